This is an optimization exercise on Yosys and OpenROAD, whose aim is small area and a short achievable clock period, not a production implementation. At most, simulation tests tie the RTL to the original design; equivalence was not proved. Order is by start time. A run may have started before the one above it ended, and the first run may already hold edits. Not every run is shown, and edits may drop behaviour that the tests do not exercise. The RTL of runs 6 to 13, 19 to 21 and 26 was laid out without a check of its function.

### config.mk
export PLATFORM = sky130hd
export DESIGN_NAME = CONV
export DESIGN_NICKNAME = CONV
export VERILOG_FILES = /design/flow/design.v
export SDC_FILE = /design/flow/constraint.sdc
export NUM_CORES = 4
export LEC_CHECK = 0
export CAP_MARGIN = 20
export CORE_MARGIN = 2
export CORE_UTILIZATION = 40
export SLEW_MARGIN = 20
### constraint.sdc
create_clock -name core_clock -period 10.0 [get_ports {clk}]
set_input_delay 2.0000 -clock core_clock [delete_from_list [all_inputs] [get_ports {clk}]]
set_output_delay 2.0000 -clock core_clock [all_outputs]
set_load 0.01 [all_outputs]
### design.v
module CONV(
 input wire reset,  
 input wire clk,  
 input wire signed [7: 0] CONV_iData0,  
 input wire signed [7: 0] CONV_iData1,  
 output reg signed [15: 0] CONV_oData  
);
parameter LengthOfConv = 8;  
parameter InState = 4'b0001,ConvState = 4'b0010,OutState = 4'b0100,ClrState = 4'b1000;
reg signed [7:0] CONV_iData0reg[LengthOfConv - 1:0];
reg signed [7:0] CONV_iData1reg[LengthOfConv - 1:0];
reg [15:0] CONV_oDatareg[2*LengthOfConv - 2:0];
reg [7: 0] index_input;  
reg [7: 0] index_conv;
reg [7: 0] index_conv2;  
reg [7: 0] index_output;  
reg [7: 0] index_clr;  
reg [3:0] state,nextstate;
wire signed [7:0] conv_a = CONV_iData0reg[index_conv2[2:0]];
wire signed [7:0] conv_b = CONV_iData1reg[index_conv[2:0]];
wire signed [15:0] conv_prod = conv_a * conv_b;
wire conv_valid = (index_conv2 < LengthOfConv) && (index_conv < LengthOfConv);
wire [7:0] conv_idx = index_conv2 + index_conv;
integer i;
always @ (posedge clk)
begin
	if(reset == 0)
	begin
		for (i = 0; i < 2*LengthOfConv - 1; i = i + 1)
			CONV_oDatareg[i] <= 16'b0;
		index_input <= 8'b0;
		index_conv	<= 8'b0;
		index_conv2 <= 8'b0;
		index_output<= 8'b0;
		index_clr <= 8'b0;
		state <= InState;
		nextstate <= ConvState;
		CONV_oData <= 0;
	end
	else
	begin
		 if (state == InState)  
		begin
			begin
				CONV_iData0reg[index_input[2:0]] <= CONV_iData0;
				CONV_iData1reg[index_input[2:0]] <= CONV_iData1;
				index_input <= index_input + 8'b1;
				 CONV_oData <= 0;  
			end
			if(index_input >= LengthOfConv - 1)
			begin
				index_input <= 8'b0;
				state <= nextstate;
				nextstate  <= OutState;
			end
		end
		 if (state == ConvState)  
		begin
			  CONV_oData <= 0;  
			 if (conv_valid)
				CONV_oDatareg[conv_idx] <= CONV_oDatareg[conv_idx] + conv_prod;
			 if (index_conv2 == LengthOfConv)  
			begin
				index_conv2 <= 8'b0;
				index_conv <= index_conv + 8'b1;
			end
			else
				index_conv2 <= index_conv2 + 8'b1;
			if(index_conv  == LengthOfConv )
			begin
				index_conv <= 8'b0;
				index_conv2 <= 8'b0;
				state <= nextstate;
				nextstate  <= ClrState;
			end
		end
		 if (state == OutState)  
		begin
			CONV_oData <= CONV_oDatareg[index_output];
			index_output <= index_output + 8'b1;
			 if (index_output == LengthOfConv * 2-2)
			begin
				 index_output <= 8'b0;
				state <= nextstate;
				nextstate  <= InState;
			end
		end
		 if (state == ClrState)  
		begin
			 CONV_oData <= 0;  
			if (index_clr < LengthOfConv * 2 - 1)
				CONV_oDatareg[index_clr] <= 0;
			index_clr<= index_clr + 8'b1;
			if(index_clr  == LengthOfConv * 2 - 1 )
			begin
				index_clr <= 8'b0;
				state <= nextstate;
				nextstate  <= ConvState;
			end
		end
	end
end
endmodule
### run.sh
#!/bin/bash
# synth_recipe.tcl (not shown) runs the flow's synth.tcl, then flattens the netlist and writes it again
# the make line also repeats each setting of config.mk as NAME=value (left out here)
make -C /OpenROAD-flow-scripts/flow DESIGN_CONFIG=/design/flow/config.mk WORK_HOME=/design/flow/orfs CLKGATE_MAP_FILE= SYNTH_SCRIPT=/design/flow/synth_recipe.tcl finish
==> summary.txt, run 1 <==
GPL Wtd Cong - 0.796
data required time of the worst path - 10.31 ns
Mapped Cells - 1,754
Yosys Warn Count - 1
Starting Density - 40.6%
XOR/XNOR Fraction of Synth Area - 1.93%
adder and majority gate portion of the synthesized area - 8.51%
Yosys top cell area share - 48.0%
DIE WIDTH - 249 µm
vias in the first global route - 15.2k
Post-Syn Area - 24,000 µm²
largest net degree at the start of global routing - 65
maximum clock rate - 124 MHz
Remaining DRCs - 0
post-DP HPWL - 40,800 µm
synthesis-stage register bit count - 458
Max Transition Viols Final - 0
crit path from - index_conv2[0]$_SDFFE_PN0N_
first-pass GRT wire length - 94,700 µm
total iterations of the first detailed-routing run - 7
endpoint class of the critical path - flip-flop
RSZ-0062 raised after global routing - no
leading area contributor after synthesis - edfxtp_1
reg2reg end - CONV_oDatareg[3][15]$_SDFFCE_PN0P_
CTS Buf Count - 48
final hold vios - 0
share of cells above drive strength 1 - 18.8%
cts hold-fix bufs - 0
Synth Area in Simple Gates - 11.6%
Antenna diodes - 0
Area growth syn-to-layout - 11.9%
largest family of logic cells by synthesized area - multiplexers
Reg-to-Reg Start - index_conv2[0]$_SDFFE_PN0N_
Final Cell Area - 26,900 µm²
critical path data arrival time - 8.35 ns
antenna violations before repair - 0
Clock Tree Root - clkbuf_16
final setup vio count - 0
Overflow after GRT - 0
H-tree level count - 2
CTS Sinks - 458
clk buf depth - 3
CTS tree - done
Max Cap Violations - 0
top area cells in the synthesized netlist - edfxtp_1 (48%), mux4_2 (17%), dfxtp_1 (6.2%)
Syn Nets - 1,892
post-synthesis mux area share - 17.5%
WL/cell - 24.1 µm
total number of vias - 14.8k
GRT Resource Usage Total - 20.3%
drt via density - 5.69
async set-reset flop share out of synthesis - 0%
Reg clk slew, reported paths - 0.06 ns
Final #Nets - 1,922
post-cts sizing count - 0
Clock Skew - 0.0377 ns
Die Area - 62,000 µm²
Skew-Pair Late Insertion Delay - 0.61 ns
Compound-Gate Fraction of Synth Area - 3.10%
row cnt - 89
Seq/Total Area, Yosys - 54.2%
commonest non-fill, non-tap cell in the layout - edfxtp_1
average size of a mapped cell - 13.7 µm²
io pins - 34
Post-Place Cell Area - 25,300 µm²
setup TNS - 0 ns
Initial DRC Count - 1,470
final WL - 62,600 µm
Most used DFF post-synth - edfxtp_1
Final Critical Period - 8.04 ns
Hold Path Class - flip-flop to flip-flop
Post-Place Setup Slack - 2.02 ns
crit share post-route - 80.4%
final setup margin - 1.96 ns
# port buffers - 33
worst reg2reg setup slack - 1.96 ns
Post-synth EDFFs - 384
total setup buffers inserted after CTS - 0
CP endpoint - CONV_oDatareg[3][15]$_SDFFCE_PN0P_
Worst-Margin Slew - 1.11 ns
Critical Setup Path Class - flip-flop to flip-flop
Unique masters post-synth - 66
worst-path maximum fanout - 43
headroom to the max-slew limit - 25.7%
run status - timing/DRC/antenna clean
CP Launch Type - flip-flop
Die Ht - 249 µm
commonest cells after routing, fill and taps aside - edfxtp_1 (384), nor2_1 (316), mux4_2 (176), nand2_1 (173), inv_1 (89)
total core area - 59,100 µm²
ANT nets after route - 0
Reg2Reg Depth - 23
kinds of logic (layout without fill, tap and decap cells):
| group | Yosys count | count (layout) |
|---|---|---|
| buffers and inverters | 184 | 253 |
| AOI/OAI and AO/OA | 109 | 109 |
| adders and majority gates | 120 | 120 |
| xor gates and xnor gates | 49 | 49 |
| and+or+nand+nor | 636 | 636 |
| DFF | 458 | 458 |
| muxes | 198 | 198 |
worst min path at each step:
| stage | depth (start not counted) | to | start |
|---|---|---|---|
| floorplan | 1 | nextstate[1]$_SDFF_PN1_ | nextstate[1]$_SDFF_PN1_ |
| global placement | 1 | nextstate[1]$_SDFF_PN1_ | nextstate[1]$_SDFF_PN1_ |
| detailed placement | 2 | nextstate[3]$_SDFF_PN0_ | nextstate[3]$_SDFF_PN0_ |
| CTS | 2 | nextstate[3]$_SDFF_PN0_ | nextstate[3]$_SDFF_PN0_ |
| global route | 2 | nextstate[0]$_SDFF_PN0_ | nextstate[0]$_SDFF_PN0_ |
| finish | 2 | nextstate[0]$_SDFF_PN0_ | nextstate[0]$_SDFF_PN0_ |
metrics by stage:
step / hold WS, ns / instances / utilization [%]
2_1_floorplan: 0.427 / 1754 / -
3_3_place_gp: 0.440 / 2506 / 42.8
3_5_place_dp: 0.462 / 2507 / 42.8
4_1_cts: 0.472 / 2596 / 45.4
5_1_grt: 0.485 / 2596 / 45.4
6_report: 0.469 / 2596 / 45.4
critical path, cell delays in order, from the launching register on:
cell       delay, ns
dfxtp_1         0.40
ha_4            0.21
fa_4            1.24
buf_4           0.50
mux4_2          0.27
nand2_1         0.07
nand2_1         0.09
a21oi_1         0.12
fa_1            0.58
inv_1           0.05
fa_1            0.50
inv_1           0.06
fa_1            0.54
inv_1           0.06
fa_1            0.38
fa_1            0.46
ha_1            0.36
o21a_1          0.20
a2111oi_2       0.09
o31ai_1         0.35
a21o_1          0.19
a21oi_2         0.08
xnor2_2         0.80
nor3_1          0.10
cell usage after synthesis, types with 3 or more instances:
| master | count |
|---|---|
| edfxtp_1 | 384 |
| nor2_1 | 316 |
| mux4_2 | 176 |
| nand2_1 | 175 |
| inv_1 | 89 |
| dfxtp_1 | 74 |
| fa_1 | 72 |
| clkbuf_1 | 53 |
| ha_1 | 48 |
| a21oi_1 | 36 |
| buf_2 | 35 |
| nor3_1 | 32 |
| xor2_1 | 25 |
| xnor2_1 | 21 |
| a22oi_1 | 20 |
| mux2i_1 | 19 |
| nand3_1 | 19 |
| nand2b_1 | 14 |
| and2_1 | 12 |
| nand4_1 | 11 |
| nor2b_1 | 11 |
| nor3_2 | 11 |
| or2_2 | 10 |
| a21o_1 | 7 |
| o21ai_0 | 7 |
| and3_1 | 6 |
| a211oi_1 | 5 |
| a31oi_1 | 5 |
| buf_1 | 4 |
| o21a_1 | 4 |
| a21boi_0 | 3 |
| a21oi_2 | 3 |
| nor4_1 | 3 |
| o31ai_1 | 3 |
| or3_1 | 3 |
cell type report:
cell class | instances | area (µm²)
fillers | 5195 | 32300
multi-input cells | 1112 | 10400
flip-flops and latches | 458 | 13000
inverters | 90 | 338
clock inverters | 23 | 209
clock buffers | 66 | 1310
repair buffers | 74 | 658
well taps | 773 | 967
metal layers:
layer,track usage [%],part of all wire [%],up-vias
li1,-,-,6485
met1,27.3,42,7643
met2,33.8,49,517
met3,2.87,6.1,117
met4,7.36,3.2,0
met5,0,0,-
flip-flops by register name, summed over array words and instances, names as in the netlist, 8 cells and up, named ones only:
register,cells
CONV_iData0reg,64
CONV_iData1reg,64
CONV_oData,16
CONV_oDatareg,256
index_clr,8
index_conv,8
index_conv2,8
index_input,8
index_output,8
Power of run 1 is not shown: the default activity estimate is doubtful for this run.
==> inputs of run 2 (changes only) <==
==> design.v (replaced) <==
module CONV(
 input wire reset,  
 input wire clk,  
 input wire signed [7: 0] CONV_iData0,  
 input wire signed [7: 0] CONV_iData1,  
 output reg signed [15: 0] CONV_oData  
);
reg [6:0] cnt;           
reg [3:0] ii;            
reg [2:0] jj;            
reg signed [7:0] ra [0:8];   
reg [15:0] rl [0:7];     
reg [15:0] ru [0:7];     
reg signed [7:0] bj;     
reg [15:0] prod;         
wire signed [7:0] a_tap = ra[6];
wire signed [15:0] mul = a_tap * bj;
reg v_d, up_d, clr_d;    
wire load = (cnt < 7'd8);
wire in_block = (cnt >= 7'd7) && (cnt <= 7'd77);
wire valid = in_block && (ii != 4'd8);
wire upper = ({1'b0, ii} + {2'b0, jj}) >= 5'd8;
wire clear = (jj == 3'd0) || (ii == 4'd7);
wire [15:0] sel = up_d ? ru[7] : rl[7];
wire [15:0] sum = (clr_d ? 16'd0 : sel) + prod;
integer s;
always @(posedge clk) begin
	if (reset == 0) begin
		cnt <= 7'd0;
		v_d <= 1'b0;
		CONV_oData <= 16'd0;
	end else begin
		cnt <= (cnt == 7'd111) ? 7'd0 : cnt + 7'd1;
		v_d <= valid;
		if (cnt >= 7'd81 && cnt <= 7'd88)
			CONV_oData <= rl[0];
		else if (cnt >= 7'd89 && cnt <= 7'd95)
			CONV_oData <= ru[0];
		else
			CONV_oData <= 16'd0;
	end
	if (cnt == 7'd6) begin
		ii <= 4'd0;
		jj <= 3'd0;
	end else if (ii == 4'd8) begin
		ii <= 4'd0;
		jj <= jj + 3'd1;
	end else
		ii <= ii + 4'd1;
	up_d <= upper;
	clr_d <= clear;
	if (cnt == 7'd6 || ii == 4'd8)
		bj <= ru[5][7:0];
	prod <= mul;
	ra[0] <= load ? CONV_iData0 : ra[8];
	for (s = 1; s < 9; s = s + 1)
		ra[s] <= ra[s-1];
	for (s = 1; s < 8; s = s + 1) begin
		rl[s] <= rl[s-1];
		ru[s] <= ru[s-1];
	end
	rl[0] <= (v_d && !up_d) ? sum : rl[7];
	ru[0] <= load ? {ru[7][15:8], CONV_iData1} : (v_d && up_d) ? sum : ru[7];
end
endmodule
==> run 2 against run 1 <==
Compared with the run above:
- largest cell class unchanged
- final area fell by 45%
- critical path type unchanged
- still clean on timing, DRC and antenna
- worst setup slack improved by 3.4 ns
- highest routed layer unchanged
- die area fell by 47%
==> summary.txt, run 2 <==
Max Transition Viols Final - 0
drt via density - 4.42
CP Launch Type - flip-flop
Unique masters post-synth - 52
setup TNS - 0 ns
Reg clk slew, reported paths - 0.07 ns
endpoint class of the critical path - flip-flop
first-pass GRT wire length - 34,300 µm
critical path data arrival time - 5.12 ns
row cnt - 64
Die Area - 32,800 µm²
Clock Tree Root - clkbuf_16
total number of vias - 6,597
total core area - 30,700 µm²
Mapped Cells - 1,010
Final Critical Period - 4.67 ns
Final #Nets - 1,197
share of cells above drive strength 1 - 8.47%
leading area contributor after synthesis - dfxtp_1
largest net degree at the start of global routing - 29
io pins - 34
CTS Buf Count - 39
fillers - 2,795
Seq/Total Area, Yosys - 62.1%
Yosys Warn Count - 4
Skew-Pair Late Insertion Delay - 0.53 ns
Worst-Margin Slew - 1.00 ns
GRT Resource Usage Total - 13.1%
CTS tree - done
# port buffers - 33
maximum clock rate - 214 MHz
final hold vios - 0
Area growth syn-to-layout - 17.1%
Syn Nets - 1,140
antenna violations before repair - 0
Clock Skew - 0.0181 ns
Post-Syn Area - 12,500 µm²
ANT nets after route - 0
CTS Sinks - 385
Most used DFF post-synth - dfxtp_1
top area cells in the synthesized netlist - dfxtp_1 (60%), fa_1 (9.1%), ha_1 (5.5%)
Overflow after GRT - 0
RSZ-0062 raised after global routing - no
top post-synthesis cells by count - dfxtp_1 (377), inv_1 (97), fa_1 (57), ha_1 (55), nand2_1 (55)
Critical Setup Path Class - flip-flop to flip-flop
cell with the most instances after synthesis - dfxtp_1
Antenna diodes - 0
final WL - 20,400 µm
post-cts sizing count - 0
commonest cells after routing, fill and taps aside - dfxtp_1 (377), inv_1 (97), fa_1 (57), nand2_1 (55), ha_1 (55)
hold_ws - 0.314 ns
WL/cell - 13.7 µm
headroom to the max-slew limit - 32.9%
run status - timing/DRC/antenna clean
synthesis-stage register bit count - 385
Max Cap Violations - 0
final setup vio count - 0
Remaining DRCs - 0
H-tree level count - 2
Die Ht - 181 µm
average size of a mapped cell - 12.4 µm²
clk buf depth - 3
Post-synth EDFFs - 8
crit share post-route - 46.7%
vias in the first global route - 6,807
post-DP HPWL - 14,200 µm
Yosys top cell area share - 60.1%
cts hold-fix bufs - 0
GPL Wtd Cong - 0.789
total iterations of the first detailed-routing run - 4
total setup buffers inserted after CTS - 0
data required time of the worst path - 10.44 ns
worst-path maximum fanout - 8
Hold Path Class - flip-flop to flip-flop
async set-reset flop share out of synthesis - 0%
commonest non-fill, non-tap cell in the layout - dfxtp_1
DIE WIDTH - 181 µm
Starting Density - 40.8%
Initial DRC Count - 246
run 2: cell types whose count changed after synthesis, moves of 27 or more:
cell | previous run | this run
clkbuf_1 | 53 | 11
and2_1 | 12 | 41
dfxtp_1 | 74 | 377
o21ai_0 | 7 | 37
buf_2 | 35 | 8
edfxtp_1 | 384 | 8
mux4_2 | 176 | 0
nand2_1 | 175 | 55
nor2_1 | 316 | 43
run 2: stage by stage:
stage,utilization [%],cells,instance area (µm²),setup WS [ns]
finish,47.8,1494,14700,5.33
global placement,43.3,1422,13300,5.39
detailed placement,43.3,1422,13300,5.32
global route,47.8,1494,14700,5.00
floorplan,-,1010,12500,5.61
CTS,47.8,1494,14700,5.29
run 2: layer usage:
metal / track usage [%] / routed length (µm) / up-vias
met5: 0 / 0 / -
li1: - / - / 3375
met4: 5.53 / 762 / 0
met2: 20.6 / 8820 / 80
met1: 17.6 / 10200 / 3094
met3: 2.62 / 617 / 48
run 2: worst paths after layout:
| path | end | cells after the start | from | slack, ns |
|---|---|---|---|---|
| setup / recovery | prod[14]$_DFF_P_ | 16 | bj[2]$_DFFE_PP_ | 5.33 |
| hold / removal | ra[6][1]$_DFF_P_ | 0 | ra[5][1]$_DFF_P_ | 0.31 |
| setup reg to reg | prod[14]$_DFF_P_ | 16 | bj[2]$_DFFE_PP_ | 5.33 |
| hold reg to reg | ra[6][1]$_DFF_P_ | 0 | ra[5][1]$_DFF_P_ | 0.31 |
run 2: final cells by class:
cell class	instances	area (µm²)	share of cell area (%)
Clock buffer	50	1120	7.62
Clock inverter	22	260	1.77
Inverter	97	364	2.48
Multi-Input combinational cell	508	4320	29.4
Sequential cell	385	7790	53.0
Tap cell	396	495	3.37
Timing Repair Buffer	36	353	2.40
run 2: cell families after synthesis:
group / Yosys count / synth area share, %
flops: 385 / 62.1
simple gates: 223 / 9.32
buf+inv: 117 / 3.58
fa+ha+maj: 112 / 14.6
compound gates: 103 / 5.16
xor+xnor: 39 / 2.72
mux: 31 / 2.58
run 2: worst max-delay path, stage by stage (launching register included):
cell,delay (ns)
edfxtp_1,0.48
nand2_1,0.20
inv_1,0.08
fa_1,0.60
inv_1,0.15
fa_1,0.56
inv_1,0.06
fa_1,0.53
inv_1,0.05
fa_1,0.52
inv_1,0.04
ha_1,0.22
or3_1,0.37
a311oi_1,0.29
o41ai_1,0.13
a21oi_1,0.18
xnor2_1,0.12
Power of run 2 is not shown: the default activity estimate is doubtful for this run.
==> inputs of run 3 (changes only) <==
--- a/design.v
+++ b/design.v
@@ -9,11 +9,35 @@
 reg [3:0] ii;            
 reg [2:0] jj;            
-reg signed [7:0] ra [0:8];   
+reg [7:0] ra [0:8];      
 reg [15:0] rl [0:7];     
 reg [15:0] ru [0:7];     
-reg signed [7:0] bj;     
-reg [15:0] prod;         
-wire signed [7:0] a_tap = ra[6];
-wire signed [15:0] mul = a_tap * bj;
+reg [7:0] bj;            
+reg [8:0] nb;            
+reg [15:0] ps, pc;       
+function [9:0] bpp;
+	input [2:0] x;
+	input [7:0] b;
+	input [8:0] n;
+	case (x)
+		3'b001, 3'b010: bpp = {{2{b[7]}}, b};
+		3'b011:         bpp = {b[7], b, 1'b0};
+		3'b100:         bpp = {n, 1'b0};
+		3'b101, 3'b110: bpp = {n[8], n};
+		default:        bpp = 10'd0;
+	endcase
+endfunction
+wire [7:0] a_tap = ra[6];
+wire [9:0] pp0 = bpp({a_tap[1:0], 1'b0}, bj, nb);
+wire [9:0] pp1 = bpp(a_tap[3:1], bj, nb);
+wire [9:0] pp2 = bpp(a_tap[5:3], bj, nb);
+wire [9:0] pp3 = bpp(a_tap[7:5], bj, nb);
+wire [15:0] r0 = {{6{pp0[9]}}, pp0};
+wire [15:0] r1 = {{4{pp1[9]}}, pp1, 2'b0};
+wire [15:0] r2 = {{2{pp2[9]}}, pp2, 4'b0};
+wire [15:0] r3 = {pp3, 6'b0};
+wire [15:0] s1 = r0 ^ r1 ^ r2;
+wire [15:0] c1 = {(r0[14:0] & r1[14:0]) | (r0[14:0] & r2[14:0]) | (r1[14:0] & r2[14:0]), 1'b0};
+wire [15:0] s2 = s1 ^ c1 ^ r3;
+wire [15:0] c2 = {(s1[14:0] & c1[14:0]) | (s1[14:0] & r3[14:0]) | (c1[14:0] & r3[14:0]), 1'b0};
 reg v_d, up_d, clr_d;    
 wire load = (cnt < 7'd8);
@@ -23,5 +47,8 @@
 wire clear = (jj == 3'd0) || (ii == 4'd7);
 wire [15:0] sel = up_d ? ru[7] : rl[7];
-wire [15:0] sum = (clr_d ? 16'd0 : sel) + prod;
+wire [15:0] base = clr_d ? 16'd0 : sel;
+wire [15:0] s3 = base ^ ps ^ pc;
+wire [15:0] c3 = {(base[14:0] & ps[14:0]) | (base[14:0] & pc[14:0]) | (ps[14:0] & pc[14:0]), 1'b0};
+wire [15:0] sum = s3 + c3;
 integer s;
 always @(posedge clk) begin
@@ -50,7 +77,10 @@
 	up_d <= upper;
 	clr_d <= clear;
-	if (cnt == 7'd6 || ii == 4'd8)
+	if (cnt == 7'd6 || ii == 4'd8) begin
 		bj <= ru[5][7:0];
-	prod <= mul;
+		nb <= 9'd0 - {ru[5][7], ru[5][7:0]};
+	end
+	ps <= s2;
+	pc <= c2;
 	ra[0] <= load ? CONV_iData0 : ra[8];
 	for (s = 1; s < 9; s = s + 1)
==> run 3 against run 2 <==
Compared with the run above:
- still clean
- wire length rose by 9.4%
- critical path depth shrank 15
- final cell count up 8.4%
- first-iteration DRC count is 70% higher
- clock skew grew 0.020 ns
==> summary.txt, run 3 <==
Yosys Warn Count - 4
vias in the first global route - 7,083
DIE WIDTH - 185 µm
cts hold-fix bufs - 0
CP Launch Type - flip-flop
total number of vias - 7,358
Final #Nets - 1,237
GPL Wtd Cong - 0.832
commonest non-fill, non-tap cell in the layout - dfxtp_1
Critical Setup Path Class - flip-flop to primary output
total setup buffers inserted after CTS - 0
Unique masters post-synth - 60
total core area - 32,300 µm²
Max Transition Viols Final - 0
post-cts sizing count - 0
WP buf/inv - 1
setup TNS - 0 ns
async set-reset flop share out of synthesis - 0%
CTS tree - done
Hold Path Class - flip-flop to flip-flop
cell with the most instances after synthesis - dfxtp_1
CTS Sinks - 405
Die Ht - 185 µm
Seq/Total Area, Yosys - 63.4%
Skew-Pair Late Insertion Delay - 0.54 ns
Clock Skew - 0.0379 ns
Final Critical Period - 3.42 ns
cell chain of the critical path - clkdlybuf4s50_1
maximum clock rate - 293 MHz
run status - timing/DRC/antenna clean
H-tree level count - 2
critical path data arrival time - 1.42 ns
RSZ-0062 raised after global routing - no
row cnt - 66
Post-synth EDFFs - 16
Post-Syn Area - 13,000 µm²
Most used DFF post-synth - dfxtp_1
Remaining DRCs - 0
synthesis-stage register bit count - 405
antenna violations before repair - 0
first-pass GRT wire length - 36,400 µm
Antenna diodes - 0
slowest stage delay, CP - 0.55 ns
Reg clk slew, reported paths - 0.07 ns
commonest cells after routing, fill and taps aside - dfxtp_1 (388), inv_1 (110), nand2_1 (77), a21oi_1 (58), nor2_1 (47)
CTS Buf Count - 41
top post-synthesis cells by count - dfxtp_1 (389), inv_1 (110), nand2_1 (77), a21oi_1 (58), nor2_1 (47)
final hold vios - 0
io pins - 34
area of the multi-input gates - 4160 µm²
final setup margin - 6.58 ns
Max Cap Violations - 0
Post-Place Setup Slack - 6.57 ns
Initial DRC Count - 418
largest net degree at the start of global routing - 40
Clock Tree Root - clkbuf_16
headroom to the max-slew limit - 38.0%
GRT Resource Usage Total - 13.7%
ANT nets after route - 0
Mapped Cells - 1,113
CP max stage cell - clkdlybuf4s50_1
Overflow after GRT - 0
Die Area - 34,100 µm²
FF/Latch Area - 8270 µm²
endpoint class of the critical path - primary output
drt via density - 4.54
Yosys top cell area share - 59.7%
fillers - 2,933
leading area contributor after synthesis - dfxtp_1
final setup vio count - 0
Area growth syn-to-layout - 16.0%
worst-path maximum fanout - 1
total iterations of the first detailed-routing run - 4
final WL - 22,400 µm
top area cells in the synthesized netlist - dfxtp_1 (60%), fa_1 (4.9%), edfxtp_1 (3.7%)
WL/cell - 13.8 µm
share of cells above drive strength 1 - 9.42%
data required time of the worst path - 8.00 ns
Starting Density - 40.4%
# port buffers - 33
post-DP HPWL - 15,100 µm
Syn Nets - 1,199
crit share post-route - 34.2%
Worst-Margin Slew - 0.929 ns
Top delay family on crit path - buffers and inverters
clk buf depth - 3
average size of a mapped cell - 11.7 µm²
-- run 3: logic make-up after synthesis --
group                    count (synthesis)  share of synthesized area, %
flip-flops                             405                          63.4
AND/OR/NAND/NOR                        204                          7.36
AO/OA/AOI/OAI                          185                          8.87
buffers and inverters                  157                          4.80
adder cells (fa/ha/maj)                 68                          8.36
multiplexers                            61                          5.02
XOR/XNOR                                33                          2.22
-- run 3: path summary, 6_finish.rpt --
check	startpoint	endpoint	slack, ns	cells past startpoint
setup / recovery	CONV_oData[15]$_SDFF_PN0_	CONV_oData[15]	6.58	1
hold / removal	ru[6][11]$_DFF_P_	ru[7][11]$_DFF_P_	0.30	0
setup reg to reg	up_d$_DFF_P_	rl[0][14]$_DFF_P_	6.82	12
hold reg to reg	ru[6][11]$_DFF_P_	ru[7][11]$_DFF_P_	0.30	0
-- run 3: area by class of cell --
cell class | instances | share of cell area (%)
clock buffers | 52 | 7.60
clock inverters | 18 | 1.25
inverters | 110 | 2.73
multi-input cells | 551 | 27.5
flip-flops and latches | 405 | 54.7
well taps | 442 | 3.65
repair buffers | 42 | 2.63
-- run 3: metal layers --
layer / vias up / wire (µm) / track usage [%]
li1: 3728 / - / -
met1: 3422 / 10600 / 18.1
met2: 141 / 9990 / 21.5
met3: 67 / 993 / 2.98
met4: 0 / 834 / 6.05
met5: - / 0 / 0
-- run 3: stage by stage --
step | utilization [%] | area [µm²] | instances | hold WS (ns)
2_1_floorplan | - | 13000 | 1113 | 0.310
3_5_place_dp | 42.7 | 13800 | 1550 | 0.312
4_1_cts | 46.9 | 15100 | 1620 | 0.305
3_3_place_gp | 42.7 | 13800 | 1550 | 0.310
5_1_grt | 46.9 | 15100 | 1620 | 0.308
6_report | 46.9 | 15100 | 1620 | 0.301
Power of run 3 is not shown: the default activity estimate is doubtful for this run.
==> inputs of run 4 (changes only) <==
--- a/config.mk
+++ b/config.mk
@@ -8,4 +8,4 @@
 export CAP_MARGIN = 20
 export CORE_MARGIN = 2
-export CORE_UTILIZATION = 40
+export CORE_UTILIZATION = 70
 export SLEW_MARGIN = 20
==> run 4 against run 3 <==
Compared with the run above:
- utilization grew 34 points
- worst setup slack lost 0.0030 ns
- critical path depth unchanged
- register-to-register slack worse by 0.17 ns
- synthesized cell count unchanged
- global-route usage rose by 13 points
- non-clock buffer count shrank 2
- sequential share of layout area grew 1.4 points
- maximum frequency is essentially flat
- worst hold slack better by 0.020 ns
==> summary.txt, run 4 <==
worst-path maximum fanout - 1
slowest stage delay, CP - 0.57 ns
commonest cells after routing, fill and taps aside - dfxtp_1 (388), inv_1 (110), nand2_1 (77), a21oi_1 (58), nor2_1 (47)
WL/cell - 18.1 µm
Reg clk slew, reported paths - 0.06 ns
Critical Setup Path Class - flip-flop to primary output
vias in the first global route - 7,840
antenna violations before repair - 0
RSZ-0062 raised after global routing - no
WP buf/inv - 1
endpoint class of the critical path - primary output
total setup buffers inserted after CTS - 0
final setup vio count - 0
Area growth syn-to-layout - 13.0%
GRT Resource Usage Total - 26.7%
Starting Density - 71.9%
met1 wire length - 11,000 µm
drt via density - 5.46
Clock Tree Root - clkbuf_16
top sig layer - met4
Final #Nets - 1,231
critical path data arrival time - 1.42 ns
total number of vias - 7,650
cell with the most instances after synthesis - dfxtp_1
top post-synthesis cells by count - dfxtp_1 (389), inv_1 (110), nand2_1 (77), a21oi_1 (58), nor2_1 (47)
Most used DFF post-synth - dfxtp_1
setup TNS - 0 ns
DIE WIDTH - 141 µm
Seq/Total Area, Yosys - 63.4%
Max Cap Violations - 0
CTS tree - done
total iterations of the first detailed-routing run - 6
final WL - 25,300 µm
crit share post-route - 34.2%
top area cells in the synthesized netlist - dfxtp_1 (60%), fa_1 (4.9%), edfxtp_1 (3.7%)
leading area contributor after synthesis - dfxtp_1
Clock Skew - 0.0154 ns
Final Critical Period - 3.42 ns
clk buf depth - 3
total core area - 18,100 µm²
maximum clock rate - 292 MHz
Post-Syn Area - 13,000 µm²
data required time of the worst path - 8.00 ns
Top delay family on crit path - buffers and inverters
GPL Wtd Cong - 0.874
row cnt - 49
Max Transition Viols Final - 0
commonest non-fill, non-tap cell in the layout - dfxtp_1
run status - timing/DRC/antenna clean
Die Ht - 141 µm
cts hold-fix bufs - 0
synthesis-stage register bit count - 405
post-cts sizing count - 0
Yosys Warn Count - 4
H-tree level count - 2
fillers - 1,034
CP max stage cell - clkdlybuf4s50_1
CP Launch Type - flip-flop
final hold vios - 0
Syn Nets - 1,199
io pins - 34
Worst-Margin Slew - 0.964 ns
Hold Path Class - flip-flop to flip-flop
Overflow after GRT - 0
Unique masters post-synth - 60
headroom to the max-slew limit - 35.6%
post-DP HPWL - 15,200 µm
first-pass GRT wire length - 41,000 µm
cell chain of the critical path - clkdlybuf4s50_1
Die Area - 19,700 µm²
Remaining DRCs - 0
CTS Sinks - 405
met3 routed WL - 1300 µm
Post-synth EDFFs - 16
Antenna diodes - 0
ANT nets after route - 0
Mapped Cells - 1,113
async set-reset flop share out of synthesis - 0%
Skew-Pair Late Insertion Delay - 0.53 ns
met2 WL - 12,300 µm
Yosys top cell area share - 59.7%
Initial DRC Count - 444
CTS Buf Count - 37
largest net degree at the start of global routing - 40
share of cells above drive strength 1 - 8.62%
average size of a mapped cell - 11.7 µm²
# port buffers - 33
[run 4: path summary, 6_finish.rpt]
path                            end  depth (start not counted)                startpoint  slack, ns
hold / removal     ru[2][9]$_DFF_P_                          0          ru[1][9]$_DFF_P_       0.32
setup / recovery      CONV_oData[6]                          1  CONV_oData[6]$_SDFF_PN0_       6.58
hold reg to reg    ru[2][9]$_DFF_P_                          0          ru[1][9]$_DFF_P_       0.32
setup reg to reg  rl[0][14]$_DFF_P_                         12              up_d$_DFF_P_       6.65
[run 4: metal layers]
metal | GRT usage (%) | up-vias
li1 | - | 3728
met1 | 34.8 | 3644
met2 | 45.5 | 219
met3 | 4.51 | 59
met4 | 9.05 | 0
met5 | 0 | -
[run 4: area by class of cell]
cell class,instances,area (µm²),share of cell area (%)
clock buffer,49,1020,6.92
clock inverter,17,214,1.45
inverter,110,413,2.80
multi-input combinational,551,4160,28.2
sequential,405,8270,56.1
tap,229,287,1.94
timing repair buffer,40,383,2.60
[run 4: logic make-up (layout without fill, tap and decap cells)]
group,after synthesis,in the layout,synth area share (%)
muxes,61,61,5.02
xor gates and xnor gates,33,33,2.22
AOI/OAI and AO/OA,185,185,8.87
adders and majority gates,68,68,8.36
and+or+nand+nor,204,204,7.36
buffers and inverters,157,216,4.80
DFF,405,405,63.4
[run 4: per-stage QoR]
step | util [%] | setup slack [ns] | instances | area [µm²] | hold slack [ns]
2_1_floorplan | - | 6.84 | 1113 | 13000 | 0.310
5_1_grt | 81.3 | 6.53 | 1401 | 14700 | 0.325
6_report | 81.3 | 6.58 | 1401 | 14700 | 0.321
3_5_place_dp | 74.4 | 6.54 | 1335 | 13500 | 0.312
4_1_cts | 81.2 | 6.56 | 1401 | 14700 | 0.316
3_3_place_gp | 74.4 | 6.61 | 1335 | 13500 | 0.310
Power of run 4 is not shown: the default activity estimate is doubtful for this run.
==> inputs of run 5 (changes only) <==
--- a/config.mk
+++ b/config.mk
@@ -9,3 +9,4 @@
 export CORE_MARGIN = 2
 export CORE_UTILIZATION = 70
+export CTS_BUF_LIST = sky130_fd_sc_hd__clkbuf_4
 export SLEW_MARGIN = 20
==> run 5 against run 4 <==
Compared with the run above:
- first-iteration DRC count rose by 26%
- flip-flop and latch count did not move
- worst hold slack got worse by 0.027 ns
- final area fell by 0.25%
- count of clock-buffer cells in the layout rose by 86
- wire length fell by 0.67%
- sequential share of layout area rose by 0.14 points
- critical path depth did not move
- die area did not move
- worst setup slack got worse by 0.21 ns
- final cell count rose by 7.2%
==> summary.txt, run 5 <==
Post-synth EDFFs - 16
CTS Sinks - 405
Top delay family on crit path - buffers and inverters
total iterations of the first detailed-routing run - 6
commonest cells after routing, fill and taps aside - dfxtp_1 (388), clkbuf_4 (135), inv_1 (110), nand2_1 (77), a21oi_1 (58)
average size of a mapped cell - 11.7 µm²
clk buf depth - 3
Hold Path Class - flip-flop to flip-flop
final WL - 25,100 µm
io pins - 34
Most used DFF post-synth - dfxtp_1
WL/cell - 16.7 µm
Post-Syn Area - 13,000 µm²
total setup buffers inserted after CTS - 0
leading area contributor after synthesis - dfxtp_1
Seq/Total Area, Yosys - 63.4%
Mapped Cells - 1,113
CP max stage cell - clkdlybuf4s50_1
CP Launch Type - flip-flop
WP buf/inv - 1
final core utilization - 81.0%
ANT nets after route - 0
H-tree level count - 3
Reg2Reg Depth - 12
vias in the first global route - 8,107
Overflow after GRT - 0
depth of the worst hold-timing path - 0
Final Critical Period - 3.63 ns
largest net degree at the start of global routing - 40
top post-synthesis cells by count - dfxtp_1 (389), inv_1 (110), nand2_1 (77), a21oi_1 (58), nor2_1 (47)
CTS Buf Count - 91
Stages on worst setup path - 1
endpoint class of the critical path - primary output
run status - timing/DRC/antenna clean
Clock Skew - 0.0537 ns
# port buffers - 33
async set-reset flop share out of synthesis - 0%
row cnt - 49
total core area - 18,100 µm²
Die Area - 19,700 µm²
fillers - 1,084
crit share post-route - 36.3%
Initial DRC Count - 558
GPL Wtd Cong - 0.874
Syn Nets - 1,199
cts hold-fix bufs - 0
cell chain of the critical path - clkdlybuf4s50_1
antenna violations before repair - 1
Max Cap Violations - 0
data required time of the worst path - 8.00 ns
GRT Resource Usage Total - 26.7%
post-cts sizing count - 0
critical path data arrival time - 1.63 ns
slowest stage delay, CP - 0.55 ns
maximum clock rate - 275 MHz
final setup vio count - 0
Starting Density - 71.9%
Max Transition Viols Final - 0
Area growth syn-to-layout - 12.7%
Skew-Pair Late Insertion Delay - 0.72 ns
Remaining DRCs - 0
top area cells in the synthesized netlist - dfxtp_1 (60%), fa_1 (4.9%), edfxtp_1 (3.7%)
Yosys Warn Count - 4
headroom to the max-slew limit - 37.7%
Unique masters post-synth - 60
post-DP HPWL - 15,200 µm
Reg clk slew, reported paths - 0.08 ns
Clock Tree Root - clkbuf_4
Die Ht - 141 µm
synthesis-stage register bit count - 405
cell with the most instances after synthesis - dfxtp_1
Worst-Margin Slew - 0.933 ns
total number of vias - 7,958
Final #Nets - 1,285
share of cells above drive strength 1 - 15.1%
first-pass GRT wire length - 40,900 µm
drt via density - 5.30
setup TNS - 0 ns
CTS tree - done
RSZ-0062 raised after global routing - no
Critical Setup Path Class - flip-flop to primary output
Yosys top cell area share - 59.7%
commonest non-fill, non-tap cell in the layout - dfxtp_1
worst-path maximum fanout - 1
DIE WIDTH - 141 µm
final hold vios - 0
==> run 5: cell counts after synthesis <==
No cell type changed its count.
==> run 5: final timing paths <==
kind	startpoint	endpoint	slack [ns]
worst max-delay path	CONV_oData[11]$_SDFF_PN0_	CONV_oData[11]	6.37
worst min-delay path	rl[1][7]$_DFF_P_	rl[2][7]$_DFF_P_	0.29
worst max register to register	up_d$_DFF_P_	rl[0][15]$_DFF_P_	6.75
worst min register to register	rl[1][7]$_DFF_P_	rl[2][7]$_DFF_P_	0.29
==> run 5: final cells by class <==
type	count	area (µm²)	share of cell area, %
clock inverter	31	181	1.23
multi-input combinational	551	4160	28.3
timing repair buffer	40	383	2.60
sequential	405	8270	56.2
clock buffer	135	1010	6.89
tap	229	287	1.95
inverter	110	413	2.81
antenna	1	2.50	0.0170
==> run 5: cells by family after synthesis <==
kind of cell | count (synthesis) | synth area share, %
adders and majority gates | 68 | 8.36
DFF | 405 | 63.4
and+or+nand+nor | 204 | 7.36
xor gates and xnor gates | 33 | 2.22
AOI/OAI and AO/OA | 185 | 8.87
muxes | 61 | 5.02
buffers and inverters | 157 | 4.80
==> run 5: metrics by stage <==
step | hold slack [ns] | cell area [µm²] | setup slack (ns) | cells
after detailed placement | 0.312 | 13500 | 6.54 | 1335
after CTS | 0.286 | 14700 | 6.30 | 1501
after global placement | 0.310 | 13500 | 6.61 | 1335
after floorplan | 0.310 | 13000 | 6.84 | 1113
final | 0.294 | 14700 | 6.37 | 1502
after global routing | 0.291 | 14700 | 6.29 | 1502
==> run 5: per-layer routing <==
| layer | share of wire (%) | vias to the layer above | GRT usage, % | wire length, µm |
|---|---|---|---|---|
| met5 | 0 | - | 0 | 0 |
| met2 | 48 | 259 | 44.7 | 12100 |
| met3 | 5.2 | 67 | 5.74 | 1310 |
| met1 | 43 | 3732 | 33.8 | 10900 |
| li1 | - | 3900 | - | - |
| met4 | 3.4 | 0 | 11.8 | 845 |
Power of run 5 is not shown: the default activity estimate is doubtful for this run.
==> inputs of run 6 (changes only) <==
--- a/design.v
+++ b/design.v
@@ -40,12 +40,12 @@
 wire [15:0] s2 = s1 ^ c1 ^ r3;
 wire [15:0] c2 = {(s1[14:0] & c1[14:0]) | (s1[14:0] & r3[14:0]) | (c1[14:0] & r3[14:0]), 1'b0};
-reg v_d, up_d, clr_d;    
+reg v_d, up_d, zu_d;     
 wire load = (cnt < 7'd8);
 wire in_block = (cnt >= 7'd7) && (cnt <= 7'd77);
 wire valid = in_block && (ii != 4'd8);
 wire upper = ({1'b0, ii} + {2'b0, jj}) >= 5'd8;
-wire clear = (jj == 3'd0) || (ii == 4'd7);
+wire zero_u = (ii == 4'd0);     
 wire [15:0] sel = up_d ? ru[7] : rl[7];
-wire [15:0] base = clr_d ? 16'd0 : sel;
+wire [15:0] base = sel;
 wire [15:0] s3 = base ^ ps ^ pc;
 wire [15:0] c3 = {(base[14:0] & ps[14:0]) | (base[14:0] & pc[14:0]) | (ps[14:0] & pc[14:0]), 1'b0};
@@ -76,5 +76,5 @@
 		ii <= ii + 4'd1;
 	up_d <= upper;
-	clr_d <= clear;
+	zu_d <= zero_u;
 	if (cnt == 7'd6 || ii == 4'd8) begin
 		bj <= ru[5][7:0];
@@ -90,6 +90,6 @@
 		ru[s] <= ru[s-1];
 	end
-	rl[0] <= (v_d && !up_d) ? sum : rl[7];
-	ru[0] <= load ? {ru[7][15:8], CONV_iData1} : (v_d && up_d) ? sum : ru[7];
+	rl[0] <= load ? 16'd0 : (v_d && !up_d) ? sum : rl[7];
+	ru[0] <= load ? {ru[7][15:8], CONV_iData1} : (v_d && up_d) ? sum : (v_d && zu_d) ? 16'd0 : ru[7];
 end
 endmodule
--- a/config.mk
+++ b/config.mk
@@ -9,4 +9,6 @@
 export CORE_MARGIN = 2
 export CORE_UTILIZATION = 70
-export CTS_BUF_LIST = sky130_fd_sc_hd__clkbuf_4
+export CTS_BUF_LIST = sky130_fd_sc_hd__clkbuf_16
+export CTS_CLUSTER_DIAMETER = 50
+export CTS_CLUSTER_SIZE = 20
 export SLEW_MARGIN = 20
==> run 6 against run 5 <==
Compared with the run above:
- critical path depth rose by 10
- clock skew fell by 0.039 ns
- maximum frequency fell by 3.7%
- count of clock-buffer cells in the layout fell by 105
- critical path type is now flip-flop to flip-flop
- via count fell by 4.6%
- final cell count fell by 9.5%
- wire length fell by 2.7%
- global-route usage fell by 1.2 points
- sequential share of layout area rose by 1.1 points
==> summary.txt, run 6 <==
Reg clk slew, reported paths - 0.08 ns
Hold Path Class - flip-flop to flip-flop
vias in the first global route - 7,556
Die Area - 19,600 µm²
Post-Syn Area - 13,000 µm²
setup TNS - 0 ns
Antenna diodes - 0
Post-synth EDFFs - 16
Critical Setup Path Class - flip-flop to flip-flop
hold_ws - 0.323 ns
slowest stage delay, CP - 1.00 ns
# port buffers - 33
cell with the most instances after synthesis - dfxtp_1
final hold vios - 0
RSZ-0062 raised after global routing - no
io pins - 34
H-tree level count - 1
Starting Density - 71.8%
total core area - 18,100 µm²
final WL - 24,500 µm
headroom to the max-slew limit - 31.5%
total setup buffers inserted after CTS - 0
total number of vias - 7,591
CTS tree - done
Clock Tree Root - clkbuf_16
Seq/Total Area, Yosys - 63.7%
async set-reset flop share out of synthesis - 0%
endpoint class of the critical path - flip-flop
Most used DFF post-synth - dfxtp_1
share of cells above drive strength 1 - 7.17%
maximum clock rate - 265 MHz
cts hold-fix bufs - 0
drt via density - 5.59
clk buf depth - 3
Final #Nets - 1,198
Overflow after GRT - 0
commonest cells after routing, fill and taps aside - dfxtp_1 (389), nand2_1 (106), inv_1 (60), a21oi_1 (56), nor2_1 (49)
Yosys top cell area share - 60.0%
post-DP HPWL - 15,700 µm
Mapped Cells - 1,091
Max Transition Viols Final - 0
row cnt - 49
Initial DRC Count - 500
Area growth syn-to-layout - 11.2%
Die Ht - 140 µm
leading area contributor after synthesis - dfxtp_1
Remaining DRCs - 0
post-cts sizing count - 0
Syn Nets - 1,176
antenna violations before repair - 0
crit share post-route - 37.7%
Post-Place Setup Slack - 6.35 ns
critical path data arrival time - 4.28 ns
largest net degree at the start of global routing - 43
GRT Resource Usage Total - 25.5%
Max Cap Violations - 0
final setup margin - 6.23 ns
final setup vio count - 0
cell chain of the critical path - mux2_2, ha_1, ha_1, inv_1, fa_1, nor2b_1, o2111ai_1, a21oi_1, o21bai_1, or4_1, nand3_1
worst-path maximum fanout - 21
DIE WIDTH - 140 µm
WP buf/inv - 1
top post-synthesis cells by count - dfxtp_1 (389), nand2_1 (106), inv_1 (57), a21oi_1 (56), nor2_1 (49)
Unique masters post-synth - 59
Worst-Margin Slew - 1.03 ns
Yosys Warn Count - 4
run status - timing/DRC/antenna clean
commonest non-fill, non-tap cell in the layout - dfxtp_1
synthesis-stage register bit count - 405
WL/cell - 18.0 µm
total iterations of the first detailed-routing run - 5
Clock Skew - 0.0146 ns
CP max stage cell - dfxtp_1
CTS Buf Count - 30
CP Launch Type - flip-flop
top area cells in the synthesized netlist - dfxtp_1 (60%), fa_1 (4.9%), edfxtp_1 (3.7%)
CTS Sinks - 405
GPL Wtd Cong - 0.867
Top delay family on crit path - flip-flops
Final Critical Period - 3.77 ns
fillers - 1,076
crit-path most repeated cell - ha_1
data required time of the worst path - 10.51 ns
first-pass GRT wire length - 39,400 µm
Skew-Pair Late Insertion Delay - 0.57 ns
average size of a mapped cell - 11.9 µm²
ANT nets after route - 0
==> run 6: changes by cell type in the layout (fill, tap and decap cells not counted), sizes merged, moves of 6 or more <==
cell / previous run / this run
inv: 114 / 69
nor2b: 11 / 28
clkinv: 25 / 6
mux2i: 44 / 17
nand2: 77 / 106
o21ai: 53 / 32
a22oi: 1 / 21
clkbuf: 135 / 30
a22o: 18 / 4
or2: 13 / 1
mux4: 2 / 8
==> run 6: stage by stage <==
step / instance area, µm² / util, % / cells
after floorplan: 13000 / - / 1091
after global placement: 13400 / 74.3 / 1310
after detailed placement: 13400 / 74.3 / 1310
after CTS: 14400 / 79.8 / 1359
after global routing: 14400 / 79.8 / 1359
final: 14400 / 79.8 / 1359
==> run 6: final cells by class <==
type,instances,area [µm²],share of cell area [%]
tap,229,287,1.99
timing repair buffer,39,375,2.60
clock buffer,30,751,5.20
clock inverter,19,231,1.60
inverter,57,214,1.48
sequential,405,8270,57.3
multi-input combinational,580,4300,29.8
==> run 6: per-layer routing <==
layer | routed length (µm) | vias up | track usage, %
li1 | - | 3699 | -
met1 | 10900 | 3622 | 35.2
met2 | 11300 | 206 | 40.8
met3 | 1360 | 64 | 4.68
met4 | 855 | 0 | 9.57
met5 | 0 | - | 0
==> run 6: kinds of logic after synthesis <==
logic type	count (synthesis)	synth area share, %
flops	405	63.7
simple gates	259	9.53
compound gates	180	8.91
buf+inv	106	3.18
fa+ha+maj	67	8.31
mux	42	4.20
xor+xnor	32	2.16
==> run 6: worst paths after layout <==
check                         from              endpoint  slack, ns  depth (start not counted)
setup / recovery      up_d$_DFF_P_  rl[0][13]$_SDFF_PP0_       6.23                         11
hold / removal    rl[4][5]$_DFF_P_      rl[5][5]$_DFF_P_       0.32                          0
setup reg to reg      up_d$_DFF_P_  rl[0][13]$_SDFF_PP0_       6.23                         11
hold reg to reg   rl[4][5]$_DFF_P_      rl[5][5]$_DFF_P_       0.32                          0
Power of run 6 is not shown: the default activity estimate is doubtful for this run.
==> inputs of run 7 (changes only) <==
--- a/config.mk
+++ b/config.mk
@@ -9,6 +9,6 @@
 export CORE_MARGIN = 2
 export CORE_UTILIZATION = 70
-export CTS_BUF_LIST = sky130_fd_sc_hd__clkbuf_16
-export CTS_CLUSTER_DIAMETER = 50
-export CTS_CLUSTER_SIZE = 20
+export CTS_BUF_LIST = sky130_fd_sc_hd__clkbuf_8
+export CTS_CLUSTER_DIAMETER = 40
+export CTS_CLUSTER_SIZE = 16
 export SLEW_MARGIN = 20
==> run 7 against run 6 <==
Compared with the run above:
- critical path depth stayed put
- utilization is 1.2 points lower
- synthesized cell count stayed put
- count of clock-buffer cells in the layout is 12 higher
- register-to-register slack hardly changed
- global-route usage is 0.84 points lower
- wire length is 3.8% lower
- flip-flop and latch count stayed put
- via count is 0.25% lower
- maximum frequency hardly changed
- final cell count is 1.0% higher
- first-iteration DRC count is 17% higher
==> summary.txt, run 7 <==
maximum clock rate - 265 MHz
endpoint class of the critical path - flip-flop
Most used DFF post-synth - dfxtp_1
Area growth syn-to-layout - 9.44%
vias in the first global route - 7,340
CTS tree - done
setup TNS - 0 ns
post-cts sizing count - 0
CTS Buf Count - 37
Max Cap Violations - 0
commonest non-fill, non-tap cell in the layout - dfxtp_1
worst reg2reg setup slack - 6.23 ns
Initial DRC Count - 587
io pins - 34
H-tree level count - 2
share of cells above drive strength 1 - 8.22%
Die Ht - 140 µm
run status - timing/DRC/antenna clean
GPL Wtd Cong - 0.867
DIE WIDTH - 140 µm
Clock Tree Root - clkbuf_8
Yosys top cell area share - 60.0%
cell chain of the critical path - mux2_2, ha_1, ha_1, inv_1, fa_1, nor2b_1, o2111ai_1, a21oi_1, o21bai_1, or4_1, nand3_1
total number of vias - 7,572
Seq/Total Area, Yosys - 63.7%
WL/cell - 17.1 µm
Yosys Warn Count - 4
critical path data arrival time - 4.25 ns
slowest stage delay, CP - 0.99 ns
CP max stage cell - dfxtp_1
Reg-to-Reg Start - up_d$_DFF_P_
Starting Density - 71.8%
Final Critical Period - 3.77 ns
cell with the most instances after synthesis - dfxtp_1
headroom to the max-slew limit - 33.3%
final setup vio count - 0
top post-synthesis cells by count - dfxtp_1 (389), nand2_1 (106), inv_1 (57), a21oi_1 (56), nor2_1 (49)
synthesis-stage register bit count - 405
GRT Resource Usage Total - 24.7%
Clock Skew - 0.0176 ns
fillers - 1,120
largest net degree at the start of global routing - 43
total iterations of the first detailed-routing run - 6
Skew-Pair Late Insertion Delay - 0.54 ns
Post-synth EDFFs - 16
commonest cells after routing, fill and taps aside - dfxtp_1 (389), nand2_1 (106), inv_1 (62), a21oi_1 (56), nor2_1 (49)
cts hold-fix bufs - 0
Hold Path Class - flip-flop to flip-flop
Overflow after GRT - 0
final WL - 23,500 µm
Top delay family on crit path - flip-flops
Max Transition Viols Final - 0
crit path from - up_d$_DFF_P_
antenna violations before repair - 0
first-pass GRT wire length - 38,000 µm
final hold vios - 0
average size of a mapped cell - 11.9 µm²
Antenna diodes - 0
async set-reset flop share out of synthesis - 0%
row cnt - 49
Unique masters post-synth - 59
CP Launch Type - flip-flop
Final #Nets - 1,205
leading area contributor after synthesis - dfxtp_1
Hold Crit Start - ra[4][1]$_DFF_P_
# port buffers - 33
clk buf depth - 3
Reg clk slew, reported paths - 0.10 ns
Worst-Margin Slew - 0.999 ns
total core area - 18,100 µm²
WP buf/inv - 1
Remaining DRCs - 0
post-DP HPWL - 15,700 µm
top area cells in the synthesized netlist - dfxtp_1 (60%), fa_1 (4.9%), edfxtp_1 (3.7%)
Critical Setup Path Class - flip-flop to flip-flop
drt via density - 5.51
ANT nets after route - 0
Post-Syn Area - 13,000 µm²
crit-path most repeated cell - ha_1
crit share post-route - 37.7%
data required time of the worst path - 10.48 ns
CTS Sinks - 405
RSZ-0062 raised after global routing - no
Syn Nets - 1,176
total setup buffers inserted after CTS - 0
Die Area - 19,600 µm²
Mapped Cells - 1,091
worst-path maximum fanout - 21
[run 7: cell counts after synthesis]
No cell type changed its count.
[run 7: worst paths after layout]
path                               end  cells after the start
setup reg to reg  rl[0][13]$_SDFF_PP0_                     11
hold / removal        ra[5][1]$_DFF_P_                      0
hold reg to reg       ra[5][1]$_DFF_P_                      0
setup / recovery  rl[0][13]$_SDFF_PP0_                     11
[run 7: layout make-up]
| cell class | count | area [µm²] | share of cell area [%] |
|---|---|---|---|
| clock buffer | 42 | 578 | 4.07 |
| clock inverter | 21 | 181 | 1.28 |
| inverter | 57 | 214 | 1.51 |
| multi-input combinational | 580 | 4300 | 30.3 |
| sequential | 405 | 8270 | 58.2 |
| tap | 229 | 287 | 2.02 |
| timing repair buffer | 39 | 375 | 2.64 |
[run 7: cell families after synthesis]
kind of cell	synth area share, %
xor+xnor	2.16
simple gates	9.53
mux	4.20
compound gates	8.91
fa+ha+maj	8.31
buf+inv	3.18
flops	63.7
[run 7: through the flow]
| stage | std cells | utilization [%] | hold WS (ns) | worst slack [ns] | area [µm²] |
|---|---|---|---|---|---|
| 3_3_place_gp | 1310 | 74.3 | 0.310 | 6.38 | 13400 |
| 4_1_cts | 1373 | 78.5 | 0.323 | 6.28 | 14200 |
| 3_5_place_dp | 1310 | 74.3 | 0.312 | 6.35 | 13400 |
| 6_report | 1373 | 78.5 | 0.323 | 6.23 | 14200 |
| 5_1_grt | 1373 | 78.5 | 0.321 | 6.01 | 14200 |
| 2_1_floorplan | 1091 | - | 0.310 | 6.61 | 13000 |
[run 7: routing by layer]
layer	global-route usage (%)	part of all wire, %
met1	34.6	46
met2	38.6	45
met4	8.98	3.1
met5	0	0
met3	4.85	5.8
Power of run 7 is not shown: the default activity estimate is doubtful for this run.
==> inputs of run 8 (changes only) <==
--- a/config.mk
+++ b/config.mk
@@ -6,4 +6,5 @@
 export NUM_CORES = 4
 export LEC_CHECK = 0
+export ABC_CLOCK_PERIOD_IN_PS = 2500
 export CAP_MARGIN = 20
 export CORE_MARGIN = 2
==> run 8 against run 7 <==
Compared with the run above:
- final area unchanged
- synthesized cell count unchanged
- worst hold slack stayed put
- die area did not move
- worst setup slack stayed put
- final cell count stayed put
- synthesized area stayed put
- first-iteration DRC count did not move
- flip-flop and latch count is the same
- wire length is the same
- sequential share of layout area is the same
- register-to-register slack about the same
- still clean on timing, DRC and antenna
==> summary.txt, run 8 <==
drt via density - 5.51
final WL - 23,500 µm
average size of a mapped cell - 11.9 µm²
Seq/Total Area, Yosys - 63.7%
async set-reset flop share out of synthesis - 0%
CTS Sinks - 405
post-cts sizing count - 0
leading area contributor after synthesis - dfxtp_1
Worst-Margin Slew - 0.999 ns
final hold vios - 0
Max Transition Viols Final - 0
Final Cell Area - 14,200 µm²
CTS tree - done
top area cells in the synthesized netlist - dfxtp_1 (60%), fa_1 (4.9%), edfxtp_1 (3.7%)
WL/cell - 17.1 µm
post-synthesis mux area share - 4.20%
run status - timing/DRC/antenna clean
cts hold-fix bufs - 0
Overflow after GRT - 0
Post-synth EDFFs - 16
Final Critical Period - 3.77 ns
Yosys Warn Count - 4
clk buf depth - 3
Remaining DRCs - 0
commonest cells after routing, fill and taps aside - dfxtp_1 (389), nand2_1 (106), inv_1 (62), a21oi_1 (56), nor2_1 (49)
row cnt - 49
maximum clock rate - 265 MHz
Post-Syn Area - 13,000 µm²
Post-Place Cell Area - 13,400 µm²
Critical Setup Path Class - flip-flop to flip-flop
Yosys top cell area share - 60.0%
Clock Tree Root - clkbuf_8
final setup vio count - 0
crit-path most repeated cell - ha_1
GRT Resource Usage Total - 24.7%
largest net degree at the start of global routing - 43
cell with the most instances after synthesis - dfxtp_1
crit share post-route - 37.7%
top post-synthesis cells by count - dfxtp_1 (389), nand2_1 (106), inv_1 (57), a21oi_1 (56), nor2_1 (49)
Starting Density - 71.8%
total iterations of the first detailed-routing run - 6
adder and majority gate portion of the synthesized area - 8.31%
Die Ht - 140 µm
critical path data arrival time - 4.25 ns
Most used DFF post-synth - dfxtp_1
Unique masters post-synth - 59
DIE WIDTH - 140 µm
vias in the first global route - 7,340
setup TNS - 0 ns
H-tree level count - 2
GPL Wtd Cong - 0.867
Clock Skew - 0.0176 ns
Die Area - 19,600 µm²
Reg clk slew, reported paths - 0.10 ns
Initial DRC Count - 587
synthesis-stage register bit count - 405
CP Launch Type - flip-flop
endpoint class of the critical path - flip-flop
total setup buffers inserted after CTS - 0
antenna violations before repair - 0
Syn Nets - 1,176
CTS Buf Count - 37
Compound-Gate Fraction of Synth Area - 8.91%
# port buffers - 33
worst-path maximum fanout - 21
hold_ws - 0.323 ns
total core area - 18,100 µm²
ANT nets after route - 0
Antenna diodes - 0
headroom to the max-slew limit - 33.3%
total number of vias - 7,572
largest family of logic cells by synthesized area - simple AND/OR/NAND/NOR gates
share of cells above drive strength 1 - 8.22%
cell chain of the critical path - mux2_2, ha_1, ha_1, inv_1, fa_1, nor2b_1, o2111ai_1, a21oi_1, o21bai_1, or4_1, nand3_1
slowest stage delay, CP - 0.99 ns
CP max stage cell - dfxtp_1
fillers - 1,120
RSZ-0062 raised after global routing - no
first-pass GRT wire length - 38,000 µm
Hold Path Class - flip-flop to flip-flop
Max Cap Violations - 0
Synth Area in Simple Gates - 9.53%
Mapped Cells - 1,091
commonest non-fill, non-tap cell in the layout - dfxtp_1
WP buf/inv - 1
Top delay family on crit path - flip-flops
io pins - 34
data required time of the worst path - 10.48 ns
Final #Nets - 1,205
post-DP HPWL - 15,700 µm
XOR/XNOR Fraction of Synth Area - 2.16%
Area growth syn-to-layout - 9.44%
Skew-Pair Late Insertion Delay - 0.54 ns
[run 8: final cells by class]
class                      count  area (µm²)  share of cell area (%)
sequential                   405        8270                    58.2
multi-input combinational    580        4300                    30.3
clock buffer                  42         578                    4.07
timing repair buffer          39         375                    2.64
tap                          229         287                    2.02
inverter                      57         214                    1.51
clock inverter                21         181                    1.28
[run 8: layer usage]
layer  track usage (%)  vias up  part of all wire (%)
met2              38.6      225                    45
met5                 0        -                     0
met3              4.85       59                   5.8
met1              34.6     3566                    46
li1                  -     3722                     -
met4              8.98        0                   3.1
[run 8: stage by stage]
| step | worst slack, ns | utilization (%) | cells |
|---|---|---|---|
| CTS | 6.28 | 78.5 | 1373 |
| finish | 6.23 | 78.5 | 1373 |
| global placement | 6.38 | 74.3 | 1310 |
| global route | 6.01 | 78.5 | 1373 |
| detailed placement | 6.35 | 74.3 | 1310 |
| floorplan | 6.61 | - | 1091 |
[run 8: kinds of logic after synthesis]
| family | Yosys count |
|---|---|
| flip-flops | 405 |
| AND/OR/NAND/NOR | 259 |
| AO/OA/AOI/OAI | 180 |
| buffers and inverters | 106 |
| adder cells (fa/ha/maj) | 67 |
| multiplexers | 42 |
| XOR/XNOR | 32 |
[run 8: path summary, 6_finish.rpt]
kind                                       start                   end  slack, ns  cells after the start
worst max-delay path                up_d$_DFF_P_  rl[0][13]$_SDFF_PP0_       6.23                     11
worst min-delay path            ra[4][1]$_DFF_P_      ra[5][1]$_DFF_P_       0.32                      0
worst max register to register      up_d$_DFF_P_  rl[0][13]$_SDFF_PP0_       6.23                     11
worst min register to register  ra[4][1]$_DFF_P_      ra[5][1]$_DFF_P_       0.32                      0
Power of run 8 is not shown: the default activity estimate is doubtful for this run.
==> inputs of run 9 (changes only) <==
==> flow/run.sh (new file) <==
#!/bin/bash
# Standard layout, with stronger port buffers and timing repair aimed at a
# shorter period than the constraint (the constraint itself is unchanged).
set -uo pipefail
export BUFFER_PORTS_ARGS="-buffer_cell sky130_fd_sc_hd__buf_2"
export SETUP_SLACK_MARGIN=7.0
bash standard.sh > standard_flow.log 2>&1
==> standard.sh (new file) <==
#!/bin/bash
# synth_recipe.tcl (not shown) runs the flow's synth.tcl, then flattens the netlist and writes it again
# the make line also repeats each setting of config.mk as NAME=value (left out here)
make -C /OpenROAD-flow-scripts/flow DESIGN_CONFIG=/design/flow/config.mk WORK_HOME=/design/flow/orfs CLKGATE_MAP_FILE= SYNTH_SCRIPT=/design/flow/synth_recipe.tcl "${@:-finish}"
--- a/config.mk
+++ b/config.mk
@@ -6,5 +6,4 @@
 export NUM_CORES = 4
 export LEC_CHECK = 0
-export ABC_CLOCK_PERIOD_IN_PS = 2500
 export CAP_MARGIN = 20
 export CORE_MARGIN = 2
removed: run.sh
==> run 9 against run 8 <==
Compared with the run above:
- utilization rose by 1.3 points
- final area increased by 1.7%
- worst hold slack lost 0.0071 ns
- still clean
- sequential share of layout area decreased by 0.83 points
- critical path depth decreased by 10
- clock skew is 0.0040 ns higher
- worst setup slack improved by 0.77 ns
==> summary.txt, run 9 <==
commonest cells after routing, fill and taps aside - dfxtp_1 (376), nand2_1 (105), inv_1 (60), a21oi_1 (52), nor2_1 (48)
setup TNS - 0 ns
CP max stage cell - dfxtp_2
fillers - 1,052
Critical Setup Path Class - flip-flop to primary output
Antenna diodes - 0
Unique masters post-synth - 59
Hold Path Class - flip-flop to flip-flop
GPL Wtd Cong - 0.869
io pins - 34
leading area contributor after synthesis - dfxtp_1
CTS Sinks - 405
CTS tree - done
critical path data arrival time - 1.00 ns
total core area - 18,100 µm²
crit share post-route - 30.0%
Starting Density - 71.8%
Die Area - 19,600 µm²
commonest non-fill, non-tap cell in the layout - dfxtp_1
Area growth syn-to-layout - 11.3%
synthesis-stage register bit count - 405
H-tree level count - 2
total number of vias - 7,721
cell chain of the critical path - buf_6
Worst-Margin Slew - 0.878 ns
Post-Syn Area - 13,000 µm²
first-pass GRT wire length - 38,900 µm
ANT nets after route - 0
CTS Buf Count - 39
Syn Nets - 1,176
cts hold-fix bufs - 0
WP buf/inv - 1
row cnt - 49
Skew-Pair Late Insertion Delay - 0.54 ns
# port buffers - 33
Clock Tree Root - clkbuf_8
Overflow after GRT - 0
share of cells above drive strength 1 - 15.7%
CP Launch Type - flip-flop
Yosys Warn Count - 4
Yosys top cell area share - 60.0%
post-DP HPWL - 15,900 µm
cell with the most instances after synthesis - dfxtp_1
largest net degree at the start of global routing - 43
async set-reset flop share out of synthesis - 0%
headroom to the max-slew limit - 41.4%
RSZ-0062 raised after global routing - yes
Final Critical Period - 3.00 ns
run status - timing/DRC/antenna clean
DIE WIDTH - 140 µm
Initial DRC Count - 512
Clock Skew - 0.0216 ns
Most used DFF post-synth - dfxtp_1
Top delay family on crit path - flip-flops
Die Ht - 140 µm
clk buf depth - 3
total iterations of the first detailed-routing run - 7
worst-path maximum fanout - 1
antenna violations before repair - 0
final hold vios - 0
maximum clock rate - 333 MHz
GRT Resource Usage Total - 25.2%
average size of a mapped cell - 11.9 µm²
Max Cap Violations - 0
Seq/Total Area, Yosys - 63.7%
Final #Nets - 1,220
Remaining DRCs - 0
final setup vio count - 0
drt via density - 5.57
Post-synth EDFFs - 16
final WL - 24,600 µm
slowest stage delay, CP - 0.36 ns
FF/Latch Area - 8290 µm²
top post-synthesis cells by count - dfxtp_1 (389), nand2_1 (106), inv_1 (57), a21oi_1 (56), nor2_1 (49)
endpoint class of the critical path - primary output
Max Transition Viols Final - 0
Mapped Cells - 1,091
data required time of the worst path - 8.00 ns
top area cells in the synthesized netlist - dfxtp_1 (60%), fa_1 (4.9%), edfxtp_1 (3.7%)
area of the multi-input gates - 4490 µm²
Reg clk slew, reported paths - 0.10 ns
vias in the first global route - 7,666
WL/cell - 17.8 µm
-- run 9: cell counts after synthesis --
No cell type changed its count.
-- run 9: cell families after synthesis --
logic type               share of synthesized area, %
AND/OR/NAND/NOR                                  9.53
buffers and inverters                            3.18
adder cells (fa/ha/maj)                          8.31
multiplexers                                     4.20
AO/OA/AOI/OAI                                    8.91
XOR/XNOR                                         2.16
flip-flops                                       63.7
-- run 9: per-layer routing --
metal	vias to the layer above	track usage [%]	routed length, µm
met4	0	8.72	648
met3	51	4.51	1430
met2	222	41.4	11600
met5	-	0	0
met1	3699	34.1	11000
li1	3749	-	-
-- run 9: stage by stage --
stage | area, µm² | setup slack [ns] | instances | util (%) | hold slack [ns]
4_1_cts | 14200 | 6.95 | 1382 | 78.5 | 0.320
2_1_floorplan | 13000 | 7.00 | 1091 | - | 0.310
3_5_place_dp | 13300 | 6.26 | 1310 | 73.4 | 0.312
3_3_place_gp | 13300 | 6.37 | 1310 | 73.4 | 0.310
5_1_grt | 14400 | 6.94 | 1387 | 79.8 | 0.320
6_report | 14400 | 7.00 | 1387 | 79.8 | 0.315
-- run 9: repair_timing --
action / CTS / global route
pin swaps: 1 / 6
gates resized for setup: 20 / 46
endpoints found under the setup margin: 33 / 43
setup buffers: 8 / 5
-- run 9: layout make-up --
| type | instances | share of cell area [%] |
|---|---|---|
| inverter | 57 | 1.48 |
| clock inverter | 23 | 1.52 |
| timing repair buffer | 52 | 2.61 |
| multi-input combinational | 580 | 31.1 |
| tap | 229 | 1.98 |
| sequential | 405 | 57.4 |
| clock buffer | 41 | 3.91 |
-- run 9: path summary, 6_finish.rpt --
check | from | to | slack, ns | cells past startpoint
worst max register to register | up_d$_DFF_P_ | rl[0][13]$_SDFF_PP0_ | 7.03 | 10
worst max-delay path | CONV_oData[9]$_SDFF_PN0_ | CONV_oData[9] | 7.00 | 1
worst min register to register | rl[1][6]$_DFF_P_ | rl[2][6]$_DFF_P_ | 0.32 | 0
worst min-delay path | rl[1][6]$_DFF_P_ | rl[2][6]$_DFF_P_ | 0.32 | 0
Power of run 9 is not shown: the default activity estimate is doubtful for this run.
==> inputs of run 10 (changes only) <==
--- a/design.v
+++ b/design.v
@@ -10,9 +10,10 @@
 reg [2:0] jj;            
 reg [7:0] ra [0:8];      
-reg [15:0] rl [0:7];     
-reg [15:0] ru [0:7];     
+reg [15:0] rf [0:7];     
+reg [15:0] rs [0:7];     
 reg [7:0] bj;            
 reg [8:0] nb;            
 reg [15:0] ps, pc;       
+reg clr_d, sw_d;         
 function [9:0] bpp;
 	input [2:0] x;
@@ -27,4 +28,9 @@
 	endcase
 endfunction
+wire load = (cnt < 7'd8);
+wire in_block = (cnt >= 7'd7) && (cnt <= 7'd77);
+wire valid = in_block && (ii != 4'd8);
+wire clear = (jj == 3'd0) || (ii == 4'd7);
+wire swap = (jj != 3'd0) && (ii == 4'd7);
 wire [7:0] a_tap = ra[6];
 wire [9:0] pp0 = bpp({a_tap[1:0], 1'b0}, bj, nb);
@@ -40,12 +46,6 @@
 wire [15:0] s2 = s1 ^ c1 ^ r3;
 wire [15:0] c2 = {(s1[14:0] & c1[14:0]) | (s1[14:0] & r3[14:0]) | (c1[14:0] & r3[14:0]), 1'b0};
-reg v_d, up_d, zu_d;     
-wire load = (cnt < 7'd8);
-wire in_block = (cnt >= 7'd7) && (cnt <= 7'd77);
-wire valid = in_block && (ii != 4'd8);
-wire upper = ({1'b0, ii} + {2'b0, jj}) >= 5'd8;
-wire zero_u = (ii == 4'd0);     
-wire [15:0] sel = up_d ? ru[7] : rl[7];
-wire [15:0] base = sel;
+wire [15:0] f_in = rf[7];
+wire [15:0] base = clr_d ? 16'd0 : f_in;
 wire [15:0] s3 = base ^ ps ^ pc;
 wire [15:0] c3 = {(base[14:0] & ps[14:0]) | (base[14:0] & pc[14:0]) | (ps[14:0] & pc[14:0]), 1'b0};
@@ -55,13 +55,11 @@
 	if (reset == 0) begin
 		cnt <= 7'd0;
-		v_d <= 1'b0;
 		CONV_oData <= 16'd0;
 	end else begin
 		cnt <= (cnt == 7'd111) ? 7'd0 : cnt + 7'd1;
-		v_d <= valid;
-		if (cnt >= 7'd81 && cnt <= 7'd88)
-			CONV_oData <= rl[0];
-		else if (cnt >= 7'd89 && cnt <= 7'd95)
-			CONV_oData <= ru[0];
+		if (cnt >= 7'd81 && cnt <= 7'd87)
+			CONV_oData <= rs[0];
+		else if (cnt >= 7'd88 && cnt <= 7'd95)
+			CONV_oData <= rf[0];
 		else
 			CONV_oData <= 16'd0;
@@ -75,21 +73,26 @@
 	end else
 		ii <= ii + 4'd1;
-	up_d <= upper;
-	zu_d <= zero_u;
+	clr_d <= clear && valid && reset;
+	sw_d <= swap && valid && reset;
 	if (cnt == 7'd6 || ii == 4'd8) begin
-		bj <= ru[5][7:0];
-		nb <= 9'd0 - {ru[5][7], ru[5][7:0]};
+		bj <= rs[5][7:0];
+		nb <= 9'd0 - {rs[5][7], rs[5][7:0]};
 	end
-	ps <= s2;
-	pc <= c2;
+	if (valid && reset) begin
+		ps <= s2;
+		pc <= c2;
+	end else begin
+		ps <= 16'd0;
+		pc <= 16'd0;
+	end
 	ra[0] <= load ? CONV_iData0 : ra[8];
 	for (s = 1; s < 9; s = s + 1)
 		ra[s] <= ra[s-1];
 	for (s = 1; s < 8; s = s + 1) begin
-		rl[s] <= rl[s-1];
-		ru[s] <= ru[s-1];
+		rf[s] <= rf[s-1];
+		rs[s] <= rs[s-1];
 	end
-	rl[0] <= load ? 16'd0 : (v_d && !up_d) ? sum : rl[7];
-	ru[0] <= load ? {ru[7][15:8], CONV_iData1} : (v_d && up_d) ? sum : (v_d && zu_d) ? 16'd0 : ru[7];
+	rf[0] <= sum;
+	rs[0] <= load ? {rs[7][15:8], CONV_iData1} : sw_d ? f_in : rs[7];
 end
 endmodule
==> run 10 against run 9 <==
Compared with the run above:
- sequential share of layout area up 1.9 points
- final area down 3.4%
- register-to-register slack better by 0.23 ns
- worst hold slack improved by 0.012 ns
- clock skew shrank 0.0075 ns
- final cell count is 2.5% lower
- utilization down 2.2 points
- count of clock-buffer cells in the layout increased by 2
- critical path depth unchanged
- critical endpoint is now CONV_oData[2]
- largest cell class unchanged
==> summary.txt, run 10 <==
synthesis-stage register bit count - 404
Die Ht - 139 µm
GRT Resource Usage Total - 22.9%
GPL Wtd Cong - 0.863
commonest non-fill, non-tap cell in the layout - dfxtp_1
antenna violations before repair - 0
Stages on worst setup path - 1
async set-reset flop share out of synthesis - 0%
run status - timing/DRC/antenna clean
adder and majority gate portion of the synthesized area - 8.07%
DIE WIDTH - 139 µm
Remaining DRCs - 0
Reg clk slew, reported paths - 0.09 ns
Yosys top cell area share - 60.6%
Mapped Cells - 1,065
# port buffers - 33
fillers - 1,147
cell chain of the critical path - buf_2
cts hold-fix bufs - 0
post-synthesis mux area share - 4.15%
Final Critical Period - 2.99 ns
leading area contributor after synthesis - dfxtp_1
met2 WL - 10,400 µm
first-pass GRT wire length - 35,100 µm
Seq/Total Area, Yosys - 64.4%
Most used DFF post-synth - dfxtp_1
Overflow after GRT - 0
ANT nets after route - 0
crit share post-route - 29.9%
setup TNS - 0 ns
critical path data arrival time - 0.99 ns
CTS Buf Count - 37
Critical Setup Path Class - flip-flop to primary output
Clock Tree Root - clkbuf_8
Hold Path Class - flip-flop to flip-flop
largest family of logic cells by synthesized area - simple AND/OR/NAND/NOR gates
total setup buffers inserted after CTS - 0
average size of a mapped cell - 12.0 µm²
WL/cell - 15.9 µm
top post-synthesis cells by count - dfxtp_1 (388), inv_1 (75), nand2_1 (64), a21oi_1 (51), o21ai_0 (46)
top sig layer - met4
Yosys Warn Count - 4
final hold vios - 0
worst-path maximum fanout - 1
row cnt - 49
Initial DRC Count - 433
RSZ-0062 raised after global routing - yes
commonest cells after routing, fill and taps aside - dfxtp_1 (379), inv_1 (81), nand2_1 (64), a21oi_1 (51), o21ai_0 (45)
WP buf/inv - 1
crit path from - CONV_oData[2]$_SDFF_PN0_
total number of vias - 7,128
worst reg2reg setup slack - 7.26 ns
Post-Syn Area - 12,800 µm²
Skew-Pair Late Insertion Delay - 0.55 ns
Antenna diodes - 0
CTS tree - done
total core area - 18,000 µm²
H-tree level count - 2
CP Launch Type - flip-flop
Post-synth EDFFs - 16
Compound-Gate Fraction of Synth Area - 8.16%
met3 routed WL - 1010 µm
clk buf depth - 3
Syn Nets - 1,147
Max Transition Viols Final - 0
Area growth syn-to-layout - 8.84%
slowest stage delay, CP - 0.32 ns
CTS Sinks - 404
Reg2Reg Depth - 9
total iterations of the first detailed-routing run - 5
largest net degree at the start of global routing - 41
final WL - 21,500 µm
post-DP HPWL - 15,000 µm
final setup vio count - 0
maximum clock rate - 334 MHz
share of cells above drive strength 1 - 11.3%
CP endpoint - CONV_oData[2]
Reg-to-Reg Start - clr_d$_DFF_P_
top area cells in the synthesized netlist - dfxtp_1 (61%), fa_1 (4.8%), edfxtp_1 (3.8%)
data required time of the worst path - 8.00 ns
headroom to the max-slew limit - 27.6%
Unique masters post-synth - 56
reg2reg end - rf[0][12]$_DFF_P_
io pins - 34
CP max stage cell - dfxtp_1
endpoint class of the critical path - primary output
Worst-Margin Slew - 1.08 ns
vias in the first global route - 6,992
met1 wire length - 9590 µm
cell with the most instances after synthesis - dfxtp_1
area of the multi-input gates - 4080 µm²
Clock Skew - 0.0141 ns
Top delay family on crit path - flip-flops
Starting Density - 71.3%
Synth Area in Simple Gates - 9.38%
Final #Nets - 1,181
Die Area - 19,400 µm²
XOR/XNOR Fraction of Synth Area - 2.09%
drt via density - 5.27
FF/Latch Area - 8260 µm²
Max Cap Violations - 0
## run 10: worst min path at each step
stage | to | cells past startpoint | startpoint | slack [ns]
5_1_grt | ra[6][4]$_DFF_P_ | 0 | ra[5][4]$_DFF_P_ | 0.33
6_report | rs[6][14]$_DFF_P_ | 0 | rs[5][14]$_DFF_P_ | 0.33
3_5_place_dp | ra[6][7]$_DFF_P_ | 0 | ra[5][7]$_DFF_P_ | 0.31
4_1_cts | rf[2][8]$_DFF_P_ | 0 | rf[1][8]$_DFF_P_ | 0.33
2_1_floorplan | ra[1][0]$_DFF_P_ | 0 | ra[0][0]$_DFF_P_ | 0.31
3_3_place_gp | ra[5][5]$_DFF_P_ | 0 | ra[4][5]$_DFF_P_ | 0.31
## run 10: repair_timing
item	CTS	global route
resized for setup	2	14
setup endpoints to repair	27	34
pin swaps	0	0
## run 10: cell type report
cell class	instances	share of cell area (%)
clock buffer	43	4.24
clock inverter	21	1.33
inverter	76	2.05
multi-input combinational	540	29.3
sequential	404	59.2
tap	229	2.05
timing repair buffer	40	1.83
## run 10: metal layers
layer	global-route usage (%)	vias to the layer above
met5	0	-
met4	8.61	0
met3	3.89	44
met2	38.0	150
met1	30.6	3352
li1	-	3582
## run 10: stage by stage
stage | setup slack [ns] | util, % | cell area, µm² | hold slack, ns | instances
6_report | 7.01 | 77.6 | 13900 | 0.327 | 1353
5_1_grt | 6.97 | 77.6 | 13900 | 0.330 | 1353
4_1_cts | 6.97 | 77.4 | 13900 | 0.328 | 1353
3_5_place_dp | 6.85 | 73.0 | 13100 | 0.312 | 1289
3_3_place_gp | 6.87 | 73.0 | 13100 | 0.310 | 1289
2_1_floorplan | 7.07 | - | 12800 | 0.310 | 1065
## run 10: cells by family (layout without fill, tap and decap cells)
family	Yosys count	count (layout)
flops	404	404
simple gates	230	230
compound gates	170	170
buf+inv	121	180
fa+ha+maj	64	64
mux	47	47
xor+xnor	29	29
Power of run 10 is not shown: the default activity estimate is doubtful for this run.
==> inputs of run 11 (changes only) <==
--- a/flow/run.sh
+++ b/flow/run.sh
@@ -4,4 +4,4 @@
 set -uo pipefail
 export BUFFER_PORTS_ARGS="-buffer_cell sky130_fd_sc_hd__buf_2"
-export SETUP_SLACK_MARGIN=7.0
+export SETUP_SLACK_MARGIN=7.3
 bash standard.sh > standard_flow.log 2>&1
==> run 11 against run 10 <==
Compared with the run above:
- non-clock buffer count is the same
- count of clock-buffer cells in the layout shrank 2
- final area is 0.75% higher
- wire length up 1.7%
- synthesized cell count is the same
- clock skew up 0.023 ns
- via count grew 1.2%
==> summary.txt, run 11 <==
CTS Buf Count - 39
row cnt - 49
GPL Wtd Cong - 0.865
Reg clk slew, reported paths - 0.09 ns
depth of the worst hold-timing path - 0
total core area - 18,000 µm²
data required time of the worst path - 8.00 ns
Syn Nets - 1,147
Worst-Margin Slew - 1.01 ns
CTS Sinks - 404
clk buf depth - 3
commonest non-fill, non-tap cell in the layout - dfxtp_1
Mapped Cells - 1,065
final WL - 21,900 µm
CP Launch Type - flip-flop
Overflow after GRT - 0
Most used DFF post-synth - dfxtp_1
Stages on worst setup path - 1
run status - timing/DRC/antenna clean
drt via density - 5.32
crit share post-route - 30.0%
total number of vias - 7,210
Clock Tree Root - clkbuf_8
RSZ-0062 raised after global routing - yes
vias in the first global route - 7,315
CP max stage cell - dfxtp_1
Remaining DRCs - 0
io pins - 34
critical path data arrival time - 1.00 ns
WL/cell - 16.2 µm
final setup vio count - 0
Final Critical Period - 3.00 ns
Reg2Reg Depth - 6
Initial DRC Count - 440
Hold Path Class - flip-flop to flip-flop
top area cells in the synthesized netlist - dfxtp_1 (61%), fa_1 (4.8%), edfxtp_1 (3.8%)
cts hold-fix bufs - 0
Clock Skew - 0.0369 ns
share of cells above drive strength 1 - 12.5%
Starting Density - 71.3%
Antenna diodes - 0
CTS tree - done
Critical Setup Path Class - flip-flop to primary output
# port buffers - 33
ANT nets after route - 0
average size of a mapped cell - 12.0 µm²
setup TNS - 0 ns
Die Ht - 139 µm
Post-Syn Area - 12,800 µm²
Post-synth EDFFs - 16
Post-Place Setup Slack - 6.79 ns
WP buf/inv - 1
final hold vios - 0
maximum clock rate - 334 MHz
H-tree level count - 2
Max Cap Violations - 0
Final Cell Area - 14,000 µm²
post-DP HPWL - 14,700 µm
Yosys top cell area share - 60.6%
headroom to the max-slew limit - 32.6%
final setup margin - 7.00 ns
antenna violations before repair - 0
Skew-Pair Late Insertion Delay - 0.55 ns
synthesis-stage register bit count - 404
DIE WIDTH - 139 µm
total iterations of the first detailed-routing run - 5
leading area contributor after synthesis - dfxtp_1
Yosys Warn Count - 4
top post-synthesis cells by count - dfxtp_1 (388), inv_1 (75), nand2_1 (64), a21oi_1 (51), o21ai_0 (46)
largest net degree at the start of global routing - 41
worst-path maximum fanout - 1
Post-Place Cell Area - 13,100 µm²
Unique masters post-synth - 56
GRT Resource Usage Total - 23.5%
slowest stage delay, CP - 0.32 ns
Max Transition Viols Final - 0
endpoint class of the critical path - primary output
commonest cells after routing, fill and taps aside - dfxtp_1 (377), inv_1 (79), nand2_1 (63), a21oi_1 (50), o21ai_0 (43)
Final #Nets - 1,183
cell chain of the critical path - buf_2
Die Area - 19,400 µm²
Area growth syn-to-layout - 9.66%
cell with the most instances after synthesis - dfxtp_1
Seq/Total Area, Yosys - 64.4%
first-pass GRT wire length - 36,200 µm
Top delay family on crit path - flip-flops
final core utilization - 78.2%
async set-reset flop share out of synthesis - 0%
-- run 11: cell counts after synthesis --
Identical to the previous run, type by type.
-- run 11: area by class of cell --
type	instances	area [µm²]
repair buffers	40	275
clock buffers	41	564
flip-flops and latches	404	8270
clock inverters	24	253
inverters	76	290
multi-input cells	540	4110
fillers	1168	3920
well taps	229	287
-- run 11: repair_timing --
item,CTS,global route
setup buffers,0,0
gates resized for setup,13,25
pin swaps,0,1
setup endpoints to repair,46,68
-- run 11: cell families (layout without fill, tap and decap cells) --
family                   after synthesis  after routing  synth area share [%]
AO/OA/AOI/OAI                        170            170                  8.16
XOR/XNOR                              29             29                  2.09
adder cells (fa/ha/maj)               64             64                  8.07
buffers and inverters                121            181                  3.77
flip-flops                           404            404                  64.4
multiplexers                          47             47                  4.15
AND/OR/NAND/NOR                      230            230                  9.38
-- run 11: per-stage QoR --
stage	instances	hold WS (ns)
after global placement	1288	0.310
after detailed placement	1288	0.312
final	1354	0.309
after CTS	1353	0.315
after global routing	1354	0.326
after floorplan	1065	0.310
-- run 11: per-layer routing --
layer / track usage (%) / part of all wire, % / up-vias
met2: 39.1 / 48 / 170
met3: 3.89 / 4.7 / 39
met5: 0 / 0 / -
met4: 8.24 / 2.8 / 0
met1: 31.5 / 45 / 3413
li1: - / - / 3588
-- run 11: worst paths after layout --
check                            from  slack, ns               end
max          CONV_oData[3]$_SDFF_PN0_       7.00     CONV_oData[3]
min reg2reg          ra[5][4]$_DFF_P_       0.31  ra[6][4]$_DFF_P_
max reg2reg           nb[5]$_DFFE_PP_       7.44  ps[7]$_SDFF_PN0_
min                  ra[5][4]$_DFF_P_       0.31  ra[6][4]$_DFF_P_
Power of run 11 is not shown: the default activity estimate is doubtful for this run.
==> inputs of run 12 (changes only) <==
--- a/design.v
+++ b/design.v
@@ -13,19 +13,6 @@
 reg [15:0] rs [0:7];     
 reg [7:0] bj;            
-reg [8:0] nb;            
 reg [15:0] ps, pc;       
 reg clr_d, sw_d;         
-function [9:0] bpp;
-	input [2:0] x;
-	input [7:0] b;
-	input [8:0] n;
-	case (x)
-		3'b001, 3'b010: bpp = {{2{b[7]}}, b};
-		3'b011:         bpp = {b[7], b, 1'b0};
-		3'b100:         bpp = {n, 1'b0};
-		3'b101, 3'b110: bpp = {n[8], n};
-		default:        bpp = 10'd0;
-	endcase
-endfunction
 wire load = (cnt < 7'd8);
 wire in_block = (cnt >= 7'd7) && (cnt <= 7'd77);
@@ -33,17 +20,92 @@
 wire clear = (jj == 3'd0) || (ii == 4'd7);
 wire swap = (jj != 3'd0) && (ii == 4'd7);
-wire [7:0] a_tap = ra[6];
-wire [9:0] pp0 = bpp({a_tap[1:0], 1'b0}, bj, nb);
-wire [9:0] pp1 = bpp(a_tap[3:1], bj, nb);
-wire [9:0] pp2 = bpp(a_tap[5:3], bj, nb);
-wire [9:0] pp3 = bpp(a_tap[7:5], bj, nb);
-wire [15:0] r0 = {{6{pp0[9]}}, pp0};
-wire [15:0] r1 = {{4{pp1[9]}}, pp1, 2'b0};
-wire [15:0] r2 = {{2{pp2[9]}}, pp2, 4'b0};
-wire [15:0] r3 = {pp3, 6'b0};
-wire [15:0] s1 = r0 ^ r1 ^ r2;
-wire [15:0] c1 = {(r0[14:0] & r1[14:0]) | (r0[14:0] & r2[14:0]) | (r1[14:0] & r2[14:0]), 1'b0};
-wire [15:0] s2 = s1 ^ c1 ^ r3;
-wire [15:0] c2 = {(s1[14:0] & c1[14:0]) | (s1[14:0] & r3[14:0]) | (c1[14:0] & r3[14:0]), 1'b0};
+wire [7:0] ma = ra[6];
+wire [7:0] mb = bj;
+wire t1 = (ma[0] & mb[6]) ^ (ma[1] & mb[5]);
+wire t2 = (ma[0] & mb[6]) & (ma[1] & mb[5]);
+wire t3 = ~(ma[0] & mb[7]) ^ (ma[1] & mb[6]) ^ (ma[2] & mb[5]);
+wire t4 = (~(ma[0] & mb[7]) & (ma[1] & mb[6])) | (~(ma[0] & mb[7]) & (ma[2] & mb[5])) | ((ma[1] & mb[6]) & (ma[2] & mb[5]));
+wire t5 = (ma[3] & mb[4]) ^ (ma[4] & mb[3]);
+wire t6 = (ma[3] & mb[4]) & (ma[4] & mb[3]);
+wire t7 = ~(ma[1] & mb[7]) ^ (ma[2] & mb[6]) ^ (ma[3] & mb[5]);
+wire t8 = (~(ma[1] & mb[7]) & (ma[2] & mb[6])) | (~(ma[1] & mb[7]) & (ma[3] & mb[5])) | ((ma[2] & mb[6]) & (ma[3] & mb[5]));
+wire t9 = (ma[4] & mb[4]) ^ (ma[5] & mb[3]) ^ (ma[6] & mb[2]);
+wire t10 = ((ma[4] & mb[4]) & (ma[5] & mb[3])) | ((ma[4] & mb[4]) & (ma[6] & mb[2])) | ((ma[5] & mb[3]) & (ma[6] & mb[2]));
+wire t11 = ~(ma[2] & mb[7]) ^ (ma[3] & mb[6]) ^ (ma[4] & mb[5]);
+wire t12 = (~(ma[2] & mb[7]) & (ma[3] & mb[6])) | (~(ma[2] & mb[7]) & (ma[4] & mb[5])) | ((ma[3] & mb[6]) & (ma[4] & mb[5]));
+wire t13 = (ma[0] & mb[4]) ^ (ma[1] & mb[3]);
+wire t14 = (ma[0] & mb[4]) & (ma[1] & mb[3]);
+wire t15 = (ma[0] & mb[5]) ^ (ma[1] & mb[4]) ^ (ma[2] & mb[3]);
+wire t16 = ((ma[0] & mb[5]) & (ma[1] & mb[4])) | ((ma[0] & mb[5]) & (ma[2] & mb[3])) | ((ma[1] & mb[4]) & (ma[2] & mb[3]));
+wire t17 = (ma[3] & mb[2]) ^ (ma[4] & mb[1]);
+wire t18 = (ma[3] & mb[2]) & (ma[4] & mb[1]);
+wire t19 = t1 ^ (ma[2] & mb[4]) ^ (ma[3] & mb[3]);
+wire t20 = (t1 & (ma[2] & mb[4])) | (t1 & (ma[3] & mb[3])) | ((ma[2] & mb[4]) & (ma[3] & mb[3]));
+wire t21 = (ma[4] & mb[2]) ^ (ma[5] & mb[1]) ^ (ma[6] & mb[0]);
+wire t22 = ((ma[4] & mb[2]) & (ma[5] & mb[1])) | ((ma[4] & mb[2]) & (ma[6] & mb[0])) | ((ma[5] & mb[1]) & (ma[6] & mb[0]));
+wire t23 = t2 ^ t3 ^ t5;
+wire t24 = (t2 & t3) | (t2 & t5) | (t3 & t5);
+wire t25 = (ma[5] & mb[2]) ^ (ma[6] & mb[1]) ^ ~(ma[7] & mb[0]);
+wire t26 = ((ma[5] & mb[2]) & (ma[6] & mb[1])) | ((ma[5] & mb[2]) & ~(ma[7] & mb[0])) | ((ma[6] & mb[1]) & ~(ma[7] & mb[0]));
+wire t27 = t4 ^ t6 ^ t7;
+wire t28 = (t4 & t6) | (t4 & t7) | (t6 & t7);
+wire t29 = t9 ^ ~(ma[7] & mb[1]) ^ 1'b1;
+wire t30 = (t9 & ~(ma[7] & mb[1])) | (t9 & 1'b1) | (~(ma[7] & mb[1]) & 1'b1);
+wire t31 = t8 ^ t10 ^ t11;
+wire t32 = (t8 & t10) | (t8 & t11) | (t10 & t11);
+wire t33 = (ma[5] & mb[4]) ^ (ma[6] & mb[3]) ^ ~(ma[7] & mb[2]);
+wire t34 = ((ma[5] & mb[4]) & (ma[6] & mb[3])) | ((ma[5] & mb[4]) & ~(ma[7] & mb[2])) | ((ma[6] & mb[3]) & ~(ma[7] & mb[2]));
+wire t35 = t12 ^ ~(ma[3] & mb[7]) ^ (ma[4] & mb[6]);
+wire t36 = (t12 & ~(ma[3] & mb[7])) | (t12 & (ma[4] & mb[6])) | (~(ma[3] & mb[7]) & (ma[4] & mb[6]));
+wire t37 = (ma[5] & mb[5]) ^ (ma[6] & mb[4]) ^ ~(ma[7] & mb[3]);
+wire t38 = ((ma[5] & mb[5]) & (ma[6] & mb[4])) | ((ma[5] & mb[5]) & ~(ma[7] & mb[3])) | ((ma[6] & mb[4]) & ~(ma[7] & mb[3]));
+wire t39 = ~(ma[4] & mb[7]) ^ (ma[5] & mb[6]) ^ (ma[6] & mb[5]);
+wire t40 = (~(ma[4] & mb[7]) & (ma[5] & mb[6])) | (~(ma[4] & mb[7]) & (ma[6] & mb[5])) | ((ma[5] & mb[6]) & (ma[6] & mb[5]));
+wire t41 = (ma[0] & mb[3]) ^ (ma[1] & mb[2]);
+wire t42 = (ma[0] & mb[3]) & (ma[1] & mb[2]);
+wire t43 = t13 ^ (ma[2] & mb[2]) ^ (ma[3] & mb[1]);
+wire t44 = (t13 & (ma[2] & mb[2])) | (t13 & (ma[3] & mb[1])) | ((ma[2] & mb[2]) & (ma[3] & mb[1]));
+wire t45 = t14 ^ t15 ^ t17;
+wire t46 = (t14 & t15) | (t14 & t17) | (t15 & t17);
+wire t47 = t16 ^ t18 ^ t19;
+wire t48 = (t16 & t18) | (t16 & t19) | (t18 & t19);
+wire t49 = t20 ^ t22 ^ t23;
+wire t50 = (t20 & t22) | (t20 & t23) | (t22 & t23);
+wire t51 = t24 ^ t26 ^ t27;
+wire t52 = (t24 & t26) | (t24 & t27) | (t26 & t27);
+wire t53 = t28 ^ t30 ^ t31;
+wire t54 = (t28 & t30) | (t28 & t31) | (t30 & t31);
+wire t55 = t32 ^ t34 ^ t35;
+wire t56 = (t32 & t34) | (t32 & t35) | (t34 & t35);
+wire t57 = t36 ^ t38 ^ t39;
+wire t58 = (t36 & t38) | (t36 & t39) | (t38 & t39);
+wire t59 = t40 ^ ~(ma[5] & mb[7]) ^ (ma[6] & mb[6]);
+wire t60 = (t40 & ~(ma[5] & mb[7])) | (t40 & (ma[6] & mb[6])) | (~(ma[5] & mb[7]) & (ma[6] & mb[6]));
+wire t61 = (ma[0] & mb[2]) ^ (ma[1] & mb[1]);
+wire t62 = (ma[0] & mb[2]) & (ma[1] & mb[1]);
+wire t63 = t41 ^ (ma[2] & mb[1]) ^ (ma[3] & mb[0]);
+wire t64 = (t41 & (ma[2] & mb[1])) | (t41 & (ma[3] & mb[0])) | ((ma[2] & mb[1]) & (ma[3] & mb[0]));
+wire t65 = t42 ^ t43 ^ (ma[4] & mb[0]);
+wire t66 = (t42 & t43) | (t42 & (ma[4] & mb[0])) | (t43 & (ma[4] & mb[0]));
+wire t67 = t44 ^ t45 ^ (ma[5] & mb[0]);
+wire t68 = (t44 & t45) | (t44 & (ma[5] & mb[0])) | (t45 & (ma[5] & mb[0]));
+wire t69 = t46 ^ t47 ^ t21;
+wire t70 = (t46 & t47) | (t46 & t21) | (t47 & t21);
+wire t71 = t48 ^ t49 ^ t25;
+wire t72 = (t48 & t49) | (t48 & t25) | (t49 & t25);
+wire t73 = t50 ^ t51 ^ t29;
+wire t74 = (t50 & t51) | (t50 & t29) | (t51 & t29);
+wire t75 = t52 ^ t53 ^ t33;
+wire t76 = (t52 & t53) | (t52 & t33) | (t53 & t33);
+wire t77 = t54 ^ t55 ^ t37;
+wire t78 = (t54 & t55) | (t54 & t37) | (t55 & t37);
+wire t79 = t56 ^ t57 ^ ~(ma[7] & mb[4]);
+wire t80 = (t56 & t57) | (t56 & ~(ma[7] & mb[4])) | (t57 & ~(ma[7] & mb[4]));
+wire t81 = t58 ^ t59 ^ ~(ma[7] & mb[5]);
+wire t82 = (t58 & t59) | (t58 & ~(ma[7] & mb[5])) | (t59 & ~(ma[7] & mb[5]));
+wire t83 = t60 ^ ~(ma[6] & mb[7]) ^ ~(ma[7] & mb[6]);
+wire t84 = (t60 & ~(ma[6] & mb[7])) | (t60 & ~(ma[7] & mb[6])) | (~(ma[6] & mb[7]) & ~(ma[7] & mb[6]));
+wire [15:0] m_s = {1'b1, t84, t82, t80, t78, t76, t74, t72, t70, t68, t66, t64, t62, t61, (ma[0] & mb[1]), (ma[0] & mb[0])};
+wire [15:0] m_c = {1'b0, (ma[7] & mb[7]), t83, t81, t79, t77, t75, t73, t71, t69, t67, t65, t63, (ma[2] & mb[0]), (ma[1] & mb[0]), 1'b0};
 wire [15:0] f_in = rf[7];
 wire [15:0] base = clr_d ? 16'd0 : f_in;
@@ -75,11 +137,9 @@
 	clr_d <= clear && valid && reset;
 	sw_d <= swap && valid && reset;
-	if (cnt == 7'd6 || ii == 4'd8) begin
+	if (cnt == 7'd6 || ii == 4'd8)
 		bj <= rs[5][7:0];
-		nb <= 9'd0 - {rs[5][7], rs[5][7:0]};
-	end
 	if (valid && reset) begin
-		ps <= s2;
-		pc <= c2;
+		ps <= m_s;
+		pc <= m_c;
 	end else begin
 		ps <= 16'd0;
--- a/flow/run.sh
+++ b/flow/run.sh
@@ -4,4 +4,4 @@
 set -uo pipefail
 export BUFFER_PORTS_ARGS="-buffer_cell sky130_fd_sc_hd__buf_2"
-export SETUP_SLACK_MARGIN=7.3
+export SETUP_SLACK_MARGIN=7.0
 bash standard.sh > standard_flow.log 2>&1
--- a/config.mk
+++ b/config.mk
@@ -9,6 +9,6 @@
 export CORE_MARGIN = 2
 export CORE_UTILIZATION = 70
-export CTS_BUF_LIST = sky130_fd_sc_hd__clkbuf_8
-export CTS_CLUSTER_DIAMETER = 40
-export CTS_CLUSTER_SIZE = 16
+export CTS_BUF_LIST = sky130_fd_sc_hd__clkbuf_16
+export CTS_CLUSTER_DIAMETER = 50
+export CTS_CLUSTER_SIZE = 20
 export SLEW_MARGIN = 20
==> run 12 against run 11 <==
Compared with the run above:
- global-route usage increased by 0.11 points
- synthesized cell count shrank 14%
- via count is 14% lower
- count of clock-buffer cells in the layout shrank 10
- synthesized area shrank 6.1%
- clock skew decreased by 0.021 ns
- wire length shrank 7.0%
- register-to-register slack got worse by 0.34 ns
- worst setup slack worse by 0.023 ns
- first-iteration DRC count shrank 36%
- maximum frequency down 0.75%
- critical path depth is the same
==> summary.txt, run 12 <==
run status - timing/DRC/antenna clean
leading area contributor after synthesis - dfxtp_1
drt via density - 5.13
Remaining DRCs - 0
commonest non-fill, non-tap cell in the layout - dfxtp_1
setup TNS - 0 ns
FF/Latch Area - 8070 µm²
Die Ht - 135 µm
Antenna diodes - 0
area of the multi-input gates - 3510 µm²
reg2reg end - pc[7]$_SDFF_PN0_
average size of a mapped cell - 13.1 µm²
share of cells above drive strength 1 - 13.3%
first-pass GRT wire length - 33,600 µm
total iterations of the first detailed-routing run - 4
worst-path maximum fanout - 1
crit path from - CONV_oData[1]$_SDFF_PN0_
# port buffers - 33
async set-reset flop share out of synthesis - 0%
slowest stage delay, CP - 0.33 ns
ANT nets after route - 0
WP buf/inv - 1
H-tree level count - 1
final WL - 20,400 µm
Most used DFF post-synth - dfxtp_1
commonest cells after routing, fill and taps aside - dfxtp_1 (376), inv_1 (102), and2_1 (59), fa_1 (50), nand2_1 (42)
hold_ws - 0.322 ns
cell with the most instances after synthesis - dfxtp_1
maximum clock rate - 331 MHz
Skew-Pair Late Insertion Delay - 0.55 ns
row cnt - 47
Die Area - 18,300 µm²
Reg clk slew, reported paths - 0.08 ns
Final Critical Period - 3.02 ns
CP max stage cell - dfxtp_1
GRT Resource Usage Total - 23.6%
post-DP HPWL - 13,200 µm
Syn Nets - 1,018
Unique masters post-synth - 52
Hold Path Class - flip-flop to flip-flop
Yosys Warn Count - 4
GR met1 Demand/Resource - 29.7%
worst reg2reg setup slack - 7.10 ns
Yosys top cell area share - 64.9%
largest net degree at the start of global routing - 33
crit share post-route - 30.2%
Clock Tree Root - clkbuf_16
Worst-Margin Slew - 0.741 ns
CP Launch Type - flip-flop
total core area - 16,700 µm²
Max Cap Violations - 0
io pins - 34
met2 Use GR - 42.3%
synthesis-stage register bit count - 398
antenna violations before repair - 0
Clock Skew - 0.0163 ns
top area cells in the synthesized netlist - dfxtp_1 (65%), fa_1 (8.3%), and2_1 (3.3%)
vias in the first global route - 6,605
total number of vias - 6,210
Stages on worst setup path - 1
Reg-to-Reg Start - bj[7]$_DFFE_PP_
final hold vios - 0
Final #Nets - 1,070
critical path data arrival time - 1.02 ns
GPL Wtd Cong - 0.829
Reg2Reg Depth - 9
DIE WIDTH - 135 µm
busiest grt layer - met2
Area growth syn-to-layout - 12.9%
Post-synth EDFFs - 8
Max Transition Viols Final - 0
Starting Density - 72.0%
fillers - 904
Post-Syn Area - 12,000 µm²
CP endpoint - CONV_oData[1]
WL/cell - 16.8 µm
Top delay family on crit path - flip-flops
data required time of the worst path - 8.00 ns
CTS tree - done
Initial DRC Count - 281
clk buf depth - 3
Seq/Total Area, Yosys - 66.9%
GR Util met3 - 4.02%
CTS Sinks - 398
Mapped Cells - 920
final setup vio count - 0
dpl cells - 1,155
Overflow after GRT - 0
cell chain of the critical path - buf_2
headroom to the max-slew limit - 50.5%
top post-synthesis cells by count - dfxtp_1 (390), inv_1 (101), and2_1 (63), fa_1 (50), nand2_1 (42)
CTS Buf Count - 30
Critical Setup Path Class - flip-flop to primary output
final non-filler cell total - 1,210
RSZ-0062 raised after global routing - yes
endpoint class of the critical path - primary output
## run 12: repair_timing
item / in CTS / in global routing
hold buffers: 0 / 0
setup endpoints to repair: 11 / 28
buffers inserted: 1 / 4
gates resized for setup: 10 / 17
pin swaps: 0 / 2
## run 12: per-layer routing
metal,up-vias,share of wire (%)
met5,-,0
met4,0,2.0
met3,40,3.9
met2,123,51
met1,3045,43
li1,3002,-
## run 12: worst reg2reg max path, stage by stage (launching register included)
cell and delay [ns]:
edfxtp_1 0.39, and2_4 0.18, fa_1 0.52, inv_1 0.05, fa_1 0.50, inv_1 0.06
fa_1 0.47, inv_1 0.06, fa_1 0.44, and2_1 0.14
## run 12: through the flow
step	instance area, µm²	worst slack (ns)	util [%]
after CTS	13500	6.98	80.9
final	13600	6.98	81.4
after detailed placement	12400	6.77	74.2
after global placement	12400	6.88	74.2
after floorplan	12000	7.07	-
after global routing	13600	6.95	81.4
## run 12: final cells by class
class	count	share of cell area, %
inverter	101	2.79
tap	220	2.03
sequential	398	59.3
clock buffer	31	5.71
multi-input combinational	399	25.8
clock inverter	19	2.17
timing repair buffer	42	2.13
## run 12: cell families after synthesis
family                     after synthesis  synth area share [%]
and+or+nand+nor                        197                  9.16
xor gates and xnor gates                19                  1.38
buffers and inverters                  123                  4.09
AOI/OAI and AO/OA                       77                  4.71
DFF                                    398                  66.9
adders and majority gates               80                  11.4
muxes                                   26                  2.33
## run 12: how the worst min path moves through the flow
stage	startpoint	to	cells after the start
floorplan	ra[0][0]$_DFF_P_	ra[1][0]$_DFF_P_	0
global placement	rs[4][0]$_DFF_P_	rs[5][0]$_DFF_P_	0
detailed placement	rf[1][0]$_DFF_P_	rf[2][0]$_DFF_P_	0
CTS	rs[4][0]$_DFF_P_	rs[5][0]$_DFF_P_	0
global route	rf[2][2]$_DFF_P_	rf[3][2]$_DFF_P_	0
finish	rf[5][2]$_DFF_P_	rf[6][2]$_DFF_P_	0
Power of run 12 is not shown: the default activity estimate is doubtful for this run.
==> inputs of run 13 (changes only) <==
--- a/config.mk
+++ b/config.mk
@@ -9,6 +9,6 @@
 export CORE_MARGIN = 2
 export CORE_UTILIZATION = 70
-export CTS_BUF_LIST = sky130_fd_sc_hd__clkbuf_16
-export CTS_CLUSTER_DIAMETER = 50
-export CTS_CLUSTER_SIZE = 20
+export CTS_BUF_LIST = sky130_fd_sc_hd__clkbuf_8
+export CTS_CLUSTER_DIAMETER = 40
+export CTS_CLUSTER_SIZE = 16
 export SLEW_MARGIN = 20
==> run 13 against run 12 <==
Compared with the run above:
- synthesized cell count is the same
- worst hold slack lost 0.0028 ns
- synthesized area is the same
- critical path depth is the same
- non-clock buffer count shrank 1
==> summary.txt, run 13 <==
Antenna diodes - 0
top area cells in the synthesized netlist - dfxtp_1 (65%), fa_1 (8.3%), and2_1 (3.3%)
run status - timing/DRC/antenna clean
Final Critical Period - 2.98 ns
row cnt - 47
commonest cells after routing, fill and taps aside - dfxtp_1 (378), inv_1 (107), and2_1 (61), fa_1 (50)
total number of vias - 6,097
Yosys top cell area share - 64.9%
Post-Place Setup Slack - 6.77 ns
endpoint class of the critical path - primary output
Remaining DRCs - 0
top post-synthesis cells by count - dfxtp_1 (390), inv_1 (101), and2_1 (63), fa_1 (50), nand2_1 (42)
CP Launch Type - flip-flop
met2 WL - 9840 µm
GPL Wtd Cong - 0.829
Area growth syn-to-layout - 10.6%
Mapped Cells - 920
slowest stage delay, CP - 0.32 ns
io pins - 34
vias in the first global route - 6,501
Reg-to-Reg Start - bj[6]$_DFFE_PP_
Die Area - 18,300 µm²
setup TNS - 0 ns
CTS Sinks - 398
DIE WIDTH - 135 µm
critical path data arrival time - 0.98 ns
Hold Path Class - flip-flop to flip-flop
Initial DRC Count - 235
Overflow after GRT - 0
top sig layer - met4
CP max stage cell - dfxtp_1
Max Cap Violations - 0
Final Cell Area - 13,300 µm²
met3 routed WL - 774 µm
first-pass GRT wire length - 32,100 µm
total iterations of the first detailed-routing run - 4
Starting Density - 72.0%
WP buf/inv - 1
Final #Nets - 1,076
worst-path maximum fanout - 1
cell with the most instances after synthesis - dfxtp_1
Unique masters post-synth - 52
ANT nets after route - 0
Clock Skew - 0.0275 ns
data required time of the worst path - 8.00 ns
Syn Nets - 1,018
CTS tree - done
Critical Setup Path Class - flip-flop to primary output
headroom to the max-slew limit - 52.8%
dpl cells - 1,155
share of cells above drive strength 1 - 13.7%
leading area contributor after synthesis - dfxtp_1
final setup margin - 7.02 ns
total core area - 16,700 µm²
crit share post-route - 29.8%
H-tree level count - 2
# port buffers - 33
Yosys Warn Count - 4
WL/cell - 16.0 µm
clk buf depth - 3
commonest non-fill, non-tap cell in the layout - dfxtp_1
final non-filler cell total - 1,223
async set-reset flop share out of synthesis - 0%
Clock Tree Root - clkbuf_8
cell chain of the critical path - buf_2
antenna violations before repair - 0
Hold Crit Start - rs[3][1]$_DFF_P_
synthesis-stage register bit count - 398
maximum clock rate - 335 MHz
Worst-Margin Slew - 0.707 ns
largest net degree at the start of global routing - 33
final WL - 19,600 µm
Skew-Pair Late Insertion Delay - 0.54 ns
fillers - 981
crit path from - CONV_oData[15]$_SDFF_PN0_
cts hold-fix bufs - 0
GRT Resource Usage Total - 22.7%
Post-Syn Area - 12,000 µm²
final setup vio count - 0
Die Ht - 135 µm
Most used DFF post-synth - dfxtp_1
average size of a mapped cell - 13.1 µm²
Post-synth EDFFs - 8
Post-Place Cell Area - 12,400 µm²
final hold vios - 0
met1 wire length - 8540 µm
Top delay family on crit path - flip-flops
drt via density - 4.99
Reg clk slew, reported paths - 0.10 ns
Seq/Total Area, Yosys - 66.9%
Max Transition Viols Final - 0
CTS Buf Count - 37
RSZ-0062 raised after global routing - yes
post-DP HPWL - 13,200 µm
==> run 13: cell counts after synthesis <==
Identical to the previous run, type by type.
==> run 13: routing by layer <==
| metal | vias up | GRT usage [%] |
|---|---|---|
| li1 | 3022 | - |
| met1 | 2938 | 28.1 |
| met2 | 105 | 39.9 |
| met3 | 32 | 4.58 |
| met4 | 0 | 7.52 |
| met5 | - | 0 |
==> run 13: through the flow <==
| stage | hold slack, ns | util [%] |
|---|---|---|
| after floorplan | 0.310 | - |
| after global placement | 0.310 | 74.2 |
| after detailed placement | 0.312 | 74.2 |
| after CTS | 0.321 | 79.3 |
| after global routing | 0.328 | 79.7 |
| final | 0.320 | 79.7 |
==> run 13: repair_timing <==
| item | 4_1_cts | 5_1_grt |
|---|---|---|
| setup buffers | 1 | 3 |
| resized for setup | 7 | 15 |
| setup endpoints to repair | 14 | 26 |
==> run 13: final cells by class <==
type,instances,area (µm²),share of cell area (%)
Inverter,101,379,2.85
Clock inverter,22,240,1.80
Multi-Input combinational cell,399,3510,26.4
Clock buffer,42,578,4.34
Timing Repair Buffer,41,269,2.02
Tap cell,220,275,2.07
Sequential cell,398,8060,60.6
==> run 13: logic make-up (layout without fill, tap and decap cells) <==
| kind of cell | after synthesis | count (layout) | share of synthesized area [%] |
|---|---|---|---|
| buf+inv | 123 | 206 | 4.09 |
| mux | 26 | 26 | 2.33 |
| flops | 398 | 398 | 66.9 |
| fa+ha+maj | 80 | 80 | 11.4 |
| compound gates | 77 | 77 | 4.71 |
| simple gates | 197 | 197 | 9.16 |
| xor+xnor | 19 | 19 | 1.38 |
==> run 13: path summary, 6_finish.rpt <==
path	endpoint	slack (ns)	cells past startpoint
worst max-delay path	CONV_oData[15]	7.02	1
worst min-delay path	rs[4][1]$_DFF_P_	0.32	0
worst max register to register	pc[9]$_SDFF_PN0_	7.07	8
worst min register to register	rs[4][1]$_DFF_P_	0.32	0
Power of run 13 is not shown: the default activity estimate is doubtful for this run.
==> inputs of run 14 (changes only) <==
--- a/design.v
+++ b/design.v
@@ -110,7 +110,5 @@
 wire [15:0] f_in = rf[7];
 wire [15:0] base = clr_d ? 16'd0 : f_in;
-wire [15:0] s3 = base ^ ps ^ pc;
-wire [15:0] c3 = {(base[14:0] & ps[14:0]) | (base[14:0] & pc[14:0]) | (ps[14:0] & pc[14:0]), 1'b0};
-wire [15:0] sum = s3 + c3;
+wire [15:0] sum = base + ps + pc;
 integer s;
 always @(posedge clk) begin
@@ -138,15 +136,11 @@
 	sw_d <= swap && valid && reset;
 	if (cnt == 7'd6 || ii == 4'd8)
-		bj <= rs[5][7:0];
-	if (valid && reset) begin
-		ps <= m_s;
-		pc <= m_c;
-	end else begin
-		ps <= 16'd0;
-		pc <= 16'd0;
-	end
+		bj <= (cnt <= 7'd69) ? rs[5][7:0] : 8'd0;
+	ps <= m_s;
+	pc <= m_c;
 	ra[0] <= load ? CONV_iData0 : ra[8];
-	for (s = 1; s < 9; s = s + 1)
+	for (s = 1; s < 8; s = s + 1)
 		ra[s] <= ra[s-1];
+	ra[8] <= (cnt == 7'd7) ? 8'd0 : ra[7];
 	for (s = 1; s < 8; s = s + 1) begin
 		rf[s] <= rf[s-1];
==> run 14 against run 13 <==
Compared with the run above:
- final area down 3.3%
- flip-flop and latch count down 1
- first-iteration DRC count down 1.3%
- critical path depth unchanged
- sequential share of layout area up 1.9 points
- maximum frequency down 0.23%
- non-clock buffer count down 4
- clock skew down 0.0043 ns
- synthesized area down 3.7%
- worst hold slack worse by 0.0038 ns
- count of clock-buffer cells in the layout down 1
- final cell count down 6.5%
==> summary.txt, run 14 <==
Skew-Pair Late Insertion Delay - 0.54 ns
slowest stage delay, CP - 0.34 ns
total core area - 16,400 µm²
headroom to the max-slew limit - 31.0%
Most used DFF post-synth - dfxtp_1
maximum clock rate - 334 MHz
Remaining DRCs - 0
Starting Density - 70.6%
H-tree level count - 2
CP Launch Type - flip-flop
final setup margin - 7.01 ns
Overflow after GRT - 0
data required time of the worst path - 8.00 ns
commonest cells after routing, fill and taps aside - dfxtp_1 (380), inv_1 (56), and2_1 (51), fa_1 (50), clkbuf_8 (41)
final hold vios - 0
antenna violations before repair - 1
Syn Nets - 936
leading area contributor after synthesis - dfxtp_1
Final #Nets - 998
synthesis-stage register bit count - 397
drt via density - 4.99
Die Ht - 133 µm
run status - timing/DRC/antenna clean
CTS Buf Count - 38
adder and majority gate portion of the synthesized area - 11.9%
commonest non-fill, non-tap cell in the layout - dfxtp_1
Worst-Margin Slew - 1.03 ns
Clock Tree Root - clkbuf_8
Mapped Cells - 838
average size of a mapped cell - 13.8 µm²
Yosys top cell area share - 67.2%
Reg-to-Reg Start - clr_d$_DFF_P_
Final Cell Area - 12,900 µm²
async set-reset flop share out of synthesis - 0%
Hold Crit Start - rs[2][0]$_DFF_P_
fillers - 960
Final Critical Period - 2.99 ns
Hold Path Class - flip-flop to flip-flop
CP max stage cell - dfxtp_2
io pins - 34
RSZ-0062 raised after global routing - yes
DIE WIDTH - 133 µm
GRT Resource Usage Total - 22.0%
row cnt - 47
endpoint class of the critical path - primary output
post-synthesis mux area share - 2.42%
total number of vias - 5,702
Area growth syn-to-layout - 11.1%
Top delay family on crit path - flip-flops
Seq/Total Area, Yosys - 69.3%
dpl cells - 1,078
largest family of logic cells by synthesized area - adder cells
vias in the first global route - 6,128
Unique masters post-synth - 46
crit share post-route - 29.9%
CTS Sinks - 397
total iterations of the first detailed-routing run - 4
GPL Wtd Cong - 0.901
post-DP HPWL - 12,400 µm
final setup vio count - 0
Post-Place Cell Area - 12,000 µm²
Antenna diodes - 0
# port buffers - 33
Post-synth EDFFs - 8
Max Cap Violations - 0
Die Area - 17,600 µm²
share of cells above drive strength 1 - 14.2%
critical path data arrival time - 0.99 ns
worst-path maximum fanout - 1
Max Transition Viols Final - 0
cts hold-fix bufs - 0
WL/cell - 16.2 µm
Yosys Warn Count - 4
cell chain of the critical path - buf_6
Post-Place Setup Slack - 6.72 ns
final WL - 18,500 µm
cell with the most instances after synthesis - dfxtp_1
worst reg2reg setup slack - 7.06 ns
setup TNS - 0 ns
Synth Area in Simple Gates - 8.70%
XOR/XNOR Fraction of Synth Area - 1.51%
WP buf/inv - 1
crit path from - CONV_oData[12]$_SDFF_PN0_
CTS tree - done
Clock Skew - 0.0232 ns
Reg clk slew, reported paths - 0.09 ns
Compound-Gate Fraction of Synth Area - 3.90%
largest net degree at the start of global routing - 21
top area cells in the synthesized netlist - dfxtp_1 (67%), fa_1 (8.6%), ha_1 (3.2%)
Post-Syn Area - 11,600 µm²
clk buf depth - 3
first-pass GRT wire length - 30,400 µm
ANT nets after route - 0
Critical Setup Path Class - flip-flop to primary output
top post-synthesis cells by count - dfxtp_1 (389), inv_1 (53), and2_1 (51), fa_1 (50), nor2b_1 (40)
final non-filler cell total - 1,143
Initial DRC Count - 232
==> run 14: kinds of logic after synthesis <==
logic type	after synthesis
AO/OA/AOI/OAI	67
XOR/XNOR	20
adder cells (fa/ha/maj)	80
buffers and inverters	68
flip-flops	397
multiplexers	26
AND/OR/NAND/NOR	180
==> run 14: per-stage QoR <==
stage / hold slack [ns] / utilization, %
global route: 0.328 / 78.4
CTS: 0.320 / 78.1
finish: 0.316 / 78.4
floorplan: 0.310 / -
detailed placement: 0.312 / 73.1
global placement: 0.310 / 73.1
==> run 14: cell type report <==
type	count	area (µm²)	area share [%]
timing repair buffer	37	245	1.91
sequential	397	8040	62.5
inverter	53	199	1.55
clock inverter	22	218	1.69
multi-input combinational	373	3330	25.9
clock buffer	41	564	4.38
tap	220	275	2.14
==> run 14: metal layers <==
metal | routed length, µm | track usage (%) | up-vias
met2 | 8980 | 36.2 | 113
li1 | - | - | 2796
met5 | 0 | 0 | -
met4 | 384 | 7.23 | 0
met1 | 8270 | 29.3 | 2763
met3 | 892 | 4.94 | 30
==> run 14: worst paths after layout <==
check,to,cells after the start
max,CONV_oData[12],1
min reg2reg,rs[3][0]$_DFF_P_,0
max reg2reg,rf[0][15]$_DFF_P_,9
min,rs[3][0]$_DFF_P_,0
==> run 14: what timing repair did <==
item | 4_1_cts | 5_1_grt
gates resized for setup | 9 | 11
setup endpoints to repair | 15 | 19
pin swaps | 0 | 1
setup buffers | 0 | 2
Power of run 14 is not shown: the default activity estimate is doubtful for this run.
==> inputs of run 15 (changes only) <==
--- a/config.mk
+++ b/config.mk
@@ -8,5 +8,5 @@
 export CAP_MARGIN = 20
 export CORE_MARGIN = 2
-export CORE_UTILIZATION = 70
+export CORE_UTILIZATION = 85
 export CTS_BUF_LIST = sky130_fd_sc_hd__clkbuf_8
 export CTS_CLUSTER_DIAMETER = 40
==> run 15 against run 14 <==
Compared with the run above:
- synthesized area is the same
- synthesized cell count is the same
- the run now fails in global routing
==> summary.txt, run 15 <==
run status - aborted with a tool error
top post-synthesis cells by count - dfxtp_1 (389), inv_1 (53), and2_1 (51), fa_1 (50), nor2b_1 (40)
H-tree level count - 2
Most used DFF post-synth - dfxtp_1
Stopped at - global routing
largest net degree at the start of global routing - 30
io pins - 34
Clock Tree Root - clkbuf_8
post-DP HPWL - 16,100 µm
Worst EP Category - sequential cell input
Post-Syn Area - 11,600 µm²
Die Ht - 121 µm
DIE WIDTH - 121 µm
cell with the most instances after synthesis - dfxtp_1
top area cells in the synthesized netlist - dfxtp_1 (67%), fa_1 (8.6%), ha_1 (3.2%)
cts hold-fix bufs - 0
Unique masters post-synth - 46
GRT Resource Usage Total - 91.4%
dpl cells - 1,034
# port buffers - 33
synthesis-stage register bit count - 397
Worst Endpoint after GRT Repair - rf[0][15]$_DFF_P_/D
Yosys Warn Count - 4
async set-reset flop share out of synthesis - 0%
Post-synth EDFFs - 8
Seq/Total Area, Yosys - 69.3%
Overflow after GRT - 732
row cnt - 42
clk buf depth - 3
Mapped Cells - 838
GPL Wtd Cong - 0.891
Syn Nets - 936
CTS Sinks - 397
Yosys top cell area share - 67.2%
CTS Buf Count - 35
Run Error - [ERROR GRT-0232] Routing congestion too high. Check the congestion heatmap in the GUI.
Starting Density - 87.2%
leading area contributor after synthesis - dfxtp_1
average size of a mapped cell - 13.8 µm²
==> run 15: cell counts after synthesis <==
Identical to the previous run, type by type.
==> run 15: logic make-up after synthesis <==
family,after synthesis,share of synthesized area (%)
muxes,26,2.42
AOI/OAI and AO/OA,67,3.90
xor gates and xnor gates,20,1.51
adders and majority gates,80,11.9
and+or+nand+nor,180,8.70
buffers and inverters,68,2.31
DFF,397,69.3
==> run 15: worst min-delay path by stage <==
stage / startpoint / endpoint
CTS: rf[3][11]$_DFF_P_ / rf[4][11]$_DFF_P_
detailed placement: rf[4][14]$_DFF_P_ / rf[5][14]$_DFF_P_
global placement: rf[4][4]$_DFF_P_ / rf[5][4]$_DFF_P_
floorplan: ra[0][0]$_DFF_P_ / ra[1][0]$_DFF_P_
==> run 15: what timing repair did <==
action / CTS
endpoints found under the setup margin: 29
hold endpoints to repair: 0
setup buffers: 10
pin swaps: 2
gates resized for setup: 36
==> run 15: metal layers <==
| layer | track usage, % | GRT overflow |
|---|---|---|
| met1 | 85.8 | 3 |
| met4 | 105 | 250 |
| met3 | 71.9 | 6 |
| met5 | 34.2 | 2 |
| met2 | 111 | 471 |
==> run 15: per-stage QoR <==
step                      utilization, %  hold slack [ns]  worst slack (ns)  cell area (µm²)
after global placement              89.7            0.310              6.84            11900
after detailed placement            89.7            0.312              6.43            11900
after CTS                           96.5            0.327              6.96            12800
after floorplan                        -            0.310              7.19            11600
==> inputs of run 16 (changes only) <==
--- a/config.mk
+++ b/config.mk
@@ -8,7 +8,7 @@
 export CAP_MARGIN = 20
 export CORE_MARGIN = 2
-export CORE_UTILIZATION = 85
-export CTS_BUF_LIST = sky130_fd_sc_hd__clkbuf_8
-export CTS_CLUSTER_DIAMETER = 40
-export CTS_CLUSTER_SIZE = 16
+export CORE_UTILIZATION = 70
+export CTS_BUF_LIST = sky130_fd_sc_hd__clkbuf_16
+export CTS_CLUSTER_DIAMETER = 45
+export CTS_CLUSTER_SIZE = 30
 export SLEW_MARGIN = 20
==> run 16 against run 15 <==
Compared with the run above:
- the run now finishes clean
- synthesized area is the same
- synthesized cell count is the same
==> summary.txt, run 16 <==
CTS tree - done
Starting Density - 70.6%
Hold Path Class - flip-flop to flip-flop
largest net degree at the start of global routing - 29
H-tree level count - 2
top post-synthesis cells by count - dfxtp_1 (389), inv_1 (53), and2_1 (51), fa_1 (50), nor2b_1 (40)
endpoint class of the critical path - primary output
final non-filler cell total - 1,142
Area growth syn-to-layout - 14.9%
Most used DFF post-synth - dfxtp_1
setup TNS - 0 ns
Unique masters post-synth - 46
final hold vios - 0
Clock Tree Root - clkbuf_16
Compound-Gate Fraction of Synth Area - 3.90%
Final Critical Period - 2.99 ns
Post-Syn Area - 11,600 µm²
Clock Skew - 0.0298 ns
total iterations of the first detailed-routing run - 4
ANT nets after route - 0
Syn Nets - 936
Overflow after GRT - 0
worst reg2reg setup slack - 7.05 ns
CP Launch Type - flip-flop
data required time of the worst path - 8.00 ns
Max Transition Viols Final - 0
FF/Latch Area - 8030 µm²
CTS Sinks - 397
share of cells above drive strength 1 - 13.4%
crit share post-route - 29.9%
Remaining DRCs - 0
vias in the first global route - 6,303
WL/cell - 17.4 µm
Post-synth EDFFs - 8
Die Area - 17,600 µm²
post-synthesis mux area share - 2.42%
hold endpoint - rs[5][6]$_DFF_P_
Top delay family on crit path - flip-flops
final WL - 19,900 µm
RSZ-0062 raised after global routing - yes
row cnt - 47
top area cells in the synthesized netlist - dfxtp_1 (67%), fa_1 (8.6%), ha_1 (3.2%)
critical path data arrival time - 0.99 ns
Critical Setup Path Class - flip-flop to primary output
GRT Resource Usage Total - 23.2%
final setup vio count - 0
area of the multi-input gates - 3330 µm²
Synth Area in Simple Gates - 8.70%
leading area contributor after synthesis - dfxtp_1
headroom to the max-slew limit - 28.1%
Yosys Warn Count - 4
depth of the worst hold-timing path - 0
clk buf depth - 3
cell chain of the critical path - buf_2
cell with the most instances after synthesis - dfxtp_1
DIE WIDTH - 133 µm
Final #Nets - 995
CTS Buf Count - 34
Skew-Pair Late Insertion Delay - 0.52 ns
CP max stage cell - dfxtp_1
worst-path maximum fanout - 1
largest family of logic cells by synthesized area - adder cells
Max Cap Violations - 0
drt via density - 5.09
adder and majority gate portion of the synthesized area - 11.9%
first-pass GRT wire length - 32,000 µm
commonest non-fill, non-tap cell in the layout - dfxtp_1
slowest stage delay, CP - 0.33 ns
WP buf/inv - 1
reg2reg end - rf[0][15]$_DFF_P_
total number of vias - 5,817
Reg-to-Reg Start - clr_d$_DFF_P_
dpl cells - 1,078
Seq/Total Area, Yosys - 69.3%
fillers - 890
maximum clock rate - 334 MHz
synthesis-stage register bit count - 397
run status - timing/DRC/antenna clean
# port buffers - 33
Yosys top cell area share - 67.2%
XOR/XNOR Fraction of Synth Area - 1.51%
commonest cells after routing, fill and taps aside - dfxtp_1 (386), inv_1 (53), and2_1 (51), fa_1 (50)
total core area - 16,400 µm²
post-DP HPWL - 12,400 µm
Worst-Margin Slew - 1.08 ns
Reg2Reg Depth - 9
antenna violations before repair - 2
GPL Wtd Cong - 0.901
average size of a mapped cell - 13.8 µm²
Die Ht - 133 µm
Initial DRC Count - 289
io pins - 34
Hold Crit Start - rs[4][6]$_DFF_P_
Reg clk slew, reported paths - 0.10 ns
Antenna diodes - 0
async set-reset flop share out of synthesis - 0%
Mapped Cells - 838
[run 16: cell type report]
class / count / area share [%]
flip-flops and latches: 397 / 60.4
multi-input cells: 373 / 25.0
clock buffers: 35 / 6.58
clock inverters: 26 / 2.89
well taps: 220 / 2.07
repair buffers: 38 / 1.62
inverters: 53 / 1.49
[run 16: worst max-delay path by stage]
stage,slack (ns),from,to,depth (start not counted)
6_report,7.01,CONV_oData[6]$_SDFF_PN0_,CONV_oData[6],1
5_1_grt,6.94,clr_d$_DFF_P_,rf[0][15]$_DFF_P_,9
4_1_cts,7.00,CONV_oData[15]$_SDFF_PN0_,CONV_oData[15],1
3_5_place_dp,6.72,clr_d$_DFF_P_,rf[0][15]$_DFF_P_,9
3_3_place_gp,6.82,clr_d$_DFF_P_,rf[0][15]$_DFF_P_,9
2_1_floorplan,7.19,clr_d$_DFF_P_,rf[0][15]$_DFF_P_,9
[run 16: through the flow]
step                setup slack (ns)  hold slack, ns  utilization [%]  cell area, µm²
finish                          7.01           0.322             81.1           13300
floorplan                       7.19           0.310                -           11600
CTS                             7.00           0.322             80.9           13300
global route                    6.94           0.323             81.1           13300
detailed placement              6.72           0.312             73.1           12000
global placement                6.82           0.310             73.1           12000
[run 16: cells by family (layout without fill, tap and decap cells)]
kind of cell | count (synthesis) | count (layout)
buffers and inverters | 68 | 152
AOI/OAI and AO/OA | 67 | 67
muxes | 26 | 26
xor gates and xnor gates | 20 | 20
adders and majority gates | 80 | 80
and+or+nand+nor | 180 | 180
DFF | 397 | 397
[run 16: metal layers]
metal	vias up	routed length, µm	track usage, %
met5	-	0	0
met4	0	429	6.75
met3	39	821	4.79
met2	108	9930	39.9
met1	2870	8680	29.9
li1	2800	-	-
[run 16: timing repair]
action	4_1_cts	5_1_grt
setup endpoints to repair	7	5
buffers inserted	0	3
hold buffers	0	0
gates resized for setup	4	5
pin swaps	0	1
hold endpoints to repair	0	0
Power of run 16 is not shown: the default activity estimate is doubtful for this run.
==> inputs of run 17 (changes only) <==
==> flow/run.sh (replaced) <==
#!/bin/bash
# Standard layout, with stronger port buffers, a stronger clock root buffer and
# timing repair aimed at a shorter period than the constraint (the constraint
# itself is unchanged).
set -uo pipefail
export BUFFER_PORTS_ARGS="-buffer_cell sky130_fd_sc_hd__buf_2"
export SETUP_SLACK_MARGIN=7.0
export CTS_ARGS="-sink_clustering_enable -repair_clock_nets -sink_clustering_size 16 -sink_clustering_max_diameter 40 -buf_list sky130_fd_sc_hd__clkbuf_8 -root_buf sky130_fd_sc_hd__clkbuf_16 -sink_clustering_levels 1"
bash standard.sh > standard_flow.log 2>&1
--- a/config.mk
+++ b/config.mk
@@ -9,6 +9,6 @@
 export CORE_MARGIN = 2
 export CORE_UTILIZATION = 70
-export CTS_BUF_LIST = sky130_fd_sc_hd__clkbuf_16
-export CTS_CLUSTER_DIAMETER = 45
-export CTS_CLUSTER_SIZE = 30
+export CTS_BUF_LIST = sky130_fd_sc_hd__clkbuf_8
+export CTS_CLUSTER_DIAMETER = 40
+export CTS_CLUSTER_SIZE = 16
 export SLEW_MARGIN = 20
==> run 17 against run 16 <==
Compared with the run above:
- worst setup slack better by 0.039 ns
- final area is 3.3% lower
- synthesized area stayed put
- first-iteration DRC count is 2.8% lower
- critical endpoint is now rf[0][15]$_DFF_P_
- clock skew is 0.0076 ns lower
- maximum frequency is 1.3% higher
- non-clock buffer count is 1 lower
- flip-flop and latch count stayed put
==> summary.txt, run 17 <==
commonest non-fill, non-tap cell in the layout - dfxtp_1
top sig layer - met4
Remaining DRCs - 0
share of cells above drive strength 1 - 13.3%
clk buf depth - 3
Seq/Total Area, Yosys - 69.3%
Final #Nets - 998
Max Transition Viols Final - 0
Most used DFF post-synth - dfxtp_1
Post-synth EDFFs - 8
Reg-to-Reg Start - clr_d$_DFF_P_
GRT Resource Usage Total - 21.8%
setup TNS - 0 ns
critical path data arrival time - 3.31 ns
cts hold-fix bufs - 0
DIE WIDTH - 133 µm
row cnt - 47
Reg clk slew, reported paths - 0.09 ns
reg2reg end - rf[0][15]$_DFF_P_
Clock Tree Root - clkbuf_16
Hold Crit Start - rs[2][0]$_DFF_P_
first-pass GRT wire length - 30,200 µm
Final Critical Period - 2.95 ns
final WL - 18,300 µm
endpoint class of the critical path - flip-flop
Unique masters post-synth - 46
RSZ-0062 raised after global routing - yes
io pins - 34
Max Cap Violations - 0
CTS Sinks - 397
worst-path maximum fanout - 16
Antenna diodes - 0
Worst-Margin Slew - 0.988 ns
# port buffers - 33
met1 wire length - 8200 µm
total core area - 16,400 µm²
leading area contributor after synthesis - dfxtp_1
Overflow after GRT - 0
Initial DRC Count - 281
Die Ht - 133 µm
top post-synthesis cells by count - dfxtp_1 (389), inv_1 (53), and2_1 (51), fa_1 (50), nor2b_1 (40)
data required time of the worst path - 10.36 ns
met3 routed WL - 978 µm
Skew-Pair Late Insertion Delay - 0.50 ns
Post-Syn Area - 11,600 µm²
Die Area - 17,600 µm²
depth of the worst hold-timing path - 0
WL/cell - 16.0 µm
Syn Nets - 936
headroom to the max-slew limit - 34.1%
CP Launch Type - flip-flop
Hold Path Class - flip-flop to flip-flop
drt via density - 4.99
Critical Setup Path Class - flip-flop to flip-flop
average size of a mapped cell - 13.8 µm²
vias in the first global route - 6,112
largest net degree at the start of global routing - 21
run status - timing/DRC/antenna clean
worst reg2reg setup slack - 7.05 ns
final hold vios - 0
CTS Buf Count - 38
fillers - 962
GPL Wtd Cong - 0.901
Yosys Warn Count - 4
Clock Skew - 0.0222 ns
post-DP HPWL - 12,400 µm
maximum clock rate - 339 MHz
H-tree level count - 2
Area growth syn-to-layout - 11.0%
total iterations of the first detailed-routing run - 5
commonest cells after routing, fill and taps aside - dfxtp_1 (388), inv_1 (56), and2_1 (51), fa_1 (50)
top area cells in the synthesized netlist - dfxtp_1 (67%), fa_1 (8.6%), ha_1 (3.2%)
Mapped Cells - 838
total number of vias - 5,698
synthesis-stage register bit count - 397
final core utilization - 78.4%
ANT nets after route - 0
cell with the most instances after synthesis - dfxtp_1
crit share post-route - 29.5%
hold endpoint - rs[3][0]$_DFF_P_
final setup vio count - 0
Yosys top cell area share - 67.2%
async set-reset flop share out of synthesis - 0%
met2 WL - 8730 µm
CTS tree - done
Starting Density - 70.6%
antenna violations before repair - 1
Reg2Reg Depth - 9
## run 17: cell count changes in the layout (fill, tap and decap cells not counted), moves of 3 or more
cell        change
clkbuf_8       +36
clkbuf_16      -30
clkinv_16       -4
clkinv_1        -3
clkinv_8        -3
clkinvlp_4      +3
inv_1           +3
inv_16          -3
inv_8           +3
## run 17: per-stage QoR
step,area [µm²],worst slack (ns),hold slack [ns],std cells
2_1_floorplan,11600,7.19,0.310,838
3_3_place_gp,12000,6.82,0.310,1078
3_5_place_dp,12000,6.72,0.312,1078
4_1_cts,12800,7.02,0.320,1141
5_1_grt,12900,6.93,0.328,1143
6_report,12900,7.05,0.316,1143
## run 17: worst max path at each step
stage                              from  depth (start not counted)  slack (ns)           endpoint
after floorplan           clr_d$_DFF_P_                          9        7.19  rf[0][15]$_DFF_P_
after global placement    clr_d$_DFF_P_                          9        6.82  rf[0][15]$_DFF_P_
after detailed placement  clr_d$_DFF_P_                          9        6.72  rf[0][15]$_DFF_P_
after CTS                 clr_d$_DFF_P_                          9        7.02  rf[0][15]$_DFF_P_
after global routing      clr_d$_DFF_P_                          9        6.93  rf[0][15]$_DFF_P_
final                     clr_d$_DFF_P_                          9        7.05  rf[0][15]$_DFF_P_
## run 17: cells by family after synthesis
| group | share of synthesized area, % |
|---|---|
| AND/OR/NAND/NOR | 8.70 |
| buffers and inverters | 2.31 |
| multiplexers | 2.42 |
| AO/OA/AOI/OAI | 3.90 |
| XOR/XNOR | 1.51 |
| flip-flops | 69.3 |
| adder cells (fa/ha/maj) | 11.9 |
## run 17: cell type report
cell class | instances | area (µm²) | area share, %
Sequential cell | 397 | 8030 | 62.4
Multi-Input combinational cell | 373 | 3330 | 25.9
Clock buffer | 41 | 621 | 4.82
Tap cell | 220 | 275 | 2.14
Clock inverter | 22 | 218 | 1.69
Inverter | 53 | 199 | 1.55
Timing Repair Buffer | 37 | 195 | 1.52
## run 17: repair_timing
action                     4_1_cts  5_1_grt
pin swaps                        0        1
hold endpoints to repair         0        0
setup endpoints to repair        4        3
buffers inserted                 0        2
gates resized for setup          3        1
## run 17: layer usage
layer	track usage [%]	vias to the layer above
met3	4.98	34
li1	-	2801
met1	29.1	2752
met2	35.8	111
met5	0	-
met4	7.29	0
## run 17: worst max-delay path: stages (launching register included)
cell,delay [ns]
dfxtp_4,0.41
nor2b_2,0.15
fa_1,0.42
ha_1,0.24
fa_1,0.42
a21o_1,0.25
a221oi_4,0.32
nor3_1,0.10
mux2i_1,0.13
a2111o_1,0.39
Power of run 17 is not shown: the default activity estimate is doubtful for this run.
==> inputs of run 18 (changes only) <==
==> flow/run.sh (replaced) <==
#!/bin/bash
# Standard layout, with stronger port buffers, a stronger clock root buffer and
# timing repair aimed at a shorter period than the constraint (the constraint
# itself is unchanged).
set -uo pipefail
export BUFFER_PORTS_ARGS="-buffer_cell sky130_fd_sc_hd__buf_2"
export SETUP_SLACK_MARGIN=7.0
export CTS_ARGS="-sink_clustering_enable -repair_clock_nets -sink_clustering_size 16 -sink_clustering_max_diameter 40 -buf_list sky130_fd_sc_hd__clkbuf_8 -root_buf sky130_fd_sc_hd__clkbuf_16"
bash standard.sh > standard_flow.log 2>&1
==> run 18 against run 17 <==
Compared with the run above:
- still clean
- via count is the same
- final cell count unchanged
- die area unchanged
- utilization did not move
- flip-flop and latch count stayed put
- first-iteration DRC count is the same
- worst setup slack did not move
- synthesized area did not move
- maximum frequency is the same
- wire length did not move
- non-clock buffer count did not move
- largest cell class unchanged
==> summary.txt, run 18 <==
run status - timing/DRC/antenna clean
first-pass GRT wire length - 30,200 µm
DIE WIDTH - 133 µm
GRT Resource Usage Total - 21.8%
top area cells in the synthesized netlist - dfxtp_1 (67%), fa_1 (8.6%), ha_1 (3.2%)
maximum clock rate - 339 MHz
met1 wire length - 8200 µm
headroom to the max-slew limit - 34.1%
Hold Crit Start - rs[2][0]$_DFF_P_
RSZ-0062 raised after global routing - yes
Clock Tree Root - clkbuf_16
commonest non-fill, non-tap cell in the layout - dfxtp_1
total core area - 16,400 µm²
final setup vio count - 0
Antenna diodes - 0
Worst-Margin Slew - 0.988 ns
CTS Buf Count - 38
Yosys top cell area share - 67.2%
Max Transition Viols Final - 0
WL/cell - 16.0 µm
largest net degree at the start of global routing - 21
met3 routed WL - 978 µm
endpoint class of the critical path - flip-flop
Syn Nets - 936
commonest cells after routing, fill and taps aside - dfxtp_1 (388), inv_1 (56), and2_1 (51), fa_1 (50)
share of cells above drive strength 1 - 13.3%
Mapped Cells - 838
H-tree level count - 2
setup TNS - 0 ns
vias in the first global route - 6,112
Seq/Total Area, Yosys - 69.3%
Post-Syn Area - 11,600 µm²
GPL Wtd Cong - 0.901
Reg clk slew, reported paths - 0.09 ns
Max Cap Violations - 0
final WL - 18,300 µm
leading area contributor after synthesis - dfxtp_1
met2 WL - 8730 µm
Starting Density - 70.6%
async set-reset flop share out of synthesis - 0%
antenna violations before repair - 1
Initial DRC Count - 281
Final Critical Period - 2.95 ns
Skew-Pair Late Insertion Delay - 0.50 ns
total iterations of the first detailed-routing run - 5
Reg-to-Reg Start - clr_d$_DFF_P_
crit share post-route - 29.5%
# port buffers - 33
synthesis-stage register bit count - 397
clk buf depth - 3
drt via density - 4.99
Remaining DRCs - 0
Unique masters post-synth - 46
worst-path maximum fanout - 16
final hold vios - 0
io pins - 34
Clock Skew - 0.0222 ns
row cnt - 47
Final #Nets - 998
Most used DFF post-synth - dfxtp_1
Die Ht - 133 µm
cell with the most instances after synthesis - dfxtp_1
Yosys Warn Count - 4
critical path data arrival time - 3.31 ns
total number of vias - 5,698
CP Launch Type - flip-flop
post-DP HPWL - 12,400 µm
average size of a mapped cell - 13.8 µm²
Critical Setup Path Class - flip-flop to flip-flop
top post-synthesis cells by count - dfxtp_1 (389), inv_1 (53), and2_1 (51), fa_1 (50), nor2b_1 (40)
CTS Sinks - 397
ANT nets after route - 0
CTS tree - done
crit path from - clr_d$_DFF_P_
data required time of the worst path - 10.36 ns
Area growth syn-to-layout - 11.0%
top sig layer - met4
Overflow after GRT - 0
Die Area - 17,600 µm²
Hold Path Class - flip-flop to flip-flop
Post-synth EDFFs - 8
[run 18: cell counts after synthesis]
Identical to the previous run, type by type.
[run 18: worst paths after layout]
check                                          to  depth (start not counted)  slack, ns
worst min register to register   rs[3][0]$_DFF_P_                          0       0.32
worst min-delay path             rs[3][0]$_DFF_P_                          0       0.32
worst max register to register  rf[0][15]$_DFF_P_                          9       7.05
worst max-delay path            rf[0][15]$_DFF_P_                          9       7.05
[run 18: kinds of logic (layout without fill, tap and decap cells)]
group                    count (synthesis)  in the layout  share of synthesized area [%]
AO/OA/AOI/OAI                           67             67                           3.90
AND/OR/NAND/NOR                        180            180                           8.70
multiplexers                            26             26                           2.42
buffers and inverters                   68            153                           2.31
flip-flops                             397            397                           69.3
XOR/XNOR                                20             20                           1.51
adder cells (fa/ha/maj)                 80             80                           11.9
[run 18: through the flow]
step | hold slack [ns] | area [µm²] | util, % | setup slack (ns) | cells
5_1_grt | 0.328 | 12900 | 78.4 | 6.93 | 1143
6_report | 0.316 | 12900 | 78.4 | 7.05 | 1143
4_1_cts | 0.320 | 12800 | 78.3 | 7.02 | 1141
2_1_floorplan | 0.310 | 11600 | - | 7.19 | 838
3_5_place_dp | 0.312 | 12000 | 73.1 | 6.72 | 1078
3_3_place_gp | 0.310 | 12000 | 73.1 | 6.82 | 1078
[run 18: critical path: stages (launching register included)]
cell and delay (ns):
dfxtp_4 0.41, nor2b_2 0.15, fa_1 0.42, ha_1 0.24, fa_1 0.42, a21o_1 0.25, a221oi_4 0.32, nor3_1 0.10
mux2i_1 0.13, a2111o_1 0.39
[run 18: per-layer routing]
metal	track usage, %	vias to the layer above
met5	0	-
met4	7.29	0
met3	4.98	34
met2	35.8	111
met1	29.1	2752
li1	-	2801
[run 18: final cells by class]
type	count	area [µm²]
Sequential cell	397	8030
Fill cell	962	3540
Multi-Input combinational cell	373	3330
Clock buffer	41	621
Tap cell	220	275
Clock inverter	22	218
Inverter	53	199
Timing Repair Buffer	37	195
[run 18: timing repair]
action,CTS,global route
endpoints found under the hold margin,0,0
setup buffers,0,2
hold buffers,0,0
endpoints found under the setup margin,4,3
pin swaps,0,1
gates resized for setup,3,1
Power of run 18 is not shown: the default activity estimate is doubtful for this run.
==> inputs of run 19 (changes only) <==
--- a/design.v
+++ b/design.v
@@ -118,8 +118,6 @@
 	end else begin
 		cnt <= (cnt == 7'd111) ? 7'd0 : cnt + 7'd1;
-		if (cnt >= 7'd81 && cnt <= 7'd87)
+		if (cnt >= 7'd81 && cnt <= 7'd95)
 			CONV_oData <= rs[0];
-		else if (cnt >= 7'd88 && cnt <= 7'd95)
-			CONV_oData <= rf[0];
 		else
 			CONV_oData <= 16'd0;
@@ -134,5 +132,5 @@
 		ii <= ii + 4'd1;
 	clr_d <= clear && valid && reset;
-	sw_d <= swap && valid && reset;
+	sw_d <= ((swap && valid) || (cnt >= 7'd86 && cnt <= 7'd93)) && reset;
 	if (cnt == 7'd6 || ii == 4'd8)
 		bj <= (cnt <= 7'd69) ? rs[5][7:0] : 8'd0;
==> flow/run.sh (replaced) <==
#!/bin/bash
# Standard layout, with stronger port buffers and timing repair aimed at a
# shorter period than the constraint (the constraint itself is unchanged).
set -uo pipefail
export BUFFER_PORTS_ARGS="-buffer_cell sky130_fd_sc_hd__buf_2"
export SETUP_SLACK_MARGIN=7.0
bash standard.sh > standard_flow.log 2>&1
==> run 19 against run 18 <==
Compared with the run above:
- count of clock-buffer cells in the layout decreased by 4
- flip-flop and latch count unchanged
- via count decreased by 2.4%
- worst hold slack improved by 0.0056 ns
- final area decreased by 2.0%
- first-iteration DRC count decreased by 20%
- sequential share of layout area increased by 1.3 points
- utilization increased by 0.70 points
- global-route usage decreased by 0.53 points
- synthesized cell count decreased by 2.5%
- critical path type is now flip-flop to primary output
- critical endpoint is now CONV_oData[9]
==> summary.txt, run 19 <==
Compound-Gate Fraction of Synth Area - 3.02%
RSZ-0062 raised after global routing - yes
first-pass GRT wire length - 29,100 µm
Die Ht - 132 µm
DIE WIDTH - 132 µm
antenna violations before repair - 0
# port buffers - 33
ANT nets after route - 0
Antenna diodes - 0
Area growth syn-to-layout - 10.4%
run status - timing/DRC/antenna clean
Clock Skew - 0.0380 ns
synthesis-stage register bit count - 397
adder and majority gate portion of the synthesized area - 11.9%
post-DP HPWL - 12,000 µm
row cnt - 46
Seq/Total Area, Yosys - 70.3%
largest net degree at the start of global routing - 30
Top delay family on crit path - flip-flops
crit share post-route - 29.9%
Max Cap Violations - 0
Most used DFF post-synth - dfxtp_1
share of cells above drive strength 1 - 13.6%
final setup vio count - 0
WP buf/inv - 1
slowest stage delay, CP - 0.32 ns
Reg clk slew, reported paths - 0.10 ns
Syn Nets - 914
Hold Path Class - flip-flop to flip-flop
Overflow after GRT - 0
cell with the most instances after synthesis - dfxtp_1
post-synthesis mux area share - 2.37%
io pins - 34
top post-synthesis cells by count - dfxtp_1 (389), and2_1 (70), fa_1 (50), inv_1 (50), nand2_1 (39)
leading area contributor after synthesis - dfxtp_1
Worst-Margin Slew - 0.714 ns
Critical Setup Path Class - flip-flop to primary output
Max Transition Viols Final - 0
Skew-Pair Late Insertion Delay - 0.55 ns
critical path data arrival time - 0.99 ns
largest family of logic cells by synthesized area - adder cells
async set-reset flop share out of synthesis - 0%
Remaining DRCs - 0
XOR/XNOR Fraction of Synth Area - 1.46%
drt via density - 4.98
H-tree level count - 2
CTS Sinks - 397
Post-synth EDFFs - 8
CTS Buf Count - 36
Mapped Cells - 817
average size of a mapped cell - 14.0 µm²
Clock Tree Root - clkbuf_8
Unique masters post-synth - 47
final WL - 17,500 µm
CP Launch Type - flip-flop
Initial DRC Count - 225
setup TNS - 0 ns
clk buf depth - 3
WL/cell - 15.6 µm
Die Area - 17,400 µm²
total core area - 15,900 µm²
fillers - 918
total iterations of the first detailed-routing run - 4
CTS tree - done
Starting Density - 71.6%
data required time of the worst path - 8.00 ns
Synth Area in Simple Gates - 8.88%
worst-path maximum fanout - 1
GRT Resource Usage Total - 21.3%
endpoint class of the critical path - primary output
commonest non-fill, non-tap cell in the layout - dfxtp_1
Post-Syn Area - 11,400 µm²
headroom to the max-slew limit - 51.9%
vias in the first global route - 6,078
total number of vias - 5,563
commonest cells after routing, fill and taps aside - dfxtp_1 (383), and2_1 (70), inv_1 (51), fa_1 (49), nand2_1 (39)
Yosys top cell area share - 68.2%
maximum clock rate - 335 MHz
Yosys Warn Count - 4
Final Critical Period - 2.99 ns
GPL Wtd Cong - 0.842
final hold vios - 0
CP max stage cell - dfxtp_1
Final #Nets - 981
top area cells in the synthesized netlist - dfxtp_1 (68%), fa_1 (8.8%), and2_1 (3.8%)
cell chain of the critical path - buf_2
run 19: cell families after synthesis:
| logic type | count (synthesis) |
|---|---|
| flops | 397 |
| simple gates | 187 |
| fa+ha+maj | 79 |
| buf+inv | 61 |
| compound gates | 49 |
| mux | 25 |
| xor+xnor | 19 |
run 19: worst paths after layout:
check / startpoint / end / slack (ns) / cells past startpoint
worst min register to register: rs[3][9]$_DFF_P_ / rs[4][9]$_DFF_P_ / 0.32 / 0
worst max register to register: rf[7][1]$_DFF_P_ / rf[0][15]$_DFF_P_ / 7.15 / 9
worst max-delay path: CONV_oData[9]$_SDFF_PN0_ / CONV_oData[9] / 7.01 / 1
worst min-delay path: rs[3][9]$_DFF_P_ / rs[4][9]$_DFF_P_ / 0.32 / 0
run 19: area by class of cell:
class                           count  area, µm²  area share, %
Sequential cell                   397       8040           63.7
Multi-Input combinational cell    359       3180           25.2
Clock buffer                       37        509           4.04
Tap cell                          216        270           2.14
Timing Repair Buffer               40        249           1.97
Inverter                           50        188           1.49
Clock inverter                     17        175           1.39
run 19: through the flow:
step | setup slack [ns] | std cells | cell area (µm²) | utilization [%] | hold slack, ns
after detailed placement | 6.72 | 1057 | 11800 | 74.3 | 0.312
after global placement | 6.80 | 1057 | 11800 | 74.3 | 0.310
after global routing | 6.97 | 1116 | 12600 | 79.1 | 0.321
after floorplan | 7.10 | 817 | 11400 | - | 0.310
final | 7.01 | 1116 | 12600 | 79.1 | 0.322
after CTS | 6.98 | 1112 | 12500 | 78.7 | 0.324
run 19: metal layers:
layer  vias up  track usage (%)  part of all wire [%]  routed length (µm)
met3        47             4.11                   3.4                 594
met4         0             9.00                   2.7                 475
li1       2723                -                     -                   -
met1      2693             27.0                    45                7780
met2       100             36.2                    49                8610
met5         -                0                     0                   0
run 19: what timing repair did:
| action | in CTS | in global routing |
|---|---|---|
| hold buffers | 0 | 0 |
| buffers inserted | 1 | 4 |
| pin swaps | 1 | 2 |
| endpoints found under the setup margin | 8 | 17 |
| gates resized for setup | 4 | 10 |
Power of run 19 is not shown: the default activity estimate is doubtful for this run.
==> inputs of run 20 (changes only) <==
==> flow/run.sh (replaced) <==
#!/bin/bash
# Standard layout, with stronger port buffers, a stronger clock root buffer and
# timing repair aimed at a shorter period than the constraint (the constraint
# itself is unchanged).
set -uo pipefail
export BUFFER_PORTS_ARGS="-buffer_cell sky130_fd_sc_hd__buf_2"
export SETUP_SLACK_MARGIN=7.0
export CTS_ARGS="-sink_clustering_enable -repair_clock_nets -sink_clustering_size 16 -sink_clustering_max_diameter 40 -buf_list sky130_fd_sc_hd__clkbuf_8 -dont_use_dummy_load"
bash standard.sh > standard_flow.log 2>&1
==> run 20 against run 19 <==
Compared with the run above:
- still clean on timing, DRC and antenna
- maximum frequency rose by 0.64%
- synthesized area did not move
- wire length fell by 1.5%
- final area fell by 1.8%
- final cell count fell by 1.8%
- worst hold slack got worse by 0.041 ns
- critical path depth did not move
- global-route usage fell by 0.10 points
- via count fell by 1.6%
- highest routed layer unchanged
==> summary.txt, run 20 <==
run status - timing/DRC/antenna clean
top sig layer - met4
io pins - 34
data required time of the worst path - 8.00 ns
hold endpoint - rf[4][9]$_DFF_P_
Clock Skew - 0.0543 ns
Critical Setup Path Class - flip-flop to primary output
Reg2Reg Depth - 9
Unique masters post-synth - 47
CP Launch Type - flip-flop
Hold Path Class - flip-flop to flip-flop
setup TNS - 0 ns
Top delay family on crit path - flip-flops
Mapped Cells - 817
WP buf/inv - 1
final WL - 17,200 µm
Yosys top cell area share - 68.2%
Clock Tree Root - clkbuf_8
Post-Syn Area - 11,400 µm²
total core area - 15,900 µm²
# port buffers - 33
critical path data arrival time - 0.97 ns
Overflow after GRT - 0
top post-synthesis cells by count - dfxtp_1 (389), and2_1 (70), fa_1 (50), inv_1 (50), nand2_1 (39)
Max Cap Violations - 0
CP max stage cell - dfxtp_1
final setup vio count - 0
maximum clock rate - 337 MHz
Antenna diodes - 0
Syn Nets - 914
Die Area - 17,400 µm²
Most used DFF post-synth - dfxtp_1
Yosys Warn Count - 4
Max Transition Viols Final - 0
async set-reset flop share out of synthesis - 0%
leading area contributor after synthesis - dfxtp_1
post-DP HPWL - 12,000 µm
Seq/Total Area, Yosys - 70.3%
CTS Sinks - 397
CTS tree - done
clk buf depth - 3
final non-filler cell total - 1,096
top area cells in the synthesized netlist - dfxtp_1 (68%), fa_1 (8.8%), and2_1 (3.8%)
largest net degree at the start of global routing - 30
depth of the worst hold-timing path - 0
Area growth syn-to-layout - 8.42%
headroom to the max-slew limit - 53.2%
reg2reg end - rf[0][15]$_DFF_P_
met1 wire length - 7640 µm
Remaining DRCs - 0
share of cells above drive strength 1 - 11.7%
Hold Crit Start - rf[3][9]$_DFF_P_
Reg-to-Reg Start - rf[7][1]$_DFF_P_
GPL Wtd Cong - 0.842
hold_ws - 0.281 ns
Initial DRC Count - 190
Die Ht - 132 µm
dpl cells - 1,057
Reg clk slew, reported paths - 0.09 ns
commonest non-fill, non-tap cell in the layout - dfxtp_1
average size of a mapped cell - 14.0 µm²
vias in the first global route - 6,045
cell with the most instances after synthesis - dfxtp_1
Final #Nets - 979
WL/cell - 15.7 µm
total iterations of the first detailed-routing run - 4
Skew-Pair Late Insertion Delay - 0.53 ns
drt via density - 4.99
Final Critical Period - 2.97 ns
GRT Resource Usage Total - 21.2%
total number of vias - 5,474
DIE WIDTH - 132 µm
endpoint class of the critical path - primary output
final hold vios - 0
synthesis-stage register bit count - 397
cts hold-fix bufs - 0
final setup margin - 7.03 ns
H-tree level count - 2
Post-Place Setup Slack - 6.72 ns
cell chain of the critical path - buf_2
slowest stage delay, CP - 0.32 ns
worst-path maximum fanout - 1
CTS Buf Count - 36
Post-synth EDFFs - 8
Worst-Margin Slew - 0.694 ns
antenna violations before repair - 0
worst reg2reg setup slack - 7.14 ns
ANT nets after route - 0
RSZ-0062 raised after global routing - yes
crit share post-route - 29.7%
commonest cells after routing, fill and taps aside - dfxtp_1 (383), and2_1 (70), inv_1 (50), fa_1 (49), nand2_1 (39)
Starting Density - 71.6%
met3 routed WL - 596 µm
first-pass GRT wire length - 28,900 µm
row cnt - 46
met2 WL - 8500 µm
[run 20: logic make-up (layout without fill, tap and decap cells)]
kind of cell	after synthesis	after routing	synth area share [%]
fa+ha+maj	79	79	11.9
compound gates	49	49	3.02
simple gates	187	187	8.88
buf+inv	61	124	2.05
xor+xnor	19	19	1.46
mux	25	25	2.37
flops	397	397	70.3
[run 20: layout make-up]
cell class	instances	area [µm²]
multi-input cells	359	3180
clock buffers	36	495
fillers	947	3560
repair buffers	38	209
flip-flops and latches	397	8040
inverters	50	188
well taps	216	270
[run 20: how the worst max path moves through the flow]
| stage | startpoint | to | slack, ns | cells past startpoint |
|---|---|---|---|---|
| 4_1_cts | CONV_oData[8]$_SDFF_PN0_ | CONV_oData[8] | 6.99 | 1 |
| 2_1_floorplan | reset | CONV_oData[10]$_SDFF_PN0_ | 7.10 | 4 |
| 3_5_place_dp | clr_d$_DFF_P_ | rf[0][15]$_DFF_P_ | 6.72 | 9 |
| 6_report | CONV_oData[13]$_SDFF_PN0_ | CONV_oData[13] | 7.03 | 1 |
| 5_1_grt | CONV_oData[10]$_SDFF_PN0_ | CONV_oData[10] | 6.98 | 1 |
| 3_3_place_gp | clr_d$_DFF_P_ | rf[0][15]$_DFF_P_ | 6.80 | 9 |
[run 20: worst register-to-register path: cells and delay by family (launching register included)]
| family | cells | cell delay [ns] |
|---|---|---|
| adders and majority gates | 3 | 1.02 |
| and+or+nand+nor | 3 | 0.75 |
| AOI/OAI and AO/OA | 3 | 0.68 |
| DFF | 1 | 0.35 |
[run 20: routing by layer]
layer / up-vias / GRT usage [%]
met2: 100 / 36.1
met4: 0 / 9.36
met5: - / 0
li1: 2697 / -
met1: 2634 / 26.8
met3: 43 / 3.88
[run 20: repair_timing]
| action | in CTS | in global routing |
|---|---|---|
| pin swaps | 1 | 2 |
| endpoints found under the setup margin | 5 | 14 |
| resized for setup | 2 | 8 |
| buffers inserted | 1 | 2 |
[run 20: stage by stage]
step,util (%),instance area [µm²]
final,77.7,12400
after global placement,74.3,11800
after floorplan,-,11400
after global routing,77.7,12400
after detailed placement,74.3,11800
after CTS,77.4,12300
Power of run 20 is not shown: the default activity estimate is doubtful for this run.
==> inputs of run 21 (changes only) <==
==> design.v (replaced) <==
module CONV(
 input wire reset,  
 input wire clk,  
 input wire signed [7: 0] CONV_iData0,  
 input wire signed [7: 0] CONV_iData1,  
 output reg signed [15: 0] CONV_oData  
);
reg [6:0] cnt;           
reg [3:0] ii;            
reg [2:0] jj;            
reg [7:0] ra [0:8];      
reg [15:0] rf [0:6];     
reg [15:0] rs [0:7];     
reg [7:0] bj;            
reg [15:0] f7s, f7c;     
reg clr_e, sw_e;         
wire load = (cnt < 7'd8);
wire [6:0] cnt_n = (reset == 0 || cnt == 7'd111) ? 7'd0 : cnt + 7'd1;
wire [3:0] ii_n = (cnt == 7'd6 || ii == 4'd8) ? 4'd0 : ii + 4'd1;
wire [2:0] jj_n = (cnt == 7'd6) ? 3'd0 : (ii == 4'd8) ? jj + 3'd1 : jj;
wire valid_n = (cnt_n >= 7'd7) && (cnt_n <= 7'd77) && (ii_n != 4'd8);
wire clear_n = valid_n && ((jj_n == 3'd0) || (ii_n == 4'd7));
wire swap_n = (valid_n && (jj_n != 3'd0) && (ii_n == 4'd7)) ||
              (cnt_n >= 7'd86 && cnt_n <= 7'd93);
wire [7:0] ma = ra[6];
wire [7:0] mb = bj;
wire [15:0] fb = clr_e ? 16'd0 : rf[6];
wire t1 = (ma[0] & mb[5]) ^ (ma[1] & mb[4]);
wire t2 = (ma[0] & mb[5]) & (ma[1] & mb[4]);
wire t3 = (ma[0] & mb[6]) ^ (ma[1] & mb[5]) ^ (ma[2] & mb[4]);
wire t4 = ((ma[0] & mb[6]) & (ma[1] & mb[5])) | ((ma[0] & mb[6]) & (ma[2] & mb[4])) | ((ma[1] & mb[5]) & (ma[2] & mb[4]));
wire t5 = (ma[3] & mb[3]) ^ (ma[4] & mb[2]);
wire t6 = (ma[3] & mb[3]) & (ma[4] & mb[2]);
wire t7 = ~(ma[0] & mb[7]) ^ (ma[1] & mb[6]) ^ (ma[2] & mb[5]);
wire t8 = (~(ma[0] & mb[7]) & (ma[1] & mb[6])) | (~(ma[0] & mb[7]) & (ma[2] & mb[5])) | ((ma[1] & mb[6]) & (ma[2] & mb[5]));
wire t9 = (ma[3] & mb[4]) ^ (ma[4] & mb[3]) ^ (ma[5] & mb[2]);
wire t10 = ((ma[3] & mb[4]) & (ma[4] & mb[3])) | ((ma[3] & mb[4]) & (ma[5] & mb[2])) | ((ma[4] & mb[3]) & (ma[5] & mb[2]));
wire t11 = (ma[6] & mb[1]) ^ ~(ma[7] & mb[0]);
wire t12 = (ma[6] & mb[1]) & ~(ma[7] & mb[0]);
wire t13 = ~(ma[1] & mb[7]) ^ (ma[2] & mb[6]) ^ (ma[3] & mb[5]);
wire t14 = (~(ma[1] & mb[7]) & (ma[2] & mb[6])) | (~(ma[1] & mb[7]) & (ma[3] & mb[5])) | ((ma[2] & mb[6]) & (ma[3] & mb[5]));
wire t15 = (ma[4] & mb[4]) ^ (ma[5] & mb[3]) ^ (ma[6] & mb[2]);
wire t16 = ((ma[4] & mb[4]) & (ma[5] & mb[3])) | ((ma[4] & mb[4]) & (ma[6] & mb[2])) | ((ma[5] & mb[3]) & (ma[6] & mb[2]));
wire t17 = ~(ma[7] & mb[1]) ^ 1'b1 ^ fb[8];
wire t18 = (~(ma[7] & mb[1]) & 1'b1) | (~(ma[7] & mb[1]) & fb[8]) | (1'b1 & fb[8]);
wire t19 = ~(ma[2] & mb[7]) ^ (ma[3] & mb[6]) ^ (ma[4] & mb[5]);
wire t20 = (~(ma[2] & mb[7]) & (ma[3] & mb[6])) | (~(ma[2] & mb[7]) & (ma[4] & mb[5])) | ((ma[3] & mb[6]) & (ma[4] & mb[5]));
wire t21 = (ma[5] & mb[4]) ^ (ma[6] & mb[3]) ^ ~(ma[7] & mb[2]);
wire t22 = ((ma[5] & mb[4]) & (ma[6] & mb[3])) | ((ma[5] & mb[4]) & ~(ma[7] & mb[2])) | ((ma[6] & mb[3]) & ~(ma[7] & mb[2]));
wire t23 = ~(ma[3] & mb[7]) ^ (ma[4] & mb[6]) ^ (ma[5] & mb[5]);
wire t24 = (~(ma[3] & mb[7]) & (ma[4] & mb[6])) | (~(ma[3] & mb[7]) & (ma[5] & mb[5])) | ((ma[4] & mb[6]) & (ma[5] & mb[5]));
wire t25 = (ma[0] & mb[3]) ^ (ma[1] & mb[2]);
wire t26 = (ma[0] & mb[3]) & (ma[1] & mb[2]);
wire t27 = (ma[0] & mb[4]) ^ (ma[1] & mb[3]) ^ (ma[2] & mb[2]);
wire t28 = ((ma[0] & mb[4]) & (ma[1] & mb[3])) | ((ma[0] & mb[4]) & (ma[2] & mb[2])) | ((ma[1] & mb[3]) & (ma[2] & mb[2]));
wire t29 = (ma[3] & mb[1]) ^ (ma[4] & mb[0]);
wire t30 = (ma[3] & mb[1]) & (ma[4] & mb[0]);
wire t31 = t1 ^ (ma[2] & mb[3]) ^ (ma[3] & mb[2]);
wire t32 = (t1 & (ma[2] & mb[3])) | (t1 & (ma[3] & mb[2])) | ((ma[2] & mb[3]) & (ma[3] & mb[2]));
wire t33 = (ma[4] & mb[1]) ^ (ma[5] & mb[0]) ^ fb[5];
wire t34 = ((ma[4] & mb[1]) & (ma[5] & mb[0])) | ((ma[4] & mb[1]) & fb[5]) | ((ma[5] & mb[0]) & fb[5]);
wire t35 = t2 ^ t3 ^ t5;
wire t36 = (t2 & t3) | (t2 & t5) | (t3 & t5);
wire t37 = (ma[5] & mb[1]) ^ (ma[6] & mb[0]) ^ fb[6];
wire t38 = ((ma[5] & mb[1]) & (ma[6] & mb[0])) | ((ma[5] & mb[1]) & fb[6]) | ((ma[6] & mb[0]) & fb[6]);
wire t39 = t4 ^ t6 ^ t7;
wire t40 = (t4 & t6) | (t4 & t7) | (t6 & t7);
wire t41 = t9 ^ t11 ^ fb[7];
wire t42 = (t9 & t11) | (t9 & fb[7]) | (t11 & fb[7]);
wire t43 = t8 ^ t10 ^ t12;
wire t44 = (t8 & t10) | (t8 & t12) | (t10 & t12);
wire t45 = t13 ^ t15 ^ t17;
wire t46 = (t13 & t15) | (t13 & t17) | (t15 & t17);
wire t47 = t14 ^ t16 ^ t18;
wire t48 = (t14 & t16) | (t14 & t18) | (t16 & t18);
wire t49 = t19 ^ t21 ^ fb[9];
wire t50 = (t19 & t21) | (t19 & fb[9]) | (t21 & fb[9]);
wire t51 = t20 ^ t22 ^ t23;
wire t52 = (t20 & t22) | (t20 & t23) | (t22 & t23);
wire t53 = (ma[6] & mb[4]) ^ ~(ma[7] & mb[3]) ^ fb[10];
wire t54 = ((ma[6] & mb[4]) & ~(ma[7] & mb[3])) | ((ma[6] & mb[4]) & fb[10]) | (~(ma[7] & mb[3]) & fb[10]);
wire t55 = t24 ^ ~(ma[4] & mb[7]) ^ (ma[5] & mb[6]);
wire t56 = (t24 & ~(ma[4] & mb[7])) | (t24 & (ma[5] & mb[6])) | (~(ma[4] & mb[7]) & (ma[5] & mb[6]));
wire t57 = (ma[6] & mb[5]) ^ ~(ma[7] & mb[4]) ^ fb[11];
wire t58 = ((ma[6] & mb[5]) & ~(ma[7] & mb[4])) | ((ma[6] & mb[5]) & fb[11]) | (~(ma[7] & mb[4]) & fb[11]);
wire t59 = ~(ma[5] & mb[7]) ^ (ma[6] & mb[6]) ^ ~(ma[7] & mb[5]);
wire t60 = (~(ma[5] & mb[7]) & (ma[6] & mb[6])) | (~(ma[5] & mb[7]) & ~(ma[7] & mb[5])) | ((ma[6] & mb[6]) & ~(ma[7] & mb[5]));
wire t61 = (ma[0] & mb[2]) ^ (ma[1] & mb[1]);
wire t62 = (ma[0] & mb[2]) & (ma[1] & mb[1]);
wire t63 = t25 ^ (ma[2] & mb[1]) ^ (ma[3] & mb[0]);
wire t64 = (t25 & (ma[2] & mb[1])) | (t25 & (ma[3] & mb[0])) | ((ma[2] & mb[1]) & (ma[3] & mb[0]));
wire t65 = t26 ^ t27 ^ t29;
wire t66 = (t26 & t27) | (t26 & t29) | (t27 & t29);
wire t67 = t28 ^ t30 ^ t31;
wire t68 = (t28 & t30) | (t28 & t31) | (t30 & t31);
wire t69 = t32 ^ t34 ^ t35;
wire t70 = (t32 & t34) | (t32 & t35) | (t34 & t35);
wire t71 = t36 ^ t38 ^ t39;
wire t72 = (t36 & t38) | (t36 & t39) | (t38 & t39);
wire t73 = t40 ^ t42 ^ t43;
wire t74 = (t40 & t42) | (t40 & t43) | (t42 & t43);
wire t75 = t44 ^ t46 ^ t47;
wire t76 = (t44 & t46) | (t44 & t47) | (t46 & t47);
wire t77 = t48 ^ t50 ^ t51;
wire t78 = (t48 & t50) | (t48 & t51) | (t50 & t51);
wire t79 = t52 ^ t54 ^ t55;
wire t80 = (t52 & t54) | (t52 & t55) | (t54 & t55);
wire t81 = t56 ^ t58 ^ t59;
wire t82 = (t56 & t58) | (t56 & t59) | (t58 & t59);
wire t83 = t60 ^ ~(ma[6] & mb[7]) ^ ~(ma[7] & mb[6]);
wire t84 = (t60 & ~(ma[6] & mb[7])) | (t60 & ~(ma[7] & mb[6])) | (~(ma[6] & mb[7]) & ~(ma[7] & mb[6]));
wire t85 = (ma[0] & mb[1]) ^ (ma[1] & mb[0]);
wire t86 = (ma[0] & mb[1]) & (ma[1] & mb[0]);
wire t87 = t61 ^ (ma[2] & mb[0]) ^ fb[2];
wire t88 = (t61 & (ma[2] & mb[0])) | (t61 & fb[2]) | ((ma[2] & mb[0]) & fb[2]);
wire t89 = t62 ^ t63 ^ fb[3];
wire t90 = (t62 & t63) | (t62 & fb[3]) | (t63 & fb[3]);
wire t91 = t64 ^ t65 ^ fb[4];
wire t92 = (t64 & t65) | (t64 & fb[4]) | (t65 & fb[4]);
wire t93 = t66 ^ t67 ^ t33;
wire t94 = (t66 & t67) | (t66 & t33) | (t67 & t33);
wire t95 = t68 ^ t69 ^ t37;
wire t96 = (t68 & t69) | (t68 & t37) | (t69 & t37);
wire t97 = t70 ^ t71 ^ t41;
wire t98 = (t70 & t71) | (t70 & t41) | (t71 & t41);
wire t99 = t72 ^ t73 ^ t45;
wire t100 = (t72 & t73) | (t72 & t45) | (t73 & t45);
wire t101 = t74 ^ t75 ^ t49;
wire t102 = (t74 & t75) | (t74 & t49) | (t75 & t49);
wire t103 = t76 ^ t77 ^ t53;
wire t104 = (t76 & t77) | (t76 & t53) | (t77 & t53);
wire t105 = t78 ^ t79 ^ t57;
wire t106 = (t78 & t79) | (t78 & t57) | (t79 & t57);
wire t107 = t80 ^ t81 ^ fb[12];
wire t108 = (t80 & t81) | (t80 & fb[12]) | (t81 & fb[12]);
wire t109 = t82 ^ t83 ^ fb[13];
wire t110 = (t82 & t83) | (t82 & fb[13]) | (t83 & fb[13]);
wire t111 = t84 ^ (ma[7] & mb[7]) ^ fb[14];
wire t112 = (t84 & (ma[7] & mb[7])) | (t84 & fb[14]) | ((ma[7] & mb[7]) & fb[14]);
wire t113 = fb[15] ^ 1'b1;
wire [15:0] m_s = {t112, t110, t108, t106, t104, t102, t100, t98, t96, t94, t92, t90, t88, t86, t85, (ma[0] & mb[0])};
wire [15:0] m_c = {t113, t111, t109, t107, t105, t103, t101, t99, t97, t95, t93, t91, t89, t87, fb[1], fb[0]};
integer s;
always @(posedge clk) begin
	if (reset == 0) begin
		cnt <= 7'd0;
		CONV_oData <= 16'd0;
	end else begin
		cnt <= (cnt == 7'd111) ? 7'd0 : cnt + 7'd1;
		if (cnt >= 7'd81 && cnt <= 7'd95)
			CONV_oData <= rs[0];
		else
			CONV_oData <= 16'd0;
	end
	ii <= ii_n;
	jj <= jj_n;
	clr_e <= clear_n;
	sw_e <= swap_n;
	if (cnt == 7'd6 || ii == 4'd8)
		bj <= (cnt <= 7'd69) ? rs[5][7:0] : 8'd0;
	f7s <= m_s;
	f7c <= m_c;
	ra[0] <= load ? CONV_iData0 : ra[8];
	for (s = 1; s < 8; s = s + 1)
		ra[s] <= ra[s-1];
	ra[8] <= (cnt == 7'd7) ? 8'd0 : ra[7];
	for (s = 1; s < 7; s = s + 1)
		rf[s] <= rf[s-1];
	rf[0] <= f7s + f7c;
	for (s = 1; s < 7; s = s + 1)
		rs[s] <= rs[s-1];
	rs[7] <= sw_e ? rf[6] : rs[6];
	rs[0] <= load ? {rs[7][15:8], CONV_iData1} : rs[7];
end
endmodule
==> run 21 against run 20 <==
Compared with the run above:
- still clean on timing, DRC and antenna
- global-route usage grew 0.25 points
- register-to-register slack got worse by 0.05 ns
- critical path depth did not move
- non-clock buffer count shrank 4
- utilization barely moved
- first-iteration DRC count rose by 3.7%
- count of clock-buffer cells in the layout down 1
- synthesized cell count up 3.7%
- die area is 0.51% higher
- flip-flop and latch count decreased by 13
- final cell count rose by 1.8%
- synthesized area grew 0.53%
- critical path type unchanged
==> summary.txt, run 21 <==
run status - timing/DRC/antenna clean
commonest non-fill, non-tap cell in the layout - dfxtp_1
Starting Density - 72.0%
Area growth syn-to-layout - 7.90%
reg2reg end - f7c[8]$_DFF_P_
CP max stage cell - dfxtp_2
hold endpoint - ra[5][1]$_DFF_P_
Largest Register - rs
io pins - 34
average size of a mapped cell - 13.6 µm²
Remaining DRCs - 0
antenna violations before repair - 1
critical path data arrival time - 0.97 ns
endpoint class of the critical path - primary output
data required time of the worst path - 8.00 ns
crit share post-route - 29.7%
CP Launch Type - flip-flop
final setup margin - 7.03 ns
Skew-Pair Late Insertion Delay - 0.52 ns
worst reg2reg setup slack - 7.09 ns
first-pass GRT wire length - 29,600 µm
CTS Sinks - 384
Hold Crit Start - ra[4][1]$_DFF_P_
commonest cells after routing, fill and taps aside - dfxtp_1 (365), and2_1 (69), inv_1 (60), fa_1 (49), nand2_1 (39)
Syn Nets - 943
final non-filler cell total - 1,116
Initial DRC Count - 197
total iterations of the first detailed-routing run - 4
Critical Setup Path Class - flip-flop to primary output
CTS tree - done
setup TNS - 0 ns
GPL Wtd Cong - 0.904
vias in the first global route - 6,113
RSZ-0062 raised after global routing - yes
synthesis-stage register bit count - 384
depth of the worst hold-timing path - 0
Yosys top cell area share - 65.6%
Reg2Reg Depth - 7
total setup buffers inserted after CTS - 0
DIE WIDTH - 132 µm
dpl cells - 1,081
Final Cell Area - 12,400 µm²
clk buf depth - 3
Mapped Cells - 847
Die Area - 17,400 µm²
largest net degree at the start of global routing - 18
max reg flops - 128
fillers - 1,002
Post-Place Cell Area - 11,800 µm²
Seq/Total Area, Yosys - 67.6%
WL/cell - 16.0 µm
Max Transition Viols Final - 0
Worst-Margin Slew - 0.969 ns
Top delay family on crit path - flip-flops
Die Ht - 132 µm
Most used DFF post-synth - dfxtp_1
cell with the most instances after synthesis - dfxtp_1
Yosys Warn Count - 4
top area cells in the synthesized netlist - dfxtp_1 (66%), fa_1 (8.5%), and2_1 (3.8%)
total number of vias - 5,687
Final #Nets - 998
Post-Place Setup Slack - 7.02 ns
Clock Tree Root - clkbuf_8
total core area - 15,900 µm²
# port buffers - 33
top post-synthesis cells by count - dfxtp_1 (376), and2_1 (69), inv_1 (60), fa_1 (49), nand2_1 (39)
Max Cap Violations - 0
final WL - 17,900 µm
drt via density - 5.10
Overflow after GRT - 0
row cnt - 46
slowest stage delay, CP - 0.33 ns
headroom to the max-slew limit - 34.7%
final setup vio count - 0
ANT nets after route - 0
H-tree level count - 2
leading area contributor after synthesis - dfxtp_1
WP buf/inv - 1
GRT Resource Usage Total - 21.5%
Reg-to-Reg Start - bj[4]$_SDFFCE_PN0P_
share of cells above drive strength 1 - 13.4%
Hold Path Class - flip-flop to flip-flop
Unique masters post-synth - 57
CTS Buf Count - 35
final hold vios - 0
Clock Skew - 0.0571 ns
async set-reset flop share out of synthesis - 0%
cts hold-fix bufs - 0
Reg clk slew, reported paths - 0.09 ns
Post-synth EDFFs - 8
Antenna diodes - 0
worst-path maximum fanout - 1
post-DP HPWL - 12,300 µm
post-cts sizing count - 11
maximum clock rate - 336 MHz
cell chain of the critical path - buf_6
Final Critical Period - 2.97 ns
Post-Syn Area - 11,500 µm²
[run 21: changes by cell type in the layout (fill, tap and decap cells not counted), sizes merged, moves of 4 or more]
| cell | delta |
|---|---|
| a21o | -4 |
| buf | -4 |
| dfxtp | -13 |
| inv | +10 |
| mux2 | +17 |
| mux2i | -8 |
| nand2b | +5 |
| nor2 | +6 |
[run 21: cell families (layout without fill, tap and decap cells)]
kind of cell / count (synthesis) / after routing / synth area share [%]
DFF: 384 / 384 / 67.6
and+or+nand+nor: 196 / 196 / 9.40
adders and majority gates: 78 / 78 / 11.7
buffers and inverters: 76 / 129 / 2.72
AOI/OAI and AO/OA: 57 / 57 / 3.52
muxes: 34 / 34 / 3.32
xor gates and xnor gates: 22 / 22 / 1.68
[run 21: worst reg2reg max path, cell delays in order (launching register included)]
cell and delay, ns:
edfxtp_1 0.52, and2_1 0.23, fa_1 0.54, inv_1 0.06, fa_1 0.44, fa_1 0.52
inv_1 0.05, fa_1 0.43
[run 21: worst max-delay path by stage]
stage / from / to / slack, ns / cells after the start
floorplan: reset / CONV_oData[10]$_SDFF_PN0_ / 7.12 / 5
global placement: reset / CONV_oData[10]$_SDFF_PN0_ / 7.08 / 6
detailed placement: reset / CONV_oData[4]$_SDFF_PN0_ / 7.02 / 6
CTS: CONV_oData[15]$_SDFF_PN0_ / CONV_oData[15] / 6.99 / 1
global route: CONV_oData[15]$_SDFF_PN0_ / CONV_oData[15] / 6.97 / 1
finish: CONV_oData[15]$_SDFF_PN0_ / CONV_oData[15] / 7.03 / 1
[run 21: stage by stage]
| stage | util [%] | hold slack [ns] |
|---|---|---|
| after floorplan | - | 0.310 |
| after global placement | 74.3 | 0.310 |
| after detailed placement | 74.3 | 0.312 |
| after CTS | 77.5 | 0.303 |
| after global routing | 77.7 | 0.306 |
| final | 77.7 | 0.298 |
[run 21: routing by layer]
layer / routed length [µm] / GRT usage, % / part of all wire, % / vias up
li1: - / - / - / 2784
met1: 7870 / 27.4 / 44 / 2752
met2: 8910 / 37.0 / 50 / 123
met3: 674 / 4.23 / 3.8 / 28
met4: 403 / 7.07 / 2.3 / 0
met5: 0 / 0 / 0 / -
[run 21: final cells by class]
cell class / instances / area (µm²) / share of cell area (%)
Clock buffer: 35 / 482 / 3.89
Inverter: 60 / 225 / 1.82
Multi-Input combinational cell: 387 / 3400 / 27.5
Sequential cell: 384 / 7780 / 62.8
Tap cell: 216 / 270 / 2.18
Timing Repair Buffer: 34 / 229 / 1.85
Power of run 21 is not shown: the default activity estimate is doubtful for this run.
==> inputs of run 22 (changes only) <==
--- a/design.v
+++ b/design.v
@@ -14,16 +14,10 @@
 reg [7:0] bj;            
 reg [15:0] f7s, f7c;     
-reg clr_e, sw_e;         
+reg sw_d;                
 wire load = (cnt < 7'd8);
-wire [6:0] cnt_n = (reset == 0 || cnt == 7'd111) ? 7'd0 : cnt + 7'd1;
-wire [3:0] ii_n = (cnt == 7'd6 || ii == 4'd8) ? 4'd0 : ii + 4'd1;
-wire [2:0] jj_n = (cnt == 7'd6) ? 3'd0 : (ii == 4'd8) ? jj + 3'd1 : jj;
-wire valid_n = (cnt_n >= 7'd7) && (cnt_n <= 7'd77) && (ii_n != 4'd8);
-wire clear_n = valid_n && ((jj_n == 3'd0) || (ii_n == 4'd7));
-wire swap_n = (valid_n && (jj_n != 3'd0) && (ii_n == 4'd7)) ||
-              (cnt_n >= 7'd86 && cnt_n <= 7'd93);
+wire in_block = (cnt >= 7'd7) && (cnt <= 7'd77);
 wire [7:0] ma = ra[6];
 wire [7:0] mb = bj;
-wire [15:0] fb = clr_e ? 16'd0 : rf[6];
+wire [15:0] fb = rf[6];
 wire t1 = (ma[0] & mb[5]) ^ (ma[1] & mb[4]);
 wire t2 = (ma[0] & mb[5]) & (ma[1] & mb[4]);
@@ -141,4 +135,5 @@
 wire [15:0] m_s = {t112, t110, t108, t106, t104, t102, t100, t98, t96, t94, t92, t90, t88, t86, t85, (ma[0] & mb[0])};
 wire [15:0] m_c = {t113, t111, t109, t107, t105, t103, t101, t99, t97, t95, t93, t91, t89, t87, fb[1], fb[0]};
+wire [15:0] f_sum = f7s + f7c;
 integer s;
 always @(posedge clk) begin
@@ -153,8 +148,13 @@
 			CONV_oData <= 16'd0;
 	end
-	ii <= ii_n;
-	jj <= jj_n;
-	clr_e <= clear_n;
-	sw_e <= swap_n;
+	if (cnt == 7'd6) begin
+		ii <= 4'd0;
+		jj <= 3'd0;
+	end else if (ii == 4'd8) begin
+		ii <= 4'd0;
+		jj <= jj + 3'd1;
+	end else
+		ii <= ii + 4'd1;
+	sw_d <= (in_block && ii == 4'd8 && jj != 3'd7) || (cnt >= 7'd86 && cnt <= 7'd93);
 	if (cnt == 7'd6 || ii == 4'd8)
 		bj <= (cnt <= 7'd69) ? rs[5][7:0] : 8'd0;
@@ -167,9 +167,8 @@
 	for (s = 1; s < 7; s = s + 1)
 		rf[s] <= rf[s-1];
-	rf[0] <= f7s + f7c;
-	for (s = 1; s < 7; s = s + 1)
+	rf[0] <= (load || (sw_d && cnt <= 7'd77)) ? 16'd0 : f_sum;
+	for (s = 1; s < 8; s = s + 1)
 		rs[s] <= rs[s-1];
-	rs[7] <= sw_e ? rf[6] : rs[6];
-	rs[0] <= load ? {rs[7][15:8], CONV_iData1} : rs[7];
+	rs[0] <= load ? {rs[7][15:8], CONV_iData1} : sw_d ? f_sum : rs[7];
 end
 endmodule
==> run 22 against run 21 <==
Compared with the run above:
- still clean
- wire length is 4.0% higher
- utilization hardly changed
- maximum frequency is 0.77% lower
- worst hold slack worse by 0.035 ns
- non-clock buffer count is 5 higher
- worst setup slack worse by 0.023 ns
- count of clock-buffer cells in the layout is 1 higher
- flip-flop and latch count is 1 lower
- die area is 1.3% lower
- register-to-register slack hardly changed
- critical path depth stayed put
==> summary.txt, run 22 <==
CP Launch Type - flip-flop
synthesis-stage register bit count - 383
Top delay family on crit path - flip-flops
critical path data arrival time - 1.00 ns
GPL Wtd Cong - 0.871
Final #Nets - 1,005
maximum clock rate - 334 MHz
commonest cells after routing, fill and taps aside - dfxtp_1 (362), and2_1 (83), inv_1 (71), fa_1 (49), nand2_1 (47)
final hold vios - 0
run status - timing/DRC/antenna clean
Hold Crit Start - rf[5][7]$_DFF_P_
final core utilization - 77.7%
hold endpoint - rf[6][7]$_DFF_P_
largest net degree at the start of global routing - 18
vias in the first global route - 6,120
Reg2Reg Depth - 7
row cnt - 46
cell with the most instances after synthesis - dfxtp_1
Remaining DRCs - 0
ANT nets after route - 0
WL/cell - 16.5 µm
Overflow after GRT - 0
final WL - 18,600 µm
Yosys Warn Count - 4
worst-path maximum fanout - 1
first-pass GRT wire length - 30,900 µm
Post-Place Setup Slack - 6.82 ns
Largest Register - rs
cell chain of the critical path - buf_6
H-tree level count - 2
worst reg2reg setup slack - 7.08 ns
# port buffers - 33
Reg clk slew, reported paths - 0.09 ns
top post-synthesis cells by count - dfxtp_1 (375), and2_1 (83), inv_1 (71), fa_1 (49), nand2_1 (47)
GRT Resource Usage Total - 22.6%
Skew-Pair Late Insertion Delay - 0.54 ns
io pins - 34
commonest non-fill, non-tap cell in the layout - dfxtp_1
hold_ws - 0.264 ns
Unique masters post-synth - 55
Worst-Margin Slew - 0.665 ns
RSZ-0062 raised after global routing - yes
top area cells in the synthesized netlist - dfxtp_1 (66%), fa_1 (8.7%), and2_1 (4.6%)
Starting Density - 71.6%
data required time of the worst path - 8.00 ns
crit share post-route - 30.0%
Syn Nets - 944
max reg flops - 128
slowest stage delay, CP - 0.34 ns
Die Area - 17,200 µm²
Most used DFF post-synth - dfxtp_1
DIE WIDTH - 131 µm
Clock Skew - 0.0840 ns
reg2reg end - f7c[9]$_DFF_P_
async set-reset flop share out of synthesis - 0%
CTS Buf Count - 36
Mapped Cells - 847
Post-synth EDFFs - 8
setup TNS - 0 ns
total core area - 15,800 µm²
Final Critical Period - 3.00 ns
total iterations of the first detailed-routing run - 4
CTS tree - done
Initial DRC Count - 245
antenna violations before repair - 0
post-DP HPWL - 12,500 µm
WP buf/inv - 1
Clock Tree Root - clkbuf_8
Antenna diodes - 0
Hold Path Class - flip-flop to flip-flop
Reg-to-Reg Start - bj[4]$_SDFFCE_PN0P_
final setup vio count - 0
Max Transition Viols Final - 0
average size of a mapped cell - 13.4 µm²
clk buf depth - 3
Max Cap Violations - 0
CTS Sinks - 383
Post-Syn Area - 11,300 µm²
endpoint class of the critical path - primary output
depth of the worst hold-timing path - 0
leading area contributor after synthesis - dfxtp_1
share of cells above drive strength 1 - 12.5%
CP max stage cell - dfxtp_2
total number of vias - 5,690
drt via density - 5.07
headroom to the max-slew limit - 55.2%
Area growth syn-to-layout - 8.53%
Critical Setup Path Class - flip-flop to primary output
final setup margin - 7.00 ns
Seq/Total Area, Yosys - 68.4%
Yosys top cell area share - 66.3%
Die Ht - 131 µm
==> run 22: cells by family (layout without fill, tap and decap cells) <==
logic type	Yosys count	in the layout	share of synthesized area [%]
and+or+nand+nor	189	189	8.76
DFF	383	383	68.4
muxes	16	16	1.50
xor gates and xnor gates	21	21	1.69
AOI/OAI and AO/OA	72	72	4.62
adders and majority gates	79	79	12.0
buffers and inverters	87	146	3.08
==> run 22: per-stage QoR <==
step,instance area [µm²],std cells
2_1_floorplan,11300,847
3_3_place_gp,11700,1081
3_5_place_dp,11700,1081
4_1_cts,12200,1117
5_1_grt,12300,1122
6_report,12300,1122
==> run 22: timing repair <==
| item | 4_1_cts | 5_1_grt |
|---|---|---|
| buffers inserted | 0 | 4 |
| hold buffers | 0 | 0 |
| gates resized for setup | 11 | 9 |
| setup endpoints to repair | 10 | 18 |
==> run 22: worst max-delay path by stage <==
| stage | startpoint | endpoint | slack (ns) | depth (start not counted) |
|---|---|---|---|---|
| CTS | CONV_oData[11]$_SDFF_PN0_ | CONV_oData[11] | 6.97 | 1 |
| finish | CONV_oData[11]$_SDFF_PN0_ | CONV_oData[11] | 7.00 | 1 |
| global placement | reset | CONV_oData[8]$_SDFF_PN0_ | 6.97 | 5 |
| detailed placement | reset | CONV_oData[1]$_SDFF_PN0_ | 6.82 | 5 |
| global route | CONV_oData[11]$_SDFF_PN0_ | CONV_oData[11] | 6.96 | 1 |
| floorplan | reset | CONV_oData[10]$_SDFF_PN0_ | 7.23 | 5 |
==> run 22: per-layer routing <==
| metal | vias up | wire [µm] | global-route usage, % |
|---|---|---|---|
| li1 | 2771 | - | - |
| met1 | 2791 | 8580 | 30.6 |
| met2 | 97 | 8990 | 37.4 |
| met3 | 31 | 637 | 4.01 |
| met4 | 0 | 350 | 7.37 |
| met5 | - | 0 | 0 |
==> run 22: final cells by class <==
cell class                      count  area [µm²]
Sequential cell                   383        7760
Clock buffer                       36         495
Timing Repair Buffer               39         258
Multi-Input combinational cell    377        3240
Tap cell                          216         270
Inverter                           71         267
Fill cell                         968        3530
Power of run 22 is not shown: the default activity estimate is doubtful for this run.
==> inputs of run 23 (changes only) <==
--- a/config.mk
+++ b/config.mk
@@ -8,5 +8,5 @@
 export CAP_MARGIN = 20
 export CORE_MARGIN = 2
-export CORE_UTILIZATION = 70
+export CORE_UTILIZATION = 77
 export CTS_BUF_LIST = sky130_fd_sc_hd__clkbuf_8
 export CTS_CLUSTER_DIAMETER = 40
==> run 23 against run 22 <==
Compared with the run above:
- first-iteration DRC count up 55%
- still clean
- global-route usage rose by 2.9 points
- count of clock-buffer cells in the layout shrank 1
- worst setup slack lost 0.0089 ns
- critical path depth did not move
==> summary.txt, run 23 <==
run status - timing/DRC/antenna clean
GPL Wtd Cong - 0.871
final WL - 18,900 µm
cell with the most instances after synthesis - dfxtp_1
GRT Resource Usage Total - 25.4%
Critical Setup Path Class - flip-flop to primary output
crit share post-route - 30.0%
final hold vios - 0
io pins - 34
depth of the worst hold-timing path - 0
Die Ht - 125 µm
Hold Crit Start - rs[3][13]$_DFF_P_
clk buf depth - 3
CTS Sinks - 383
Area growth syn-to-layout - 8.30%
maximum clock rate - 333 MHz
Reg2Reg Depth - 8
average size of a mapped cell - 13.4 µm²
final setup vio count - 0
antenna violations before repair - 0
Post-Place Setup Slack - 6.61 ns
CP endpoint - CONV_oData[15]
Post-Syn Area - 11,300 µm²
Clock Skew - 0.0719 ns
Final #Nets - 1,005
Mapped Cells - 847
max reg flops - 128
CTS tree - done
Remaining DRCs - 0
cts hold-fix bufs - 0
Max Cap Violations - 0
Syn Nets - 944
Yosys top cell area share - 66.3%
first-pass GRT wire length - 31,200 µm
dpl cells - 1,049
Final Critical Period - 3.00 ns
reg2reg end - f7c[10]$_DFF_P_
Seq/Total Area, Yosys - 68.4%
busiest grt layer - met2
Clock Tree Root - clkbuf_8
drt via density - 5.34
share of cells above drive strength 1 - 12.1%
post-DP HPWL - 12,700 µm
largest net degree at the start of global routing - 18
hold_ws - 0.291 ns
setup TNS - 0 ns
met2 Use GR - 43.0%
GR met1 Demand/Resource - 33.5%
Overflow after GRT - 0
final setup margin - 7.00 ns
WP buf/inv - 1
CTS Buf Count - 35
Reg clk slew, reported paths - 0.09 ns
RSZ-0062 raised after global routing - yes
Reg-to-Reg Start - bj[7]$_SDFFCE_PN0P_
H-tree level count - 2
top area cells in the synthesized netlist - dfxtp_1 (66%), fa_1 (8.7%), and2_1 (4.6%)
# port buffers - 33
crit path from - CONV_oData[15]$_SDFF_PN0_
CP Launch Type - flip-flop
GR Util met3 - 4.58%
commonest cells after routing, fill and taps aside - dfxtp_1 (365), and2_1 (83), inv_1 (71), fa_1 (49), nand2_1 (47)
cell chain of the critical path - buf_6
async set-reset flop share out of synthesis - 0%
Starting Density - 78.2%
Max Transition Viols Final - 0
Unique masters post-synth - 55
Post-synth EDFFs - 8
Hold Path Class - flip-flop to flip-flop
total iterations of the first detailed-routing run - 4
row cnt - 44
DIE WIDTH - 125 µm
WL/cell - 17.4 µm
total core area - 14,500 µm²
critical path data arrival time - 1.00 ns
final non-filler cell total - 1,090
Skew-Pair Late Insertion Delay - 0.54 ns
data required time of the worst path - 8.00 ns
vias in the first global route - 6,233
Stages on worst setup path - 1
headroom to the max-slew limit - 47.1%
Initial DRC Count - 379
worst-path maximum fanout - 1
CP max stage cell - dfxtp_2
leading area contributor after synthesis - dfxtp_1
Most used DFF post-synth - dfxtp_1
endpoint class of the critical path - primary output
total number of vias - 5,818
Die Area - 15,700 µm²
worst reg2reg setup slack - 7.08 ns
ANT nets after route - 0
Largest Register - rs
top post-synthesis cells by count - dfxtp_1 (375), and2_1 (83), inv_1 (71), fa_1 (49), nand2_1 (47)
fillers - 710
Yosys Warn Count - 4
Antenna diodes - 0
synthesis-stage register bit count - 383
Top delay family on crit path - flip-flops
slowest stage delay, CP - 0.36 ns
Worst-Margin Slew - 0.785 ns
commonest non-fill, non-tap cell in the layout - dfxtp_1
-- run 23: cell families after synthesis --
| kind of cell | share of synthesized area, % |
|---|---|
| flip-flops | 68.4 |
| AND/OR/NAND/NOR | 8.76 |
| buffers and inverters | 3.08 |
| adder cells (fa/ha/maj) | 12.0 |
| AO/OA/AOI/OAI | 4.62 |
| XOR/XNOR | 1.69 |
| multiplexers | 1.50 |
-- run 23: worst min path at each step --
stage | endpoint | slack (ns)
after global routing | rs[4][13]$_DFF_P_ | 0.30
after floorplan | f7c[0]$_DFF_P_ | 0.31
after detailed placement | ra[6][3]$_DFF_P_ | 0.31
final | rs[4][13]$_DFF_P_ | 0.29
after CTS | rs[4][13]$_DFF_P_ | 0.30
after global placement | rs[3][9]$_DFF_P_ | 0.31
-- run 23: timing repair --
| item | CTS | global route |
|---|---|---|
| setup endpoints to repair | 12 | 16 |
| resized for setup | 15 | 4 |
| buffers inserted | 0 | 5 |
-- run 23: per-stage QoR --
stage          cell area [µm²]  utilization, %
2_1_floorplan            11300               -
3_3_place_gp             11700            80.5
3_5_place_dp             11700            80.5
4_1_cts                  12200            84.2
5_1_grt                  12300            84.7
6_report                 12300            84.7
-- run 23: routing by layer --
| layer | wire length, µm | vias up |
|---|---|---|
| li1 | - | 2763 |
| met3 | 814 | 37 |
| met5 | 0 | - |
| met4 | 491 | 0 |
| met2 | 9360 | 150 |
| met1 | 8280 | 2868 |
-- run 23: layout make-up --
class / instances / area [µm²] / area share, %
Timing Repair Buffer: 40 / 290 / 2.37
Multi-Input combinational cell: 377 / 3240 / 26.4
Sequential cell: 383 / 7760 / 63.2
Clock buffer: 35 / 482 / 3.93
Inverter: 71 / 267 / 2.17
Tap cell: 184 / 230 / 1.88
Power of run 23 is not shown: the default activity estimate is doubtful for this run.
==> inputs of run 24 (changes only) <==
--- a/flow/run.sh
+++ b/flow/run.sh
@@ -5,5 +5,5 @@
 set -uo pipefail
 export BUFFER_PORTS_ARGS="-buffer_cell sky130_fd_sc_hd__buf_2"
-export SETUP_SLACK_MARGIN=7.0
+export SETUP_SLACK_MARGIN=7.2
 export CTS_ARGS="-sink_clustering_enable -repair_clock_nets -sink_clustering_size 16 -sink_clustering_max_diameter 40 -buf_list sky130_fd_sc_hd__clkbuf_8 -dont_use_dummy_load"
 bash standard.sh > standard_flow.log 2>&1
--- a/config.mk
+++ b/config.mk
@@ -8,5 +8,5 @@
 export CAP_MARGIN = 20
 export CORE_MARGIN = 2
-export CORE_UTILIZATION = 77
+export CORE_UTILIZATION = 70
 export CTS_BUF_LIST = sky130_fd_sc_hd__clkbuf_8
 export CTS_CLUSTER_DIAMETER = 40
==> run 24 against run 23 <==
Compared with the run above:
- synthesized area unchanged
- worst hold slack worse by 0.027 ns
- highest routed layer unchanged
- final cell count up 3.9%
- still clean
- die area up 9.7%
- largest cell class unchanged
- critical endpoint is now CONV_oData[11]
==> summary.txt, run 24 <==
slowest stage delay, CP - 0.34 ns
GPL Wtd Cong - 0.871
io pins - 34
WL/cell - 16.7 µm
CTS tree - done
Largest Register - rs
Remaining DRCs - 0
average size of a mapped cell - 13.4 µm²
async set-reset flop share out of synthesis - 0%
maximum clock rate - 334 MHz
Yosys top cell area share - 66.3%
final setup margin - 7.00 ns
antenna violations before repair - 0
Final #Nets - 1,016
Reg-to-Reg Start - bj[4]$_SDFFCE_PN0P_
Synth Area in Simple Gates - 8.76%
headroom to the max-slew limit - 54.6%
run status - timing/DRC/antenna clean
Clock Tree Root - clkbuf_8
Starting Density - 71.6%
depth of the worst hold-timing path - 0
# port buffers - 33
area of the multi-input gates - 3300 µm²
final hold vios - 0
Final Critical Period - 3.00 ns
Overflow after GRT - 0
Compound-Gate Fraction of Synth Area - 4.62%
final WL - 18,900 µm
vias in the first global route - 6,186
CP max stage cell - dfxtp_2
Clock Skew - 0.0842 ns
data required time of the worst path - 8.00 ns
Die Area - 17,200 µm²
total core area - 15,800 µm²
share of cells above drive strength 1 - 16.7%
final core utilization - 79.0%
WP buf/inv - 1
CTS Buf Count - 36
endpoint class of the critical path - primary output
commonest cells after routing, fill and taps aside - dfxtp_1 (355), and2_1 (74), inv_1 (67), nand2_1 (47), fa_1 (41)
Unique masters post-synth - 55
Post-Place Setup Slack - 6.82 ns
leading area contributor after synthesis - dfxtp_1
largest net degree at the start of global routing - 18
post-synthesis mux area share - 1.50%
total iterations of the first detailed-routing run - 4
cell with the most instances after synthesis - dfxtp_1
Seq/Total Area, Yosys - 68.4%
critical path data arrival time - 1.00 ns
Die Ht - 131 µm
commonest non-fill, non-tap cell in the layout - dfxtp_1
CP Launch Type - flip-flop
Max Cap Violations - 0
Skew-Pair Late Insertion Delay - 0.54 ns
worst-path maximum fanout - 1
Syn Nets - 944
adder and majority gate portion of the synthesized area - 12.0%
hold endpoint - rf[6][7]$_DFF_P_
Hold Crit Start - rf[5][7]$_DFF_P_
GRT Resource Usage Total - 22.8%
CTS Sinks - 383
Hold Path Class - flip-flop to flip-flop
cts hold-fix bufs - 0
first-pass GRT wire length - 31,200 µm
Reg clk slew, reported paths - 0.09 ns
Post-Syn Area - 11,300 µm²
RSZ-0062 raised after global routing - yes
Critical Setup Path Class - flip-flop to primary output
reg2reg end - f7c[6]$_DFF_P_
DIE WIDTH - 131 µm
Yosys Warn Count - 4
fillers - 922
setup TNS - 0 ns
ANT nets after route - 0
Reg2Reg Depth - 7
cell chain of the critical path - buf_6
Initial DRC Count - 201
Post-Place Cell Area - 11,700 µm²
row cnt - 46
max reg flops - 128
top area cells in the synthesized netlist - dfxtp_1 (66%), fa_1 (8.7%), and2_1 (4.6%)
Top delay family on crit path - flip-flops
Area growth syn-to-layout - 10.4%
Worst-Margin Slew - 0.674 ns
top post-synthesis cells by count - dfxtp_1 (375), and2_1 (83), inv_1 (71), fa_1 (49), nand2_1 (47)
crit share post-route - 30.0%
Mapped Cells - 847
final setup vio count - 0
Max Transition Viols Final - 0
largest family of logic cells by synthesized area - adder cells
Antenna diodes - 0
worst reg2reg setup slack - 7.18 ns
total number of vias - 5,701
Most used DFF post-synth - dfxtp_1
synthesis-stage register bit count - 383
clk buf depth - 3
FF/Latch Area - 7780 µm²
post-DP HPWL - 12,500 µm
H-tree level count - 2
drt via density - 5.03
XOR/XNOR Fraction of Synth Area - 1.69%
Final Cell Area - 12,500 µm²
Post-synth EDFFs - 8
## run 24: cell counts after synthesis
Identical to the previous run, type by type.
## run 24: layout make-up
class | count | area share, %
timing repair buffer | 50 | 3.18
multi-input combinational | 377 | 26.4
inverter | 71 | 2.13
sequential | 383 | 62.2
clock buffer | 36 | 3.96
tap | 216 | 2.16
## run 24: cells by family (layout without fill, tap and decap cells)
kind of cell	Yosys count	in the layout
adders and majority gates	79	79
muxes	16	16
xor gates and xnor gates	21	21
AOI/OAI and AO/OA	72	72
DFF	383	383
and+or+nand+nor	189	189
buffers and inverters	87	157
## run 24: metal layers
layer,vias to the layer above,wire length (µm),global-route usage [%]
li1,2792,-,-
met1,2793,8780,30.8
met2,83,9170,38.0
met3,33,578,3.74
met4,0,358,7.37
met5,-,0,0
## run 24: per-stage QoR
stage / instances / hold slack, ns
finish: 1133 / 0.264
global route: 1133 / 0.280
CTS: 1127 / 0.269
detailed placement: 1081 / 0.312
global placement: 1081 / 0.309
floorplan: 847 / 0.310
## run 24: worst max path at each step
stage	cells past startpoint	end	startpoint	slack, ns
after floorplan	5	CONV_oData[10]$_SDFF_PN0_	reset	7.23
after global placement	5	CONV_oData[8]$_SDFF_PN0_	reset	6.97
after global routing	1	CONV_oData[11]	CONV_oData[11]$_SDFF_PN0_	6.96
final	1	CONV_oData[11]	CONV_oData[11]$_SDFF_PN0_	7.00
after CTS	1	CONV_oData[11]	CONV_oData[11]$_SDFF_PN0_	6.97
after detailed placement	5	CONV_oData[1]$_SDFF_PN0_	reset	6.82
## run 24: repair_timing
item,4_1_cts,5_1_grt
resized for setup,35,25
pin swaps,6,16
buffers inserted,10,5
setup endpoints to repair,29,30
Power of run 24 is not shown: the default activity estimate is doubtful for this run.
==> inputs of run 25 (changes only) <==
==> flow/run.sh (replaced) <==
#!/bin/bash
# Standard layout, with stronger port buffers, a stronger clock root buffer and
# timing repair aimed at a shorter period than the constraint (the constraint
# itself is unchanged).
set -uo pipefail
export BUFFER_PORTS_ARGS="-buffer_cell sky130_fd_sc_hd__buf_2"
export SETUP_SLACK_MARGIN=7.1
export CTS_ARGS="-sink_clustering_enable -repair_clock_nets -sink_clustering_size 12 -sink_clustering_max_diameter 35 -buf_list sky130_fd_sc_hd__clkbuf_16 -dont_use_dummy_load"
bash standard.sh > standard_flow.log 2>&1
==> run 25 against run 24 <==
Compared with the run above:
- count of clock-buffer cells in the layout up 8
- register-to-register slack worse by 0.05 ns
- worst setup slack worse by 0.00095 ns
- largest cell class unchanged
- wire length up 9.8%
- clock skew down 0.0074 ns
- still clean
- maximum frequency about the same
==> summary.txt, run 25 <==
run status - timing/DRC/antenna clean
RSZ-0062 raised after global routing - yes
post-DP HPWL - 12,500 µm
commonest cells after routing, fill and taps aside - dfxtp_1 (355), and2_1 (79), inv_1 (68), nand2_1 (47), fa_1 (47)
clk buf depth - 3
headroom to the max-slew limit - 49.0%
worst-path maximum fanout - 1
Max Cap Violations - 0
leading area contributor after synthesis - dfxtp_1
maximum clock rate - 333 MHz
largest net degree at the start of global routing - 18
data required time of the worst path - 8.00 ns
CTS tree - done
final hold vios - 0
CP Launch Type - flip-flop
top post-synthesis cells by count - dfxtp_1 (375), and2_1 (83), inv_1 (71), fa_1 (49), nand2_1 (47)
CTS Sinks - 383
row cnt - 46
CTS Buf Count - 44
FF/Latch Area - 7770 µm²
Die Ht - 131 µm
Mapped Cells - 847
Most used DFF post-synth - dfxtp_1
Unique masters post-synth - 55
critical path data arrival time - 1.00 ns
Post-Syn Area - 11,300 µm²
Clock Tree Root - clkbuf_16
commonest non-fill, non-tap cell in the layout - dfxtp_1
Starting Density - 71.6%
share of cells above drive strength 1 - 15.9%
total number of vias - 5,954
top area cells in the synthesized netlist - dfxtp_1 (66%), fa_1 (8.7%), and2_1 (4.6%)
io pins - 34
cell with the most instances after synthesis - dfxtp_1
final setup vio count - 0
slowest stage delay, CP - 0.36 ns
endpoint class of the critical path - primary output
cell chain of the critical path - buf_6
Seq/Total Area, Yosys - 68.4%
Skew-Pair Late Insertion Delay - 0.53 ns
Remaining DRCs - 0
average size of a mapped cell - 13.4 µm²
Largest Register - rs
vias in the first global route - 6,490
total core area - 15,800 µm²
max reg flops - 128
# port buffers - 33
final WL - 20,700 µm
Critical Setup Path Class - flip-flop to primary output
total iterations of the first detailed-routing run - 5
first-pass GRT wire length - 33,600 µm
Final Cell Area - 13,000 µm²
Yosys top cell area share - 66.3%
cts hold-fix bufs - 0
setup TNS - 0 ns
Antenna diodes - 0
Post-Place Cell Area - 11,700 µm²
GRT Resource Usage Total - 24.9%
drt via density - 5.23
Final #Nets - 1,022
Overflow after GRT - 0
final non-filler cell total - 1,139
Reg clk slew, reported paths - 0.06 ns
ANT nets after route - 0
Die Area - 17,200 µm²
dpl cells - 1,081
synthesis-stage register bit count - 383
H-tree level count - 2
fillers - 816
Syn Nets - 944
WP buf/inv - 1
GPL Wtd Cong - 0.871
async set-reset flop share out of synthesis - 0%
area of the multi-input gates - 3270 µm²
Top delay family on crit path - flip-flops
Area growth syn-to-layout - 15.2%
Worst-Margin Slew - 0.757 ns
Post-synth EDFFs - 8
Final Critical Period - 3.00 ns
DIE WIDTH - 131 µm
WL/cell - 18.2 µm
Yosys Warn Count - 4
CP max stage cell - dfxtp_2
Max Transition Viols Final - 0
Hold Path Class - flip-flop to flip-flop
antenna violations before repair - 2
Initial DRC Count - 285
Clock Skew - 0.0768 ns
crit share post-route - 30.0%
## run 25: cell counts after synthesis
No cell type changed its count.
## run 25: metal layers
layer	share of wire (%)	up-vias	global-route usage, %
met5	0.034	-	0
met4	2.5	2	8.76
met3	4.5	54	5.36
met2	50	169	41.9
met1	43	2926	32.2
li1	-	2803	-
## run 25: final cells by class
class                      count  share of cell area, %
tap                          216                   2.07
timing repair buffer          48                   2.81
multi-input combinational    377                   25.1
clock buffer                  44                   8.44
sequential                   383                   59.6
inverter                      71                   2.04
## run 25: path summary, 6_finish.rpt
| check | start | to | slack, ns | cells after the start |
|---|---|---|---|---|
| max reg2reg | bj[6]$_SDFFCE_PN0P_ | f7c[6]$_DFF_P_ | 7.13 | 7 |
| min | rf[2][6]$_DFF_P_ | rf[3][6]$_DFF_P_ | 0.30 | 0 |
| max | CONV_oData[15]$_SDFF_PN0_ | CONV_oData[15] | 7.00 | 1 |
| min reg2reg | rf[2][6]$_DFF_P_ | rf[3][6]$_DFF_P_ | 0.30 | 0 |
## run 25: cells by family after synthesis
logic type,synth area share (%)
flops,68.4
simple gates,8.76
buf+inv,3.08
fa+ha+maj,12.0
compound gates,4.62
xor+xnor,1.69
mux,1.50
## run 25: timing repair
action	CTS	global route
setup buffers	9	4
resized for setup	22	22
endpoints found under the setup margin	21	25
pin swaps	0	7
## run 25: metrics by stage
stage	util [%]	setup WS [ns]	hold slack, ns
finish	82.4	7.00	0.296
global route	82.4	6.97	0.293
CTS	81.8	6.98	0.295
detailed placement	73.9	6.82	0.312
global placement	73.9	6.97	0.309
floorplan	-	7.23	0.310
Power of run 25 is not shown: the default activity estimate is doubtful for this run.
==> inputs of run 26 (changes only) <==
--- a/design.v
+++ b/design.v
@@ -8,5 +8,4 @@
 reg [6:0] cnt;           
 reg [3:0] ii;            
-reg [2:0] jj;            
 reg [7:0] ra [0:8];      
 reg [15:0] rf [0:6];     
@@ -148,13 +147,6 @@
 			CONV_oData <= 16'd0;
 	end
-	if (cnt == 7'd6) begin
-		ii <= 4'd0;
-		jj <= 3'd0;
-	end else if (ii == 4'd8) begin
-		ii <= 4'd0;
-		jj <= jj + 3'd1;
-	end else
-		ii <= ii + 4'd1;
-	sw_d <= (in_block && ii == 4'd8 && jj != 3'd7) || (cnt >= 7'd86 && cnt <= 7'd93);
+	ii <= (cnt == 7'd6 || ii == 4'd8) ? 4'd0 : ii + 4'd1;
+	sw_d <= (in_block && ii == 4'd8) || (cnt >= 7'd86 && cnt <= 7'd93);
 	if (cnt == 7'd6 || ii == 4'd8)
 		bj <= (cnt <= 7'd69) ? rs[5][7:0] : 8'd0;
==> flow/run.sh (replaced) <==
#!/bin/bash
# Standard layout, with stronger port buffers, a stronger clock root buffer and
# timing repair aimed at a shorter period than the constraint (the constraint
# itself is unchanged).
set -uo pipefail
export BUFFER_PORTS_ARGS="-buffer_cell sky130_fd_sc_hd__buf_2"
export SETUP_SLACK_MARGIN=7.0
export CTS_ARGS="-sink_clustering_enable -repair_clock_nets -sink_clustering_size 16 -sink_clustering_max_diameter 40 -buf_list sky130_fd_sc_hd__clkbuf_8 -dont_use_dummy_load"
bash standard.sh > standard_flow.log 2>&1
==> run 26 against run 25 <==
Compared with the run above:
- count of clock-buffer cells in the layout decreased by 8
- synthesized cell count increased by 3.7%
- final area decreased by 6.1%
- worst setup slack improved by 0.013 ns
- utilization decreased by 5.1 points
- sequential share of layout area increased by 3.3 points
- highest routed layer is now met4
==> summary.txt, run 26 <==
RSZ-0062 raised after global routing - yes
Worst-Margin Slew - 0.718 ns
async set-reset flop share out of synthesis - 0%
hold endpoint - rf[1][15]$_DFF_P_
GPL Wtd Cong - 0.839
Antenna diodes - 0
cell chain of the critical path - buf_6
Top delay family on crit path - flip-flops
critical path data arrival time - 0.99 ns
total core area - 15,800 µm²
Remaining DRCs - 0
clk buf depth - 3
antenna violations before repair - 0
Final Cell Area - 12,200 µm²
crit share post-route - 29.9%
commonest cells after routing, fill and taps aside - dfxtp_1 (363), and2_1 (80), inv_1 (75), nand2_1 (74), fa_1 (49)
synthesis-stage register bit count - 380
CTS tree - done
Syn Nets - 973
Post-Place Cell Area - 11,700 µm²
io pins - 34
cell with the most instances after synthesis - dfxtp_1
met2 Use GR - 37.8%
Most used DFF post-synth - dfxtp_1
Seq/Total Area, Yosys - 68.0%
WP buf/inv - 1
DIE WIDTH - 131 µm
top post-synthesis cells by count - dfxtp_1 (372), and2_1 (81), inv_1 (75), nand2_1 (74), fa_1 (49)
setup TNS - 0 ns
final setup vio count - 0
area of the multi-input gates - 3260 µm²
Largest Register - rs
headroom to the max-slew limit - 52.1%
Hold Crit Start - rf[0][15]$_SDFF_PP0_
first-pass GRT wire length - 31,400 µm
Overflow after GRT - 0
top area cells in the synthesized netlist - dfxtp_1 (66%), fa_1 (8.7%), and2_1 (4.5%)
CTS Sinks - 380
final hold vios - 0
GR Util met3 - 4.71%
Post-Syn Area - 11,300 µm²
largest net degree at the start of global routing - 25
Initial DRC Count - 367
Max Cap Violations - 0
busiest grt layer - met2
Mapped Cells - 878
worst reg2reg setup slack - 7.08 ns
Area growth syn-to-layout - 8.25%
Reg-to-Reg Start - bj[4]$_SDFFCE_PN0P_
Die Area - 17,200 µm²
reg2reg end - f7c[6]$_DFF_P_
maximum clock rate - 335 MHz
Unique masters post-synth - 56
Critical Setup Path Class - flip-flop to primary output
Yosys Warn Count - 4
Skew-Pair Late Insertion Delay - 0.53 ns
total iterations of the first detailed-routing run - 6
total number of vias - 5,884
average size of a mapped cell - 12.9 µm²
commonest non-fill, non-tap cell in the layout - dfxtp_1
Final #Nets - 1,032
cts hold-fix bufs - 0
Post-synth EDFFs - 8
Reg2Reg Depth - 7
GR met1 Demand/Resource - 31.6%
worst-path maximum fanout - 1
CP max stage cell - dfxtp_2
Post-Place Setup Slack - 7.06 ns
Starting Density - 71.5%
Clock Tree Root - clkbuf_8
Die Ht - 131 µm
Clock Skew - 0.0668 ns
endpoint class of the critical path - primary output
slowest stage delay, CP - 0.33 ns
max reg flops - 128
depth of the worst hold-timing path - 0
fillers - 956
Max Transition Viols Final - 0
data required time of the worst path - 8.00 ns
drt via density - 5.11
row cnt - 46
CTS Buf Count - 36
H-tree level count - 2
Reg clk slew, reported paths - 0.09 ns
final setup margin - 7.01 ns
Yosys top cell area share - 65.8%
run status - timing/DRC/antenna clean
ANT nets after route - 0
final WL - 19,100 µm
WL/cell - 16.6 µm
# port buffers - 33
final core utilization - 77.4%
share of cells above drive strength 1 - 9.84%
leading area contributor after synthesis - dfxtp_1
GRT Resource Usage Total - 23.2%
post-DP HPWL - 13,400 µm
vias in the first global route - 6,228
Final Critical Period - 2.99 ns
Hold Path Class - flip-flop to flip-flop
CP Launch Type - flip-flop
FF/Latch Area - 7700 µm²
==> run 26: cell types whose count changed in the layout (fill, tap and decap cells not counted), moves of 9 or more <==
cell,delta
a21oi_1,+12
clkbuf_8,+36
clkbuf_16,-44
buf_4,-9
dfxtp_2,-11
o21ai_1,-16
nor3_1,+13
o21ai_0,+10
nor2_1,-12
nand2_1,+27
==> run 26: worst max path at each step <==
stage                                  start                         to  depth (start not counted)
floorplan                              reset  CONV_oData[10]$_SDFF_PN0_                          4
global placement            ra[6][3]$_DFF_P_            f7c[10]$_DFF_P_                          7
detailed placement       bj[4]$_SDFFCE_PN0P_             f7c[6]$_DFF_P_                          7
CTS                 CONV_oData[2]$_SDFF_PN0_              CONV_oData[2]                          1
global route        CONV_oData[0]$_SDFF_PN0_              CONV_oData[0]                          1
finish              CONV_oData[2]$_SDFF_PN0_              CONV_oData[2]                          1
==> run 26: through the flow <==
| stage | hold WS, ns | std cells |
|---|---|---|
| 6_report | 0.275 | 1151 |
| 3_3_place_gp | 0.309 | 1113 |
| 3_5_place_dp | 0.312 | 1113 |
| 4_1_cts | 0.272 | 1149 |
| 5_1_grt | 0.278 | 1151 |
| 2_1_floorplan | 0.310 | 878 |
==> run 26: cell type report <==
class	count	area share (%)
clock buffers	36	4.05
inverters	75	2.30
multi-input cells	407	26.6
flip-flops and latches	380	62.9
well taps	216	2.21
repair buffers	37	1.95
==> run 26: logic make-up (layout without fill, tap and decap cells) <==
kind of cell	count (synthesis)	count (layout)	share of synthesized area, %
buffers and inverters	91	148	3.38
flip-flops	380	380	68.0
adder cells (fa/ha/maj)	77	77	11.8
multiplexers	4	4	0.354
AO/OA/AOI/OAI	84	84	4.93
XOR/XNOR	9	9	0.697
AND/OR/NAND/NOR	233	233	10.9
==> run 26: timing repair <==
action	CTS	global route
endpoints found under the setup margin	7	12
resized for setup	10	7
buffers inserted	0	2
hold endpoints to repair	0	0
==> run 26: per-layer routing <==
metal	routed length, µm	vias to the layer above
met4	323	0
met2	9140	138
met3	880	28
met1	8710	2822
met5	0	-
li1	-	2896
Power of run 26 is not shown: the default activity estimate is doubtful for this run.
==> inputs of run 27 (changes only) <==
==> design.v (replaced) <==
module CONV(
 input wire reset,  
 input wire clk,  
 input wire signed [7: 0] CONV_iData0,  
 input wire signed [7: 0] CONV_iData1,  
 output reg signed [15: 0] CONV_oData  
);
reg [6:0] cnt;           
reg [3:0] ii;            
reg [7:0] ra [0:8];      
reg [15:0] rf [0:6];     
reg [15:0] rs [0:7];     
reg [7:0] bj;            
reg [15:0] f7s, f7c;     
reg sw_d;                
wire load = (cnt < 7'd8);
wire in_block = (cnt >= 7'd7) && (cnt <= 7'd77);
wire [7:0] ma = ra[6];
wire [7:0] mb = bj;
wire [15:0] fb = rf[6];
wire t1 = (ma[0] & mb[5]) ^ (ma[1] & mb[4]);
wire t2 = (ma[0] & mb[5]) & (ma[1] & mb[4]);
wire t3, t4;
assign {t4, t3} = {1'b0, (ma[0] & mb[6])} + {1'b0, (ma[1] & mb[5])} + {1'b0, (ma[2] & mb[4])};
wire t5 = (ma[3] & mb[3]) ^ (ma[4] & mb[2]);
wire t6 = (ma[3] & mb[3]) & (ma[4] & mb[2]);
wire t7, t8;
assign {t8, t7} = {1'b0, ~(ma[0] & mb[7])} + {1'b0, (ma[1] & mb[6])} + {1'b0, (ma[2] & mb[5])};
wire t9, t10;
assign {t10, t9} = {1'b0, (ma[3] & mb[4])} + {1'b0, (ma[4] & mb[3])} + {1'b0, (ma[5] & mb[2])};
wire t11 = (ma[6] & mb[1]) ^ ~(ma[7] & mb[0]);
wire t12 = (ma[6] & mb[1]) & ~(ma[7] & mb[0]);
wire t13, t14;
assign {t14, t13} = {1'b0, ~(ma[1] & mb[7])} + {1'b0, (ma[2] & mb[6])} + {1'b0, (ma[3] & mb[5])};
wire t15, t16;
assign {t16, t15} = {1'b0, (ma[4] & mb[4])} + {1'b0, (ma[5] & mb[3])} + {1'b0, (ma[6] & mb[2])};
wire t17, t18;
assign {t18, t17} = {1'b0, ~(ma[7] & mb[1])} + {1'b0, 1'b1} + {1'b0, fb[8]};
wire t19, t20;
assign {t20, t19} = {1'b0, ~(ma[2] & mb[7])} + {1'b0, (ma[3] & mb[6])} + {1'b0, (ma[4] & mb[5])};
wire t21, t22;
assign {t22, t21} = {1'b0, (ma[5] & mb[4])} + {1'b0, (ma[6] & mb[3])} + {1'b0, ~(ma[7] & mb[2])};
wire t23, t24;
assign {t24, t23} = {1'b0, ~(ma[3] & mb[7])} + {1'b0, (ma[4] & mb[6])} + {1'b0, (ma[5] & mb[5])};
wire t25 = (ma[0] & mb[3]) ^ (ma[1] & mb[2]);
wire t26 = (ma[0] & mb[3]) & (ma[1] & mb[2]);
wire t27, t28;
assign {t28, t27} = {1'b0, (ma[0] & mb[4])} + {1'b0, (ma[1] & mb[3])} + {1'b0, (ma[2] & mb[2])};
wire t29 = (ma[3] & mb[1]) ^ (ma[4] & mb[0]);
wire t30 = (ma[3] & mb[1]) & (ma[4] & mb[0]);
wire t31, t32;
assign {t32, t31} = {1'b0, t1} + {1'b0, (ma[2] & mb[3])} + {1'b0, (ma[3] & mb[2])};
wire t33, t34;
assign {t34, t33} = {1'b0, (ma[4] & mb[1])} + {1'b0, (ma[5] & mb[0])} + {1'b0, fb[5]};
wire t35, t36;
assign {t36, t35} = {1'b0, t2} + {1'b0, t3} + {1'b0, t5};
wire t37, t38;
assign {t38, t37} = {1'b0, (ma[5] & mb[1])} + {1'b0, (ma[6] & mb[0])} + {1'b0, fb[6]};
wire t39, t40;
assign {t40, t39} = {1'b0, t4} + {1'b0, t6} + {1'b0, t7};
wire t41, t42;
assign {t42, t41} = {1'b0, t9} + {1'b0, t11} + {1'b0, fb[7]};
wire t43, t44;
assign {t44, t43} = {1'b0, t8} + {1'b0, t10} + {1'b0, t12};
wire t45, t46;
assign {t46, t45} = {1'b0, t13} + {1'b0, t15} + {1'b0, t17};
wire t47, t48;
assign {t48, t47} = {1'b0, t14} + {1'b0, t16} + {1'b0, t18};
wire t49, t50;
assign {t50, t49} = {1'b0, t19} + {1'b0, t21} + {1'b0, fb[9]};
wire t51, t52;
assign {t52, t51} = {1'b0, t20} + {1'b0, t22} + {1'b0, t23};
wire t53, t54;
assign {t54, t53} = {1'b0, (ma[6] & mb[4])} + {1'b0, ~(ma[7] & mb[3])} + {1'b0, fb[10]};
wire t55, t56;
assign {t56, t55} = {1'b0, t24} + {1'b0, ~(ma[4] & mb[7])} + {1'b0, (ma[5] & mb[6])};
wire t57, t58;
assign {t58, t57} = {1'b0, (ma[6] & mb[5])} + {1'b0, ~(ma[7] & mb[4])} + {1'b0, fb[11]};
wire t59, t60;
assign {t60, t59} = {1'b0, ~(ma[5] & mb[7])} + {1'b0, (ma[6] & mb[6])} + {1'b0, ~(ma[7] & mb[5])};
wire t61 = (ma[0] & mb[2]) ^ (ma[1] & mb[1]);
wire t62 = (ma[0] & mb[2]) & (ma[1] & mb[1]);
wire t63, t64;
assign {t64, t63} = {1'b0, t25} + {1'b0, (ma[2] & mb[1])} + {1'b0, (ma[3] & mb[0])};
wire t65, t66;
assign {t66, t65} = {1'b0, t26} + {1'b0, t27} + {1'b0, t29};
wire t67, t68;
assign {t68, t67} = {1'b0, t28} + {1'b0, t30} + {1'b0, t31};
wire t69, t70;
assign {t70, t69} = {1'b0, t32} + {1'b0, t34} + {1'b0, t35};
wire t71, t72;
assign {t72, t71} = {1'b0, t36} + {1'b0, t38} + {1'b0, t39};
wire t73, t74;
assign {t74, t73} = {1'b0, t40} + {1'b0, t42} + {1'b0, t43};
wire t75, t76;
assign {t76, t75} = {1'b0, t44} + {1'b0, t46} + {1'b0, t47};
wire t77, t78;
assign {t78, t77} = {1'b0, t48} + {1'b0, t50} + {1'b0, t51};
wire t79, t80;
assign {t80, t79} = {1'b0, t52} + {1'b0, t54} + {1'b0, t55};
wire t81, t82;
assign {t82, t81} = {1'b0, t56} + {1'b0, t58} + {1'b0, t59};
wire t83, t84;
assign {t84, t83} = {1'b0, t60} + {1'b0, ~(ma[6] & mb[7])} + {1'b0, ~(ma[7] & mb[6])};
wire t85 = (ma[0] & mb[1]) ^ (ma[1] & mb[0]);
wire t86 = (ma[0] & mb[1]) & (ma[1] & mb[0]);
wire t87, t88;
assign {t88, t87} = {1'b0, t61} + {1'b0, (ma[2] & mb[0])} + {1'b0, fb[2]};
wire t89, t90;
assign {t90, t89} = {1'b0, t62} + {1'b0, t63} + {1'b0, fb[3]};
wire t91, t92;
assign {t92, t91} = {1'b0, t64} + {1'b0, t65} + {1'b0, fb[4]};
wire t93, t94;
assign {t94, t93} = {1'b0, t66} + {1'b0, t67} + {1'b0, t33};
wire t95, t96;
assign {t96, t95} = {1'b0, t68} + {1'b0, t69} + {1'b0, t37};
wire t97, t98;
assign {t98, t97} = {1'b0, t70} + {1'b0, t71} + {1'b0, t41};
wire t99, t100;
assign {t100, t99} = {1'b0, t72} + {1'b0, t73} + {1'b0, t45};
wire t101, t102;
assign {t102, t101} = {1'b0, t74} + {1'b0, t75} + {1'b0, t49};
wire t103, t104;
assign {t104, t103} = {1'b0, t76} + {1'b0, t77} + {1'b0, t53};
wire t105, t106;
assign {t106, t105} = {1'b0, t78} + {1'b0, t79} + {1'b0, t57};
wire t107, t108;
assign {t108, t107} = {1'b0, t80} + {1'b0, t81} + {1'b0, fb[12]};
wire t109, t110;
assign {t110, t109} = {1'b0, t82} + {1'b0, t83} + {1'b0, fb[13]};
wire t111, t112;
assign {t112, t111} = {1'b0, t84} + {1'b0, (ma[7] & mb[7])} + {1'b0, fb[14]};
wire t113 = fb[15] ^ 1'b1;
wire [15:0] m_s = {t112, t110, t108, t106, t104, t102, t100, t98, t96, t94, t92, t90, t88, t86, t85, (ma[0] & mb[0])};
wire [15:0] m_c = {t113, t111, t109, t107, t105, t103, t101, t99, t97, t95, t93, t91, t89, t87, fb[1], fb[0]};
wire [15:0] ak_g = f7s & f7c;
wire [15:0] ak_p = f7s ^ f7c;
wire bk_g1 = ak_g[1] | (ak_p[1] & ak_g[0]);
wire bk_p1 = ak_p[1] & ak_p[0];
wire bk_g2 = ak_g[3] | (ak_p[3] & ak_g[2]);
wire bk_p2 = ak_p[3] & ak_p[2];
wire bk_g3 = ak_g[5] | (ak_p[5] & ak_g[4]);
wire bk_p3 = ak_p[5] & ak_p[4];
wire bk_g4 = ak_g[7] | (ak_p[7] & ak_g[6]);
wire bk_p4 = ak_p[7] & ak_p[6];
wire bk_g5 = ak_g[9] | (ak_p[9] & ak_g[8]);
wire bk_p5 = ak_p[9] & ak_p[8];
wire bk_g6 = ak_g[11] | (ak_p[11] & ak_g[10]);
wire bk_p6 = ak_p[11] & ak_p[10];
wire bk_g7 = ak_g[13] | (ak_p[13] & ak_g[12]);
wire bk_p7 = ak_p[13] & ak_p[12];
wire bk_g8 = ak_g[15] | (ak_p[15] & ak_g[14]);
wire bk_p8 = ak_p[15] & ak_p[14];
wire bk_g9 = bk_g2 | (bk_p2 & bk_g1);
wire bk_p9 = bk_p2 & bk_p1;
wire bk_g10 = bk_g4 | (bk_p4 & bk_g3);
wire bk_p10 = bk_p4 & bk_p3;
wire bk_g11 = bk_g6 | (bk_p6 & bk_g5);
wire bk_p11 = bk_p6 & bk_p5;
wire bk_g12 = bk_g8 | (bk_p8 & bk_g7);
wire bk_p12 = bk_p8 & bk_p7;
wire bk_g13 = bk_g10 | (bk_p10 & bk_g9);
wire bk_p13 = bk_p10 & bk_p9;
wire bk_g14 = bk_g12 | (bk_p12 & bk_g11);
wire bk_p14 = bk_p12 & bk_p11;
wire bk_g15 = bk_g14 | (bk_p14 & bk_g13);
wire bk_p15 = bk_p14 & bk_p13;
wire bk_g16 = bk_g11 | (bk_p11 & bk_g13);
wire bk_p16 = bk_p11 & bk_p13;
wire bk_g17 = bk_g3 | (bk_p3 & bk_g9);
wire bk_p17 = bk_p3 & bk_p9;
wire bk_g18 = bk_g5 | (bk_p5 & bk_g13);
wire bk_p18 = bk_p5 & bk_p13;
wire bk_g19 = bk_g7 | (bk_p7 & bk_g16);
wire bk_p19 = bk_p7 & bk_p16;
wire bk_g20 = ak_g[2] | (ak_p[2] & bk_g1);
wire bk_p20 = ak_p[2] & bk_p1;
wire bk_g21 = ak_g[4] | (ak_p[4] & bk_g9);
wire bk_p21 = ak_p[4] & bk_p9;
wire bk_g22 = ak_g[6] | (ak_p[6] & bk_g17);
wire bk_p22 = ak_p[6] & bk_p17;
wire bk_g23 = ak_g[8] | (ak_p[8] & bk_g13);
wire bk_p23 = ak_p[8] & bk_p13;
wire bk_g24 = ak_g[10] | (ak_p[10] & bk_g18);
wire bk_p24 = ak_p[10] & bk_p18;
wire bk_g25 = ak_g[12] | (ak_p[12] & bk_g16);
wire bk_p25 = ak_p[12] & bk_p16;
wire bk_g26 = ak_g[14] | (ak_p[14] & bk_g19);
wire bk_p26 = ak_p[14] & bk_p19;
wire [15:0] f_sum = {ak_p[15] ^ bk_g26, ak_p[14] ^ bk_g19, ak_p[13] ^ bk_g25, ak_p[12] ^ bk_g16, ak_p[11] ^ bk_g24, ak_p[10] ^ bk_g18, ak_p[9] ^ bk_g23, ak_p[8] ^ bk_g13, ak_p[7] ^ bk_g22, ak_p[6] ^ bk_g17, ak_p[5] ^ bk_g21, ak_p[4] ^ bk_g9, ak_p[3] ^ bk_g20, ak_p[2] ^ bk_g1, ak_p[1] ^ ak_g[0], ak_p[0]};
integer s;
always @(posedge clk) begin
	if (reset == 0) begin
		cnt <= 7'd0;
		CONV_oData <= 16'd0;
	end else begin
		cnt <= (cnt == 7'd111) ? 7'd0 : cnt + 7'd1;
		if (cnt >= 7'd81 && cnt <= 7'd95)
			CONV_oData <= rs[0];
		else
			CONV_oData <= 16'd0;
	end
	ii <= (cnt == 7'd6 || ii == 4'd8) ? 4'd0 : ii + 4'd1;
	sw_d <= (in_block && ii == 4'd8) || (cnt >= 7'd86 && cnt <= 7'd93);
	if (cnt == 7'd6 || ii == 4'd8)
		bj <= (cnt <= 7'd69) ? rs[5][7:0] : 8'd0;
	f7s <= m_s;
	f7c <= m_c;
	ra[0] <= load ? CONV_iData0 : ra[8];
	for (s = 1; s < 8; s = s + 1)
		ra[s] <= ra[s-1];
	ra[8] <= (cnt == 7'd7) ? 8'd0 : ra[7];
	for (s = 1; s < 7; s = s + 1)
		rf[s] <= rf[s-1];
	rf[0] <= (load || (sw_d && cnt <= 7'd77)) ? 16'd0 : f_sum;
	for (s = 1; s < 8; s = s + 1)
		rs[s] <= rs[s-1];
	rs[0] <= load ? {rs[7][15:8], CONV_iData1} : sw_d ? f_sum : rs[7];
end
endmodule
==> run 27 against run 26 <==
Compared with the run above:
- final area down 2.3%
- count of clock-buffer cells in the layout down 5
- sequential share of layout area up 1.5 points
- worst hold slack better by 0.029 ns
- flip-flop and latch count unchanged
- synthesized cell count down 7.6%
- highest routed layer unchanged
==> summary.txt, run 27 <==
Clock Skew - 0.0757 ns
Clock Tree Root - clkbuf_8
commonest cells after routing, fill and taps aside - dfxtp_1 (364), inv_1 (93), and2_1 (70), fa_1 (54), nand2_1 (46)
Final Critical Period - 3.03 ns
synthesis-stage register bit count - 380
total iterations of the first detailed-routing run - 4
Yosys top cell area share - 67.4%
setup TNS - 0 ns
Reg2Reg Depth - 8
Die Ht - 130 µm
cell with the most instances after synthesis - dfxtp_1
commonest non-fill, non-tap cell in the layout - dfxtp_1
GPL Wtd Cong - 0.850
worst-path maximum fanout - 1
io pins - 34
Area growth syn-to-layout - 8.30%
Yosys Warn Count - 4
Skew-Pair Late Insertion Delay - 0.58 ns
max reg flops - 128
Top delay family on crit path - flip-flops
async set-reset flop share out of synthesis - 0%
critical path data arrival time - 1.03 ns
CP Launch Type - flip-flop
final WL - 16,500 µm
Hold Path Class - flip-flop to flip-flop
Post-Syn Area - 11,000 µm²
Worst-Margin Slew - 0.644 ns
cts hold-fix bufs - 0
reg2reg end - f7c[8]$_DFF_P_
headroom to the max-slew limit - 57.0%
RSZ-0062 raised after global routing - yes
cell chain of the critical path - buf_6
ANT nets after route - 0
Reg clk slew, reported paths - 0.09 ns
post-DP HPWL - 11,500 µm
Max Cap Violations - 0
Unique masters post-synth - 42
Critical Setup Path Class - flip-flop to primary output
Mapped Cells - 811
CP max stage cell - dfxtp_2
crit share post-route - 30.3%
Reg-to-Reg Start - bj[7]$_SDFFCE_PN0P_
CTS Sinks - 380
Overflow after GRT - 0
average size of a mapped cell - 13.6 µm²
row cnt - 45
endpoint class of the critical path - primary output
run status - timing/DRC/antenna clean
Most used DFF post-synth - dfxtp_1
# port buffers - 33
WL/cell - 15.3 µm
Stages on worst setup path - 1
clk buf depth - 3
largest net degree at the start of global routing - 27
final setup vio count - 0
vias in the first global route - 5,741
Initial DRC Count - 249
GRT Resource Usage Total - 21.3%
leading area contributor after synthesis - dfxtp_1
Post-synth EDFFs - 8
total core area - 15,300 µm²
H-tree level count - 1
share of cells above drive strength 1 - 12.8%
Starting Density - 72.1%
Final #Nets - 970
Largest Register - rs
worst reg2reg setup slack - 7.06 ns
Syn Nets - 911
drt via density - 4.91
first-pass GRT wire length - 27,500 µm
DIE WIDTH - 130 µm
crit path from - CONV_oData[5]$_SDFF_PN0_
CP endpoint - CONV_oData[5]
top area cells in the synthesized netlist - dfxtp_1 (67%), fa_1 (10%), and2_1 (4.2%)
Max Transition Viols Final - 0
antenna violations before repair - 0
CTS Buf Count - 31
data required time of the worst path - 8.00 ns
maximum clock rate - 330 MHz
slowest stage delay, CP - 0.34 ns
final hold vios - 0
CTS tree - done
Remaining DRCs - 0
total number of vias - 5,298
top post-synthesis cells by count - dfxtp_1 (372), inv_1 (94), and2_1 (74), fa_1 (56), nand2_1 (46)
Seq/Total Area, Yosys - 69.6%
Die Area - 16,800 µm²
WP buf/inv - 1
## run 27: area by class of cell
| class | count | area, µm² |
|---|---|---|
| Multi-Input combinational cell | 324 | 2950 |
| Tap cell | 211 | 264 |
| Clock buffer | 31 | 427 |
| Timing Repair Buffer | 38 | 263 |
| Inverter | 95 | 357 |
| Sequential cell | 380 | 7700 |
| Fill cell | 921 | 3350 |
| Antenna cell | 1 | 2.50 |
## run 27: metal layers
layer | wire, µm | vias up | global-route usage (%)
li1 | - | 2581 | -
met1 | 7320 | 2566 | 27.9
met2 | 7950 | 117 | 36.2
met3 | 855 | 34 | 4.34
met4 | 370 | 0 | 5.95
met5 | 0 | - | 0
## run 27: worst min path at each step
stage / from / endpoint / slack, ns / cells past startpoint
after floorplan: rf[6][0]$_DFF_P_ / f7c[0]$_DFF_P_ / 0.31 / 0
after CTS: rs[0][1]$_DFF_P_ / rs[1][1]$_DFF_P_ / 0.31 / 0
after detailed placement: ra[4][0]$_DFF_P_ / ra[5][0]$_DFF_P_ / 0.31 / 0
after global placement: rs[1][10]$_DFF_P_ / rs[2][10]$_DFF_P_ / 0.31 / 0
final: rs[0][1]$_DFF_P_ / rs[1][1]$_DFF_P_ / 0.30 / 0
after global routing: rs[0][1]$_DFF_P_ / rs[1][1]$_DFF_P_ / 0.31 / 0
## run 27: logic make-up (layout without fill, tap and decap cells)
family	after synthesis	count (layout)	share of synthesized area, %
AO/OA/AOI/OAI	44	44	2.47
XOR/XNOR	14	14	1.11
adder cells (fa/ha/maj)	82	82	13.1
buffers and inverters	107	164	3.84
flip-flops	380	380	69.6
multiplexers	17	17	1.67
other	0	1	0
AND/OR/NAND/NOR	167	167	8.21
## run 27: timing repair
action / in CTS / in global routing
setup endpoints to repair: 19 / 23
resized for setup: 6 / 18
setup buffers: 2 / 1
pin swaps: 0 / 5
## run 27: per-stage QoR
stage | cells | setup slack, ns | hold WS, ns | area, µm² | util, %
final | 1080 | 6.97 | 0.304 | 12000 | 78.1
after global placement | 1045 | 6.58 | 0.310 | 11400 | 74.6
after floorplan | 811 | 7.11 | 0.310 | 11000 | -
after global routing | 1079 | 6.91 | 0.313 | 12000 | 78.1
after detailed placement | 1045 | 6.46 | 0.312 | 11400 | 74.6
after CTS | 1078 | 6.93 | 0.308 | 11900 | 77.6
Power of run 27 is not shown: the default activity estimate is doubtful for this run.
==> inputs of run 28 (changes only) <==
==> flow/run.sh (replaced) <==
#!/bin/bash
# Standard layout, with stronger port buffers, a stronger clock root buffer and
# timing repair aimed at a shorter period than the constraint (the constraint
# itself is unchanged).
set -uo pipefail
export BUFFER_PORTS_ARGS="-buffer_cell sky130_fd_sc_hd__buf_2"
export SETUP_SLACK_MARGIN=7.0
export CTS_ARGS="-sink_clustering_enable -repair_clock_nets -sink_clustering_size 12 -sink_clustering_max_diameter 35 -buf_list sky130_fd_sc_hd__clkbuf_4 -dont_use_dummy_load -root_buf sky130_fd_sc_hd__clkbuf_16"
bash standard.sh > standard_flow.log 2>&1
==> run 28 against run 27 <==
Compared with the run above:
- still clean
- synthesized cell count did not move
- register-to-register slack about the same
- worst setup slack improved by 0.074 ns
- final area decreased by 0.36%
- worst hold slack got worse by 0.043 ns
- sequential share of layout area up 0.18 points
- first-iteration DRC count rose by 0.80%
- non-clock buffer count increased by 4
- via count is 2.2% higher
- critical path type unchanged
==> summary.txt, run 28 <==
WP buf/inv - 1
crit path from - CONV_oData[10]$_SDFF_PN0_
XOR/XNOR Fraction of Synth Area - 1.11%
Remaining DRCs - 0
busiest grt layer - met2
Clock Skew - 0.0698 ns
Mapped Cells - 811
Reg-to-Reg Start - bj[4]$_SDFFCE_PN0P_
data required time of the worst path - 8.00 ns
Post-synth EDFFs - 8
endpoint class of the critical path - primary output
Most used DFF post-synth - dfxtp_1
total core area - 15,300 µm²
Reg clk slew, reported paths - 0.11 ns
Largest Register - rs
io pins - 34
maximum clock rate - 338 MHz
largest net degree at the start of global routing - 27
reg2reg end - f7c[10]$_DFF_P_
Skew-Pair Late Insertion Delay - 0.50 ns
met2 Use GR - 36.0%
final hold vios - 0
drt via density - 4.94
post-DP HPWL - 11,500 µm
slowest stage delay, CP - 0.33 ns
commonest non-fill, non-tap cell in the layout - dfxtp_1
total number of vias - 5,413
CP endpoint - CONV_oData[10]
worst-path maximum fanout - 1
Starting Density - 72.1%
CP Launch Type - flip-flop
cell chain of the critical path - buf_2
CP max stage cell - dfxtp_1
Area growth syn-to-layout - 7.92%
Syn Nets - 911
GR Util met3 - 5.37%
total iterations of the first detailed-routing run - 4
Seq/Total Area, Yosys - 69.6%
vias in the first global route - 5,937
top area cells in the synthesized netlist - dfxtp_1 (67%), fa_1 (10%), and2_1 (4.2%)
top post-synthesis cells by count - dfxtp_1 (372), inv_1 (94), and2_1 (74), fa_1 (56), nand2_1 (46)
WL/cell - 15.2 µm
Die Area - 16,800 µm²
Critical Setup Path Class - flip-flop to primary output
crit share post-route - 29.6%
Stages on worst setup path - 1
Post-Syn Area - 11,000 µm²
headroom to the max-slew limit - 57.5%
Compound-Gate Fraction of Synth Area - 2.47%
CTS tree - done
async set-reset flop share out of synthesis - 0%
leading area contributor after synthesis - dfxtp_1
CTS Buf Count - 44
Yosys top cell area share - 67.4%
average size of a mapped cell - 13.6 µm²
run status - timing/DRC/antenna clean
antenna violations before repair - 0
ANT nets after route - 0
depth of the worst hold-timing path - 0
Max Cap Violations - 0
GPL Wtd Cong - 0.850
critical path data arrival time - 0.96 ns
row cnt - 45
first-pass GRT wire length - 27,900 µm
cts hold-fix bufs - 0
Final Critical Period - 2.96 ns
commonest cells after routing, fill and taps aside - dfxtp_1 (369), inv_1 (93), and2_1 (72), fa_1 (54), nand2_1 (46)
GR met1 Demand/Resource - 28.1%
Yosys Warn Count - 4
Worst-Margin Slew - 0.638 ns
Unique masters post-synth - 42
worst reg2reg setup slack - 7.06 ns
Reg2Reg Depth - 8
dpl cells - 1,045
hold_ws - 0.261 ns
Die Ht - 130 µm
RSZ-0062 raised after global routing - yes
post-synthesis mux area share - 1.67%
Clock Tree Root - clkbuf_16
Hold Path Class - flip-flop to flip-flop
# port buffers - 33
H-tree level count - 2
GRT Resource Usage Total - 21.8%
synthesis-stage register bit count - 380
adder and majority gate portion of the synthesized area - 13.1%
clk buf depth - 3
share of cells above drive strength 1 - 13.7%
Final #Nets - 987
CTS Sinks - 380
Antenna diodes - 0
Overflow after GRT - 0
Top delay family on crit path - flip-flops
max reg flops - 128
final non-filler cell total - 1,096
Initial DRC Count - 251
DIE WIDTH - 130 µm
final WL - 16,600 µm
Synth Area in Simple Gates - 8.21%
largest family of logic cells by synthesized area - adder cells
final setup vio count - 0
Max Transition Viols Final - 0
cell with the most instances after synthesis - dfxtp_1
setup TNS - 0 ns
[run 28: cell count changes in the layout (fill, tap and decap cells not counted), sizes merged]
cell and delta:
clkbuf +13, buf +4, diode -1
[run 28: layer usage]
| metal | wire, µm | share of wire, % |
|---|---|---|
| met1 | 7510 | 45 |
| met2 | 7920 | 48 |
| met3 | 813 | 4.9 |
| met4 | 389 | 2.3 |
| met5 | 0 | 0 |
[run 28: layout make-up]
| class | count | area (µm²) |
|---|---|---|
| clock buffer | 44 | 418 |
| fill | 942 | 3400 |
| inverter | 95 | 357 |
| multi-input combinational | 324 | 2950 |
| sequential | 380 | 7690 |
| tap | 211 | 264 |
| timing repair buffer | 42 | 243 |
[run 28: through the flow]
| step | area [µm²] | util [%] | worst slack, ns |
|---|---|---|---|
| floorplan | 11000 | - | 7.11 |
| global placement | 11400 | 74.6 | 6.58 |
| detailed placement | 11400 | 74.6 | 6.46 |
| CTS | 11900 | 77.4 | 7.00 |
| global route | 11900 | 77.8 | 6.98 |
| finish | 11900 | 77.8 | 7.04 |
[run 28: timing repair]
action,4_1_cts,5_1_grt
resized for setup,1,10
endpoints found under the setup margin,9,7
pin swaps,0,1
endpoints found under the hold margin,0,0
setup buffers,2,5
[run 28: logic make-up after synthesis]
family / Yosys count
muxes: 17
xor gates and xnor gates: 14
adders and majority gates: 82
AOI/OAI and AO/OA: 44
DFF: 380
and+or+nand+nor: 167
buffers and inverters: 107
[run 28: worst min-delay path by stage]
stage	start	slack [ns]	to
6_report	ra[0][3]$_DFF_P_	0.26	ra[1][3]$_DFF_P_
3_3_place_gp	rs[1][10]$_DFF_P_	0.31	rs[2][10]$_DFF_P_
4_1_cts	ra[0][3]$_DFF_P_	0.26	ra[1][3]$_DFF_P_
5_1_grt	ra[0][3]$_DFF_P_	0.25	ra[1][3]$_DFF_P_
3_5_place_dp	ra[4][0]$_DFF_P_	0.31	ra[5][0]$_DFF_P_
2_1_floorplan	rf[6][0]$_DFF_P_	0.31	f7c[0]$_DFF_P_
Power of run 28 is not shown: the default activity estimate is doubtful for this run.
==> inputs of run 29 (changes only) <==
==> flow/run.sh (replaced) <==
#!/bin/bash
# Standard layout, with stronger port buffers, a stronger clock root buffer and
# timing repair aimed at a shorter period than the constraint (the constraint
# itself is unchanged).
set -uo pipefail
export BUFFER_PORTS_ARGS="-buffer_cell sky130_fd_sc_hd__buf_2"
export SETUP_SLACK_MARGIN=7.0
export CTS_ARGS="-sink_clustering_enable -repair_clock_nets -sink_clustering_size 16 -sink_clustering_max_diameter 40 -buf_list sky130_fd_sc_hd__clkbuf_8 -dont_use_dummy_load -root_buf sky130_fd_sc_hd__clkbuf_16"
bash standard.sh > standard_flow.log 2>&1
==> run 29 against run 28 <==
Compared with the run above:
- still clean on timing, DRC and antenna
- wire length is 0.75% higher
- critical path depth unchanged
- global-route usage decreased by 0.22 points
- critical path type unchanged
- critical endpoint is now CONV_oData[5]
==> summary.txt, run 29 <==
row cnt - 45
io pins - 34
setup TNS - 0 ns
Reg-to-Reg Start - bj[4]$_SDFFCE_PN0P_
Worst-Margin Slew - 0.635 ns
Overflow after GRT - 0
run status - timing/DRC/antenna clean
Final #Nets - 971
average size of a mapped cell - 13.6 µm²
Stages on worst setup path - 1
CTS Buf Count - 31
CTS tree - done
Largest Register - rs
commonest cells after routing, fill and taps aside - dfxtp_1 (366), inv_1 (93), and2_1 (71), fa_1 (53), nand2_1 (46)
ANT nets after route - 0
reg2reg end - f7c[8]$_DFF_P_
Remaining DRCs - 0
cell chain of the critical path - buf_6
top post-synthesis cells by count - dfxtp_1 (372), inv_1 (94), and2_1 (74), fa_1 (56), nand2_1 (46)
Post-synth EDFFs - 8
total iterations of the first detailed-routing run - 4
fillers - 914
CP Launch Type - flip-flop
final setup vio count - 0
Antenna diodes - 0
data required time of the worst path - 8.00 ns
Reg clk slew, reported paths - 0.09 ns
GPL Wtd Cong - 0.850
post-DP HPWL - 11,500 µm
share of cells above drive strength 1 - 12.7%
Max Transition Viols Final - 0
CP endpoint - CONV_oData[5]
Final Critical Period - 2.96 ns
dpl cells - 1,045
DIE WIDTH - 130 µm
commonest non-fill, non-tap cell in the layout - dfxtp_1
endpoint class of the critical path - primary output
clk buf depth - 3
vias in the first global route - 5,746
Top delay family on crit path - flip-flops
WP buf/inv - 1
Die Ht - 130 µm
synthesis-stage register bit count - 380
largest net degree at the start of global routing - 27
max reg flops - 128
Post-Syn Area - 11,000 µm²
crit share post-route - 29.6%
maximum clock rate - 337 MHz
Max Cap Violations - 0
crit path from - CONV_oData[5]$_SDFF_PN0_
Yosys top cell area share - 67.4%
Area growth syn-to-layout - 8.46%
WL/cell - 15.5 µm
first-pass GRT wire length - 27,900 µm
H-tree level count - 1
final non-filler cell total - 1,080
leading area contributor after synthesis - dfxtp_1
top area cells in the synthesized netlist - dfxtp_1 (67%), fa_1 (10%), and2_1 (4.2%)
Reg2Reg Depth - 7
final WL - 16,800 µm
cell with the most instances after synthesis - dfxtp_1
Critical Setup Path Class - flip-flop to primary output
area of the multi-input gates - 2950 µm²
critical path data arrival time - 0.96 ns
GRT Resource Usage Total - 21.6%
final hold vios - 0
Yosys Warn Count - 4
worst reg2reg setup slack - 7.09 ns
slowest stage delay, CP - 0.34 ns
Unique masters post-synth - 42
Clock Tree Root - clkbuf_16
antenna violations before repair - 0
Hold Path Class - flip-flop to flip-flop
total core area - 15,300 µm²
FF/Latch Area - 7690 µm²
drt via density - 4.92
Clock Skew - 0.0655 ns
Initial DRC Count - 291
RSZ-0062 raised after global routing - yes
async set-reset flop share out of synthesis - 0%
# port buffers - 33
CP max stage cell - dfxtp_2
worst-path maximum fanout - 1
headroom to the max-slew limit - 57.6%
Syn Nets - 911
Most used DFF post-synth - dfxtp_1
cts hold-fix bufs - 0
Skew-Pair Late Insertion Delay - 0.51 ns
Die Area - 16,800 µm²
Mapped Cells - 811
Starting Density - 72.1%
Seq/Total Area, Yosys - 69.6%
CTS Sinks - 380
total number of vias - 5,318
==> run 29: cell types whose count changed in the layout (fill, tap and decap cells not counted), sizes merged <==
cell and change:
buf -3, clkbuf -13
==> run 29: logic make-up after synthesis <==
logic type	count (synthesis)	share of synthesized area, %
AOI/OAI and AO/OA	44	2.47
buffers and inverters	107	3.84
xor gates and xnor gates	14	1.11
and+or+nand+nor	167	8.21
DFF	380	69.6
muxes	17	1.67
adders and majority gates	82	13.1
==> run 29: cell type report <==
cell class	count	share of cell area, %
clock buffers	31	3.84
well taps	211	2.20
multi-input cells	324	24.6
inverters	95	2.98
repair buffers	39	2.10
flip-flops and latches	380	64.2
==> run 29: worst min-delay path by stage <==
| stage | to | slack (ns) | cells after the start | from |
|---|---|---|---|---|
| 2_1_floorplan | f7c[0]$_DFF_P_ | 0.31 | 0 | rf[6][0]$_DFF_P_ |
| 3_3_place_gp | rs[2][10]$_DFF_P_ | 0.31 | 0 | rs[1][10]$_DFF_P_ |
| 3_5_place_dp | ra[5][0]$_DFF_P_ | 0.31 | 0 | ra[4][0]$_DFF_P_ |
| 4_1_cts | rs[1][1]$_DFF_P_ | 0.31 | 0 | rs[0][1]$_DFF_P_ |
| 5_1_grt | rs[1][1]$_DFF_P_ | 0.31 | 0 | rs[0][1]$_DFF_P_ |
| 6_report | rs[1][1]$_DFF_P_ | 0.30 | 0 | rs[0][1]$_DFF_P_ |
==> run 29: per-stage QoR <==
stage	util [%]	setup WS, ns	cell area [µm²]	hold WS (ns)
global placement	74.6	6.58	11400	0.310
floorplan	-	7.11	11000	0.310
CTS	77.7	7.00	11900	0.308
global route	78.2	6.99	12000	0.313
finish	78.2	7.04	12000	0.302
detailed placement	74.6	6.46	11400	0.312
==> run 29: worst reg2reg max path, stage by stage (launching register included) <==
cell and delay, ns:
edfxtp_1 0.54, and2_4 0.21, fa_1 0.53, fa_1 0.42
inv_1 0.08, fa_1 0.43, fa_1 0.50, inv_1 0.04
==> run 29: what timing repair did <==
item                       CTS  global route
setup endpoints to repair    5             9
setup buffers                2             2
pin swaps                    0             5
resized for setup            2            17
==> run 29: routing by layer <==
metal  track usage [%]  up-vias  part of all wire (%)
met5                 0        -                     0
li1                  -     2579                     -
met1              28.5     2571                    45
met2              36.7      126                    48
met3              4.54       42                   4.7
met4              5.88        0                   2.6
Power of run 29 is not shown: the default activity estimate is doubtful for this run.
==> inputs of run 30 (changes only) <==
--- a/flow/run.sh
+++ b/flow/run.sh
@@ -5,5 +5,5 @@
 set -uo pipefail
 export BUFFER_PORTS_ARGS="-buffer_cell sky130_fd_sc_hd__buf_2"
-export SETUP_SLACK_MARGIN=7.0
+export SETUP_SLACK_MARGIN=7.15
 export CTS_ARGS="-sink_clustering_enable -repair_clock_nets -sink_clustering_size 16 -sink_clustering_max_diameter 40 -buf_list sky130_fd_sc_hd__clkbuf_8 -dont_use_dummy_load -root_buf sky130_fd_sc_hd__clkbuf_16"
 bash standard.sh > standard_flow.log 2>&1
==> run 30 against run 29 <==
Compared with the run above:
- still clean
- final cell count rose by 0.93%
- synthesized area did not move
- die area did not move
- non-clock buffer count rose by 6
- register-to-register slack improved by 0.03 ns
- sequential share of layout area fell by 0.92 points
- global-route usage fell by 0.16 points
- maximum frequency rose by 1.3%
- first-iteration DRC count fell by 32%
- worst hold slack got worse by 0.0095 ns
- critical endpoint is now CONV_oData[10]
==> summary.txt, run 30 <==
run status - timing/DRC/antenna clean
Critical Setup Path Class - flip-flop to primary output
WL/cell - 15.4 µm
max reg flops - 128
Starting Density - 72.1%
# port buffers - 33
ANT nets after route - 0
largest family of logic cells by synthesized area - adder cells
Most used DFF post-synth - dfxtp_1
critical path data arrival time - 0.92 ns
Reg2Reg Depth - 7
DIE WIDTH - 130 µm
vias in the first global route - 5,671
Remaining DRCs - 0
maximum clock rate - 342 MHz
Synth Area in Simple Gates - 8.21%
final WL - 16,700 µm
depth of the worst hold-timing path - 0
share of cells above drive strength 1 - 16.8%
CTS Sinks - 380
worst reg2reg setup slack - 7.12 ns
total core area - 15,300 µm²
largest net degree at the start of global routing - 24
top post-synthesis cells by count - dfxtp_1 (372), inv_1 (94), and2_1 (74), fa_1 (56), nand2_1 (46)
Post-synth EDFFs - 8
hold endpoint - rs[7][2]$_DFF_P_
synthesis-stage register bit count - 380
XOR/XNOR Fraction of Synth Area - 1.11%
Compound-Gate Fraction of Synth Area - 2.47%
cts hold-fix bufs - 0
Die Area - 16,800 µm²
final core utilization - 79.5%
average size of a mapped cell - 13.6 µm²
Reg-to-Reg Start - bj[7]$_SDFFCE_PN0P_
endpoint class of the critical path - primary output
Initial DRC Count - 198
async set-reset flop share out of synthesis - 0%
io pins - 34
total iterations of the first detailed-routing run - 4
slowest stage delay, CP - 0.33 ns
Reg clk slew, reported paths - 0.09 ns
crit share post-route - 29.2%
Yosys top cell area share - 67.4%
commonest cells after routing, fill and taps aside - dfxtp_1 (357), inv_1 (86), and2_1 (67), fa_1 (48), nand2_1 (45)
total number of vias - 5,291
Worst-Margin Slew - 0.650 ns
FF/Latch Area - 7710 µm²
Clock Skew - 0.0486 ns
GPL Wtd Cong - 0.832
first-pass GRT wire length - 27,500 µm
final non-filler cell total - 1,090
CTS tree - done
area of the multi-input gates - 2990 µm²
dpl cells - 1,044
top area cells in the synthesized netlist - dfxtp_1 (67%), fa_1 (10%), and2_1 (4.2%)
cell with the most instances after synthesis - dfxtp_1
Final Cell Area - 12,200 µm²
Hold Crit Start - rs[6][2]$_DFF_P_
leading area contributor after synthesis - dfxtp_1
Unique masters post-synth - 42
adder and majority gate portion of the synthesized area - 13.1%
Syn Nets - 911
Final Critical Period - 2.92 ns
Antenna diodes - 0
Die Ht - 130 µm
Top delay family on crit path - flip-flops
Area growth syn-to-layout - 10.2%
post-synthesis mux area share - 1.67%
setup TNS - 0 ns
Mapped Cells - 811
worst-path maximum fanout - 1
CP Launch Type - flip-flop
H-tree level count - 2
final setup vio count - 0
CTS Buf Count - 35
Overflow after GRT - 0
commonest non-fill, non-tap cell in the layout - dfxtp_1
Largest Register - rs
Max Cap Violations - 0
Post-Place Cell Area - 11,400 µm²
final hold vios - 0
CP max stage cell - dfxtp_2
Final #Nets - 981
GRT Resource Usage Total - 21.5%
cell chain of the critical path - buf_6
Max Transition Viols Final - 0
clk buf depth - 3
Clock Tree Root - clkbuf_16
WP buf/inv - 1
row cnt - 45
reg2reg end - f7c[10]$_DFF_P_
Skew-Pair Late Insertion Delay - 0.48 ns
Hold Path Class - flip-flop to flip-flop
drt via density - 4.85
Post-Syn Area - 11,000 µm²
headroom to the max-slew limit - 56.2%
Seq/Total Area, Yosys - 69.6%
antenna violations before repair - 0
RSZ-0062 raised after global routing - yes
Yosys Warn Count - 4
data required time of the worst path - 8.00 ns
post-DP HPWL - 11,300 µm
fillers - 899
## run 30: cells by family after synthesis
group | after synthesis
AO/OA/AOI/OAI | 44
XOR/XNOR | 14
adder cells (fa/ha/maj) | 82
buffers and inverters | 107
flip-flops | 380
multiplexers | 17
AND/OR/NAND/NOR | 167
## run 30: final cells by class
class / instances / share of cell area, %
clock buffer: 35 / 4.42
inverter: 95 / 2.93
multi-input combinational: 324 / 24.6
sequential: 380 / 63.3
tap: 211 / 2.17
timing repair buffer: 45 / 2.59
## run 30: worst max path at each step
stage	slack, ns	from	cells after the start	to
floorplan	7.17	reset	5	CONV_oData[10]$_SDFF_PN0_
global placement	6.92	reset	5	CONV_oData[12]$_SDFF_PN0_
detailed placement	6.79	reset	5	CONV_oData[0]$_SDFF_PN0_
CTS	7.05	CONV_oData[10]$_SDFF_PN0_	1	CONV_oData[10]
global route	7.04	ra[6][1]$_DFF_P_	8	f7c[7]$_DFF_P_
finish	7.08	CONV_oData[10]$_SDFF_PN0_	1	CONV_oData[10]
## run 30: what timing repair did
action | 4_1_cts | 5_1_grt
pin swaps | 10 | 24
gates cloned | 0 | 0
resized for setup | 24 | 28
buffers inserted | 6 | 5
endpoints found under the setup margin | 22 | 27
## run 30: through the flow
step	worst slack, ns	hold slack (ns)
2_1_floorplan	7.17	0.310
3_3_place_gp	6.92	0.310
3_5_place_dp	6.79	0.312
4_1_cts	7.05	0.293
5_1_grt	7.04	0.299
6_report	7.08	0.293
## run 30: per-layer routing
| layer | part of all wire (%) | wire length (µm) | global-route usage [%] |
|---|---|---|---|
| met1 | 48 | 7960 | 30.3 |
| met2 | 46 | 7720 | 33.8 |
| met3 | 4.2 | 707 | 4.13 |
| met4 | 2.1 | 350 | 7.40 |
| met5 | 0 | 0 | 0 |
Power of run 30 is not shown: the default activity estimate is doubtful for this run.
==> inputs of run 31 (changes only) <==
--- a/design.v
+++ b/design.v
@@ -7,5 +7,4 @@
 );
 reg [6:0] cnt;           
-reg [3:0] ii;            
 reg [7:0] ra [0:8];      
 reg [15:0] rf [0:6];     
@@ -15,5 +14,6 @@
 reg sw_d;                
 wire load = (cnt < 7'd8);
-wire in_block = (cnt >= 7'd7) && (cnt <= 7'd77);
+wire bubble = (cnt == 7'd15) || (cnt == 7'd24) || (cnt == 7'd33) || (cnt == 7'd42) ||
+              (cnt == 7'd51) || (cnt == 7'd60) || (cnt == 7'd69);
 wire [7:0] ma = ra[6];
 wire [7:0] mb = bj;
@@ -201,7 +201,6 @@
 			CONV_oData <= 16'd0;
 	end
-	ii <= (cnt == 7'd6 || ii == 4'd8) ? 4'd0 : ii + 4'd1;
-	sw_d <= (in_block && ii == 4'd8) || (cnt >= 7'd86 && cnt <= 7'd93);
-	if (cnt == 7'd6 || ii == 4'd8)
+	sw_d <= bubble || (cnt >= 7'd86 && cnt <= 7'd93);
+	if (cnt == 7'd6 || bubble || cnt == 7'd78)
 		bj <= (cnt <= 7'd69) ? rs[5][7:0] : 8'd0;
 	f7s <= m_s;
--- a/flow/run.sh
+++ b/flow/run.sh
@@ -5,5 +5,5 @@
 set -uo pipefail
 export BUFFER_PORTS_ARGS="-buffer_cell sky130_fd_sc_hd__buf_2"
-export SETUP_SLACK_MARGIN=7.15
+export SETUP_SLACK_MARGIN=7.0
 export CTS_ARGS="-sink_clustering_enable -repair_clock_nets -sink_clustering_size 16 -sink_clustering_max_diameter 40 -buf_list sky130_fd_sc_hd__clkbuf_8 -dont_use_dummy_load -root_buf sky130_fd_sc_hd__clkbuf_16"
 bash standard.sh > standard_flow.log 2>&1
==> run 31 against run 30 <==
Compared with the run above:
- critical endpoint is now CONV_oData[6]
- wire length down 1.0%
- utilization shrank 1.3 points
- clock skew is 0.015 ns higher
- critical path type unchanged
- worst hold slack better by 0.0096 ns
==> summary.txt, run 31 <==
Worst-Margin Slew - 0.709 ns
top area cells in the synthesized netlist - dfxtp_1 (67%), fa_1 (10%), and2_1 (3.6%)
Area growth syn-to-layout - 8.46%
worst-path maximum fanout - 1
cts hold-fix bufs - 0
commonest cells after routing, fill and taps aside - dfxtp_1 (364), inv_1 (91), and2_1 (64), fa_1 (56), nand2_1 (48)
final hold vios - 0
slowest stage delay, CP - 0.33 ns
CTS Sinks - 376
Unique masters post-synth - 44
Antenna diodes - 0
Remaining DRCs - 0
data required time of the worst path - 8.00 ns
Post-Syn Area - 11,000 µm²
crit share post-route - 29.4%
Largest Register - rs
synthesis-stage register bit count - 376
RSZ-0062 raised after global routing - yes
Max Cap Violations - 0
clk buf depth - 3
Hold Path Class - flip-flop to flip-flop
WP buf/inv - 1
Final Critical Period - 2.94 ns
CP max stage cell - dfxtp_1
Mapped Cells - 810
post-DP HPWL - 11,200 µm
Most used DFF post-synth - dfxtp_1
Clock Skew - 0.0638 ns
final core utilization - 78.2%
setup TNS - 0 ns
endpoint class of the critical path - primary output
Yosys Warn Count - 4
total number of vias - 5,331
drt via density - 4.93
io pins - 34
antenna violations before repair - 0
Die Area - 16,700 µm²
WL/cell - 15.3 µm
H-tree level count - 2
Reg clk slew, reported paths - 0.09 ns
CP Launch Type - flip-flop
largest net degree at the start of global routing - 17
Overflow after GRT - 0
Max Transition Viols Final - 0
async set-reset flop share out of synthesis - 0%
run status - timing/DRC/antenna clean
headroom to the max-slew limit - 52.4%
Post-synth EDFFs - 8
Initial DRC Count - 259
critical path data arrival time - 0.94 ns
top post-synthesis cells by count - dfxtp_1 (368), inv_1 (91), and2_1 (64), fa_1 (56), nand2_1 (48)
row cnt - 45
final WL - 16,600 µm
# port buffers - 33
Yosys top cell area share - 67.0%
ANT nets after route - 0
maximum clock rate - 340 MHz
Critical Setup Path Class - flip-flop to primary output
average size of a mapped cell - 13.6 µm²
share of cells above drive strength 1 - 11.6%
GPL Wtd Cong - 0.810
fillers - 933
cell chain of the critical path - buf_2
CTS Buf Count - 35
area of the multi-input gates - 2960 µm²
FF/Latch Area - 7610 µm²
total core area - 15,300 µm²
total iterations of the first detailed-routing run - 4
Top delay family on crit path - flip-flops
Die Ht - 129 µm
DIE WIDTH - 129 µm
first-pass GRT wire length - 27,100 µm
cell with the most instances after synthesis - dfxtp_1
Syn Nets - 909
commonest non-fill, non-tap cell in the layout - dfxtp_1
Final #Nets - 972
CTS tree - done
max reg flops - 128
Skew-Pair Late Insertion Delay - 0.49 ns
Clock Tree Root - clkbuf_16
GRT Resource Usage Total - 21.3%
final setup vio count - 0
leading area contributor after synthesis - dfxtp_1
vias in the first global route - 5,594
Seq/Total Area, Yosys - 69.2%
Starting Density - 72.1%
run 31: cell types whose count changed in the layout (fill, tap and decap cells not counted), sizes merged, moves of 2 or more:
cell	delta
xor2	-2
and2	-10
inv	-4
o211ai	+2
dfxtp	-4
nand2	+2
nand3b	+3
nor2b	+8
buf	-5
run 31: cell families (layout without fill, tap and decap cells):
logic type	count (synthesis)	count (layout)	share of synthesized area, %
xor+xnor	12	12	0.956
buf+inv	105	166	3.96
simple gates	172	172	8.37
flops	376	376	69.2
mux	17	17	1.67
compound gates	47	47	2.83
fa+ha+maj	81	81	13.0
run 31: final cells by class:
class / count / area share (%)
timing repair buffer: 40 / 1.83
sequential: 376 / 63.8
clock buffer: 35 / 4.51
tap: 211 / 2.21
multi-input combinational: 329 / 24.8
inverter: 91 / 2.86
run 31: final timing paths:
path	slack [ns]	to	from	cells past startpoint
setup / recovery	7.06	CONV_oData[6]	CONV_oData[6]$_SDFF_PN0_	1
hold / removal	0.30	rf[5][9]$_DFF_P_	rf[4][9]$_DFF_P_	0
setup reg to reg	7.10	f7c[7]$_DFF_P_	ra[6][1]$_DFF_P_	8
hold reg to reg	0.30	rf[5][9]$_DFF_P_	rf[4][9]$_DFF_P_	0
run 31: stage by stage:
stage | cell area, µm² | setup slack, ns | instances | hold WS [ns]
6_report | 11900 | 7.06 | 1082 | 0.303
5_1_grt | 11900 | 6.99 | 1082 | 0.298
3_3_place_gp | 11300 | 6.89 | 1041 | 0.310
4_1_cts | 11900 | 7.01 | 1076 | 0.303
3_5_place_dp | 11300 | 6.83 | 1041 | 0.312
2_1_floorplan | 11000 | 7.17 | 810 | 0.310
run 31: routing by layer:
layer	vias up	routed length (µm)	part of all wire [%]	track usage, %
met4	0	337	2.0	6.27
met5	-	0	0	0
li1	2590	-	-	-
met2	103	8110	49	35.0
met3	34	656	4.0	5.12
met1	2604	7470	45	28.5
run 31: worst reg2reg max path: stages (launching register included):
cell     delay [ns]
dfxtp_1        0.54
nand2_1        0.14
fa_1           0.50
inv_1          0.06
fa_1           0.50
inv_1          0.06
fa_1           0.49
fa_1           0.50
inv_1          0.04
run 31: repair_timing:
| item | in CTS | in global routing |
|---|---|---|
| resized for setup | 0 | 4 |
| hold endpoints to repair | 0 | 0 |
| setup endpoints to repair | 0 | 4 |
| setup buffers | 0 | 6 |
Power of run 31 is not shown: the default activity estimate is doubtful for this run.
==> inputs of run 32 (changes only) <==
--- a/config.mk
+++ b/config.mk
@@ -8,5 +8,5 @@
 export CAP_MARGIN = 20
 export CORE_MARGIN = 2
-export CORE_UTILIZATION = 70
+export CORE_UTILIZATION = 75
 export CTS_BUF_LIST = sky130_fd_sc_hd__clkbuf_8
 export CTS_CLUSTER_DIAMETER = 40
==> run 32 against run 31 <==
Compared with the run above:
- global-route usage increased by 1.4 points
- worst setup slack got worse by 0.017 ns
- final area shrank 0.41%
==> summary.txt, run 32 <==
Max Transition Viols Final - 0
top area cells in the synthesized netlist - dfxtp_1 (67%), fa_1 (10%), and2_1 (3.6%)
endpoint class of the critical path - primary output
Seq/Total Area, Yosys - 69.2%
Post-synth EDFFs - 8
Die Ht - 125 µm
GPL Wtd Cong - 0.845
Worst-Margin Slew - 0.637 ns
largest net degree at the start of global routing - 25
worst reg2reg setup slack - 7.08 ns
CP Launch Type - flip-flop
setup TNS - 0 ns
WL/cell - 16.1 µm
fillers - 810
average size of a mapped cell - 13.6 µm²
Die Area - 15,600 µm²
ANT nets after route - 0
leading area contributor after synthesis - dfxtp_1
total iterations of the first detailed-routing run - 4
FF/Latch Area - 7610 µm²
DIE WIDTH - 125 µm
Largest Register - rs
run status - timing/DRC/antenna clean
Remaining DRCs - 0
# port buffers - 33
Top delay family on crit path - flip-flops
worst-path maximum fanout - 1
Reg clk slew, reported paths - 0.10 ns
Clock Skew - 0.0602 ns
commonest cells after routing, fill and taps aside - dfxtp_1 (364), inv_1 (89), and2_1 (64), fa_1 (54), nand2_1 (48)
Initial DRC Count - 195
CP max stage cell - dfxtp_2
Antenna diodes - 0
Reg2Reg Depth - 8
dpl cells - 1,014
async set-reset flop share out of synthesis - 0%
first-pass GRT wire length - 27,900 µm
io pins - 34
final hold vios - 0
final WL - 16,900 µm
slowest stage delay, CP - 0.34 ns
share of cells above drive strength 1 - 11.6%
Final #Nets - 968
top post-synthesis cells by count - dfxtp_1 (368), inv_1 (91), and2_1 (64), fa_1 (56), nand2_1 (48)
WP buf/inv - 1
area of the multi-input gates - 2960 µm²
Skew-Pair Late Insertion Delay - 0.49 ns
Syn Nets - 909
CTS Sinks - 376
Hold Crit Start - rs[1][5]$_DFF_P_
data required time of the worst path - 8.00 ns
Max Cap Violations - 0
Hold Path Class - flip-flop to flip-flop
Overflow after GRT - 0
commonest non-fill, non-tap cell in the layout - dfxtp_1
cell chain of the critical path - buf_2
cts hold-fix bufs - 0
drt via density - 5.07
Unique masters post-synth - 44
row cnt - 44
max reg flops - 128
vias in the first global route - 5,693
maximum clock rate - 338 MHz
Yosys Warn Count - 4
Post-Syn Area - 11,000 µm²
post-DP HPWL - 11,500 µm
Stages on worst setup path - 1
hold endpoint - rs[2][5]$_DFF_P_
antenna violations before repair - 0
clk buf depth - 3
crit share post-route - 29.6%
final setup vio count - 0
Mapped Cells - 810
reg2reg end - f7c[7]$_DFF_P_
CTS Buf Count - 35
Most used DFF post-synth - dfxtp_1
Starting Density - 76.2%
depth of the worst hold-timing path - 0
cell with the most instances after synthesis - dfxtp_1
Reg-to-Reg Start - bj[7]$_SDFFCE_PN0P_
total core area - 14,400 µm²
Final Critical Period - 2.96 ns
CTS tree - done
Area growth syn-to-layout - 8.02%
GRT Resource Usage Total - 22.7%
Critical Setup Path Class - flip-flop to primary output
Clock Tree Root - clkbuf_16
headroom to the max-slew limit - 57.5%
total number of vias - 5,331
final non-filler cell total - 1,051
critical path data arrival time - 0.96 ns
Yosys top cell area share - 67.0%
H-tree level count - 2
synthesis-stage register bit count - 376
RSZ-0062 raised after global routing - yes
run 32: cell counts after synthesis:
No cell type changed its count.
run 32: logic make-up after synthesis:
kind of cell	share of synthesized area [%]
AOI/OAI and AO/OA	2.83
adders and majority gates	13.0
muxes	1.67
DFF	69.2
buffers and inverters	3.96
xor gates and xnor gates	0.956
and+or+nand+nor	8.37
run 32: layout make-up:
type,instances,area share (%)
Sequential cell,376,64.1
Multi-Input combinational cell,329,24.9
Clock buffer,35,4.53
Inverter,91,2.88
Tap cell,184,1.94
Timing Repair Buffer,36,1.66
run 32: worst max path at each step:
stage	startpoint	end
floorplan	reset	CONV_oData[10]$_SDFF_PN0_
finish	CONV_oData[8]$_SDFF_PN0_	CONV_oData[8]
detailed placement	reset	CONV_oData[10]$_SDFF_PN0_
CTS	CONV_oData[8]$_SDFF_PN0_	CONV_oData[8]
global route	bj[6]$_SDFFCE_PN0P_	f7c[7]$_DFF_P_
global placement	reset	CONV_oData[8]$_SDFF_PN0_
run 32: repair_timing:
| item | CTS | global route |
|---|---|---|
| resized for setup | 1 | 9 |
| endpoints found under the hold margin | 0 | 0 |
| buffers inserted | 2 | 0 |
| pin swaps | 0 | 2 |
| endpoints found under the setup margin | 3 | 6 |
run 32: routing by layer:
layer  vias up  track usage, %  wire length, µm
met3        37            4.32              772
met5         -               0                0
met1      2596            31.0             7490
met4         0            7.97              449
li1       2586               -                -
met2       112            37.1             8160
run 32: through the flow:
step	instance area (µm²)	setup WS, ns	hold WS, ns	utilization (%)
floorplan	11000	7.17	0.310	-
global placement	11300	6.92	0.310	78.4
detailed placement	11300	6.85	0.312	78.4
CTS	11900	7.01	0.296	82.2
global route	11900	6.98	0.288	82.4
finish	11900	7.04	0.293	82.4
Power of run 32 is not shown: the default activity estimate is doubtful for this run.
==> inputs of run 33 (changes only) <==
--- a/flow/run.sh
+++ b/flow/run.sh
@@ -4,5 +4,5 @@
 # itself is unchanged).
 set -uo pipefail
-export BUFFER_PORTS_ARGS="-buffer_cell sky130_fd_sc_hd__buf_2"
+export BUFFER_PORTS_ARGS="-buffer_cell sky130_fd_sc_hd__buf_4"
 export SETUP_SLACK_MARGIN=7.0
 export CTS_ARGS="-sink_clustering_enable -repair_clock_nets -sink_clustering_size 16 -sink_clustering_max_diameter 40 -buf_list sky130_fd_sc_hd__clkbuf_8 -dont_use_dummy_load -root_buf sky130_fd_sc_hd__clkbuf_16"
--- a/config.mk
+++ b/config.mk
@@ -8,5 +8,5 @@
 export CAP_MARGIN = 20
 export CORE_MARGIN = 2
-export CORE_UTILIZATION = 75
+export CORE_UTILIZATION = 70
 export CTS_BUF_LIST = sky130_fd_sc_hd__clkbuf_8
 export CTS_CLUSTER_DIAMETER = 40
==> run 33 against run 32 <==
Compared with the run above:
- worst hold slack got worse by 0.011 ns
- die area rose by 6.9%
- flip-flop and latch count did not move
- still clean on timing, DRC and antenna
- synthesized area did not move
- utilization fell by 3.6 points
- final area rose by 1.1%
- first-iteration DRC count rose by 10%
- maximum frequency rose by 0.68%
- register-to-register slack got worse by 0.02 ns
- worst setup slack improved by 0.020 ns
- clock skew barely moved
- non-clock buffer count rose by 5
==> summary.txt, run 33 <==
Max Transition Viols Final - 0
Antenna diodes - 0
leading area contributor after synthesis - dfxtp_1
headroom to the max-slew limit - 48.8%
endpoint class of the critical path - flip-flop
GPL Wtd Cong - 0.826
XOR/XNOR Fraction of Synth Area - 0.956%
H-tree level count - 2
WL/cell - 15.3 µm
antenna violations before repair - 0
commonest cells after routing, fill and taps aside - dfxtp_1 (367), inv_1 (91), and2_1 (64), fa_1 (56), nand2_1 (48)
Worst-Margin Slew - 0.762 ns
largest family of logic cells by synthesized area - adder cells
Die Area - 16,700 µm²
vias in the first global route - 5,657
# port buffers - 33
Syn Nets - 909
maximum clock rate - 340 MHz
Critical Setup Path Class - flip-flop to flip-flop
adder and majority gate portion of the synthesized area - 13.0%
DIE WIDTH - 129 µm
final WL - 16,600 µm
ANT nets after route - 0
Post-Syn Area - 11,000 µm²
clk buf depth - 3
final hold vios - 0
Largest Register - rs
crit share post-route - 29.4%
Hold Path Class - flip-flop to flip-flop
final setup vio count - 0
cell with the most instances after synthesis - dfxtp_1
Mapped Cells - 810
Area growth syn-to-layout - 9.25%
post-synthesis mux area share - 1.67%
CP Launch Type - flip-flop
Die Ht - 129 µm
final setup margin - 7.06 ns
total iterations of the first detailed-routing run - 5
Final Cell Area - 12,000 µm²
slowest stage delay, CP - 0.56 ns
Max Cap Violations - 0
Unique masters post-synth - 44
Final Critical Period - 2.94 ns
data required time of the worst path - 10.35 ns
Synth Area in Simple Gates - 8.37%
top post-synthesis cells by count - dfxtp_1 (368), inv_1 (91), and2_1 (64), fa_1 (56), nand2_1 (48)
CTS Buf Count - 35
setup TNS - 0 ns
Compound-Gate Fraction of Synth Area - 2.83%
cell chain of the critical path - buf_4, and2_1, fa_1, fa_1, fa_1, fa_1, inv_1
Post-Place Cell Area - 11,400 µm²
Final #Nets - 973
Most used DFF post-synth - dfxtp_1
share of cells above drive strength 1 - 11.4%
average size of a mapped cell - 13.6 µm²
worst-path maximum fanout - 4
largest net degree at the start of global routing - 17
total core area - 15,300 µm²
Seq/Total Area, Yosys - 69.2%
Overflow after GRT - 0
critical path data arrival time - 3.29 ns
drt via density - 4.91
Yosys Warn Count - 4
Skew-Pair Late Insertion Delay - 0.49 ns
io pins - 34
crit-path most repeated cell - fa_1
async set-reset flop share out of synthesis - 0%
GRT Resource Usage Total - 21.3%
Starting Density - 72.1%
fillers - 923
first-pass GRT wire length - 27,200 µm
Remaining DRCs - 0
total number of vias - 5,319
Post-synth EDFFs - 8
post-DP HPWL - 11,400 µm
max reg flops - 128
CTS tree - done
cts hold-fix bufs - 0
Yosys top cell area share - 67.0%
Initial DRC Count - 215
row cnt - 45
top area cells in the synthesized netlist - dfxtp_1 (67%), fa_1 (10%), and2_1 (3.6%)
RSZ-0062 raised after global routing - yes
Clock Skew - 0.0598 ns
Clock Tree Root - clkbuf_16
CTS Sinks - 376
commonest non-fill, non-tap cell in the layout - dfxtp_1
synthesis-stage register bit count - 376
CP max stage cell - fa_1
hold_ws - 0.281 ns
Reg clk slew, reported paths - 0.08 ns
run status - timing/DRC/antenna clean
Post-Place Setup Slack - 6.83 ns
run 33: path summary, 6_finish.rpt:
check | depth (start not counted) | slack, ns | end | start
worst max-delay path | 7 | 7.06 | f7c[10]$_DFF_P_ | bj[7]$_SDFFCE_PN0P_
worst min register to register | 0 | 0.28 | rf[5][4]$_DFF_P_ | rf[4][4]$_DFF_P_
worst max register to register | 7 | 7.06 | f7c[10]$_DFF_P_ | bj[7]$_SDFFCE_PN0P_
worst min-delay path | 0 | 0.28 | rf[5][4]$_DFF_P_ | rf[4][4]$_DFF_P_
run 33: what timing repair did:
| item | in CTS | in global routing |
|---|---|---|
| hold endpoints to repair | 0 | 0 |
| cloned | 0 | 0 |
| endpoints found under the setup margin | 2 | 4 |
| setup buffers | 1 | 6 |
| resized for setup | 0 | 1 |
run 33: per-stage QoR:
step / util [%] / instances
floorplan: - / 810
global placement: 74.9 / 1041
detailed placement: 74.9 / 1041
CTS: 78.4 / 1077
global route: 78.7 / 1083
finish: 78.7 / 1083
run 33: cells by family (layout without fill, tap and decap cells):
logic type	count (synthesis)	after routing
flops	376	376
compound gates	47	47
buf+inv	105	167
simple gates	172	172
xor+xnor	12	12
mux	17	17
fa+ha+maj	81	81
run 33: metal layers:
metal	part of all wire, %	track usage (%)
met3	4.1	4.05
met1	45	28.3
met2	48	35.4
met4	2.5	7.74
met5	0	0
run 33: area by class of cell:
cell class                      count  area [µm²]  area share, %
Tap cell                          211         264           2.20
Inverter                           91         342           2.84
Timing Repair Buffer               41         308           2.56
Sequential cell                   376        7610           63.3
Clock buffer                       35         538           4.48
Multi-Input combinational cell    329        2960           24.6
run 33: critical path, delay by kind of cell, from the launching register on:
kind,cells,cell delay (ns)
buffers and inverters,2,0.21
AND/OR/NAND/NOR,1,0.15
flip-flops,1,0.44
adder cells (fa/ha/maj),4,2.00
Power of run 33 is not shown: the default activity estimate is doubtful for this run.
==> inputs of run 34 (changes only) <==
==> flow/run.sh (replaced) <==
#!/bin/bash
# Standard layout, with stronger port buffers, a stronger clock root buffer and
# timing repair aimed at a shorter period than the constraint (the constraint
# itself is unchanged).
set -uo pipefail
export BUFFER_PORTS_ARGS="-buffer_cell sky130_fd_sc_hd__buf_2"
export SETUP_SLACK_MARGIN=7.0
export CTS_ARGS="-sink_clustering_enable -repair_clock_nets -sink_clustering_size 12 -sink_clustering_max_diameter 35 -buf_list sky130_fd_sc_hd__clkbuf_4 -dont_use_dummy_load -root_buf sky130_fd_sc_hd__clkbuf_16"
bash standard.sh > standard_flow.log 2>&1
==> run 34 against run 33 <==
Compared with the run above:
- largest cell class unchanged
- via count is 0.34% lower
- worst setup slack worse by 0.023 ns
- first-iteration DRC count is 14% lower
==> summary.txt, run 34 <==
Hold Path Class - flip-flop to flip-flop
slowest stage delay, CP - 0.35 ns
antenna violations before repair - 0
async set-reset flop share out of synthesis - 0%
cell chain of the critical path - buf_6
top area cells in the synthesized netlist - dfxtp_1 (67%), fa_1 (10%), and2_1 (3.6%)
headroom to the max-slew limit - 53.4%
Die Ht - 129 µm
CTS tree - done
area of the multi-input gates - 2960 µm²
Unique masters post-synth - 44
maximum clock rate - 338 MHz
largest net degree at the start of global routing - 17
fillers - 953
leading area contributor after synthesis - dfxtp_1
Yosys Warn Count - 4
CP max stage cell - dfxtp_2
total core area - 15,300 µm²
Reg clk slew, reported paths - 0.12 ns
clk buf depth - 3
endpoint class of the critical path - primary output
GRT Resource Usage Total - 20.8%
Seq/Total Area, Yosys - 69.2%
worst-path maximum fanout - 1
cell with the most instances after synthesis - dfxtp_1
Antenna diodes - 0
Max Cap Violations - 0
Critical Setup Path Class - flip-flop to primary output
Starting Density - 72.1%
Worst-Margin Slew - 0.694 ns
DIE WIDTH - 129 µm
drt via density - 4.87
synthesis-stage register bit count - 376
data required time of the worst path - 8.00 ns
Mapped Cells - 810
setup TNS - 0 ns
Overflow after GRT - 0
final setup vio count - 0
Area growth syn-to-layout - 7.44%
Post-Syn Area - 11,000 µm²
share of cells above drive strength 1 - 12.6%
Final Critical Period - 2.96 ns
RSZ-0062 raised after global routing - no
run status - timing/DRC/antenna clean
Largest Register - rs
total iterations of the first detailed-routing run - 4
WL/cell - 14.9 µm
WP buf/inv - 1
Most used DFF post-synth - dfxtp_1
vias in the first global route - 5,624
crit share post-route - 29.6%
Skew-Pair Late Insertion Delay - 0.50 ns
commonest cells after routing, fill and taps aside - dfxtp_1 (361), inv_1 (91), and2_1 (64), fa_1 (56), nand2_1 (48)
Die Area - 16,700 µm²
post-DP HPWL - 11,200 µm
ANT nets after route - 0
top post-synthesis cells by count - dfxtp_1 (368), inv_1 (91), and2_1 (64), fa_1 (56), nand2_1 (48)
Yosys top cell area share - 67.0%
FF/Latch Area - 7620 µm²
Top delay family on crit path - flip-flops
CTS Sinks - 376
Initial DRC Count - 184
Final #Nets - 979
CP Launch Type - flip-flop
Remaining DRCs - 0
io pins - 34
GPL Wtd Cong - 0.810
CTS Buf Count - 43
Clock Tree Root - clkbuf_16
Post-synth EDFFs - 8
Max Transition Viols Final - 0
final WL - 16,300 µm
first-pass GRT wire length - 26,900 µm
# port buffers - 33
final hold vios - 0
Syn Nets - 909
critical path data arrival time - 0.96 ns
Clock Skew - 0.0777 ns
row cnt - 45
cts hold-fix bufs - 0
commonest non-fill, non-tap cell in the layout - dfxtp_1
H-tree level count - 2
total number of vias - 5,301
max reg flops - 128
average size of a mapped cell - 13.6 µm²
==> run 34: changes by cell type in the layout (fill, tap and decap cells not counted), sizes merged <==
cell	delta
clkbuf	+8
buf	-2
==> run 34: timing repair <==
item,in CTS,in global routing
pin swaps,0,0
setup buffers,0,5
resized for setup,1,9
setup endpoints to repair,1,6
==> run 34: path summary, 6_finish.rpt <==
path	from	end	slack [ns]	cells past startpoint
max	CONV_oData[7]$_SDFF_PN0_	CONV_oData[7]	7.04	1
min	rf[2][8]$_DFF_P_	rf[3][8]$_DFF_P_	0.28	0
max reg2reg	ra[6][3]$_DFF_P_	f7c[10]$_DFF_P_	7.10	6
min reg2reg	rf[2][8]$_DFF_P_	rf[3][8]$_DFF_P_	0.28	0
==> run 34: through the flow <==
stage | utilization, % | instances | hold slack (ns) | setup WS [ns] | cell area, µm²
2_1_floorplan | - | 810 | 0.310 | 7.17 | 11000
3_5_place_dp | 74.3 | 1041 | 0.312 | 6.83 | 11300
3_3_place_gp | 74.3 | 1041 | 0.310 | 6.89 | 11300
4_1_cts | 77.0 | 1084 | 0.281 | 7.01 | 11800
6_report | 77.4 | 1089 | 0.281 | 7.04 | 11800
5_1_grt | 77.4 | 1089 | 0.281 | 7.00 | 11800
==> run 34: area by class of cell <==
cell class / count / area share, %
clock buffers: 43 / 3.47
inverters: 91 / 2.89
multi-input cells: 329 / 25.0
flip-flops and latches: 376 / 64.5
well taps: 211 / 2.23
repair buffers: 39 / 1.94
==> run 34: logic make-up (layout without fill, tap and decap cells) <==
group | Yosys count | after routing | share of synthesized area [%]
adder cells (fa/ha/maj) | 81 | 81 | 13.0
AO/OA/AOI/OAI | 47 | 47 | 2.83
XOR/XNOR | 12 | 12 | 0.956
AND/OR/NAND/NOR | 172 | 172 | 8.37
buffers and inverters | 105 | 173 | 3.96
flip-flops | 376 | 376 | 69.2
multiplexers | 17 | 17 | 1.67
==> run 34: layer usage <==
metal | routed length, µm | GRT usage (%)
met4 | 334 | 7.29
met1 | 7470 | 28.0
met5 | 0 | 0
met2 | 7830 | 34.0
met3 | 623 | 4.34
Power of run 34 is not shown: the default activity estimate is doubtful for this run.
==> inputs of run 35 (changes only) <==
==> flow/run.sh (replaced) <==
#!/bin/bash
# Standard layout (standard synthesis unchanged), with:
#  - full-adder polarity clean-up of the synthesized netlist (flow/fa_polarity.py),
#  - stronger port buffers,
#  - a stronger clock root buffer and no dummy clock loads,
#  - timing repair aimed at a shorter period than the constraint (the constraint
#    itself is unchanged).
# Each tool's output goes to its own log file in this folder (and ORFS's own logs
# under orfs/logs).
set -uo pipefail
export BUFFER_PORTS_ARGS="-buffer_cell sky130_fd_sc_hd__buf_2"
export SETUP_SLACK_MARGIN=7.0
export CTS_ARGS="-sink_clustering_enable -repair_clock_nets -sink_clustering_size 16 -sink_clustering_max_diameter 40 -buf_list sky130_fd_sc_hd__clkbuf_8 -dont_use_dummy_load -root_buf sky130_fd_sc_hd__clkbuf_16"
R=orfs/results/${FLOW_PLATFORM:-sky130hd}/CONV/base

bash standard.sh synth > standard_synth.log 2>&1
if openroad -python -exit flow/fa_polarity.py "$R/1_synth.odb" "$R/1_synth_fapol.odb" > fa_polarity.log 2>&1 \
   && [[ -s "$R/1_synth_fapol.odb" ]]; then
  mv "$R/1_synth.odb" "$R/1_synth_orig.odb"
  mv "$R/1_synth_fapol.odb" "$R/1_synth.odb"
  touch "$R/1_synth.sdc"
fi
bash standard.sh > standard_flow.log 2>&1
==> flow/fa_polarity.py (new file) <==
"""Remove inverters around full-adder cells in the synthesized netlist.

A full adder is self-dual: FA(~a, ~b, ~c) = ~FA(a, b, c) for both outputs. For each
fa cell this chooses whether it computes its function on complemented inputs (so
that its outputs carry complemented values), picking the choices that need the
fewest inverters, then rewires every consumer to the true or the complemented copy
of its signal and removes the inverters left without loads. The logic function of
every register input and output port is unchanged.

usage: openroad -python -exit fa_polarity.py IN.odb OUT.odb
"""
import sys
import random
import odb

src, dst = sys.argv[1], sys.argv[2]
db = odb.dbDatabase.create()
odb.read_db(db, src)
block = db.getChip().getBlock()
INV = db.findMaster("sky130_fd_sc_hd__inv_1")


def mname(inst):
    return inst.getMaster().getName()


def is_inv(inst):
    return mname(inst).startswith("sky130_fd_sc_hd__inv_")


def is_fa(inst):
    return mname(inst).startswith("sky130_fd_sc_hd__fa_")


def sig_iterms(inst):
    return [it for it in inst.getITerms() if it.getSigType() not in ("POWER", "GROUND")]


def driver(net):
    for it in net.getITerms():
        if it.getSigType() in ("POWER", "GROUND"):
            continue
        if it.getIoType() == "OUTPUT":
            return it
    return None


def base(net):
    """Follow inverters back: (net not driven by an inverter, polarity)."""
    pol = 0
    seen = 0
    while True:
        d = driver(net)
        if d is None or not is_inv(d.getInst()):
            return net, pol
        a = d.getInst().findITerm("A").getNet()
        if a is None:
            return net, pol
        net = a
        pol ^= 1
        seen += 1
        if seen > 100:
            raise RuntimeError("inverter loop")


# nets with ports stay as they are (their inverters are kept)
port_nets = set(n.getName() for n in block.getNets() if len(n.getBTerms()) > 0)

# consumers: (iterm, base net, polarity, consumer instance if fa)
cons = []
for inst in block.getInsts():
    if is_inv(inst):
        continue
    for it in sig_iterms(inst):
        if it.getIoType() != "INPUT":
            continue
        net = it.getNet()
        if net is None or net.getSigType() in ("POWER", "GROUND", "CLOCK"):
            continue
        b, pol = base(net)
        cons.append((it, b, pol, inst if is_fa(inst) else None))

# a consumer on a port net, or a chain through a port net, is left alone
def touches_port(it, b):
    net = it.getNet()
    while True:
        if net.getName() in port_nets:
            return True
        if net.getName() == b.getName():
            return False
        d = driver(net)
        net = d.getInst().findITerm("A").getNet()

cons = [c for c in cons if not touches_port(c[0], c[1])]

fas = [i for i in block.getInsts() if is_fa(i)]
phi = {i.getName(): 0 for i in fas}


def src_phi(b):
    d = driver(b)
    if d is not None and is_fa(d.getInst()):
        return phi[d.getInst().getName()]
    return 0


def need(c):
    it, b, pol, f = c
    return pol ^ (phi[f.getName()] if f is not None else 0) ^ src_phi(b)


def cost():
    return len(set(c[1].getName() for c in cons if need(c)))


best = cost()
start = best
improved = True
while improved:
    improved = False
    for f in fas:
        n = f.getName()
        phi[n] ^= 1
        c = cost()
        if c < best:
            best = c
            improved = True
        else:
            phi[n] ^= 1
print(f"fa_polarity: {sum(phi.values())} of {len(fas)} adders flipped, "
      f"inverted signals {start} -> {best}")

# rewire
old_invs = [i for i in block.getInsts() if is_inv(i)]
comp = {}
k = 0
for c in cons:
    it, b, pol, f = c
    want = b
    if need(c):
        key = b.getName()
        if key not in comp:
            k += 1
            net = odb.dbNet_create(block, f"fapol_n{k}")
            inv = odb.dbInst_create(block, INV, f"fapol_inv{k}")
            inv.findITerm("A").connect(b)
            inv.findITerm("Y").connect(net)
            for pit in inv.getITerms():
                if pit.getSigType() == "POWER":
                    pass
            comp[key] = net
        want = comp[key]
    if it.getNet().getName() != want.getName():
        it.disconnect()
        it.connect(want)

# remove inverters without loads, repeatedly
changed = True
removed = 0
while changed:
    changed = False
    for inst in list(block.getInsts()):
        if not is_inv(inst) or inst.getName().startswith("fapol_"):
            continue
        y = inst.findITerm("Y").getNet()
        loads = 0
        if y is not None:
            loads = sum(1 for it in y.getITerms() if it.getIoType() == "INPUT") + len(y.getBTerms())
        if loads == 0:
            odb.dbInst_destroy(inst)
            if y is not None and len(y.getITerms()) == 0 and len(y.getBTerms()) == 0:
                odb.dbNet_destroy(y)
            removed += 1
            changed = True
print(f"fa_polarity: {k} inverters added, {removed} removed")

# power pins of the new inverters follow the global connections of the design
odb.write_db(db, dst)
==> run 35 against run 34 <==
Compared with the run above:
- first-iteration DRC count rose by 14%
- clock skew down 0.028 ns
- highest routed layer unchanged
- critical endpoint is now CONV_oData[10]
- worst setup slack lost 0.0061 ns
==> summary.txt, run 35 <==
headroom to the max-slew limit - 41.0%
CTS Buf Count - 35
final setup vio count - 0
CP Launch Type - flip-flop
drt via density - 5.07
post-DP HPWL - 11,100 µm
GRT Resource Usage Total - 21.0%
vias in the first global route - 5,351
CP max stage cell - dfxtp_2
row cnt - 45
Reg clk slew, reported paths - 0.09 ns
max reg flops - 128
share of cells above drive strength 1 - 11.8%
Overflow after GRT - 0
Skew-Pair Late Insertion Delay - 0.49 ns
Max Cap Violations - 0
Antenna diodes - 0
total core area - 15,200 µm²
setup TNS - 0 ns
H-tree level count - 2
Clock Skew - 0.0500 ns
DIE WIDTH - 129 µm
endpoint class of the critical path - primary output
maximum clock rate - 337 MHz
data required time of the worst path - 8.00 ns
Remaining DRCs - 0
WP buf/inv - 1
CTS tree - done
RSZ-0062 raised after global routing - yes
FF/Latch Area - 7610 µm²
final hold vios - 0
Area growth syn-to-layout - 8.17%
Die Area - 16,500 µm²
GPL Wtd Cong - 0.838
Hold Path Class - flip-flop to flip-flop
Final #Nets - 932
Top delay family on crit path - flip-flops
io pins - 34
Mapped Cells - 774
commonest cells after routing, fill and taps aside - dfxtp_1 (364), and2_1 (63), fa_1 (56), inv_1 (55), nand2_1 (48)
Clock Tree Root - clkbuf_16
first-pass GRT wire length - 26,600 µm
run status - timing/DRC/antenna clean
Final Critical Period - 2.97 ns
Starting Density - 71.5%
average size of a mapped cell - 14.0 µm²
commonest non-fill, non-tap cell in the layout - dfxtp_1
Initial DRC Count - 209
area of the multi-input gates - 2960 µm²
cell chain of the critical path - buf_6
Yosys Warn Count - 4
final core utilization - 77.3%
ANT nets after route - 0
Worst-Margin Slew - 0.879 ns
total iterations of the first detailed-routing run - 4
# port buffers - 33
final WL - 16,300 µm
fillers - 930
Largest Register - rs
antenna violations before repair - 0
CTS Sinks - 376
crit share post-route - 29.7%
Critical Setup Path Class - flip-flop to primary output
Max Transition Viols Final - 0
clk buf depth - 3
total number of vias - 5,164
Syn Nets - 873
WL/cell - 16.0 µm
Die Ht - 129 µm
largest net degree at the start of global routing - 17
critical path data arrival time - 0.97 ns
hold_ws - 0.296 ns
slowest stage delay, CP - 0.38 ns
worst-path maximum fanout - 1
Post-Syn Area - 10,900 µm²
==> run 35: worst register-to-register path, cell delays in order, from the launching register on <==
cell      delay, ns
edfxtp_1       0.58
nand2_1        0.15
fa_1           0.50
fa_1           0.53
inv_1          0.06
fa_1           0.53
fa_1           0.41
==> run 35: area by class of cell <==
| type | instances | share of cell area (%) |
|---|---|---|
| sequential | 376 | 64.8 |
| multi-input combinational | 329 | 25.2 |
| clock buffer | 35 | 4.58 |
| tap | 188 | 2.00 |
| inverter | 55 | 1.76 |
| timing repair buffer | 36 | 1.70 |
==> run 35: worst paths after layout <==
kind / start / cells past startpoint / endpoint / slack [ns]
worst max-delay path: CONV_oData[10]$_SDFF_PN0_ / 1 / CONV_oData[10] / 7.03
worst min-delay path: rf[1][3]$_DFF_P_ / 0 / rf[2][3]$_DFF_P_ / 0.30
worst max register to register: bj[5]$_SDFFCE_PN0P_ / 6 / f7c[7]$_DFF_P_ / 7.07
worst min register to register: rf[1][3]$_DFF_P_ / 0 / rf[2][3]$_DFF_P_ / 0.30
==> run 35: metal layers <==
metal  part of all wire (%)  track usage, %
met1                     48            29.4
met2                     46            32.8
met3                    4.5            5.16
met4                    2.2            7.16
met5                      0               0
==> run 35: metrics by stage <==
stage / worst slack [ns] / instance area, µm² / cells
global placement: 6.96 / 11200 / 982
global route: 6.99 / 11800 / 1019
floorplan: 7.17 / 10900 / 774
finish: 7.03 / 11800 / 1019
detailed placement: 6.90 / 11200 / 982
CTS: 7.01 / 11700 / 1017
==> run 35: what timing repair did <==
action | 4_1_cts | 5_1_grt
cloned | 0 | 0
hold buffers | 0 | 0
gates resized for setup | 2 | 5
endpoints found under the setup margin | 2 | 8
setup buffers | 0 | 2
Power of run 35 is not shown: the default activity estimate is doubtful for this run.

[static timing again, ports no longer ideal]
In the flow no input, the clock included, has a driving cell. The finished layouts below were timed again as built, in two steps. Step 1 assumes that a clkbuf_16 drives the clock port and a buf_2 every other input. Step 2, shift: input delay + t, output delay - t, t = (earliest + latest rising clock arrival at the registers) / 2. This alone moves slack from input paths to output paths. a / b / c = no drivers / after step 1 / after step 2; a / b = the first two.
| run | t (ns) | setup slack, ns | slew at the worst register clock pin (ns) | worst slew at a driven data input, ns | cell pins on the clock port's net |
|---|---|---|---|---|---|
| run 1 | 0.647 | 1.965 / 1.965 / 1.965 | 0.07 / 0.07 | 0.05 | 1 |
| run 2 | 0.565 | 5.327 / 5.327 / 5.327 | 0.07 / 0.07 | 0.04 | 1 |
| run 3 | 0.566 | 6.583 / 6.533 / 6.568 | 0.07 / 0.07 | 0.03 | 1 |
| run 4 | 0.564 | 6.580 / 6.534 / 6.434 | 0.07 / 0.07 | 0.04 | 1 |
| run 5 | 0.738 | 6.367 / 6.327 / 6.431 | 0.08 / 0.08 | 0.06 | 1 |
| run 6 | 0.608 | 6.226 / 6.226 / 6.226 | 0.08 / 0.08 | 0.05 | 1 |
| run 7 | 0.577 | 6.225 / 6.225 / 6.225 | 0.10 / 0.10 | 0.05 | 1 |
| run 8 | 0.577 | 6.225 / 6.225 / 6.225 | 0.10 / 0.10 | 0.05 | 1 |
| run 9 | 0.572 | 6.996 / 6.954 / 7.006 | 0.10 / 0.10 | 0.03 | 1 |
| run 10 | 0.583 | 7.009 / 6.971 / 6.848 | 0.09 / 0.09 | 0.04 | 1 |
| run 11 | 0.576 | 7.005 / 6.964 / 6.908 | 0.10 / 0.10 | 0.04 | 1 |
| run 12 | 0.585 | 6.982 / 6.938 / 6.788 | 0.08 / 0.08 | 0.03 | 1 |
| run 13 | 0.568 | 7.015 / 6.974 / 6.759 | 0.10 / 0.10 | 0.04 | 1 |
| run 14 | 0.572 | 7.008 / 6.969 / 6.899 | 0.09 / 0.09 | 0.03 | 1 |
| run 16 | 0.550 | 7.010 / 6.967 / 6.843 | 0.10 / 0.10 | 0.03 | 1 |
| run 17 | 0.529 | 7.049 / 7.016 / 6.897 | 0.09 / 0.09 | 0.03 | 1 |
| run 18 | 0.529 | 7.049 / 7.016 / 6.897 | 0.09 / 0.09 | 0.03 | 1 |
| run 19 | 0.568 | 7.011 / 6.970 / 6.755 | 0.10 / 0.10 | 0.05 | 1 |
| run 20 | 0.540 | 7.030 / 6.991 / 6.771 | 0.10 / 0.10 | 0.05 | 1 |
| run 21 | 0.534 | 7.028 / 6.989 / 7.006 | 0.09 / 0.09 | 0.04 | 1 |
| run 22 | 0.533 | 7.005 / 6.969 / 6.727 | 0.09 / 0.09 | 0.03 | 1 |
| run 23 | 0.545 | 6.996 / 6.954 / 6.757 | 0.09 / 0.09 | 0.04 | 1 |
| run 24 | 0.534 | 7.002 / 6.966 / 6.917 | 0.09 / 0.09 | 0.03 | 1 |
| run 25 | 0.538 | 7.001 / 6.958 / 6.666 | 0.06 / 0.06 | 0.03 | 1 |
| run 26 | 0.543 | 7.014 / 6.972 / 7.080 | 0.09 / 0.09 | 0.03 | 1 |
| run 27 | 0.582 | 6.969 / 6.931 / 6.841 | 0.09 / 0.09 | 0.03 | 1 |
| run 28 | 0.506 | 7.043 / 7.003 / 6.843 | 0.11 / 0.11 | 0.03 | 1 |
| run 29 | 0.524 | 7.037 / 6.994 / 6.863 | 0.09 / 0.09 | 0.03 | 1 |
| run 30 | 0.498 | 7.076 / 7.035 / 6.840 | 0.09 / 0.09 | 0.03 | 1 |
| run 31 | 0.504 | 7.060 / 7.014 / 6.852 | 0.09 / 0.09 | 0.03 | 1 |
| run 32 | 0.508 | 7.042 / 6.997 / 6.871 | 0.10 / 0.10 | 0.03 | 1 |
| run 33 | 0.501 | 7.062 / 7.021 / 6.841 | 0.09 / 0.09 | 0.03 | 1 |
| run 34 | 0.505 | 7.039 / 6.998 / 6.859 | 0.12 / 0.12 | 0.03 | 1 |
| run 35 | 0.502 | 7.033 / 6.992 / 6.931 | 0.09 / 0.09 | 0.03 | 1 |
After both steps setup and hold are still met in every run listed. For run 25, which loses most, drivers alone change the setup slack by -0.043 ns; drivers and shift together by -0.335 ns.
